From an optimization exercise on the open Yosys and OpenROAD flow, aimed at small area, a short achievable clock period and few clock cycles; shortcuts taken in it are not production practice. At most, simulation tests tie the RTL to the original design; equivalence was not proved. The runs stand in the order in which they began. Some may have run side by side, so a run need not build on the results above it, and the first need not be the original design. Not every run is shown, and edits may drop behaviour that the tests do not exercise. No functional check of the RTL was part of runs 4 to 14, 17, 28, 33 and 34.

## constraint.sdc

```tcl
create_clock -name core_clock -period 10.0 [get_ports {clk}]
set_input_delay 2.0000 -clock core_clock [delete_from_list [all_inputs] [get_ports {clk}]]
set_output_delay 2.0000 -clock core_clock [all_outputs]
set_load 0.01 [all_outputs]
```

## design.v

```verilog
module lmfe_med49 (
	clk,
	RST,
	SEN,
	INS,
	DEL,
	MED
);
input  clk;
input  RST;
input  SEN;
input  [7:0] INS;
input  [7:0] DEL;
output [7:0] MED;
wire [7:0] out00, out01, out02, out03, out04, out05, out06, out07, out08, out09,
	out10, out11, out12, out13, out14, out15, out16, out17, out18, out19,
	out20, out21, out22, out23, out24, out25, out26, out27, out28, out29,
	out30, out31, out32, out33, out34, out35, out36, out37, out38, out39,
	out40, out41, out42, out43, out44, out45, out46, out47, out48;
wire [7:0] w_INS, w_DEL, w_min, w_max;
assign MED = out24;
assign w_INS = (SEN)? 255: INS;
assign w_DEL = (SEN)? 255: DEL;
assign w_min = 8'h00;
assign w_max = 8'hff;
COMPARE C00 (.clk(clk), .RST(RST), .INS(w_INS), .DEL(w_DEL), .PRE(w_min), .NXT(out01), .OUT(out00));
COMPARE C01 (.clk(clk), .RST(RST), .INS(w_INS), .DEL(w_DEL), .PRE(out00), .NXT(out02), .OUT(out01));
COMPARE C02 (.clk(clk), .RST(RST), .INS(w_INS), .DEL(w_DEL), .PRE(out01), .NXT(out03), .OUT(out02));
COMPARE C03 (.clk(clk), .RST(RST), .INS(w_INS), .DEL(w_DEL), .PRE(out02), .NXT(out04), .OUT(out03));
COMPARE C04 (.clk(clk), .RST(RST), .INS(w_INS), .DEL(w_DEL), .PRE(out03), .NXT(out05), .OUT(out04));
COMPARE C05 (.clk(clk), .RST(RST), .INS(w_INS), .DEL(w_DEL), .PRE(out04), .NXT(out06), .OUT(out05));
COMPARE C06 (.clk(clk), .RST(RST), .INS(w_INS), .DEL(w_DEL), .PRE(out05), .NXT(out07), .OUT(out06));
COMPARE C07 (.clk(clk), .RST(RST), .INS(w_INS), .DEL(w_DEL), .PRE(out06), .NXT(out08), .OUT(out07));
COMPARE C08 (.clk(clk), .RST(RST), .INS(w_INS), .DEL(w_DEL), .PRE(out07), .NXT(out09), .OUT(out08));
COMPARE C09 (.clk(clk), .RST(RST), .INS(w_INS), .DEL(w_DEL), .PRE(out08), .NXT(out10), .OUT(out09));
COMPARE C10 (.clk(clk), .RST(RST), .INS(w_INS), .DEL(w_DEL), .PRE(out09), .NXT(out11), .OUT(out10));
COMPARE C11 (.clk(clk), .RST(RST), .INS(w_INS), .DEL(w_DEL), .PRE(out10), .NXT(out12), .OUT(out11));
COMPARE C12 (.clk(clk), .RST(RST), .INS(w_INS), .DEL(w_DEL), .PRE(out11), .NXT(out13), .OUT(out12));
COMPARE C13 (.clk(clk), .RST(RST), .INS(w_INS), .DEL(w_DEL), .PRE(out12), .NXT(out14), .OUT(out13));
COMPARE C14 (.clk(clk), .RST(RST), .INS(w_INS), .DEL(w_DEL), .PRE(out13), .NXT(out15), .OUT(out14));
COMPARE C15 (.clk(clk), .RST(RST), .INS(w_INS), .DEL(w_DEL), .PRE(out14), .NXT(out16), .OUT(out15));
COMPARE C16 (.clk(clk), .RST(RST), .INS(w_INS), .DEL(w_DEL), .PRE(out15), .NXT(out17), .OUT(out16));
COMPARE C17 (.clk(clk), .RST(RST), .INS(w_INS), .DEL(w_DEL), .PRE(out16), .NXT(out18), .OUT(out17));
COMPARE C18 (.clk(clk), .RST(RST), .INS(w_INS), .DEL(w_DEL), .PRE(out17), .NXT(out19), .OUT(out18));
COMPARE C19 (.clk(clk), .RST(RST), .INS(w_INS), .DEL(w_DEL), .PRE(out18), .NXT(out20), .OUT(out19));
COMPARE C20 (.clk(clk), .RST(RST), .INS(w_INS), .DEL(w_DEL), .PRE(out19), .NXT(out21), .OUT(out20));
COMPARE C21 (.clk(clk), .RST(RST), .INS(w_INS), .DEL(w_DEL), .PRE(out20), .NXT(out22), .OUT(out21));
COMPARE C22 (.clk(clk), .RST(RST), .INS(w_INS), .DEL(w_DEL), .PRE(out21), .NXT(out23), .OUT(out22));
COMPARE C23 (.clk(clk), .RST(RST), .INS(w_INS), .DEL(w_DEL), .PRE(out22), .NXT(out24), .OUT(out23));
COMPARE C24 (.clk(clk), .RST(RST), .INS(w_INS), .DEL(w_DEL), .PRE(out23), .NXT(out25), .OUT(out24));
COMPARE C25 (.clk(clk), .RST(RST), .INS(w_INS), .DEL(w_DEL), .PRE(out24), .NXT(out26), .OUT(out25));
COMPARE C26 (.clk(clk), .RST(RST), .INS(w_INS), .DEL(w_DEL), .PRE(out25), .NXT(out27), .OUT(out26));
COMPARE C27 (.clk(clk), .RST(RST), .INS(w_INS), .DEL(w_DEL), .PRE(out26), .NXT(out28), .OUT(out27));
COMPARE C28 (.clk(clk), .RST(RST), .INS(w_INS), .DEL(w_DEL), .PRE(out27), .NXT(out29), .OUT(out28));
COMPARE C29 (.clk(clk), .RST(RST), .INS(w_INS), .DEL(w_DEL), .PRE(out28), .NXT(out30), .OUT(out29));
COMPARE C30 (.clk(clk), .RST(RST), .INS(w_INS), .DEL(w_DEL), .PRE(out29), .NXT(out31), .OUT(out30));
COMPARE C31 (.clk(clk), .RST(RST), .INS(w_INS), .DEL(w_DEL), .PRE(out30), .NXT(out32), .OUT(out31));
COMPARE C32 (.clk(clk), .RST(RST), .INS(w_INS), .DEL(w_DEL), .PRE(out31), .NXT(out33), .OUT(out32));
COMPARE C33 (.clk(clk), .RST(RST), .INS(w_INS), .DEL(w_DEL), .PRE(out32), .NXT(out34), .OUT(out33));
COMPARE C34 (.clk(clk), .RST(RST), .INS(w_INS), .DEL(w_DEL), .PRE(out33), .NXT(out35), .OUT(out34));
COMPARE C35 (.clk(clk), .RST(RST), .INS(w_INS), .DEL(w_DEL), .PRE(out34), .NXT(out36), .OUT(out35));
COMPARE C36 (.clk(clk), .RST(RST), .INS(w_INS), .DEL(w_DEL), .PRE(out35), .NXT(out37), .OUT(out36));
COMPARE C37 (.clk(clk), .RST(RST), .INS(w_INS), .DEL(w_DEL), .PRE(out36), .NXT(out38), .OUT(out37));
COMPARE C38 (.clk(clk), .RST(RST), .INS(w_INS), .DEL(w_DEL), .PRE(out37), .NXT(out39), .OUT(out38));
COMPARE C39 (.clk(clk), .RST(RST), .INS(w_INS), .DEL(w_DEL), .PRE(out38), .NXT(out40), .OUT(out39));
COMPARE C40 (.clk(clk), .RST(RST), .INS(w_INS), .DEL(w_DEL), .PRE(out39), .NXT(out41), .OUT(out40));
COMPARE C41 (.clk(clk), .RST(RST), .INS(w_INS), .DEL(w_DEL), .PRE(out40), .NXT(out42), .OUT(out41));
COMPARE C42 (.clk(clk), .RST(RST), .INS(w_INS), .DEL(w_DEL), .PRE(out41), .NXT(out43), .OUT(out42));
COMPARE C43 (.clk(clk), .RST(RST), .INS(w_INS), .DEL(w_DEL), .PRE(out42), .NXT(out44), .OUT(out43));
COMPARE C44 (.clk(clk), .RST(RST), .INS(w_INS), .DEL(w_DEL), .PRE(out43), .NXT(out45), .OUT(out44));
COMPARE C45 (.clk(clk), .RST(RST), .INS(w_INS), .DEL(w_DEL), .PRE(out44), .NXT(out46), .OUT(out45));
COMPARE C46 (.clk(clk), .RST(RST), .INS(w_INS), .DEL(w_DEL), .PRE(out45), .NXT(out47), .OUT(out46));
COMPARE C47 (.clk(clk), .RST(RST), .INS(w_INS), .DEL(w_DEL), .PRE(out46), .NXT(out48), .OUT(out47));
COMPARE C48 (.clk(clk), .RST(RST), .INS(w_INS), .DEL(w_DEL), .PRE(out47), .NXT(w_max), .OUT(out48));
endmodule
module COMPARE (clk, RST, INS, DEL, PRE, NXT, OUT);
input clk;
input RST;
input [7:0] INS;
input [7:0] DEL;
input [7:0] PRE;
input [7:0] NXT;
output reg [7:0] OUT;
reg [7:0] n_OUT;
always @ (posedge clk, posedge RST) begin
	if (RST) begin
		OUT <= 8'hff;
	end else begin
		OUT <= n_OUT;
	end
end
always @ * begin
	n_OUT = OUT;
	if (INS<DEL) begin
		if (OUT>INS && OUT<=DEL && PRE>INS) begin
			n_OUT = PRE;
		end else if (OUT>INS && OUT<=DEL && PRE<=INS) begin
			n_OUT = INS;
		end
	end else if (INS>DEL) begin
		if (OUT<INS && OUT>=DEL && NXT<INS) begin
			n_OUT = NXT;
		end else if (OUT<INS && OUT>=DEL && NXT>=INS) begin
			n_OUT = INS;
		end
	end
end
endmodule
module lmfe_filter_ctrl (
	clk,
	RST,
	IEN,
	DIN,
	Q,
	MED,
	A,
	D,
	CE,
	WE,
	SE,
	INS,
	DEL,
	DOUT,
	OV,
	BZ
);
input			clk;
input			RST;
input			IEN;
input	[7:0]	DIN;
input	[7:0]	Q;
input	[7:0]	MED;
output	[9:0]	A;
output	[7:0]	D;
output			CE;
output			WE;
output			SE;
output	[7:0]	INS;
output	[7:0]	DEL;
output	[7:0]	DOUT;
output			OV;
output			BZ;
parameter ST_IDL = 4'h0;
parameter ST_W7L = 4'h1;
parameter ST_R49 = 4'h2;
parameter ST_R7R = 4'h3;
parameter ST_W1L = 4'h4;
parameter ST_R7D = 4'h5;
parameter ST_R7L = 4'h6;
parameter ST_O1LU = 4'h7;
parameter ST_W1LU = 4'h8;
parameter ST_R7DU = 4'h9;
parameter ST_END = 4'ha;
reg		[9:0]	A;
reg		[7:0]	D;
reg				CE;
reg				WE;
reg				SE;
reg		[7:0]	INS;
reg		[7:0]	DEL;
reg		[7:0]	DOUT;
reg				OV;
reg				BZ;
reg		[7:0]	i;
integer			j;
reg		[7:0]	n_DOUT;
reg				n_BZ;
reg				n_OV;
reg		[9:0]	n_A;
reg		[7:0]	n_D;
reg				n_CE;
reg				n_WE;
reg				n_SE;
reg		[7:0]	n_INS;
reg		[7:0]	n_DEL;
reg		[3:0]	state, n_state;
reg		[9:0]	wa, n_wa;
reg		[9:0]	wc, n_wc;
reg		[5:0]	rc, n_rc;
reg		[7:0]	lc, n_lc;
reg		[14:0]	pc, n_pc;	 
reg		[7:0]	px, n_px;
reg		[7:0]	py, n_py;
reg		[7:0]	mv[0:48];
reg		[7:0]	n_mv[0:48];
reg		[7:0]	mx[0:48];
reg		[7:0]	my[0:48];
reg		[7:0]	ix[0:48];
reg		[7:0]	iy[0:48];
reg				noob[0:48];
reg		[7:0]	med_buf[0:126];
reg		[7:0]	n_med_buf[0:126];
always @ (posedge clk, posedge RST) begin
	if (RST) begin
		state <= ST_IDL;
	end else begin
		state <= n_state;
	end
end
always @ * begin
	n_state = state;
	case (state)
		ST_IDL: begin
			if (IEN) begin
				n_state = ST_W7L;
			end else begin
				n_state = ST_IDL;
			end
		end
		ST_W7L: begin
			if (wc<895) begin
				n_state = ST_W7L;
			end else begin
				n_state = ST_R49;
			end
		end
		ST_R49: begin
			if (rc<51) begin
				n_state = ST_R49;
			end else begin
				n_state = ST_R7R;
			end
		end
		ST_R7R: begin
			if (rc<9) begin
				n_state = ST_R7R;
			end else if (lc==127 && (pc<639 || pc>16000)) begin
				n_state = ST_R7D;
			end else if (lc==127) begin
				n_state = ST_W1L;
			end else begin
				n_state = ST_R7R;
			end
		end
		ST_W1L: begin
			if (wc<128) begin
				n_state = ST_W1L;
			end else begin
				n_state = ST_R7D;
			end
		end
		ST_R7D: begin
			if (rc<9) begin
				n_state = ST_R7D;
			end else begin
				n_state = ST_R7L;
			end
		end
		ST_R7L: begin
			if (rc<9) begin
				n_state = ST_R7L;
			end else if (lc==127 && (pc<511 || pc>16000)) begin
				n_state = ST_O1LU;
			end else if (lc==127) begin
				n_state = ST_W1LU;
			end else begin
				n_state = ST_R7L;
			end
		end
		ST_O1LU: begin
			if (lc<128) begin
				n_state = ST_O1LU;
			end else if (pc<16256) begin
				n_state = ST_R7DU;
			end else begin
				n_state = ST_END;
			end
		end
		ST_W1LU: begin
			if (wc<128) begin
				n_state = ST_W1LU;
			end else begin
				n_state = ST_R7DU;
			end
		end
		ST_R7DU: begin
			if (rc<9) begin
				n_state = ST_R7DU;
			end else begin
				n_state = ST_R7R;
			end
		end
		ST_END: begin
			n_state = ST_END;
		end
		default: begin
			n_state = ST_IDL;
		end
	endcase
end
always @ (posedge clk, posedge RST) begin
	if (RST) begin
		DOUT <= 1'b0;
		BZ   <= 1'b0;
		OV   <= 1'b0;
		A    <= 1'b0;
		D    <= 1'b0;
		CE   <= 1'b1;
		WE   <= 1'b1;
		SE   <= 1'b1;
		INS  <= 8'hff;
		DEL  <= 8'hff;
	end else begin
		DOUT <= n_DOUT;
		BZ   <= n_BZ;
		OV   <= n_OV;
		A    <= n_A;
		D    <= n_D;
		CE   <= n_CE;
		WE   <= n_WE;
		SE   <= n_SE;
		INS  <= n_INS;
		DEL  <= n_DEL;
	end
end
always @ * begin
	n_DOUT = DOUT;
	n_BZ   = BZ;
	n_OV   = OV;
	n_A    = A;
	n_D    = D;
	n_CE   = CE;
	n_WE   = WE;
	n_SE   = SE;
	n_INS  = INS;
	n_DEL  = DEL;
	case (state)
		ST_IDL: begin
			if (IEN) begin
				n_A    = wa;
				n_D    = DIN;
				n_CE   = 1'b0;
				n_WE   = 1'b0;
			end else begin
			end
		end
		ST_W7L: begin
			if (wc<895) begin
				n_BZ = (wc==894)? 1'b1: 1'b0;
				n_A  = wa;
				n_D  = DIN;
			end else begin
				n_CE  = 1'b0;
				n_WE  = 1'b1;
			end
		end
		ST_R49: begin
			if (rc<51) begin
				n_A   = (rc<49)? ((my[rc]-3)<<7) + (mx[rc]-3): 0;				
				n_SE  = (rc>1)? 1'b0: 1'b1;
				n_INS = (rc>1)? (noob[rc-2]>0)? Q: 0: 8'hff;
			end else begin
				n_SE = 1'b1;
			end
		end		
		ST_R7R: begin
			if (rc<9) begin
				n_OV   = (rc<1)? 1'b1: 0;
				n_DOUT = (rc<1)? MED: 0;
				n_A    = (rc<7)? ((my[6+rc*7]-3)<<7) + (mx[6+rc*7]-3): 0;
				n_SE   = (rc>1)? 1'b0: 1'b1;
				n_INS  = (rc>1)? (noob[6+(rc-2)*7]>0)? Q: 0: 8'hff;
				n_DEL  = (rc>1)? mv[0+(rc-2)*7]: 8'hff;
			end else if (lc==127 && (pc<639 || pc>16000)) begin
				n_SE = 1'b1;
			end else if (lc==127) begin
				n_BZ = 1'b0;
				n_SE = 1'b1;
			end else begin
				n_SE = 1'b1;
			end
		end
		ST_W1L: begin
			if (wc<128) begin
				n_BZ   = (wc==127)? 1'b1: 1'b0;
				n_OV   = (rc<1)? 1'b1: 0;
				n_DOUT = (rc<1)? MED: 0;
				n_A    = wa;
				n_D    = DIN;
				n_CE = 0;
				n_WE = 0;
			end else begin
				n_CE = 1'b0;
				n_WE = 1'b1;
			end
		end
		ST_R7D: begin
			if (rc<9) begin
				n_OV   = (rc<1)? 1'b1: 0;
				n_DOUT = (rc<1)? MED: 0;
				n_A    = (rc<7)? ((my[42+rc]-3)<<7) + (mx[42+rc]-3): 0;
				n_SE   = (rc>1)? 1'b0: 1'b1;
				n_INS  = (rc>1)? (noob[42+(rc-2)]>0)? Q: 0: 8'hff;
				n_DEL  = (rc>1)? mv[0+(rc-2)]: 8'hff;
			end else begin
				n_SE = 1'b1;
			end
		end
		ST_R7L: begin
			if (rc<9) begin
				n_A    = (rc<7)? ((my[rc*7]-3)<<7) + (mx[rc*7]-3): 0;
				n_SE   = (rc>1)? 1'b0: 1'b1;
				n_INS  = (rc>1)? (noob[(rc-2)*7]>0)? Q: 0: 8'hff;
				n_DEL  = (rc>1)? mv[6+(rc-2)*7]: 8'hff;				
			end else if (lc==127 && (pc<511 || pc>16000)) begin
				n_SE = 1'b1;
			end else if (lc==127) begin
				n_BZ = 1'b0;
				n_SE = 1'b1;
			end else begin
				n_SE = 1'b1;
			end
		end
		ST_O1LU: begin
			if (lc<128) begin
				n_OV   = 1'b1;
				n_DOUT = (lc<1)? MED: med_buf[127-lc];
			end else if (pc<16256) begin
				n_OV = 1'b0;
			end else begin
				n_OV = 1'b0;
			end
		end
		ST_W1LU: begin
			if (wc<128) begin
				n_BZ = (wc==127)? 1'b1: 1'b0;
				n_OV   = 1'b1;
				n_DOUT = (lc<1)? MED: med_buf[127-lc];
				n_A  = wa;
				n_D  = DIN;
				n_CE = 1'b0;
				n_WE = 1'b0;
			end else begin
				n_OV = 1'b0;
				n_CE = 1'b0;
				n_WE = 1'b1;
			end
		end
		ST_R7DU: begin
			if (rc<9) begin
				n_A    = (rc<7)? ((my[42+rc]-3)<<7) + (mx[42+rc]-3): 0;
				n_SE   = (rc>1)? 1'b0: 1'b1;
				n_INS  = (rc>1)? (noob[42+(rc-2)]>0)? Q: 0: 8'hff;
				n_DEL  = (rc>1)? mv[0+(rc-2)]: 8'hff;
			end else begin
				n_SE = 1'b1;
			end
		end
		ST_END: begin
		end
	endcase
end
always @ (posedge clk, posedge RST) begin
	if (RST) begin
		wa <= 0;
		wc <= 0;
		rc <= 0;
		lc <= 0;
		pc <= 0;
		px <= 3;
		py <= 3;
	end else begin
		wa <= n_wa;
		wc <= n_wc;
		rc <= n_rc;
		lc <= n_lc;
		pc <= n_pc;
		px <= n_px;
		py <= n_py;		
	end
end
always @ (posedge clk, posedge RST) begin
	if (RST) begin
		for (i=0; i<49; i=i+1) begin
			mv[i] <= 0;
		end
	end else begin
		for (i=0; i<49; i=i+1) begin
			mv[i] <= n_mv[i];
		end
	end
end
always @ (posedge clk, posedge RST) begin
	if (RST) begin
		for (i=0; i<127; i=i+1) begin
			med_buf[i] <= 0;
		end
	end else begin
		for (i=0; i<127; i=i+1) begin
			med_buf[i] <= n_med_buf[i];
		end
	end
end
always @ * begin
	n_wa = wa;
	n_wc = wc;
	n_rc = rc;
	n_lc = lc;
	n_pc = pc;
	n_px = px;
	n_py = py;
	case (state)
		ST_IDL: begin
			if (IEN) begin
				n_wa = wa + 1;
				n_wc = 0;
			end else begin
			end
		end
		ST_W7L: begin
			if (wc<895) begin
				n_wa = wa + 1;
				n_wc = wc + 1;
			end else begin
				n_rc = 0;
			end
		end
		ST_R49: begin
			if (rc<51) begin
				n_rc = rc + 1;
			end else begin
				n_rc = 0;
				n_lc = lc + 1;
				n_pc = pc + 1;
				n_px = px + 1;
			end
		end
		ST_R7R: begin	
			if (rc<9) begin
				n_rc = rc + 1;
			end else if (lc==127 && (pc<639 || pc>16000)) begin
				n_rc = 0;
				n_lc = 0;
				n_pc = pc + 1;
				n_py = py + 1;
			end else if (lc==127) begin
				n_wc = 0;
				n_lc = 0;
				n_pc = pc + 1;
				n_py = py + 1;
			end else begin
				n_rc = 0;
				n_lc = lc + 1;
				n_pc = pc + 1;
				n_px = px + 1;
			end
		end
		ST_W1L: begin
			if (wc<128) begin
				n_lc = lc + 1;
				n_wa = wa + 1;
				n_wc = wc + 1;
			end else begin
				n_lc = 0;
				n_rc = 0;
			end
		end
		ST_R7D: begin
			if (rc<9) begin
				n_rc = rc + 1;
			end else begin
				n_rc = 0;
				n_lc = lc + 1;
				n_pc = pc + 1;
				n_px = px - 1;
			end
		end
		ST_R7L: begin
			if (rc<9) begin
				n_rc = rc + 1;
			end else if (lc==127 && (pc<511 || pc>16000)) begin
				n_rc = 0;
				n_lc = 0;
				n_pc = pc + 1;
				n_py = py + 1;
			end else if (lc==127) begin
				n_wc = 0;
				n_lc = 0;
				n_pc = pc + 1;
				n_py = py + 1;
			end else begin
				n_rc = 0;
				n_lc = lc + 1;
				n_pc = pc + 1;
				n_px = px - 1;
			end
		end
		ST_O1LU: begin
			if (lc<128) begin
				n_lc = lc + 1;
			end else if (pc<16256) begin
				n_lc = 0;
			end else begin
			end
		end
		ST_W1LU: begin
			if (wc<128) begin
				n_lc = lc + 1;
				n_wa = wa + 1;
				n_wc = wc + 1;
			end else begin
				n_lc = 0;
				n_rc = 0;
			end
		end
		ST_R7DU: begin
			if (rc<9) begin
				n_rc = rc + 1;
			end else begin
				n_rc = 0;
				n_lc = lc + 1;
				n_pc = pc + 1;
				n_px = px + 1;
			end
		end
		ST_END: begin
		end
	endcase
end
always @ * begin
	for (j=0; j<49; j=j+1) begin
		n_mv[j] = mv[j];
		if (state==ST_R49 && rc<51 && rc>1) begin
			if (j==rc-2) n_mv[j] = (noob[j]>0)? Q: 0;
		end else if (state==ST_R7R && rc<9 && rc >1) begin
			if (j/7==rc-2) n_mv[j] = (j%7==6)? ((noob[j]>0)? Q: 0): mv[(j%7==6)? j: j+1];
		end else if ((state==ST_R7D || state==ST_R7DU) && rc<9 && rc >1) begin
			if (j%7==rc-2) n_mv[j] = (j/7==6)? ((noob[j]>0)? Q: 0): mv[(j/7==6)? j: j+7];
		end else if (state==ST_R7L && rc<9 && rc >1) begin
			if (j/7==rc-2) n_mv[j] = (j%7==0)? ((noob[j]>0)? Q: 0): mv[(j%7==0)? j: j-1];
		end
	end
end
always @ * begin
	for (i=0; i<127; i=i+1) begin
		n_med_buf[i] = med_buf[i];
	end
	if (state==ST_R7L && rc<1) begin
		n_med_buf[lc-1] = MED;
	end else begin
	end
end
always @ * begin
	for (i=0; i<7; i=i+1) begin
		mx[7*i+0] = px-3;
		mx[7*i+1] = px-2;
		mx[7*i+2] = px-1;
		mx[7*i+3] = px;
		mx[7*i+4] = px+1;
		mx[7*i+5] = px+2;
		mx[7*i+6] = px+3;
	end
end
always @ * begin
	for (i=0; i<7; i=i+1) begin
		my[i+0] = py-3;
		my[i+7] = py-2;
		my[i+14] = py-1;
		my[i+21] = py;
		my[i+28] = py+1;
		my[i+35] = py+2;
		my[i+42] = py+3;
	end
end
always @ * begin
	for (i=0; i<49; i=i+1) begin
		noob[i] = (mx[i]>2 && mx[i]<131 && my[i]>2 && my[i]<131)? 1'b1: 1'b0;
	end
end
endmodule
module lmfe_top (
	clk,
	reset,
	Din,
	in_en,
	busy,
	out_valid,
	Dout,
	sram_a,
	sram_d,
	sram_cen,
	sram_wen,
	sram_q
);
input			clk;
input			reset;
input	[7:0]	Din;
input			in_en;
output			busy;
output			out_valid;
output	[7:0]	Dout;
output	[9:0]	sram_a;
output	[7:0]	sram_d;
output			sram_cen;
output			sram_wen;
input	[7:0]	sram_q;
wire	[9:0]	sram_address;
wire	[7:0]	sram_in;
wire	[7:0]	sram_out;
wire	[7:0]	sort_insert;
wire	[7:0]	sort_delete;
wire	[7:0]	sort_median;
wire 			chip_enable;
wire			write_enable;
wire			sort_enable;
lmfe_filter_ctrl i_lmfe_filter_ctrl (
	.clk	(clk),
	.RST	(reset),
	.IEN	(in_en),
	.DIN	(Din),
	.Q		(sram_out),
	.MED	(sort_median),
	.A		(sram_address),
	.D		(sram_in),	
	.CE		(chip_enable),
	.WE		(write_enable),
	.SE		(sort_enable),
	.INS	(sort_insert),
	.DEL	(sort_delete),
	.DOUT	(Dout),
	.OV		(out_valid),
	.BZ		(busy)
);
lmfe_med49 i_lmfe_med49 (
	.clk	(clk),
	.RST	(reset),
	.SEN	(sort_enable),
	.INS	(sort_insert),
	.DEL	(sort_delete),
	.MED	(sort_median)
);
assign sram_a   = sram_address;
assign sram_d   = sram_in;
assign sram_cen = chip_enable;
assign sram_wen = write_enable;
assign sram_out = sram_q;
endmodule
```

## config.mk

```make
export PLATFORM = sky130hd
export DESIGN_NAME = lmfe_top
export DESIGN_NICKNAME = lmfe_top
export VERILOG_FILES = /design/flow/design.v
export SDC_FILE = /design/flow/constraint.sdc
export NUM_CORES = 4
export LEC_CHECK = 0
export CAP_MARGIN = 20
export CORE_MARGIN = 2
export CORE_UTILIZATION = 22
export PLACE_DENSITY = 0.3
export SLEW_MARGIN = 20
```

## run.sh

```bash
#!/bin/bash
# synth_recipe.tcl (not shown) runs the flow's synth.tcl, then flattens the netlist and writes it again
# the make line also repeats each setting of config.mk as NAME=value (left out here)
make -C /OpenROAD-flow-scripts/flow DESIGN_CONFIG=/design/flow/config.mk WORK_HOME=/design/flow/orfs CLKGATE_MAP_FILE= SYNTH_SCRIPT=/design/flow/synth_recipe.tcl finish
```

==> metrics.md, run 1 <==
| Metric | Value |
|---|---|
| Status | `complete, no violations` |
| Number of distinct library cell variants in the gate-level netlist after synthesis | `134` |
| Largest family of logic cells by synthesized area | `compound AO/OA/AOI/OAI gates` |
| Number of nets produced by synthesis | `15,700` |
| Average routed wire per standard cell | `46.0 um` |
| Number of resized instances in the post-cts repair step | `0` |
| Reg-to-reg startpoint | `i_lmfe_filter_ctrl.rc[2]` |
| Maximum buffer depth of the clock tree | `4` |
| Average vias per placed instance | `5.94` |
| Worst Path Arrival | `9300 ps` |
| Buffers inserted during post-CTS setup optimization | `0` |
| Placeable core region | `615,000 sq um` |
| Pre-antenna DRT Iters | `13` |
| Number of warnings printed during yosys synthesis | `9` |
| Number of pins exceeding their max-slew limit in the final report | `0` |
| Clock input transition at the sequential cells of the worst setup and hold paths | `60 ps` |
| Unrepaired setup endpoints after global routing | `false` |
| Final critical delay including setup and external delays | `8430 ps` |
| Starting utilization of the core area | `0.221` |
| Hold crit path type | `register to register` |
| Critical path class | `register to register` |
| Die extent in y | `790 um` |
| Clock tree root buffer cell | `sky130_fd_sc_hd__clkbuf_16` |
| Post-route DRC | `0` |
| Most frequent standard cell in the layout excluding fill and tap cells | `sky130_fd_sc_hd__nor2_1` |
| Top FF cell, synth | `sky130_fd_sc_hd__dfrtp_1` |
| Setup Total Neg Slack | `0 ps` |
| Share of final-layout standard cells stronger than drive strength 1 | `0.229` |
| Initial antenna violation count | `231` |
| Register-to-register setup slack | `1570 ps` |
| Top-level port count | `49` |
| Final instance area | `162,000 sq um` |
| Number of buffers added on ports | `48` |
| Simple-gate share of the synthesized area | `0.145` |
| Worst-path fanout max | `25` |
| Total number of vias | `140,000` |
| Worst-case reg-to-reg path depth | `23` |
| Global routing usage on met2 | `0.500` |
| Met3 demand-to-capacity share in global routing | `0.0681` |
| FF+latch count, synth | `1,916` |
| Highest-count cells in the layout ignoring fill and taps | `sky130_fd_sc_hd__nor2_1 (1,567), sky130_fd_sc_hd__dfrtp_1 (1,497), sky130_fd_sc_hd__mux2_2 (1,090)` |
| Xor/xnor share of the synthesized area | `0.0106` |
| Routed wire length | `1,090,000 um` |
| Final number of setup-violating endpoints | `0` |
| Post-Synth Adder-Cell Area | `0.0816` |
| Endpoint of the worst hold path | `i_lmfe_filter_ctrl.wa[9]` |
| Gp weighted congestion | `1.06` |
| Net count, final | `16,100` |
| Global-route wire length before repair | `1,410,000 um` |
| H-tree levels | `5` |
| Final worst-path cycle share | `0.843` |
| TritonCTS clock tree | `built` |
| Post-synthesis instance total | `14,800` |
| Largest clock skew in the final design | `113 ps` |
| Antenna-violating nets left | `0` |
| Hold wc startpoint | `i_lmfe_filter_ctrl.wa[9]` |
| Post-cts hold buffer count | `0` |
| Dpl hpwl | `776,000 um` |
| Number of cells traversed by the worst hold path | `1` |
| Capture instance of the worst register-to-register path | `i_lmfe_filter_ctrl.INS[3]` |
| Upper clock frequency limit | `119 MHz` |
| Total grt overflow | `0` |
| Avg Cell Area, Syn | `9.21 sq um` |
| Data required time of the critical path | `10,870 ps` |
| Number of flops mapped to enable cells by yosys | `0` |
| Layout overhead on the synthesized area | `19.3%` |
| Width of the die | `790 um` |
| Vias in the first global route | `134,000` |
| Hold violation count in the final report | `0` |
| Element type at the critical path start | `register` |
| Share of synthesized registers carrying an async set or reset | `1.00` |
| Grt met1 use | `0.465` |
| Actual transition at the worst max-transition pin | `1330 ps` |
| Maximum number of pins on one net before global-route repair | `153` |
| Row count | `288` |
| Sinks on Clock Net | `1,916` |
| Total routing resource utilization after global routing | `0.336` |
| Total Die Area | `624,000 sq um` |
| Share of the synthesized area in compound gates (AO/OA/AOI/OAI) | `0.257` |
| Standard cell area after detailed placement | `152,000 sq um` |
| Maximum capacitance violations | `0` |
| Post-synthesis mux area share | `0.117` |
| Combined area of all synthesized cells | `136,000 sq um` |
| Kind of end point of the critical path | `register` |
| Most crowded layer after global routing | `met2` |
| Clock buffer count from CTS | `279` |
| Insertion delay of the later-clocked pin in the worst-skew pair | `1020 ps` |
| Worst relative slew slack | `0.111` |
| Sequential area share after synthesis | `0.357` |
| First DRT Iteration DRCs | `18,900` |
[stage by stage]
stage	hold WS, ps	utilization	setup WS, ps	std cells
6_report	464	0.263	1570	23600
5_1_grt	504	0.263	1390	23500
4_1_cts	468	0.263	1860	23500
3_5_place_dp	460	0.248	1860	23000
3_3_place_gp	459	0.247	1100	23000
2_1_floorplan	434	-	-18250	14800
[metal layers]
layer  up-vias  wire length (um)
met5         -               558
met4        42             58900
met3      1744             80100
met2      7002            459000
met1     73800            489000
li1      57800                 -
[worst max-delay path by stage]
stage	depth (start not counted)	slack [ps]	to	startpoint
after detailed placement	24	1860	i_lmfe_filter_ctrl.DEL[4]	i_lmfe_filter_ctrl.rc[2]
after global routing	24	1390	i_lmfe_filter_ctrl.INS[1]	i_lmfe_filter_ctrl.rc[2]
final	23	1570	i_lmfe_filter_ctrl.INS[3]	i_lmfe_filter_ctrl.rc[2]
after floorplan	1	-18250	i_lmfe_filter_ctrl.A[0]	reset
after CTS	24	1860	i_lmfe_filter_ctrl.INS[1]	i_lmfe_filter_ctrl.rc[2]
after global placement	24	1100	i_lmfe_filter_ctrl.DEL[6]	i_lmfe_filter_ctrl.rc[2]
[flip-flops by register name, indices dropped and copies added, names as in the netlist, 10 cells and up]
name                        count
i_lmfe_filter_ctrl.mv         392
i_lmfe_filter_ctrl.wa          10
i_lmfe_filter_ctrl.wc          10
i_lmfe_filter_ctrl.med_buf   1016
i_lmfe_filter_ctrl.pc          15
i_lmfe_filter_ctrl.A           10
[worst max-delay path, stage by stage, from the launching register on]
cell and delay [ps]:
sky130_fd_sc_hd__dfrtp_1 360, sky130_fd_sc_hd__buf_4 240, sky130_fd_sc_hd__inv_1 90, sky130_fd_sc_hd__buf_4 210
sky130_fd_sc_hd__ha_1 550, sky130_fd_sc_hd__a21boi_1 260, sky130_fd_sc_hd__xnor2_2 470, sky130_fd_sc_hd__inv_1 370
sky130_fd_sc_hd__fa_1 570, sky130_fd_sc_hd__inv_1 70, sky130_fd_sc_hd__ha_1 360, sky130_fd_sc_hd__a21oi_1 260
sky130_fd_sc_hd__and2_1 410, sky130_fd_sc_hd__xnor2_4 290, sky130_fd_sc_hd__nand2_1 620, sky130_fd_sc_hd__nor2_2 540
sky130_fd_sc_hd__buf_4 370, sky130_fd_sc_hd__or3_1 210, sky130_fd_sc_hd__nor4_4 40, sky130_fd_sc_hd__buf_4 260
sky130_fd_sc_hd__a211oi_1 620, sky130_fd_sc_hd__a31oi_2 440, sky130_fd_sc_hd__o41ai_1 520, sky130_fd_sc_hd__a21oi_1 120
[synthesized netlist by cell type (191+ instances only)]
library cell               instances  share of area
sky130_fd_sc_hd__mux2i_1         341          0.025
sky130_fd_sc_hd__o311ai_0        194          0.013
sky130_fd_sc_hd__o21ai_0         750          0.028
sky130_fd_sc_hd__nand4_1         379          0.017
sky130_fd_sc_hd__nor2_1         1765          0.049
sky130_fd_sc_hd__a22o_1          250          0.016
sky130_fd_sc_hd__o21a_1          258          0.014
sky130_fd_sc_hd__a22oi_1         678          0.037
sky130_fd_sc_hd__clkbuf_1        765          0.021
sky130_fd_sc_hd__a221oi_1        276          0.018
sky130_fd_sc_hd__a222oi_1        263          0.019
sky130_fd_sc_hd__ha_1            868          0.080
sky130_fd_sc_hd__a21oi_1        1010          0.037
sky130_fd_sc_hd__o211ai_1        191          0.011
sky130_fd_sc_hd__dfstp_2         415          0.080
sky130_fd_sc_hd__nand2_1        1037          0.029
sky130_fd_sc_hd__mux2_2         1090          0.090
sky130_fd_sc_hd__nor3_1          223         0.0082
sky130_fd_sc_hd__dfrtp_1        1501           0.28
sky130_fd_sc_hd__a31oi_1         204         0.0094
[cells by family (layout without fill, tap and decap cells)]
kind of cell	Yosys count	in the layout
AO/OA/AOI/OAI	4963	4963
AND/OR/NAND/NOR	4289	4289
flip-flops	1916	1916
multiplexers	1440	1440
buffers and inverters	1125	1772
adder cells (fa/ha/maj)	881	881
XOR/XNOR	148	148
other	0	95
[cell type report]
class,instances,area [sq um]
Antenna cell,95,238
Clock buffer,418,8270
Clock inverter,78,1060
Fill cell,65800,453000
Inverter,183,726
Multi-Input combinational cell,11700,84400
Sequential cell,1916,48500
Tap cell,8120,10200
Timing Repair Buffer,1093,8710
Testbench counts, summed over its fixed seeds: cycles 1,085,424.
Power of run 1 is not shown: the default activity estimate is doubtful for this run.
==> inputs of run 2 (changes only) <==
==> design.v (replaced) <==
module lmfe_med49 (
	clk,
	INS,
	TR,
	ZF,
	MED
);
input			clk;
input	[7:0]	INS;
input	[2:0]	TR;		 
input			ZF;		 
output	[7:0]	MED;	 
reg		[7:0]	slot [0:55];
reg		[55:0]	flag;
reg		[5:0]	Z;		 
reg		[4:0]	L;		 
reg				d7;
reg		[5:0]	mb;		 
integer			p;
reg		[6:0]	ins_rot;
always @ * begin
	case (TR)
		3'd0: ins_rot = {INS[5:0], INS[6]};
		3'd1: ins_rot = {INS[4:0], INS[6:5]};
		3'd2: ins_rot = {INS[3:0], INS[6:4]};
		3'd3: ins_rot = {INS[2:0], INS[6:3]};
		3'd4: ins_rot = {INS[1:0], INS[6:2]};
		3'd5: ins_rot = {INS[0], INS[6:1]};
		default: ins_rot = INS[6:0];
	endcase
end
reg		[6:0]	s;
always @ * begin
	s = {2'd0, L};
	for (p = 0; p < 56; p = p + 1)
		s = s + {6'd0, flag[p] & ~slot[p][6]};
end
wire	dec0 = (s >= 7'd25);	 
reg		[2:0]	znew, zold;
always @ * begin
	znew = {2'd0, ~INS[7]};
	for (p = 0; p < 6; p = p + 1)
		znew = znew + {2'd0, ~slot[p][7]};
	zold = 3'd0;
	for (p = 48; p < 55; p = p + 1)
		zold = zold + {2'd0, ~slot[p][7]};
end
wire	[5:0]	zn = Z + {3'd0, znew} - {3'd0, zold};
wire			d7n = (zn < 6'd25);
wire			init = (TR == 3'd6);
assign MED = {d7, mb, ~dec0};
always @ (posedge clk) begin
	slot[0] <= {INS[7], ins_rot};
	for (p = 0; p < 55; p = p + 1)
		slot[p+1] <= {slot[p][7], slot[p][5:0], slot[p][6]};
	mb <= {mb[4:0], ~dec0};
	if (init) begin
		flag[0] <= (INS[7] == d7n);
		for (p = 0; p < 48; p = p + 1)
			flag[p+1] <= (slot[p][7] == d7n);
		for (p = 48; p < 55; p = p + 1)
			flag[p+1] <= 1'b0;
		d7 <= d7n;
		L  <= d7n ? zn[4:0] : 5'd0;
	end else begin
		flag[0] <= 1'b0;
		for (p = 0; p < 55; p = p + 1)
			flag[p+1] <= flag[p] & (slot[p][6] ^ dec0);
		if (!dec0) L <= s[4:0];
	end
	if (ZF)
		Z <= 6'd49;
	else if (init)
		Z <= zn;
end
endmodule
module lmfe_filter_ctrl (
	clk,
	RST,
	IEN,
	DIN,
	Q,
	MED,
	A,
	D,
	CEN,
	WEN,
	INS,
	TR,
	ZF,
	DOUT,
	OV,
	BZ
);
input			clk;
input			RST;
input			IEN;
input	[7:0]	DIN;
input	[7:0]	Q;
input	[7:0]	MED;
output	[9:0]	A;
output	[7:0]	D;
output			CEN;
output			WEN;
output	[7:0]	INS;
output	[2:0]	TR;
output			ZF;
output	[7:0]	DOUT;
output			OV;
output			BZ;
localparam ST_IDL  = 2'd0;
localparam ST_LOAD = 2'd1;
localparam ST_RUN  = 2'd2;
localparam ST_END  = 2'd3;
reg		[9:0]	A;
reg		[7:0]	D;
reg				CEN;
reg				WEN;
reg		[7:0]	DOUT;
reg				OV;
reg				BZ;
reg		[1:0]	state;
reg		[2:0]	t;		 
reg		[7:0]	j;		 
reg		[7:0]	y;		 
reg				v1, v2;	 
reg				d1, d2;	 
reg				okA, okB;	 
wire	run = (state == ST_RUN);
wire	col_in = ~j[7];						 
wire	[7:0] yt = y + {5'd0, t};			 
wire	rd_ok = run && col_in && (t != 3'd6) && (yt >= 8'd3) && (yt <= 8'd130);
wire	wr_ok = run && col_in && (y <= 8'd124);
wire	[2:0] rrow = y[2:0] + t + 3'd5;		 
wire	[2:0] wrow = y[2:0] + 3'd3;			 
wire	last_load = (y[1:0] == 2'd2) && (j[6:0] == 7'd127);
wire	last_col = (j == 8'd130);
assign TR = (t >= 3'd2) ? (t - 3'd2) : (t + 3'd5);
assign ZF = ~run;
assign INS = v2 ? (d2 ? D : Q) : 8'd0;
always @ (posedge clk, posedge RST) begin
	if (RST) begin
		state <= ST_IDL;
		t <= 3'd0;
		j <= 8'd0;
		y <= 8'd0;
		A <= 10'd0;
		D <= 8'd0;
		CEN <= 1'b1;
		WEN <= 1'b1;
		DOUT <= 8'd0;
		OV <= 1'b0;
		BZ <= 1'b0;
		v1 <= 1'b0;
		v2 <= 1'b0;
		d1 <= 1'b0;
		d2 <= 1'b0;
		okA <= 1'b0;
		okB <= 1'b0;
	end else begin
		v2 <= v1;
		d2 <= d1;
		v1 <= 1'b0;
		d1 <= 1'b0;
		OV <= 1'b0;
		case (state)
			ST_IDL: begin
				CEN <= 1'b1;
				WEN <= 1'b1;
				if (IEN) begin
					A <= 10'd0;
					D <= DIN;
					CEN <= 1'b0;
					WEN <= 1'b0;
					j <= 8'd1;
					y <= 8'd0;
					state <= ST_LOAD;
				end
			end
			ST_LOAD: begin
				A <= {1'b0, y[1:0], j[6:0]};
				D <= DIN;
				CEN <= 1'b0;
				WEN <= 1'b0;
				{y[1:0], j[6:0]} <= {y[1:0], j[6:0]} + 9'd1;
				if (last_load) begin
					BZ <= 1'b1;
					state <= ST_RUN;
					t <= 3'd0;
					j <= 8'd0;
					y <= 8'd0;
				end
			end
			ST_RUN: begin
				if (t == 3'd6) begin
					A <= {wrow, j[6:0]};
					CEN <= ~wr_ok;
					WEN <= 1'b0;
					v1 <= wr_ok;
					d1 <= 1'b1;
				end else begin
					A <= {rrow, j[6:0]};
					CEN <= ~rd_ok;
					WEN <= 1'b1;
					v1 <= rd_ok;
				end
				if (t == 3'd5) D <= DIN;
				BZ <= ~((t == 3'd4) && wr_ok);
				if (t == 3'd1) begin
					OV <= okB;
					DOUT <= MED;
				end
				if (t == 3'd6) begin
					t <= 3'd0;
					okA <= (j >= 8'd3) && (y <= 8'd127);
					okB <= okA;
					if (last_col) begin
						j <= 8'd0;
						y <= y + 8'd1;
					end else begin
						j <= j + 8'd1;
					end
				end else begin
					t <= t + 3'd1;
				end
				if ((y == 8'd128) && (j == 8'd1) && (t == 3'd1)) begin
					state <= ST_END;
				end
			end
			ST_END: begin
				CEN <= 1'b1;
				WEN <= 1'b1;
				BZ <= 1'b1;
			end
		endcase
	end
end
endmodule
module lmfe_top (
	clk,
	reset,
	Din,
	in_en,
	busy,
	out_valid,
	Dout,
	sram_a,
	sram_d,
	sram_cen,
	sram_wen,
	sram_q
);
input			clk;
input			reset;
input	[7:0]	Din;
input			in_en;
output			busy;
output			out_valid;
output	[7:0]	Dout;
output	[9:0]	sram_a;
output	[7:0]	sram_d;
output			sram_cen;
output			sram_wen;
input	[7:0]	sram_q;
wire	[7:0]	ins;
wire	[2:0]	tr;
wire			zforce;
wire	[7:0]	med;
lmfe_filter_ctrl i_lmfe_filter_ctrl (
	.clk	(clk),
	.RST	(reset),
	.IEN	(in_en),
	.DIN	(Din),
	.Q		(sram_q),
	.MED	(med),
	.A		(sram_a),
	.D		(sram_d),
	.CEN	(sram_cen),
	.WEN	(sram_wen),
	.INS	(ins),
	.TR		(tr),
	.ZF		(zforce),
	.DOUT	(Dout),
	.OV		(out_valid),
	.BZ		(busy)
);
lmfe_med49 i_lmfe_med49 (
	.clk	(clk),
	.INS	(ins),
	.TR		(tr),
	.ZF		(zforce),
	.MED	(med)
);
endmodule
==> metrics.md, run 2 <==
| Metric | Value |
|---|---|
| Combined area of all synthesized cells | `18,500 sq um` |
| Yosys top cell area share | `0.533` |
| Unrepaired setup endpoints after global routing | `false` |
| Register-to-register setup slack | `1600 ps` |
| Share of synthesized registers carrying an async set or reset | `0.102` |
| Total Die Area | `86,600 sq um` |
| First DRT Iteration DRCs | `404` |
| Status | `complete, no violations` |
| Reg-to-reg startpoint | `i_lmfe_med49.flag[0]` |
| Critical path buffers and inverters | `3` |
| Top delay family on crit path | `adder cells` |
| Insertion delay of the later-clocked pin in the worst-skew pair | `590 ps` |
| Data required time of the critical path | `10,460 ps` |
| Gp weighted congestion | `0.708` |
| Dpl hpwl | `27,000 um` |
| Number of flops mapped to enable cells by yosys | `6` |
| Top FF cell, synth | `sky130_fd_sc_hd__dfxtp_1` |
| Clock buffer count from CTS | `66` |
| Setup crit end | `i_lmfe_med49.flag[14]` |
| Vias in the first global route | `11,100` |
| Most numerous cell in the Yosys netlist | `sky130_fd_sc_hd__dfxtp_1` |
| Number of pins exceeding their max-slew limit in the final report | `0` |
| Final critical delay including setup and external delays | `8400 ps` |
| Highest-count cells in the layout ignoring fill and taps | `sky130_fd_sc_hd__dfxtp_1 (494), sky130_fd_sc_hd__nand2_1 (104), sky130_fd_sc_hd__inv_1 (103)` |
| Top-level port count | `49` |
| Top post-synthesis cells by area | `sky130_fd_sc_hd__dfxtp_1 (53%), sky130_fd_sc_hd__dfrtp_1 (7.4%), sky130_fd_sc_hd__fa_1 (6.4%), sky130_fd_sc_hd__ha_1 (4.0%), sky130_fd_sc_hd__xnor2_1 (2.4%)` |
| Average routed wire per standard cell | `15.0 um` |
| Average vias per placed instance | `3.92` |
| Critical path, cell by cell | `nor2b_1 > ha_1 > inv_1 > fa_1 > fa_1 > fa_1 > fa_1 > fa_1 > fa_1 > fa_1 > fa_1 > inv_1 > ha_1 > fa_1 > a211oi_1 > o21bai_1 > a211oi_1 > o22a_1 > buf_4 > a211oi_1 > a211o_1` |
| Start point of the critical path | `i_lmfe_med49.flag[0]` |
| Largest Register | `i_lmfe_med49.slot` |
| Width of the die | `294 um` |
| Final number of setup-violating endpoints | `0` |
| Share of final-layout standard cells stronger than drive strength 1 | `0.102` |
| Most frequent standard cell in the layout excluding fill and tap cells | `sky130_fd_sc_hd__dfxtp_1` |
| Element type at the critical path start | `register` |
| Kind of end point of the critical path | `register` |
| Setup Total Neg Slack | `0 ps` |
| Routed wire length | `40,500 um` |
| Commonest cells in the netlist | `sky130_fd_sc_hd__dfxtp_1 (494), sky130_fd_sc_hd__inv_1 (104), sky130_fd_sc_hd__nand2_1 (104), sky130_fd_sc_hd__fa_1 (59), sky130_fd_sc_hd__ha_1 (59)` |
| Total routing resource utilization after global routing | `0.0967` |
| Maximum capacitance violations | `0` |
| Pre-antenna DRT Iters | `5` |
| Row count | `106` |
| Die extent in y | `294 um` |
| Hold violation count in the final report | `0` |
| Setup Slack @ Placement | `1430 ps` |
| Total grt overflow | `0` |
| Largest clock skew in the final design | `26.2 ps` |
| Clock tree root buffer cell | `sky130_fd_sc_hd__clkbuf_16` |
| Most used cell, CP | `sky130_fd_sc_hd__fa_1` |
| Antenna-violating nets left | `0` |
| TritonCTS clock tree | `built` |
| Critical Path Slowest Stage Cell | `sky130_fd_sc_hd__o22a_1` |
| Post-route DRC | `0` |
| Delay contributed by the slowest stage of the critical path | `820 ps` |
| FF+latch count, synth | `557` |
| Worst-case reg-to-reg path depth | `21` |
| Buffers inserted during post-CTS setup optimization | `0` |
| Actual transition at the worst max-transition pin | `956 ps` |
| Routed length on met3 | `1630 um` |
| Number of warnings printed during yosys synthesis | `3` |
| Post-cts hold buffer count | `0` |
| Routed met2 length | `18,100 um` |
| Capture instance of the worst register-to-register path | `i_lmfe_med49.flag[14]` |
| Net count, final | `1,708` |
| Number of resized instances in the post-cts repair step | `0` |
| Upper clock frequency limit | `119 MHz` |
| Clock input transition at the sequential cells of the worst setup and hold paths | `60 ps` |
| Flip-flop count of the largest register after layout | `426` |
| H-tree levels | `3` |
| Registers with the most flip-flops | `i_lmfe_med49.slot: 426 flops, i_lmfe_med49.flag: 56 flops, i_lmfe_filter_ctrl.A: 10 flops` |
| Worst Slack Setup Final | `1600 ps` |
| Final worst-path cycle share | `0.840` |
| Hold crit path type | `register to register` |
| Placeable core region | `83,600 sq um` |
| Starting utilization of the core area | `0.222` |
| Cell accounting for the most synthesized area | `sky130_fd_sc_hd__dfxtp_1` |
| Sequential area share after synthesis | `0.620` |
| Worst-path fanout max | `19` |
| Sum of routed wire segments on met1 | `19,600 um` |
| Global-route wire length before repair | `64,600 um` |
| Number of diodes added for antenna fixing | `0` |
| Sinks on Clock Net | `557` |
| Post-synthesis instance total | `1,511` |
| Number of nets produced by synthesis | `1,648` |
| Critical path class | `register to register` |
| Layout overhead on the synthesized area | `20.9%` |
| Number of buffers added on ports | `48` |
| Maximum number of pins on one net before global-route repair | `83` |
| Cell count along the critical path | `21` |
| Avg Cell Area, Syn | `12.3 sq um` |
| Worst relative slew slack | `0.363` |
| Initial antenna violation count | `0` |
| Total number of vias | `10,600` |
| Number of distinct library cell variants in the gate-level netlist after synthesis | `72` |
| Top routing layer in use | `met4` |
| Worst Path Arrival | `8860 ps` |
| Maximum buffer depth of the clock tree | `3` |
[run 2: cell count changes in the layout (fill, tap and decap cells not counted), sizes merged, moves of 332 or more]
cell | before | now
nor2 | 1774 | 38
dfrtp | 1501 | 55
mux2 | 1092 | 26
buf | 1048 | 12
a21oi | 1021 | 20
nand2 | 1042 | 104
ha | 868 | 59
o21ai | 799 | 42
a22oi | 679 | 2
dfxtp | 0 | 494
dfstp | 415 | 2
nand4 | 379 | 5
clkbuf | 420 | 87
mux2i | 344 | 12
[run 2: worst reg2reg max path, stage by stage, from the launching register on]
cell                       delay [ps]
sky130_fd_sc_hd__dfxtp_1          320
sky130_fd_sc_hd__nor2b_1          220
sky130_fd_sc_hd__ha_1             280
sky130_fd_sc_hd__inv_1             80
sky130_fd_sc_hd__fa_1             410
sky130_fd_sc_hd__fa_1             520
sky130_fd_sc_hd__fa_1             530
sky130_fd_sc_hd__fa_1             530
sky130_fd_sc_hd__fa_1             530
sky130_fd_sc_hd__fa_1             520
sky130_fd_sc_hd__fa_1             520
sky130_fd_sc_hd__fa_1             540
sky130_fd_sc_hd__inv_1             40
sky130_fd_sc_hd__ha_1             210
sky130_fd_sc_hd__fa_1             400
sky130_fd_sc_hd__a211oi_1         370
sky130_fd_sc_hd__o21bai_1         130
sky130_fd_sc_hd__a211oi_1         460
sky130_fd_sc_hd__o22a_1           820
sky130_fd_sc_hd__buf_4            450
sky130_fd_sc_hd__a211oi_1         140
sky130_fd_sc_hd__a211o_1          260
[run 2: through the flow]
step / utilization / area (sq um) / hold WS (ps) / instances
5_1_grt: 0.268 / 22400 / 320 / 2698
6_report: 0.268 / 22400 / 308 / 2698
3_3_place_gp: 0.242 / 20200 / 310 / 2583
2_1_floorplan: - / 18500 / 310 / 1511
3_5_place_dp: 0.242 / 20300 / 312 / 2583
4_1_cts: 0.268 / 22400 / 308 / 2698
[run 2: worst min-delay path by stage]
| stage | startpoint | endpoint | cells past startpoint |
|---|---|---|---|
| 3_5_place_dp | i_lmfe_med49.slot[15][3] | i_lmfe_med49.slot[16][4] | 0 |
| 2_1_floorplan | i_lmfe_med49.slot[9][0] | i_lmfe_med49.slot[10][1] | 0 |
| 4_1_cts | i_lmfe_med49.slot[13][2] | i_lmfe_med49.slot[14][3] | 0 |
| 3_3_place_gp | i_lmfe_med49.slot[25][2] | i_lmfe_med49.slot[26][3] | 0 |
| 6_report | i_lmfe_med49.slot[3][4] | i_lmfe_med49.slot[4][5] | 0 |
| 5_1_grt | i_lmfe_med49.slot[12][0] | i_lmfe_med49.slot[13][1] | 0 |
[run 2: per-layer routing]
| metal | GRT usage | vias to the layer above |
|---|---|---|
| li1 | - | 5262 |
| met1 | 0.131 | 5051 |
| met2 | 0.149 | 185 |
| met3 | 0.0241 | 72 |
| met4 | 0.0353 | 0 |
| met5 | 0 | - |
[run 2: layout make-up]
type / count / area [sq um]
Clock buffer: 87 / 1830
Clock inverter: 28 / 319
Fill cell: 8646 / 61100
Inverter: 105 / 397
Multi-Input combinational cell: 781 / 6430
Sequential cell: 557 / 11500
Tap cell: 1080 / 1350
Timing Repair Buffer: 60 / 583
[run 2: logic make-up after synthesis]
logic type / Yosys count / share of synthesized area
AO/OA/AOI/OAI: 222 / 0.0864
XOR/XNOR: 73 / 0.0345
adder cells (fa/ha/maj): 118 / 0.104
buffers and inverters: 173 / 0.0371
flip-flops: 557 / 0.620
multiplexers: 40 / 0.0247
AND/OR/NAND/NOR: 328 / 0.0935
Testbench counts for the RTL of run 2, summed over its fixed seeds: cycles 706,620.
Power of run 2 is not shown: default switching activity piles up to over one toggle a cycle in this logic, so the estimate is an artifact.
==> inputs of run 3 (changes only) <==
--- a/config.mk
+++ b/config.mk
@@ -5,8 +5,10 @@
 export SDC_FILE = /design/flow/constraint.sdc
 export NUM_CORES = 4
 export LEC_CHECK = 0
+export ABC_CLOCK_PERIOD_IN_PS = 5000
 export CAP_MARGIN = 20
 export CORE_MARGIN = 2
 export CORE_UTILIZATION = 22
 export PLACE_DENSITY = 0.3
+export SETUP_SLACK_MARGIN = 4
 export SLEW_MARGIN = 20
==> metrics.md, run 3 <==
| Metric | Value |
|---|---|
| Xor/xnor share of the synthesized area | `0.0345` |
| Hold crit path type | `register to register` |
| Global-route wire length before repair | `69,600 um` |
| Simple-gate share of the synthesized area | `0.0935` |
| Element type at the critical path start | `register` |
| Number of warnings printed during yosys synthesis | `3` |
| Largest family of logic cells by synthesized area | `adder cells` |
| Final number of setup-violating endpoints | `0` |
| Highest-count cells in the layout ignoring fill and taps | `sky130_fd_sc_hd__dfxtp_1 (482), sky130_fd_sc_hd__nand2_1 (101), sky130_fd_sc_hd__inv_1 (98)` |
| Vias in the first global route | `11,400` |
| Number of buffers added on ports | `48` |
| Gp weighted congestion | `0.712` |
| Sequential area share after synthesis | `0.620` |
| Average vias per placed instance | `3.95` |
| Initial antenna violation count | `1` |
| Filler cells | `8,550` |
| Dpl hpwl | `27,900 um` |
| Total grt overflow | `0` |
| Upper clock frequency limit | `141 MHz` |
| Flip-flop count of the largest register after layout | `426` |
| Critical path class | `register to register` |
| Yosys top cell area share | `0.533` |
| Net count, final | `1,755` |
| Final worst-path cycle share | `0.707` |
| Largest clock skew in the final design | `16.2 ps` |
| Insertion delay of the later-clocked pin in the worst-skew pair | `610 ps` |
| Combined area of the multi-input logic cells | `7150 sq um` |
| Avg Cell Area, Syn | `12.3 sq um` |
| Pre-antenna DRT Iters | `5` |
| Top post-synthesis cells by area | `sky130_fd_sc_hd__dfxtp_1 (53%), sky130_fd_sc_hd__dfrtp_1 (7.4%), sky130_fd_sc_hd__fa_1 (6.4%), sky130_fd_sc_hd__ha_1 (4.0%), sky130_fd_sc_hd__xnor2_1 (2.4%)` |
| Total area of sequential cells | `11,500 sq um` |
| Register-to-register setup slack | `2930 ps` |
| Maximum buffer depth of the clock tree | `3` |
| Top FF cell, synth | `sky130_fd_sc_hd__dfxtp_1` |
| Top-level port count | `49` |
| Maximum capacitance violations | `0` |
| Total Die Area | `86,600 sq um` |
| Status | `complete, no violations` |
| First DRT Iteration DRCs | `415` |
| Setup Total Neg Slack | `0 ps` |
| Placeable core region | `83,600 sq um` |
| Combined area of all synthesized cells | `18,500 sq um` |
| Data required time of the critical path | `10,550 ps` |
| H-tree levels | `2` |
| Kind of end point of the critical path | `register` |
| Total number of vias | `10,900` |
| Layout overhead on the synthesized area | `29.1%` |
| Unrepaired setup endpoints after global routing | `true` |
| Worst Path Arrival | `7620 ps` |
| Die extent in y | `294 um` |
| Post-cts hold buffer count | `0` |
| Clock tree root buffer cell | `sky130_fd_sc_hd__clkbuf_16` |
| Post-route DRC | `0` |
| Actual transition at the worst max-transition pin | `1000 ps` |
| Share of synthesized registers carrying an async set or reset | `0.102` |
| Clock input transition at the sequential cells of the worst setup and hold paths | `60 ps` |
| Number of nets produced by synthesis | `1,648` |
| Commonest cells in the netlist | `sky130_fd_sc_hd__dfxtp_1 (494), sky130_fd_sc_hd__inv_1 (104), sky130_fd_sc_hd__nand2_1 (104), sky130_fd_sc_hd__fa_1 (59), sky130_fd_sc_hd__ha_1 (59)` |
| FF+latch count, synth | `557` |
| Number of distinct library cell variants in the gate-level netlist after synthesis | `72` |
| Row count | `106` |
| TritonCTS clock tree | `built` |
| Post-Synth Adder-Cell Area | `0.104` |
| Hold violation count in the final report | `0` |
| Worst relative slew slack | `0.322` |
| Clock buffer count from CTS | `61` |
| Cell accounting for the most synthesized area | `sky130_fd_sc_hd__dfxtp_1` |
| Most numerous cell in the Yosys netlist | `sky130_fd_sc_hd__dfxtp_1` |
| Number of flops mapped to enable cells by yosys | `6` |
| Total routing resource utilization after global routing | `0.105` |
| Post-synthesis mux area share | `0.0247` |
| Registers with the most flip-flops | `i_lmfe_med49.slot: 426 flops, i_lmfe_med49.flag: 56 flops, i_lmfe_filter_ctrl.A: 10 flops` |
| Worst-path fanout max | `5` |
| Final critical delay including setup and external delays | `7070 ps` |
| Routed wire length | `44,600 um` |
| Number of pins exceeding their max-slew limit in the final report | `0` |
| Antenna-violating nets left | `0` |
| Sinks on Clock Net | `557` |
| Maximum number of pins on one net before global-route repair | `76` |
| Most frequent standard cell in the layout excluding fill and tap cells | `sky130_fd_sc_hd__dfxtp_1` |
| Starting utilization of the core area | `0.222` |
| Share of final-layout standard cells stronger than drive strength 1 | `0.195` |
| Share of the synthesized area in compound gates (AO/OA/AOI/OAI) | `0.0864` |
| Average routed wire per standard cell | `16.2 um` |
| Width of the die | `294 um` |
| Largest Register | `i_lmfe_med49.slot` |
| Post-synthesis instance total | `1,511` |
run 3: cell counts after synthesis:
Identical to the previous run, type by type.
run 3: logic make-up after synthesis:
| group | count (synthesis) |
|---|---|
| compound gates | 222 |
| xor+xnor | 73 |
| fa+ha+maj | 118 |
| buf+inv | 173 |
| flops | 557 |
| mux | 40 |
| simple gates | 328 |
run 3: through the flow:
stage | worst slack, ps | util | instance area (sq um) | hold WS, ps | std cells
floorplan | 3350 | - | 19000 | 310 | 1511
global placement | 2310 | 0.246 | 20600 | 310 | 2583
detailed placement | 2310 | 0.246 | 20600 | 312 | 2583
CTS | 2900 | 0.282 | 23600 | 312 | 2741
global route | 2680 | 0.286 | 23900 | 327 | 2749
finish | 2930 | 0.286 | 23900 | 318 | 2750
run 3: critical path, stage by stage, from the launching register on:
cell and delay [ps]:
sky130_fd_sc_hd__dfxtp_4 350, sky130_fd_sc_hd__nand2b_4 150, sky130_fd_sc_hd__fa_2 530, sky130_fd_sc_hd__fa_1 550, sky130_fd_sc_hd__inv_1 50, sky130_fd_sc_hd__fa_1 490
sky130_fd_sc_hd__inv_2 50, sky130_fd_sc_hd__fa_1 540, sky130_fd_sc_hd__fa_1 430, sky130_fd_sc_hd__fa_1 520, sky130_fd_sc_hd__fa_1 440, sky130_fd_sc_hd__fa_1 510
sky130_fd_sc_hd__inv_1 40, sky130_fd_sc_hd__ha_2 190, sky130_fd_sc_hd__fa_2 390, sky130_fd_sc_hd__a211oi_4 280, sky130_fd_sc_hd__or2_4 170, sky130_fd_sc_hd__nand4b_1 180
sky130_fd_sc_hd__buf_4 220, sky130_fd_sc_hd__o22a_4 260, sky130_fd_sc_hd__buf_6 150, sky130_fd_sc_hd__clkbuf_16 160, sky130_fd_sc_hd__a211oi_1 240, sky130_fd_sc_hd__a211o_1 130
run 3: layout make-up:
cell class              count  share of cell area
clock inverters            20              0.0113
diodes                      1            0.000105
inverters                 105              0.0166
well taps                1080              0.0565
repair buffers            111              0.0567
clock buffers              94              0.0787
flip-flops and latches    557               0.481
multi-input cells         782               0.299
run 3: routing by layer:
layer,track usage,routed length (um),part of all wire
met1,0.142,21300,0.48
met2,0.168,20600,0.46
met3,0.0193,1450,0.032
met4,0.0396,1280,0.029
met5,0,0,0
run 3: repair_timing:
item                                    CTS  global route
cloned                                   11             2
gates resized for setup                  76            51
buffers inserted                         33             6
pin swaps                                23            51
endpoints found under the setup margin   71            69
run 3: final timing paths:
path	startpoint	end	cells past startpoint
setup / recovery	i_lmfe_med49.slot[35][6]	i_lmfe_med49.flag[14]	23
hold / removal	i_lmfe_med49.slot[23][1]	i_lmfe_med49.slot[24][2]	0
setup reg to reg	i_lmfe_med49.slot[35][6]	i_lmfe_med49.flag[14]	23
hold reg to reg	i_lmfe_med49.slot[23][1]	i_lmfe_med49.slot[24][2]	0
max in group asynchronous	reset	i_lmfe_filter_ctrl.D[6]	3
min in group asynchronous	reset	i_lmfe_filter_ctrl.j[6]	3
Power of run 3 is left out for the same reason.
==> inputs of run 4 (changes only) <==
--- a/design.v
+++ b/design.v
@@ -14,6 +14,7 @@
 reg		[55:0]	flag;
 reg		[5:0]	Z;		 
 reg		[4:0]	L;		 
+reg		[5:0]	CA, CB;	 
 reg				d7;
 reg		[5:0]	mb;		 
 integer			p;
@@ -29,13 +30,9 @@
 		default: ins_rot = INS[6:0];
 	endcase
 end
-reg		[6:0]	s;
-always @ * begin
-	s = {2'd0, L};
-	for (p = 0; p < 56; p = p + 1)
-		s = s + {6'd0, flag[p] & ~slot[p][6]};
-end
-wire	dec0 = (s >= 7'd25);	 
+wire			init = (TR == 3'd6);
+wire	[6:0]	s = {2'd0, L} + {1'd0, CA} + {1'd0, CB};
+wire			dec0 = (s >= 7'd25);	 
 reg		[2:0]	znew, zold;
 always @ * begin
 	znew = {2'd0, ~INS[7]};
@@ -47,13 +44,30 @@
 end
 wire	[5:0]	zn = Z + {3'd0, znew} - {3'd0, zold};
 wire			d7n = (zn < 6'd25);
-wire			init = (TR == 3'd6);
+reg		[56:0]	x0, x1;
+reg				fe, bb;
+always @ * begin
+	for (p = 0; p < 56; p = p + 1) begin
+		fe = init ? (p < 48) : flag[p];
+		bb = init ? slot[p][7] : slot[p][6];
+		x0[p] = fe & ~bb & ~slot[p][5];
+		x1[p] = fe & bb & ~slot[p][5];
+	end
+	x0[56] = init & ~INS[7] & ~INS[6];
+	x1[56] = init & INS[7] & ~INS[6];
+end
+wire	[5:0]	C0A, C0B, C1A, C1B;
+lmfe_popc57 i_pc0 (.x(x0), .A(C0A), .B(C0B));
+lmfe_popc57 i_pc1 (.x(x1), .A(C1A), .B(C1B));
+wire			sel0 = init ? ~d7n : dec0;
 assign MED = {d7, mb, ~dec0};
 always @ (posedge clk) begin
 	slot[0] <= {INS[7], ins_rot};
 	for (p = 0; p < 55; p = p + 1)
 		slot[p+1] <= {slot[p][7], slot[p][5:0], slot[p][6]};
 	mb <= {mb[4:0], ~dec0};
+	CA <= sel0 ? C0A : C1A;
+	CB <= sel0 ? C0B : C1B;
 	if (init) begin
 		flag[0] <= (INS[7] == d7n);
 		for (p = 0; p < 48; p = p + 1)
@@ -74,6 +88,241 @@
 		Z <= zn;
 end
 endmodule
+module lmfe_popc57 (x, A, B);
+input	[56:0]	x;
+output	[5:0]	A;
+output	[5:0]	B;
+wire s1;
+wire c2;
+assign s1 = x[0] ^ x[1] ^ x[2];
+assign c2 = (x[0] & x[1]) | (x[0] & x[2]) | (x[1] & x[2]);
+wire s3;
+wire c4;
+assign s3 = x[3] ^ x[4] ^ x[5];
+assign c4 = (x[3] & x[4]) | (x[3] & x[5]) | (x[4] & x[5]);
+wire s5;
+wire c6;
+assign s5 = x[6] ^ x[7] ^ x[8];
+assign c6 = (x[6] & x[7]) | (x[6] & x[8]) | (x[7] & x[8]);
+wire s7;
+wire c8;
+assign s7 = x[9] ^ x[10] ^ x[11];
+assign c8 = (x[9] & x[10]) | (x[9] & x[11]) | (x[10] & x[11]);
+wire s9;
+wire c10;
+assign s9 = x[12] ^ x[13] ^ x[14];
+assign c10 = (x[12] & x[13]) | (x[12] & x[14]) | (x[13] & x[14]);
+wire s11;
+wire c12;
+assign s11 = x[15] ^ x[16] ^ x[17];
+assign c12 = (x[15] & x[16]) | (x[15] & x[17]) | (x[16] & x[17]);
+wire s13;
+wire c14;
+assign s13 = x[18] ^ x[19] ^ x[20];
+assign c14 = (x[18] & x[19]) | (x[18] & x[20]) | (x[19] & x[20]);
+wire s15;
+wire c16;
+assign s15 = x[21] ^ x[22];
+assign c16 = x[21] & x[22];
+wire s17;
+wire c18;
+assign s17 = x[23] ^ x[24] ^ x[25];
+assign c18 = (x[23] & x[24]) | (x[23] & x[25]) | (x[24] & x[25]);
+wire s19;
+wire c20;
+assign s19 = x[26] ^ x[27] ^ x[28];
+assign c20 = (x[26] & x[27]) | (x[26] & x[28]) | (x[27] & x[28]);
+wire s21;
+wire c22;
+assign s21 = x[29] ^ x[30] ^ x[31];
+assign c22 = (x[29] & x[30]) | (x[29] & x[31]) | (x[30] & x[31]);
+wire s23;
+wire c24;
+assign s23 = x[32] ^ x[33] ^ x[34];
+assign c24 = (x[32] & x[33]) | (x[32] & x[34]) | (x[33] & x[34]);
+wire s25;
+wire c26;
+assign s25 = x[35] ^ x[36] ^ x[37];
+assign c26 = (x[35] & x[36]) | (x[35] & x[37]) | (x[36] & x[37]);
+wire s27;
+wire c28;
+assign s27 = x[38] ^ x[39] ^ x[40];
+assign c28 = (x[38] & x[39]) | (x[38] & x[40]) | (x[39] & x[40]);
+wire s29;
+wire c30;
+assign s29 = x[41] ^ x[42] ^ x[43];
+assign c30 = (x[41] & x[42]) | (x[41] & x[43]) | (x[42] & x[43]);
+wire s31;
+wire c32;
+assign s31 = x[44] ^ x[45] ^ x[46];
+assign c32 = (x[44] & x[45]) | (x[44] & x[46]) | (x[45] & x[46]);
+wire s33;
+wire c34;
+assign s33 = x[47] ^ x[48] ^ x[49];
+assign c34 = (x[47] & x[48]) | (x[47] & x[49]) | (x[48] & x[49]);
+wire s35;
+wire c36;
+assign s35 = x[50] ^ x[51] ^ x[52];
+assign c36 = (x[50] & x[51]) | (x[50] & x[52]) | (x[51] & x[52]);
+wire s37;
+wire c38;
+assign s37 = x[53] ^ x[54] ^ x[55];
+assign c38 = (x[53] & x[54]) | (x[53] & x[55]) | (x[54] & x[55]);
+wire s39;
+wire c40;
+assign s39 = x[56] ^ s1;
+assign c40 = x[56] & s1;
+wire s41;
+wire c42;
+assign s41 = c2 ^ c4;
+assign c42 = c2 & c4;
+wire s43;
+wire c44;
+assign s43 = s3 ^ s5 ^ s7;
+assign c44 = (s3 & s5) | (s3 & s7) | (s5 & s7);
+wire s45;
+wire c46;
+assign s45 = s9 ^ s11 ^ s13;
+assign c46 = (s9 & s11) | (s9 & s13) | (s11 & s13);
+wire s47;
+wire c48;
+assign s47 = s15 ^ s17 ^ s19;
+assign c48 = (s15 & s17) | (s15 & s19) | (s17 & s19);
+wire s49;
+wire c50;
+assign s49 = c6 ^ c8 ^ c10;
+assign c50 = (c6 & c8) | (c6 & c10) | (c8 & c10);
+wire s51;
+wire c52;
+assign s51 = c12 ^ c14 ^ c16;
+assign c52 = (c12 & c14) | (c12 & c16) | (c14 & c16);
+wire s53;
+wire c54;
+assign s53 = c18 ^ c20 ^ c22;
+assign c54 = (c18 & c20) | (c18 & c22) | (c20 & c22);
+wire s55;
+wire c56;
+assign s55 = c24 ^ c26 ^ c28;
+assign c56 = (c24 & c26) | (c24 & c28) | (c26 & c28);
+wire s57;
+wire c58;
+assign s57 = c30 ^ c32;
+assign c58 = c30 & c32;
+wire s59;
+wire c60;
+assign s59 = s21 ^ s23 ^ s25;
+assign c60 = (s21 & s23) | (s21 & s25) | (s23 & s25);
+wire s61;
+wire c62;
+assign s61 = s27 ^ s29 ^ s31;
+assign c62 = (s27 & s29) | (s27 & s31) | (s29 & s31);
+wire s63;
+wire c64;
+assign s63 = c34 ^ c36 ^ c38;
+assign c64 = (c34 & c36) | (c34 & c38) | (c36 & c38);
+wire s65;
+wire c66;
+assign s65 = c40 ^ s41 ^ c44;
+assign c66 = (c40 & s41) | (c40 & c44) | (s41 & c44);
+wire s67;
+wire c68;
+assign s67 = c46 ^ c48 ^ s49;
+assign c68 = (c46 & c48) | (c46 & s49) | (c48 & s49);
+wire s69;
+wire c70;
+assign s69 = s33 ^ s35 ^ s37;
+assign c70 = (s33 & s35) | (s33 & s37) | (s35 & s37);
+wire s71;
+wire c72;
+assign s71 = s39 ^ s43;
+assign c72 = s39 & s43;
+wire s73;
+wire c74;
+assign s73 = s51 ^ s53 ^ s55;
+assign c74 = (s51 & s53) | (s51 & s55) | (s53 & s55);
+wire s75;
+wire c76;
+assign s75 = s57 ^ c60 ^ c62;
+assign c76 = (s57 & c60) | (s57 & c62) | (c60 & c62);
+wire s77;
+wire c78;
+assign s77 = s63 ^ s65;
+assign c78 = s63 & s65;
+wire s79;
+wire c80;
+assign s79 = c42 ^ c50 ^ c52;
+assign c80 = (c42 & c50) | (c42 & c52) | (c50 & c52);
+wire s81;
+wire c82;
+assign s81 = c54 ^ c56 ^ c58;
+assign c82 = (c54 & c56) | (c54 & c58) | (c56 & c58);
+wire s83;
+wire c84;
+assign s83 = c64 ^ c66 ^ c68;
+assign c84 = (c64 & c66) | (c64 & c68) | (c66 & c68);
+wire s85;
+wire c86;
+assign s85 = s45 ^ s47 ^ s59;
+assign c86 = (s45 & s47) | (s45 & s59) | (s47 & s59);
+wire s87;
+wire c88;
+assign s87 = s67 ^ c70 ^ c72;
+assign c88 = (s67 & c70) | (s67 & c72) | (c70 & c72);
+wire s89;
+wire c90;
+assign s89 = s73 ^ s75;
+assign c90 = s73 & s75;
+wire s91;
+wire c92;
+assign s91 = c74 ^ c76 ^ c78;
+assign c92 = (c74 & c76) | (c74 & c78) | (c76 & c78);
+wire s93;
+wire c94;
+assign s93 = s79 ^ s81 ^ s83;
+assign c94 = (s79 & s81) | (s79 & s83) | (s81 & s83);
+wire s95;
+wire c96;
+assign s95 = c80 ^ c82;
+assign c96 = c80 & c82;
+wire s97;
+wire c98;
+assign s97 = s61 ^ s69;
+assign c98 = s61 & s69;
+wire s99;
+wire c100;
+assign s99 = s77 ^ c86 ^ s87;
+assign c100 = (s77 & c86) | (s77 & s87) | (c86 & s87);
+wire s101;
+wire c102;
+assign s101 = c88 ^ c90 ^ s91;
+assign c102 = (c88 & c90) | (c88 & s91) | (c90 & s91);
+wire s103;
+wire c104;
+assign s103 = c84 ^ c92 ^ c94;
+assign c104 = (c84 & c92) | (c84 & c94) | (c92 & c94);
+wire s105;
+wire c106;
+assign s105 = s71 ^ s85;
+assign c106 = s71 & s85;
+wire s107;
+wire c108;
+assign s107 = s89 ^ c98 ^ s99;
+assign c108 = (s89 & c98) | (s89 & s99) | (c98 & s99);
+wire s109;
+wire c110;
+assign s109 = s93 ^ c100 ^ s101;
+assign c110 = (s93 & c100) | (s93 & s101) | (c100 & s101);
+wire s111;
+wire c112;
+assign s111 = s95 ^ c102 ^ s103;
+assign c112 = (s95 & c102) | (s95 & s103) | (c102 & s103);
+wire s113;
+wire c114;
+assign s113 = c96 ^ c104;
+assign c114 = c96 & c104;
+assign A = {c114, c112, c110, c108, c106, s97};
+assign B = {1'b0, s113, s111, s109, s107, s105};
+endmodule
 module lmfe_filter_ctrl (
 	clk,
 	RST,
==> config.mk (replaced) <==
export PLATFORM = sky130hd
export DESIGN_NAME = lmfe_top
export DESIGN_NICKNAME = lmfe_top
export VERILOG_FILES = /design/flow/design.v
export SDC_FILE = /design/flow/constraint.sdc
export NUM_CORES = 4
export LEC_CHECK = 0
export ABC_CLOCK_PERIOD_IN_PS = 4000
export CAP_MARGIN = 20
export CORE_MARGIN = 2
export CORE_UTILIZATION = 40
export PLACE_DENSITY = 0.55
export SETUP_SLACK_MARGIN = 5
export SLEW_MARGIN = 20
==> metrics.md, run 4 <==
| Metric | Value |
|---|---|
| Share of synthesized registers carrying an async set or reset | `0.0993` |
| Global-route wire length before repair | `74,300 um` |
| Final critical delay including setup and external delays | `6340 ps` |
| Critical path buffers and inverters | `6` |
| Actual transition at the worst max-transition pin | `1010 ps` |
| Most numerous cell in the Yosys netlist | `sky130_fd_sc_hd__dfxtp_1` |
| Layout overhead on the synthesized area | `20.1%` |
| Element type at the critical path start | `input port` |
| Flip-flop count of the largest register after layout | `432` |
| Status | `complete, no violations` |
| Net count, final | `2,141` |
| Die extent in y | `234 um` |
| Total Die Area | `54,700 sq um` |
| Total grt overflow | `0` |
| Width of the die | `234 um` |
| Worst-path fanout max | `6` |
| Placeable core region | `52,300 sq um` |
| Gp weighted congestion | `0.839` |
| Insertion delay of the later-clocked pin in the worst-skew pair | `610 ps` |
| Largest clock skew in the final design | `23.2 ps` |
| Number of nets produced by synthesis | `2,053` |
| Critical Path Slowest Stage Cell | `sky130_fd_sc_hd__fa_2` |
| Number of flops mapped to enable cells by yosys | `6` |
| Total number of vias | `13,300` |
| Hold crit path type | `register to register` |
| Highest-count cells in the layout ignoring fill and taps | `sky130_fd_sc_hd__dfxtp_1 (511), sky130_fd_sc_hd__nor2_1 (170), sky130_fd_sc_hd__inv_1 (154)` |
| Filler cells | `4,703` |
| Total routing resource utilization after global routing | `0.173` |
| Registers with the most flip-flops | `i_lmfe_med49.slot: 432 flops, i_lmfe_med49.flag: 56 flops, i_lmfe_filter_ctrl.A: 10 flops` |
| Avg Cell Area, Syn | `11.3 sq um` |
| Number of warnings printed during yosys synthesis | `3` |
| Share of final-layout standard cells stronger than drive strength 1 | `0.139` |
| Top-level port count | `49` |
| Final worst-path cycle share | `0.634` |
| Average vias per placed instance | `4.98` |
| Final number of setup-violating endpoints | `0` |
| Post-cts hold buffer count | `0` |
| Unrepaired setup endpoints after global routing | `true` |
| Post-placement cell count | `2,534` |
| Fin cells | `2,681` |
| Maximum number of pins on one net before global-route repair | `68` |
| Post-route DRC | `0` |
| Average routed wire per standard cell | `17.4 um` |
| H-tree levels | `2` |
| Combined area of all synthesized cells | `21,100 sq um` |
| Critical path, cell by cell | `buf_6 > mux2_4 > nand2_4 > ha_4 > fa_1 > fa_1 > ha_2 > fa_2 > inv_2 > fa_2 > inv_2 > ha_4 > a211oi_4 > buf_4 > buf_6 > nor2_4 > nor3_4 > a31o_2 > a2bb2oi_4 > buf_12 > mux2_4` |
| Worst Path Arrival | `6830 ps` |
| Top FF cell, synth | `sky130_fd_sc_hd__dfxtp_1` |
| Number of pins exceeding their max-slew limit in the final report | `0` |
| Vias in the first global route | `13,700` |
| Top delay family on crit path | `adder cells` |
| First DRT Iteration DRCs | `939` |
| Data required time of the critical path | `10,490 ps` |
| Most frequent standard cell in the layout excluding fill and tap cells | `sky130_fd_sc_hd__dfxtp_1` |
| Sinks on Clock Net | `574` |
| Starting utilization of the core area | `0.404` |
| Cell accounting for the most synthesized area | `sky130_fd_sc_hd__dfxtp_1` |
| TritonCTS clock tree | `built` |
| Dpl hpwl | `28,300 um` |
| Clock tree root buffer cell | `sky130_fd_sc_hd__clkbuf_16` |
| Initial antenna violation count | `0` |
| Largest Register | `i_lmfe_med49.slot` |
| Number of distinct library cell variants in the gate-level netlist after synthesis | `70` |
| Clock input transition at the sequential cells of the worst setup and hold paths | `60 ps` |
| Yosys top cell area share | `0.484` |
| Hold violation count in the final report | `0` |
| Kind of end point of the critical path | `register` |
| Row count | `84` |
| Post-synthesis instance total | `1,862` |
| Setup Total Neg Slack | `0 ps` |
| Routed wire length | `46,500 um` |
| Worst hold slack after final layout | `321 ps` |
| Number of buffers added on ports | `48` |
| Antenna-violating nets left | `0` |
| Critical path class | `input port to register` |
| Number of diodes added for antenna fixing | `0` |
| Maximum capacitance violations | `0` |
| Clock buffer count from CTS | `57` |
| Maximum buffer depth of the clock tree | `3` |
| Top post-synthesis cells by area | `sky130_fd_sc_hd__dfxtp_1 (48%), sky130_fd_sc_hd__fa_1 (10%), sky130_fd_sc_hd__dfrtp_1 (6.5%), sky130_fd_sc_hd__ha_1 (3.7%), sky130_fd_sc_hd__nor2_1 (3.1%)` |
| Upper clock frequency limit | `158 MHz` |
| Sequential area share after synthesis | `0.560` |
| Commonest cells in the netlist | `sky130_fd_sc_hd__dfxtp_1 (511), sky130_fd_sc_hd__nor2_1 (172), sky130_fd_sc_hd__inv_1 (161), sky130_fd_sc_hd__nand2_1 (110), sky130_fd_sc_hd__fa_1 (109)` |
| FF+latch count, synth | `574` |
| Delay contributed by the slowest stage of the critical path | `550 ps` |
| Pre-antenna DRT Iters | `5` |
| Worst relative slew slack | `0.325` |
-- run 4: area by class of cell --
class	instances	area, sq um	area share
clock buffers	70	1580	0.0622
clock inverters	32	439	0.0173
inverters	162	632	0.0249
multi-input cells	1061	8850	0.349
flip-flops and latches	574	11800	0.467
well taps	688	861	0.0339
repair buffers	93	1160	0.0459
repair inverters	1	8.76	0.000345
-- run 4: kinds of logic (layout without fill, tap and decap cells) --
logic type | Yosys count | after routing | synth area share
adder cells (fa/ha/maj) | 172 | 172 | 0.141
flip-flops | 574 | 574 | 0.560
buffers and inverters | 233 | 358 | 0.0422
AND/OR/NAND/NOR | 480 | 486 | 0.113
multiplexers | 89 | 89 | 0.0444
XOR/XNOR | 24 | 24 | 0.00995
AO/OA/AOI/OAI | 290 | 290 | 0.0897
-- run 4: worst paths after layout --
check                                          from                          to  slack [ps]  cells after the start
min reg2reg                i_lmfe_med49.slot[38][1]    i_lmfe_med49.slot[39][2]         320                      0
max                                       sram_q[7]          i_lmfe_med49.CA[1]        3660                     21
min in group asynchronous                     reset  i_lmfe_filter_ctrl.DOUT[6]        1890                      3
max reg2reg                 i_lmfe_filter_ctrl.t[1]          i_lmfe_med49.CB[3]        3780                     22
max in group asynchronous                     reset     i_lmfe_filter_ctrl.t[0]        7550                      3
min                        i_lmfe_med49.slot[38][1]    i_lmfe_med49.slot[39][2]         320                      0
-- run 4: per-layer routing --
| layer | track usage | up-vias | share of wire |
|---|---|---|---|
| li1 | - | 6427 | - |
| met1 | 0.236 | 6525 | 0.46 |
| met2 | 0.277 | 325 | 0.47 |
| met3 | 0.0332 | 66 | 0.048 |
| met4 | 0.0558 | 0 | 0.025 |
| met5 | 0 | - | 0 |
-- run 4: worst register-to-register path: stages (launching register included) --
cell and delay [ps]:
sky130_fd_sc_hd__dfrtp_2 510, sky130_fd_sc_hd__clkinvlp_4 220, sky130_fd_sc_hd__ha_1 340, sky130_fd_sc_hd__nand2_1 100, sky130_fd_sc_hd__o2bb2ai_4 210, sky130_fd_sc_hd__nand2_8 210, sky130_fd_sc_hd__inv_16 270, sky130_fd_sc_hd__buf_16 320
sky130_fd_sc_hd__nor3b_1 180, sky130_fd_sc_hd__nor2_1 110, sky130_fd_sc_hd__nor2_1 60, sky130_fd_sc_hd__fa_1 530, sky130_fd_sc_hd__inv_1 60, sky130_fd_sc_hd__fa_1 420, sky130_fd_sc_hd__fa_1 400, sky130_fd_sc_hd__inv_1 80
sky130_fd_sc_hd__fa_1 420, sky130_fd_sc_hd__fa_1 360, sky130_fd_sc_hd__inv_1 80, sky130_fd_sc_hd__fa_1 420, sky130_fd_sc_hd__inv_1 90, sky130_fd_sc_hd__fa_1 430, sky130_fd_sc_hd__mux2_4 270
-- run 4: stage by stage --
step / setup WS [ps] / utilization / instance area [sq um]
2_1_floorplan: 3530 / - / 21300
3_3_place_gp: 1940 / 0.428 / 22400
3_5_place_dp: 1790 / 0.428 / 22400
4_1_cts: 3600 / 0.478 / 25000
5_1_grt: 3500 / 0.485 / 25400
6_report: 3660 / 0.485 / 25400
-- run 4: repair_timing --
item / in CTS / in global routing
pin swaps: 46 / 25
endpoints found under the setup margin: 71 / 71
cloned: 13 / 3
resized for setup: 82 / 52
buffers inserted: 18 / 11
Power of run 4 is not shown: the default activity estimate is doubtful for this run.
==> inputs of run 5 (changes only) <==
--- a/config.mk
+++ b/config.mk
@@ -5,10 +5,9 @@
 export SDC_FILE = /design/flow/constraint.sdc
 export NUM_CORES = 4
 export LEC_CHECK = 0
-export ABC_CLOCK_PERIOD_IN_PS = 4000
 export CAP_MARGIN = 20
 export CORE_MARGIN = 2
 export CORE_UTILIZATION = 40
 export PLACE_DENSITY = 0.55
-export SETUP_SLACK_MARGIN = 5
+export SETUP_SLACK_MARGIN = 3
 export SLEW_MARGIN = 20
==> metrics.md, run 5 <==
| Metric | Value |
|---|---|
| Number of warnings printed during yosys synthesis | `3` |
| Number of nets produced by synthesis | `2,053` |
| Routed wire length | `42,800 um` |
| Number of buffers added on ports | `48` |
| Share of synthesized registers carrying an async set or reset | `0.0993` |
| Filler cells | `4,775` |
| Maximum number of pins on one net before global-route repair | `85` |
| Number of pins exceeding their max-slew limit in the final report | `0` |
| Post-placement cell count | `2,536` |
| Setup Total Neg Slack | `0 ps` |
| Final instance area | `24,400 sq um` |
| Yosys top cell area share | `0.484` |
| Most used cell, CP | `sky130_fd_sc_hd__fa_1` |
| Kind of end point of the critical path | `register` |
| Hold violation count in the final report | `0` |
| Largest Register | `i_lmfe_med49.slot` |
| Post-synthesis instance total | `1,862` |
| Worst-case reg-to-reg path depth | `19` |
| Initial antenna violation count | `0` |
| First DRT Iteration DRCs | `878` |
| Post-route DRC | `0` |
| Number of cells traversed by the worst hold path | `0` |
| Maximum capacitance violations | `0` |
| Register-to-register setup slack | `3440 ps` |
| Unrepaired setup endpoints after global routing | `false` |
| Critical path, cell by cell | `clkdlybuf4s50_1 > mux2_2 > nand2_2 > ha_1 > fa_1 > fa_1 > ha_1 > fa_1 > xnor2_1 > fa_1 > inv_1 > ha_1 > nor2b_1 > o21a_1 > or3_1 > and3_1 > clkbuf_8 > o21ai_0 > o211ai_1` |
| Worst Path Arrival | `7290 ps` |
| Combined area of all synthesized cells | `21,100 sq um` |
| Vias in the first global route | `13,200` |
| Die extent in y | `234 um` |
| Average vias per placed instance | `4.92` |
| Data required time of the critical path | `10,480 ps` |
| Total routing resource utilization after global routing | `0.160` |
| Pre-antenna DRT Iters | `5` |
| Final number of setup-violating endpoints | `0` |
| Share of final-layout standard cells stronger than drive strength 1 | `0.0944` |
| Top FF cell, synth | `sky130_fd_sc_hd__dfxtp_1` |
| Registers with the most flip-flops | `i_lmfe_med49.slot: 432 flops, i_lmfe_med49.flag: 56 flops, i_lmfe_filter_ctrl.A: 10 flops` |
| Element type at the critical path start | `input port` |
| Clock buffer count from CTS | `56` |
| Worst Slack Setup Final | `3190 ps` |
| Final worst-path cycle share | `0.681` |
| Layout overhead on the synthesized area | `15.7%` |
| FF+latch count, synth | `574` |
| Number of diodes added for antenna fixing | `0` |
| Critical path class | `input port to register` |
| Commonest cells in the netlist | `sky130_fd_sc_hd__dfxtp_1 (511), sky130_fd_sc_hd__nor2_1 (172), sky130_fd_sc_hd__inv_1 (161), sky130_fd_sc_hd__nand2_1 (110), sky130_fd_sc_hd__fa_1 (109)` |
| Number of distinct library cell variants in the gate-level netlist after synthesis | `70` |
| Maximum buffer depth of the clock tree | `3` |
| Net count, final | `2,105` |
| Width of the die | `234 um` |
| Gp weighted congestion | `0.810` |
| Top post-synthesis cells by area | `sky130_fd_sc_hd__dfxtp_1 (48%), sky130_fd_sc_hd__fa_1 (10%), sky130_fd_sc_hd__dfrtp_1 (6.5%), sky130_fd_sc_hd__ha_1 (3.7%), sky130_fd_sc_hd__nor2_1 (3.1%)` |
| Final critical delay including setup and external delays | `6810 ps` |
| Worst relative slew slack | `0.296` |
| Worst-path fanout max | `50` |
| Actual transition at the worst max-transition pin | `1060 ps` |
| Clock tree root buffer cell | `sky130_fd_sc_hd__clkbuf_16` |
| H-tree levels | `2` |
| Fin cells | `2,647` |
| Top-level port count | `49` |
| Highest-count cells in the layout ignoring fill and taps | `sky130_fd_sc_hd__dfxtp_1 (511), sky130_fd_sc_hd__nor2_1 (172), sky130_fd_sc_hd__inv_1 (160)` |
| Insertion delay of the later-clocked pin in the worst-skew pair | `620 ps` |
| Antenna-violating nets left | `0` |
| Total number of vias | `13,000` |
| Largest clock skew in the final design | `23.9 ps` |
| Status | `complete, no violations` |
| Placeable core region | `52,300 sq um` |
| Avg Cell Area, Syn | `11.3 sq um` |
| Delay contributed by the slowest stage of the critical path | `540 ps` |
| TritonCTS clock tree | `built` |
| Row count | `84` |
| Average routed wire per standard cell | `16.2 um` |
| Dpl hpwl | `28,200 um` |
| Clock input transition at the sequential cells of the worst setup and hold paths | `70 ps` |
| Total area of sequential cells | `11,800 sq um` |
| Global-route wire length before repair | `69,500 um` |
| Hold crit path type | `register to register` |
| Combined area of the multi-input logic cells | `8510 sq um` |
| Flip-flop count of the largest register after layout | `432` |
| Total Die Area | `54,700 sq um` |
| Cell accounting for the most synthesized area | `sky130_fd_sc_hd__dfxtp_1` |
| Critical Path Slowest Stage Cell | `sky130_fd_sc_hd__fa_1` |
| Total grt overflow | `0` |
| Most numerous cell in the Yosys netlist | `sky130_fd_sc_hd__dfxtp_1` |
| Number of flops mapped to enable cells by yosys | `6` |
| Standard cell area after detailed placement | `22,300 sq um` |
| Sequential area share after synthesis | `0.560` |
| Most frequent standard cell in the layout excluding fill and tap cells | `sky130_fd_sc_hd__dfxtp_1` |
| Setup Slack @ Placement | `1610 ps` |
| Sinks on Clock Net | `574` |
| Starting utilization of the core area | `0.404` |
| Upper clock frequency limit | `147 MHz` |
[run 5: layer usage]
layer,track usage,vias up,share of wire
met5,0,-,0
li1,-,6332,-
met2,0.251,309,0.46
met3,0.0270,76,0.044
met1,0.220,6295,0.47
met4,0.0623,0,0.028
[run 5: critical path: cells and delay by family]
| kind | cells | cell delay, ps |
|---|---|---|
| compound gates | 3 | 560 |
| xor+xnor | 1 | 160 |
| fa+ha+maj | 7 | 2670 |
| buf+inv | 3 | 710 |
| mux | 1 | 270 |
| simple gates | 4 | 850 |
[run 5: cell families (layout without fill, tap and decap cells)]
logic type	after synthesis	in the layout	synth area share
mux	89	89	0.0444
fa+ha+maj	172	172	0.141
simple gates	480	482	0.113
buf+inv	233	328	0.0422
xor+xnor	24	24	0.00995
compound gates	290	290	0.0897
flops	574	574	0.560
[run 5: path summary, 6_finish.rpt]
kind	startpoint	end
max in group asynchronous	reset	i_lmfe_filter_ctrl.t[2]
worst min register to register	i_lmfe_med49.slot[16][2]	i_lmfe_med49.slot[17][3]
worst min-delay path	i_lmfe_med49.slot[16][2]	i_lmfe_med49.slot[17][3]
worst max register to register	i_lmfe_filter_ctrl.t[1]	i_lmfe_med49.CB[3]
worst max-delay path	sram_q[7]	i_lmfe_med49.flag[23]
min in group asynchronous	reset	i_lmfe_filter_ctrl.DOUT[0]
[run 5: what timing repair did]
action | CTS | global route
pin swaps | 2 | 5
gates resized for setup | 16 | 12
gates cloned | 3 | 1
buffers inserted | 1 | 2
setup endpoints to repair | 66 | 66
hold buffers | 0 | 0
[run 5: area by class of cell]
cell class | count | area share
inverters | 162 | 0.0259
clock buffers | 76 | 0.0671
repair buffers | 63 | 0.0289
multi-input cells | 1057 | 0.348
clock inverters | 27 | 0.0103
flip-flops and latches | 574 | 0.484
well taps | 688 | 0.0352
[run 5: per-stage QoR]
stage               hold slack (ps)  utilization
detailed placement              312        0.426
finish                          324        0.467
global route                    329        0.467
floorplan                       310            -
CTS                             325        0.465
global placement                310        0.426
Power of run 5 is not shown: the default activity estimate is doubtful for this run.
==> inputs of run 6 (changes only) <==
--- a/design.v
+++ b/design.v
@@ -1,13 +1,19 @@
 module lmfe_med49 (
 	clk,
 	INS,
+	PIX,
 	TR,
+	INIT,
+	PRE,
 	ZF,
 	MED
 );
 input			clk;
 input	[7:0]	INS;
+input	[7:0]	PIX;	 
 input	[2:0]	TR;		 
+input			INIT;	 
+input			PRE;	 
 input			ZF;		 
 output	[7:0]	MED;	 
 reg		[7:0]	slot [0:55];
@@ -30,12 +36,12 @@
 		default: ins_rot = INS[6:0];
 	endcase
 end
-wire			init = (TR == 3'd6);
+wire			init = INIT;
 wire	[6:0]	s = {2'd0, L} + {1'd0, CA} + {1'd0, CB};
 wire			dec0 = (s >= 7'd25);	 
 reg		[2:0]	znew, zold;
 always @ * begin
-	znew = {2'd0, ~INS[7]};
+	znew = {2'd0, ~PIX[7]};
 	for (p = 0; p < 6; p = p + 1)
 		znew = znew + {2'd0, ~slot[p][7]};
 	zold = 3'd0;
@@ -45,16 +51,13 @@
 wire	[5:0]	zn = Z + {3'd0, znew} - {3'd0, zold};
 wire			d7n = (zn < 6'd25);
 reg		[56:0]	x0, x1;
-reg				fe, bb;
 always @ * begin
 	for (p = 0; p < 56; p = p + 1) begin
-		fe = init ? (p < 48) : flag[p];
-		bb = init ? slot[p][7] : slot[p][6];
-		x0[p] = fe & ~bb & ~slot[p][5];
-		x1[p] = fe & bb & ~slot[p][5];
+		x0[p] = ~slot[p][5] & ((flag[p] & ~slot[p][6]) | ((p < 48) & init & ~slot[p][7]));
+		x1[p] = ~slot[p][5] & ((flag[p] & slot[p][6]) | ((p < 48) & init & slot[p][7]));
 	end
-	x0[56] = init & ~INS[7] & ~INS[6];
-	x1[56] = init & INS[7] & ~INS[6];
+	x0[56] = init & ~PIX[7] & ~PIX[6];
+	x1[56] = init & PIX[7] & ~PIX[6];
 end
 wire	[5:0]	C0A, C0B, C1A, C1B;
 lmfe_popc57 i_pc0 (.x(x0), .A(C0A), .B(C0B));
@@ -69,7 +72,7 @@
 	CA <= sel0 ? C0A : C1A;
 	CB <= sel0 ? C0B : C1B;
 	if (init) begin
-		flag[0] <= (INS[7] == d7n);
+		flag[0] <= (PIX[7] == d7n);
 		for (p = 0; p < 48; p = p + 1)
 			flag[p+1] <= (slot[p][7] == d7n);
 		for (p = 48; p < 55; p = p + 1)
@@ -79,7 +82,7 @@
 	end else begin
 		flag[0] <= 1'b0;
 		for (p = 0; p < 55; p = p + 1)
-			flag[p+1] <= flag[p] & (slot[p][6] ^ dec0);
+			flag[p+1] <= flag[p] & (slot[p][6] ^ dec0) & ~PRE;
 		if (!dec0) L <= s[4:0];
 	end
 	if (ZF)
@@ -335,7 +338,10 @@
 	CEN,
 	WEN,
 	INS,
+	PIX,
 	TR,
+	INIT,
+	PRE,
 	ZF,
 	DOUT,
 	OV,
@@ -352,7 +358,10 @@
 output			CEN;
 output			WEN;
 output	[7:0]	INS;
+output	[7:0]	PIX;
 output	[2:0]	TR;
+output			INIT;
+output			PRE;
 output			ZF;
 output	[7:0]	DOUT;
 output			OV;
@@ -375,6 +384,8 @@
 reg				v1, v2;	 
 reg				d1, d2;	 
 reg				okA, okB;	 
+reg				INIT;		 
+reg				PRE;		 
 wire	run = (state == ST_RUN);
 wire	col_in = ~j[7];						 
 wire	[7:0] yt = y + {5'd0, t};			 
@@ -387,94 +398,43 @@
 assign TR = (t >= 3'd2) ? (t - 3'd2) : (t + 3'd5);
 assign ZF = ~run;
 assign INS = v2 ? (d2 ? D : Q) : 8'd0;
+assign PIX = v2 ? D : 8'd0;
 always @ (posedge clk, posedge RST) begin
 	if (RST) begin
 		state <= ST_IDL;
-		t <= 3'd0;
-		j <= 8'd0;
-		y <= 8'd0;
-		A <= 10'd0;
-		D <= 8'd0;
 		CEN <= 1'b1;
 		WEN <= 1'b1;
-		DOUT <= 8'd0;
 		OV <= 1'b0;
 		BZ <= 1'b0;
-		v1 <= 1'b0;
-		v2 <= 1'b0;
-		d1 <= 1'b0;
-		d2 <= 1'b0;
 		okA <= 1'b0;
 		okB <= 1'b0;
 	end else begin
-		v2 <= v1;
-		d2 <= d1;
-		v1 <= 1'b0;
-		d1 <= 1'b0;
 		OV <= 1'b0;
 		case (state)
 			ST_IDL: begin
-				CEN <= 1'b1;
-				WEN <= 1'b1;
-				if (IEN) begin
-					A <= 10'd0;
-					D <= DIN;
-					CEN <= 1'b0;
-					WEN <= 1'b0;
-					j <= 8'd1;
-					y <= 8'd0;
-					state <= ST_LOAD;
-				end
+				CEN <= ~IEN;
+				WEN <= ~IEN;
+				if (IEN) state <= ST_LOAD;	 
 			end
 			ST_LOAD: begin
-				A <= {1'b0, y[1:0], j[6:0]};
-				D <= DIN;
 				CEN <= 1'b0;
 				WEN <= 1'b0;
-				{y[1:0], j[6:0]} <= {y[1:0], j[6:0]} + 9'd1;
 				if (last_load) begin
 					BZ <= 1'b1;
 					state <= ST_RUN;
-					t <= 3'd0;
-					j <= 8'd0;
-					y <= 8'd0;
 				end
 			end
 			ST_RUN: begin
-				if (t == 3'd6) begin
-					A <= {wrow, j[6:0]};
-					CEN <= ~wr_ok;
-					WEN <= 1'b0;
-					v1 <= wr_ok;
-					d1 <= 1'b1;
-				end else begin
-					A <= {rrow, j[6:0]};
-					CEN <= ~rd_ok;
-					WEN <= 1'b1;
-					v1 <= rd_ok;
-				end
-				if (t == 3'd5) D <= DIN;
+				CEN <= (t == 3'd6) ? ~wr_ok : ~rd_ok;
+				WEN <= (t != 3'd6);
 				BZ <= ~((t == 3'd4) && wr_ok);
-				if (t == 3'd1) begin
-					OV <= okB;
-					DOUT <= MED;
-				end
+				if (t == 3'd1) OV <= okB;
 				if (t == 3'd6) begin
-					t <= 3'd0;
-					okA <= (j >= 8'd3) && (y <= 8'd127);
+					okA <= (j >= 8'd3) && ~y[7];
 					okB <= okA;
-					if (last_col) begin
-						j <= 8'd0;
-						y <= y + 8'd1;
-					end else begin
-						j <= j + 8'd1;
-					end
-				end else begin
-					t <= t + 3'd1;
 				end
-				if ((y == 8'd128) && (j == 8'd1) && (t == 3'd1)) begin
+				if ((y == 8'd128) && (j == 8'd1) && (t == 3'd1))
 					state <= ST_END;
-				end
 			end
 			ST_END: begin
 				CEN <= 1'b1;
@@ -484,6 +444,57 @@
 		endcase
 	end
 end
+always @ (posedge clk) begin
+	v2 <= v1;
+	d2 <= d1;
+	v1 <= 1'b0;
+	d1 <= 1'b0;
+	INIT <= run && (t == 3'd0);
+	PRE <= run && (t == 3'd6);
+	case (state)
+		ST_IDL: begin
+			A <= 10'd0;
+			D <= DIN;
+			j <= 8'd1;
+			y <= 8'd0;
+		end
+		ST_LOAD: begin
+			A <= {1'b0, y[1:0], j[6:0]};
+			D <= DIN;
+			{y[1:0], j[6:0]} <= {y[1:0], j[6:0]} + 9'd1;
+			if (last_load) begin
+				t <= 3'd0;
+				j <= 8'd0;
+				y <= 8'd0;
+			end
+		end
+		ST_RUN: begin
+			if (t == 3'd6) begin
+				A <= {wrow, j[6:0]};
+				v1 <= wr_ok;
+				d1 <= 1'b1;
+			end else begin
+				A <= {rrow, j[6:0]};
+				v1 <= rd_ok;
+			end
+			if (t == 3'd5) D <= DIN;
+			if (t == 3'd1) DOUT <= MED;
+			if (t == 3'd6) begin
+				t <= 3'd0;
+				if (last_col) begin
+					j <= 8'd0;
+					y <= y + 8'd1;
+				end else begin
+					j <= j + 8'd1;
+				end
+			end else begin
+				t <= t + 3'd1;
+			end
+		end
+		default: begin
+		end
+	endcase
+end
 endmodule
 module lmfe_top (
 	clk,
@@ -512,7 +523,10 @@
 output			sram_wen;
 input	[7:0]	sram_q;
 wire	[7:0]	ins;
+wire	[7:0]	pix;
 wire	[2:0]	tr;
+wire			init;
+wire			pre;
 wire			zforce;
 wire	[7:0]	med;
 lmfe_filter_ctrl i_lmfe_filter_ctrl (
@@ -527,7 +541,10 @@
 	.CEN	(sram_cen),
 	.WEN	(sram_wen),
 	.INS	(ins),
+	.PIX	(pix),
 	.TR		(tr),
+	.INIT	(init),
+	.PRE	(pre),
 	.ZF		(zforce),
 	.DOUT	(Dout),
 	.OV		(out_valid),
@@ -536,7 +553,10 @@
 lmfe_med49 i_lmfe_med49 (
 	.clk	(clk),
 	.INS	(ins),
+	.PIX	(pix),
 	.TR		(tr),
+	.INIT	(init),
+	.PRE	(pre),
 	.ZF		(zforce),
 	.MED	(med)
 );
--- a/config.mk
+++ b/config.mk
@@ -7,7 +7,7 @@
 export LEC_CHECK = 0
 export CAP_MARGIN = 20
 export CORE_MARGIN = 2
-export CORE_UTILIZATION = 40
-export PLACE_DENSITY = 0.55
-export SETUP_SLACK_MARGIN = 3
+export CORE_UTILIZATION = 50
+export PLACE_DENSITY = 0.65
+export SETUP_SLACK_MARGIN = 5
 export SLEW_MARGIN = 20
==> metrics.md, run 6 <==
| Metric | Value |
|---|---|
| Total number of vias | `12,900` |
| Total routing resource utilization after global routing | `0.203` |
| Final worst-path cycle share | `0.502` |
| Combined area of all synthesized cells | `21,300 sq um` |
| H-tree levels | `2` |
| Average vias per placed instance | `5.28` |
| Worst relative slew slack | `0.275` |
| Upper clock frequency limit | `199 MHz` |
| Dpl hpwl | `27,900 um` |
| Initial antenna violation count | `0` |
| Worst Path Arrival | `5510 ps` |
| Number of pins exceeding their max-slew limit in the final report | `0` |
| Number of warnings printed during yosys synthesis | `3` |
| Commonest cells in the netlist | `sky130_fd_sc_hd__dfxtp_1 (517), sky130_fd_sc_hd__inv_1 (141), sky130_fd_sc_hd__fa_1 (109), sky130_fd_sc_hd__nand2_1 (90), sky130_fd_sc_hd__nand2b_1 (86)` |
| Yosys top cell area share | `0.487` |
| Clock buffer count from CTS | `56` |
| Width of the die | `210 um` |
| Gp weighted congestion | `0.858` |
| Placeable core region | `41,900 sq um` |
| Data required time of the critical path | `10,490 ps` |
| Element type at the critical path start | `register` |
| TritonCTS clock tree | `built` |
| Status | `complete, no violations` |
| Number of buffers added on ports | `48` |
| Registers with the most flip-flops | `i_lmfe_med49.slot: 432 flops, i_lmfe_med49.flag: 56 flops, i_lmfe_filter_ctrl.A: 10 flops` |
| Largest clock skew in the final design | `13.3 ps` |
| Net count, final | `2,055` |
| Maximum buffer depth of the clock tree | `3` |
| Worst-path fanout max | `7` |
| Insertion delay of the later-clocked pin in the worst-skew pair | `600 ps` |
| Maximum capacitance violations | `0` |
| Hold crit path type | `register to register` |
| Layout overhead on the synthesized area | `17.5%` |
| Number of distinct library cell variants in the gate-level netlist after synthesis | `70` |
| Highest-count cells in the layout ignoring fill and taps | `sky130_fd_sc_hd__dfxtp_1 (515), sky130_fd_sc_hd__inv_1 (137), sky130_fd_sc_hd__fa_1 (108)` |
| Clock tree root buffer cell | `sky130_fd_sc_hd__clkbuf_16` |
| Final instance area | `25,000 sq um` |
| Row count | `75` |
| Standard cell area after detailed placement | `22,300 sq um` |
| Filler cells | `3,336` |
| Number of nets produced by synthesis | `1,963` |
| Largest Register | `i_lmfe_med49.slot` |
| Most frequent standard cell in the layout excluding fill and tap cells | `sky130_fd_sc_hd__dfxtp_1` |
| Number of diodes added for antenna fixing | `0` |
| Actual transition at the worst max-transition pin | `1090 ps` |
| Routed wire length | `45,300 um` |
| Vias in the first global route | `13,100` |
| Cell accounting for the most synthesized area | `sky130_fd_sc_hd__dfxtp_1` |
| Most numerous cell in the Yosys netlist | `sky130_fd_sc_hd__dfxtp_1` |
| First DRT Iteration DRCs | `962` |
| Antenna-violating nets left | `0` |
| Average routed wire per standard cell | `18.5 um` |
| FF+latch count, synth | `576` |
| Total grt overflow | `0` |
| Starting utilization of the core area | `0.507` |
| Number of flops mapped to enable cells by yosys | `51` |
| Top FF cell, synth | `sky130_fd_sc_hd__dfxtp_1` |
| Critical path class | `register to register` |
| Post-synthesis instance total | `1,774` |
| Post-placement cell count | `2,307` |
| Final critical delay including setup and external delays | `5020 ps` |
| Share of final-layout standard cells stronger than drive strength 1 | `0.124` |
| Maximum number of pins on one net before global-route repair | `62` |
| Total Die Area | `44,200 sq um` |
| Top post-synthesis cells by area | `sky130_fd_sc_hd__dfxtp_1 (49%), sky130_fd_sc_hd__fa_1 (10%), sky130_fd_sc_hd__edfxtp_1 (7.2%), sky130_fd_sc_hd__ha_1 (3.6%), sky130_fd_sc_hd__xnor2_1 (2.8%)` |
| Flip-flop count of the largest register after layout | `432` |
| Avg Cell Area, Syn | `12.0 sq um` |
| Kind of end point of the critical path | `register` |
| Pre-antenna DRT Iters | `5` |
| Post-route DRC | `0` |
| Global-route wire length before repair | `69,800 um` |
| Fin cells | `2,447` |
| Die extent in y | `210 um` |
| Final number of setup-violating endpoints | `0` |
| Unrepaired setup endpoints after global routing | `true` |
| Hold violation count in the final report | `0` |
| Clock input transition at the sequential cells of the worst setup and hold paths | `70 ps` |
| Top-level port count | `49` |
| Sinks on Clock Net | `576` |
| Worst hold slack after final layout | `319 ps` |
| Setup Total Neg Slack | `0 ps` |
| Share of synthesized registers carrying an async set or reset | `0.0139` |
| Sequential area share after synthesis | `0.568` |
## run 6: layout make-up
class	count	area [sq um]	share of cell area
repair buffers	94	1150	0.0458
clock inverters	27	258	0.0103
well taps	539	674	0.0270
clock buffers	73	1620	0.0648
inverters	142	537	0.0215
multi-input cells	996	8670	0.347
flip-flops and latches	576	12100	0.484
## run 6: logic make-up (layout without fill, tap and decap cells)
family / Yosys count / after routing / synth area share
DFF: 576 / 576 / 0.568
and+or+nand+nor: 434 / 434 / 0.108
AOI/OAI and AO/OA: 268 / 270 / 0.0893
buffers and inverters: 204 / 336 / 0.0396
adders and majority gates: 170 / 170 / 0.138
xor gates and xnor gates: 82 / 82 / 0.0341
muxes: 40 / 40 / 0.0229
## run 6: path summary, 6_finish.rpt
kind / startpoint / to / slack [ps] / depth (start not counted)
max: i_lmfe_filter_ctrl.D[7] / i_lmfe_med49.CB[4] / 4980 / 17
min: i_lmfe_med49.slot[15][4] / i_lmfe_med49.slot[16][5] / 320 / 0
max reg2reg: i_lmfe_filter_ctrl.D[7] / i_lmfe_med49.CB[4] / 4980 / 17
min reg2reg: i_lmfe_med49.slot[15][4] / i_lmfe_med49.slot[16][5] / 320 / 0
max in group asynchronous: reset / i_lmfe_filter_ctrl.WEN / 8070 / 2
min in group asynchronous: reset / i_lmfe_filter_ctrl.OV / 1650 / 2
## run 6: timing repair
action	4_1_cts	5_1_grt
gates cloned	6	6
hold buffers	0	0
setup buffers	17	10
gates resized for setup	39	39
pin swaps	16	27
endpoints found under the setup margin	66	66
## run 6: per-layer routing
| metal | up-vias | GRT usage | wire, um |
|---|---|---|---|
| met1 | 6365 | 0.271 | 20100 |
| li1 | 6115 | - | - |
| met3 | 75 | 0.0486 | 2900 |
| met2 | 360 | 0.326 | 21200 |
| met4 | 0 | 0.0658 | 1120 |
| met5 | - | 0 | 0 |
## run 6: metrics by stage
stage / setup WS, ps / utilization
floorplan: 5030 / -
global placement: 4020 / 0.531
detailed placement: 3840 / 0.531
CTS: 4920 / 0.587
global route: 4810 / 0.596
finish: 4980 / 0.596
## run 6: worst max-delay path: stages (launching register included)
cell                        delay [ps]
sky130_fd_sc_hd__edfxtp_1          410
sky130_fd_sc_hd__nand2_2           140
sky130_fd_sc_hd__ha_4              220
sky130_fd_sc_hd__fa_1              490
sky130_fd_sc_hd__fa_1              500
sky130_fd_sc_hd__ha_2              170
sky130_fd_sc_hd__inv_2              30
sky130_fd_sc_hd__fa_1              480
sky130_fd_sc_hd__inv_2              40
sky130_fd_sc_hd__fa_1              490
sky130_fd_sc_hd__ha_1              330
sky130_fd_sc_hd__a211oi_4          250
sky130_fd_sc_hd__o21bai_2          130
sky130_fd_sc_hd__a21oi_4           240
sky130_fd_sc_hd__xor2_4            230
sky130_fd_sc_hd__buf_12            160
sky130_fd_sc_hd__o2bb2ai_4         210
sky130_fd_sc_hd__mux2_2            380
Power of run 6 is not shown: the default activity estimate is doubtful for this run.
==> inputs of run 7 (changes only) <==
--- a/config.mk
+++ b/config.mk
@@ -5,9 +5,10 @@
 export SDC_FILE = /design/flow/constraint.sdc
 export NUM_CORES = 4
 export LEC_CHECK = 0
+export ABC_CLOCK_PERIOD_IN_PS = 4000
 export CAP_MARGIN = 20
 export CORE_MARGIN = 2
-export CORE_UTILIZATION = 50
-export PLACE_DENSITY = 0.65
+export CORE_UTILIZATION = 40
+export PLACE_DENSITY = 0.55
 export SETUP_SLACK_MARGIN = 5
 export SLEW_MARGIN = 20
==> metrics.md, run 7 <==
| Metric | Value |
|---|---|
| Final critical delay including setup and external delays | `4970 ps` |
| Number of warnings printed during yosys synthesis | `3` |
| Post-placement cell count | `2,456` |
| Post-route DRC | `0` |
| Global-route wire length before repair | `70,700 um` |
| Yosys top cell area share | `0.487` |
| Fin cells | `2,605` |
| Gp weighted congestion | `0.837` |
| Clock input transition at the sequential cells of the worst setup and hold paths | `60 ps` |
| First DRT Iteration DRCs | `845` |
| FF+latch count, synth | `576` |
| Total number of vias | `12,800` |
| Top FF cell, synth | `sky130_fd_sc_hd__dfxtp_1` |
| Row count | `84` |
| Share of final-layout standard cells stronger than drive strength 1 | `0.119` |
| Hold crit path type | `register to register` |
| Dpl hpwl | `28,600 um` |
| TritonCTS clock tree | `built` |
| Hold wc startpoint | `i_lmfe_med49.slot[37][4]` |
| Number of pins exceeding their max-slew limit in the final report | `0` |
| Cell accounting for the most synthesized area | `sky130_fd_sc_hd__dfxtp_1` |
| Worst hold slack after final layout | `310 ps` |
| Actual transition at the worst max-transition pin | `1080 ps` |
| Top-level port count | `49` |
| Die extent in y | `235 um` |
| Starting utilization of the core area | `0.405` |
| Most numerous cell in the Yosys netlist | `sky130_fd_sc_hd__dfxtp_1` |
| Endpoint of the worst hold path | `i_lmfe_med49.slot[38][5]` |
| Maximum buffer depth of the clock tree | `3` |
| Setup Total Neg Slack | `0 ps` |
| Largest clock skew in the final design | `25.9 ps` |
| Routed wire length | `46,900 um` |
| Pre-antenna DRT Iters | `7` |
| Number of cells traversed by the worst hold path | `0` |
| Status | `complete, no violations` |
| Vias in the first global route | `12,800` |
| Top post-synthesis cells by area | `sky130_fd_sc_hd__dfxtp_1 (49%), sky130_fd_sc_hd__fa_1 (10%), sky130_fd_sc_hd__edfxtp_1 (7.2%), sky130_fd_sc_hd__ha_1 (3.6%), sky130_fd_sc_hd__xnor2_1 (2.8%)` |
| Data required time of the critical path | `10,490 ps` |
| Avg Cell Area, Syn | `12.0 sq um` |
| Worst relative slew slack | `0.258` |
| Net count, final | `2,062` |
| Clock tree root buffer cell | `sky130_fd_sc_hd__clkbuf_16` |
| Total routing resource utilization after global routing | `0.161` |
| Kind of end point of the critical path | `register` |
| Critical path class | `register to register` |
| Commonest cells in the netlist | `sky130_fd_sc_hd__dfxtp_1 (517), sky130_fd_sc_hd__inv_1 (141), sky130_fd_sc_hd__fa_1 (109), sky130_fd_sc_hd__nand2_1 (90), sky130_fd_sc_hd__nand2b_1 (86)` |
| Worst-path fanout max | `6` |
| Worst-case reg-to-reg path depth | `18` |
| Antenna-violating nets left | `0` |
| Total grt overflow | `0` |
| Critical path, cell by cell | `nand2_2 > ha_4 > fa_1 > fa_1 > ha_1 > inv_1 > fa_1 > inv_1 > fa_1 > inv_2 > fa_2 > nand2b_4 > a21oi_4 > xnor2_4 > o31a_4 > buf_12 > o2bb2ai_4 > mux2_4` |
| Sinks on Clock Net | `576` |
| Flip-flop count of the largest register after layout | `432` |
| Delay contributed by the slowest stage of the critical path | `540 ps` |
| Number of nets produced by synthesis | `1,963` |
| Combined area of the multi-input logic cells | `8620 sq um` |
| Sequential area share after synthesis | `0.568` |
| Initial antenna violation count | `0` |
| Element type at the critical path start | `register` |
| Capture instance of the worst register-to-register path | `i_lmfe_med49.CA[3]` |
| Unrepaired setup endpoints after global routing | `true` |
| Top delay family on crit path | `adder cells` |
| Layout overhead on the synthesized area | `18.7%` |
| Most used cell, CP | `sky130_fd_sc_hd__fa_1` |
| Largest Register | `i_lmfe_med49.slot` |
| Number of diodes added for antenna fixing | `0` |
| Combined area of all synthesized cells | `21,300 sq um` |
| Average vias per placed instance | `4.91` |
| Total area of sequential cells | `12,100 sq um` |
| Average routed wire per standard cell | `18.0 um` |
| Number of distinct library cell variants in the gate-level netlist after synthesis | `70` |
| Filler cells | `4,718` |
| Placeable core region | `52,600 sq um` |
| Number of buffers added on ports | `48` |
| Post-synthesis instance total | `1,774` |
| Clock buffer count from CTS | `56` |
| Reg-to-reg startpoint | `i_lmfe_filter_ctrl.D[7]` |
| Number of flops mapped to enable cells by yosys | `51` |
| Worst Path Arrival | `5460 ps` |
| Hold violation count in the final report | `0` |
| Registers with the most flip-flops | `i_lmfe_med49.slot: 432 flops, i_lmfe_med49.flag: 56 flops, i_lmfe_filter_ctrl.A: 10 flops` |
| H-tree levels | `2` |
| Most frequent standard cell in the layout excluding fill and tap cells | `sky130_fd_sc_hd__dfxtp_1` |
| Maximum capacitance violations | `0` |
| Maximum number of pins on one net before global-route repair | `64` |
| Critical path buffers and inverters | `4` |
| Final worst-path cycle share | `0.497` |
| Width of the die | `235 um` |
| Insertion delay of the later-clocked pin in the worst-skew pair | `620 ps` |
| Final number of setup-violating endpoints | `0` |
| Total Die Area | `55,000 sq um` |
| Upper clock frequency limit | `201 MHz` |
| Critical Path Slowest Stage Cell | `sky130_fd_sc_hd__fa_1` |
| Register-to-register setup slack | `5030 ps` |
| Share of synthesized registers carrying an async set or reset | `0.0139` |
| Highest-count cells in the layout ignoring fill and taps | `sky130_fd_sc_hd__dfxtp_1 (515), sky130_fd_sc_hd__inv_1 (139), sky130_fd_sc_hd__fa_1 (108)` |
[run 7: per-layer routing]
layer | part of all wire | vias to the layer above | global-route usage
met3 | 0.054 | 95 | 0.0256
met5 | 0 | - | 0
met4 | 0.028 | 0 | 0.0543
li1 | - | 6134 | -
met2 | 0.45 | 338 | 0.257
met1 | 0.47 | 6223 | 0.224
[run 7: kinds of logic (layout without fill, tap and decap cells)]
| group | after synthesis | in the layout | synth area share |
|---|---|---|---|
| adders and majority gates | 170 | 170 | 0.138 |
| buffers and inverters | 204 | 344 | 0.0396 |
| and+or+nand+nor | 434 | 434 | 0.108 |
| muxes | 40 | 40 | 0.0229 |
| xor gates and xnor gates | 82 | 82 | 0.0341 |
| AOI/OAI and AO/OA | 268 | 271 | 0.0893 |
| DFF | 576 | 576 | 0.568 |
[run 7: worst max path at each step]
stage,cells after the start,from,end
floorplan,19,i_lmfe_filter_ctrl.v2,i_lmfe_med49.CA[0]
global placement,17,i_lmfe_filter_ctrl.v2,i_lmfe_med49.CB[4]
detailed placement,17,i_lmfe_filter_ctrl.v2,i_lmfe_med49.CB[4]
CTS,18,i_lmfe_filter_ctrl.D[7],i_lmfe_med49.CA[3]
global route,20,i_lmfe_filter_ctrl.D[7],i_lmfe_med49.flag[0]
finish,18,i_lmfe_filter_ctrl.D[7],i_lmfe_med49.CA[3]
[run 7: cell type report]
cell class              instances  share of cell area
clock buffers                  73              0.0624
inverters                     142              0.0213
flip-flops and latches        576               0.479
repair buffers                100              0.0463
multi-input cells             997               0.341
well taps                     688              0.0341
clock inverters                29              0.0155
[run 7: per-stage QoR]
step,util,area (sq um),setup slack [ps]
after global placement,0.427,22400,3910
after CTS,0.472,24800,4920
after floorplan,-,21300,5030
after global routing,0.480,25200,4830
final,0.480,25200,5030
after detailed placement,0.427,22400,3860
[run 7: what timing repair did]
action                     4_1_cts  5_1_grt
pin swaps                       14       17
cloned                           5       10
setup endpoints to repair       66       65
gates resized for setup         29       33
setup buffers                   14       17
hold buffers                     0        0
Power of run 7 is not shown: the default activity estimate is doubtful for this run.
==> inputs of run 8 (changes only) <==
--- a/design.v
+++ b/design.v
@@ -20,7 +20,8 @@
 reg		[55:0]	flag;
 reg		[5:0]	Z;		 
 reg		[4:0]	L;		 
-reg		[5:0]	CA, CB;	 
+reg		[5:0]	C0A, C0B, C1A, C1B;	 
+reg				sel;	 
 reg				d7;
 reg		[5:0]	mb;		 
 integer			p;
@@ -37,6 +38,8 @@
 	endcase
 end
 wire			init = INIT;
+wire	[5:0]	CA = sel ? C0A : C1A;
+wire	[5:0]	CB = sel ? C0B : C1B;
 wire	[6:0]	s = {2'd0, L} + {1'd0, CA} + {1'd0, CB};
 wire			dec0 = (s >= 7'd25);	 
 reg		[2:0]	znew, zold;
@@ -59,18 +62,20 @@
 	x0[56] = init & ~PIX[7] & ~PIX[6];
 	x1[56] = init & PIX[7] & ~PIX[6];
 end
-wire	[5:0]	C0A, C0B, C1A, C1B;
-lmfe_popc57 i_pc0 (.x(x0), .A(C0A), .B(C0B));
-lmfe_popc57 i_pc1 (.x(x1), .A(C1A), .B(C1B));
-wire			sel0 = init ? ~d7n : dec0;
+wire	[5:0]	n0A, n0B, n1A, n1B;
+lmfe_popc57 i_pc0 (.x(x0), .A(n0A), .B(n0B));
+lmfe_popc57 i_pc1 (.x(x1), .A(n1A), .B(n1B));
 assign MED = {d7, mb, ~dec0};
 always @ (posedge clk) begin
 	slot[0] <= {INS[7], ins_rot};
 	for (p = 0; p < 55; p = p + 1)
 		slot[p+1] <= {slot[p][7], slot[p][5:0], slot[p][6]};
 	mb <= {mb[4:0], ~dec0};
-	CA <= sel0 ? C0A : C1A;
-	CB <= sel0 ? C0B : C1B;
+	C0A <= n0A;
+	C0B <= n0B;
+	C1A <= n1A;
+	C1B <= n1B;
+	sel <= init ? ~d7n : dec0;
 	if (init) begin
 		flag[0] <= (PIX[7] == d7n);
 		for (p = 0; p < 48; p = p + 1)
==> metrics.md, run 8 <==
| Metric | Value |
|---|---|
| FF+latch count, synth | `588` |
| Final critical delay including setup and external delays | `4810 ps` |
| Yosys top cell area share | `0.495` |
| Clock tree root buffer cell | `sky130_fd_sc_hd__clkbuf_16` |
| Kind of end point of the critical path | `register` |
| Upper clock frequency limit | `208 MHz` |
| Post-placement cell count | `2,505` |
| Average routed wire per standard cell | `17.3 um` |
| Data required time of the critical path | `10,530 ps` |
| TritonCTS clock tree | `built` |
| Final number of setup-violating endpoints | `0` |
| Avg Cell Area, Syn | `11.7 sq um` |
| Post-synthesis instance total | `1,825` |
| Maximum capacitance violations | `0` |
| Hold violation count in the final report | `0` |
| Width of the die | `235 um` |
| First DRT Iteration DRCs | `818` |
| Top-level port count | `49` |
| Layout overhead on the synthesized area | `17.0%` |
| Gp weighted congestion | `0.807` |
| Largest Register | `i_lmfe_med49.slot` |
| Post-route DRC | `0` |
| H-tree levels | `2` |
| Worst-path fanout max | `7` |
| Number of diodes added for antenna fixing | `0` |
| Placeable core region | `52,700 sq um` |
| Combined area of all synthesized cells | `21,400 sq um` |
| Starting utilization of the core area | `0.406` |
| Antenna-violating nets left | `0` |
| Insertion delay of the later-clocked pin in the worst-skew pair | `620 ps` |
| Number of warnings printed during yosys synthesis | `3` |
| Die extent in y | `235 um` |
| Most numerous cell in the Yosys netlist | `sky130_fd_sc_hd__dfxtp_1` |
| Share of synthesized registers carrying an async set or reset | `0.0136` |
| Maximum number of pins on one net before global-route repair | `76` |
| Setup Slack @ Placement | `3350 ps` |
| Final worst-path cycle share | `0.481` |
| Commonest cells in the netlist | `sky130_fd_sc_hd__dfxtp_1 (529), sky130_fd_sc_hd__inv_1 (191), sky130_fd_sc_hd__fa_1 (109), sky130_fd_sc_hd__nand2_1 (94), sky130_fd_sc_hd__a21oi_1 (90)` |
| Average vias per placed instance | `4.98` |
| Number of cells traversed by the worst hold path | `0` |
| Actual transition at the worst max-transition pin | `963 ps` |
| Total Die Area | `55,300 sq um` |
| Sinks on Clock Net | `588` |
| Setup Total Neg Slack | `0 ps` |
| Reg-to-reg startpoint | `i_lmfe_med49.slot[49][7]` |
| Number of buffers added on ports | `48` |
| Clock input transition at the sequential cells of the worst setup and hold paths | `60 ps` |
| Flip-flop count of the largest register after layout | `432` |
| Share of final-layout standard cells stronger than drive strength 1 | `0.118` |
| Cell accounting for the most synthesized area | `sky130_fd_sc_hd__dfxtp_1` |
| Hold wc startpoint | `i_lmfe_med49.slot[0][4]` |
| Critical path class | `register to register` |
| Largest clock skew in the final design | `22.4 ps` |
| Hold crit path type | `register to register` |
| Most frequent standard cell in the layout excluding fill and tap cells | `sky130_fd_sc_hd__dfxtp_1` |
| Top FF cell, synth | `sky130_fd_sc_hd__dfxtp_1` |
| Total grt overflow | `0` |
| Post-cts hold buffer count | `0` |
| Vias in the first global route | `13,300` |
| Total routing resource utilization after global routing | `0.167` |
| Worst Path Arrival | `5340 ps` |
| Worst Slack Setup Final | `5190 ps` |
| Element type at the critical path start | `register` |
| Top post-synthesis cells by area | `sky130_fd_sc_hd__dfxtp_1 (50%), sky130_fd_sc_hd__fa_1 (10%), sky130_fd_sc_hd__edfxtp_1 (7.2%), sky130_fd_sc_hd__ha_1 (3.6%), sky130_fd_sc_hd__inv_1 (3.4%)` |
| Row count | `84` |
| Number of distinct library cell variants in the gate-level netlist after synthesis | `73` |
| Maximum buffer depth of the clock tree | `3` |
| Number of flops mapped to enable cells by yosys | `51` |
| Sequential area share after synthesis | `0.577` |
| Number of nets produced by synthesis | `2,014` |
| Global-route wire length before repair | `73,300 um` |
| Dpl hpwl | `29,800 um` |
| Status | `complete, no violations` |
| Unrepaired setup endpoints after global routing | `false` |
| Highest-count cells in the layout ignoring fill and taps | `sky130_fd_sc_hd__dfxtp_1 (526), sky130_fd_sc_hd__inv_1 (190), sky130_fd_sc_hd__fa_1 (108)` |
| Capture instance of the worst register-to-register path | `i_lmfe_med49.flag[1]` |
| Pre-antenna DRT Iters | `6` |
| Clock buffer count from CTS | `58` |
| Total number of vias | `13,100` |
| Number of pins exceeding their max-slew limit in the final report | `0` |
| Fin cells | `2,633` |
| Routed wire length | `45,700 um` |
| Register-to-register setup slack | `5190 ps` |
| Worst-case reg-to-reg path depth | `20` |
| Net count, final | `2,086` |
| Worst relative slew slack | `0.358` |
| Endpoint of the worst hold path | `i_lmfe_med49.slot[1][5]` |
| Initial antenna violation count | `0` |
| Registers with the most flip-flops | `i_lmfe_med49.slot: 432 flops, i_lmfe_med49.flag: 56 flops, i_lmfe_filter_ctrl.A: 10 flops` |
| Worst hold slack after final layout | `317 ps` |
| Filler cells | `4,722` |
==> run 8: cell count changes in the layout (fill, tap and decap cells not counted), moves of 25 or more <==
cell | previous run | this run
sky130_fd_sc_hd__nand2b_1 | 85 | 47
sky130_fd_sc_hd__inv_1 | 139 | 190
sky130_fd_sc_hd__nand3_1 | 63 | 12
sky130_fd_sc_hd__o21ai_0 | 15 | 72
sky130_fd_sc_hd__a21oi_1 | 40 | 88
sky130_fd_sc_hd__xnor2_1 | 64 | 24
sky130_fd_sc_hd__nor3_1 | 14 | 57
sky130_fd_sc_hd__o21bai_1 | 45 | 1
sky130_fd_sc_hd__a22oi_2 | 0 | 25
==> run 8: cells by family after synthesis <==
kind of cell / share of synthesized area
AOI/OAI and AO/OA: 0.120
xor gates and xnor gates: 0.0139
adders and majority gates: 0.138
buffers and inverters: 0.0486
DFF: 0.577
muxes: 0.0147
and+or+nand+nor: 0.0887
==> run 8: worst max path at each step <==
| stage | from | end | slack (ps) | cells after the start |
|---|---|---|---|---|
| floorplan | i_lmfe_filter_ctrl.v2 | i_lmfe_med49.flag[39] | 5000 | 19 |
| global placement | i_lmfe_filter_ctrl.v2 | i_lmfe_med49.flag[21] | 3430 | 19 |
| detailed placement | i_lmfe_filter_ctrl.v2 | i_lmfe_med49.flag[25] | 3350 | 19 |
| CTS | i_lmfe_filter_ctrl.D[7] | i_lmfe_med49.flag[25] | 4990 | 20 |
| global route | i_lmfe_med49.slot[49][7] | i_lmfe_med49.flag[21] | 5000 | 19 |
| finish | i_lmfe_med49.slot[49][7] | i_lmfe_med49.flag[1] | 5190 | 20 |
==> run 8: worst max-delay path: stages (launching register included) <==
cell and delay [ps]:
sky130_fd_sc_hd__dfxtp_1 330, sky130_fd_sc_hd__inv_1 50, sky130_fd_sc_hd__ha_1 300, sky130_fd_sc_hd__fa_1 510
sky130_fd_sc_hd__fa_1 440, sky130_fd_sc_hd__ha_2 210, sky130_fd_sc_hd__fa_1 420, sky130_fd_sc_hd__xor2_1 200
sky130_fd_sc_hd__fa_1 540, sky130_fd_sc_hd__inv_1 60, sky130_fd_sc_hd__ha_4 290, sky130_fd_sc_hd__nand3_1 100
sky130_fd_sc_hd__o2111ai_2 240, sky130_fd_sc_hd__xnor2_2 160, sky130_fd_sc_hd__o21ai_4 110, sky130_fd_sc_hd__buf_12 140
sky130_fd_sc_hd__inv_6 90, sky130_fd_sc_hd__nor2_4 50, sky130_fd_sc_hd__buf_12 150, sky130_fd_sc_hd__clkbuf_16 160
sky130_fd_sc_hd__a22oi_2 170
==> run 8: layout make-up <==
cell class | instances | area [sq um] | share of cell area
clock buffer | 85 | 1690 | 0.0677
clock inverter | 23 | 350 | 0.0140
inverter | 193 | 733 | 0.0293
multi-input combinational | 979 | 8170 | 0.327
sequential | 588 | 12300 | 0.493
tap | 688 | 861 | 0.0344
timing repair buffer | 77 | 868 | 0.0347
==> run 8: timing repair <==
item | CTS | global route
setup endpoints to repair | 70 | 60
pin swaps | 8 | 16
cloned | 4 | 1
buffers inserted | 9 | 6
endpoints found under the hold margin | 0 | 0
resized for setup | 19 | 22
==> run 8: stage by stage <==
| step | area (sq um) | utilization |
|---|---|---|
| final | 25000 | 0.475 |
| after global routing | 25000 | 0.475 |
| after CTS | 24800 | 0.471 |
| after detailed placement | 22500 | 0.428 |
| after global placement | 22500 | 0.428 |
| after floorplan | 21400 | - |
==> run 8: metal layers <==
metal / vias to the layer above / GRT usage / wire (um)
met1: 6439 / 0.230 / 21000
met5: - / 0 / 0
li1: 6320 / - / -
met4: 0 / 0.0583 / 1020
met3: 64 / 0.0331 / 2220
met2: 281 / 0.261 / 21400
Power of run 8 is not shown: the default activity estimate is doubtful for this run.
==> inputs of run 9 (changes only) <==
--- a/config.mk
+++ b/config.mk
@@ -5,7 +5,7 @@
 export SDC_FILE = /design/flow/constraint.sdc
 export NUM_CORES = 4
 export LEC_CHECK = 0
-export ABC_CLOCK_PERIOD_IN_PS = 4000
+export ABC_CLOCK_PERIOD_IN_PS = 3000
 export CAP_MARGIN = 20
 export CORE_MARGIN = 2
 export CORE_UTILIZATION = 40
==> metrics.md, run 9 <==
| Metric | Value |
|---|---|
| Status | `complete, no violations` |
| Number of nets produced by synthesis | `2,014` |
| Top post-synthesis cells by area | `sky130_fd_sc_hd__dfxtp_1 (50%), sky130_fd_sc_hd__fa_1 (10%), sky130_fd_sc_hd__edfxtp_1 (7.2%), sky130_fd_sc_hd__ha_1 (3.6%), sky130_fd_sc_hd__inv_1 (3.4%)` |
| Dpl hpwl | `29,800 um` |
| Data required time of the critical path | `10,530 ps` |
| Width of the die | `235 um` |
| Top FF cell, synth | `sky130_fd_sc_hd__dfxtp_1` |
| Post-cts hold buffer count | `0` |
| Critical path, cell by cell | `inv_1 > ha_1 > fa_1 > fa_1 > ha_2 > fa_1 > xor2_1 > fa_1 > inv_1 > ha_4 > nand3_1 > o2111ai_2 > xnor2_2 > o21ai_4 > buf_12 > inv_6 > nor2_4 > buf_12 > clkbuf_16 > a22oi_2` |
| H-tree levels | `2` |
| Element type at the critical path start | `register` |
| Commonest cells in the netlist | `sky130_fd_sc_hd__dfxtp_1 (529), sky130_fd_sc_hd__inv_1 (191), sky130_fd_sc_hd__fa_1 (109), sky130_fd_sc_hd__nand2_1 (94), sky130_fd_sc_hd__a21oi_1 (90)` |
| Starting utilization of the core area | `0.406` |
| Standard cell area after detailed placement | `22,500 sq um` |
| Final worst-path cycle share | `0.481` |
| Net count, final | `2,086` |
| Maximum number of pins on one net before global-route repair | `76` |
| Routed wire length | `45,700 um` |
| Die extent in y | `235 um` |
| Post-synthesis mux area share | `0.0147` |
| Total number of vias | `13,100` |
| Routed length on met3 | `2220 um` |
| Final number of setup-violating endpoints | `0` |
| Yosys top cell area share | `0.495` |
| FF+latch count, synth | `588` |
| Top delay family on crit path | `adder cells` |
| First DRT Iteration DRCs | `818` |
| Routed met2 length | `21,400 um` |
| Number of pins exceeding their max-slew limit in the final report | `0` |
| Flip-flop count of the largest register after layout | `432` |
| Pre-antenna DRT Iters | `6` |
| Largest clock skew in the final design | `22.4 ps` |
| Simple-gate share of the synthesized area | `0.0887` |
| Hold crit path type | `register to register` |
| Average vias per placed instance | `4.98` |
| Cell accounting for the most synthesized area | `sky130_fd_sc_hd__dfxtp_1` |
| Total grt overflow | `0` |
| Critical path class | `register to register` |
| Sequential area share after synthesis | `0.577` |
| Average routed wire per standard cell | `17.3 um` |
| Top-level port count | `49` |
| Share of synthesized registers carrying an async set or reset | `0.0136` |
| Post-route DRC | `0` |
| Highest-count cells in the layout ignoring fill and taps | `sky130_fd_sc_hd__dfxtp_1 (526), sky130_fd_sc_hd__inv_1 (190), sky130_fd_sc_hd__fa_1 (108)` |
| Unrepaired setup endpoints after global routing | `false` |
| Maximum buffer depth of the clock tree | `3` |
| Sum of routed wire segments on met1 | `21,000 um` |
| Antenna-violating nets left | `0` |
| Insertion delay of the later-clocked pin in the worst-skew pair | `620 ps` |
| Total routing resource utilization after global routing | `0.167` |
| Clock input transition at the sequential cells of the worst setup and hold paths | `60 ps` |
| Largest Register | `i_lmfe_med49.slot` |
| Worst Path Arrival | `5340 ps` |
| Clock buffer count from CTS | `58` |
| Hold violation count in the final report | `0` |
| Critical Path Slowest Stage Cell | `sky130_fd_sc_hd__fa_1` |
| Kind of end point of the critical path | `register` |
| Global-route wire length before repair | `73,300 um` |
| Share of the synthesized area in compound gates (AO/OA/AOI/OAI) | `0.120` |
| Number of warnings printed during yosys synthesis | `3` |
| Number of distinct library cell variants in the gate-level netlist after synthesis | `73` |
| Layout overhead on the synthesized area | `17.0%` |
| Total Die Area | `55,300 sq um` |
| Largest family of logic cells by synthesized area | `adder cells` |
| Most used cell, CP | `sky130_fd_sc_hd__fa_1` |
| Critical path buffers and inverters | `6` |
| Most numerous cell in the Yosys netlist | `sky130_fd_sc_hd__dfxtp_1` |
| Vias in the first global route | `13,300` |
| Row count | `84` |
| Setup Total Neg Slack | `0 ps` |
| Share of final-layout standard cells stronger than drive strength 1 | `0.118` |
| Upper clock frequency limit | `208 MHz` |
| Combined area of all synthesized cells | `21,400 sq um` |
| Final critical delay including setup and external delays | `4810 ps` |
| Worst relative slew slack | `0.358` |
| Post-synthesis instance total | `1,825` |
| Delay contributed by the slowest stage of the critical path | `540 ps` |
| Most frequent standard cell in the layout excluding fill and tap cells | `sky130_fd_sc_hd__dfxtp_1` |
| Xor/xnor share of the synthesized area | `0.0139` |
| TritonCTS clock tree | `built` |
| Sinks on Clock Net | `588` |
| Number of flops mapped to enable cells by yosys | `51` |
| Clock tree root buffer cell | `sky130_fd_sc_hd__clkbuf_16` |
| Final instance area | `25,000 sq um` |
| Actual transition at the worst max-transition pin | `963 ps` |
| Number of buffers added on ports | `48` |
| Avg Cell Area, Syn | `11.7 sq um` |
| Top routing layer in use | `met4` |
| Post-Synth Adder-Cell Area | `0.138` |
| Maximum capacitance violations | `0` |
| Worst-path fanout max | `7` |
| Initial antenna violation count | `0` |
| Registers with the most flip-flops | `i_lmfe_med49.slot: 432 flops, i_lmfe_med49.flag: 56 flops, i_lmfe_filter_ctrl.A: 10 flops` |
| Gp weighted congestion | `0.807` |
| Placeable core region | `52,700 sq um` |
| Number of diodes added for antenna fixing | `0` |
| Filler cells | `4,722` |
==> run 9: cell counts in the layout (fill, tap and decap cells not counted) <==
Identical to the previous run, type by type.
==> run 9: layer usage <==
metal,up-vias,track usage
met1,6439,0.230
met3,64,0.0331
met4,0,0.0583
li1,6320,-
met5,-,0
met2,281,0.261
==> run 9: path summary, 6_finish.rpt <==
check	startpoint	end	slack (ps)	cells past startpoint
worst min register to register	i_lmfe_med49.slot[0][4]	i_lmfe_med49.slot[1][5]	320	0
worst max-delay path	i_lmfe_med49.slot[49][7]	i_lmfe_med49.flag[1]	5190	20
worst min-delay path	i_lmfe_med49.slot[0][4]	i_lmfe_med49.slot[1][5]	320	0
min in group asynchronous	reset	i_lmfe_filter_ctrl.okB	1680	2
worst max register to register	i_lmfe_med49.slot[49][7]	i_lmfe_med49.flag[1]	5190	20
max in group asynchronous	reset	i_lmfe_filter_ctrl.WEN	8000	2
==> run 9: per-stage QoR <==
stage / hold slack (ps) / worst slack (ps) / cells / utilization
after floorplan: 310 / 5000 / 1825 / -
final: 317 / 5190 / 2633 / 0.475
after CTS: 315 / 4990 / 2626 / 0.471
after global routing: 317 / 5000 / 2633 / 0.475
after detailed placement: 312 / 3350 / 2505 / 0.428
after global placement: 310 / 3430 / 2504 / 0.428
==> run 9: repair_timing <==
| item | in CTS | in global routing |
|---|---|---|
| pin swaps | 8 | 16 |
| resized for setup | 19 | 22 |
| cloned | 4 | 1 |
| buffers inserted | 9 | 6 |
| endpoints found under the setup margin | 70 | 60 |
==> run 9: kinds of logic after synthesis <==
group	Yosys count
AOI/OAI and AO/OA	374
xor gates and xnor gates	34
adders and majority gates	170
buffers and inverters	259
DFF	588
muxes	29
and+or+nand+nor	371
==> run 9: layout make-up <==
cell class / count / area, sq um / area share
flip-flops and latches: 588 / 12300 / 0.493
multi-input cells: 979 / 8170 / 0.327
clock buffers: 85 / 1690 / 0.0677
repair buffers: 77 / 868 / 0.0347
well taps: 688 / 861 / 0.0344
inverters: 193 / 733 / 0.0293
clock inverters: 23 / 350 / 0.0140
Power of run 9 is not shown: the default activity estimate is doubtful for this run.
==> inputs of run 10 (changes only) <==
--- a/design.v
+++ b/design.v
@@ -45,14 +45,17 @@
 reg		[2:0]	znew, zold;
 always @ * begin
 	znew = {2'd0, ~PIX[7]};
-	for (p = 0; p < 6; p = p + 1)
+	for (p = 0; p < 5; p = p + 1)
 		znew = znew + {2'd0, ~slot[p][7]};
 	zold = 3'd0;
-	for (p = 48; p < 55; p = p + 1)
+	for (p = 47; p < 54; p = p + 1)
 		zold = zold + {2'd0, ~slot[p][7]};
 end
-wire	[5:0]	zn = Z + {3'd0, znew} - {3'd0, zold};
-wire			d7n = (zn < 6'd25);
+wire	[5:0]	zpn = Z + {3'd0, znew} - {3'd0, zold};
+reg		[5:0]	ZP;
+reg				lt25, lt24;		 
+wire	[5:0]	zn = ZP + {5'd0, ~slot[0][7]};
+wire			d7n = slot[0][7] ? lt25 : lt24;	 
 reg		[56:0]	x0, x1;
 always @ * begin
 	for (p = 0; p < 56; p = p + 1) begin
@@ -90,6 +93,9 @@
 			flag[p+1] <= flag[p] & (slot[p][6] ^ dec0) & ~PRE;
 		if (!dec0) L <= s[4:0];
 	end
+	ZP <= zpn;
+	lt25 <= (zpn < 6'd25);
+	lt24 <= (zpn < 6'd24);
 	if (ZF)
 		Z <= 6'd49;
 	else if (init)
@@ -388,6 +394,7 @@
 reg		[7:0]	y;		 
 reg				v1, v2;	 
 reg				d1, d2;	 
+reg				pv;		 
 reg				okA, okB;	 
 reg				INIT;		 
 reg				PRE;		 
@@ -403,7 +410,7 @@
 assign TR = (t >= 3'd2) ? (t - 3'd2) : (t + 3'd5);
 assign ZF = ~run;
 assign INS = v2 ? (d2 ? D : Q) : 8'd0;
-assign PIX = v2 ? D : 8'd0;
+assign PIX = pv ? D : 8'd0;
 always @ (posedge clk, posedge RST) begin
 	if (RST) begin
 		state <= ST_IDL;
@@ -458,6 +465,7 @@
 	PRE <= run && (t == 3'd6);
 	case (state)
 		ST_IDL: begin
+			pv <= 1'b0;
 			A <= 10'd0;
 			D <= DIN;
 			j <= 8'd1;
@@ -476,6 +484,7 @@
 		ST_RUN: begin
 			if (t == 3'd6) begin
 				A <= {wrow, j[6:0]};
+				pv <= wr_ok;
 				v1 <= wr_ok;
 				d1 <= 1'b1;
 			end else begin
--- a/config.mk
+++ b/config.mk
@@ -5,7 +5,6 @@
 export SDC_FILE = /design/flow/constraint.sdc
 export NUM_CORES = 4
 export LEC_CHECK = 0
-export ABC_CLOCK_PERIOD_IN_PS = 3000
 export CAP_MARGIN = 20
 export CORE_MARGIN = 2
 export CORE_UTILIZATION = 40
==> metrics.md, run 10 <==
| Metric | Value |
|---|---|
| Worst relative slew slack | `0.445` |
| Number of pins exceeding their max-slew limit in the final report | `0` |
| Clock input transition at the sequential cells of the worst setup and hold paths | `60 ps` |
| Top FF cell, synth | `sky130_fd_sc_hd__dfxtp_1` |
| Number of buffers added on ports | `48` |
| Worst Path Arrival | `5320 ps` |
| Pre-antenna DRT Iters | `5` |
| Worst Slack Setup Final | `5150 ps` |
| H-tree levels | `2` |
| Worst-path fanout max | `61` |
| Vias in the first global route | `12,100` |
| Post-route DRC | `0` |
| Maximum capacitance violations | `0` |
| First DRT Iteration DRCs | `550` |
| Initial antenna violation count | `0` |
| Total routing resource utilization after global routing | `0.148` |
| TritonCTS clock tree | `built` |
| Number of warnings printed during yosys synthesis | `3` |
| Total grt overflow | `0` |
| Total Die Area | `54,600 sq um` |
| Average routed wire per standard cell | `15.6 um` |
| Actual transition at the worst max-transition pin | `826 ps` |
| Net count, final | `1,981` |
| Final number of setup-violating endpoints | `0` |
| Top delay family on crit path | `adder cells` |
| Die extent in y | `234 um` |
| Cell accounting for the most synthesized area | `sky130_fd_sc_hd__dfxtp_1` |
| Hold crit path type | `register to register` |
| Number of nets produced by synthesis | `1,909` |
| Data required time of the critical path | `10,470 ps` |
| Most used cell, CP | `sky130_fd_sc_hd__fa_1` |
| Upper clock frequency limit | `206 MHz` |
| Top-level port count | `49` |
| Largest clock skew in the final design | `21.0 ps` |
| Combined area of all synthesized cells | `21,100 sq um` |
| Most numerous cell in the Yosys netlist | `sky130_fd_sc_hd__dfxtp_1` |
| Critical path buffers and inverters | `5` |
| Layout overhead on the synthesized area | `16.8%` |
| Placeable core region | `52,300 sq um` |
| Starting utilization of the core area | `0.403` |
| Element type at the critical path start | `register` |
| Share of final-layout standard cells stronger than drive strength 1 | `0.0957` |
| Clock tree root buffer cell | `sky130_fd_sc_hd__clkbuf_16` |
| Post-synthesis instance total | `1,720` |
| Hold violation count in the final report | `0` |
| Avg Cell Area, Syn | `12.3 sq um` |
| Row count | `84` |
| Most frequent standard cell in the layout excluding fill and tap cells | `sky130_fd_sc_hd__dfxtp_1` |
| Sequential area share after synthesis | `0.592` |
| Delay contributed by the slowest stage of the critical path | `550 ps` |
| Maximum buffer depth of the clock tree | `3` |
| Unrepaired setup endpoints after global routing | `false` |
| Registers with the most flip-flops | `i_lmfe_med49.slot: 431 flops, i_lmfe_med49.flag: 56 flops, i_lmfe_filter_ctrl.A: 10 flops` |
| Setup Slack @ Placement | `3910 ps` |
| Flip-flop count of the largest register after layout | `431` |
| Gp weighted congestion | `0.819` |
| Average vias per placed instance | `4.66` |
| Critical path, cell by cell | `buf_16 > inv_12 > buf_16 > o22ai_1 > nor2b_1 > fa_1 > inv_1 > fa_1 > fa_1 > fa_1 > inv_1 > fa_1 > fa_1 > fa_1` |
| Insertion delay of the later-clocked pin in the worst-skew pair | `610 ps` |
| Yosys top cell area share | `0.509` |
| Kind of end point of the critical path | `register` |
| Number of flops mapped to enable cells by yosys | `52` |
| Global routing usage on met2 | `0.241` |
| Most crowded layer after global routing | `met2` |
| Final worst-path cycle share | `0.485` |
| Worst hold slack after final layout | `322 ps` |
| Antenna-violating nets left | `0` |
| Commonest cells in the netlist | `sky130_fd_sc_hd__dfxtp_1 (536), sky130_fd_sc_hd__inv_1 (196), sky130_fd_sc_hd__fa_1 (109), sky130_fd_sc_hd__o22ai_1 (105), sky130_fd_sc_hd__nand2_1 (85)` |
| Clock buffer count from CTS | `58` |
| FF+latch count, synth | `596` |
| Number of distinct library cell variants in the gate-level netlist after synthesis | `67` |
| Width of the die | `234 um` |
| Top post-synthesis cells by area | `sky130_fd_sc_hd__dfxtp_1 (51%), sky130_fd_sc_hd__fa_1 (10%), sky130_fd_sc_hd__edfxtp_1 (7.4%), sky130_fd_sc_hd__ha_1 (3.6%), sky130_fd_sc_hd__inv_1 (3.5%)` |
| Critical path class | `register to register` |
| Status | `complete, no violations` |
| Grt met1 use | `0.202` |
| Met3 demand-to-capacity share in global routing | `0.0260` |
| Routed wire length | `39,400 um` |
| Global-route wire length before repair | `64,400 um` |
| Final critical delay including setup and external delays | `4850 ps` |
| Highest-count cells in the layout ignoring fill and taps | `sky130_fd_sc_hd__dfxtp_1 (535), sky130_fd_sc_hd__inv_1 (196), sky130_fd_sc_hd__fa_1 (109)` |
| Setup Total Neg Slack | `0 ps` |
| Share of synthesized registers carrying an async set or reset | `0.0134` |
| Largest Register | `i_lmfe_med49.slot` |
| Sinks on Clock Net | `596` |
| Maximum number of pins on one net before global-route repair | `68` |
| Total number of vias | `11,800` |
| Critical Path Slowest Stage Cell | `sky130_fd_sc_hd__fa_1` |
| Dpl hpwl | `27,100 um` |
[run 10: final timing paths]
check                                    startpoint                           to  slack [ps]  depth (start not counted)
min                        i_lmfe_med49.slot[46][2]     i_lmfe_med49.slot[47][3]         320                          0
max in group asynchronous                     reset       i_lmfe_filter_ctrl.CEN        7990                          2
min reg2reg                i_lmfe_med49.slot[46][2]     i_lmfe_med49.slot[47][3]         320                          0
max                         i_lmfe_filter_ctrl.INIT          i_lmfe_med49.C0B[3]        5150                         14
max reg2reg                 i_lmfe_filter_ctrl.INIT          i_lmfe_med49.C0B[3]        5150                         14
min in group asynchronous                     reset  i_lmfe_filter_ctrl.state[1]        1680                          2
[run 10: routing by layer]
layer,up-vias,wire length [um]
met5,-,0
met4,0,743
met3,59,1400
met2,151,18200
met1,5732,19000
li1,5827,-
[run 10: cells by family (layout without fill, tap and decap cells)]
group                    count (synthesis)  count (layout)  share of synthesized area
flip-flops                             596             596                      0.592
AND/OR/NAND/NOR                        316             316                     0.0776
buffers and inverters                  243             362                     0.0441
AO/OA/AOI/OAI                          226             226                     0.0726
adder cells (fa/ha/maj)                170             170                      0.140
XOR/XNOR                               130             130                     0.0540
multiplexers                            39              39                     0.0199
other                                    0               1                          0
[run 10: final cells by class]
| cell class | instances | area, sq um |
|---|---|---|
| flip-flops and latches | 596 | 12500 |
| well taps | 688 | 861 |
| inverters | 198 | 756 |
| repair buffers | 57 | 609 |
| clock inverters | 38 | 596 |
| multi-input cells | 881 | 7700 |
| clock buffers | 69 | 1630 |
| diodes | 1 | 2.50 |
| fillers | 4712 | 27700 |
[run 10: what timing repair did]
action,CTS,global route
gates resized for setup,6,7
setup endpoints to repair,12,50
setup buffers,0,0
hold buffers,0,0
cloned,0,1
[run 10: stage by stage]
step / std cells / util / instance area (sq um)
detailed placement: 2419 / 0.427 / 22300
floorplan: 1720 / - / 21100
global placement: 2419 / 0.427 / 22300
CTS: 2526 / 0.470 / 24600
finish: 2528 / 0.471 / 24600
global route: 2527 / 0.471 / 24600
Power of run 10 is not shown: the default activity estimate is doubtful for this run.
==> inputs of run 11 (changes only) <==
==> flow/run.sh (new file) <==
#!/bin/bash
set -euo pipefail
bash standard.sh SETUP_SLACK_MARGIN=6.3 finish > standard.log 2>&1
==> standard.sh (new file) <==
#!/bin/bash
# synth_recipe.tcl (not shown) runs the flow's synth.tcl, then flattens the netlist and writes it again
# the make line also repeats each setting of config.mk as NAME=value (left out here)
make -C /OpenROAD-flow-scripts/flow DESIGN_CONFIG=/design/flow/config.mk WORK_HOME=/design/flow/orfs CLKGATE_MAP_FILE= SYNTH_SCRIPT=/design/flow/synth_recipe.tcl "${@:-finish}"
--- a/config.mk
+++ b/config.mk
@@ -9,5 +9,4 @@
 export CORE_MARGIN = 2
 export CORE_UTILIZATION = 40
 export PLACE_DENSITY = 0.55
-export SETUP_SLACK_MARGIN = 5
 export SLEW_MARGIN = 20
removed: run.sh
==> metrics.md, run 11 <==
| Metric | Value |
|---|---|
| Hold violation count in the final report | `0` |
| Element type at the critical path start | `register` |
| Registers with the most flip-flops | `i_lmfe_med49.slot: 431 flops, i_lmfe_med49.flag: 56 flops, i_lmfe_filter_ctrl.A: 10 flops` |
| Total routing resource utilization after global routing | `0.159` |
| Number of cells traversed by the worst hold path | `0` |
| Maximum buffer depth of the clock tree | `3` |
| Average vias per placed instance | `4.71` |
| Layout overhead on the synthesized area | `21.6%` |
| Hold crit path type | `register to register` |
| Reg-to-reg startpoint | `i_lmfe_filter_ctrl.INIT` |
| Routed wire length | `42,800 um` |
| Final critical delay including setup and external delays | `4310 ps` |
| Combined area of all synthesized cells | `21,100 sq um` |
| Worst-path fanout max | `4` |
| Total number of vias | `12,100` |
| Commonest cells in the netlist | `sky130_fd_sc_hd__dfxtp_1 (536), sky130_fd_sc_hd__inv_1 (196), sky130_fd_sc_hd__fa_1 (109), sky130_fd_sc_hd__o22ai_1 (105), sky130_fd_sc_hd__nand2_1 (85)` |
| Number of pins exceeding their max-slew limit in the final report | `0` |
| Hold wc startpoint | `i_lmfe_med49.slot[2][2]` |
| Share of final-layout standard cells stronger than drive strength 1 | `0.161` |
| Starting utilization of the core area | `0.403` |
| Clock input transition at the sequential cells of the worst setup and hold paths | `70 ps` |
| Initial antenna violation count | `0` |
| Row count | `84` |
| Top post-synthesis cells by area | `sky130_fd_sc_hd__dfxtp_1 (51%), sky130_fd_sc_hd__fa_1 (10%), sky130_fd_sc_hd__edfxtp_1 (7.4%), sky130_fd_sc_hd__ha_1 (3.6%), sky130_fd_sc_hd__inv_1 (3.5%)` |
| Final cell utilization of the core | `0.490` |
| Total Die Area | `54,600 sq um` |
| Clock buffer count from CTS | `57` |
| Sinks on Clock Net | `596` |
| Global routing usage on met2 | `0.261` |
| Post-synthesis instance total | `1,720` |
| Antenna-violating nets left | `0` |
| Number of distinct library cell variants in the gate-level netlist after synthesis | `67` |
| Worst relative slew slack | `0.434` |
| Avg Cell Area, Syn | `12.3 sq um` |
| Number of flops mapped to enable cells by yosys | `52` |
| Final worst-path cycle share | `0.431` |
| Grt met1 use | `0.215` |
| Width of the die | `234 um` |
| Number of warnings printed during yosys synthesis | `3` |
| Upper clock frequency limit | `232 MHz` |
| Clock tree root buffer cell | `sky130_fd_sc_hd__clkbuf_16` |
| Status | `complete, no violations` |
| Register-to-register setup slack | `5690 ps` |
| Setup Total Neg Slack | `0 ps` |
| Insertion delay of the later-clocked pin in the worst-skew pair | `610 ps` |
| Number of nets produced by synthesis | `1,909` |
| Pre-antenna DRT Iters | `4` |
| Number of buffers added on ports | `48` |
| Endpoint of the worst hold path | `i_lmfe_med49.slot[3][3]` |
| Sequential area share after synthesis | `0.592` |
| Share of synthesized registers carrying an async set or reset | `0.0134` |
| Filler cells | `4,625` |
| Top FF cell, synth | `sky130_fd_sc_hd__dfxtp_1` |
| Kind of end point of the critical path | `register` |
| Total grt overflow | `0` |
| Largest clock skew in the final design | `19.5 ps` |
| Critical path class | `register to register` |
| Flip-flop count of the largest register after layout | `431` |
| Cell accounting for the most synthesized area | `sky130_fd_sc_hd__dfxtp_1` |
| Gp weighted congestion | `0.815` |
| Largest Register | `i_lmfe_med49.slot` |
| Post-cts hold buffer count | `0` |
| First DRT Iteration DRCs | `588` |
| Met3 demand-to-capacity share in global routing | `0.0345` |
| Worst-case reg-to-reg path depth | `15` |
| TritonCTS clock tree | `built` |
| Vias in the first global route | `12,500` |
| Actual transition at the worst max-transition pin | `842 ps` |
| Data required time of the critical path | `10,550 ps` |
| Die extent in y | `234 um` |
| Worst Path Arrival | `4850 ps` |
| Final number of setup-violating endpoints | `0` |
| Average routed wire per standard cell | `16.6 um` |
| Maximum number of pins on one net before global-route repair | `34` |
| Yosys top cell area share | `0.509` |
| Most frequent standard cell in the layout excluding fill and tap cells | `sky130_fd_sc_hd__dfxtp_1` |
| Number of diodes added for antenna fixing | `0` |
| Most numerous cell in the Yosys netlist | `sky130_fd_sc_hd__dfxtp_1` |
| Placeable core region | `52,300 sq um` |
| Maximum capacitance violations | `0` |
| Dpl hpwl | `27,500 um` |
| Unrepaired setup endpoints after global routing | `true` |
| Post-route DRC | `0` |
| Net count, final | `2,026` |
| FF+latch count, synth | `596` |
| Most crowded layer after global routing | `met2` |
| Highest-count cells in the layout ignoring fill and taps | `sky130_fd_sc_hd__dfxtp_1 (531), sky130_fd_sc_hd__inv_1 (183), sky130_fd_sc_hd__o22ai_1 (102)` |
| H-tree levels | `2` |
| Top-level port count | `49` |
| Global-route wire length before repair | `68,000 um` |
| Capture instance of the worst register-to-register path | `i_lmfe_med49.C1B[2]` |
run 11: what timing repair did:
item / CTS / global route
endpoints found under the setup margin: 89 / 85
cloned: 10 / 5
pin swaps: 35 / 72
resized for setup: 62 / 45
buffers inserted: 24 / 7
run 11: critical path, stage by stage (launching register included):
cell                      delay, ps
sky130_fd_sc_hd__dfxtp_4        400
sky130_fd_sc_hd__buf_4          140
sky130_fd_sc_hd__buf_16         120
sky130_fd_sc_hd__buf_4          130
sky130_fd_sc_hd__a22oi_1         70
sky130_fd_sc_hd__or2_2          300
sky130_fd_sc_hd__fa_1           500
sky130_fd_sc_hd__inv_1           50
sky130_fd_sc_hd__ha_1           190
sky130_fd_sc_hd__fa_1           600
sky130_fd_sc_hd__ha_2           190
sky130_fd_sc_hd__inv_2           40
sky130_fd_sc_hd__fa_1           460
sky130_fd_sc_hd__fa_1           490
sky130_fd_sc_hd__inv_1           60
sky130_fd_sc_hd__fa_2           520
run 11: logic make-up (layout without fill, tap and decap cells):
| family | count (synthesis) | count (layout) | share of synthesized area |
|---|---|---|---|
| AO/OA/AOI/OAI | 226 | 226 | 0.0726 |
| multiplexers | 39 | 39 | 0.0199 |
| flip-flops | 596 | 596 | 0.592 |
| AND/OR/NAND/NOR | 316 | 316 | 0.0776 |
| adder cells (fa/ha/maj) | 170 | 170 | 0.140 |
| XOR/XNOR | 130 | 130 | 0.0540 |
| buffers and inverters | 243 | 407 | 0.0441 |
run 11: area by class of cell:
type                            instances  area (sq um)  share of cell area
Sequential cell                       596         12500               0.488
Multi-Input combinational cell        881          8100               0.316
Clock buffer                           81          1740              0.0680
Timing Repair Buffer                  100          1290              0.0504
Tap cell                              688           861              0.0336
Inverter                              198           772              0.0301
Clock inverter                         25           332              0.0129
Timing Repair inverter                  3          36.3             0.00141
run 11: worst max-delay path by stage:
stage | slack, ps | startpoint | cells past startpoint | endpoint
finish | 5690 | i_lmfe_filter_ctrl.INIT | 15 | i_lmfe_med49.C1B[2]
global route | 5640 | i_lmfe_filter_ctrl.INIT | 15 | i_lmfe_med49.C1B[2]
CTS | 5700 | i_lmfe_filter_ctrl.INIT | 15 | i_lmfe_med49.C0B[2]
detailed placement | 4360 | i_lmfe_filter_ctrl.INIT | 13 | i_lmfe_med49.C0B[3]
global placement | 4420 | i_lmfe_filter_ctrl.INIT | 13 | i_lmfe_med49.C0B[3]
floorplan | 5920 | i_lmfe_filter_ctrl.INIT | 14 | i_lmfe_med49.C0B[3]
run 11: through the flow:
step	cells	hold slack, ps	setup WS (ps)	instance area [sq um]
after CTS	2560	322	5700	25200
after floorplan	1720	310	5920	21300
final	2572	319	5690	25600
after detailed placement	2420	312	4360	22500
after global routing	2572	328	5640	25600
after global placement	2418	310	4420	22500
run 11: layer usage:
metal,vias to the layer above,part of all wire
met3,45,0.041
li1,5900,-
met1,5967,0.47
met5,-,0
met4,0,0.014
met2,207,0.48
Power of run 11 is not shown: the default activity estimate is doubtful for this run.
==> inputs of run 12 (changes only) <==
--- a/config.mk
+++ b/config.mk
@@ -8,5 +8,7 @@
 export CAP_MARGIN = 20
 export CORE_MARGIN = 2
 export CORE_UTILIZATION = 40
+export CTS_BUF_LIST = sky130_fd_sc_hd__clkbuf_4 sky130_fd_sc_hd__clkbuf_8
+export CTS_CLUSTER_SIZE = 20
 export PLACE_DENSITY = 0.55
 export SLEW_MARGIN = 20
==> metrics.md, run 12 <==
| Metric | Value |
|---|---|
| Status | `complete, no violations` |
| Worst relative slew slack | `0.433` |
| Clock input transition at the sequential cells of the worst setup and hold paths | `60 ps` |
| Largest clock skew in the final design | `29.3 ps` |
| Reg-to-reg startpoint | `i_lmfe_filter_ctrl.INIT` |
| Most numerous cell in the Yosys netlist | `sky130_fd_sc_hd__dfxtp_1` |
| Number of flops mapped to enable cells by yosys | `52` |
| Critical path buffers and inverters | `5` |
| Number of distinct library cell variants in the gate-level netlist after synthesis | `67` |
| Number of cells traversed by the worst hold path | `0` |
| Pre-antenna DRT Iters | `5` |
| Upper clock frequency limit | `235 MHz` |
| Placeable core region | `52,300 sq um` |
| Total number of vias | `12,300` |
| Average vias per placed instance | `4.68` |
| Final number of setup-violating endpoints | `0` |
| Worst Slack Setup Final | `5740 ps` |
| Insertion delay of the later-clocked pin in the worst-skew pair | `690 ps` |
| Worst-case reg-to-reg path depth | `14` |
| Actual transition at the worst max-transition pin | `843 ps` |
| Registers with the most flip-flops | `i_lmfe_med49.slot: 431 flops, i_lmfe_med49.flag: 56 flops, i_lmfe_filter_ctrl.A: 10 flops` |
| Cell accounting for the most synthesized area | `sky130_fd_sc_hd__dfxtp_1` |
| Starting utilization of the core area | `0.403` |
| Unrepaired setup endpoints after global routing | `true` |
| Commonest cells in the netlist | `sky130_fd_sc_hd__dfxtp_1 (536), sky130_fd_sc_hd__inv_1 (196), sky130_fd_sc_hd__fa_1 (109), sky130_fd_sc_hd__o22ai_1 (105), sky130_fd_sc_hd__nand2_1 (85)` |
| First DRT Iteration DRCs | `507` |
| Flip-flop count of the largest register after layout | `431` |
| Top-level port count | `49` |
| Hold violation count in the final report | `0` |
| Clock tree root buffer cell | `sky130_fd_sc_hd__clkbuf_8` |
| Final worst-path cycle share | `0.426` |
| Sinks on Clock Net | `596` |
| Sequential area share after synthesis | `0.592` |
| Critical Path Slowest Stage Cell | `sky130_fd_sc_hd__fa_2` |
| Total grt overflow | `0` |
| Top delay family on crit path | `adder cells` |
| Total Die Area | `54,600 sq um` |
| Top post-synthesis cells by area | `sky130_fd_sc_hd__dfxtp_1 (51%), sky130_fd_sc_hd__fa_1 (10%), sky130_fd_sc_hd__edfxtp_1 (7.4%), sky130_fd_sc_hd__ha_1 (3.6%), sky130_fd_sc_hd__inv_1 (3.5%)` |
| Start point of the critical path | `i_lmfe_filter_ctrl.INIT` |
| Setup Total Neg Slack | `0 ps` |
| Hold wc startpoint | `i_lmfe_med49.slot[44][0]` |
| Row count | `84` |
| FF+latch count, synth | `596` |
| Most frequent standard cell in the layout excluding fill and tap cells | `sky130_fd_sc_hd__dfxtp_1` |
| Number of buffers added on ports | `48` |
| Dpl hpwl | `27,500 um` |
| Total routing resource utilization after global routing | `0.163` |
| Maximum number of pins on one net before global-route repair | `34` |
| Worst hold slack after final layout | `311 ps` |
| Cell count along the critical path | `14` |
| Routed wire length | `42,800 um` |
| Gp weighted congestion | `0.815` |
| Element type at the critical path start | `register` |
| Share of synthesized registers carrying an async set or reset | `0.0134` |
| Post-synthesis instance total | `1,720` |
| Setup Slack @ Placement | `4360 ps` |
| Post-route DRC | `0` |
| Data required time of the critical path | `10,630 ps` |
| Average routed wire per standard cell | `16.2 um` |
| Post-cts hold buffer count | `0` |
| Number of nets produced by synthesis | `1,909` |
| Kind of end point of the critical path | `register` |
| Antenna-violating nets left | `0` |
| Highest-count cells in the layout ignoring fill and taps | `sky130_fd_sc_hd__dfxtp_1 (531), sky130_fd_sc_hd__inv_1 (183), sky130_fd_sc_hd__clkbuf_8 (119)` |
| Avg Cell Area, Syn | `12.3 sq um` |
| Critical path, cell by cell | `buf_16 > buf_12 > a22oi_2 > or2_4 > fa_1 > fa_2 > inv_2 > fa_1 > ha_2 > inv_2 > fa_1 > fa_1 > inv_2 > fa_2` |
| Layout overhead on the synthesized area | `21.9%` |
| TritonCTS clock tree | `built` |
| Global-route wire length before repair | `69,200 um` |
| Net count, final | `2,064` |
| Final cell utilization of the core | `0.491` |
| Vias in the first global route | `12,900` |
| Maximum buffer depth of the clock tree | `3` |
| Combined area of all synthesized cells | `21,100 sq um` |
| Clock buffer count from CTS | `97` |
| Worst-path fanout max | `7` |
| Hold crit path type | `register to register` |
| Yosys top cell area share | `0.509` |
| Number of warnings printed during yosys synthesis | `3` |
| Number of pins exceeding their max-slew limit in the final report | `0` |
| Final critical delay including setup and external delays | `4260 ps` |
| Critical path class | `register to register` |
| Worst Path Arrival | `4890 ps` |
| Initial antenna violation count | `1` |
| Top FF cell, synth | `sky130_fd_sc_hd__dfxtp_1` |
| H-tree levels | `3` |
| Share of final-layout standard cells stronger than drive strength 1 | `0.194` |
| Maximum capacitance violations | `0` |
| Most used cell, CP | `sky130_fd_sc_hd__fa_1` |
| Width of the die | `234 um` |
| Die extent in y | `234 um` |
| Delay contributed by the slowest stage of the critical path | `510 ps` |
| Largest Register | `i_lmfe_med49.slot` |
[run 12: cell counts after synthesis]
Identical to the previous run, type by type.
[run 12: final cells by class]
cell class,instances,area (sq um)
Antenna cell,1,2.50
Clock buffer,149,1860
Clock inverter,25,277
Fill cell,4665,26600
Inverter,198,762
Multi-Input combinational cell,881,8120
Sequential cell,596,12500
Tap cell,688,861
Timing Repair Buffer,99,1300
Timing Repair inverter,2,17.5
[run 12: cells by family (layout without fill, tap and decap cells)]
group,count (synthesis),count (layout),share of synthesized area
AND/OR/NAND/NOR,316,316,0.0776
flip-flops,596,596,0.592
buffers and inverters,243,473,0.0441
other,0,1,0
multiplexers,39,39,0.0199
XOR/XNOR,130,130,0.0540
adder cells (fa/ha/maj),170,170,0.140
AO/OA/AOI/OAI,226,226,0.0726
[run 12: metrics by stage]
stage | std cells | cell area [sq um]
finish | 2639 | 25700
global route | 2639 | 25700
CTS | 2629 | 25300
detailed placement | 2420 | 22500
global placement | 2418 | 22500
floorplan | 1720 | 21300
[run 12: worst register-to-register path: cells and delay by family, from the launching register on]
family                   cells  cell delay [ps]
flip-flops                   1              410
AND/OR/NAND/NOR              1              270
buffers and inverters        5              470
AO/OA/AOI/OAI                1               40
adder cells (fa/ha/maj)      7             2990
[run 12: final timing paths]
path | endpoint | slack, ps
min in group asynchronous | i_lmfe_filter_ctrl.BZ | 1610
max in group asynchronous | i_lmfe_filter_ctrl.CEN | 8060
worst min register to register | i_lmfe_med49.slot[45][1] | 310
worst max-delay path | i_lmfe_med49.C1B[2] | 5740
worst min-delay path | i_lmfe_med49.slot[45][1] | 310
worst max register to register | i_lmfe_med49.C1B[2] | 5740
[run 12: repair_timing]
item,CTS,global route
endpoints found under the setup margin,91,84
setup buffers,24,7
cloned,11,2
pin swaps,32,69
resized for setup,63,41
[run 12: layer usage]
layer / wire [um] / vias up / global-route usage
li1: - / 6002 / -
met2: 20300 / 242 / 0.263
met1: 19700 / 6027 / 0.216
met4: 954 / 0 / 0.0560
met5: 0 / - / 0
met3: 1760 / 70 / 0.0386
Power of run 12 is not shown: the default activity estimate is doubtful for this run.
==> inputs of run 13 (changes only) <==
--- a/design.v
+++ b/design.v
@@ -41,18 +41,20 @@
 wire	[5:0]	CA = sel ? C0A : C1A;
 wire	[5:0]	CB = sel ? C0B : C1B;
 wire	[6:0]	s = {2'd0, L} + {1'd0, CA} + {1'd0, CB};
-wire			dec0 = (s >= 7'd25);	 
+wire	[6:0]	s0 = {2'd0, L} + {1'd0, C0A} + {1'd0, C0B};
+wire	[6:0]	s1 = {2'd0, L} + {1'd0, C1A} + {1'd0, C1B};
+wire			dec0 = sel ? (s0 >= 7'd25) : (s1 >= 7'd25);	 
 reg		[2:0]	znew, zold;
 always @ * begin
-	znew = {2'd0, ~PIX[7]};
-	for (p = 0; p < 5; p = p + 1)
+	znew = 3'd0;
+	for (p = 0; p < 4; p = p + 1)
 		znew = znew + {2'd0, ~slot[p][7]};
 	zold = 3'd0;
-	for (p = 47; p < 54; p = p + 1)
+	for (p = 46; p < 53; p = p + 1)
 		zold = zold + {2'd0, ~slot[p][7]};
 end
-wire	[5:0]	zpn = Z + {3'd0, znew} - {3'd0, zold};
-reg		[5:0]	ZP;
+reg		[5:0]	Z4, ZP;
+wire	[5:0]	zpn = Z4 + {5'd0, ~slot[0][7]} + {5'd0, ~PIX[7]};
 reg				lt25, lt24;		 
 wire	[5:0]	zn = ZP + {5'd0, ~slot[0][7]};
 wire			d7n = slot[0][7] ? lt25 : lt24;	 
@@ -93,6 +95,7 @@
 			flag[p+1] <= flag[p] & (slot[p][6] ^ dec0) & ~PRE;
 		if (!dec0) L <= s[4:0];
 	end
+	Z4 <= Z + {3'd0, znew} - {3'd0, zold};
 	ZP <= zpn;
 	lt25 <= (zpn < 6'd25);
 	lt24 <= (zpn < 6'd24);
==> flow/run.sh (replaced) <==
#!/bin/bash
set -euo pipefail
bash standard.sh SETUP_SLACK_MARGIN=6.5 finish > standard.log 2>&1
--- a/config.mk
+++ b/config.mk
@@ -8,7 +8,7 @@
 export CAP_MARGIN = 20
 export CORE_MARGIN = 2
 export CORE_UTILIZATION = 40
-export CTS_BUF_LIST = sky130_fd_sc_hd__clkbuf_4 sky130_fd_sc_hd__clkbuf_8
-export CTS_CLUSTER_SIZE = 20
+export CTS_CLUSTER_DIAMETER = 60
+export CTS_CLUSTER_SIZE = 24
 export PLACE_DENSITY = 0.55
 export SLEW_MARGIN = 20
==> metrics.md, run 13 <==
| Metric | Value |
|---|---|
| Number of flops mapped to enable cells by yosys | `52` |
| Total Die Area | `57,500 sq um` |
| Row count | `86` |
| Total grt overflow | `0` |
| Filler cells | `5,005` |
| Fin cells | `2,732` |
| Dpl hpwl | `30,500 um` |
| Largest Register | `i_lmfe_med49.slot` |
| Die extent in y | `240 um` |
| Top-level port count | `49` |
| Flip-flop count of the largest register after layout | `430` |
| Share of synthesized registers carrying an async set or reset | `0.0133` |
| Reg-to-reg startpoint | `i_lmfe_filter_ctrl.INIT` |
| Number of nets produced by synthesis | `2,100` |
| Post-placement cell count | `2,631` |
| Layout overhead on the synthesized area | `16.6%` |
| Number of pins exceeding their max-slew limit in the final report | `0` |
| Post-synthesis instance total | `1,891` |
| Combined area of all synthesized cells | `22,200 sq um` |
| Avg Cell Area, Syn | `11.8 sq um` |
| Cell accounting for the most synthesized area | `sky130_fd_sc_hd__dfxtp_1` |
| Top post-synthesis cells by area | `sky130_fd_sc_hd__dfxtp_1 (49%), sky130_fd_sc_hd__fa_1 (11%), sky130_fd_sc_hd__edfxtp_1 (7.0%), sky130_fd_sc_hd__ha_1 (4.0%), sky130_fd_sc_hd__nand2_1 (3.3%)` |
| Highest-count cells in the layout ignoring fill and taps | `sky130_fd_sc_hd__dfxtp_1 (538), sky130_fd_sc_hd__nand2_1 (191), sky130_fd_sc_hd__inv_1 (165)` |
| Number of cells traversed by the worst hold path | `0` |
| Total number of vias | `13,100` |
| Global-route wire length before repair | `72,400 um` |
| Gp weighted congestion | `0.852` |
| Clock buffer count from CTS | `42` |
| Total area of sequential cells | `12,600 sq um` |
| Commonest cells in the netlist | `sky130_fd_sc_hd__dfxtp_1 (541), sky130_fd_sc_hd__nand2_1 (195), sky130_fd_sc_hd__inv_1 (176), sky130_fd_sc_hd__fa_1 (119), sky130_fd_sc_hd__nand2b_1 (97)` |
| Total routing resource utilization after global routing | `0.160` |
| First DRT Iteration DRCs | `667` |
| Final critical delay including setup and external delays | `4220 ps` |
| Standard cell area after detailed placement | `23,600 sq um` |
| Most numerous cell in the Yosys netlist | `sky130_fd_sc_hd__dfxtp_1` |
| Worst-case reg-to-reg path depth | `15` |
| Maximum buffer depth of the clock tree | `3` |
| Most frequent standard cell in the layout excluding fill and tap cells | `sky130_fd_sc_hd__dfxtp_1` |
| Worst-path fanout max | `6` |
| Register-to-register setup slack | `5780 ps` |
| Average routed wire per standard cell | `16.9 um` |
| Hold violation count in the final report | `0` |
| Worst Path Arrival | `4740 ps` |
| Kind of end point of the critical path | `register` |
| Net count, final | `2,162` |
| Actual transition at the worst max-transition pin | `1120 ps` |
| Number of warnings printed during yosys synthesis | `3` |
| Unrepaired setup endpoints after global routing | `true` |
| Pre-antenna DRT Iters | `5` |
| Hold crit path type | `register to register` |
| Largest clock skew in the final design | `22.4 ps` |
| Hold wc startpoint | `i_lmfe_med49.slot[14][4]` |
| Final instance area | `25,900 sq um` |
| Number of buffers added on ports | `48` |
| Top FF cell, synth | `sky130_fd_sc_hd__dfxtp_1` |
| Starting utilization of the core area | `0.404` |
| Registers with the most flip-flops | `i_lmfe_med49.slot: 430 flops, i_lmfe_med49.flag: 56 flops, i_lmfe_filter_ctrl.A: 10 flops` |
| Clock tree root buffer cell | `sky130_fd_sc_hd__clkbuf_16` |
| Share of final-layout standard cells stronger than drive strength 1 | `0.113` |
| Sequential area share after synthesis | `0.567` |
| Data required time of the critical path | `10,520 ps` |
| Placeable core region | `55,000 sq um` |
| Antenna-violating nets left | `0` |
| Maximum number of pins on one net before global-route repair | `53` |
| Critical path class | `register to register` |
| Status | `complete, no violations` |
| Endpoint of the worst hold path | `i_lmfe_med49.slot[15][5]` |
| Vias in the first global route | `13,500` |
| Maximum capacitance violations | `0` |
| TritonCTS clock tree | `built` |
| Initial antenna violation count | `1` |
| FF+latch count, synth | `601` |
| Routed wire length | `46,300 um` |
| Width of the die | `240 um` |
| Capture instance of the worst register-to-register path | `i_lmfe_med49.C1B[2]` |
| Average vias per placed instance | `4.80` |
| Post-route DRC | `0` |
| Final number of setup-violating endpoints | `0` |
| Worst relative slew slack | `0.251` |
| Combined area of the multi-input logic cells | `9090 sq um` |
| Final worst-path cycle share | `0.422` |
| Element type at the critical path start | `register` |
| Clock input transition at the sequential cells of the worst setup and hold paths | `90 ps` |
| H-tree levels | `2` |
| Number of distinct library cell variants in the gate-level netlist after synthesis | `66` |
| Upper clock frequency limit | `237 MHz` |
| Insertion delay of the later-clocked pin in the worst-skew pair | `590 ps` |
| Sinks on Clock Net | `601` |
| Setup Total Neg Slack | `0 ps` |
| Yosys top cell area share | `0.487` |
==> run 13: cell count changes after synthesis, moves of 23 or more <==
cell and change:
sky130_fd_sc_hd__nand2_1 +110, sky130_fd_sc_hd__o22ai_1 -100, sky130_fd_sc_hd__nand2b_1 +70, sky130_fd_sc_hd__a21oi_1 +59, sky130_fd_sc_hd__a21o_1 +58, sky130_fd_sc_hd__xnor2_1 -51, sky130_fd_sc_hd__or4_1 +48, sky130_fd_sc_hd__a22oi_1 -42
sky130_fd_sc_hd__o311ai_0 +39, sky130_fd_sc_hd__nor2_1 -28, sky130_fd_sc_hd__or2_2 -23
==> run 13: per-stage QoR <==
| step | utilization | hold slack (ps) | worst slack [ps] |
|---|---|---|---|
| 3_3_place_gp | 0.429 | 310 | 4690 |
| 6_report | 0.471 | 317 | 5780 |
| 2_1_floorplan | - | 310 | 5890 |
| 3_5_place_dp | 0.429 | 312 | 4630 |
| 5_1_grt | 0.471 | 326 | 5680 |
| 4_1_cts | 0.464 | 319 | 5760 |
==> run 13: routing by layer <==
layer / up-vias / wire, um / part of all wire / GRT usage
met5: - / 0 / 0 / 0
met4: 0 / 1310 / 0.028 / 0.0570
met1: 6392 / 21300 / 0.46 / 0.211
met3: 81 / 1900 / 0.041 / 0.0280
met2: 222 / 21800 / 0.47 / 0.265
li1: 6408 / - / - / -
==> run 13: how the worst max path moves through the flow <==
stage                       startpoint  slack, ps             endpoint
2_1_floorplan  i_lmfe_filter_ctrl.INIT       5890  i_lmfe_med49.C1B[3]
3_3_place_gp   i_lmfe_filter_ctrl.INIT       4690  i_lmfe_med49.C0B[2]
3_5_place_dp   i_lmfe_filter_ctrl.INIT       4630  i_lmfe_med49.C0B[3]
4_1_cts        i_lmfe_filter_ctrl.INIT       5760  i_lmfe_med49.C1B[3]
5_1_grt        i_lmfe_filter_ctrl.INIT       5680  i_lmfe_med49.C1B[2]
6_report       i_lmfe_filter_ctrl.INIT       5780  i_lmfe_med49.C1B[2]
==> run 13: repair_timing <==
action / CTS / global route
setup endpoints to repair: 100 / 85
hold buffers: 0 / 0
setup buffers: 10 / 4
gates cloned: 5 / 7
hold endpoints to repair: 0 / 0
resized for setup: 67 / 67
pin swaps: 4 / 19
==> run 13: cells by family (layout without fill, tap and decap cells) <==
family | count (synthesis) | in the layout | synth area share
compound gates | 258 | 258 | 0.0822
mux | 29 | 29 | 0.0138
buf+inv | 240 | 332 | 0.0414
simple gates | 490 | 490 | 0.116
flops | 601 | 601 | 0.567
fa+ha+maj | 190 | 190 | 0.147
other cells | 0 | 1 | 0
xor+xnor | 83 | 83 | 0.0327
==> run 13: cell type report <==
class	instances	share of cell area
diodes	1	0.0000966
clock buffers	49	0.0452
clock inverters	25	0.0139
inverters	176	0.0256
multi-input cells	1050	0.351
flip-flops and latches	601	0.486
well taps	748	0.0361
repair buffers	82	0.0420
==> run 13: critical path: stages (launching register included) <==
cell	delay [ps]
sky130_fd_sc_hd__dfxtp_4	370
sky130_fd_sc_hd__buf_12	150
sky130_fd_sc_hd__buf_16	150
sky130_fd_sc_hd__nand2_4	50
sky130_fd_sc_hd__a21oi_2	70
sky130_fd_sc_hd__fa_2	580
sky130_fd_sc_hd__inv_2	50
sky130_fd_sc_hd__fa_2	420
sky130_fd_sc_hd__fa_2	560
sky130_fd_sc_hd__inv_2	50
sky130_fd_sc_hd__ha_4	150
sky130_fd_sc_hd__fa_1	480
sky130_fd_sc_hd__inv_1	50
sky130_fd_sc_hd__fa_1	490
sky130_fd_sc_hd__inv_2	40
sky130_fd_sc_hd__fa_2	500
Power of run 13 is not shown: the default activity estimate is doubtful for this run.
==> inputs of run 14 (changes only) <==
--- a/config.mk
+++ b/config.mk
@@ -8,7 +8,5 @@
 export CAP_MARGIN = 20
 export CORE_MARGIN = 2
 export CORE_UTILIZATION = 40
-export CTS_CLUSTER_DIAMETER = 60
-export CTS_CLUSTER_SIZE = 24
 export PLACE_DENSITY = 0.55
 export SLEW_MARGIN = 20
==> metrics.md, run 14 <==
| Metric | Value |
|---|---|
| Status | `complete, no violations` |
| Hold violation count in the final report | `0` |
| Clock input transition at the sequential cells of the worst setup and hold paths | `70 ps` |
| Reg-to-reg startpoint | `i_lmfe_filter_ctrl.INIT` |
| Pre-antenna DRT Iters | `5` |
| Number of buffers added on ports | `48` |
| Share of synthesized registers carrying an async set or reset | `0.0133` |
| Routed met2 length | `21,800 um` |
| Avg Cell Area, Syn | `11.8 sq um` |
| Number of distinct library cell variants in the gate-level netlist after synthesis | `66` |
| Critical Path Slowest Stage Cell | `sky130_fd_sc_hd__fa_2` |
| Routed wire length | `46,800 um` |
| Antenna-violating nets left | `0` |
| Number of diodes added for antenna fixing | `0` |
| Vias in the first global route | `13,800` |
| Endpoint of the worst hold path | `i_lmfe_med49.slot[37][2]` |
| Maximum number of pins on one net before global-route repair | `53` |
| Setup Total Neg Slack | `0 ps` |
| Total Die Area | `57,500 sq um` |
| Average vias per placed instance | `4.77` |
| Final cell utilization of the core | `0.484` |
| Filler cells | `4,935` |
| Highest-count cells in the layout ignoring fill and taps | `sky130_fd_sc_hd__dfxtp_1 (537), sky130_fd_sc_hd__nand2_1 (190), sky130_fd_sc_hd__inv_1 (166)` |
| Sum of routed wire segments on met1 | `21,400 um` |
| Number of nets produced by synthesis | `2,100` |
| Sinks on Clock Net | `601` |
| Starting utilization of the core area | `0.404` |
| Number of pins exceeding their max-slew limit in the final report | `0` |
| Initial antenna violation count | `3` |
| Number of warnings printed during yosys synthesis | `3` |
| Largest Register | `i_lmfe_med49.slot` |
| Registers with the most flip-flops | `i_lmfe_med49.slot: 430 flops, i_lmfe_med49.flag: 56 flops, i_lmfe_filter_ctrl.A: 10 flops` |
| Most used cell, CP | `sky130_fd_sc_hd__fa_2` |
| Post-synthesis instance total | `1,891` |
| Clock buffer count from CTS | `59` |
| Post-placement cell count | `2,631` |
| Dpl hpwl | `30,500 um` |
| TritonCTS clock tree | `built` |
| Worst-path fanout max | `7` |
| Top routing layer in use | `met5` |
| Sequential area share after synthesis | `0.567` |
| Post-route DRC | `0` |
| Worst Slack Setup Final | `5730 ps` |
| Share of final-layout standard cells stronger than drive strength 1 | `0.132` |
| Number of flops mapped to enable cells by yosys | `52` |
| Top post-synthesis cells by area | `sky130_fd_sc_hd__dfxtp_1 (49%), sky130_fd_sc_hd__fa_1 (11%), sky130_fd_sc_hd__edfxtp_1 (7.0%), sky130_fd_sc_hd__ha_1 (4.0%), sky130_fd_sc_hd__nand2_1 (3.3%)` |
| Final critical delay including setup and external delays | `4270 ps` |
| Gp weighted congestion | `0.852` |
| Total routing resource utilization after global routing | `0.162` |
| Die extent in y | `240 um` |
| Placeable core region | `55,000 sq um` |
| H-tree levels | `2` |
| Width of the die | `240 um` |
| Yosys top cell area share | `0.487` |
| Total grt overflow | `0` |
| Net count, final | `2,192` |
| Global-route wire length before repair | `73,200 um` |
| Top-level port count | `49` |
| Largest clock skew in the final design | `22.9 ps` |
| Total number of vias | `13,300` |
| Maximum buffer depth of the clock tree | `3` |
| Cell accounting for the most synthesized area | `sky130_fd_sc_hd__dfxtp_1` |
| Fin cells | `2,781` |
| Hold crit path type | `register to register` |
| Upper clock frequency limit | `234 MHz` |
| Most numerous cell in the Yosys netlist | `sky130_fd_sc_hd__dfxtp_1` |
| Average routed wire per standard cell | `16.8 um` |
| FF+latch count, synth | `601` |
| Row count | `86` |
| Kind of end point of the critical path | `register` |
| Final worst-path cycle share | `0.427` |
| First DRT Iteration DRCs | `714` |
| Number of cells traversed by the worst hold path | `0` |
| Actual transition at the worst max-transition pin | `1080 ps` |
| Setup Slack @ Placement | `4630 ps` |
| Commonest cells in the netlist | `sky130_fd_sc_hd__dfxtp_1 (541), sky130_fd_sc_hd__nand2_1 (195), sky130_fd_sc_hd__inv_1 (176), sky130_fd_sc_hd__fa_1 (119), sky130_fd_sc_hd__nand2b_1 (97)` |
| Flip-flop count of the largest register after layout | `430` |
| Most frequent standard cell in the layout excluding fill and tap cells | `sky130_fd_sc_hd__dfxtp_1` |
| Layout overhead on the synthesized area | `19.6%` |
| Worst-case reg-to-reg path depth | `15` |
| Combined area of all synthesized cells | `22,200 sq um` |
| Routed length on met3 | `2190 um` |
| Post-cts hold buffer count | `0` |
| Hold wc startpoint | `i_lmfe_med49.slot[36][1]` |
| Worst Path Arrival | `4830 ps` |
| Final number of setup-violating endpoints | `0` |
| Register-to-register setup slack | `5730 ps` |
| Unrepaired setup endpoints after global routing | `true` |
| Critical path, cell by cell | `buf_6 > buf_16 > nand2_4 > a21oi_4 > fa_2 > inv_2 > fa_2 > fa_2 > inv_2 > ha_4 > fa_1 > inv_1 > fa_1 > inv_2 > fa_2` |
| Capture instance of the worst register-to-register path | `i_lmfe_med49.C1B[2]` |
| Element type at the critical path start | `register` |
| Maximum capacitance violations | `0` |
| Delay contributed by the slowest stage of the critical path | `580 ps` |
| Insertion delay of the later-clocked pin in the worst-skew pair | `620 ps` |
| Worst relative slew slack | `0.280` |
| Critical path class | `register to register` |
| Clock tree root buffer cell | `sky130_fd_sc_hd__clkbuf_16` |
| Top FF cell, synth | `sky130_fd_sc_hd__dfxtp_1` |
| Data required time of the critical path | `10,560 ps` |
run 14: cell counts after synthesis:
No cell type changed its count.
run 14: worst max path at each step:
stage          slack [ps]                  end                    start
2_1_floorplan        5890  i_lmfe_med49.C1B[3]  i_lmfe_filter_ctrl.INIT
3_3_place_gp         4690  i_lmfe_med49.C0B[2]  i_lmfe_filter_ctrl.INIT
3_5_place_dp         4630  i_lmfe_med49.C0B[3]  i_lmfe_filter_ctrl.INIT
4_1_cts              5770  i_lmfe_med49.C1B[3]  i_lmfe_filter_ctrl.INIT
5_1_grt              5620  i_lmfe_med49.C1B[2]  i_lmfe_filter_ctrl.INIT
6_report             5730  i_lmfe_med49.C1B[2]  i_lmfe_filter_ctrl.INIT
run 14: worst max-delay path, delay by kind of cell (launching register included):
family | cells | cell delay, ps
compound gates | 1 | 60
fa+ha+maj | 7 | 3180
buf+inv | 6 | 500
flops | 1 | 410
simple gates | 1 | 60
run 14: final cells by class:
cell class	count	area, sq um	area share
sequential	601	12600	0.474
clock inverter	26	340	0.0128
clock buffer	85	1720	0.0646
tap	748	936	0.0352
inverter	176	663	0.0249
multi-input combinational	1050	9170	0.345
timing repair buffer	95	1170	0.0439
run 14: stage by stage:
stage                     hold WS [ps]  cell area [sq um]
after global routing               325              26600
final                              312              26600
after global placement             310              23600
after CTS                          316              26000
after detailed placement           312              23600
after floorplan                    310              22400
run 14: per-layer routing:
| layer | track usage | vias to the layer above |
|---|---|---|
| li1 | - | 6477 |
| met1 | 0.212 | 6457 |
| met2 | 0.267 | 233 |
| met3 | 0.0343 | 110 |
| met4 | 0.0542 | 2 |
| met5 | 0 | - |
run 14: kinds of logic (layout without fill, tap and decap cells):
family,Yosys count,after routing,share of synthesized area
AO/OA/AOI/OAI,258,258,0.0822
flip-flops,601,601,0.567
XOR/XNOR,83,83,0.0327
multiplexers,29,29,0.0138
buffers and inverters,240,382,0.0414
AND/OR/NAND/NOR,490,490,0.116
adder cells (fa/ha/maj),190,190,0.147
run 14: timing repair:
action                                  4_1_cts  5_1_grt
cloned                                        4        8
gates resized for setup                      77       94
pin swaps                                     1       21
endpoints found under the setup margin      118       81
buffers inserted                             12       15
Power of run 14 is not shown: the default activity estimate is doubtful for this run.
==> inputs of run 15 (changes only) <==
--- a/design.v
+++ b/design.v
@@ -18,7 +18,6 @@
 output	[7:0]	MED;	 
 reg		[7:0]	slot [0:55];
 reg		[55:0]	flag;
-reg		[5:0]	Z;		 
 reg		[4:0]	L;		 
 reg		[5:0]	C0A, C0B, C1A, C1B;	 
 reg				sel;	 
@@ -44,17 +43,8 @@
 wire	[6:0]	s0 = {2'd0, L} + {1'd0, C0A} + {1'd0, C0B};
 wire	[6:0]	s1 = {2'd0, L} + {1'd0, C1A} + {1'd0, C1B};
 wire			dec0 = sel ? (s0 >= 7'd25) : (s1 >= 7'd25);	 
-reg		[2:0]	znew, zold;
-always @ * begin
-	znew = 3'd0;
-	for (p = 0; p < 4; p = p + 1)
-		znew = znew + {2'd0, ~slot[p][7]};
-	zold = 3'd0;
-	for (p = 46; p < 53; p = p + 1)
-		zold = zold + {2'd0, ~slot[p][7]};
-end
-reg		[5:0]	Z4, ZP;
-wire	[5:0]	zpn = Z4 + {5'd0, ~slot[0][7]} + {5'd0, ~PIX[7]};
+reg		[5:0]	QZ, ZP;
+wire	[5:0]	zpn = QZ + {5'd0, ~slot[0][7]} + {5'd0, ~PIX[7]} - {5'd0, ~slot[48][7]} - {5'd0, ~slot[47][7]};
 reg				lt25, lt24;		 
 wire	[5:0]	zn = ZP + {5'd0, ~slot[0][7]};
 wire			d7n = slot[0][7] ? lt25 : lt24;	 
@@ -95,14 +85,13 @@
 			flag[p+1] <= flag[p] & (slot[p][6] ^ dec0) & ~PRE;
 		if (!dec0) L <= s[4:0];
 	end
-	Z4 <= Z + {3'd0, znew} - {3'd0, zold};
 	ZP <= zpn;
 	lt25 <= (zpn < 6'd25);
 	lt24 <= (zpn < 6'd24);
 	if (ZF)
-		Z <= 6'd49;
-	else if (init)
-		Z <= zn;
+		QZ <= 6'd48;
+	else
+		QZ <= QZ + {5'd0, ~slot[0][7]} - {5'd0, ~slot[48][7]};
 end
 endmodule
 module lmfe_popc57 (x, A, B);
@@ -495,7 +484,6 @@
 				v1 <= rd_ok;
 			end
 			if (t == 3'd5) D <= DIN;
-			if (t == 3'd1) DOUT <= MED;
 			if (t == 3'd6) begin
 				t <= 3'd0;
 				if (last_col) begin
@@ -509,8 +497,10 @@
 			end
 		end
 		default: begin
+			A <= {rrow, j[6:0]};
 		end
 	endcase
+	DOUT <= MED;	 
 end
 endmodule
 module lmfe_top (
==> flow/run.sh (replaced) <==
#!/bin/bash
set -euo pipefail
bash standard.sh SETUP_SLACK_MARGIN=7 finish > standard.log 2>&1
--- a/config.mk
+++ b/config.mk
@@ -8,5 +8,7 @@
 export CAP_MARGIN = 20
 export CORE_MARGIN = 2
 export CORE_UTILIZATION = 40
+export CTS_CLUSTER_DIAMETER = 60
+export CTS_CLUSTER_SIZE = 24
 export PLACE_DENSITY = 0.55
 export SLEW_MARGIN = 20
==> metrics.md, run 15 <==
| Metric | Value |
|---|---|
| Cell accounting for the most synthesized area | `sky130_fd_sc_hd__dfxtp_1` |
| Maximum capacitance violations | `0` |
| Total area of sequential cells | `12,100 sq um` |
| Hold wc startpoint | `i_lmfe_med49.slot[22][4]` |
| Initial antenna violation count | `1` |
| Number of buffers added on ports | `48` |
| Clock tree root buffer cell | `sky130_fd_sc_hd__clkbuf_16` |
| Insertion delay of the later-clocked pin in the worst-skew pair | `590 ps` |
| Reg-to-reg startpoint | `i_lmfe_filter_ctrl.INIT` |
| Worst Slack Setup Final | `5730 ps` |
| Layout overhead on the synthesized area | `19.6%` |
| Pre-antenna DRT Iters | `5` |
| Registers with the most flip-flops | `i_lmfe_med49.slot: 426 flops, i_lmfe_med49.flag: 56 flops, i_lmfe_filter_ctrl.A: 10 flops` |
| Avg Cell Area, Syn | `11.4 sq um` |
| Total routing resource utilization after global routing | `0.168` |
| Register-to-register setup slack | `5730 ps` |
| Number of nets produced by synthesis | `2,099` |
| Upper clock frequency limit | `234 MHz` |
| Top-level port count | `49` |
| Most frequent standard cell in the layout excluding fill and tap cells | `sky130_fd_sc_hd__dfxtp_1` |
| Dpl hpwl | `29,000 um` |
| Antenna-violating nets left | `0` |
| Total Die Area | `55,900 sq um` |
| Maximum number of pins on one net before global-route repair | `62` |
| Number of pins exceeding their max-slew limit in the final report | `0` |
| Data required time of the critical path | `10,470 ps` |
| Highest-count cells in the layout ignoring fill and taps | `sky130_fd_sc_hd__dfxtp_1 (528), sky130_fd_sc_hd__inv_1 (189), sky130_fd_sc_hd__nand2_1 (146)` |
| Final worst-path cycle share | `0.427` |
| Clock buffer count from CTS | `42` |
| Placeable core region | `53,600 sq um` |
| H-tree levels | `2` |
| Number of cells traversed by the worst hold path | `0` |
| Average routed wire per standard cell | `17.8 um` |
| Commonest cells in the netlist | `sky130_fd_sc_hd__dfxtp_1 (542), sky130_fd_sc_hd__inv_1 (201), sky130_fd_sc_hd__nand2_1 (148), sky130_fd_sc_hd__fa_1 (113), sky130_fd_sc_hd__ha_1 (72)` |
| Actual transition at the worst max-transition pin | `1000 ps` |
| Combined area of the multi-input logic cells | `8980 sq um` |
| Largest clock skew in the final design | `25.1 ps` |
| Total number of vias | `13,400` |
| Number of distinct library cell variants in the gate-level netlist after synthesis | `67` |
| First DRT Iteration DRCs | `817` |
| Worst-case reg-to-reg path depth | `13` |
| Hold violation count in the final report | `0` |
| Routed wire length | `48,200 um` |
| Maximum buffer depth of the clock tree | `3` |
| Final number of setup-violating endpoints | `0` |
| Clock input transition at the sequential cells of the worst setup and hold paths | `80 ps` |
| Net count, final | `2,184` |
| Share of synthesized registers carrying an async set or reset | `0.0137` |
| Combined area of all synthesized cells | `21,600 sq um` |
| Flip-flop count of the largest register after layout | `426` |
| Worst Path Arrival | `4740 ps` |
| Filler cells | `4,827` |
| Hold crit path type | `register to register` |
| Worst-path fanout max | `7` |
| TritonCTS clock tree | `built` |
| Sequential area share after synthesis | `0.558` |
| Setup Slack @ Placement | `4860 ps` |
| Die extent in y | `237 um` |
| Largest Register | `i_lmfe_med49.slot` |
| Post-cts hold buffer count | `0` |
| Top FF cell, synth | `sky130_fd_sc_hd__dfxtp_1` |
| Total grt overflow | `0` |
| Most numerous cell in the Yosys netlist | `sky130_fd_sc_hd__dfxtp_1` |
| Setup Total Neg Slack | `0 ps` |
| Final cell utilization of the core | `0.483` |
| Unrepaired setup endpoints after global routing | `true` |
| Capture instance of the worst register-to-register path | `i_lmfe_med49.C1B[3]` |
| Post-synthesis instance total | `1,895` |
| Status | `complete, no violations` |
| Row count | `85` |
| Critical path class | `register to register` |
| Starting utilization of the core area | `0.403` |
| Yosys top cell area share | `0.502` |
| Worst relative slew slack | `0.333` |
| Kind of end point of the critical path | `register` |
| Element type at the critical path start | `register` |
| FF+latch count, synth | `584` |
| Top post-synthesis cells by area | `sky130_fd_sc_hd__dfxtp_1 (50%), sky130_fd_sc_hd__fa_1 (10%), sky130_fd_sc_hd__edfxtp_1 (4.7%), sky130_fd_sc_hd__ha_1 (4.2%), sky130_fd_sc_hd__inv_1 (3.5%)` |
| Sinks on Clock Net | `584` |
| Number of flops mapped to enable cells by yosys | `34` |
| Gp weighted congestion | `0.813` |
| Share of final-layout standard cells stronger than drive strength 1 | `0.178` |
| Final critical delay including setup and external delays | `4270 ps` |
| Post-route DRC | `0` |
| Vias in the first global route | `13,500` |
| Width of the die | `237 um` |
| Global-route wire length before repair | `74,000 um` |
| Average vias per placed instance | `4.94` |
| Endpoint of the worst hold path | `i_lmfe_med49.slot[23][5]` |
| Number of warnings printed during yosys synthesis | `3` |
[run 15: cell count changes in the layout (fill, tap and decap cells not counted), moves of 32 or more]
cell                       before  now
sky130_fd_sc_hd__nand2_1      190  146
sky130_fd_sc_hd__o22ai_1        5   37
sky130_fd_sc_hd__nand2b_1      96   33
sky130_fd_sc_hd__nand3_1       19   66
sky130_fd_sc_hd__xnor2_1       21   68
sky130_fd_sc_hd__a21oi_1       60   22
sky130_fd_sc_hd__xor2_1        59   19
sky130_fd_sc_hd__o211ai_1       2   54
sky130_fd_sc_hd__a21o_1        62    6
[run 15: logic make-up (layout without fill, tap and decap cells)]
family	Yosys count	count (layout)	share of synthesized area
flip-flops	584	584	0.558
AND/OR/NAND/NOR	481	481	0.116
buffers and inverters	279	394	0.0519
adder cells (fa/ha/maj)	185	185	0.146
AO/OA/AOI/OAI	249	249	0.0772
other	0	3	0
multiplexers	29	29	0.0141
XOR/XNOR	88	88	0.0360
[run 15: worst max-delay path, stage by stage (launching register included)]
cell and delay (ps):
sky130_fd_sc_hd__dfxtp_4 390, sky130_fd_sc_hd__buf_12 130, sky130_fd_sc_hd__buf_16 130, sky130_fd_sc_hd__a22oi_2 140, sky130_fd_sc_hd__nor2_1 80, sky130_fd_sc_hd__fa_2 410, sky130_fd_sc_hd__fa_1 570, sky130_fd_sc_hd__inv_2 50
sky130_fd_sc_hd__fa_2 360, sky130_fd_sc_hd__fa_1 480, sky130_fd_sc_hd__inv_1 60, sky130_fd_sc_hd__fa_2 350, sky130_fd_sc_hd__fa_2 550, sky130_fd_sc_hd__fa_2 430
[run 15: layout make-up]
class | count | share of cell area
tap | 696 | 0.0337
multi-input combinational | 1032 | 0.347
clock buffer | 47 | 0.0446
antenna | 3 | 0.000290
timing repair buffer | 110 | 0.0563
sequential | 584 | 0.468
clock inverter | 27 | 0.0152
inverter | 205 | 0.0312
timing repair inverter | 5 | 0.00401
[run 15: timing repair]
item                                    4_1_cts  5_1_grt
pin swaps                                    49       36
endpoints found under the setup margin      114      115
gates resized for setup                     215       95
cloned                                       13        8
setup buffers                                20       18
[run 15: layer usage]
layer / share of wire / GRT usage / up-vias
li1: - / - / 6485
met1: 0.45 / 0.227 / 6555
met2: 0.47 / 0.276 / 279
met3: 0.048 / 0.0232 / 77
met4: 0.031 / 0.0595 / 0
met5: 0 / 0 / -
[run 15: how the worst max path moves through the flow]
stage / start / end / slack (ps) / depth (start not counted)
after floorplan: i_lmfe_filter_ctrl.INIT / i_lmfe_med49.C0B[2] / 5910 / 16
after global placement: i_lmfe_filter_ctrl.INIT / i_lmfe_med49.C1B[2] / 4940 / 13
after detailed placement: i_lmfe_filter_ctrl.INIT / i_lmfe_med49.C1B[3] / 4860 / 11
after CTS: i_lmfe_filter_ctrl.INIT / i_lmfe_med49.C1B[3] / 5770 / 13
after global routing: i_lmfe_filter_ctrl.INIT / i_lmfe_med49.C0B[2] / 5600 / 14
final: i_lmfe_filter_ctrl.INIT / i_lmfe_med49.C1B[3] / 5730 / 13
[run 15: per-stage QoR]
stage                     area [sq um]  hold slack, ps  instances
final                            25900             317       2709
after floorplan                  21800             310       1895
after detailed placement         22800             312       2573
after global routing             25900             324       2707
after global placement           22800             310       2572
after CTS                        25200             319       2680
Testbench counts for the RTL of run 15, summed over its fixed seeds: cycles 706,620.
Power of run 15 is not shown: the default activity estimate is doubtful for this run.
==> inputs of run 16 (changes only) <==
==> flow/run.sh (replaced) <==
#!/bin/bash
set -euo pipefail
bash standard.sh SETUP_SLACK_MARGIN=6.5 finish > standard.log 2>&1
==> metrics.md, run 16 <==
| Metric | Value |
|---|---|
| Most used cell, CP | `sky130_fd_sc_hd__fa_2` |
| Top delay family on crit path | `adder cells` |
| Number of diodes added for antenna fixing | `0` |
| Final number of setup-violating endpoints | `0` |
| Post-cts hold buffer count | `0` |
| Setup Total Neg Slack | `0 ps` |
| Critical Path Slowest Stage Cell | `sky130_fd_sc_hd__fa_2` |
| Routed wire length | `44,800 um` |
| Worst-case reg-to-reg path depth | `13` |
| Total grt overflow | `0` |
| Die extent in y | `237 um` |
| Combined area of all synthesized cells | `21,600 sq um` |
| TritonCTS clock tree | `built` |
| Actual transition at the worst max-transition pin | `996 ps` |
| Share of final-layout standard cells stronger than drive strength 1 | `0.122` |
| Yosys top cell area share | `0.502` |
| Number of distinct library cell variants in the gate-level netlist after synthesis | `67` |
| Average routed wire per standard cell | `16.7 um` |
| Starting utilization of the core area | `0.403` |
| Combined area of the multi-input logic cells | `8780 sq um` |
| Standard cell area after detailed placement | `22,800 sq um` |
| Sinks on Clock Net | `584` |
| Total Die Area | `55,900 sq um` |
| Total area of sequential cells | `12,100 sq um` |
| Total number of vias | `13,100` |
| Number of warnings printed during yosys synthesis | `3` |
| Hold wc startpoint | `i_lmfe_med49.slot[49][4]` |
| Largest clock skew in the final design | `15.3 ps` |
| Final critical delay including setup and external delays | `4250 ps` |
| Net count, final | `2,158` |
| Placeable core region | `53,600 sq um` |
| Data required time of the critical path | `10,450 ps` |
| Row count | `85` |
| Top post-synthesis cells by area | `sky130_fd_sc_hd__dfxtp_1 (50%), sky130_fd_sc_hd__fa_1 (10%), sky130_fd_sc_hd__edfxtp_1 (4.7%), sky130_fd_sc_hd__ha_1 (4.2%), sky130_fd_sc_hd__inv_1 (3.5%)` |
| First DRT Iteration DRCs | `748` |
| Largest Register | `i_lmfe_med49.slot` |
| Dpl hpwl | `29,100 um` |
| Antenna-violating nets left | `0` |
| Worst relative slew slack | `0.336` |
| Clock buffer count from CTS | `41` |
| Number of cells traversed by the worst hold path | `0` |
| Worst hold slack after final layout | `324 ps` |
| Hold violation count in the final report | `0` |
| Number of nets produced by synthesis | `2,099` |
| Clock input transition at the sequential cells of the worst setup and hold paths | `80 ps` |
| Top-level port count | `49` |
| Reg-to-reg startpoint | `i_lmfe_filter_ctrl.INIT` |
| Maximum buffer depth of the clock tree | `3` |
| Hold crit path type | `register to register` |
| Endpoint of the worst hold path | `i_lmfe_med49.slot[50][5]` |
| Kind of end point of the critical path | `register` |
| Registers with the most flip-flops | `i_lmfe_med49.slot: 426 flops, i_lmfe_med49.flag: 56 flops, i_lmfe_filter_ctrl.A: 10 flops` |
| Critical path class | `register to register` |
| Top FF cell, synth | `sky130_fd_sc_hd__dfxtp_1` |
| Maximum capacitance violations | `0` |
| Clock tree root buffer cell | `sky130_fd_sc_hd__clkbuf_16` |
| Layout overhead on the synthesized area | `15.6%` |
| Pre-antenna DRT Iters | `7` |
| Initial antenna violation count | `0` |
| Worst-path fanout max | `13` |
| Avg Cell Area, Syn | `11.4 sq um` |
| Final worst-path cycle share | `0.425` |
| Critical path buffers and inverters | `4` |
| Critical path, cell by cell | `buf_12 > buf_12 > a22oi_2 > nor2_2 > fa_2 > fa_1 > inv_2 > fa_2 > fa_1 > inv_1 > fa_2 > fa_2 > fa_2` |
| Cell accounting for the most synthesized area | `sky130_fd_sc_hd__dfxtp_1` |
| Number of flops mapped to enable cells by yosys | `34` |
| Average vias per placed instance | `4.90` |
| Capture instance of the worst register-to-register path | `i_lmfe_med49.C1B[3]` |
| Status | `complete, no violations` |
| Total routing resource utilization after global routing | `0.161` |
| Share of synthesized registers carrying an async set or reset | `0.0137` |
| Global-route wire length before repair | `71,300 um` |
| Sequential area share after synthesis | `0.558` |
| Post-route DRC | `0` |
| Flip-flop count of the largest register after layout | `426` |
| Register-to-register setup slack | `5750 ps` |
| Most frequent standard cell in the layout excluding fill and tap cells | `sky130_fd_sc_hd__dfxtp_1` |
| Insertion delay of the later-clocked pin in the worst-skew pair | `590 ps` |
| FF+latch count, synth | `584` |
| Maximum number of pins on one net before global-route repair | `62` |
| Post-synthesis instance total | `1,895` |
| H-tree levels | `2` |
| Unrepaired setup endpoints after global routing | `true` |
| Vias in the first global route | `13,100` |
| Element type at the critical path start | `register` |
| Width of the die | `237 um` |
| Filler cells | `4,913` |
| Delay contributed by the slowest stage of the critical path | `540 ps` |
| Highest-count cells in the layout ignoring fill and taps | `sky130_fd_sc_hd__dfxtp_1 (539), sky130_fd_sc_hd__inv_1 (189), sky130_fd_sc_hd__nand2_1 (147)` |
| Upper clock frequency limit | `235 MHz` |
| Final instance area | `25,000 sq um` |
| Number of pins exceeding their max-slew limit in the final report | `0` |
| Most numerous cell in the Yosys netlist | `sky130_fd_sc_hd__dfxtp_1` |
| Commonest cells in the netlist | `sky130_fd_sc_hd__dfxtp_1 (542), sky130_fd_sc_hd__inv_1 (201), sky130_fd_sc_hd__nand2_1 (148), sky130_fd_sc_hd__fa_1 (113), sky130_fd_sc_hd__ha_1 (72)` |
| Number of buffers added on ports | `48` |
| Worst Path Arrival | `4710 ps` |
| Gp weighted congestion | `0.810` |
## run 16: layout make-up
cell class / instances / share of cell area
clock inverter: 27 / 0.0162
tap: 696 / 0.0348
multi-input combinational: 1035 / 0.351
inverter: 205 / 0.0318
timing repair inverter: 2 / 0.00100
timing repair buffer: 85 / 0.0399
sequential: 584 / 0.483
clock buffer: 43 / 0.0417
## run 16: cells by family (layout without fill, tap and decap cells)
group	Yosys count	after routing	share of synthesized area
buffers and inverters	279	362	0.0519
multiplexers	29	29	0.0141
adder cells (fa/ha/maj)	185	185	0.146
flip-flops	584	584	0.558
XOR/XNOR	88	88	0.0360
AND/OR/NAND/NOR	481	484	0.116
AO/OA/AOI/OAI	249	249	0.0772
## run 16: worst max-delay path by stage
stage | start | slack [ps] | end | cells after the start
2_1_floorplan | i_lmfe_filter_ctrl.INIT | 5910 | i_lmfe_med49.C0B[2] | 16
3_3_place_gp | i_lmfe_filter_ctrl.INIT | 4950 | i_lmfe_med49.C1B[2] | 13
3_5_place_dp | i_lmfe_filter_ctrl.INIT | 4890 | i_lmfe_med49.C1B[3] | 11
4_1_cts | i_lmfe_filter_ctrl.INIT | 5770 | i_lmfe_med49.C0B[3] | 14
5_1_grt | i_lmfe_filter_ctrl.INIT | 5650 | i_lmfe_med49.C0B[2] | 15
6_report | i_lmfe_filter_ctrl.INIT | 5750 | i_lmfe_med49.C1B[3] | 13
## run 16: metrics by stage
step,cells,worst slack (ps),utilization
CTS,2671,5770,0.462
detailed placement,2573,4890,0.425
global route,2677,5650,0.466
finish,2677,5750,0.466
global placement,2572,4950,0.425
floorplan,1895,5910,-
## run 16: timing repair
item                       in CTS  in global routing
pin swaps                      23                 27
setup endpoints to repair      93                 75
gates resized for setup        65                 48
gates cloned                    7                  2
setup buffers                  21                  4
## run 16: metal layers
metal,track usage,share of wire,wire length (um),vias to the layer above
met2,0.270,0.47,21200,228
li1,-,-,-,6405
met4,0.0495,0.021,952,0
met1,0.215,0.47,20900,6412
met5,0,0,0,-
met3,0.0235,0.037,1680,60
Power of run 16 is not shown: the default activity estimate is doubtful for this run.
==> inputs of run 17 (changes only) <==
--- a/design.v
+++ b/design.v
@@ -48,11 +48,18 @@
 reg				lt25, lt24;		 
 wire	[5:0]	zn = ZP + {5'd0, ~slot[0][7]};
 wire			d7n = slot[0][7] ? lt25 : lt24;	 
+reg				ia, ib;
+always @ (posedge clk) begin
+	ia <= PRE;
+	ib <= (TR == 3'd5);
+end
 reg		[56:0]	x0, x1;
+reg				ix;
 always @ * begin
 	for (p = 0; p < 56; p = p + 1) begin
-		x0[p] = ~slot[p][5] & ((flag[p] & ~slot[p][6]) | ((p < 48) & init & ~slot[p][7]));
-		x1[p] = ~slot[p][5] & ((flag[p] & slot[p][6]) | ((p < 48) & init & slot[p][7]));
+		ix = (p < 16) ? init : (p < 32) ? ia : (p < 48) ? ib : 1'b0;
+		x0[p] = ~slot[p][5] & ((flag[p] & ~slot[p][6]) | (ix & ~slot[p][7]));
+		x1[p] = ~slot[p][5] & ((flag[p] & slot[p][6]) | (ix & slot[p][7]));
 	end
 	x0[56] = init & ~PIX[7] & ~PIX[6];
 	x1[56] = init & PIX[7] & ~PIX[6];
==> metrics.md, run 17 <==
| Metric | Value |
|---|---|
| Data required time of the critical path | `10,460 ps` |
| Combined area of all synthesized cells | `21,200 sq um` |
| Element type at the critical path start | `register` |
| Total number of vias | `12,200` |
| Number of distinct library cell variants in the gate-level netlist after synthesis | `66` |
| Total routing resource utilization after global routing | `0.154` |
| Width of the die | `234 um` |
| Share of synthesized registers carrying an async set or reset | `0.0137` |
| Final critical delay including setup and external delays | `4200 ps` |
| Filler cells | `4,798` |
| Number of diodes added for antenna fixing | `0` |
| Vias in the first global route | `12,300` |
| Clock input transition at the sequential cells of the worst setup and hold paths | `90 ps` |
| Post-route DRC | `0` |
| Average routed wire per standard cell | `16.0 um` |
| TritonCTS clock tree | `built` |
| Clock tree root buffer cell | `sky130_fd_sc_hd__clkbuf_16` |
| Unrepaired setup endpoints after global routing | `true` |
| Initial antenna violation count | `0` |
| Worst relative slew slack | `0.366` |
| Net count, final | `2,069` |
| Maximum number of pins on one net before global-route repair | `51` |
| Maximum capacitance violations | `0` |
| Antenna-violating nets left | `0` |
| Top FF cell, synth | `sky130_fd_sc_hd__dfxtp_1` |
| Top post-synthesis cells by area | `sky130_fd_sc_hd__dfxtp_1 (51%), sky130_fd_sc_hd__fa_1 (11%), sky130_fd_sc_hd__edfxtp_1 (4.8%), sky130_fd_sc_hd__ha_1 (4.3%), sky130_fd_sc_hd__inv_1 (3.6%)` |
| Largest clock skew in the final design | `22.3 ps` |
| Total area of sequential cells | `12,100 sq um` |
| Largest Register | `i_lmfe_med49.slot` |
| Post-placement cell count | `2,484` |
| Insertion delay of the later-clocked pin in the worst-skew pair | `590 ps` |
| Clock buffer count from CTS | `42` |
| Fin cells | `2,581` |
| Global-route wire length before repair | `66,200 um` |
| Combined area of the multi-input logic cells | `8300 sq um` |
| Worst-path fanout max | `5` |
| H-tree levels | `2` |
| Registers with the most flip-flops | `i_lmfe_med49.slot: 426 flops, i_lmfe_med49.flag: 56 flops, i_lmfe_filter_ctrl.A: 10 flops` |
| Upper clock frequency limit | `238 MHz` |
| Final worst-path cycle share | `0.420` |
| Hold violation count in the final report | `0` |
| Total Die Area | `54,900 sq um` |
| Commonest cells in the netlist | `sky130_fd_sc_hd__dfxtp_1 (544), sky130_fd_sc_hd__inv_1 (202), sky130_fd_sc_hd__fa_1 (113), sky130_fd_sc_hd__nand2_1 (103), sky130_fd_sc_hd__o22ai_1 (102)` |
| Kind of end point of the critical path | `register` |
| Flip-flop count of the largest register after layout | `426` |
| Starting utilization of the core area | `0.404` |
| Final number of setup-violating endpoints | `0` |
| Yosys top cell area share | `0.513` |
| Worst hold slack after final layout | `321 ps` |
| Worst Path Arrival | `4660 ps` |
| Cell accounting for the most synthesized area | `sky130_fd_sc_hd__dfxtp_1` |
| Top-level port count | `49` |
| Layout overhead on the synthesized area | `15.1%` |
| Total grt overflow | `0` |
| Number of nets produced by synthesis | `1,998` |
| Sinks on Clock Net | `586` |
| Actual transition at the worst max-transition pin | `943 ps` |
| Hold crit path type | `register to register` |
| Dpl hpwl | `28,100 um` |
| Placeable core region | `52,600 sq um` |
| Critical path class | `register to register` |
| Status | `complete, no violations` |
| Gp weighted congestion | `0.810` |
| Most frequent standard cell in the layout excluding fill and tap cells | `sky130_fd_sc_hd__dfxtp_1` |
| FF+latch count, synth | `586` |
| Post-synthesis instance total | `1,793` |
| Pre-antenna DRT Iters | `5` |
| Avg Cell Area, Syn | `11.8 sq um` |
| Die extent in y | `234 um` |
| Sequential area share after synthesis | `0.571` |
| Row count | `84` |
| Number of pins exceeding their max-slew limit in the final report | `0` |
| Post-cts hold buffer count | `0` |
| Number of warnings printed during yosys synthesis | `3` |
| Average vias per placed instance | `4.74` |
| First DRT Iteration DRCs | `609` |
| Number of flops mapped to enable cells by yosys | `34` |
| Routed wire length | `41,400 um` |
| Final cell utilization of the core | `0.465` |
| Setup Total Neg Slack | `0 ps` |
| Maximum buffer depth of the clock tree | `3` |
| Highest-count cells in the layout ignoring fill and taps | `sky130_fd_sc_hd__dfxtp_1 (541), sky130_fd_sc_hd__inv_1 (192), sky130_fd_sc_hd__nand2_1 (103)` |
| Most numerous cell in the Yosys netlist | `sky130_fd_sc_hd__dfxtp_1` |
| Number of buffers added on ports | `48` |
| Share of final-layout standard cells stronger than drive strength 1 | `0.115` |
-- run 17: cell types whose count changed in the layout (fill, tap and decap cells not counted), sizes merged, moves of 8 or more --
cell | before | now
xor2 | 19 | 48
or3 | 13 | 5
nand2b | 33 | 47
or4 | 48 | 0
nand3 | 66 | 18
o22ai | 52 | 102
and3 | 5 | 15
buf | 34 | 25
nand2 | 148 | 103
a221oi | 1 | 15
o211ai | 54 | 1
-- run 17: worst max-delay path, stage by stage (launching register included) --
cell,delay (ps)
sky130_fd_sc_hd__dfxtp_4,420
sky130_fd_sc_hd__clkbuf_16,180
sky130_fd_sc_hd__a22oi_1,60
sky130_fd_sc_hd__or2_2,300
sky130_fd_sc_hd__fa_1,500
sky130_fd_sc_hd__fa_2,380
sky130_fd_sc_hd__fa_2,560
sky130_fd_sc_hd__inv_1,50
sky130_fd_sc_hd__ha_2,170
sky130_fd_sc_hd__fa_1,480
sky130_fd_sc_hd__inv_1,50
sky130_fd_sc_hd__fa_1,470
sky130_fd_sc_hd__inv_1,40
sky130_fd_sc_hd__fa_1,420
-- run 17: stage by stage --
step	area, sq um	setup slack, ps
3_3_place_gp	22500	5130
3_5_place_dp	22500	5080
4_1_cts	24100	5780
2_1_floorplan	21400	5880
6_report	24400	5800
5_1_grt	24400	5730
-- run 17: logic make-up (layout without fill, tap and decap cells) --
kind of cell    count (synthesis)  after routing  synth area share
compound gates                263            263            0.0829
xor+xnor                      110            110            0.0454
fa+ha+maj                     186            186             0.150
buf+inv                       256            356            0.0483
flops                         586            586             0.571
mux                            31             31            0.0154
simple gates                  361            361            0.0873
-- run 17: layout make-up --
class | count | share of cell area
clock inverter | 27 | 0.0132
clock buffer | 46 | 0.0463
sequential | 586 | 0.497
timing repair inverter | 2 | 0.00113
tap | 688 | 0.0353
multi-input combinational | 951 | 0.340
timing repair buffer | 77 | 0.0342
inverter | 204 | 0.0331
-- run 17: worst paths after layout --
| check | startpoint | endpoint | slack [ps] | cells past startpoint |
|---|---|---|---|---|
| max | i_lmfe_filter_ctrl.INIT | i_lmfe_med49.C1B[2] | 5800 | 13 |
| min | i_lmfe_med49.slot[44][1] | i_lmfe_med49.slot[45][2] | 320 | 0 |
| max reg2reg | i_lmfe_filter_ctrl.INIT | i_lmfe_med49.C1B[2] | 5800 | 13 |
| min reg2reg | i_lmfe_med49.slot[44][1] | i_lmfe_med49.slot[45][2] | 320 | 0 |
| max in group asynchronous | reset | i_lmfe_filter_ctrl.CEN | 8030 | 2 |
| min in group asynchronous | reset | i_lmfe_filter_ctrl.state[0] | 1670 | 2 |
-- run 17: routing by layer --
| metal | GRT usage | vias to the layer above | share of wire |
|---|---|---|---|
| met1 | 0.209 | 5892 | 0.47 |
| met4 | 0.0505 | 0 | 0.025 |
| met3 | 0.0241 | 70 | 0.043 |
| met5 | 0 | - | 0 |
| li1 | - | 6057 | - |
| met2 | 0.251 | 224 | 0.46 |
-- run 17: what timing repair did --
item,in CTS,in global routing
endpoints found under the setup margin,54,48
cloned,3,4
pin swaps,1,9
setup buffers,8,9
resized for setup,31,44
Power of run 17 is not shown: the default activity estimate is doubtful for this run.
==> inputs of run 18 (changes only) <==
--- a/design.v
+++ b/design.v
@@ -19,7 +19,8 @@
 reg		[7:0]	slot [0:55];
 reg		[55:0]	flag;
 reg		[4:0]	L;		 
-reg		[5:0]	C0A, C0B, C1A, C1B;	 
+reg		[5:0]	C00, C01, C02;	 
+reg		[5:0]	C10, C11, C12;	 
 reg				sel;	 
 reg				d7;
 reg		[5:0]	mb;		 
@@ -37,12 +38,12 @@
 	endcase
 end
 wire			init = INIT;
-wire	[5:0]	CA = sel ? C0A : C1A;
-wire	[5:0]	CB = sel ? C0B : C1B;
-wire	[6:0]	s = {2'd0, L} + {1'd0, CA} + {1'd0, CB};
-wire	[6:0]	s0 = {2'd0, L} + {1'd0, C0A} + {1'd0, C0B};
-wire	[6:0]	s1 = {2'd0, L} + {1'd0, C1A} + {1'd0, C1B};
-wire			dec0 = sel ? (s0 >= 7'd25) : (s1 >= 7'd25);	 
+wire	[6:0]	s0, s1;
+wire			ge0, ge1;
+lmfe_sum4 i_s0 (.L(L), .R0(C00), .R1(C01), .R2(C02), .S(s0), .GE(ge0));
+lmfe_sum4 i_s1 (.L(L), .R0(C10), .R1(C11), .R2(C12), .S(s1), .GE(ge1));
+wire	[6:0]	s = sel ? s0 : s1;		 
+wire			dec0 = sel ? ge0 : ge1;	 
 reg		[5:0]	QZ, ZP;
 wire	[5:0]	zpn = QZ + {5'd0, ~slot[0][7]} + {5'd0, ~PIX[7]} - {5'd0, ~slot[48][7]} - {5'd0, ~slot[47][7]};
 reg				lt25, lt24;		 
@@ -64,19 +65,21 @@
 	x0[56] = init & ~PIX[7] & ~PIX[6];
 	x1[56] = init & PIX[7] & ~PIX[6];
 end
-wire	[5:0]	n0A, n0B, n1A, n1B;
-lmfe_popc57 i_pc0 (.x(x0), .A(n0A), .B(n0B));
-lmfe_popc57 i_pc1 (.x(x1), .A(n1A), .B(n1B));
+wire	[5:0]	n00, n01, n02, n10, n11, n12;
+lmfe_popc57 i_pc0 (.x(x0), .R0(n00), .R1(n01), .R2(n02));
+lmfe_popc57 i_pc1 (.x(x1), .R0(n10), .R1(n11), .R2(n12));
 assign MED = {d7, mb, ~dec0};
 always @ (posedge clk) begin
 	slot[0] <= {INS[7], ins_rot};
 	for (p = 0; p < 55; p = p + 1)
 		slot[p+1] <= {slot[p][7], slot[p][5:0], slot[p][6]};
 	mb <= {mb[4:0], ~dec0};
-	C0A <= n0A;
-	C0B <= n0B;
-	C1A <= n1A;
-	C1B <= n1B;
+	C00 <= n00;
+	C01 <= n01;
+	C02 <= n02;
+	C10 <= n10;
+	C11 <= n11;
+	C12 <= n12;
 	sel <= init ? ~d7n : dec0;
 	if (init) begin
 		flag[0] <= (PIX[7] == d7n);
@@ -101,10 +104,11 @@
 		QZ <= QZ + {5'd0, ~slot[0][7]} - {5'd0, ~slot[48][7]};
 end
 endmodule
-module lmfe_popc57 (x, A, B);
-input	[56:0]	x;
-output	[5:0]	A;
-output	[5:0]	B;
+module lmfe_popc57 (x, R0, R1, R2);
+input [56:0] x;
+output [5:0] R0;
+output [5:0] R1;
+output [5:0] R2;
 wire s1;
 wire c2;
 assign s1 = x[0] ^ x[1] ^ x[2];
@@ -313,28 +317,146 @@
 wire c104;
 assign s103 = c84 ^ c92 ^ c94;
 assign c104 = (c84 & c92) | (c84 & c94) | (c92 & c94);
-wire s105;
-wire c106;
-assign s105 = s71 ^ s85;
-assign c106 = s71 & s85;
-wire s107;
-wire c108;
-assign s107 = s89 ^ c98 ^ s99;
-assign c108 = (s89 & c98) | (s89 & s99) | (c98 & s99);
-wire s109;
-wire c110;
-assign s109 = s93 ^ c100 ^ s101;
-assign c110 = (s93 & c100) | (s93 & s101) | (c100 & s101);
-wire s111;
-wire c112;
-assign s111 = s95 ^ c102 ^ s103;
-assign c112 = (s95 & c102) | (s95 & s103) | (c102 & s103);
-wire s113;
-wire c114;
-assign s113 = c96 ^ c104;
-assign c114 = c96 & c104;
-assign A = {c114, c112, c110, c108, c106, s97};
-assign B = {1'b0, s113, s111, s109, s107, s105};
+assign R0 = {1'b0, c96, s95, s93, s89, s71};
+assign R1 = {1'b0, c104, c102, c100, c98, s85};
+assign R2 = {1'b0, 1'b0, s103, s101, s99, s97};
+endmodule
+module lmfe_sum4 (L, R0, R1, R2, S, GE);
+input [4:0] L;
+input [5:0] R0;
+input [5:0] R1;
+input [5:0] R2;
+output [6:0] S;
+output GE;
+wire s1;
+wire c2;
+assign s1 = L[0] ^ R0[0];
+assign c2 = L[0] & R0[0];
+wire s3;
+wire c4;
+assign s3 = L[1] ^ R0[1] ^ R1[1];
+assign c4 = (L[1] & R0[1]) | (L[1] & R1[1]) | (R0[1] & R1[1]);
+wire s5;
+wire c6;
+assign s5 = L[2] ^ R0[2] ^ R1[2];
+assign c6 = (L[2] & R0[2]) | (L[2] & R1[2]) | (R0[2] & R1[2]);
+wire s7;
+wire c8;
+assign s7 = L[3] ^ R0[3] ^ R1[3];
+assign c8 = (L[3] & R0[3]) | (L[3] & R1[3]) | (R0[3] & R1[3]);
+wire s9;
+wire c10;
+assign s9 = L[4] ^ R0[4] ^ R1[4];
+assign c10 = (L[4] & R0[4]) | (L[4] & R1[4]) | (R0[4] & R1[4]);
+wire s11;
+wire c12;
+assign s11 = R0[5] ^ R1[5];
+assign c12 = R0[5] & R1[5];
+wire s13;
+wire c14;
+assign s13 = R1[0] ^ R2[0];
+assign c14 = R1[0] & R2[0];
+wire s15;
+wire c16;
+assign s15 = R2[1] ^ c2 ^ s3;
+assign c16 = (R2[1] & c2) | (R2[1] & s3) | (c2 & s3);
+wire s17;
+wire c18;
+assign s17 = R2[2] ^ c4 ^ s5;
+assign c18 = (R2[2] & c4) | (R2[2] & s5) | (c4 & s5);
+wire s19;
+wire c20;
+assign s19 = R2[3] ^ c6 ^ s7;
+assign c20 = (R2[3] & c6) | (R2[3] & s7) | (c6 & s7);
+wire s21;
+wire c22;
+assign s21 = R2[4] ^ c8 ^ s9;
+assign c22 = (R2[4] & c8) | (R2[4] & s9) | (c8 & s9);
+wire s23;
+wire c24;
+assign s23 = R2[5] ^ c10 ^ s11;
+assign c24 = (R2[5] & c10) | (R2[5] & s11) | (c10 & s11);
+wire [6:0] P = {c12, c22, c20, c18, c16, c14, s1};
+wire [6:0] Q = {c24, s23, s21, s19, s17, s15, s13};
+assign S = P + Q;
+wire [7:0] u, v;   
+assign v[0] = 1'b0;
+assign u[0] = ~(P[0] ^ Q[0]);
+assign v[1] = P[0] | Q[0];
+assign u[1] = ~(P[1] ^ Q[1]);
+assign v[2] = P[1] | Q[1];
+assign u[2] = ~(P[2] ^ Q[2]);
+assign v[3] = P[2] | Q[2];
+assign u[3] = P[3] ^ Q[3];
+assign v[4] = P[3] & Q[3];
+assign u[4] = P[4] ^ Q[4];
+assign v[5] = P[4] & Q[4];
+assign u[5] = ~(P[5] ^ Q[5]);
+assign v[6] = P[5] | Q[5];
+assign u[6] = ~(P[6] ^ Q[6]);
+assign v[7] = P[6] | Q[6];
+assign u[7] = 1'b0;
+wire [6:0] G0, P0;
+assign G0[0] = u[0] & v[0];
+assign P0[0] = u[0] | v[0];
+assign G0[1] = u[1] & v[1];
+assign P0[1] = u[1] | v[1];
+assign G0[2] = u[2] & v[2];
+assign P0[2] = u[2] | v[2];
+assign G0[3] = u[3] & v[3];
+assign P0[3] = u[3] | v[3];
+assign G0[4] = u[4] & v[4];
+assign P0[4] = u[4] | v[4];
+assign G0[5] = u[5] & v[5];
+assign P0[5] = u[5] | v[5];
+assign G0[6] = u[6] & v[6];
+assign P0[6] = u[6] | v[6];
+wire [6:0] G1, P1;
+assign G1[0] = G0[0];
+assign P1[0] = P0[0];
+assign G1[1] = G0[1] | (P0[1] & G0[0]);
+assign P1[1] = P0[1] & P0[0];
+assign G1[2] = G0[2] | (P0[2] & G0[1]);
+assign P1[2] = P0[2] & P0[1];
+assign G1[3] = G0[3] | (P0[3] & G0[2]);
+assign P1[3] = P0[3] & P0[2];
+assign G1[4] = G0[4] | (P0[4] & G0[3]);
+assign P1[4] = P0[4] & P0[3];
+assign G1[5] = G0[5] | (P0[5] & G0[4]);
+assign P1[5] = P0[5] & P0[4];
+assign G1[6] = G0[6] | (P0[6] & G0[5]);
+assign P1[6] = P0[6] & P0[5];
+wire [6:0] G2, P2;
+assign G2[0] = G1[0];
+assign P2[0] = P1[0];
+assign G2[1] = G1[1];
+assign P2[1] = P1[1];
+assign G2[2] = G1[2] | (P1[2] & G1[0]);
+assign P2[2] = P1[2] & P1[0];
+assign G2[3] = G1[3] | (P1[3] & G1[1]);
+assign P2[3] = P1[3] & P1[1];
+assign G2[4] = G1[4] | (P1[4] & G1[2]);
+assign P2[4] = P1[4] & P1[2];
+assign G2[5] = G1[5] | (P1[5] & G1[3]);
+assign P2[5] = P1[5] & P1[3];
+assign G2[6] = G1[6] | (P1[6] & G1[4]);
+assign P2[6] = P1[6] & P1[4];
+wire [6:0] G3, P3;
+assign G3[0] = G2[0];
+assign P3[0] = P2[0];
+assign G3[1] = G2[1];
+assign P3[1] = P2[1];
+assign G3[2] = G2[2];
+assign P3[2] = P2[2];
+assign G3[3] = G2[3];
+assign P3[3] = P2[3];
+assign G3[4] = G2[4] | (P2[4] & G2[0]);
+assign P3[4] = P2[4] & P2[0];
+assign G3[5] = G2[5] | (P2[5] & G2[1]);
+assign P3[5] = P2[5] & P2[1];
+assign G3[6] = G2[6] | (P2[6] & G2[2]);
+assign P3[6] = P2[6] & P2[2];
+assign GE = v[7] ^ G3[6];
 endmodule
 module lmfe_filter_ctrl (
 	clk,
==> metrics.md, run 18 <==
| Metric | Value |
|---|---|
| Final critical delay including setup and external delays | `3730 ps` |
| Worst hold slack after final layout | `316 ps` |
| Top routing layer in use | `met4` |
| First DRT Iteration DRCs | `995` |
| Hold crit path type | `register to register` |
| Combined area of all synthesized cells | `22,400 sq um` |
| Kind of end point of the critical path | `register` |
| Delay contributed by the slowest stage of the critical path | `590 ps` |
| Routed met2 length | `24,100 um` |
| Hold wc startpoint | `i_lmfe_med49.slot[23][1]` |
| Worst-path fanout max | `11` |
| Share of synthesized registers carrying an async set or reset | `0.0135` |
| Critical Path Slowest Stage Cell | `sky130_fd_sc_hd__fa_1` |
| Vias in the first global route | `14,500` |
| Capture instance of the worst register-to-register path | `i_lmfe_med49.C02[3]` |
| Total number of vias | `14,500` |
| Standard cell area after detailed placement | `23,600 sq um` |
| Sum of routed wire segments on met1 | `22,900 um` |
| Layout overhead on the synthesized area | `18.4%` |
| Insertion delay of the later-clocked pin in the worst-skew pair | `610 ps` |
| Post-route DRC | `0` |
| Maximum number of pins on one net before global-route repair | `97` |
| Routed wire length | `51,700 um` |
| Final cell utilization of the core | `0.481` |
| Sequential area share after synthesis | `0.546` |
| Die extent in y | `241 um` |
| Gp weighted congestion | `0.805` |
| Endpoint of the worst hold path | `i_lmfe_med49.slot[24][2]` |
| Most numerous cell in the Yosys netlist | `sky130_fd_sc_hd__dfxtp_1` |
| Number of diodes added for antenna fixing | `0` |
| Dpl hpwl | `30,700 um` |
| Pre-antenna DRT Iters | `5` |
| Register-to-register setup slack | `6270 ps` |
| Number of nets produced by synthesis | `2,201` |
| Global-route wire length before repair | `80,500 um` |
| Maximum buffer depth of the clock tree | `3` |
| Sinks on Clock Net | `592` |
| FF+latch count, synth | `592` |
| Avg Cell Area, Syn | `11.2 sq um` |
| Clock buffer count from CTS | `42` |
| Total routing resource utilization after global routing | `0.178` |
| H-tree levels | `2` |
| Maximum capacitance violations | `0` |
| Placeable core region | `55,200 sq um` |
| Cell accounting for the most synthesized area | `sky130_fd_sc_hd__dfxtp_1` |
| Total grt overflow | `0` |
| Clock tree root buffer cell | `sky130_fd_sc_hd__clkbuf_16` |
| Reg-to-reg startpoint | `i_lmfe_filter_ctrl.INIT` |
| Post-synthesis instance total | `1,998` |
| Final number of setup-violating endpoints | `0` |
| Actual transition at the worst max-transition pin | `1030 ps` |
| Most frequent standard cell in the layout excluding fill and tap cells | `sky130_fd_sc_hd__dfxtp_1` |
| Commonest cells in the netlist | `sky130_fd_sc_hd__dfxtp_1 (550), sky130_fd_sc_hd__inv_1 (227), sky130_fd_sc_hd__fa_1 (106), sky130_fd_sc_hd__nand2_1 (100), sky130_fd_sc_hd__a22oi_1 (99)` |
| Top FF cell, synth | `sky130_fd_sc_hd__dfxtp_1` |
| Antenna-violating nets left | `0` |
| Initial antenna violation count | `0` |
| Worst Path Arrival | `4270 ps` |
| Total Die Area | `57,900 sq um` |
| Yosys top cell area share | `0.491` |
| Final worst-path cycle share | `0.373` |
| Largest Register | `i_lmfe_med49.slot` |
| Upper clock frequency limit | `268 MHz` |
| Share of final-layout standard cells stronger than drive strength 1 | `0.143` |
| Number of buffers added on ports | `48` |
| Number of flops mapped to enable cells by yosys | `34` |
| Most used cell, CP | `sky130_fd_sc_hd__fa_2` |
| Number of warnings printed during yosys synthesis | `3` |
| Critical path class | `register to register` |
| Largest clock skew in the final design | `42.1 ps` |
| Net count, final | `2,281` |
| TritonCTS clock tree | `built` |
| Clock input transition at the sequential cells of the worst setup and hold paths | `90 ps` |
| Width of the die | `241 um` |
| Row count | `86` |
| Hold violation count in the final report | `0` |
| Starting utilization of the core area | `0.406` |
| Critical path, cell by cell | `buf_4 > clkinv_8 > o22ai_1 > nor2b_2 > fa_2 > fa_1 > inv_1 > fa_2 > fa_1 > inv_1 > fa_2 > fa_2` |
| Top-level port count | `49` |
| Average routed wire per standard cell | `18.1 um` |
| Routed length on met3 | `2750 um` |
| Worst relative slew slack | `0.316` |
| Number of pins exceeding their max-slew limit in the final report | `0` |
| Final instance area | `26,500 sq um` |
| Data required time of the critical path | `10,540 ps` |
| Worst-case reg-to-reg path depth | `12` |
| Number of distinct library cell variants in the gate-level netlist after synthesis | `72` |
| Average vias per placed instance | `5.08` |
| Status | `complete, no violations` |
| Top post-synthesis cells by area | `sky130_fd_sc_hd__dfxtp_1 (49%), sky130_fd_sc_hd__fa_1 (9.5%), sky130_fd_sc_hd__edfxtp_1 (4.6%), sky130_fd_sc_hd__ha_1 (4.4%), sky130_fd_sc_hd__inv_1 (3.8%)` |
| Unrepaired setup endpoints after global routing | `true` |
| Post-cts hold buffer count | `0` |
| Setup Total Neg Slack | `0 ps` |
| Registers with the most flip-flops | `i_lmfe_med49.slot: 426 flops, i_lmfe_med49.flag: 56 flops, i_lmfe_filter_ctrl.A: 10 flops` |
| Number of cells traversed by the worst hold path | `0` |
| Highest-count cells in the layout ignoring fill and taps | `sky130_fd_sc_hd__dfxtp_1 (547), sky130_fd_sc_hd__inv_1 (215), sky130_fd_sc_hd__nand2_1 (92)` |
| Element type at the critical path start | `register` |
| Flip-flop count of the largest register after layout | `426` |
run 18: cell types whose count changed in the layout (fill, tap and decap cells not counted), moves of 30 or more:
cell	change
sky130_fd_sc_hd__a22oi_1	+46
sky130_fd_sc_hd__nand3_1	+35
sky130_fd_sc_hd__nor4b_1	+45
sky130_fd_sc_hd__o22ai_1	-42
sky130_fd_sc_hd__or3_1	+46
sky130_fd_sc_hd__or4_1	+46
sky130_fd_sc_hd__xor2_1	-30
run 18: logic make-up after synthesis:
logic type                 after synthesis  share of synthesized area
DFF                                    592                      0.546
and+or+nand+nor                        532                      0.135
buffers and inverters                  315                     0.0555
AOI/OAI and AO/OA                      265                     0.0802
adders and majority gates              185                      0.139
xor gates and xnor gates                85                     0.0335
muxes                                   24                     0.0114
run 18: worst max-delay path, delay by kind of cell (launching register included):
kind | cells | cell delay, ps
compound gates | 1 | 60
fa+ha+maj | 6 | 2680
simple gates | 1 | 170
flops | 1 | 390
buf+inv | 4 | 360
run 18: layout make-up:
class | instances | area, sq um
Multi-Input combinational cell | 1096 | 9510
Fill cell | 4967 | 28700
Tap cell | 748 | 936
Inverter | 229 | 883
Clock buffer | 45 | 1080
Timing Repair inverter | 1 | 6.26
Clock inverter | 27 | 404
Timing Repair Buffer | 116 | 1490
Sequential cell | 592 | 12200
run 18: how the worst max path moves through the flow:
stage | from | endpoint | slack (ps) | cells after the start
floorplan | i_lmfe_filter_ctrl.INIT | i_lmfe_med49.C12[3] | 6280 | 13
global route | i_lmfe_filter_ctrl.INIT | i_lmfe_med49.C12[3] | 6180 | 12
detailed placement | i_lmfe_filter_ctrl.INIT | i_lmfe_med49.C12[3] | 5040 | 10
global placement | i_lmfe_filter_ctrl.INIT | i_lmfe_med49.C12[3] | 5160 | 10
finish | i_lmfe_filter_ctrl.INIT | i_lmfe_med49.C02[3] | 6270 | 12
CTS | i_lmfe_filter_ctrl.INIT | i_lmfe_med49.C12[3] | 6260 | 12
run 18: repair_timing:
item	4_1_cts	5_1_grt
pin swaps	49	47
resized for setup	74	84
setup endpoints to repair	92	80
gates cloned	14	3
setup buffers	38	11
run 18: stage by stage:
stage / cells / setup slack, ps
after CTS: 2840 / 6260
after global placement: 2716 / 5160
after global routing: 2854 / 6180
final: 2854 / 6270
after floorplan: 1998 / 6280
after detailed placement: 2716 / 5040
run 18: metal layers:
| layer | vias to the layer above | GRT usage |
|---|---|---|
| li1 | 6919 | - |
| met1 | 7082 | 0.238 |
| met2 | 396 | 0.288 |
| met3 | 102 | 0.0295 |
| met4 | 0 | 0.0738 |
| met5 | - | 0 |
Testbench counts for the RTL of run 18, summed over its fixed seeds: cycles 706,620.
Power of run 18 is not shown: the default activity estimate is doubtful for this run.
==> inputs of run 19 (changes only) <==
==> flow/run.sh (replaced) <==
#!/bin/bash
set -euo pipefail
bash standard.sh SETUP_SLACK_MARGIN=6.0 finish > standard.log 2>&1
==> metrics.md, run 19 <==
| Metric | Value |
|---|---|
| Hold crit path type | `register to register` |
| Kind of end point of the critical path | `register` |
| Number of flops mapped to enable cells by yosys | `34` |
| Net count, final | `2,242` |
| Placeable core region | `55,200 sq um` |
| Number of diodes added for antenna fixing | `0` |
| Maximum buffer depth of the clock tree | `3` |
| Share of final-layout standard cells stronger than drive strength 1 | `0.0878` |
| Flip-flop count of the largest register after layout | `426` |
| Insertion delay of the later-clocked pin in the worst-skew pair | `610 ps` |
| Total Die Area | `57,900 sq um` |
| Largest Register | `i_lmfe_med49.slot` |
| Average routed wire per standard cell | `17.1 um` |
| Sequential area share after synthesis | `0.546` |
| Reg-to-reg startpoint | `i_lmfe_filter_ctrl.INIT` |
| Delay contributed by the slowest stage of the critical path | `510 ps` |
| Worst-path fanout max | `11` |
| Die extent in y | `241 um` |
| Fin cells | `2,820` |
| Number of warnings printed during yosys synthesis | `3` |
| Hold violation count in the final report | `0` |
| Critical path class | `register to register` |
| Largest clock skew in the final design | `31.5 ps` |
| Top post-synthesis cells by area | `sky130_fd_sc_hd__dfxtp_1 (49%), sky130_fd_sc_hd__fa_1 (9.5%), sky130_fd_sc_hd__edfxtp_1 (4.6%), sky130_fd_sc_hd__ha_1 (4.4%), sky130_fd_sc_hd__inv_1 (3.8%)` |
| Commonest cells in the netlist | `sky130_fd_sc_hd__dfxtp_1 (550), sky130_fd_sc_hd__inv_1 (227), sky130_fd_sc_hd__fa_1 (106), sky130_fd_sc_hd__nand2_1 (100), sky130_fd_sc_hd__a22oi_1 (99)` |
| Actual transition at the worst max-transition pin | `1010 ps` |
| Filler cells | `5,060` |
| Number of pins exceeding their max-slew limit in the final report | `0` |
| First DRT Iteration DRCs | `895` |
| Maximum capacitance violations | `0` |
| Post-route DRC | `0` |
| Highest-count cells in the layout ignoring fill and taps | `sky130_fd_sc_hd__dfxtp_1 (547), sky130_fd_sc_hd__inv_1 (224), sky130_fd_sc_hd__nand2_1 (100)` |
| Total number of vias | `14,200` |
| Most used cell, CP | `sky130_fd_sc_hd__fa_1` |
| Number of cells traversed by the worst hold path | `0` |
| Total grt overflow | `0` |
| Sinks on Clock Net | `592` |
| Data required time of the critical path | `10,470 ps` |
| Setup Total Neg Slack | `0 ps` |
| Total routing resource utilization after global routing | `0.166` |
| Number of nets produced by synthesis | `2,201` |
| Most numerous cell in the Yosys netlist | `sky130_fd_sc_hd__dfxtp_1` |
| Final number of setup-violating endpoints | `0` |
| Routed wire length | `48,100 um` |
| Top FF cell, synth | `sky130_fd_sc_hd__dfxtp_1` |
| Dpl hpwl | `30,600 um` |
| Hold wc startpoint | `i_lmfe_med49.slot[14][2]` |
| Initial antenna violation count | `1` |
| Unrepaired setup endpoints after global routing | `true` |
| Critical Path Slowest Stage Cell | `sky130_fd_sc_hd__fa_1` |
| Worst relative slew slack | `0.325` |
| Number of buffers added on ports | `48` |
| Final worst-path cycle share | `0.389` |
| Maximum number of pins on one net before global-route repair | `113` |
| TritonCTS clock tree | `built` |
| Average vias per placed instance | `5.05` |
| Combined area of all synthesized cells | `22,400 sq um` |
| Worst Path Arrival | `4360 ps` |
| Post-placement cell count | `2,715` |
| Starting utilization of the core area | `0.406` |
| Vias in the first global route | `14,000` |
| Cell accounting for the most synthesized area | `sky130_fd_sc_hd__dfxtp_1` |
| Width of the die | `241 um` |
| Pre-antenna DRT Iters | `5` |
| Element type at the critical path start | `register` |
| Post-cts hold buffer count | `0` |
| Clock tree root buffer cell | `sky130_fd_sc_hd__clkbuf_16` |
| Global-route wire length before repair | `75,900 um` |
| Yosys top cell area share | `0.491` |
| FF+latch count, synth | `592` |
| Layout overhead on the synthesized area | `13.8%` |
| Gp weighted congestion | `0.826` |
| Registers with the most flip-flops | `i_lmfe_med49.slot: 426 flops, i_lmfe_med49.flag: 56 flops, i_lmfe_filter_ctrl.A: 10 flops` |
| Register-to-register setup slack | `6110 ps` |
| Capture instance of the worst register-to-register path | `i_lmfe_med49.C12[3]` |
| Clock buffer count from CTS | `44` |
| Upper clock frequency limit | `257 MHz` |
| Most frequent standard cell in the layout excluding fill and tap cells | `sky130_fd_sc_hd__dfxtp_1` |
| Status | `complete, no violations` |
| Top-level port count | `49` |
| Number of distinct library cell variants in the gate-level netlist after synthesis | `72` |
| Share of synthesized registers carrying an async set or reset | `0.0135` |
| Row count | `86` |
| H-tree levels | `2` |
| Critical path, cell by cell | `buf_16 > a22oi_1 > or2_2 > fa_1 > fa_2 > fa_1 > fa_1 > inv_1 > fa_1 > fa_1` |
| Antenna-violating nets left | `0` |
| Endpoint of the worst hold path | `i_lmfe_med49.slot[15][3]` |
| Final critical delay including setup and external delays | `3890 ps` |
| Avg Cell Area, Syn | `11.2 sq um` |
| Clock input transition at the sequential cells of the worst setup and hold paths | `90 ps` |
| Worst-case reg-to-reg path depth | `10` |
| Post-synthesis instance total | `1,998` |
## run 19: cell counts after synthesis
No cell type changed its count.
## run 19: worst max-delay path, delay by kind of cell (launching register included)
kind,cells,cell delay (ps)
AOI/OAI and AO/OA,1,70
and+or+nand+nor,1,310
buffers and inverters,2,220
DFF,1,460
adders and majority gates,6,2690
## run 19: cell type report
type	instances	area, sq um	share of cell area
Clock buffer	47	1140	0.0448
Clock inverter	32	458	0.0179
Inverter	229	871	0.0341
Multi-Input combinational cell	1093	9020	0.354
Sequential cell	592	12200	0.480
Tap cell	748	936	0.0367
Timing Repair Buffer	78	837	0.0328
Timing Repair inverter	1	7.51	0.000294
## run 19: metal layers
| layer | track usage | part of all wire | vias to the layer above |
|---|---|---|---|
| met5 | 0 | 0 | - |
| met4 | 0.0653 | 0.032 | 0 |
| met3 | 0.0263 | 0.047 | 83 |
| met2 | 0.270 | 0.47 | 320 |
| met1 | 0.222 | 0.45 | 6988 |
| li1 | - | - | 6840 |
## run 19: logic make-up (layout without fill, tap and decap cells)
family,after synthesis,after routing,share of synthesized area
buffers and inverters,315,387,0.0555
XOR/XNOR,85,85,0.0335
multiplexers,24,24,0.0114
AND/OR/NAND/NOR,532,532,0.135
adder cells (fa/ha/maj),185,185,0.139
flip-flops,592,592,0.546
AO/OA/AOI/OAI,265,267,0.0802
## run 19: how the worst max path moves through the flow
stage                            start                  end  slack [ps]  cells past startpoint
4_1_cts        i_lmfe_filter_ctrl.INIT  i_lmfe_med49.C12[3]        5940                     10
3_5_place_dp   i_lmfe_filter_ctrl.INIT  i_lmfe_med49.C12[3]        4900                     10
2_1_floorplan  i_lmfe_filter_ctrl.INIT  i_lmfe_med49.C12[3]        6000                     12
5_1_grt        i_lmfe_filter_ctrl.INIT  i_lmfe_med49.C12[3]        5980                     10
6_report       i_lmfe_filter_ctrl.INIT  i_lmfe_med49.C12[3]        6110                     10
3_3_place_gp   i_lmfe_filter_ctrl.INIT  i_lmfe_med49.C12[3]        5020                     10
## run 19: repair_timing
action / 4_1_cts / 5_1_grt
setup endpoints to repair: 47 / 38
gates resized for setup: 11 / 15
gates cloned: 3 / 3
pin swaps: 1 / 2
setup buffers: 12 / 8
## run 19: stage by stage
stage	worst slack (ps)	instance area [sq um]	utilization	hold slack, ps
global route	5980	25500	0.462	311
finish	6110	25500	0.462	315
floorplan	6000	22400	-	310
global placement	5020	23500	0.426	310
CTS	5940	25300	0.459	318
detailed placement	4900	23500	0.426	312
Power of run 19 is not shown: the default activity estimate is doubtful for this run.
==> inputs of run 20 (changes only) <==
==> flow/run.sh (replaced) <==
#!/bin/bash
set -euo pipefail
bash standard.sh SETUP_SLACK_MARGIN=6.2 finish > standard.log 2>&1
==> metrics.md, run 20 <==
| Metric | Value |
|---|---|
| Post-route DRC | `0` |
| Placeable core region | `55,200 sq um` |
| Final cell utilization of the core | `0.464` |
| Endpoint of the worst hold path | `i_lmfe_med49.slot[26][5]` |
| Post-synthesis instance total | `1,998` |
| First DRT Iteration DRCs | `861` |
| Avg Cell Area, Syn | `11.2 sq um` |
| Vias in the first global route | `13,800` |
| Hold wc startpoint | `i_lmfe_med49.slot[25][4]` |
| Total number of vias | `14,300` |
| Dpl hpwl | `30,700 um` |
| Starting utilization of the core area | `0.406` |
| Worst Path Arrival | `4320 ps` |
| Number of distinct library cell variants in the gate-level netlist after synthesis | `72` |
| FF+latch count, synth | `592` |
| Post-Synth Adder-Cell Area | `0.139` |
| Number of nets produced by synthesis | `2,201` |
| Global-route wire length before repair | `74,700 um` |
| Insertion delay of the later-clocked pin in the worst-skew pair | `600 ps` |
| Pre-antenna DRT Iters | `8` |
| Largest clock skew in the final design | `27.6 ps` |
| Registers with the most flip-flops | `i_lmfe_med49.slot: 426 flops, i_lmfe_med49.flag: 56 flops, i_lmfe_filter_ctrl.A: 10 flops` |
| Clock input transition at the sequential cells of the worst setup and hold paths | `80 ps` |
| Number of cells traversed by the worst hold path | `0` |
| Number of buffers added on ports | `48` |
| Setup Total Neg Slack | `0 ps` |
| Post-cts hold buffer count | `0` |
| Clock buffer count from CTS | `42` |
| Worst-path fanout max | `6` |
| Flip-flop count of the largest register after layout | `426` |
| Gp weighted congestion | `0.798` |
| TritonCTS clock tree | `built` |
| Upper clock frequency limit | `259 MHz` |
| Worst-case reg-to-reg path depth | `11` |
| Antenna-violating nets left | `0` |
| Top post-synthesis cells by area | `sky130_fd_sc_hd__dfxtp_1 (49%), sky130_fd_sc_hd__fa_1 (9.5%), sky130_fd_sc_hd__edfxtp_1 (4.6%), sky130_fd_sc_hd__ha_1 (4.4%), sky130_fd_sc_hd__inv_1 (3.8%)` |
| Share of the synthesized area in compound gates (AO/OA/AOI/OAI) | `0.0802` |
| Filler cells | `5,012` |
| Kind of end point of the critical path | `register` |
| Critical path class | `register to register` |
| Hold crit path type | `register to register` |
| Number of warnings printed during yosys synthesis | `3` |
| Fin cells | `2,819` |
| Net count, final | `2,245` |
| Largest family of logic cells by synthesized area | `adder cells` |
| Data required time of the critical path | `10,460 ps` |
| Initial antenna violation count | `0` |
| Capture instance of the worst register-to-register path | `i_lmfe_med49.C02[2]` |
| Maximum number of pins on one net before global-route repair | `97` |
| Simple-gate share of the synthesized area | `0.135` |
| Post-synthesis mux area share | `0.0114` |
| Cell accounting for the most synthesized area | `sky130_fd_sc_hd__dfxtp_1` |
| Status | `complete, no violations` |
| Top FF cell, synth | `sky130_fd_sc_hd__dfxtp_1` |
| Final critical delay including setup and external delays | `3860 ps` |
| Maximum buffer depth of the clock tree | `3` |
| Share of final-layout standard cells stronger than drive strength 1 | `0.0951` |
| Width of the die | `241 um` |
| Sequential area share after synthesis | `0.546` |
| Most frequent standard cell in the layout excluding fill and tap cells | `sky130_fd_sc_hd__dfxtp_1` |
| Sinks on Clock Net | `592` |
| Routed wire length | `48,300 um` |
| Number of pins exceeding their max-slew limit in the final report | `0` |
| Most numerous cell in the Yosys netlist | `sky130_fd_sc_hd__dfxtp_1` |
| Row count | `86` |
| Clock tree root buffer cell | `sky130_fd_sc_hd__clkbuf_16` |
| Total routing resource utilization after global routing | `0.164` |
| Unrepaired setup endpoints after global routing | `true` |
| Final number of setup-violating endpoints | `0` |
| Average routed wire per standard cell | `17.1 um` |
| Hold violation count in the final report | `0` |
| Commonest cells in the netlist | `sky130_fd_sc_hd__dfxtp_1 (550), sky130_fd_sc_hd__inv_1 (227), sky130_fd_sc_hd__fa_1 (106), sky130_fd_sc_hd__nand2_1 (100), sky130_fd_sc_hd__a22oi_1 (99)` |
| Total Die Area | `57,900 sq um` |
| Xor/xnor share of the synthesized area | `0.0335` |
| Register-to-register setup slack | `6140 ps` |
| Highest-count cells in the layout ignoring fill and taps | `sky130_fd_sc_hd__dfxtp_1 (547), sky130_fd_sc_hd__inv_1 (220), sky130_fd_sc_hd__nand2_1 (100)` |
| H-tree levels | `2` |
| Top-level port count | `49` |
| Share of synthesized registers carrying an async set or reset | `0.0135` |
| Yosys top cell area share | `0.491` |
| Combined area of all synthesized cells | `22,400 sq um` |
| Layout overhead on the synthesized area | `14.3%` |
| Largest Register | `i_lmfe_med49.slot` |
| Average vias per placed instance | `5.06` |
| Die extent in y | `241 um` |
| Element type at the critical path start | `register` |
| Post-placement cell count | `2,715` |
| Number of diodes added for antenna fixing | `0` |
| Total grt overflow | `0` |
| Maximum capacitance violations | `0` |
| Actual transition at the worst max-transition pin | `991 ps` |
| Worst relative slew slack | `0.340` |
| Final worst-path cycle share | `0.386` |
| Number of flops mapped to enable cells by yosys | `34` |
| Reg-to-reg startpoint | `i_lmfe_filter_ctrl.INIT` |
-- run 20: metrics by stage --
stage	worst slack, ps	hold slack, ps	area (sq um)
2_1_floorplan	6200	310	22500
3_3_place_gp	5150	310	23500
3_5_place_dp	5060	312	23500
4_1_cts	6150	319	25400
5_1_grt	6070	322	25600
6_report	6140	319	25600
-- run 20: per-layer routing --
layer  vias up  part of all wire  global-route usage
met5         -                 0                   0
met1      7008              0.46               0.219
met3        70             0.047              0.0252
met4         0             0.025              0.0548
li1       6829                 -                   -
met2       348              0.47               0.272
-- run 20: final cells by class --
type | instances | area (sq um) | share of cell area
clock buffers | 45 | 1070 | 0.0418
inverters | 229 | 872 | 0.0340
clock inverters | 28 | 435 | 0.0170
repair inverters | 1 | 7.51 | 0.000293
multi-input cells | 1094 | 9120 | 0.356
repair buffers | 82 | 943 | 0.0368
well taps | 748 | 936 | 0.0365
flip-flops and latches | 592 | 12200 | 0.478
-- run 20: worst max-delay path by stage --
stage	startpoint	endpoint	slack, ps
6_report	i_lmfe_filter_ctrl.INIT	i_lmfe_med49.C02[2]	6140
5_1_grt	i_lmfe_filter_ctrl.INIT	i_lmfe_med49.C02[3]	6070
4_1_cts	i_lmfe_filter_ctrl.INIT	i_lmfe_med49.C12[3]	6150
3_5_place_dp	i_lmfe_filter_ctrl.INIT	i_lmfe_med49.C12[3]	5060
3_3_place_gp	i_lmfe_filter_ctrl.INIT	i_lmfe_med49.C12[3]	5150
2_1_floorplan	i_lmfe_filter_ctrl.INIT	i_lmfe_med49.C02[3]	6200
-- run 20: critical path: stages (launching register included) --
cell                         delay, ps
sky130_fd_sc_hd__dfxtp_4           440
sky130_fd_sc_hd__clkinvlp_4        200
sky130_fd_sc_hd__clkbuf_16         210
sky130_fd_sc_hd__o22ai_1           100
sky130_fd_sc_hd__nand2b_1           90
sky130_fd_sc_hd__fa_1              520
sky130_fd_sc_hd__fa_2              430
sky130_fd_sc_hd__fa_2              550
sky130_fd_sc_hd__inv_2              50
sky130_fd_sc_hd__ha_4              150
sky130_fd_sc_hd__fa_1              480
sky130_fd_sc_hd__fa_1              500
-- run 20: kinds of logic after synthesis --
| group | Yosys count |
|---|---|
| buffers and inverters | 315 |
| flip-flops | 592 |
| AO/OA/AOI/OAI | 265 |
| adder cells (fa/ha/maj) | 185 |
| multiplexers | 24 |
| XOR/XNOR | 85 |
| AND/OR/NAND/NOR | 532 |
-- run 20: repair_timing --
action / in CTS / in global routing
cloned: 5 / 4
gates resized for setup: 23 / 30
endpoints found under the setup margin: 60 / 49
pin swaps: 5 / 25
setup buffers: 15 / 7
Power of run 20 is not shown: the default activity estimate is doubtful for this run.
==> inputs of run 21 (changes only) <==
--- a/config.mk
+++ b/config.mk
@@ -8,7 +8,7 @@
 export CAP_MARGIN = 20
 export CORE_MARGIN = 2
 export CORE_UTILIZATION = 40
-export CTS_CLUSTER_DIAMETER = 60
-export CTS_CLUSTER_SIZE = 24
+export CTS_CLUSTER_DIAMETER = 80
+export CTS_CLUSTER_SIZE = 32
 export PLACE_DENSITY = 0.55
 export SLEW_MARGIN = 20
==> metrics.md, run 21 <==
| Metric | Value |
|---|---|
| Routed wire length | `48,600 um` |
| Largest Register | `i_lmfe_med49.slot` |
| Highest-count cells in the layout ignoring fill and taps | `sky130_fd_sc_hd__dfxtp_1 (547), sky130_fd_sc_hd__inv_1 (221), sky130_fd_sc_hd__nand2_1 (100)` |
| Number of flops mapped to enable cells by yosys | `34` |
| H-tree levels | `1` |
| Final critical delay including setup and external delays | `3800 ps` |
| Starting utilization of the core area | `0.406` |
| Clock input transition at the sequential cells of the worst setup and hold paths | `110 ps` |
| Final worst-path cycle share | `0.380` |
| Data required time of the critical path | `10,490 ps` |
| Number of nets produced by synthesis | `2,201` |
| Cell accounting for the most synthesized area | `sky130_fd_sc_hd__dfxtp_1` |
| Number of pins exceeding their max-slew limit in the final report | `0` |
| Unrepaired setup endpoints after global routing | `true` |
| Capture instance of the worst register-to-register path | `i_lmfe_med49.C02[3]` |
| Worst-case reg-to-reg path depth | `12` |
| Pre-antenna DRT Iters | `7` |
| Worst-path fanout max | `6` |
| Antenna-violating nets left | `0` |
| Sinks on Clock Net | `592` |
| Number of diodes added for antenna fixing | `0` |
| FF+latch count, synth | `592` |
| Vias in the first global route | `13,800` |
| Average routed wire per standard cell | `17.3 um` |
| Start point of the critical path | `i_lmfe_filter_ctrl.INIT` |
| Commonest cells in the netlist | `sky130_fd_sc_hd__dfxtp_1 (550), sky130_fd_sc_hd__inv_1 (227), sky130_fd_sc_hd__fa_1 (106), sky130_fd_sc_hd__nand2_1 (100), sky130_fd_sc_hd__a22oi_1 (99)` |
| Final number of setup-violating endpoints | `0` |
| Average vias per placed instance | `5.03` |
| Setup Total Neg Slack | `0 ps` |
| Yosys top cell area share | `0.491` |
| Post-route DRC | `0` |
| Element type at the critical path start | `register` |
| Net count, final | `2,247` |
| Number of warnings printed during yosys synthesis | `3` |
| Actual transition at the worst max-transition pin | `1010 ps` |
| Row count | `86` |
| Clock tree root buffer cell | `sky130_fd_sc_hd__clkbuf_16` |
| Setup crit end | `i_lmfe_med49.C02[3]` |
| Maximum capacitance violations | `0` |
| Initial antenna violation count | `0` |
| Share of final-layout standard cells stronger than drive strength 1 | `0.0948` |
| Combined area of all synthesized cells | `22,400 sq um` |
| Sequential area share after synthesis | `0.546` |
| Placeable core region | `55,200 sq um` |
| Die extent in y | `241 um` |
| Number of distinct library cell variants in the gate-level netlist after synthesis | `72` |
| Upper clock frequency limit | `263 MHz` |
| Global-route wire length before repair | `74,800 um` |
| Most frequent standard cell in the layout excluding fill and tap cells | `sky130_fd_sc_hd__dfxtp_1` |
| Number of buffers added on ports | `48` |
| Critical path class | `register to register` |
| Clock buffer count from CTS | `30` |
| First DRT Iteration DRCs | `1,067` |
| Top-level port count | `49` |
| Avg Cell Area, Syn | `11.2 sq um` |
| TritonCTS clock tree | `built` |
| Top FF cell, synth | `sky130_fd_sc_hd__dfxtp_1` |
| Total Die Area | `57,900 sq um` |
| Total grt overflow | `0` |
| Hold crit path type | `register to register` |
| Largest clock skew in the final design | `28.7 ps` |
| Maximum buffer depth of the clock tree | `3` |
| Post-synthesis instance total | `1,998` |
| Maximum number of pins on one net before global-route repair | `97` |
| Status | `complete, no violations` |
| Share of synthesized registers carrying an async set or reset | `0.0135` |
| Total routing resource utilization after global routing | `0.163` |
| Gp weighted congestion | `0.798` |
| Total number of vias | `14,200` |
| Worst Path Arrival | `4290 ps` |
| Kind of end point of the critical path | `register` |
| Most numerous cell in the Yosys netlist | `sky130_fd_sc_hd__dfxtp_1` |
| Insertion delay of the later-clocked pin in the worst-skew pair | `620 ps` |
| Worst relative slew slack | `0.326` |
| Width of the die | `241 um` |
| Final cell utilization of the core | `0.461` |
| Registers with the most flip-flops | `i_lmfe_med49.slot: 426 flops, i_lmfe_med49.flag: 56 flops, i_lmfe_filter_ctrl.A: 10 flops` |
| Flip-flop count of the largest register after layout | `426` |
| Top post-synthesis cells by area | `sky130_fd_sc_hd__dfxtp_1 (49%), sky130_fd_sc_hd__fa_1 (9.5%), sky130_fd_sc_hd__edfxtp_1 (4.6%), sky130_fd_sc_hd__ha_1 (4.4%), sky130_fd_sc_hd__inv_1 (3.8%)` |
| Layout overhead on the synthesized area | `13.6%` |
| Hold violation count in the final report | `0` |
| Dpl hpwl | `30,700 um` |
| Reg-to-reg startpoint | `i_lmfe_filter_ctrl.INIT` |
| Register-to-register setup slack | `6200 ps` |
| Post-cts hold buffer count | `0` |
==> run 21: cell counts after synthesis <==
No cell type changed its count.
==> run 21: cell families (layout without fill, tap and decap cells) <==
kind of cell             Yosys count  count (layout)  share of synthesized area
flip-flops                       592             592                      0.546
AND/OR/NAND/NOR                  532             532                      0.135
buffers and inverters            315             381                     0.0555
AO/OA/AOI/OAI                    265             268                     0.0802
adder cells (fa/ha/maj)          185             185                      0.139
XOR/XNOR                          85              85                     0.0335
multiplexers                      24              24                     0.0114
==> run 21: worst min-delay path by stage <==
stage / from / to / depth (start not counted)
finish: i_lmfe_med49.slot[35][3] / i_lmfe_med49.slot[36][4] / 0
global route: i_lmfe_med49.slot[35][3] / i_lmfe_med49.slot[36][4] / 0
CTS: i_lmfe_med49.slot[35][3] / i_lmfe_med49.slot[36][4] / 0
detailed placement: i_lmfe_med49.slot[14][4] / i_lmfe_med49.slot[15][5] / 0
global placement: i_lmfe_med49.slot[19][1] / i_lmfe_med49.slot[20][2] / 0
floorplan: i_lmfe_filter_ctrl.d1 / i_lmfe_filter_ctrl.d2 / 0
==> run 21: final cells by class <==
| class | count | area, sq um |
|---|---|---|
| Clock buffer | 36 | 825 |
| Sequential cell | 592 | 12200 |
| Multi-Input combinational cell | 1094 | 9120 |
| Tap cell | 748 | 936 |
| Timing Repair inverter | 2 | 12.5 |
| Clock inverter | 19 | 350 |
| Inverter | 229 | 872 |
| Timing Repair Buffer | 95 | 1110 |
| Fill cell | 5041 | 29700 |
==> run 21: repair_timing <==
action                     4_1_cts  5_1_grt
buffers inserted                19       15
pin swaps                       10       28
resized for setup               35       22
cloned                           6        5
setup endpoints to repair       60       54
==> run 21: per-stage QoR <==
stage	cell area, sq um	instances	setup slack [ps]	hold WS (ps)
after floorplan	22500	1998	6200	310
after CTS	25100	2795	6180	313
after detailed placement	23500	2715	5060	312
after global placement	23500	2715	5150	310
final	25500	2815	6200	318
after global routing	25500	2815	6090	315
==> run 21: worst max-delay path, cell delays in order, from the launching register on <==
cell and delay [ps]:
sky130_fd_sc_hd__dfxtp_4 450, sky130_fd_sc_hd__clkinvlp_4 160, sky130_fd_sc_hd__buf_8 160, sky130_fd_sc_hd__buf_12 120
sky130_fd_sc_hd__o22ai_1 120, sky130_fd_sc_hd__nand2b_1 100, sky130_fd_sc_hd__fa_1 490, sky130_fd_sc_hd__fa_2 430
sky130_fd_sc_hd__fa_2 350, sky130_fd_sc_hd__fa_1 480, sky130_fd_sc_hd__inv_1 50, sky130_fd_sc_hd__fa_2 330
sky130_fd_sc_hd__fa_1 440
==> run 21: layer usage <==
layer | track usage | up-vias | share of wire
li1 | - | 6809 | -
met5 | 0 | - | 0
met2 | 0.270 | 342 | 0.47
met3 | 0.0229 | 69 | 0.048
met1 | 0.223 | 6933 | 0.45
met4 | 0.0427 | 0 | 0.026
Power of run 21 is not shown: the default activity estimate is doubtful for this run.
==> inputs of run 22 (changes only) <==
--- a/config.mk
+++ b/config.mk
@@ -7,8 +7,8 @@
 export LEC_CHECK = 0
 export CAP_MARGIN = 20
 export CORE_MARGIN = 2
-export CORE_UTILIZATION = 40
-export CTS_CLUSTER_DIAMETER = 80
-export CTS_CLUSTER_SIZE = 32
-export PLACE_DENSITY = 0.55
+export CORE_UTILIZATION = 55
+export CTS_CLUSTER_DIAMETER = 60
+export CTS_CLUSTER_SIZE = 24
+export PLACE_DENSITY = 0.7
 export SLEW_MARGIN = 20
==> metrics.md, run 22 <==
| Metric | Value |
|---|---|
| Status | `complete, no violations` |
| Vias in the first global route | `14,200` |
| Net count, final | `2,240` |
| Sinks on Clock Net | `592` |
| Final number of setup-violating endpoints | `0` |
| Pre-antenna DRT Iters | `5` |
| Registers with the most flip-flops | `i_lmfe_med49.slot: 426 flops, i_lmfe_med49.flag: 56 flops, i_lmfe_filter_ctrl.A: 10 flops` |
| Critical path class | `register to register` |
| Global-route wire length before repair | `73,300 um` |
| Highest-count cells in the layout ignoring fill and taps | `sky130_fd_sc_hd__dfxtp_1 (548), sky130_fd_sc_hd__inv_1 (221), sky130_fd_sc_hd__nand2_1 (100)` |
| Setup Total Neg Slack | `0 ps` |
| Upper clock frequency limit | `265 MHz` |
| Gp weighted congestion | `0.864` |
| Filler cells | `3,128` |
| Reg-to-reg startpoint | `i_lmfe_filter_ctrl.INIT` |
| Avg Cell Area, Syn | `11.2 sq um` |
| Post-cts hold buffer count | `0` |
| Number of pins exceeding their max-slew limit in the final report | `0` |
| TritonCTS clock tree | `built` |
| Number of cells traversed by the worst hold path | `0` |
| Hold wc startpoint | `i_lmfe_med49.slot[35][4]` |
| Combined area of all synthesized cells | `22,400 sq um` |
| Total grt overflow | `0` |
| Hold violation count in the final report | `0` |
| Share of final-layout standard cells stronger than drive strength 1 | `0.0864` |
| Antenna-violating nets left | `0` |
| Share of synthesized registers carrying an async set or reset | `0.0135` |
| Starting utilization of the core area | `0.560` |
| Maximum capacitance violations | `0` |
| Data required time of the critical path | `10,460 ps` |
| Element type at the critical path start | `register` |
| Number of buffers added on ports | `48` |
| Layout overhead on the synthesized area | `12.1%` |
| FF+latch count, synth | `592` |
| Most frequent standard cell in the layout excluding fill and tap cells | `sky130_fd_sc_hd__dfxtp_1` |
| Number of nets produced by synthesis | `2,201` |
| Total number of vias | `14,300` |
| Final critical delay including setup and external delays | `3780 ps` |
| Post-route DRC | `0` |
| H-tree levels | `2` |
| Worst-path fanout max | `5` |
| Average vias per placed instance | `5.55` |
| Dpl hpwl | `29,400 um` |
| Final cell utilization of the core | `0.628` |
| Insertion delay of the later-clocked pin in the worst-skew pair | `580 ps` |
| Unrepaired setup endpoints after global routing | `true` |
| Most numerous cell in the Yosys netlist | `sky130_fd_sc_hd__dfxtp_1` |
| Row count | `73` |
| Largest clock skew in the final design | `26.0 ps` |
| Average routed wire per standard cell | `17.8 um` |
| Post-synthesis instance total | `1,998` |
| Largest Register | `i_lmfe_med49.slot` |
| Actual transition at the worst max-transition pin | `1010 ps` |
| Placeable core region | `40,000 sq um` |
| Width of the die | `206 um` |
| Maximum buffer depth of the clock tree | `3` |
| Worst relative slew slack | `0.329` |
| Flip-flop count of the largest register after layout | `426` |
| Initial antenna violation count | `0` |
| Die extent in y | `206 um` |
| First DRT Iteration DRCs | `1,071` |
| Final worst-path cycle share | `0.378` |
| Endpoint of the worst hold path | `i_lmfe_med49.slot[36][5]` |
| Maximum number of pins on one net before global-route repair | `97` |
| Yosys top cell area share | `0.491` |
| Capture instance of the worst register-to-register path | `i_lmfe_med49.C02[3]` |
| Clock input transition at the sequential cells of the worst setup and hold paths | `90 ps` |
| Cell accounting for the most synthesized area | `sky130_fd_sc_hd__dfxtp_1` |
| Number of distinct library cell variants in the gate-level netlist after synthesis | `72` |
| Commonest cells in the netlist | `sky130_fd_sc_hd__dfxtp_1 (550), sky130_fd_sc_hd__inv_1 (227), sky130_fd_sc_hd__fa_1 (106), sky130_fd_sc_hd__nand2_1 (100), sky130_fd_sc_hd__a22oi_1 (99)` |
| Sequential area share after synthesis | `0.546` |
| Worst-case reg-to-reg path depth | `11` |
| Total routing resource utilization after global routing | `0.219` |
| Top post-synthesis cells by area | `sky130_fd_sc_hd__dfxtp_1 (49%), sky130_fd_sc_hd__fa_1 (9.5%), sky130_fd_sc_hd__edfxtp_1 (4.6%), sky130_fd_sc_hd__ha_1 (4.4%), sky130_fd_sc_hd__inv_1 (3.8%)` |
| Worst Path Arrival | `4240 ps` |
| Clock buffer count from CTS | `40` |
| Total Die Area | `42,400 sq um` |
| Kind of end point of the critical path | `register` |
| Clock tree root buffer cell | `sky130_fd_sc_hd__clkbuf_16` |
| Register-to-register setup slack | `6220 ps` |
| Number of diodes added for antenna fixing | `0` |
| Number of flops mapped to enable cells by yosys | `34` |
| Top FF cell, synth | `sky130_fd_sc_hd__dfxtp_1` |
| Number of warnings printed during yosys synthesis | `3` |
| Top-level port count | `49` |
| Hold crit path type | `register to register` |
| Routed wire length | `46,000 um` |
## run 22: cell types whose count changed in the layout (fill, tap and decap cells not counted), moves of 3 or more
cell	before	now
sky130_fd_sc_hd__clkbuf_16	34	42
sky130_fd_sc_hd__o22ai_1	51	54
sky130_fd_sc_hd__nor2_1	70	73
sky130_fd_sc_hd__or2_2	19	23
sky130_fd_sc_hd__or2_4	4	0
sky130_fd_sc_hd__clkinv_16	3	0
sky130_fd_sc_hd__nor2_2	3	0
sky130_fd_sc_hd__o22ai_2	3	0
sky130_fd_sc_hd__a22oi_2	4	0
sky130_fd_sc_hd__buf_4	26	18
sky130_fd_sc_hd__clkinv_2	0	3
sky130_fd_sc_hd__a22oi_1	95	99
sky130_fd_sc_hd__buf_12	9	3
sky130_fd_sc_hd__buf_6	3	0
## run 22: worst max path at each step
stage,startpoint,end,slack [ps],depth (start not counted)
finish,i_lmfe_filter_ctrl.INIT,i_lmfe_med49.C02[3],6220,11
global route,i_lmfe_med49.ia,i_lmfe_med49.C12[3],6140,10
CTS,i_lmfe_filter_ctrl.INIT,i_lmfe_med49.C12[3],6170,10
detailed placement,i_lmfe_filter_ctrl.INIT,i_lmfe_med49.C12[3],5070,10
global placement,i_lmfe_filter_ctrl.INIT,i_lmfe_med49.C12[3],5180,10
floorplan,i_lmfe_filter_ctrl.INIT,i_lmfe_med49.C02[3],6200,12
## run 22: repair_timing
| item | in CTS | in global routing |
|---|---|---|
| cloned | 6 | 3 |
| setup endpoints to repair | 57 | 53 |
| endpoints found under the hold margin | 0 | 0 |
| resized for setup | 22 | 15 |
| buffers inserted | 11 | 7 |
| pin swaps | 8 | 11 |
## run 22: layout make-up
type                       instances  area [sq um]  area share
sequential                       592         12200       0.487
multi-input combinational       1095          9090       0.362
clock buffer                      45          1050      0.0418
timing repair buffer              78           898      0.0357
inverter                         229           875      0.0348
tap                              525           657      0.0261
clock inverter                    21           320      0.0127
timing repair inverter             1          7.51    0.000299
## run 22: cells by family after synthesis
group	share of synthesized area
AOI/OAI and AO/OA	0.0802
xor gates and xnor gates	0.0335
adders and majority gates	0.139
buffers and inverters	0.0555
DFF	0.546
muxes	0.0114
and+or+nand+nor	0.135
## run 22: critical path, cell delays in order, from the launching register on
cell                         delay, ps
sky130_fd_sc_hd__dfxtp_4           440
sky130_fd_sc_hd__clkinvlp_4        170
sky130_fd_sc_hd__bufbuf_16         300
sky130_fd_sc_hd__o22ai_1           110
sky130_fd_sc_hd__nand2b_1          100
sky130_fd_sc_hd__fa_2              500
sky130_fd_sc_hd__fa_2              400
sky130_fd_sc_hd__fa_2              360
sky130_fd_sc_hd__fa_1              480
sky130_fd_sc_hd__inv_1              50
sky130_fd_sc_hd__fa_2              330
sky130_fd_sc_hd__fa_1              420
## run 22: stage by stage
stage | cell area, sq um | setup slack, ps | std cells | hold slack, ps
after floorplan | 22500 | 6200 | 1998 | 310
after global placement | 23300 | 5180 | 2492 | 310
after detailed placement | 23300 | 5070 | 2493 | 312
after CTS | 25000 | 6170 | 2576 | 318
after global routing | 25100 | 6140 | 2586 | 320
final | 25100 | 6220 | 2586 | 318
## run 22: routing by layer
| layer | global-route usage | vias to the layer above | share of wire |
|---|---|---|---|
| li1 | - | 6824 | - |
| met3 | 0.0371 | 84 | 0.060 |
| met5 | 0 | - | 0 |
| met1 | 0.288 | 7027 | 0.43 |
| met2 | 0.369 | 412 | 0.48 |
| met4 | 0.0755 | 0 | 0.029 |
Power of run 22 is not shown: the default activity estimate is doubtful for this run.
==> inputs of run 23 (changes only) <==
--- a/config.mk
+++ b/config.mk
@@ -7,8 +7,8 @@
 export LEC_CHECK = 0
 export CAP_MARGIN = 20
 export CORE_MARGIN = 2
-export CORE_UTILIZATION = 55
+export CORE_UTILIZATION = 65
 export CTS_CLUSTER_DIAMETER = 60
 export CTS_CLUSTER_SIZE = 24
-export PLACE_DENSITY = 0.7
+export PLACE_DENSITY = 0.8
 export SLEW_MARGIN = 20
==> metrics.md, run 23 <==
| Metric | Value |
|---|---|
| Pre-antenna DRT Iters | `6` |
| Maximum buffer depth of the clock tree | `3` |
| Vias in the first global route | `14,400` |
| Data required time of the critical path | `10,440 ps` |
| Worst-case reg-to-reg path depth | `11` |
| Unrepaired setup endpoints after global routing | `true` |
| Clock buffer count from CTS | `38` |
| Yosys top cell area share | `0.491` |
| Total area of sequential cells | `12,200 sq um` |
| Die extent in y | `190 um` |
| Worst Path Arrival | `4320 ps` |
| Commonest cells in the netlist | `sky130_fd_sc_hd__dfxtp_1 (550), sky130_fd_sc_hd__inv_1 (227), sky130_fd_sc_hd__fa_1 (106), sky130_fd_sc_hd__nand2_1 (100), sky130_fd_sc_hd__a22oi_1 (99)` |
| Placeable core region | `34,300 sq um` |
| Dpl hpwl | `29,400 um` |
| Capture instance of the worst register-to-register path | `i_lmfe_med49.C02[2]` |
| Most frequent standard cell in the layout excluding fill and tap cells | `sky130_fd_sc_hd__dfxtp_1` |
| Final critical delay including setup and external delays | `3870 ps` |
| Clock input transition at the sequential cells of the worst setup and hold paths | `90 ps` |
| H-tree levels | `2` |
| Register-to-register setup slack | `6130 ps` |
| Start point of the critical path | `i_lmfe_filter_ctrl.INIT` |
| Number of buffers added on ports | `48` |
| Starting utilization of the core area | `0.654` |
| Total routing resource utilization after global routing | `0.263` |
| Insertion delay of the later-clocked pin in the worst-skew pair | `580 ps` |
| Upper clock frequency limit | `258 MHz` |
| Avg Cell Area, Syn | `11.2 sq um` |
| Post-route DRC | `0` |
| Kind of end point of the critical path | `register` |
| Top FF cell, synth | `sky130_fd_sc_hd__dfxtp_1` |
| Layout overhead on the synthesized area | `11.4%` |
| Setup Total Neg Slack | `0 ps` |
| Post-synthesis instance total | `1,998` |
| Hold violation count in the final report | `0` |
| Cell accounting for the most synthesized area | `sky130_fd_sc_hd__dfxtp_1` |
| Share of final-layout standard cells stronger than drive strength 1 | `0.0852` |
| Top post-synthesis cells by area | `sky130_fd_sc_hd__dfxtp_1 (49%), sky130_fd_sc_hd__fa_1 (9.5%), sky130_fd_sc_hd__edfxtp_1 (4.6%), sky130_fd_sc_hd__ha_1 (4.4%), sky130_fd_sc_hd__inv_1 (3.8%)` |
| Most numerous cell in the Yosys netlist | `sky130_fd_sc_hd__dfxtp_1` |
| Worst-path fanout max | `7` |
| Actual transition at the worst max-transition pin | `1080 ps` |
| Element type at the critical path start | `register` |
| Maximum number of pins on one net before global-route repair | `97` |
| Number of diodes added for antenna fixing | `0` |
| FF+latch count, synth | `592` |
| Hold crit path type | `register to register` |
| Maximum capacitance violations | `0` |
| TritonCTS clock tree | `built` |
| Total grt overflow | `0` |
| Post-placement cell count | `2,421` |
| Clock tree root buffer cell | `sky130_fd_sc_hd__clkbuf_16` |
| Largest clock skew in the final design | `23.8 ps` |
| Number of nets produced by synthesis | `2,201` |
| Fin cells | `2,521` |
| Routed wire length | `48,800 um` |
| Share of synthesized registers carrying an async set or reset | `0.0135` |
| Total number of vias | `14,800` |
| Status | `complete, no violations` |
| Highest-count cells in the layout ignoring fill and taps | `sky130_fd_sc_hd__dfxtp_1 (547), sky130_fd_sc_hd__inv_1 (224), sky130_fd_sc_hd__nand2_1 (100)` |
| Gp weighted congestion | `0.856` |
| Number of flops mapped to enable cells by yosys | `34` |
| Net count, final | `2,246` |
| Final number of setup-violating endpoints | `0` |
| Flip-flop count of the largest register after layout | `426` |
| Global-route wire length before repair | `74,800 um` |
| Reg-to-reg startpoint | `i_lmfe_filter_ctrl.INIT` |
| Average routed wire per standard cell | `19.4 um` |
| Row count | `68` |
| Critical path class | `register to register` |
| Number of pins exceeding their max-slew limit in the final report | `0` |
| Sequential area share after synthesis | `0.546` |
| Average vias per placed instance | `5.86` |
| Filler cells | `2,227` |
| Setup crit end | `i_lmfe_med49.C02[2]` |
| Final worst-path cycle share | `0.387` |
| Total Die Area | `36,000 sq um` |
| Width of the die | `190 um` |
| Number of warnings printed during yosys synthesis | `3` |
| Largest Register | `i_lmfe_med49.slot` |
| Initial antenna violation count | `1` |
| Worst relative slew slack | `0.261` |
| First DRT Iteration DRCs | `1,397` |
| Number of distinct library cell variants in the gate-level netlist after synthesis | `72` |
| Registers with the most flip-flops | `i_lmfe_med49.slot: 426 flops, i_lmfe_med49.flag: 56 flops, i_lmfe_filter_ctrl.A: 10 flops` |
| Worst hold slack after final layout | `315 ps` |
| Sinks on Clock Net | `592` |
| Antenna-violating nets left | `0` |
| Top-level port count | `49` |
| Combined area of the multi-input logic cells | `9110 sq um` |
| Combined area of all synthesized cells | `22,400 sq um` |
[run 23: cell count changes in the layout (fill, tap and decap cells not counted), moves of 2 or more]
cell	previous run	this run
sky130_fd_sc_hd__inv_6	1	5
sky130_fd_sc_hd__inv_16	5	3
sky130_fd_sc_hd__buf_4	18	25
sky130_fd_sc_hd__mux2i_2	2	0
sky130_fd_sc_hd__bufbuf_16	3	1
sky130_fd_sc_hd__inv_2	4	1
sky130_fd_sc_hd__buf_6	0	2
sky130_fd_sc_hd__inv_1	221	224
sky130_fd_sc_hd__mux2i_1	13	15
sky130_fd_sc_hd__o221a_4	1	4
sky130_fd_sc_hd__buf_8	3	1
[run 23: cell families (layout without fill, tap and decap cells)]
kind of cell / count (synthesis) / count (layout) / synth area share
DFF: 592 / 592 / 0.546
and+or+nand+nor: 532 / 532 / 0.135
buffers and inverters: 315 / 377 / 0.0555
AOI/OAI and AO/OA: 265 / 271 / 0.0802
adders and majority gates: 185 / 185 / 0.139
xor gates and xnor gates: 85 / 85 / 0.0335
muxes: 24 / 24 / 0.0114
[run 23: worst min-delay path by stage]
stage | from | endpoint | slack, ps | cells after the start
after floorplan | i_lmfe_filter_ctrl.d1 | i_lmfe_filter_ctrl.d2 | 310 | 0
after global placement | i_lmfe_med49.slot[28][2] | i_lmfe_med49.slot[29][3] | 310 | 0
after detailed placement | i_lmfe_filter_ctrl.d1 | i_lmfe_filter_ctrl.d2 | 310 | 0
after CTS | i_lmfe_med49.slot[19][3] | i_lmfe_med49.slot[20][4] | 320 | 0
after global routing | i_lmfe_med49.slot[19][3] | i_lmfe_med49.slot[20][4] | 310 | 0
final | i_lmfe_med49.slot[3][2] | i_lmfe_med49.slot[4][3] | 320 | 0
[run 23: timing repair]
action,in CTS,in global routing
hold buffers,0,0
setup endpoints to repair,78,68
resized for setup,17,11
pin swaps,4,3
setup buffers,11,15
cloned,6,5
[run 23: worst max-delay path, stage by stage (launching register included)]
cell and delay [ps]:
sky130_fd_sc_hd__dfxtp_4 420, sky130_fd_sc_hd__clkinvlp_4 110, sky130_fd_sc_hd__buf_4 170, sky130_fd_sc_hd__o22ai_1 120
sky130_fd_sc_hd__nand2b_1 120, sky130_fd_sc_hd__fa_1 510, sky130_fd_sc_hd__fa_2 420, sky130_fd_sc_hd__fa_2 550
sky130_fd_sc_hd__inv_1 50, sky130_fd_sc_hd__ha_1 190, sky130_fd_sc_hd__fa_1 590, sky130_fd_sc_hd__fa_1 490
[run 23: final cells by class]
type	instances	area share
Multi-Input combinational cell	1097	0.365
Tap cell	455	0.0228
Inverter	229	0.0350
Timing Repair Buffer	83	0.0351
Clock inverter	20	0.0112
Clock buffer	43	0.0405
Sequential cell	592	0.490
Timing Repair inverter	2	0.000601
[run 23: per-stage QoR]
step,setup slack (ps),area (sq um),utilization
2_1_floorplan,6200,22500,-
3_3_place_gp,5220,23200,0.676
3_5_place_dp,5100,23200,0.676
4_1_cts,6130,24700,0.721
5_1_grt,6060,25000,0.728
6_report,6130,25000,0.728
[run 23: per-layer routing]
| metal | share of wire | vias to the layer above | wire length [um] | GRT usage |
|---|---|---|---|---|
| li1 | - | 6842 | - | - |
| met1 | 0.40 | 7144 | 19600 | 0.352 |
| met2 | 0.48 | 646 | 23500 | 0.442 |
| met3 | 0.080 | 142 | 3930 | 0.0454 |
| met4 | 0.037 | 0 | 1790 | 0.0757 |
| met5 | 0 | - | 0 | 0 |
Power of run 23 is not shown: the default activity estimate is doubtful for this run.
==> inputs of run 24 (changes only) <==
--- a/config.mk
+++ b/config.mk
@@ -7,8 +7,9 @@
 export LEC_CHECK = 0
 export CAP_MARGIN = 20
 export CORE_MARGIN = 2
-export CORE_UTILIZATION = 65
+export CORE_UTILIZATION = 55
 export CTS_CLUSTER_DIAMETER = 60
 export CTS_CLUSTER_SIZE = 24
-export PLACE_DENSITY = 0.8
+export PLACE_DENSITY = 0.7
 export SLEW_MARGIN = 20
+export TNS_END_PERCENT = 5
==> metrics.md, run 24 <==
| Metric | Value |
|---|---|
| Critical path buffers and inverters | `5` |
| Gp weighted congestion | `0.845` |
| Final critical delay including setup and external delays | `3850 ps` |
| Placeable core region | `40,000 sq um` |
| Most frequent standard cell in the layout excluding fill and tap cells | `sky130_fd_sc_hd__dfxtp_1` |
| Layout overhead on the synthesized area | `11.7%` |
| Final number of setup-violating endpoints | `0` |
| Top delay family on crit path | `adder cells` |
| Hold crit path type | `register to register` |
| Element type at the critical path start | `register` |
| Width of the die | `206 um` |
| Combined area of all synthesized cells | `22,400 sq um` |
| Clock input transition at the sequential cells of the worst setup and hold paths | `100 ps` |
| Kind of end point of the critical path | `register` |
| Yosys top cell area share | `0.491` |
| FF+latch count, synth | `592` |
| Average vias per placed instance | `5.57` |
| Share of synthesized registers carrying an async set or reset | `0.0135` |
| Post-synthesis instance total | `1,998` |
| Top-level port count | `49` |
| Status | `complete, no violations` |
| Number of diodes added for antenna fixing | `0` |
| Highest-count cells in the layout ignoring fill and taps | `sky130_fd_sc_hd__dfxtp_1 (547), sky130_fd_sc_hd__inv_1 (224), sky130_fd_sc_hd__nand2_1 (100)` |
| First DRT Iteration DRCs | `1,075` |
| Average routed wire per standard cell | `18.3 um` |
| H-tree levels | `2` |
| Number of pins exceeding their max-slew limit in the final report | `0` |
| Insertion delay of the later-clocked pin in the worst-skew pair | `580 ps` |
| Clock tree root buffer cell | `sky130_fd_sc_hd__clkbuf_16` |
| Maximum capacitance violations | `0` |
| Worst-path fanout max | `9` |
| Post-route DRC | `0` |
| Hold violation count in the final report | `0` |
| Pre-antenna DRT Iters | `5` |
| Initial antenna violation count | `0` |
| Delay contributed by the slowest stage of the critical path | `580 ps` |
| Number of distinct library cell variants in the gate-level netlist after synthesis | `72` |
| Top post-synthesis cells by area | `sky130_fd_sc_hd__dfxtp_1 (49%), sky130_fd_sc_hd__fa_1 (9.5%), sky130_fd_sc_hd__edfxtp_1 (4.6%), sky130_fd_sc_hd__ha_1 (4.4%), sky130_fd_sc_hd__inv_1 (3.8%)` |
| Top FF cell, synth | `sky130_fd_sc_hd__dfxtp_1` |
| Upper clock frequency limit | `260 MHz` |
| TritonCTS clock tree | `built` |
| Maximum buffer depth of the clock tree | `3` |
| Sinks on Clock Net | `592` |
| Avg Cell Area, Syn | `11.2 sq um` |
| Clock buffer count from CTS | `38` |
| Most used cell, CP | `sky130_fd_sc_hd__fa_1` |
| Worst relative slew slack | `0.349` |
| Worst Path Arrival | `4300 ps` |
| Setup Total Neg Slack | `0 ps` |
| Die extent in y | `206 um` |
| Total routing resource utilization after global routing | `0.224` |
| Net count, final | `2,239` |
| Vias in the first global route | `14,200` |
| Share of final-layout standard cells stronger than drive strength 1 | `0.0835` |
| Final instance area | `25,000 sq um` |
| Row count | `73` |
| Registers with the most flip-flops | `i_lmfe_med49.slot: 426 flops, i_lmfe_med49.flag: 56 flops, i_lmfe_filter_ctrl.A: 10 flops` |
| Actual transition at the worst max-transition pin | `977 ps` |
| Global-route wire length before repair | `74,400 um` |
| Critical path class | `register to register` |
| Post-cts hold buffer count | `0` |
| Total number of vias | `14,400` |
| Final cell utilization of the core | `0.626` |
| Critical path, cell by cell | `clkinvlp_4 > buf_8 > buf_4 > o22ai_1 > nor2b_1 > fa_2 > fa_1 > inv_1 > fa_2 > fa_1 > inv_1 > fa_1 > fa_1` |
| Data required time of the critical path | `10,450 ps` |
| Routed wire length | `47,300 um` |
| Commonest cells in the netlist | `sky130_fd_sc_hd__dfxtp_1 (550), sky130_fd_sc_hd__inv_1 (227), sky130_fd_sc_hd__fa_1 (106), sky130_fd_sc_hd__nand2_1 (100), sky130_fd_sc_hd__a22oi_1 (99)` |
| Final worst-path cycle share | `0.385` |
| Number of nets produced by synthesis | `2,201` |
| Cell accounting for the most synthesized area | `sky130_fd_sc_hd__dfxtp_1` |
| Standard cell area after detailed placement | `23,300 sq um` |
| Dpl hpwl | `29,300 um` |
| Total grt overflow | `0` |
| Unrepaired setup endpoints after global routing | `true` |
| Number of warnings printed during yosys synthesis | `3` |
| Number of buffers added on ports | `48` |
| Largest Register | `i_lmfe_med49.slot` |
| Total Die Area | `42,400 sq um` |
| Worst hold slack after final layout | `322 ps` |
| Maximum number of pins on one net before global-route repair | `97` |
| Most numerous cell in the Yosys netlist | `sky130_fd_sc_hd__dfxtp_1` |
| Antenna-violating nets left | `0` |
| Starting utilization of the core area | `0.560` |
| Sequential area share after synthesis | `0.546` |
| Critical Path Slowest Stage Cell | `sky130_fd_sc_hd__fa_1` |
| Flip-flop count of the largest register after layout | `426` |
| Largest clock skew in the final design | `23.9 ps` |
| Number of flops mapped to enable cells by yosys | `34` |
run 24: area by class of cell:
type / count / area, sq um
fill: 3152 / 15000
sequential: 592 / 12200
multi-input combinational: 1097 / 9120
clock buffer: 45 / 1040
inverter: 229 / 871
timing repair buffer: 77 / 826
tap: 525 / 657
clock inverter: 19 / 273
timing repair inverter: 1 / 7.51
run 24: routing by layer:
layer,vias up,GRT usage,share of wire,routed length (um)
li1,6820,-,-,-
met1,7021,0.295,0.44,20700
met3,99,0.0430,0.063,3000
met2,462,0.369,0.47,22100
met4,0,0.0786,0.031,1450
met5,-,0,0,0
run 24: worst paths after layout:
kind,endpoint,from,depth (start not counted),slack [ps]
setup / recovery,i_lmfe_med49.C02[3],i_lmfe_filter_ctrl.INIT,13,6150
hold / removal,i_lmfe_med49.slot[1][4],i_lmfe_med49.slot[0][3],0,320
setup reg to reg,i_lmfe_med49.C02[3],i_lmfe_filter_ctrl.INIT,13,6150
hold reg to reg,i_lmfe_med49.slot[1][4],i_lmfe_med49.slot[0][3],0,320
max in group asynchronous,i_lmfe_filter_ctrl.CEN,reset,2,8030
min in group asynchronous,i_lmfe_filter_ctrl.okB,reset,2,1680
run 24: cell families (layout without fill, tap and decap cells):
logic type,after synthesis,after routing,share of synthesized area
flops,592,592,0.546
compound gates,265,271,0.0802
simple gates,532,532,0.135
fa+ha+maj,185,185,0.139
mux,24,24,0.0114
buf+inv,315,371,0.0555
xor+xnor,85,85,0.0335
run 24: stage by stage:
| step | setup slack [ps] | std cells |
|---|---|---|
| after global placement | 5210 | 2491 |
| after global routing | 6070 | 2585 |
| after detailed placement | 5120 | 2491 |
| after CTS | 6170 | 2575 |
| after floorplan | 6200 | 1998 |
| final | 6150 | 2585 |
run 24: timing repair:
item                       in CTS  in global routing
pin swaps                       5                  3
gates cloned                    7                  3
setup buffers                  13                  7
hold endpoints to repair        0                  0
resized for setup              21                  7
setup endpoints to repair      79                 70
Power of run 24 is not shown: the default activity estimate is doubtful for this run.
==> inputs of run 25 (changes only) <==
--- a/config.mk
+++ b/config.mk
@@ -12,4 +12,4 @@
 export CTS_CLUSTER_SIZE = 24
 export PLACE_DENSITY = 0.7
 export SLEW_MARGIN = 20
-export TNS_END_PERCENT = 5
+export TNS_END_PERCENT = 25
==> metrics.md, run 25 <==
| Metric | Value |
|---|---|
| Number of pins exceeding their max-slew limit in the final report | `0` |
| Clock input transition at the sequential cells of the worst setup and hold paths | `90 ps` |
| Most frequent standard cell in the layout excluding fill and tap cells | `sky130_fd_sc_hd__dfxtp_1` |
| Net count, final | `2,239` |
| TritonCTS clock tree | `built` |
| Commonest cells in the netlist | `sky130_fd_sc_hd__dfxtp_1 (550), sky130_fd_sc_hd__inv_1 (227), sky130_fd_sc_hd__fa_1 (106), sky130_fd_sc_hd__nand2_1 (100), sky130_fd_sc_hd__a22oi_1 (99)` |
| Hold violation count in the final report | `0` |
| Insertion delay of the later-clocked pin in the worst-skew pair | `580 ps` |
| Yosys top cell area share | `0.491` |
| Vias in the first global route | `14,200` |
| Sinks on Clock Net | `592` |
| Routed wire length | `47,300 um` |
| Clock tree root buffer cell | `sky130_fd_sc_hd__clkbuf_16` |
| Top-level port count | `49` |
| Total Die Area | `42,400 sq um` |
| Combined area of all synthesized cells | `22,400 sq um` |
| Worst-path fanout max | `9` |
| Filler cells | `3,148` |
| Final number of setup-violating endpoints | `0` |
| Actual transition at the worst max-transition pin | `977 ps` |
| Maximum buffer depth of the clock tree | `3` |
| Total grt overflow | `0` |
| Final worst-path cycle share | `0.383` |
| Initial antenna violation count | `0` |
| Dpl hpwl | `29,300 um` |
| Upper clock frequency limit | `261 MHz` |
| Number of distinct library cell variants in the gate-level netlist after synthesis | `72` |
| Antenna-violating nets left | `0` |
| Worst relative slew slack | `0.349` |
| Gp weighted congestion | `0.845` |
| Share of synthesized registers carrying an async set or reset | `0.0135` |
| Row count | `73` |
| Setup Slack @ Placement | `5120 ps` |
| Global-route wire length before repair | `74,400 um` |
| Number of buffers added on ports | `48` |
| First DRT Iteration DRCs | `1,109` |
| Number of diodes added for antenna fixing | `0` |
| Post-route DRC | `0` |
| Width of the die | `206 um` |
| Average routed wire per standard cell | `18.3 um` |
| Clock buffer count from CTS | `38` |
| Sequential area share after synthesis | `0.546` |
| Unrepaired setup endpoints after global routing | `true` |
| Number of nets produced by synthesis | `2,201` |
| Avg Cell Area, Syn | `11.2 sq um` |
| Top FF cell, synth | `sky130_fd_sc_hd__dfxtp_1` |
| Layout overhead on the synthesized area | `11.7%` |
| Share of final-layout standard cells stronger than drive strength 1 | `0.0825` |
| Kind of end point of the critical path | `register` |
| Most numerous cell in the Yosys netlist | `sky130_fd_sc_hd__dfxtp_1` |
| Setup Total Neg Slack | `0 ps` |
| Highest-count cells in the layout ignoring fill and taps | `sky130_fd_sc_hd__dfxtp_1 (547), sky130_fd_sc_hd__inv_1 (224), sky130_fd_sc_hd__nand2_1 (100)` |
| Final critical delay including setup and external delays | `3830 ps` |
| Worst hold slack after final layout | `324 ps` |
| Registers with the most flip-flops | `i_lmfe_med49.slot: 426 flops, i_lmfe_med49.flag: 56 flops, i_lmfe_filter_ctrl.A: 10 flops` |
| Starting utilization of the core area | `0.560` |
| Status | `complete, no violations` |
| Largest Register | `i_lmfe_med49.slot` |
| Critical path class | `register to register` |
| Total routing resource utilization after global routing | `0.224` |
| Data required time of the critical path | `10,450 ps` |
| Die extent in y | `206 um` |
| Post-synthesis instance total | `1,998` |
| Post-cts hold buffer count | `0` |
| Element type at the critical path start | `register` |
| Worst Slack Setup Final | `6170 ps` |
| Placeable core region | `40,000 sq um` |
| Total number of vias | `14,400` |
| H-tree levels | `2` |
| Maximum number of pins on one net before global-route repair | `97` |
| Largest clock skew in the final design | `21.9 ps` |
| Top post-synthesis cells by area | `sky130_fd_sc_hd__dfxtp_1 (49%), sky130_fd_sc_hd__fa_1 (9.5%), sky130_fd_sc_hd__edfxtp_1 (4.6%), sky130_fd_sc_hd__ha_1 (4.4%), sky130_fd_sc_hd__inv_1 (3.8%)` |
| FF+latch count, synth | `592` |
| Maximum capacitance violations | `0` |
| Worst Path Arrival | `4280 ps` |
| Average vias per placed instance | `5.56` |
| Flip-flop count of the largest register after layout | `426` |
| Cell accounting for the most synthesized area | `sky130_fd_sc_hd__dfxtp_1` |
| Number of warnings printed during yosys synthesis | `3` |
| Hold crit path type | `register to register` |
| Pre-antenna DRT Iters | `5` |
| Number of flops mapped to enable cells by yosys | `34` |
[run 25: changes by cell type in the layout (fill, tap and decap cells not counted)]
cell,delta
sky130_fd_sc_hd__buf_12,+1
sky130_fd_sc_hd__buf_4,-1
sky130_fd_sc_hd__a22oi_1,+2
sky130_fd_sc_hd__a22oi_2,-2
[run 25: worst paths after layout]
check                                         from                 endpoint  slack, ps  cells past startpoint
max                        i_lmfe_filter_ctrl.INIT      i_lmfe_med49.C02[3]       6170                     13
min                        i_lmfe_med49.slot[0][3]  i_lmfe_med49.slot[1][4]        320                      0
max reg2reg                i_lmfe_filter_ctrl.INIT      i_lmfe_med49.C02[3]       6170                     13
min reg2reg                i_lmfe_med49.slot[0][3]  i_lmfe_med49.slot[1][4]        320                      0
max in group asynchronous                    reset   i_lmfe_filter_ctrl.CEN       8030                      2
min in group asynchronous                    reset   i_lmfe_filter_ctrl.okB       1680                      2
[run 25: final cells by class]
| cell class | instances | area [sq um] | share of cell area |
|---|---|---|---|
| multi-input cells | 1097 | 9110 | 0.364 |
| clock buffers | 45 | 1040 | 0.0416 |
| well taps | 525 | 657 | 0.0262 |
| repair buffers | 77 | 838 | 0.0335 |
| flip-flops and latches | 592 | 12200 | 0.489 |
| inverters | 229 | 871 | 0.0348 |
| clock inverters | 19 | 273 | 0.0109 |
| repair inverters | 1 | 7.51 | 0.000300 |
[run 25: cells by family (layout without fill, tap and decap cells)]
| kind of cell | Yosys count | in the layout | synth area share |
|---|---|---|---|
| multiplexers | 24 | 24 | 0.0114 |
| flip-flops | 592 | 592 | 0.546 |
| adder cells (fa/ha/maj) | 185 | 185 | 0.139 |
| XOR/XNOR | 85 | 85 | 0.0335 |
| buffers and inverters | 315 | 371 | 0.0555 |
| AND/OR/NAND/NOR | 532 | 532 | 0.135 |
| AO/OA/AOI/OAI | 265 | 271 | 0.0802 |
[run 25: per-stage QoR]
stage | instances | area, sq um | util
after floorplan | 1998 | 22500 | -
after global placement | 2491 | 23300 | 0.581
after detailed placement | 2491 | 23300 | 0.581
after CTS | 2576 | 24900 | 0.622
after global routing | 2585 | 25000 | 0.626
final | 2585 | 25000 | 0.626
[run 25: worst max-delay path: stages, from the launching register on]
cell                         delay (ps)
sky130_fd_sc_hd__dfxtp_4            400
sky130_fd_sc_hd__clkinvlp_4          90
sky130_fd_sc_hd__buf_8              140
sky130_fd_sc_hd__buf_4              130
sky130_fd_sc_hd__o22ai_1             50
sky130_fd_sc_hd__nor2b_1            160
sky130_fd_sc_hd__fa_2               560
sky130_fd_sc_hd__inv_1               50
sky130_fd_sc_hd__fa_2               360
sky130_fd_sc_hd__fa_2               370
sky130_fd_sc_hd__fa_1               500
sky130_fd_sc_hd__inv_1               50
sky130_fd_sc_hd__fa_1               380
sky130_fd_sc_hd__fa_1               440
[run 25: repair_timing]
| action | 4_1_cts | 5_1_grt |
|---|---|---|
| gates cloned | 7 | 3 |
| pin swaps | 5 | 2 |
| gates resized for setup | 21 | 5 |
| setup endpoints to repair | 79 | 70 |
| buffers inserted | 14 | 6 |
[run 25: per-layer routing]
metal / share of wire / up-vias / global-route usage
met2: 0.47 / 471 / 0.369
met1: 0.43 / 6979 / 0.295
met3: 0.068 / 94 / 0.0438
met5: 0 / - / 0
li1: - / 6817 / -
met4: 0.029 / 0 / 0.0798
Power of run 25 is not shown: the default activity estimate is doubtful for this run.
==> inputs of run 26 (changes only) <==
--- a/design.v
+++ b/design.v
@@ -5,6 +5,7 @@
 	TR,
 	INIT,
 	PRE,
+	PRE2,
 	ZF,
 	MED
 );
@@ -14,13 +15,14 @@
 input	[2:0]	TR;		 
 input			INIT;	 
 input			PRE;	 
+input			PRE2;	 
 input			ZF;		 
 output	[7:0]	MED;	 
 reg		[7:0]	slot [0:55];
 reg		[55:0]	flag;
 reg		[4:0]	L;		 
-reg		[5:0]	C00, C01, C02;	 
-reg		[5:0]	C10, C11, C12;	 
+reg		[6:0]	T00, T01, T02, T03;	 
+reg		[6:0]	T10, T11, T12, T13;	 
 reg				sel;	 
 reg				d7;
 reg		[5:0]	mb;		 
@@ -38,48 +40,61 @@
 	endcase
 end
 wire			init = INIT;
-wire	[6:0]	s0, s1;
 wire			ge0, ge1;
-lmfe_sum4 i_s0 (.L(L), .R0(C00), .R1(C01), .R2(C02), .S(s0), .GE(ge0));
-lmfe_sum4 i_s1 (.L(L), .R0(C10), .R1(C11), .R2(C12), .S(s1), .GE(ge1));
-wire	[6:0]	s = sel ? s0 : s1;		 
+lmfe_ge25 i_g0 (.R0(T00), .R1(T01), .R2(T02), .R3(T03), .GE(ge0));
+lmfe_ge25 i_g1 (.R0(T10), .R1(T11), .R2(T12), .R3(T13), .GE(ge1));
 wire			dec0 = sel ? ge0 : ge1;	 
+wire	[6:0]	tc0 = sel ? T00 : T10;
+wire	[6:0]	tc1 = sel ? T01 : T11;
+wire	[6:0]	tc2 = sel ? T02 : T12;
+wire	[6:0]	tc3 = sel ? T03 : T13;
+wire	[6:0]	tcur;
+lmfe_add4 i_tc (.R0(tc0), .R1(tc1), .R2(tc2), .R3(tc3), .S(tcur));
 reg		[5:0]	QZ, ZP;
 wire	[5:0]	zpn = QZ + {5'd0, ~slot[0][7]} + {5'd0, ~PIX[7]} - {5'd0, ~slot[48][7]} - {5'd0, ~slot[47][7]};
 reg				lt25, lt24;		 
 wire	[5:0]	zn = ZP + {5'd0, ~slot[0][7]};
 wire			d7n = slot[0][7] ? lt25 : lt24;	 
-reg				ia, ib;
+reg				ia, ib, ic, ic1;
 always @ (posedge clk) begin
 	ia <= PRE;
 	ib <= (TR == 3'd5);
+	ic1 <= PRE2;
+	ic <= ic1;
 end
 reg		[56:0]	x0, x1;
 reg				ix;
 always @ * begin
 	for (p = 0; p < 56; p = p + 1) begin
-		ix = (p < 16) ? init : (p < 32) ? ia : (p < 48) ? ib : 1'b0;
+		ix = (p < 12) ? init : (p < 24) ? ia : (p < 36) ? ib : (p < 48) ? ic : 1'b0;
 		x0[p] = ~slot[p][5] & ((flag[p] & ~slot[p][6]) | (ix & ~slot[p][7]));
 		x1[p] = ~slot[p][5] & ((flag[p] & slot[p][6]) | (ix & slot[p][7]));
 	end
 	x0[56] = init & ~PIX[7] & ~PIX[6];
 	x1[56] = init & PIX[7] & ~PIX[6];
 end
-wire	[5:0]	n00, n01, n02, n10, n11, n12;
-lmfe_popc57 i_pc0 (.x(x0), .R0(n00), .R1(n01), .R2(n02));
-lmfe_popc57 i_pc1 (.x(x1), .R0(n10), .R1(n11), .R2(n12));
+wire	[4:0]	e0 = init ? 5'd0 : L;
+wire	[6:0]	e10 = init ? {1'b0, ZP} : tc0;
+wire	[6:0]	e11 = init ? {6'd0, ~slot[0][7]} : tc1;
+wire	[6:0]	e12 = init ? 7'd0 : tc2;
+wire	[6:0]	e13 = init ? 7'd0 : tc3;
+wire	[6:0]	n00, n01, n02, n03, n10, n11, n12, n13;
+lmfe_cnt0 i_c0 (.x(x0), .E(e0), .R0(n00), .R1(n01), .R2(n02), .R3(n03));
+lmfe_cnt1 i_c1 (.x(x1), .E0(e10), .E1(e11), .E2(e12), .E3(e13), .R0(n10), .R1(n11), .R2(n12), .R3(n13));
 assign MED = {d7, mb, ~dec0};
 always @ (posedge clk) begin
 	slot[0] <= {INS[7], ins_rot};
 	for (p = 0; p < 55; p = p + 1)
 		slot[p+1] <= {slot[p][7], slot[p][5:0], slot[p][6]};
 	mb <= {mb[4:0], ~dec0};
-	C00 <= n00;
-	C01 <= n01;
-	C02 <= n02;
-	C10 <= n10;
-	C11 <= n11;
-	C12 <= n12;
+	T00 <= n00;
+	T01 <= n01;
+	T02 <= n02;
+	T03 <= n03;
+	T10 <= n10;
+	T11 <= n11;
+	T12 <= n12;
+	T13 <= n13;
 	sel <= init ? ~d7n : dec0;
 	if (init) begin
 		flag[0] <= (PIX[7] == d7n);
@@ -93,7 +108,7 @@
 		flag[0] <= 1'b0;
 		for (p = 0; p < 55; p = p + 1)
 			flag[p+1] <= flag[p] & (slot[p][6] ^ dec0) & ~PRE;
-		if (!dec0) L <= s[4:0];
+		if (!dec0) L <= tcur[4:0];
 	end
 	ZP <= zpn;
 	lt25 <= (zpn < 6'd25);
@@ -104,11 +119,13 @@
 		QZ <= QZ + {5'd0, ~slot[0][7]} - {5'd0, ~slot[48][7]};
 end
 endmodule
-module lmfe_popc57 (x, R0, R1, R2);
+module lmfe_cnt0 (x, E, R0, R1, R2, R3);
 input [56:0] x;
-output [5:0] R0;
-output [5:0] R1;
-output [5:0] R2;
+input [4:0] E;
+output [6:0] R0;
+output [6:0] R1;
+output [6:0] R2;
+output [6:0] R3;
 wire s1;
 wire c2;
 assign s1 = x[0] ^ x[1] ^ x[2];
@@ -139,60 +156,60 @@
 assign c14 = (x[18] & x[19]) | (x[18] & x[20]) | (x[19] & x[20]);
 wire s15;
 wire c16;
-assign s15 = x[21] ^ x[22];
-assign c16 = x[21] & x[22];
+assign s15 = x[21] ^ x[22] ^ x[23];
+assign c16 = (x[21] & x[22]) | (x[21] & x[23]) | (x[22] & x[23]);
 wire s17;
 wire c18;
-assign s17 = x[23] ^ x[24] ^ x[25];
-assign c18 = (x[23] & x[24]) | (x[23] & x[25]) | (x[24] & x[25]);
+assign s17 = x[24] ^ x[25] ^ x[26];
+assign c18 = (x[24] & x[25]) | (x[24] & x[26]) | (x[25] & x[26]);
 wire s19;
 wire c20;
-assign s19 = x[26] ^ x[27] ^ x[28];
-assign c20 = (x[26] & x[27]) | (x[26] & x[28]) | (x[27] & x[28]);
+assign s19 = x[27] ^ x[28] ^ x[29];
+assign c20 = (x[27] & x[28]) | (x[27] & x[29]) | (x[28] & x[29]);
 wire s21;
 wire c22;
-assign s21 = x[29] ^ x[30] ^ x[31];
-assign c22 = (x[29] & x[30]) | (x[29] & x[31]) | (x[30] & x[31]);
+assign s21 = x[30] ^ x[31] ^ x[32];
+assign c22 = (x[30] & x[31]) | (x[30] & x[32]) | (x[31] & x[32]);
 wire s23;
 wire c24;
-assign s23 = x[32] ^ x[33] ^ x[34];
-assign c24 = (x[32] & x[33]) | (x[32] & x[34]) | (x[33] & x[34]);
+assign s23 = x[33] ^ x[34] ^ x[35];
+assign c24 = (x[33] & x[34]) | (x[33] & x[35]) | (x[34] & x[35]);
 wire s25;
 wire c26;
-assign s25 = x[35] ^ x[36] ^ x[37];
-assign c26 = (x[35] & x[36]) | (x[35] & x[37]) | (x[36] & x[37]);
+assign s25 = x[36] ^ x[37] ^ x[38];
+assign c26 = (x[36] & x[37]) | (x[36] & x[38]) | (x[37] & x[38]);
 wire s27;
 wire c28;
-assign s27 = x[38] ^ x[39] ^ x[40];
-assign c28 = (x[38] & x[39]) | (x[38] & x[40]) | (x[39] & x[40]);
+assign s27 = x[39] ^ x[40] ^ x[41];
+assign c28 = (x[39] & x[40]) | (x[39] & x[41]) | (x[40] & x[41]);
 wire s29;
 wire c30;
-assign s29 = x[41] ^ x[42] ^ x[43];
-assign c30 = (x[41] & x[42]) | (x[41] & x[43]) | (x[42] & x[43]);
+assign s29 = x[42] ^ x[43] ^ x[44];
+assign c30 = (x[42] & x[43]) | (x[42] & x[44]) | (x[43] & x[44]);
 wire s31;
 wire c32;
-assign s31 = x[44] ^ x[45] ^ x[46];
-assign c32 = (x[44] & x[45]) | (x[44] & x[46]) | (x[45] & x[46]);
+assign s31 = x[45] ^ x[46] ^ x[47];
+assign c32 = (x[45] & x[46]) | (x[45] & x[47]) | (x[46] & x[47]);
 wire s33;
 wire c34;
-assign s33 = x[47] ^ x[48] ^ x[49];
-assign c34 = (x[47] & x[48]) | (x[47] & x[49]) | (x[48] & x[49]);
+assign s33 = x[48] ^ x[49] ^ x[50];
+assign c34 = (x[48] & x[49]) | (x[48] & x[50]) | (x[49] & x[50]);
 wire s35;
 wire c36;
-assign s35 = x[50] ^ x[51] ^ x[52];
-assign c36 = (x[50] & x[51]) | (x[50] & x[52]) | (x[51] & x[52]);
+assign s35 = x[51] ^ x[52] ^ x[53];
+assign c36 = (x[51] & x[52]) | (x[51] & x[53]) | (x[52] & x[53]);
 wire s37;
 wire c38;
-assign s37 = x[53] ^ x[54] ^ x[55];
-assign c38 = (x[53] & x[54]) | (x[53] & x[55]) | (x[54] & x[55]);
+assign s37 = x[54] ^ x[55] ^ x[56];
+assign c38 = (x[54] & x[55]) | (x[54] & x[56]) | (x[55] & x[56]);
 wire s39;
 wire c40;
-assign s39 = x[56] ^ s1;
-assign c40 = x[56] & s1;
+assign s39 = E[0] ^ s1;
+assign c40 = E[0] & s1;
 wire s41;
 wire c42;
-assign s41 = c2 ^ c4;
-assign c42 = c2 & c4;
+assign s41 = E[1] ^ c2 ^ c4;
+assign c42 = (E[1] & c2) | (E[1] & c4) | (c2 & c4);
 wire s43;
 wire c44;
 assign s43 = s3 ^ s5 ^ s7;
@@ -247,138 +264,420 @@
 assign c68 = (c46 & c48) | (c46 & s49) | (c48 & s49);
 wire s69;
 wire c70;
-assign s69 = s33 ^ s35 ^ s37;
-assign c70 = (s33 & s35) | (s33 & s37) | (s35 & s37);
+assign s69 = E[2] ^ c42;
+assign c70 = E[2] & c42;
 wire s71;
 wire c72;
-assign s71 = s39 ^ s43;
-assign c72 = s39 & s43;
+assign s71 = s33 ^ s35 ^ s37;
+assign c72 = (s33 & s35) | (s33 & s37) | (s35 & s37);
 wire s73;
 wire c74;
-assign s73 = s51 ^ s53 ^ s55;
-assign c74 = (s51 & s53) | (s51 & s55) | (s53 & s55);
+assign s73 = s39 ^ s43;
+assign c74 = s39 & s43;
 wire s75;
 wire c76;
-assign s75 = s57 ^ c60 ^ c62;
-assign c76 = (s57 & c60) | (s57 & c62) | (c60 & c62);
+assign s75 = s51 ^ s53 ^ s55;
+assign c76 = (s51 & s53) | (s51 & s55) | (s53 & s55);
 wire s77;
 wire c78;
-assign s77 = s63 ^ s65;
-assign c78 = s63 & s65;
+assign s77 = s57 ^ c60 ^ c62;
+assign c78 = (s57 & c60) | (s57 & c62) | (c60 & c62);
 wire s79;
 wire c80;
-assign s79 = c42 ^ c50 ^ c52;
-assign c80 = (c42 & c50) | (c42 & c52) | (c50 & c52);
+assign s79 = s63 ^ s65;
+assign c80 = s63 & s65;
 wire s81;
 wire c82;
-assign s81 = c54 ^ c56 ^ c58;
-assign c82 = (c54 & c56) | (c54 & c58) | (c56 & c58);
+assign s81 = c50 ^ c52 ^ c54;
+assign c82 = (c50 & c52) | (c50 & c54) | (c52 & c54);
 wire s83;
 wire c84;
-assign s83 = c64 ^ c66 ^ c68;
-assign c84 = (c64 & c66) | (c64 & c68) | (c66 & c68);
+assign s83 = c56 ^ c58 ^ c64;
+assign c84 = (c56 & c58) | (c56 & c64) | (c58 & c64);
 wire s85;
 wire c86;
-assign s85 = s45 ^ s47 ^ s59;
-assign c86 = (s45 & s47) | (s45 & s59) | (s47 & s59);
+assign s85 = c66 ^ c68 ^ s69;
+assign c86 = (c66 & c68) | (c66 & s69) | (c68 & s69);
 wire s87;
 wire c88;
-assign s87 = s67 ^ c70 ^ c72;
-assign c88 = (s67 & c70) | (s67 & c72) | (c70 & c72);
+assign s87 = s45 ^ s47 ^ s59;
+assign c88 = (s45 & s47) | (s45 & s59) | (s47 & s59);
 wire s89;
 wire c90;
-assign s89 = s73 ^ s75;
-assign c90 = s73 & s75;
+assign s89 = s67 ^ c72 ^ c74;
+assign c90 = (s67 & c72) | (s67 & c74) | (c72 & c74);
 wire s91;
 wire c92;
-assign s91 = c74 ^ c76 ^ c78;
-assign c92 = (c74 & c76) | (c74 & c78) | (c76 & c78);
+assign s91 = s75 ^ s77;
+assign c92 = s75 & s77;
 wire s93;
 wire c94;
-assign s93 = s79 ^ s81 ^ s83;
-assign c94 = (s79 & s81) | (s79 & s83) | (s81 & s83);
+assign s93 = c76 ^ c78 ^ c80;
+assign c94 = (c76 & c78) | (c76 & c80) | (c78 & c80);
 wire s95;
 wire c96;
-assign s95 = c80 ^ c82;
-assign c96 = c80 & c82;
+assign s95 = s81 ^ s83 ^ s85;
+assign c96 = (s81 & s83) | (s81 & s85) | (s83 & s85);
 wire s97;
 wire c98;
-assign s97 = s61 ^ s69;
-assign c98 = s61 & s69;
+assign s97 = E[3] ^ c70 ^ c82;
+assign c98 = (E[3] & c70) | (E[3] & c82) | (c70 & c82);
 wire s99;
 wire c100;
-assign s99 = s77 ^ c86 ^ s87;
-assign c100 = (s77 & c86) | (s77 & s87) | (c86 & s87);
+assign s99 = c84 ^ c86;
+assign c100 = c84 & c86;
+assign R0 = {1'b0, 1'b0, E[4], c94, c90, s79, s61};
+assign R1 = {1'b0, 1'b0, c98, c96, c92, c88, s71};
+assign R2 = {1'b0, 1'b0, c100, s97, s93, s89, s73};
+assign R3 = {1'b0, 1'b0, 1'b0, s99, s95, s91, s87};
+endmodule
+module lmfe_cnt1 (x, E0, E1, E2, E3, R0, R1, R2, R3);
+input [56:0] x;
+input [6:0] E0;
+input [6:0] E1;
+input [6:0] E2;
+input [6:0] E3;
+output [6:0] R0;
+output [6:0] R1;
+output [6:0] R2;
+output [6:0] R3;
+wire s1;
+wire c2;
+assign s1 = x[0] ^ x[1] ^ x[2];
+assign c2 = (x[0] & x[1]) | (x[0] & x[2]) | (x[1] & x[2]);
+wire s3;
+wire c4;
+assign s3 = x[3] ^ x[4] ^ x[5];
+assign c4 = (x[3] & x[4]) | (x[3] & x[5]) | (x[4] & x[5]);
+wire s5;
+wire c6;
+assign s5 = x[6] ^ x[7] ^ x[8];
+assign c6 = (x[6] & x[7]) | (x[6] & x[8]) | (x[7] & x[8]);
+wire s7;
+wire c8;
+assign s7 = x[9] ^ x[10] ^ x[11];
+assign c8 = (x[9] & x[10]) | (x[9] & x[11]) | (x[10] & x[11]);
+wire s9;
+wire c10;
+assign s9 = x[12] ^ x[13] ^ x[14];
+assign c10 = (x[12] & x[13]) | (x[12] & x[14]) | (x[13] & x[14]);
+wire s11;
+wire c12;
+assign s11 = x[15] ^ x[16] ^ x[17];
+assign c12 = (x[15] & x[16]) | (x[15] & x[17]) | (x[16] & x[17]);
+wire s13;
+wire c14;
+assign s13 = x[18] ^ x[19] ^ x[20];
+assign c14 = (x[18] & x[19]) | (x[18] & x[20]) | (x[19] & x[20]);
+wire s15;
+wire c16;
+assign s15 = x[21] ^ x[22] ^ x[23];
+assign c16 = (x[21] & x[22]) | (x[21] & x[23]) | (x[22] & x[23]);
+wire s17;
+wire c18;
+assign s17 = x[24] ^ x[25] ^ x[26];
+assign c18 = (x[24] & x[25]) | (x[24] & x[26]) | (x[25] & x[26]);
+wire s19;
+wire c20;
+assign s19 = x[27] ^ x[28];
+assign c20 = x[27] & x[28];
+wire s21;
+wire c22;
+assign s21 = x[29] ^ x[30] ^ x[31];
+assign c22 = (x[29] & x[30]) | (x[29] & x[31]) | (x[30] & x[31]);
+wire s23;
+wire c24;
+assign s23 = x[32] ^ x[33] ^ x[34];
+assign c24 = (x[32] & x[33]) | (x[32] & x[34]) | (x[33] & x[34]);
+wire s25;
+wire c26;
+assign s25 = x[35] ^ x[36] ^ x[37];
+assign c26 = (x[35] & x[36]) | (x[35] & x[37]) | (x[36] & x[37]);
+wire s27;
+wire c28;
+assign s27 = x[38] ^ x[39] ^ x[40];
+assign c28 = (x[38] & x[39]) | (x[38] & x[40]) | (x[39] & x[40]);
+wire s29;
+wire c30;
+assign s29 = x[41] ^ x[42] ^ x[43];
+assign c30 = (x[41] & x[42]) | (x[41] & x[43]) | (x[42] & x[43]);
+wire s31;
+wire c32;
+assign s31 = x[44] ^ x[45] ^ x[46];
+assign c32 = (x[44] & x[45]) | (x[44] & x[46]) | (x[45] & x[46]);
+wire s33;
+wire c34;
+assign s33 = x[47] ^ x[48] ^ x[49];
+assign c34 = (x[47] & x[48]) | (x[47] & x[49]) | (x[48] & x[49]);
+wire s35;
+wire c36;
+assign s35 = x[50] ^ x[51] ^ x[52];
+assign c36 = (x[50] & x[51]) | (x[50] & x[52]) | (x[51] & x[52]);
+wire s37;
+wire c38;
+assign s37 = x[53] ^ x[54] ^ x[55];
+assign c38 = (x[53] & x[54]) | (x[53] & x[55]) | (x[54] & x[55]);
+wire s39;
+wire c40;
+assign s39 = x[56] ^ E0[0] ^ E1[0];
+assign c40 = (x[56] & E0[0]) | (x[56] & E1[0]) | (E0[0] & E1[0]);
+wire s41;
+wire c42;
+assign s41 = E2[0] ^ E3[0] ^ s1;
+assign c42 = (E2[0] & E3[0]) | (E2[0] & s1) | (E3[0] & s1);
+wire s43;
+wire c44;
+assign s43 = s3 ^ s5;
+assign c44 = s3 & s5;
+wire s45;
+wire c46;
+assign s45 = E0[1] ^ E1[1] ^ E2[1];
+assign c46 = (E0[1] & E1[1]) | (E0[1] & E2[1]) | (E1[1] & E2[1]);
+wire s47;
+wire c48;
+assign s47 = E3[1] ^ c2 ^ c4;
+assign c48 = (E3[1] & c2) | (E3[1] & c4) | (c2 & c4);
+wire s49;
+wire c50;
+assign s49 = c6 ^ c8 ^ c10;
+assign c50 = (c6 & c8) | (c6 & c10) | (c8 & c10);
+wire s51;
+wire c52;
+assign s51 = c12 ^ c14;
+assign c52 = c12 & c14;
+wire s53;
+wire c54;
+assign s53 = s7 ^ s9 ^ s11;
+assign c54 = (s7 & s9) | (s7 & s11) | (s9 & s11);
+wire s55;
+wire c56;
+assign s55 = s13 ^ s15 ^ s17;
+assign c56 = (s13 & s15) | (s13 & s17) | (s15 & s17);
+wire s57;
+wire c58;
+assign s57 = s19 ^ s21 ^ s23;
+assign c58 = (s19 & s21) | (s19 & s23) | (s21 & s23);
+wire s59;
+wire c60;
+assign s59 = c16 ^ c18 ^ c20;
+assign c60 = (c16 & c18) | (c16 & c20) | (c18 & c20);
+wire s61;
+wire c62;
+assign s61 = c22 ^ c24 ^ c26;
+assign c62 = (c22 & c24) | (c22 & c26) | (c24 & c26);
+wire s63;
+wire c64;
+assign s63 = c28 ^ c30 ^ c32;
+assign c64 = (c28 & c30) | (c28 & c32) | (c30 & c32);
+wire s65;
+wire c66;
+assign s65 = c34 ^ c36 ^ c38;
+assign c66 = (c34 & c36) | (c34 & c38) | (c36 & c38);
+wire s67;
+wire c68;
+assign s67 = c40 ^ c42;
+assign c68 = c40 & c42;
+wire s69;
+wire c70;
+assign s69 = s25 ^ s27 ^ s29;
+assign c70 = (s25 & s27) | (s25 & s29) | (s27 & s29);
+wire s71;
+wire c72;
+assign s71 = s31 ^ s33 ^ s35;
+assign c72 = (s31 & s33) | (s31 & s35) | (s33 & s35);
+wire s73;
+wire c74;
+assign s73 = c44 ^ s45 ^ s47;
+assign c74 = (c44 & s45) | (c44 & s47) | (s45 & s47);
+wire s75;
+wire c76;
+assign s75 = s49 ^ s51 ^ c54;
+assign c76 = (s49 & s51) | (s49 & c54) | (s51 & c54);
+wire s77;
+wire c78;
+assign s77 = c56 ^ c58 ^ s59;
+assign c78 = (c56 & c58) | (c56 & s59) | (c58 & s59);
+wire s79;
+wire c80;
+assign s79 = E0[2] ^ E1[2] ^ E2[2];
+assign c80 = (E0[2] & E1[2]) | (E0[2] & E2[2]) | (E1[2] & E2[2]);
+wire s81;
+wire c82;
+assign s81 = E3[2] ^ c46 ^ c48;
+assign c82 = (E3[2] & c46) | (E3[2] & c48) | (c46 & c48);
+wire s83;
+wire c84;
+assign s83 = c50 ^ c52 ^ c60;
+assign c84 = (c50 & c52) | (c50 & c60) | (c52 & c60);
+wire s85;
+wire c86;
+assign s85 = c62 ^ c64;
+assign c86 = c62 & c64;
+wire s87;
+wire c88;
+assign s87 = s37 ^ s39 ^ s41;
+assign c88 = (s37 & s39) | (s37 & s41) | (s39 & s41);
+wire s89;
+wire c90;
+assign s89 = s43 ^ s53;
+assign c90 = s43 & s53;
+wire s91;
+wire c92;
+assign s91 = s61 ^ s63 ^ s65;
+assign c92 = (s61 & s63) | (s61 & s65) | (s63 & s65);
+wire s93;
+wire c94;
+assign s93 = s67 ^ c70 ^ c72;
+assign c94 = (s67 & c70) | (s67 & c72) | (c70 & c72);
+wire s95;
+wire c96;
+assign s95 = s73 ^ s75;
+assign c96 = s73 & s75;
+wire s97;
+wire c98;
+assign s97 = c66 ^ c68 ^ c74;
+assign c98 = (c66 & c68) | (c66 & c74) | (c68 & c74);
+wire s99;
+wire c100;
+assign s99 = c76 ^ c78 ^ s79;
+assign c100 = (c76 & c78) | (c76 & s79) | (c78 & s79);
 wire s101;
 wire c102;
-assign s101 = c88 ^ c90 ^ s91;
-assign c102 = (c88 & c90) | (c88 & s91) | (c90 & s91);
+assign s101 = s81 ^ s83 ^ s85;
+assign c102 = (s81 & s83) | (s81 & s85) | (s83 & s85);
 wire s103;
 wire c104;
-assign s103 = c84 ^ c92 ^ c94;
-assign c104 = (c84 & c92) | (c84 & c94) | (c92 & c94);
-assign R0 = {1'b0, c96, s95, s93, s89, s71};
-assign R1 = {1'b0, c104, c102, c100, c98, s85};
-assign R2 = {1'b0, 1'b0, s103, s101, s99, s97};
+assign s103 = E0[3] ^ E1[3] ^ E2[3];
+assign c104 = (E0[3] & E1[3]) | (E0[3] & E2[3]) | (E1[3] & E2[3]);
+wire s105;
+wire c106;
+assign s105 = E3[3] ^ c80 ^ c82;
+assign c106 = (E3[3] & c80) | (E3[3] & c82) | (c80 & c82);
+wire s107;
+wire c108;
+assign s107 = c84 ^ c86;
+assign c108 = c84 & c86;
+wire s109;
+wire c110;
+assign s109 = E0[4] ^ E1[4];
+assign c110 = E0[4] & E1[4];
+wire s111;
+wire c112;
+assign s111 = s55 ^ s57 ^ s69;
+assign c112 = (s55 & s57) | (s55 & s69) | (s57 & s69);
+wire s113;
+wire c114;
+assign s113 = s77 ^ c88 ^ c90;
+assign c114 = (s77 & c88) | (s77 & c90) | (c88 & c90);
+wire s115;
+wire c116;
+assign s115 = s91 ^ s93;
+assign c116 = s91 & s93;
+wire s117;
+wire c118;
+assign s117 = c92 ^ c94 ^ c96;
+assign c118 = (c92 & c94) | (c92 & c96) | (c94 & c96);
+wire s119;
+wire c120;
+assign s119 = s97 ^ s99 ^ s101;
+assign c120 = (s97 & s99) | (s97 & s101) | (s99 & s101);
+wire s121;
+wire c122;
+assign s121 = c98 ^ c100 ^ c102;
+assign c122 = (c98 & c100) | (c98 & c102) | (c100 & c102);
+wire s123;
+wire c124;
+assign s123 = s103 ^ s105 ^ s107;
+assign c124 = (s103 & s105) | (s103 & s107) | (s105 & s107);
+wire s125;
+wire c126;
+assign s125 = E2[4] ^ E3[4] ^ c104;
+assign c126 = (E2[4] & E3[4]) | (E2[4] & c104) | (E3[4] & c104);
+wire s127;
+wire c128;
+assign s127 = c106 ^ c108 ^ s109;
+assign c128 = (c106 & c108) | (c106 & s109) | (c108 & s109);
+wire s129;
+wire c130;
+assign s129 = E0[5] ^ E1[5] ^ E2[5];
+assign c130 = (E0[5] & E1[5]) | (E0[5] & E2[5]) | (E1[5] & E2[5]);
+wire s131;
+wire c132;
+assign s131 = E3[5] ^ c110;
+assign c132 = E3[5] & c110;
+wire s133;
+wire c134;
+assign s133 = E0[6] ^ E1[6] ^ E2[6];
+assign c134 = (E0[6] & E1[6]) | (E0[6] & E2[6]) | (E1[6] & E2[6]);
+assign R0 = {E3[6], c126, c122, c118, c114, s95, s71};
+assign R1 = {c130, c128, c124, c120, c116, c112, s87};
+assign R2 = {c132, s129, s125, s121, s117, s113, s89};
+assign R3 = {s133, s131, s127, s123, s119, s115, s111};
 endmodule
-module lmfe_sum4 (L, R0, R1, R2, S, GE);
-input [4:0] L;
-input [5:0] R0;
-input [5:0] R1;
-input [5:0] R2;
-output [6:0] S;
+module lmfe_ge25 (R0, R1, R2, R3, GE);
+input [6:0] R0;
+input [6:0] R1;
+input [6:0] R2;
+input [6:0] R3;
 output GE;
 wire s1;
 wire c2;
-assign s1 = L[0] ^ R0[0];
-assign c2 = L[0] & R0[0];
+assign s1 = R0[0] ^ R1[0];
+assign c2 = R0[0] & R1[0];
 wire s3;
 wire c4;
-assign s3 = L[1] ^ R0[1] ^ R1[1];
-assign c4 = (L[1] & R0[1]) | (L[1] & R1[1]) | (R0[1] & R1[1]);
+assign s3 = R0[1] ^ R1[1] ^ R2[1];
+assign c4 = (R0[1] & R1[1]) | (R0[1] & R2[1]) | (R1[1] & R2[1]);
 wire s5;
 wire c6;
-assign s5 = L[2] ^ R0[2] ^ R1[2];
-assign c6 = (L[2] & R0[2]) | (L[2] & R1[2]) | (R0[2] & R1[2]);
+assign s5 = R0[2] ^ R1[2] ^ R2[2];
+assign c6 = (R0[2] & R1[2]) | (R0[2] & R2[2]) | (R1[2] & R2[2]);
 wire s7;
 wire c8;
-assign s7 = L[3] ^ R0[3] ^ R1[3];
-assign c8 = (L[3] & R0[3]) | (L[3] & R1[3]) | (R0[3] & R1[3]);
+assign s7 = R0[3] ^ R1[3] ^ R2[3];
+assign c8 = (R0[3] & R1[3]) | (R0[3] & R2[3]) | (R1[3] & R2[3]);
 wire s9;
 wire c10;
-assign s9 = L[4] ^ R0[4] ^ R1[4];
-assign c10 = (L[4] & R0[4]) | (L[4] & R1[4]) | (R0[4] & R1[4]);
+assign s9 = R0[4] ^ R1[4] ^ R2[4];
+assign c10 = (R0[4] & R1[4]) | (R0[4] & R2[4]) | (R1[4] & R2[4]);
 wire s11;
 wire c12;
-assign s11 = R0[5] ^ R1[5];
-assign c12 = R0[5] & R1[5];
+assign s11 = R0[5] ^ R1[5] ^ R2[5];
+assign c12 = (R0[5] & R1[5]) | (R0[5] & R2[5]) | (R1[5] & R2[5]);
 wire s13;
 wire c14;
-assign s13 = R1[0] ^ R2[0];
-assign c14 = R1[0] & R2[0];
+assign s13 = R0[6] ^ R1[6] ^ R2[6];
+assign c14 = (R0[6] & R1[6]) | (R0[6] & R2[6]) | (R1[6] & R2[6]);
 wire s15;
 wire c16;
-assign s15 = R2[1] ^ c2 ^ s3;
-assign c16 = (R2[1] & c2) | (R2[1] & s3) | (c2 & s3);
+assign s15 = R2[0] ^ R3[0];
+assign c16 = R2[0] & R3[0];
 wire s17;
 wire c18;
-assign s17 = R2[2] ^ c4 ^ s5;
-assign c18 = (R2[2] & c4) | (R2[2] & s5) | (c4 & s5);
+assign s17 = R3[1] ^ c2 ^ s3;
+assign c18 = (R3[1] & c2) | (R3[1] & s3) | (c2 & s3);
 wire s19;
 wire c20;
-assign s19 = R2[3] ^ c6 ^ s7;
-assign c20 = (R2[3] & c6) | (R2[3] & s7) | (c6 & s7);
+assign s19 = R3[2] ^ c4 ^ s5;
+assign c20 = (R3[2] & c4) | (R3[2] & s5) | (c4 & s5);
 wire s21;
 wire c22;
-assign s21 = R2[4] ^ c8 ^ s9;
-assign c22 = (R2[4] & c8) | (R2[4] & s9) | (c8 & s9);
+assign s21 = R3[3] ^ c6 ^ s7;
+assign c22 = (R3[3] & c6) | (R3[3] & s7) | (c6 & s7);
 wire s23;
 wire c24;
-assign s23 = R2[5] ^ c10 ^ s11;
-assign c24 = (R2[5] & c10) | (R2[5] & s11) | (c10 & s11);
-wire [6:0] P = {c12, c22, c20, c18, c16, c14, s1};
-wire [6:0] Q = {c24, s23, s21, s19, s17, s15, s13};
-assign S = P + Q;
+assign s23 = R3[4] ^ c8 ^ s9;
+assign c24 = (R3[4] & c8) | (R3[4] & s9) | (c8 & s9);
+wire s25;
+wire c26;
+assign s25 = R3[5] ^ c10 ^ s11;
+assign c26 = (R3[5] & c10) | (R3[5] & s11) | (c10 & s11);
+wire s27;
+wire c28;
+assign s27 = R3[6] ^ c12 ^ s13;
+assign c28 = (R3[6] & c12) | (R3[6] & s13) | (c12 & s13);
+wire [6:0] P = {c26, c24, c22, c20, c18, c16, s1};
+wire [6:0] Q = {s27, s25, s23, s21, s19, s17, s15};
 wire [7:0] u, v;   
 assign v[0] = 1'b0;
 assign u[0] = ~(P[0] ^ Q[0]);
@@ -458,6 +757,70 @@
 assign P3[6] = P2[6] & P2[2];
 assign GE = v[7] ^ G3[6];
 endmodule
+module lmfe_add4 (R0, R1, R2, R3, S);
+input [6:0] R0;
+input [6:0] R1;
+input [6:0] R2;
+input [6:0] R3;
+output [6:0] S;
+wire s1;
+wire c2;
+assign s1 = R0[0] ^ R1[0];
+assign c2 = R0[0] & R1[0];
+wire s3;
+wire c4;
+assign s3 = R0[1] ^ R1[1] ^ R2[1];
+assign c4 = (R0[1] & R1[1]) | (R0[1] & R2[1]) | (R1[1] & R2[1]);
+wire s5;
+wire c6;
+assign s5 = R0[2] ^ R1[2] ^ R2[2];
+assign c6 = (R0[2] & R1[2]) | (R0[2] & R2[2]) | (R1[2] & R2[2]);
+wire s7;
+wire c8;
+assign s7 = R0[3] ^ R1[3] ^ R2[3];
+assign c8 = (R0[3] & R1[3]) | (R0[3] & R2[3]) | (R1[3] & R2[3]);
+wire s9;
+wire c10;
+assign s9 = R0[4] ^ R1[4] ^ R2[4];
+assign c10 = (R0[4] & R1[4]) | (R0[4] & R2[4]) | (R1[4] & R2[4]);
+wire s11;
+wire c12;
+assign s11 = R0[5] ^ R1[5] ^ R2[5];
+assign c12 = (R0[5] & R1[5]) | (R0[5] & R2[5]) | (R1[5] & R2[5]);
+wire s13;
+wire c14;
+assign s13 = R0[6] ^ R1[6] ^ R2[6];
+assign c14 = (R0[6] & R1[6]) | (R0[6] & R2[6]) | (R1[6] & R2[6]);
+wire s15;
+wire c16;
+assign s15 = R2[0] ^ R3[0];
+assign c16 = R2[0] & R3[0];
+wire s17;
+wire c18;
+assign s17 = R3[1] ^ c2 ^ s3;
+assign c18 = (R3[1] & c2) | (R3[1] & s3) | (c2 & s3);
+wire s19;
+wire c20;
+assign s19 = R3[2] ^ c4 ^ s5;
+assign c20 = (R3[2] & c4) | (R3[2] & s5) | (c4 & s5);
+wire s21;
+wire c22;
+assign s21 = R3[3] ^ c6 ^ s7;
+assign c22 = (R3[3] & c6) | (R3[3] & s7) | (c6 & s7);
+wire s23;
+wire c24;
+assign s23 = R3[4] ^ c8 ^ s9;
+assign c24 = (R3[4] & c8) | (R3[4] & s9) | (c8 & s9);
+wire s25;
+wire c26;
+assign s25 = R3[5] ^ c10 ^ s11;
+assign c26 = (R3[5] & c10) | (R3[5] & s11) | (c10 & s11);
+wire s27;
+wire c28;
+assign s27 = R3[6] ^ c12 ^ s13;
+assign c28 = (R3[6] & c12) | (R3[6] & s13) | (c12 & s13);
+assign S = {c26, c24, c22, c20, c18, c16, s1} + {s27, s25, s23, s21, s19, s17, s15};
+endmodule
 module lmfe_filter_ctrl (
 	clk,
 	RST,
@@ -474,6 +837,7 @@
 	TR,
 	INIT,
 	PRE,
+	PRE2,
 	ZF,
 	DOUT,
 	OV,
@@ -494,6 +858,7 @@
 output	[2:0]	TR;
 output			INIT;
 output			PRE;
+output			PRE2;
 output			ZF;
 output	[7:0]	DOUT;
 output			OV;
@@ -519,6 +884,7 @@
 reg				okA, okB;	 
 reg				INIT;		 
 reg				PRE;		 
+reg				PRE2;		 
 wire	run = (state == ST_RUN);
 wire	col_in = ~j[7];						 
 wire	[7:0] yt = y + {5'd0, t};			 
@@ -584,6 +950,7 @@
 	d1 <= 1'b0;
 	INIT <= run && (t == 3'd0);
 	PRE <= run && (t == 3'd6);
+	PRE2 <= run && (t == 3'd5);
 	case (state)
 		ST_IDL: begin
 			pv <= 1'b0;
@@ -663,6 +1030,7 @@
 wire	[2:0]	tr;
 wire			init;
 wire			pre;
+wire			pre2;
 wire			zforce;
 wire	[7:0]	med;
 lmfe_filter_ctrl i_lmfe_filter_ctrl (
@@ -681,6 +1049,7 @@
 	.TR		(tr),
 	.INIT	(init),
 	.PRE	(pre),
+	.PRE2	(pre2),
 	.ZF		(zforce),
 	.DOUT	(Dout),
 	.OV		(out_valid),
@@ -693,6 +1062,7 @@
 	.TR		(tr),
 	.INIT	(init),
 	.PRE	(pre),
+	.PRE2	(pre2),
 	.ZF		(zforce),
 	.MED	(med)
 );
--- a/config.mk
+++ b/config.mk
@@ -12,4 +12,3 @@
 export CTS_CLUSTER_SIZE = 24
 export PLACE_DENSITY = 0.7
 export SLEW_MARGIN = 20
-export TNS_END_PERCENT = 25
==> metrics.md, run 26 <==
| Metric | Value |
|---|---|
| Top-level port count | `49` |
| Flip-flop count of the largest register after layout | `426` |
| Total grt overflow | `0` |
| Upper clock frequency limit | `267 MHz` |
| Maximum capacitance violations | `0` |
| Worst-path fanout max | `30` |
| Status | `complete, no violations` |
| Placeable core region | `40,700 sq um` |
| Critical path class | `register to register` |
| Row count | `74` |
| Combined area of all synthesized cells | `22,600 sq um` |
| Top delay family on crit path | `adder cells` |
| First DRT Iteration DRCs | `940` |
| Cell accounting for the most synthesized area | `sky130_fd_sc_hd__dfxtp_1` |
| Die extent in y | `207 um` |
| Data required time of the critical path | `10,470 ps` |
| Hold crit path type | `register to register` |
| Maximum buffer depth of the clock tree | `3` |
| Most frequent standard cell in the layout excluding fill and tap cells | `sky130_fd_sc_hd__dfxtp_1` |
| Actual transition at the worst max-transition pin | `948 ps` |
| Final worst-path cycle share | `0.375` |
| Final number of setup-violating endpoints | `0` |
| Total Die Area | `42,700 sq um` |
| Worst Path Arrival | `4220 ps` |
| Initial antenna violation count | `2` |
| Critical Path Slowest Stage Cell | `sky130_fd_sc_hd__inv_1` |
| Number of pins exceeding their max-slew limit in the final report | `0` |
| Share of final-layout standard cells stronger than drive strength 1 | `0.0769` |
| Number of distinct library cell variants in the gate-level netlist after synthesis | `62` |
| Clock input transition at the sequential cells of the worst setup and hold paths | `90 ps` |
| Maximum number of pins on one net before global-route repair | `93` |
| Top FF cell, synth | `sky130_fd_sc_hd__dfxtp_1` |
| Most used cell, CP | `sky130_fd_sc_hd__fa_1` |
| H-tree levels | `2` |
| FF+latch count, synth | `615` |
| Average vias per placed instance | `5.19` |
| Total routing resource utilization after global routing | `0.211` |
| Pre-antenna DRT Iters | `5` |
| Number of warnings printed during yosys synthesis | `3` |
| Net count, final | `2,175` |
| Worst relative slew slack | `0.367` |
| Post-route DRC | `0` |
| Critical path buffers and inverters | `2` |
| Most numerous cell in the Yosys netlist | `sky130_fd_sc_hd__dfxtp_1` |
| Delay contributed by the slowest stage of the critical path | `680 ps` |
| Final critical delay including setup and external delays | `3750 ps` |
| Gp weighted congestion | `0.872` |
| Registers with the most flip-flops | `i_lmfe_med49.slot: 426 flops, i_lmfe_med49.flag: 56 flops, i_lmfe_filter_ctrl.A: 10 flops` |
| Global-route wire length before repair | `69,900 um` |
| Width of the die | `207 um` |
| Yosys top cell area share | `0.507` |
| Vias in the first global route | `13,500` |
| Sinks on Clock Net | `615` |
| Number of flops mapped to enable cells by yosys | `34` |
| Post-cts hold buffer count | `0` |
| Element type at the critical path start | `register` |
| Hold violation count in the final report | `0` |
| Setup Total Neg Slack | `0 ps` |
| Number of buffers added on ports | `48` |
| Sequential area share after synthesis | `0.562` |
| Number of diodes added for antenna fixing | `0` |
| Insertion delay of the later-clocked pin in the worst-skew pair | `590 ps` |
| Total number of vias | `13,000` |
| Dpl hpwl | `30,200 um` |
| Commonest cells in the netlist | `sky130_fd_sc_hd__dfxtp_1 (573), sky130_fd_sc_hd__nand2_1 (197), sky130_fd_sc_hd__inv_1 (169), sky130_fd_sc_hd__fa_1 (126), sky130_fd_sc_hd__nand2b_1 (98)` |
| Post-synthesis instance total | `1,902` |
| Share of synthesized registers carrying an async set or reset | `0.0130` |
| Top post-synthesis cells by area | `sky130_fd_sc_hd__dfxtp_1 (51%), sky130_fd_sc_hd__fa_1 (11%), sky130_fd_sc_hd__edfxtp_1 (4.5%), sky130_fd_sc_hd__ha_1 (4.3%), sky130_fd_sc_hd__nand2_1 (3.3%)` |
| Largest clock skew in the final design | `27.5 ps` |
| TritonCTS clock tree | `built` |
| Clock tree root buffer cell | `sky130_fd_sc_hd__clkbuf_16` |
| Layout overhead on the synthesized area | `10.9%` |
| Avg Cell Area, Syn | `11.9 sq um` |
| Unrepaired setup endpoints after global routing | `true` |
| Critical path, cell by cell | `inv_1 > o21ai_0 > nand2b_1 > fa_1 > fa_1 > fa_1 > inv_1 > fa_1 > fa_1` |
| Kind of end point of the critical path | `register` |
| Largest Register | `i_lmfe_med49.slot` |
| Average routed wire per standard cell | `17.2 um` |
| Routed wire length | `43,300 um` |
| Starting utilization of the core area | `0.555` |
| Clock buffer count from CTS | `40` |
| Highest-count cells in the layout ignoring fill and taps | `sky130_fd_sc_hd__dfxtp_1 (571), sky130_fd_sc_hd__nand2_1 (197), sky130_fd_sc_hd__inv_1 (169)` |
| Antenna-violating nets left | `0` |
| Number of nets produced by synthesis | `2,125` |
==> run 26: changes by cell type after synthesis, moves of 33 or more <==
cell	change
sky130_fd_sc_hd__a21o_1	+33
sky130_fd_sc_hd__a21oi_1	+37
sky130_fd_sc_hd__a22oi_1	-95
sky130_fd_sc_hd__inv_1	-58
sky130_fd_sc_hd__nand2_1	+97
sky130_fd_sc_hd__nand2b_1	+73
sky130_fd_sc_hd__nand3_1	-38
sky130_fd_sc_hd__nor4b_1	-47
sky130_fd_sc_hd__o22ai_1	-33
sky130_fd_sc_hd__or3_1	-56
sky130_fd_sc_hd__or4_1	-47
==> run 26: path summary, 6_finish.rpt <==
path,from,end,slack [ps],cells past startpoint
worst min-delay path,i_lmfe_med49.slot[47][4],i_lmfe_med49.slot[48][5],310,0
worst max-delay path,i_lmfe_filter_ctrl.INIT,i_lmfe_med49.T03[2],6250,9
max in group asynchronous,reset,i_lmfe_filter_ctrl.CEN,8030,2
worst max register to register,i_lmfe_filter_ctrl.INIT,i_lmfe_med49.T03[2],6250,9
worst min register to register,i_lmfe_med49.slot[47][4],i_lmfe_med49.slot[48][5],310,0
min in group asynchronous,reset,i_lmfe_filter_ctrl.state[1],1670,2
==> run 26: cells by family (layout without fill, tap and decap cells) <==
group	count (synthesis)	count (layout)	synth area share
mux	39	39	0.0184
buf+inv	226	297	0.0421
compound gates	255	255	0.0838
flops	615	615	0.562
xor+xnor	92	92	0.0356
fa+ha+maj	205	205	0.155
simple gates	470	473	0.103
==> run 26: final cells by class <==
cell class	instances	area (sq um)
fill	3207	15700
sequential	615	12700
multi-input combinational	1064	9070
clock buffer	43	1040
tap	532	666
timing repair buffer	61	638
inverter	170	638
clock inverter	23	310
==> run 26: per-layer routing <==
layer / up-vias / global-route usage / routed length, um
met5: - / 0 / 0
met4: 0 / 0.0689 / 1270
met3: 96 / 0.0441 / 2080
met2: 284 / 0.341 / 20000
met1: 6309 / 0.285 / 19900
li1: 6335 / - / -
==> run 26: timing repair <==
| item | CTS | global route |
|---|---|---|
| buffers inserted | 2 | 5 |
| gates cloned | 3 | 0 |
| resized for setup | 8 | 9 |
| endpoints found under the setup margin | 51 | 61 |
| pin swaps | 3 | 4 |
==> run 26: metrics by stage <==
step | instances | area, sq um | utilization | hold slack [ps] | setup WS [ps]
floorplan | 1902 | 22600 | - | 310 | 6290
global placement | 2432 | 23500 | 0.577 | 310 | 5850
detailed placement | 2432 | 23500 | 0.577 | 312 | 5740
CTS | 2503 | 25000 | 0.613 | 317 | 6200
global route | 2508 | 25100 | 0.615 | 320 | 6030
finish | 2508 | 25100 | 0.615 | 314 | 6250
Testbench counts for the RTL of run 26, summed over its fixed seeds: cycles 706,620.
Power of run 26 is not shown: the default activity estimate is doubtful for this run.
==> inputs of run 27 (changes only) <==
==> flow/run.sh (replaced) <==
#!/bin/bash
set -euo pipefail
bash standard.sh SETUP_SLACK_MARGIN=6.6 finish > standard.log 2>&1
==> metrics.md, run 27 <==
| Metric | Value |
|---|---|
| Upper clock frequency limit | `290 MHz` |
| Sequential area share after synthesis | `0.562` |
| Element type at the critical path start | `register` |
| Start point of the critical path | `i_lmfe_med49.T10[5]` |
| Worst relative slew slack | `0.393` |
| Insertion delay of the later-clocked pin in the worst-skew pair | `580 ps` |
| Data required time of the critical path | `10,460 ps` |
| Top-level port count | `49` |
| Commonest cells in the netlist | `sky130_fd_sc_hd__dfxtp_1 (573), sky130_fd_sc_hd__nand2_1 (197), sky130_fd_sc_hd__inv_1 (169), sky130_fd_sc_hd__fa_1 (126), sky130_fd_sc_hd__nand2b_1 (98)` |
| Share of final-layout standard cells stronger than drive strength 1 | `0.114` |
| Unrepaired setup endpoints after global routing | `true` |
| Maximum buffer depth of the clock tree | `3` |
| Flip-flop count of the largest register after layout | `426` |
| Number of warnings printed during yosys synthesis | `3` |
| Post-route DRC | `0` |
| Maximum number of pins on one net before global-route repair | `47` |
| Total number of vias | `13,300` |
| Capture instance of the worst register-to-register path | `i_lmfe_med49.flag[25]` |
| Clock input transition at the sequential cells of the worst setup and hold paths | `80 ps` |
| Filler cells | `3,106` |
| Clock tree root buffer cell | `sky130_fd_sc_hd__clkbuf_16` |
| Largest Register | `i_lmfe_med49.slot` |
| Row count | `74` |
| Hold violation count in the final report | `0` |
| Top FF cell, synth | `sky130_fd_sc_hd__dfxtp_1` |
| Avg Cell Area, Syn | `11.9 sq um` |
| Post-synthesis instance total | `1,902` |
| Dpl hpwl | `29,800 um` |
| Number of pins exceeding their max-slew limit in the final report | `0` |
| Setup crit end | `i_lmfe_med49.flag[25]` |
| Routed wire length | `45,200 um` |
| Register-to-register setup slack | `6550 ps` |
| Layout overhead on the synthesized area | `13.9%` |
| Total Die Area | `42,700 sq um` |
| Number of diodes added for antenna fixing | `0` |
| Average routed wire per standard cell | `17.8 um` |
| Average vias per placed instance | `5.24` |
| FF+latch count, synth | `615` |
| Largest clock skew in the final design | `18.4 ps` |
| Total routing resource utilization after global routing | `0.217` |
| Final cell utilization of the core | `0.632` |
| Status | `complete, no violations` |
| Setup Total Neg Slack | `0 ps` |
| Registers with the most flip-flops | `i_lmfe_med49.slot: 426 flops, i_lmfe_med49.flag: 56 flops, i_lmfe_filter_ctrl.A: 10 flops` |
| Width of the die | `207 um` |
| Die extent in y | `207 um` |
| Worst-path fanout max | `8` |
| Post-placement cell count | `2,431` |
| Number of buffers added on ports | `48` |
| Vias in the first global route | `13,800` |
| Maximum capacitance violations | `0` |
| Fin cells | `2,535` |
| Placeable core region | `40,700 sq um` |
| Sinks on Clock Net | `615` |
| Cell accounting for the most synthesized area | `sky130_fd_sc_hd__dfxtp_1` |
| Clock buffer count from CTS | `41` |
| Worst Path Arrival | `3910 ps` |
| Number of distinct library cell variants in the gate-level netlist after synthesis | `62` |
| Number of flops mapped to enable cells by yosys | `34` |
| Most frequent standard cell in the layout excluding fill and tap cells | `sky130_fd_sc_hd__dfxtp_1` |
| Reg-to-reg startpoint | `i_lmfe_med49.T10[5]` |
| Gp weighted congestion | `0.881` |
| Final worst-path cycle share | `0.345` |
| Post-cts hold buffer count | `0` |
| Actual transition at the worst max-transition pin | `903 ps` |
| Starting utilization of the core area | `0.555` |
| Final critical delay including setup and external delays | `3450 ps` |
| TritonCTS clock tree | `built` |
| Share of synthesized registers carrying an async set or reset | `0.0130` |
| Initial antenna violation count | `0` |
| Kind of end point of the critical path | `register` |
| Most numerous cell in the Yosys netlist | `sky130_fd_sc_hd__dfxtp_1` |
| First DRT Iteration DRCs | `966` |
| Worst hold slack after final layout | `323 ps` |
| Worst-case reg-to-reg path depth | `12` |
| Total grt overflow | `0` |
| Final number of setup-violating endpoints | `0` |
| Global-route wire length before repair | `71,800 um` |
| H-tree levels | `2` |
| Hold crit path type | `register to register` |
| Top post-synthesis cells by area | `sky130_fd_sc_hd__dfxtp_1 (51%), sky130_fd_sc_hd__fa_1 (11%), sky130_fd_sc_hd__edfxtp_1 (4.5%), sky130_fd_sc_hd__ha_1 (4.3%), sky130_fd_sc_hd__nand2_1 (3.3%)` |
| Combined area of all synthesized cells | `22,600 sq um` |
| Number of nets produced by synthesis | `2,125` |
| Net count, final | `2,203` |
| Pre-antenna DRT Iters | `5` |
| Yosys top cell area share | `0.507` |
| Antenna-violating nets left | `0` |
| Highest-count cells in the layout ignoring fill and taps | `sky130_fd_sc_hd__dfxtp_1 (563), sky130_fd_sc_hd__nand2_1 (196), sky130_fd_sc_hd__inv_1 (166)` |
| Critical path class | `register to register` |
run 27: cell count changes in the layout (fill, tap and decap cells not counted), moves of 7 or more:
cell	change
sky130_fd_sc_hd__clkdlybuf4s50_1	-30
sky130_fd_sc_hd__dlygate4sd2_1	+28
sky130_fd_sc_hd__o221ai_1	-17
sky130_fd_sc_hd__o221ai_2	+16
sky130_fd_sc_hd__buf_4	+15
sky130_fd_sc_hd__dfxtp_1	-8
sky130_fd_sc_hd__o21ai_0	-8
sky130_fd_sc_hd__o21ai_1	+8
sky130_fd_sc_hd__clkbuf_16	+7
run 27: layout make-up:
cell class / instances / area [sq um] / share of cell area
repair buffers: 86 / 967 / 0.0375
repair inverters: 2 / 12.5 / 0.000486
clock buffers: 44 / 1100 / 0.0427
flip-flops and latches: 615 / 12700 / 0.494
inverters: 170 / 642 / 0.0249
multi-input cells: 1064 / 9320 / 0.362
clock inverters: 22 / 335 / 0.0130
well taps: 532 / 666 / 0.0258
run 27: worst min-delay path by stage:
stage,to,start,cells past startpoint,slack [ps]
CTS,i_lmfe_med49.slot[32][3],i_lmfe_med49.slot[31][2],0,330
floorplan,i_lmfe_filter_ctrl.d2,i_lmfe_filter_ctrl.d1,0,310
global route,i_lmfe_med49.slot[1][3],i_lmfe_med49.slot[0][2],0,330
detailed placement,i_lmfe_med49.slot[11][2],i_lmfe_med49.slot[10][1],0,310
global placement,i_lmfe_med49.slot[17][5],i_lmfe_med49.slot[16][4],0,310
finish,i_lmfe_med49.slot[53][5],i_lmfe_med49.slot[52][4],0,320
run 27: metrics by stage:
step	instance area, sq um	setup slack (ps)
after floorplan	22600	6610
after global placement	23500	5850
after detailed placement	23500	5750
after CTS	25400	6600
after global routing	25800	6480
final	25800	6550
run 27: cells by family (layout without fill, tap and decap cells):
kind of cell    count (synthesis)  count (layout)  share of synthesized area
compound gates                255             255                     0.0838
buf+inv                       226             324                     0.0421
flops                         615             615                      0.562
simple gates                  470             473                      0.103
fa+ha+maj                     205             205                      0.155
mux                            39              39                     0.0184
xor+xnor                       92              92                     0.0356
run 27: critical path, stage by stage (launching register included):
cell	delay [ps]
sky130_fd_sc_hd__dfxtp_2	330
sky130_fd_sc_hd__fa_1	560
sky130_fd_sc_hd__inv_2	40
sky130_fd_sc_hd__fa_1	440
sky130_fd_sc_hd__ha_1	330
sky130_fd_sc_hd__inv_2	110
sky130_fd_sc_hd__o221ai_4	120
sky130_fd_sc_hd__and3_4	210
sky130_fd_sc_hd__or3_4	390
sky130_fd_sc_hd__o31ai_4	290
sky130_fd_sc_hd__buf_12	210
sky130_fd_sc_hd__clkbuf_16	190
sky130_fd_sc_hd__o221ai_2	90
run 27: per-layer routing:
layer	global-route usage	up-vias	wire, um
li1	-	6401	-
met1	0.296	6413	20400
met2	0.352	355	20900
met3	0.0405	105	2420
met4	0.0671	0	1440
met5	0	-	0
run 27: repair_timing:
action	CTS	global route
cloned	8	4
setup buffers	24	2
setup endpoints to repair	116	72
pin swaps	8	13
gates resized for setup	63	60
Power of run 27 is not shown: the default activity estimate is doubtful for this run.
==> inputs of run 28 (changes only) <==
--- a/design.v
+++ b/design.v
@@ -901,8 +901,6 @@
 always @ (posedge clk, posedge RST) begin
 	if (RST) begin
 		state <= ST_IDL;
-		CEN <= 1'b1;
-		WEN <= 1'b1;
 		OV <= 1'b0;
 		BZ <= 1'b0;
 		okA <= 1'b0;
@@ -911,21 +909,15 @@
 		OV <= 1'b0;
 		case (state)
 			ST_IDL: begin
-				CEN <= ~IEN;
-				WEN <= ~IEN;
 				if (IEN) state <= ST_LOAD;	 
 			end
 			ST_LOAD: begin
-				CEN <= 1'b0;
-				WEN <= 1'b0;
 				if (last_load) begin
 					BZ <= 1'b1;
 					state <= ST_RUN;
 				end
 			end
 			ST_RUN: begin
-				CEN <= (t == 3'd6) ? ~wr_ok : ~rd_ok;
-				WEN <= (t != 3'd6);
 				BZ <= ~((t == 3'd4) && wr_ok);
 				if (t == 3'd1) OV <= okB;
 				if (t == 3'd6) begin
@@ -936,14 +928,32 @@
 					state <= ST_END;
 			end
 			ST_END: begin
-				CEN <= 1'b1;
-				WEN <= 1'b1;
 				BZ <= 1'b1;
 			end
 		endcase
 	end
 end
 always @ (posedge clk) begin
+	case (state)
+		ST_IDL: begin
+			CEN <= ~IEN;
+			WEN <= ~IEN;
+		end
+		ST_LOAD: begin
+			CEN <= 1'b0;
+			WEN <= 1'b0;
+		end
+		ST_RUN: begin
+			CEN <= (t == 3'd6) ? ~wr_ok : ~rd_ok;
+			WEN <= (t != 3'd6);
+		end
+		default: begin
+			CEN <= 1'b1;
+			WEN <= 1'b1;
+		end
+	endcase
+end
+always @ (posedge clk) begin
 	v2 <= v1;
 	d2 <= d1;
 	v1 <= 1'b0;
==> metrics.md, run 28 <==
| Metric | Value |
|---|---|
| Status | `complete, no violations` |
| Sinks on Clock Net | `615` |
| Post-synthesis instance total | `2,024` |
| Maximum capacitance violations | `0` |
| Standard cell area after detailed placement | `24,200 sq um` |
| Commonest cells in the netlist | `sky130_fd_sc_hd__dfxtp_1 (575), sky130_fd_sc_hd__inv_1 (218), sky130_fd_sc_hd__fa_1 (126), sky130_fd_sc_hd__nand2_1 (113), sky130_fd_sc_hd__nor2_1 (77)` |
| Kind of end point of the critical path | `register` |
| Largest Register | `i_lmfe_med49.slot` |
| Global-route wire length before repair | `77,700 um` |
| Starting utilization of the core area | `0.558` |
| Pre-antenna DRT Iters | `5` |
| Share of synthesized registers carrying an async set or reset | `0.00976` |
| Largest family of logic cells by synthesized area | `adder cells` |
| Cell accounting for the most synthesized area | `sky130_fd_sc_hd__dfxtp_1` |
| Data required time of the critical path | `10,500 ps` |
| Delay contributed by the slowest stage of the critical path | `520 ps` |
| Xor/xnor share of the synthesized area | `0.0344` |
| Placeable core region | `41,900 sq um` |
| Post-route DRC | `0` |
| Most used cell, CP | `sky130_fd_sc_hd__fa_1` |
| Simple-gate share of the synthesized area | `0.105` |
| Final number of setup-violating endpoints | `0` |
| FF+latch count, synth | `615` |
| Dpl hpwl | `31,800 um` |
| Number of flops mapped to enable cells by yosys | `34` |
| Avg Cell Area, Syn | `11.6 sq um` |
| Largest clock skew in the final design | `23.0 ps` |
| First DRT Iteration DRCs | `1,061` |
| Gp weighted congestion | `0.860` |
| Hold violation count in the final report | `0` |
| Clock tree root buffer cell | `sky130_fd_sc_hd__clkbuf_16` |
| Upper clock frequency limit | `282 MHz` |
| Post-synthesis mux area share | `0.0203` |
| Hold crit path type | `register to register` |
| Post-Synth Adder-Cell Area | `0.150` |
| Average vias per placed instance | `5.45` |
| Number of buffers added on ports | `48` |
| Number of warnings printed during yosys synthesis | `3` |
| Maximum number of pins on one net before global-route repair | `104` |
| Clock buffer count from CTS | `41` |
| Vias in the first global route | `14,800` |
| Average routed wire per standard cell | `18.5 um` |
| Worst relative slew slack | `0.314` |
| Combined area of the multi-input logic cells | `9590 sq um` |
| Sequential area share after synthesis | `0.542` |
| Critical path, cell by cell | `fa_1 > fa_1 > inv_1 > ha_1 > o21bai_1 > maj3_2 > a211oi_4 > o211ai_4 > clkbuf_16 > or4_1 > o211ai_1` |
| Top-level port count | `49` |
| H-tree levels | `2` |
| Worst Path Arrival | `4040 ps` |
| Flip-flop count of the largest register after layout | `426` |
| Most numerous cell in the Yosys netlist | `sky130_fd_sc_hd__dfxtp_1` |
| Critical Path Slowest Stage Cell | `sky130_fd_sc_hd__fa_1` |
| Total area of sequential cells | `12,700 sq um` |
| Combined area of all synthesized cells | `23,400 sq um` |
| Final critical delay including setup and external delays | `3550 ps` |
| Final worst-path cycle share | `0.355` |
| Critical path buffers and inverters | `2` |
| Antenna-violating nets left | `0` |
| Highest-count cells in the layout ignoring fill and taps | `sky130_fd_sc_hd__dfxtp_1 (561), sky130_fd_sc_hd__inv_1 (204), sky130_fd_sc_hd__nand2_1 (113)` |
| Clock input transition at the sequential cells of the worst setup and hold paths | `80 ps` |
| Actual transition at the worst max-transition pin | `1020 ps` |
| Number of nets produced by synthesis | `2,245` |
| Insertion delay of the later-clocked pin in the worst-skew pair | `580 ps` |
| Most frequent standard cell in the layout excluding fill and tap cells | `sky130_fd_sc_hd__dfxtp_1` |
| Element type at the critical path start | `register` |
| Width of the die | `210 um` |
| Yosys top cell area share | `0.492` |
| Layout overhead on the synthesized area | `12.4%` |
| Total grt overflow | `0` |
| Number of pins exceeding their max-slew limit in the final report | `0` |
| Number of distinct library cell variants in the gate-level netlist after synthesis | `69` |
| Worst-path fanout max | `31` |
| Unrepaired setup endpoints after global routing | `true` |
| Die extent in y | `210 um` |
| Filler cells | `3,196` |
| Post-cts hold buffer count | `0` |
| Top FF cell, synth | `sky130_fd_sc_hd__dfxtp_1` |
| Top delay family on crit path | `adder cells` |
| TritonCTS clock tree | `built` |
| Row count | `75` |
| Routed wire length | `48,900 um` |
| Maximum buffer depth of the clock tree | `3` |
| Final cell utilization of the core | `0.627` |
| Registers with the most flip-flops | `i_lmfe_med49.slot: 426 flops, i_lmfe_med49.flag: 56 flops, i_lmfe_filter_ctrl.A: 10 flops` |
| Share of the synthesized area in compound gates (AO/OA/AOI/OAI) | `0.0923` |
| Top post-synthesis cells by area | `sky130_fd_sc_hd__dfxtp_1 (49%), sky130_fd_sc_hd__fa_1 (11%), sky130_fd_sc_hd__edfxtp_1 (4.4%), sky130_fd_sc_hd__ha_1 (4.1%), sky130_fd_sc_hd__inv_1 (3.5%)` |
| Total routing resource utilization after global routing | `0.223` |
| Total number of vias | `14,400` |
| Net count, final | `2,304` |
| Critical path class | `register to register` |
| Total Die Area | `44,200 sq um` |
| Final instance area | `26,300 sq um` |
| Initial antenna violation count | `1` |
| Share of final-layout standard cells stronger than drive strength 1 | `0.111` |
| Setup Total Neg Slack | `0 ps` |
[run 28: cell count changes after synthesis, sizes merged, moves of 30 or more]
cell     before  now
a21o         43    9
o211ai        2   52
nand2b       98   36
inv         170  219
nor2         47   77
or4           1   49
nand3        28   64
o22ai        21   52
nand2       197  113
a2bb2oi       0   48
o221ai       51    3
a22oi         4   50
a21oi        69   23
[run 28: area by class of cell]
class / instances / share of cell area
diodes: 1 / 0.0000952
clock buffers: 44 / 0.0411
clock inverters: 26 / 0.0118
inverters: 219 / 0.0317
multi-input cells: 1109 / 0.364
flip-flops and latches: 615 / 0.483
well taps: 539 / 0.0256
repair buffers: 95 / 0.0414
repair inverters: 2 / 0.000571
[run 28: worst register-to-register path, cell delays in order, from the launching register on]
cell,delay [ps]
sky130_fd_sc_hd__dfxtp_2,350
sky130_fd_sc_hd__fa_1,520
sky130_fd_sc_hd__fa_1,520
sky130_fd_sc_hd__inv_1,40
sky130_fd_sc_hd__ha_1,250
sky130_fd_sc_hd__o21bai_1,160
sky130_fd_sc_hd__maj3_2,330
sky130_fd_sc_hd__a211oi_4,270
sky130_fd_sc_hd__o211ai_4,160
sky130_fd_sc_hd__clkbuf_16,250
sky130_fd_sc_hd__or4_1,500
sky130_fd_sc_hd__o211ai_1,120
[run 28: cells by family after synthesis]
kind of cell / after synthesis
adder cells (fa/ha/maj): 205
buffers and inverters: 300
AND/OR/NAND/NOR: 467
multiplexers: 45
flip-flops: 615
AO/OA/AOI/OAI: 300
XOR/XNOR: 92
[run 28: per-stage QoR]
| stage | setup WS [ps] | hold WS [ps] | instances |
|---|---|---|---|
| final | 6450 | 322 | 2650 |
| after global routing | 6360 | 324 | 2650 |
| after CTS | 6500 | 326 | 2637 |
| after detailed placement | 5330 | 312 | 2540 |
| after global placement | 5460 | 310 | 2540 |
| after floorplan | 6570 | 310 | 2024 |
[run 28: timing repair]
| item | CTS | global route |
|---|---|---|
| setup buffers | 21 | 9 |
| gates cloned | 6 | 2 |
| endpoints found under the setup margin | 123 | 72 |
| pin swaps | 2 | 29 |
| resized for setup | 68 | 63 |
[run 28: worst paths after layout]
path,start,end,slack [ps],cells after the start
min in group asynchronous,reset,i_lmfe_filter_ctrl.OV,1640,2
max in group asynchronous,reset,i_lmfe_filter_ctrl.state[1],8140,2
hold / removal,i_lmfe_med49.slot[26][4],i_lmfe_med49.slot[27][5],320,0
setup / recovery,i_lmfe_med49.T02[1],i_lmfe_med49.flag[30],6450,11
setup reg to reg,i_lmfe_med49.T02[1],i_lmfe_med49.flag[30],6450,11
hold reg to reg,i_lmfe_med49.slot[26][4],i_lmfe_med49.slot[27][5],320,0
[run 28: layer usage]
metal	up-vias	routed length (um)	GRT usage
met5	-	0	0
met4	0	1260	0.0763
met3	84	2450	0.0313
met2	390	23500	0.378
met1	7063	21700	0.296
li1	6909	-	-
Power of run 28 is not shown: the default activity estimate is doubtful for this run.
==> inputs of run 29 (changes only) <==
--- a/design.v
+++ b/design.v
@@ -901,6 +901,8 @@
 always @ (posedge clk, posedge RST) begin
 	if (RST) begin
 		state <= ST_IDL;
+		CEN <= 1'b1;
+		WEN <= 1'b1;
 		OV <= 1'b0;
 		BZ <= 1'b0;
 		okA <= 1'b0;
@@ -909,15 +911,21 @@
 		OV <= 1'b0;
 		case (state)
 			ST_IDL: begin
+				CEN <= ~IEN;
+				WEN <= ~IEN;
 				if (IEN) state <= ST_LOAD;	 
 			end
 			ST_LOAD: begin
+				CEN <= 1'b0;
+				WEN <= 1'b0;
 				if (last_load) begin
 					BZ <= 1'b1;
 					state <= ST_RUN;
 				end
 			end
 			ST_RUN: begin
+				CEN <= (t == 3'd6) ? ~wr_ok : ~rd_ok;
+				WEN <= (t != 3'd6);
 				BZ <= ~((t == 3'd4) && wr_ok);
 				if (t == 3'd1) OV <= okB;
 				if (t == 3'd6) begin
@@ -928,32 +936,14 @@
 					state <= ST_END;
 			end
 			ST_END: begin
+				CEN <= 1'b1;
+				WEN <= 1'b1;
 				BZ <= 1'b1;
 			end
 		endcase
 	end
 end
 always @ (posedge clk) begin
-	case (state)
-		ST_IDL: begin
-			CEN <= ~IEN;
-			WEN <= ~IEN;
-		end
-		ST_LOAD: begin
-			CEN <= 1'b0;
-			WEN <= 1'b0;
-		end
-		ST_RUN: begin
-			CEN <= (t == 3'd6) ? ~wr_ok : ~rd_ok;
-			WEN <= (t != 3'd6);
-		end
-		default: begin
-			CEN <= 1'b1;
-			WEN <= 1'b1;
-		end
-	endcase
-end
-always @ (posedge clk) begin
 	v2 <= v1;
 	d2 <= d1;
 	v1 <= 1'b0;
--- a/config.mk
+++ b/config.mk
@@ -7,8 +7,8 @@
 export LEC_CHECK = 0
 export CAP_MARGIN = 20
 export CORE_MARGIN = 2
-export CORE_UTILIZATION = 55
+export CORE_UTILIZATION = 48
 export CTS_CLUSTER_DIAMETER = 60
 export CTS_CLUSTER_SIZE = 24
-export PLACE_DENSITY = 0.7
+export PLACE_DENSITY = 0.62
 export SLEW_MARGIN = 20
==> metrics.md, run 29 <==
| Metric | Value |
|---|---|
| Total number of vias | `13,100` |
| Setup Total Neg Slack | `0 ps` |
| Share of final-layout standard cells stronger than drive strength 1 | `0.116` |
| Insertion delay of the later-clocked pin in the worst-skew pair | `590 ps` |
| FF+latch count, synth | `615` |
| Antenna-violating nets left | `0` |
| Vias in the first global route | `13,400` |
| Standard cell area after detailed placement | `23,600 sq um` |
| Number of nets produced by synthesis | `2,125` |
| Filler cells | `3,869` |
| Hold crit path type | `register to register` |
| Kind of end point of the critical path | `register` |
| Row count | `79` |
| Layout overhead on the synthesized area | `14.4%` |
| Clock tree root buffer cell | `sky130_fd_sc_hd__clkbuf_16` |
| Number of cells traversed by the worst hold path | `0` |
| Routed wire length | `45,200 um` |
| Post-route DRC | `0` |
| Combined area of all synthesized cells | `22,600 sq um` |
| Total routing resource utilization after global routing | `0.184` |
| Post-synthesis instance total | `1,902` |
| Most frequent standard cell in the layout excluding fill and tap cells | `sky130_fd_sc_hd__dfxtp_1` |
| Registers with the most flip-flops | `i_lmfe_med49.slot: 426 flops, i_lmfe_med49.flag: 56 flops, i_lmfe_filter_ctrl.A: 10 flops` |
| Initial antenna violation count | `0` |
| Cell accounting for the most synthesized area | `sky130_fd_sc_hd__dfxtp_1` |
| Start point of the critical path | `i_lmfe_med49.T10[3]` |
| Largest clock skew in the final design | `23.8 ps` |
| Number of distinct library cell variants in the gate-level netlist after synthesis | `62` |
| Average routed wire per standard cell | `17.2 um` |
| Commonest cells in the netlist | `sky130_fd_sc_hd__dfxtp_1 (573), sky130_fd_sc_hd__nand2_1 (197), sky130_fd_sc_hd__inv_1 (169), sky130_fd_sc_hd__fa_1 (126), sky130_fd_sc_hd__nand2b_1 (98)` |
| Upper clock frequency limit | `292 MHz` |
| Starting utilization of the core area | `0.486` |
| Clock buffer count from CTS | `42` |
| Worst Path Arrival | `3890 ps` |
| First DRT Iteration DRCs | `819` |
| Hold violation count in the final report | `0` |
| Maximum buffer depth of the clock tree | `3` |
| Final number of setup-violating endpoints | `0` |
| Clock input transition at the sequential cells of the worst setup and hold paths | `90 ps` |
| Avg Cell Area, Syn | `11.9 sq um` |
| Number of buffers added on ports | `48` |
| Gp weighted congestion | `0.853` |
| Worst-path fanout max | `8` |
| Number of warnings printed during yosys synthesis | `3` |
| Reg-to-reg startpoint | `i_lmfe_med49.T10[3]` |
| Data required time of the critical path | `10,460 ps` |
| Final instance area | `25,900 sq um` |
| Width of the die | `221 um` |
| Highest-count cells in the layout ignoring fill and taps | `sky130_fd_sc_hd__dfxtp_1 (562), sky130_fd_sc_hd__nand2_1 (195), sky130_fd_sc_hd__inv_1 (164)` |
| Final critical delay including setup and external delays | `3430 ps` |
| Total Die Area | `48,900 sq um` |
| Top-level port count | `49` |
| Total grt overflow | `0` |
| Worst-case reg-to-reg path depth | `12` |
| Global-route wire length before repair | `71,800 um` |
| Unrepaired setup endpoints after global routing | `true` |
| Die extent in y | `221 um` |
| Post-cts hold buffer count | `0` |
| Flip-flop count of the largest register after layout | `426` |
| Yosys top cell area share | `0.507` |
| Number of flops mapped to enable cells by yosys | `34` |
| Largest Register | `i_lmfe_med49.slot` |
| TritonCTS clock tree | `built` |
| Maximum number of pins on one net before global-route repair | `30` |
| Status | `complete, no violations` |
| H-tree levels | `2` |
| Sequential area share after synthesis | `0.562` |
| Register-to-register setup slack | `6570 ps` |
| Final worst-path cycle share | `0.343` |
| Dpl hpwl | `30,700 um` |
| Net count, final | `2,212` |
| Sinks on Clock Net | `615` |
| Maximum capacitance violations | `0` |
| Average vias per placed instance | `5.00` |
| Top post-synthesis cells by area | `sky130_fd_sc_hd__dfxtp_1 (51%), sky130_fd_sc_hd__fa_1 (11%), sky130_fd_sc_hd__edfxtp_1 (4.5%), sky130_fd_sc_hd__ha_1 (4.3%), sky130_fd_sc_hd__nand2_1 (3.3%)` |
| Element type at the critical path start | `register` |
| Placeable core region | `46,600 sq um` |
| Worst relative slew slack | `0.428` |
| Most numerous cell in the Yosys netlist | `sky130_fd_sc_hd__dfxtp_1` |
| Capture instance of the worst register-to-register path | `i_lmfe_med49.flag[17]` |
| Top FF cell, synth | `sky130_fd_sc_hd__dfxtp_1` |
| Critical path class | `register to register` |
| Number of pins exceeding their max-slew limit in the final report | `0` |
| Actual transition at the worst max-transition pin | `852 ps` |
| Setup crit end | `i_lmfe_med49.flag[17]` |
| Share of synthesized registers carrying an async set or reset | `0.0130` |
| Number of diodes added for antenna fixing | `0` |
| Pre-antenna DRT Iters | `4` |
==> run 29: layer usage <==
metal	GRT usage	vias to the layer above	wire, um
met5	0	-	0
met4	0.0753	0	1410
met3	0.0295	81	1870
met2	0.293	249	20900
met1	0.253	6363	21000
li1	-	6428	-
==> run 29: area by class of cell <==
| cell class | count | area, sq um | area share |
|---|---|---|---|
| multi-input cells | 1063 | 9200 | 0.356 |
| clock inverters | 25 | 350 | 0.0135 |
| inverters | 170 | 642 | 0.0248 |
| well taps | 607 | 759 | 0.0294 |
| flip-flops and latches | 615 | 12700 | 0.492 |
| repair inverters | 2 | 12.5 | 0.000484 |
| clock buffers | 46 | 1110 | 0.0428 |
| repair buffers | 95 | 1080 | 0.0416 |
==> run 29: repair_timing <==
action | 4_1_cts | 5_1_grt
endpoints found under the hold margin | 0 | 0
gates resized for setup | 72 | 43
setup buffers | 22 | 12
pin swaps | 7 | 17
gates cloned | 7 | 4
setup endpoints to repair | 122 | 64
==> run 29: kinds of logic (layout without fill, tap and decap cells) <==
logic type,after synthesis,after routing,share of synthesized area
DFF,615,615,0.562
and+or+nand+nor,470,472,0.103
AOI/OAI and AO/OA,255,255,0.0838
buffers and inverters,226,338,0.0421
adders and majority gates,205,205,0.155
xor gates and xnor gates,92,92,0.0356
muxes,39,39,0.0184
==> run 29: per-stage QoR <==
step	instances	utilization	hold slack [ps]	setup WS, ps
after CTS	2607	0.549	316	6590
after global placement	2507	0.507	310	5750
after floorplan	1902	-	310	6610
after global routing	2623	0.556	317	6480
after detailed placement	2507	0.507	312	5660
final	2623	0.556	313	6570
==> run 29: how the worst min path moves through the flow <==
stage,start,end
finish,i_lmfe_med49.slot[13][4],i_lmfe_med49.slot[14][5]
global route,i_lmfe_med49.slot[13][3],i_lmfe_med49.slot[14][4]
CTS,i_lmfe_med49.slot[13][4],i_lmfe_med49.slot[14][5]
detailed placement,i_lmfe_med49.slot[2][0],i_lmfe_med49.slot[3][1]
global placement,i_lmfe_med49.slot[22][3],i_lmfe_med49.slot[23][4]
floorplan,i_lmfe_filter_ctrl.d1,i_lmfe_filter_ctrl.d2
==> run 29: critical path: stages (launching register included) <==
cell,delay [ps]
sky130_fd_sc_hd__dfxtp_1,330
sky130_fd_sc_hd__inv_1,60
sky130_fd_sc_hd__fa_1,500
sky130_fd_sc_hd__fa_1,510
sky130_fd_sc_hd__inv_1,40
sky130_fd_sc_hd__ha_1,300
sky130_fd_sc_hd__a22oi_2,240
sky130_fd_sc_hd__nor4_2,80
sky130_fd_sc_hd__or3_4,420
sky130_fd_sc_hd__o31ai_4,370
sky130_fd_sc_hd__buf_6,200
sky130_fd_sc_hd__buf_12,160
sky130_fd_sc_hd__o221ai_1,100
Testbench counts for the RTL of run 29, summed over its fixed seeds: cycles 706,620.
Power of run 29 is not shown: the default activity estimate is doubtful for this run.
==> inputs of run 30 (changes only) <==
==> flow/run.sh (replaced) <==
#!/bin/bash
set -euo pipefail
bash standard.sh SETUP_SLACK_MARGIN=6.8 finish > standard.log 2>&1
--- a/config.mk
+++ b/config.mk
@@ -7,8 +7,8 @@
 export LEC_CHECK = 0
 export CAP_MARGIN = 20
 export CORE_MARGIN = 2
-export CORE_UTILIZATION = 48
+export CORE_UTILIZATION = 55
 export CTS_CLUSTER_DIAMETER = 60
 export CTS_CLUSTER_SIZE = 24
-export PLACE_DENSITY = 0.62
+export PLACE_DENSITY = 0.7
 export SLEW_MARGIN = 20
==> metrics.md, run 30 <==
| Metric | Value |
|---|---|
| Top-level port count | `49` |
| Upper clock frequency limit | `281 MHz` |
| Initial antenna violation count | `0` |
| Maximum capacitance violations | `0` |
| Actual transition at the worst max-transition pin | `950 ps` |
| Worst-case reg-to-reg path depth | `13` |
| Number of distinct library cell variants in the gate-level netlist after synthesis | `62` |
| Clock buffer count from CTS | `41` |
| Endpoint of the worst hold path | `i_lmfe_med49.slot[51][5]` |
| Reg-to-reg startpoint | `i_lmfe_med49.T11[4]` |
| Worst hold slack after final layout | `311 ps` |
| Antenna-violating nets left | `0` |
| Critical path class | `register to register` |
| Flip-flop count of the largest register after layout | `426` |
| Maximum buffer depth of the clock tree | `3` |
| Hold wc startpoint | `i_lmfe_med49.slot[50][4]` |
| Hold violation count in the final report | `0` |
| Dpl hpwl | `29,800 um` |
| Total grt overflow | `0` |
| Average vias per placed instance | `5.31` |
| Share of final-layout standard cells stronger than drive strength 1 | `0.171` |
| Highest-count cells in the layout ignoring fill and taps | `sky130_fd_sc_hd__dfxtp_1 (559), sky130_fd_sc_hd__nand2_1 (195), sky130_fd_sc_hd__inv_1 (151)` |
| Hold crit path type | `register to register` |
| Total area of sequential cells | `12,700 sq um` |
| Data required time of the critical path | `10,510 ps` |
| Die extent in y | `207 um` |
| Starting utilization of the core area | `0.555` |
| Top post-synthesis cells by area | `sky130_fd_sc_hd__dfxtp_1 (51%), sky130_fd_sc_hd__fa_1 (11%), sky130_fd_sc_hd__edfxtp_1 (4.5%), sky130_fd_sc_hd__ha_1 (4.3%), sky130_fd_sc_hd__nand2_1 (3.3%)` |
| Sequential area share after synthesis | `0.562` |
| Yosys top cell area share | `0.507` |
| FF+latch count, synth | `615` |
| Final worst-path cycle share | `0.356` |
| Post-synthesis instance total | `1,902` |
| Largest Register | `i_lmfe_med49.slot` |
| Clock tree root buffer cell | `sky130_fd_sc_hd__clkbuf_16` |
| Post-route DRC | `0` |
| Post-cts hold buffer count | `0` |
| Combined area of the multi-input logic cells | `9500 sq um` |
| Row count | `74` |
| Worst Path Arrival | `4070 ps` |
| Unrepaired setup endpoints after global routing | `true` |
| Largest clock skew in the final design | `24.7 ps` |
| Final number of setup-violating endpoints | `0` |
| Pre-antenna DRT Iters | `5` |
| Capture instance of the worst register-to-register path | `i_lmfe_med49.flag[24]` |
| Number of pins exceeding their max-slew limit in the final report | `0` |
| Filler cells | `2,986` |
| Fin cells | `2,571` |
| Total routing resource utilization after global routing | `0.225` |
| Registers with the most flip-flops | `i_lmfe_med49.slot: 426 flops, i_lmfe_med49.flag: 56 flops, i_lmfe_filter_ctrl.A: 10 flops` |
| Setup Total Neg Slack | `0 ps` |
| First DRT Iteration DRCs | `870` |
| Insertion delay of the later-clocked pin in the worst-skew pair | `600 ps` |
| Number of warnings printed during yosys synthesis | `3` |
| Clock input transition at the sequential cells of the worst setup and hold paths | `90 ps` |
| TritonCTS clock tree | `built` |
| Post-placement cell count | `2,432` |
| H-tree levels | `2` |
| Placeable core region | `40,700 sq um` |
| Net count, final | `2,236` |
| Element type at the critical path start | `register` |
| Layout overhead on the synthesized area | `16.9%` |
| Combined area of all synthesized cells | `22,600 sq um` |
| Sinks on Clock Net | `615` |
| Number of flops mapped to enable cells by yosys | `34` |
| Worst-path fanout max | `8` |
| Commonest cells in the netlist | `sky130_fd_sc_hd__dfxtp_1 (573), sky130_fd_sc_hd__nand2_1 (197), sky130_fd_sc_hd__inv_1 (169), sky130_fd_sc_hd__fa_1 (126), sky130_fd_sc_hd__nand2b_1 (98)` |
| Kind of end point of the critical path | `register` |
| Average routed wire per standard cell | `18.4 um` |
| Number of cells traversed by the worst hold path | `0` |
| Worst relative slew slack | `0.362` |
| Worst Slack Setup Final | `6440 ps` |
| Setup Slack @ Placement | `5520 ps` |
| Top FF cell, synth | `sky130_fd_sc_hd__dfxtp_1` |
| Global-route wire length before repair | `74,500 um` |
| Most frequent standard cell in the layout excluding fill and tap cells | `sky130_fd_sc_hd__dfxtp_1` |
| Gp weighted congestion | `0.861` |
| Vias in the first global route | `13,900` |
| Maximum number of pins on one net before global-route repair | `28` |
| Final critical delay including setup and external delays | `3560 ps` |
| Routed wire length | `47,300 um` |
| Width of the die | `207 um` |
| Share of synthesized registers carrying an async set or reset | `0.0130` |
| Total Die Area | `42,700 sq um` |
| Avg Cell Area, Syn | `11.9 sq um` |
| Status | `complete, no violations` |
| Number of buffers added on ports | `48` |
| Total number of vias | `13,600` |
| Register-to-register setup slack | `6440 ps` |
| Number of nets produced by synthesis | `2,125` |
| Cell accounting for the most synthesized area | `sky130_fd_sc_hd__dfxtp_1` |
| Most numerous cell in the Yosys netlist | `sky130_fd_sc_hd__dfxtp_1` |
==> run 30: cell counts after synthesis <==
Identical to the previous run, type by type.
==> run 30: per-stage QoR <==
step | instance area, sq um | util
after global placement | 23500 | 0.577
after CTS | 26100 | 0.640
after global routing | 26400 | 0.649
after floorplan | 22700 | -
after detailed placement | 23500 | 0.578
final | 26400 | 0.649
==> run 30: cell type report <==
| cell class | instances | area share |
|---|---|---|
| Antenna cell | 1 | 0.0000947 |
| Clock buffer | 44 | 0.0404 |
| Clock inverter | 24 | 0.0155 |
| Inverter | 170 | 0.0243 |
| Multi-Input combinational cell | 1063 | 0.359 |
| Sequential cell | 615 | 0.482 |
| Tap cell | 532 | 0.0252 |
| Timing Repair Buffer | 120 | 0.0530 |
| Timing Repair inverter | 2 | 0.000568 |
==> run 30: worst max-delay path, stage by stage, from the launching register on <==
cell,delay [ps]
sky130_fd_sc_hd__dfxtp_2,360
sky130_fd_sc_hd__inv_1,60
sky130_fd_sc_hd__fa_1,470
sky130_fd_sc_hd__fa_2,540
sky130_fd_sc_hd__inv_1,70
sky130_fd_sc_hd__ha_4,290
sky130_fd_sc_hd__o221ai_4,100
sky130_fd_sc_hd__or3_1,390
sky130_fd_sc_hd__mux2i_1,500
sky130_fd_sc_hd__o31ai_4,140
sky130_fd_sc_hd__buf_4,170
sky130_fd_sc_hd__buf_6,130
sky130_fd_sc_hd__buf_16,150
sky130_fd_sc_hd__o221ai_2,110
==> run 30: worst max path at each step <==
stage / from / to / slack, ps
final: i_lmfe_med49.T11[4] / i_lmfe_med49.flag[24] / 6440
after global placement: i_lmfe_filter_ctrl.INIT / i_lmfe_med49.T03[2] / 5650
after global routing: i_lmfe_med49.T11[4] / i_lmfe_med49.flag[24] / 6300
after CTS: i_lmfe_med49.T00[1] / i_lmfe_med49.flag[24] / 6610
after detailed placement: i_lmfe_filter_ctrl.INIT / i_lmfe_med49.T03[2] / 5520
after floorplan: i_lmfe_med49.sel / i_lmfe_med49.L[4] / 6780
==> run 30: repair_timing <==
item,4_1_cts,5_1_grt
buffers inserted,45,11
pin swaps,46,41
cloned,14,0
resized for setup,185,89
setup endpoints to repair,126,96
==> run 30: cell families (layout without fill, tap and decap cells) <==
logic type / Yosys count / in the layout / share of synthesized area
AND/OR/NAND/NOR: 470 / 472 / 0.103
flip-flops: 615 / 615 / 0.562
XOR/XNOR: 92 / 92 / 0.0356
AO/OA/AOI/OAI: 255 / 255 / 0.0838
buffers and inverters: 226 / 360 / 0.0421
adder cells (fa/ha/maj): 205 / 205 / 0.155
other: 0 / 1 / 0
multiplexers: 39 / 39 / 0.0184
==> run 30: metal layers <==
metal  track usage  up-vias  share of wire
met5             0        -              0
met4        0.0767        0          0.035
met3        0.0485      105          0.053
met2         0.365      370           0.47
met1         0.301     6710           0.44
li1              -     6459              -
Power of run 30 is not shown: the default activity estimate is doubtful for this run.
==> inputs of run 31 (changes only) <==
--- a/design.v
+++ b/design.v
@@ -7,7 +7,8 @@
 	PRE,
 	PRE2,
 	ZF,
-	MED
+	MEDB,
+	MED7
 );
 input			clk;
 input	[7:0]	INS;
@@ -17,15 +18,15 @@
 input			PRE;	 
 input			PRE2;	 
 input			ZF;		 
-output	[7:0]	MED;	 
-reg		[7:0]	slot [0:55];
-reg		[55:0]	flag;
+output			MEDB;	 
+output			MED7;	 
+reg		[7:0]	slot [0:54];
+reg		[54:0]	flag;
 reg		[4:0]	L;		 
 reg		[6:0]	T00, T01, T02, T03;	 
 reg		[6:0]	T10, T11, T12, T13;	 
 reg				sel;	 
 reg				d7;
-reg		[5:0]	mb;		 
 integer			p;
 reg		[6:0]	ins_rot;
 always @ * begin
@@ -62,16 +63,16 @@
 	ic1 <= PRE2;
 	ic <= ic1;
 end
-reg		[56:0]	x0, x1;
+reg		[55:0]	x0, x1;
 reg				ix;
 always @ * begin
-	for (p = 0; p < 56; p = p + 1) begin
+	for (p = 0; p < 55; p = p + 1) begin
 		ix = (p < 12) ? init : (p < 24) ? ia : (p < 36) ? ib : (p < 48) ? ic : 1'b0;
 		x0[p] = ~slot[p][5] & ((flag[p] & ~slot[p][6]) | (ix & ~slot[p][7]));
 		x1[p] = ~slot[p][5] & ((flag[p] & slot[p][6]) | (ix & slot[p][7]));
 	end
-	x0[56] = init & ~PIX[7] & ~PIX[6];
-	x1[56] = init & PIX[7] & ~PIX[6];
+	x0[55] = init & ~PIX[7] & ~PIX[6];
+	x1[55] = init & PIX[7] & ~PIX[6];
 end
 wire	[4:0]	e0 = init ? 5'd0 : L;
 wire	[6:0]	e10 = init ? {1'b0, ZP} : tc0;
@@ -81,12 +82,12 @@
 wire	[6:0]	n00, n01, n02, n03, n10, n11, n12, n13;
 lmfe_cnt0 i_c0 (.x(x0), .E(e0), .R0(n00), .R1(n01), .R2(n02), .R3(n03));
 lmfe_cnt1 i_c1 (.x(x1), .E0(e10), .E1(e11), .E2(e12), .E3(e13), .R0(n10), .R1(n11), .R2(n12), .R3(n13));
-assign MED = {d7, mb, ~dec0};
+assign MEDB = ~dec0;
+assign MED7 = d7;
 always @ (posedge clk) begin
 	slot[0] <= {INS[7], ins_rot};
-	for (p = 0; p < 55; p = p + 1)
+	for (p = 0; p < 54; p = p + 1)
 		slot[p+1] <= {slot[p][7], slot[p][5:0], slot[p][6]};
-	mb <= {mb[4:0], ~dec0};
 	T00 <= n00;
 	T01 <= n01;
 	T02 <= n02;
@@ -100,13 +101,13 @@
 		flag[0] <= (PIX[7] == d7n);
 		for (p = 0; p < 48; p = p + 1)
 			flag[p+1] <= (slot[p][7] == d7n);
-		for (p = 48; p < 55; p = p + 1)
+		for (p = 48; p < 54; p = p + 1)
 			flag[p+1] <= 1'b0;
 		d7 <= d7n;
 		L  <= d7n ? zn[4:0] : 5'd0;
 	end else begin
 		flag[0] <= 1'b0;
-		for (p = 0; p < 55; p = p + 1)
+		for (p = 0; p < 54; p = p + 1)
 			flag[p+1] <= flag[p] & (slot[p][6] ^ dec0) & ~PRE;
 		if (!dec0) L <= tcur[4:0];
 	end
@@ -120,7 +121,7 @@
 end
 endmodule
 module lmfe_cnt0 (x, E, R0, R1, R2, R3);
-input [56:0] x;
+input [55:0] x;
 input [4:0] E;
 output [6:0] R0;
 output [6:0] R1;
@@ -156,52 +157,52 @@
 assign c14 = (x[18] & x[19]) | (x[18] & x[20]) | (x[19] & x[20]);
 wire s15;
 wire c16;
-assign s15 = x[21] ^ x[22] ^ x[23];
-assign c16 = (x[21] & x[22]) | (x[21] & x[23]) | (x[22] & x[23]);
+assign s15 = x[21] ^ x[22];
+assign c16 = x[21] & x[22];
 wire s17;
 wire c18;
-assign s17 = x[24] ^ x[25] ^ x[26];
-assign c18 = (x[24] & x[25]) | (x[24] & x[26]) | (x[25] & x[26]);
+assign s17 = x[23] ^ x[24] ^ x[25];
+assign c18 = (x[23] & x[24]) | (x[23] & x[25]) | (x[24] & x[25]);
 wire s19;
 wire c20;
-assign s19 = x[27] ^ x[28] ^ x[29];
-assign c20 = (x[27] & x[28]) | (x[27] & x[29]) | (x[28] & x[29]);
+assign s19 = x[26] ^ x[27] ^ x[28];
+assign c20 = (x[26] & x[27]) | (x[26] & x[28]) | (x[27] & x[28]);
 wire s21;
 wire c22;
-assign s21 = x[30] ^ x[31] ^ x[32];
-assign c22 = (x[30] & x[31]) | (x[30] & x[32]) | (x[31] & x[32]);
+assign s21 = x[29] ^ x[30] ^ x[31];
+assign c22 = (x[29] & x[30]) | (x[29] & x[31]) | (x[30] & x[31]);
 wire s23;
 wire c24;
-assign s23 = x[33] ^ x[34] ^ x[35];
-assign c24 = (x[33] & x[34]) | (x[33] & x[35]) | (x[34] & x[35]);
+assign s23 = x[32] ^ x[33] ^ x[34];
+assign c24 = (x[32] & x[33]) | (x[32] & x[34]) | (x[33] & x[34]);
 wire s25;
 wire c26;
-assign s25 = x[36] ^ x[37] ^ x[38];
-assign c26 = (x[36] & x[37]) | (x[36] & x[38]) | (x[37] & x[38]);
+assign s25 = x[35] ^ x[36] ^ x[37];
+assign c26 = (x[35] & x[36]) | (x[35] & x[37]) | (x[36] & x[37]);
 wire s27;
 wire c28;
-assign s27 = x[39] ^ x[40] ^ x[41];
-assign c28 = (x[39] & x[40]) | (x[39] & x[41]) | (x[40] & x[41]);
+assign s27 = x[38] ^ x[39] ^ x[40];
+assign c28 = (x[38] & x[39]) | (x[38] & x[40]) | (x[39] & x[40]);
 wire s29;
 wire c30;
-assign s29 = x[42] ^ x[43] ^ x[44];
-assign c30 = (x[42] & x[43]) | (x[42] & x[44]) | (x[43] & x[44]);
+assign s29 = x[41] ^ x[42] ^ x[43];
+assign c30 = (x[41] & x[42]) | (x[41] & x[43]) | (x[42] & x[43]);
 wire s31;
 wire c32;
-assign s31 = x[45] ^ x[46] ^ x[47];
-assign c32 = (x[45] & x[46]) | (x[45] & x[47]) | (x[46] & x[47]);
+assign s31 = x[44] ^ x[45] ^ x[46];
+assign c32 = (x[44] & x[45]) | (x[44] & x[46]) | (x[45] & x[46]);
 wire s33;
 wire c34;
-assign s33 = x[48] ^ x[49] ^ x[50];
-assign c34 = (x[48] & x[49]) | (x[48] & x[50]) | (x[49] & x[50]);
+assign s33 = x[47] ^ x[48] ^ x[49];
+assign c34 = (x[47] & x[48]) | (x[47] & x[49]) | (x[48] & x[49]);
 wire s35;
 wire c36;
-assign s35 = x[51] ^ x[52] ^ x[53];
-assign c36 = (x[51] & x[52]) | (x[51] & x[53]) | (x[52] & x[53]);
+assign s35 = x[50] ^ x[51] ^ x[52];
+assign c36 = (x[50] & x[51]) | (x[50] & x[52]) | (x[51] & x[52]);
 wire s37;
 wire c38;
-assign s37 = x[54] ^ x[55] ^ x[56];
-assign c38 = (x[54] & x[55]) | (x[54] & x[56]) | (x[55] & x[56]);
+assign s37 = x[53] ^ x[54] ^ x[55];
+assign c38 = (x[53] & x[54]) | (x[53] & x[55]) | (x[54] & x[55]);
 wire s39;
 wire c40;
 assign s39 = E[0] ^ s1;
@@ -332,7 +333,7 @@
 assign R3 = {1'b0, 1'b0, 1'b0, s99, s95, s91, s87};
 endmodule
 module lmfe_cnt1 (x, E0, E1, E2, E3, R0, R1, R2, R3);
-input [56:0] x;
+input [55:0] x;
 input [6:0] E0;
 input [6:0] E1;
 input [6:0] E2;
@@ -379,240 +380,216 @@
 assign c18 = (x[24] & x[25]) | (x[24] & x[26]) | (x[25] & x[26]);
 wire s19;
 wire c20;
-assign s19 = x[27] ^ x[28];
-assign c20 = x[27] & x[28];
+assign s19 = x[27] ^ x[28] ^ x[29];
+assign c20 = (x[27] & x[28]) | (x[27] & x[29]) | (x[28] & x[29]);
 wire s21;
 wire c22;
-assign s21 = x[29] ^ x[30] ^ x[31];
-assign c22 = (x[29] & x[30]) | (x[29] & x[31]) | (x[30] & x[31]);
+assign s21 = x[30] ^ x[31] ^ x[32];
+assign c22 = (x[30] & x[31]) | (x[30] & x[32]) | (x[31] & x[32]);
 wire s23;
 wire c24;
-assign s23 = x[32] ^ x[33] ^ x[34];
-assign c24 = (x[32] & x[33]) | (x[32] & x[34]) | (x[33] & x[34]);
+assign s23 = x[33] ^ x[34] ^ x[35];
+assign c24 = (x[33] & x[34]) | (x[33] & x[35]) | (x[34] & x[35]);
 wire s25;
 wire c26;
-assign s25 = x[35] ^ x[36] ^ x[37];
-assign c26 = (x[35] & x[36]) | (x[35] & x[37]) | (x[36] & x[37]);
+assign s25 = x[36] ^ x[37] ^ x[38];
+assign c26 = (x[36] & x[37]) | (x[36] & x[38]) | (x[37] & x[38]);
 wire s27;
 wire c28;
-assign s27 = x[38] ^ x[39] ^ x[40];
-assign c28 = (x[38] & x[39]) | (x[38] & x[40]) | (x[39] & x[40]);
+assign s27 = x[39] ^ x[40] ^ x[41];
+assign c28 = (x[39] & x[40]) | (x[39] & x[41]) | (x[40] & x[41]);
 wire s29;
 wire c30;
-assign s29 = x[41] ^ x[42] ^ x[43];
-assign c30 = (x[41] & x[42]) | (x[41] & x[43]) | (x[42] & x[43]);
+assign s29 = x[42] ^ x[43] ^ x[44];
+assign c30 = (x[42] & x[43]) | (x[42] & x[44]) | (x[43] & x[44]);
 wire s31;
 wire c32;
-assign s31 = x[44] ^ x[45] ^ x[46];
-assign c32 = (x[44] & x[45]) | (x[44] & x[46]) | (x[45] & x[46]);
+assign s31 = x[45] ^ x[46] ^ x[47];
+assign c32 = (x[45] & x[46]) | (x[45] & x[47]) | (x[46] & x[47]);
 wire s33;
 wire c34;
-assign s33 = x[47] ^ x[48] ^ x[49];
-assign c34 = (x[47] & x[48]) | (x[47] & x[49]) | (x[48] & x[49]);
+assign s33 = x[48] ^ x[49] ^ x[50];
+assign c34 = (x[48] & x[49]) | (x[48] & x[50]) | (x[49] & x[50]);
 wire s35;
 wire c36;
-assign s35 = x[50] ^ x[51] ^ x[52];
-assign c36 = (x[50] & x[51]) | (x[50] & x[52]) | (x[51] & x[52]);
+assign s35 = x[51] ^ x[52] ^ x[53];
+assign c36 = (x[51] & x[52]) | (x[51] & x[53]) | (x[52] & x[53]);
 wire s37;
 wire c38;
-assign s37 = x[53] ^ x[54] ^ x[55];
-assign c38 = (x[53] & x[54]) | (x[53] & x[55]) | (x[54] & x[55]);
+assign s37 = x[54] ^ x[55] ^ E0[0];
+assign c38 = (x[54] & x[55]) | (x[54] & E0[0]) | (x[55] & E0[0]);
 wire s39;
 wire c40;
-assign s39 = x[56] ^ E0[0] ^ E1[0];
-assign c40 = (x[56] & E0[0]) | (x[56] & E1[0]) | (E0[0] & E1[0]);
+assign s39 = E1[0] ^ E2[0] ^ E3[0];
+assign c40 = (E1[0] & E2[0]) | (E1[0] & E3[0]) | (E2[0] & E3[0]);
 wire s41;
 wire c42;
-assign s41 = E2[0] ^ E3[0] ^ s1;
-assign c42 = (E2[0] & E3[0]) | (E2[0] & s1) | (E3[0] & s1);
+assign s41 = s1 ^ s3;
+assign c42 = s1 & s3;
 wire s43;
 wire c44;
-assign s43 = s3 ^ s5;
-assign c44 = s3 & s5;
+assign s43 = E0[1] ^ E1[1] ^ E2[1];
+assign c44 = (E0[1] & E1[1]) | (E0[1] & E2[1]) | (E1[1] & E2[1]);
 wire s45;
 wire c46;
-assign s45 = E0[1] ^ E1[1] ^ E2[1];
-assign c46 = (E0[1] & E1[1]) | (E0[1] & E2[1]) | (E1[1] & E2[1]);
+assign s45 = E3[1] ^ c2 ^ c4;
+assign c46 = (E3[1] & c2) | (E3[1] & c4) | (c2 & c4);
 wire s47;
 wire c48;
-assign s47 = E3[1] ^ c2 ^ c4;
-assign c48 = (E3[1] & c2) | (E3[1] & c4) | (c2 & c4);
+assign s47 = c6 ^ c8 ^ c10;
+assign c48 = (c6 & c8) | (c6 & c10) | (c8 & c10);
 wire s49;
 wire c50;
-assign s49 = c6 ^ c8 ^ c10;
-assign c50 = (c6 & c8) | (c6 & c10) | (c8 & c10);
+assign s49 = s5 ^ s7 ^ s9;
+assign c50 = (s5 & s7) | (s5 & s9) | (s7 & s9);
 wire s51;
 wire c52;
-assign s51 = c12 ^ c14;
-assign c52 = c12 & c14;
+assign s51 = s11 ^ s13 ^ s15;
+assign c52 = (s11 & s13) | (s11 & s15) | (s13 & s15);
 wire s53;
 wire c54;
-assign s53 = s7 ^ s9 ^ s11;
-assign c54 = (s7 & s9) | (s7 & s11) | (s9 & s11);
+assign s53 = s17 ^ s19 ^ s21;
+assign c54 = (s17 & s19) | (s17 & s21) | (s19 & s21);
 wire s55;
 wire c56;
-assign s55 = s13 ^ s15 ^ s17;
-assign c56 = (s13 & s15) | (s13 & s17) | (s15 & s17);
+assign s55 = c12 ^ c14 ^ c16;
+assign c56 = (c12 & c14) | (c12 & c16) | (c14 & c16);
 wire s57;
 wire c58;
-assign s57 = s19 ^ s21 ^ s23;
-assign c58 = (s19 & s21) | (s19 & s23) | (s21 & s23);
+assign s57 = c18 ^ c20 ^ c22;
+assign c58 = (c18 & c20) | (c18 & c22) | (c20 & c22);
 wire s59;
 wire c60;
-assign s59 = c16 ^ c18 ^ c20;
-assign c60 = (c16 & c18) | (c16 & c20) | (c18 & c20);
+assign s59 = c24 ^ c26 ^ c28;
+assign c60 = (c24 & c26) | (c24 & c28) | (c26 & c28);
 wire s61;
 wire c62;
-assign s61 = c22 ^ c24 ^ c26;
-assign c62 = (c22 & c24) | (c22 & c26) | (c24 & c26);
+assign s61 = c30 ^ c32 ^ c34;
+assign c62 = (c30 & c32) | (c30 & c34) | (c32 & c34);
 wire s63;
 wire c64;
-assign s63 = c28 ^ c30 ^ c32;
-assign c64 = (c28 & c30) | (c28 & c32) | (c30 & c32);
+assign s63 = c36 ^ c38;
+assign c64 = c36 & c38;
 wire s65;
 wire c66;
-assign s65 = c34 ^ c36 ^ c38;
-assign c66 = (c34 & c36) | (c34 & c38) | (c36 & c38);
+assign s65 = s23 ^ s25 ^ s27;
+assign c66 = (s23 & s25) | (s23 & s27) | (s25 & s27);
 wire s67;
 wire c68;
-assign s67 = c40 ^ c42;
-assign c68 = c40 & c42;
+assign s67 = s29 ^ s31 ^ s33;
+assign c68 = (s29 & s31) | (s29 & s33) | (s31 & s33);
 wire s69;
 wire c70;
-assign s69 = s25 ^ s27 ^ s29;
-assign c70 = (s25 & s27) | (s25 & s29) | (s27 & s29);
+assign s69 = c40 ^ c42 ^ s43;
+assign c70 = (c40 & c42) | (c40 & s43) | (c42 & s43);
 wire s71;
 wire c72;
-assign s71 = s31 ^ s33 ^ s35;
-assign c72 = (s31 & s33) | (s31 & s35) | (s33 & s35);
+assign s71 = s45 ^ s47 ^ c50;
+assign c72 = (s45 & s47) | (s45 & c50) | (s47 & c50);
 wire s73;
 wire c74;
-assign s73 = c44 ^ s45 ^ s47;
-assign c74 = (c44 & s45) | (c44 & s47) | (s45 & s47);
+assign s73 = c52 ^ c54 ^ s55;
+assign c74 = (c52 & c54) | (c52 & s55) | (c54 & s55);
 wire s75;
 wire c76;
-assign s75 = s49 ^ s51 ^ c54;
-assign c76 = (s49 & s51) | (s49 & c54) | (s51 & c54);
+assign s75 = E0[2] ^ E1[2] ^ E2[2];
+assign c76 = (E0[2] & E1[2]) | (E0[2] & E2[2]) | (E1[2] & E2[2]);
 wire s77;
 wire c78;
-assign s77 = c56 ^ c58 ^ s59;
-assign c78 = (c56 & c58) | (c56 & s59) | (c58 & s59);
+assign s77 = E3[2] ^ c44 ^ c46;
+assign c78 = (E3[2] & c44) | (E3[2] & c46) | (c44 & c46);
 wire s79;
 wire c80;
-assign s79 = E0[2] ^ E1[2] ^ E2[2];
-assign c80 = (E0[2] & E1[2]) | (E0[2] & E2[2]) | (E1[2] & E2[2]);
+assign s79 = c48 ^ c56 ^ c58;
+assign c80 = (c48 & c56) | (c48 & c58) | (c56 & c58);
 wire s81;
 wire c82;
-assign s81 = E3[2] ^ c46 ^ c48;
-assign c82 = (E3[2] & c46) | (E3[2] & c48) | (c46 & c48);
+assign s81 = s35 ^ s37 ^ s39;
+assign c82 = (s35 & s37) | (s35 & s39) | (s37 & s39);
 wire s83;
 wire c84;
-assign s83 = c50 ^ c52 ^ c60;
-assign c84 = (c50 & c52) | (c50 & c60) | (c52 & c60);
+assign s83 = s41 ^ s49;
+assign c84 = s41 & s49;
 wire s85;
 wire c86;
-assign s85 = c62 ^ c64;
-assign c86 = c62 & c64;
+assign s85 = s57 ^ s59 ^ s61;
+assign c86 = (s57 & s59) | (s57 & s61) | (s59 & s61);
 wire s87;
 wire c88;
-assign s87 = s37 ^ s39 ^ s41;
-assign c88 = (s37 & s39) | (s37 & s41) | (s39 & s41);
+assign s87 = s63 ^ c66 ^ c68;
+assign c88 = (s63 & c66) | (s63 & c68) | (c66 & c68);
 wire s89;
 wire c90;
-assign s89 = s43 ^ s53;
-assign c90 = s43 & s53;
+assign s89 = s69 ^ s71;
+assign c90 = s69 & s71;
 wire s91;
 wire c92;
-assign s91 = s61 ^ s63 ^ s65;
-assign c92 = (s61 & s63) | (s61 & s65) | (s63 & s65);
+assign s91 = c60 ^ c62 ^ c64;
+assign c92 = (c60 & c62) | (c60 & c64) | (c62 & c64);
 wire s93;
 wire c94;
-assign s93 = s67 ^ c70 ^ c72;
-assign c94 = (s67 & c70) | (s67 & c72) | (c70 & c72);
+assign s93 = c70 ^ c72 ^ c74;
+assign c94 = (c70 & c72) | (c70 & c74) | (c72 & c74);
 wire s95;
 wire c96;
-assign s95 = s73 ^ s75;
-assign c96 = s73 & s75;
+assign s95 = s75 ^ s77 ^ s79;
+assign c96 = (s75 & s77) | (s75 & s79) | (s77 & s79);
 wire s97;
 wire c98;
-assign s97 = c66 ^ c68 ^ c74;
-assign c98 = (c66 & c68) | (c66 & c74) | (c68 & c74);
+assign s97 = E0[3] ^ E1[3] ^ E2[3];
+assign c98 = (E0[3] & E1[3]) | (E0[3] & E2[3]) | (E1[3] & E2[3]);
 wire s99;
 wire c100;
-assign s99 = c76 ^ c78 ^ s79;
-assign c100 = (c76 & c78) | (c76 & s79) | (c78 & s79);
+assign s99 = E3[3] ^ c76 ^ c78;
+assign c100 = (E3[3] & c76) | (E3[3] & c78) | (c76 & c78);
 wire s101;
 wire c102;
-assign s101 = s81 ^ s83 ^ s85;
-assign c102 = (s81 & s83) | (s81 & s85) | (s83 & s85);
+assign s101 = s51 ^ s53 ^ s65;
+assign c102 = (s51 & s53) | (s51 & s65) | (s53 & s65);
 wire s103;
 wire c104;
-assign s103 = E0[3] ^ E1[3] ^ E2[3];
-assign c104 = (E0[3] & E1[3]) | (E0[3] & E2[3]) | (E1[3] & E2[3]);
+assign s103 = s73 ^ c82 ^ c84;
+assign c104 = (s73 & c82) | (s73 & c84) | (c82 & c84);
 wire s105;
 wire c106;
-assign s105 = E3[3] ^ c80 ^ c82;
-assign c106 = (E3[3] & c80) | (E3[3] & c82) | (c80 & c82);
+assign s105 = s85 ^ s87;
+assign c106 = s85 & s87;
 wire s107;
 wire c108;
-assign s107 = c84 ^ c86;
-assign c108 = c84 & c86;
+assign s107 = c86 ^ c88 ^ c90;
+assign c108 = (c86 & c88) | (c86 & c90) | (c88 & c90);
 wire s109;
 wire c110;
-assign s109 = E0[4] ^ E1[4];
-assign c110 = E0[4] & E1[4];
+assign s109 = s91 ^ s93 ^ s95;
+assign c110 = (s91 & s93) | (s91 & s95) | (s93 & s95);
 wire s111;
 wire c112;
-assign s111 = s55 ^ s57 ^ s69;
-assign c112 = (s55 & s57) | (s55 & s69) | (s57 & s69);
+assign s111 = c80 ^ c92 ^ c94;
+assign c112 = (c80 & c92) | (c80 & c94) | (c92 & c94);
 wire s113;
 wire c114;
-assign s113 = s77 ^ c88 ^ c90;
-assign c114 = (s77 & c88) | (s77 & c90) | (c88 & c90);
+assign s113 = c96 ^ s97 ^ s99;
+assign c114 = (c96 & s97) | (c96 & s99) | (s97 & s99);
 wire s115;
 wire c116;
-assign s115 = s91 ^ s93;
-assign c116 = s91 & s93;
+assign s115 = E0[4] ^ E1[4] ^ E2[4];
+assign c116 = (E0[4] & E1[4]) | (E0[4] & E2[4]) | (E1[4] & E2[4]);
 wire s117;
 wire c118;
-assign s117 = c92 ^ c94 ^ c96;
-assign c118 = (c92 & c94) | (c92 & c96) | (c94 & c96);
+assign s117 = E3[4] ^ c98 ^ c100;
+assign c118 = (E3[4] & c98) | (E3[4] & c100) | (c98 & c100);
 wire s119;
 wire c120;
-assign s119 = s97 ^ s99 ^ s101;
-assign c120 = (s97 & s99) | (s97 & s101) | (s99 & s101);
+assign s119 = E0[5] ^ E1[5] ^ E2[5];
+assign c120 = (E0[5] & E1[5]) | (E0[5] & E2[5]) | (E1[5] & E2[5]);
 wire s121;
 wire c122;
-assign s121 = c98 ^ c100 ^ c102;
-assign c122 = (c98 & c100) | (c98 & c102) | (c100 & c102);
-wire s123;
-wire c124;
-assign s123 = s103 ^ s105 ^ s107;
-assign c124 = (s103 & s105) | (s103 & s107) | (s105 & s107);
-wire s125;
-wire c126;
-assign s125 = E2[4] ^ E3[4] ^ c104;
-assign c126 = (E2[4] & E3[4]) | (E2[4] & c104) | (E3[4] & c104);
-wire s127;
-wire c128;
-assign s127 = c106 ^ c108 ^ s109;
-assign c128 = (c106 & c108) | (c106 & s109) | (c108 & s109);
-wire s129;
-wire c130;
-assign s129 = E0[5] ^ E1[5] ^ E2[5];
-assign c130 = (E0[5] & E1[5]) | (E0[5] & E2[5]) | (E1[5] & E2[5]);
-wire s131;
-wire c132;
-assign s131 = E3[5] ^ c110;
-assign c132 = E3[5] & c110;
-wire s133;
-wire c134;
-assign s133 = E0[6] ^ E1[6] ^ E2[6];
-assign c134 = (E0[6] & E1[6]) | (E0[6] & E2[6]) | (E1[6] & E2[6]);
-assign R0 = {E3[6], c126, c122, c118, c114, s95, s71};
-assign R1 = {c130, c128, c124, c120, c116, c112, s87};
-assign R2 = {c132, s129, s125, s121, s117, s113, s89};
-assign R3 = {s133, s131, s127, s123, s119, s115, s111};
+assign s121 = E0[6] ^ E1[6];
+assign c122 = E0[6] & E1[6];
+assign R0 = {E2[6], E3[5], c112, c108, c104, s89, s67};
+assign R1 = {E3[6], c116, c114, c110, c106, c102, s81};
+assign R2 = {c120, c118, s115, s111, s107, s103, s83};
+assign R3 = {s121, s119, s117, s113, s109, s105, s101};
 endmodule
 module lmfe_ge25 (R0, R1, R2, R3, GE);
 input [6:0] R0;
@@ -827,7 +804,8 @@
 	IEN,
 	DIN,
 	Q,
-	MED,
+	MEDB,
+	MED7,
 	A,
 	D,
 	CEN,
@@ -848,7 +826,8 @@
 input			IEN;
 input	[7:0]	DIN;
 input	[7:0]	Q;
-input	[7:0]	MED;
+input			MEDB;	 
+input			MED7;	 
 output	[9:0]	A;
 output	[7:0]	D;
 output			CEN;
@@ -996,7 +975,7 @@
 			A <= {rrow, j[6:0]};
 		end
 	endcase
-	DOUT <= MED;	 
+	DOUT <= {MED7, DOUT[5:0], MEDB};
 end
 endmodule
 module lmfe_top (
@@ -1032,14 +1011,16 @@
 wire			pre;
 wire			pre2;
 wire			zforce;
-wire	[7:0]	med;
+wire			medb;
+wire			med7;
 lmfe_filter_ctrl i_lmfe_filter_ctrl (
 	.clk	(clk),
 	.RST	(reset),
 	.IEN	(in_en),
 	.DIN	(Din),
 	.Q		(sram_q),
-	.MED	(med),
+	.MEDB	(medb),
+	.MED7	(med7),
 	.A		(sram_a),
 	.D		(sram_d),
 	.CEN	(sram_cen),
@@ -1064,6 +1045,7 @@
 	.PRE	(pre),
 	.PRE2	(pre2),
 	.ZF		(zforce),
-	.MED	(med)
+	.MEDB	(medb),
+	.MED7	(med7)
 );
 endmodule
==> flow/run.sh (replaced) <==
#!/bin/bash
set -euo pipefail
bash standard.sh SETUP_SLACK_MARGIN=6.6 finish > standard.log 2>&1
==> metrics.md, run 31 <==
| Metric | Value |
|---|---|
| Total routing resource utilization after global routing | `0.216` |
| Largest clock skew in the final design | `24.5 ps` |
| First DRT Iteration DRCs | `819` |
| Endpoint of the worst hold path | `i_lmfe_med49.slot[2][4]` |
| Registers with the most flip-flops | `i_lmfe_med49.slot: 419 flops, i_lmfe_med49.flag: 55 flops, i_lmfe_filter_ctrl.A: 10 flops` |
| Number of buffers added on ports | `48` |
| Most frequent standard cell in the layout excluding fill and tap cells | `sky130_fd_sc_hd__dfxtp_1` |
| Simple-gate share of the synthesized area | `0.0906` |
| Row count | `73` |
| Pre-antenna DRT Iters | `5` |
| Top delay family on crit path | `adder cells` |
| Highest-count cells in the layout ignoring fill and taps | `sky130_fd_sc_hd__dfxtp_1 (551), sky130_fd_sc_hd__inv_1 (195), sky130_fd_sc_hd__nand2_1 (121)` |
| Data required time of the critical path | `10,440 ps` |
| Antenna-violating nets left | `0` |
| Status | `complete, no violations` |
| Starting utilization of the core area | `0.560` |
| Setup Total Neg Slack | `0 ps` |
| Reg-to-reg startpoint | `i_lmfe_med49.T01[1]` |
| Maximum number of pins on one net before global-route repair | `44` |
| Upper clock frequency limit | `292 MHz` |
| Capture instance of the worst register-to-register path | `i_lmfe_med49.flag[31]` |
| Kind of end point of the critical path | `register` |
| Share of the synthesized area in compound gates (AO/OA/AOI/OAI) | `0.0779` |
| Sinks on Clock Net | `607` |
| Critical path, cell by cell | `fa_1 > fa_1 > inv_1 > ha_1 > o21bai_4 > maj3_2 > o211ai_1 > o2111a_2 > buf_6 > buf_12 > buf_12 > xnor2_2 > o22ai_1` |
| Average routed wire per standard cell | `17.7 um` |
| Top post-synthesis cells by area | `sky130_fd_sc_hd__dfxtp_1 (50%), sky130_fd_sc_hd__fa_1 (11%), sky130_fd_sc_hd__edfxtp_1 (4.6%), sky130_fd_sc_hd__xnor2_1 (4.2%), sky130_fd_sc_hd__ha_1 (4.1%)` |
| Final number of setup-violating endpoints | `0` |
| Element type at the critical path start | `register` |
| Xor/xnor share of the synthesized area | `0.0569` |
| Width of the die | `206 um` |
| Register-to-register setup slack | `6570 ps` |
| Final critical delay including setup and external delays | `3430 ps` |
| Post-Synth Adder-Cell Area | `0.154` |
| Delay contributed by the slowest stage of the critical path | `520 ps` |
| Hold violation count in the final report | `0` |
| Combined area of all synthesized cells | `22,400 sq um` |
| Critical path buffers and inverters | `4` |
| Most numerous cell in the Yosys netlist | `sky130_fd_sc_hd__dfxtp_1` |
| Total number of vias | `13,200` |
| Total Die Area | `42,400 sq um` |
| Global-route wire length before repair | `71,400 um` |
| Number of flops mapped to enable cells by yosys | `34` |
| Final worst-path cycle share | `0.343` |
| Worst relative slew slack | `0.380` |
| Number of nets produced by synthesis | `2,103` |
| Share of final-layout standard cells stronger than drive strength 1 | `0.134` |
| Worst Path Arrival | `3860 ps` |
| Critical path class | `register to register` |
| Commonest cells in the netlist | `sky130_fd_sc_hd__dfxtp_1 (565), sky130_fd_sc_hd__inv_1 (207), sky130_fd_sc_hd__fa_1 (125), sky130_fd_sc_hd__nand2_1 (124), sky130_fd_sc_hd__xnor2_1 (107)` |
| Post-cts hold buffer count | `0` |
| Total grt overflow | `0` |
| Insertion delay of the later-clocked pin in the worst-skew pair | `580 ps` |
| Cell accounting for the most synthesized area | `sky130_fd_sc_hd__dfxtp_1` |
| Largest family of logic cells by synthesized area | `adder cells` |
| Gp weighted congestion | `0.865` |
| Number of distinct library cell variants in the gate-level netlist after synthesis | `69` |
| TritonCTS clock tree | `built` |
| Post-route DRC | `0` |
| Critical Path Slowest Stage Cell | `sky130_fd_sc_hd__fa_1` |
| Clock buffer count from CTS | `39` |
| Top-level port count | `49` |
| Actual transition at the worst max-transition pin | `928 ps` |
| Unrepaired setup endpoints after global routing | `true` |
| Largest Register | `i_lmfe_med49.slot` |
| Maximum capacitance violations | `0` |
| Worst-path fanout max | `5` |
| Flip-flop count of the largest register after layout | `419` |
| Number of pins exceeding their max-slew limit in the final report | `0` |
| Clock input transition at the sequential cells of the worst setup and hold paths | `90 ps` |
| Worst-case reg-to-reg path depth | `13` |
| Vias in the first global route | `13,400` |
| Post-synthesis instance total | `1,886` |
| Routed wire length | `44,600 um` |
| Post-synthesis mux area share | `0.0139` |
| Avg Cell Area, Syn | `11.9 sq um` |
| Hold wc startpoint | `i_lmfe_med49.slot[1][3]` |
| Sequential area share after synthesis | `0.560` |
| Number of warnings printed during yosys synthesis | `3` |
| Top FF cell, synth | `sky130_fd_sc_hd__dfxtp_1` |
| Clock tree root buffer cell | `sky130_fd_sc_hd__clkbuf_16` |
| Share of synthesized registers carrying an async set or reset | `0.0132` |
| Net count, final | `2,187` |
| Initial antenna violation count | `0` |
| Number of cells traversed by the worst hold path | `0` |
| FF+latch count, synth | `607` |
| Layout overhead on the synthesized area | `15.2%` |
| Yosys top cell area share | `0.505` |
| Placeable core region | `40,000 sq um` |
| Standard cell area after detailed placement | `23,400 sq um` |
| Final instance area | `25,800 sq um` |
| Die extent in y | `206 um` |
| Number of diodes added for antenna fixing | `0` |
| Average vias per placed instance | `5.23` |
| H-tree levels | `2` |
| Hold crit path type | `register to register` |
| Dpl hpwl | `29,400 um` |
| Maximum buffer depth of the clock tree | `3` |
-- run 31: changes by cell type in the layout (fill, tap and decap cells not counted), sizes merged, moves of 19 or more --
cell	before	now
nand2	197	124
o22ai	21	94
nand2b	98	49
buf	84	40
xnor2	73	117
a21oi	69	29
o221ai	51	11
inv	180	219
a22oi	4	40
dlygate4sd2	3	28
a21o	43	22
nor2	47	66
-- run 31: metal layers --
layer | global-route usage | wire length [um] | vias to the layer above
li1 | - | - | 6332
met1 | 0.292 | 20200 | 6454
met2 | 0.353 | 21000 | 316
met3 | 0.0410 | 2250 | 75
met4 | 0.0679 | 1110 | 0
met5 | 0 | 0 | -
-- run 31: worst max-delay path by stage --
stage / cells past startpoint / slack [ps] / startpoint / to
6_report: 13 / 6570 / i_lmfe_med49.T01[1] / i_lmfe_med49.flag[31]
3_5_place_dp: 13 / 5670 / i_lmfe_filter_ctrl.INIT / i_lmfe_med49.T03[2]
4_1_cts: 10 / 6550 / i_lmfe_med49.ia / i_lmfe_med49.T03[2]
5_1_grt: 13 / 6500 / i_lmfe_med49.T01[1] / i_lmfe_med49.flag[31]
3_3_place_gp: 13 / 5740 / i_lmfe_filter_ctrl.INIT / i_lmfe_med49.T03[2]
2_1_floorplan: 11 / 6600 / i_lmfe_med49.sel / i_lmfe_med49.T13[2]
-- run 31: repair_timing --
| item | in CTS | in global routing |
|---|---|---|
| buffers inserted | 11 | 18 |
| cloned | 8 | 5 |
| resized for setup | 80 | 93 |
| pin swaps | 7 | 49 |
| endpoints found under the hold margin | 0 | 0 |
| setup endpoints to repair | 119 | 72 |
-- run 31: cell families (layout without fill, tap and decap cells) --
logic type | Yosys count | after routing
xor gates and xnor gates | 137 | 137
AOI/OAI and AO/OA | 250 | 250
adders and majority gates | 202 | 202
and+or+nand+nor | 398 | 398
muxes | 29 | 29
buffers and inverters | 263 | 371
DFF | 607 | 607
-- run 31: final cells by class --
cell class	count	area, sq um
sequential	607	12600
timing repair buffer	93	1150
multi-input combinational	1016	9230
inverter	209	831
tap	525	657
timing repair inverter	4	38.8
fill	3038	14200
clock buffer	41	1030
clock inverter	24	294
-- run 31: metrics by stage --
step                hold slack [ps]   util  setup WS, ps  cells
finish                          319  0.645          6570   2519
detailed placement              312  0.584          5670   2412
CTS                             320  0.629          6550   2496
floorplan                       310      -          6600   1886
global placement                310  0.584          5740   2412
global route                    319  0.645          6500   2519
-- run 31: worst register-to-register path, cell delays in order (launching register included) --
cell	delay [ps]
sky130_fd_sc_hd__dfxtp_2	330
sky130_fd_sc_hd__fa_1	500
sky130_fd_sc_hd__fa_1	520
sky130_fd_sc_hd__inv_1	50
sky130_fd_sc_hd__ha_1	260
sky130_fd_sc_hd__o21bai_4	170
sky130_fd_sc_hd__maj3_2	320
sky130_fd_sc_hd__o211ai_1	230
sky130_fd_sc_hd__o2111a_2	300
sky130_fd_sc_hd__buf_6	120
sky130_fd_sc_hd__buf_12	140
sky130_fd_sc_hd__buf_12	160
sky130_fd_sc_hd__xnor2_2	120
sky130_fd_sc_hd__o22ai_1	90
Testbench counts for the RTL of run 31, summed over its fixed seeds: cycles 706,620.
Power of run 31 is not shown: the default activity estimate is doubtful for this run.
==> inputs of run 32 (changes only) <==
--- a/config.mk
+++ b/config.mk
@@ -7,8 +7,8 @@
 export LEC_CHECK = 0
 export CAP_MARGIN = 20
 export CORE_MARGIN = 2
-export CORE_UTILIZATION = 55
+export CORE_UTILIZATION = 48
 export CTS_CLUSTER_DIAMETER = 60
 export CTS_CLUSTER_SIZE = 24
-export PLACE_DENSITY = 0.7
+export PLACE_DENSITY = 0.62
 export SLEW_MARGIN = 20
==> metrics.md, run 32 <==
| Metric | Value |
|---|---|
| Status | `complete, no violations` |
| Kind of end point of the critical path | `register` |
| Data required time of the critical path | `10,470 ps` |
| Average vias per placed instance | `4.99` |
| Worst-case reg-to-reg path depth | `13` |
| Number of flops mapped to enable cells by yosys | `34` |
| Worst Slack Setup Final | `6610 ps` |
| Register-to-register setup slack | `6610 ps` |
| TritonCTS clock tree | `built` |
| Final worst-path cycle share | `0.339` |
| Fin cells | `2,603` |
| Hold wc startpoint | `i_lmfe_med49.slot[0][1]` |
| Grt met1 use | `0.257` |
| Post-placement cell count | `2,494` |
| Antenna-violating nets left | `0` |
| Initial antenna violation count | `0` |
| Share of synthesized registers carrying an async set or reset | `0.0132` |
| Number of cells traversed by the worst hold path | `0` |
| Setup Slack @ Placement | `6070 ps` |
| Registers with the most flip-flops | `i_lmfe_med49.slot: 419 flops, i_lmfe_med49.flag: 55 flops, i_lmfe_filter_ctrl.A: 10 flops` |
| Maximum number of pins on one net before global-route repair | `44` |
| Avg Cell Area, Syn | `11.9 sq um` |
| Dpl hpwl | `29,900 um` |
| Actual transition at the worst max-transition pin | `972 ps` |
| Die extent in y | `220 um` |
| Most crowded layer after global routing | `met2` |
| Endpoint of the worst hold path | `i_lmfe_med49.slot[1][2]` |
| Setup Total Neg Slack | `0 ps` |
| Top FF cell, synth | `sky130_fd_sc_hd__dfxtp_1` |
| Pre-antenna DRT Iters | `5` |
| Largest Register | `i_lmfe_med49.slot` |
| Net count, final | `2,187` |
| Starting utilization of the core area | `0.484` |
| Row count | `79` |
| Number of pins exceeding their max-slew limit in the final report | `0` |
| Share of final-layout standard cells stronger than drive strength 1 | `0.122` |
| Gp weighted congestion | `0.837` |
| Number of nets produced by synthesis | `2,103` |
| Yosys top cell area share | `0.505` |
| Layout overhead on the synthesized area | `15.3%` |
| Number of diodes added for antenna fixing | `0` |
| Total number of vias | `13,000` |
| Clock buffer count from CTS | `42` |
| Reg-to-reg startpoint | `i_lmfe_med49.T12[1]` |
| Upper clock frequency limit | `295 MHz` |
| Hold crit path type | `register to register` |
| First DRT Iteration DRCs | `737` |
| Routed wire length | `44,400 um` |
| Final number of setup-violating endpoints | `0` |
| Number of distinct library cell variants in the gate-level netlist after synthesis | `69` |
| Post-synthesis instance total | `1,886` |
| H-tree levels | `2` |
| Total grt overflow | `0` |
| FF+latch count, synth | `607` |
| Clock tree root buffer cell | `sky130_fd_sc_hd__clkbuf_16` |
| Worst Path Arrival | `3860 ps` |
| Global routing usage on met2 | `0.303` |
| Final critical delay including setup and external delays | `3390 ps` |
| Post-route DRC | `0` |
| Width of the die | `220 um` |
| Unrepaired setup endpoints after global routing | `true` |
| Largest clock skew in the final design | `29.2 ps` |
| Placeable core region | `46,300 sq um` |
| Most numerous cell in the Yosys netlist | `sky130_fd_sc_hd__dfxtp_1` |
| Worst relative slew slack | `0.351` |
| Highest-count cells in the layout ignoring fill and taps | `sky130_fd_sc_hd__dfxtp_1 (548), sky130_fd_sc_hd__inv_1 (203), sky130_fd_sc_hd__nand2_1 (122)` |
| Met3 demand-to-capacity share in global routing | `0.0259` |
| Vias in the first global route | `13,200` |
| Number of warnings printed during yosys synthesis | `3` |
| Maximum buffer depth of the clock tree | `3` |
| Most frequent standard cell in the layout excluding fill and tap cells | `sky130_fd_sc_hd__dfxtp_1` |
| Worst-path fanout max | `6` |
| Element type at the critical path start | `register` |
| Hold violation count in the final report | `0` |
| Total routing resource utilization after global routing | `0.185` |
| Maximum capacitance violations | `0` |
| Number of buffers added on ports | `48` |
| Cell accounting for the most synthesized area | `sky130_fd_sc_hd__dfxtp_1` |
| Flip-flop count of the largest register after layout | `419` |
| Capture instance of the worst register-to-register path | `i_lmfe_med49.flag[22]` |
| Filler cells | `3,832` |
| Sequential area share after synthesis | `0.560` |
| Top-level port count | `49` |
| Average routed wire per standard cell | `17.1 um` |
| Commonest cells in the netlist | `sky130_fd_sc_hd__dfxtp_1 (565), sky130_fd_sc_hd__inv_1 (207), sky130_fd_sc_hd__fa_1 (125), sky130_fd_sc_hd__nand2_1 (124), sky130_fd_sc_hd__xnor2_1 (107)` |
| Global-route wire length before repair | `70,500 um` |
| Clock input transition at the sequential cells of the worst setup and hold paths | `90 ps` |
| Sinks on Clock Net | `607` |
| Insertion delay of the later-clocked pin in the worst-skew pair | `590 ps` |
| Critical path class | `register to register` |
| Final cell utilization of the core | `0.558` |
| Total Die Area | `48,400 sq um` |
| Top post-synthesis cells by area | `sky130_fd_sc_hd__dfxtp_1 (50%), sky130_fd_sc_hd__fa_1 (11%), sky130_fd_sc_hd__edfxtp_1 (4.6%), sky130_fd_sc_hd__xnor2_1 (4.2%), sky130_fd_sc_hd__ha_1 (4.1%)` |
| Combined area of all synthesized cells | `22,400 sq um` |
-- run 32: cell counts after synthesis --
No cell type changed its count.
-- run 32: repair_timing --
action,4_1_cts,5_1_grt
pin swaps,4,33
hold buffers,0,0
setup buffers,14,17
resized for setup,71,60
setup endpoints to repair,108,72
cloned,4,4
endpoints found under the hold margin,0,0
-- run 32: layout make-up --
type	instances	area, sq um	area share
well taps	607	759	0.0294
clock inverters	22	317	0.0123
repair inverters	1	11.3	0.000436
multi-input cells	1016	9130	0.354
inverters	209	826	0.0320
flip-flops and latches	607	12600	0.487
repair buffers	93	1060	0.0412
clock buffers	48	1140	0.0441
-- run 32: kinds of logic after synthesis --
logic type               Yosys count  synth area share
multiplexers                      29            0.0139
AND/OR/NAND/NOR                  398            0.0906
AO/OA/AOI/OAI                    250            0.0779
buffers and inverters            263            0.0466
adder cells (fa/ha/maj)          202             0.154
XOR/XNOR                         137            0.0569
flip-flops                       607             0.560
-- run 32: how the worst max path moves through the flow --
| stage | from | endpoint | slack (ps) | cells past startpoint |
|---|---|---|---|---|
| finish | i_lmfe_med49.T12[1] | i_lmfe_med49.flag[22] | 6610 | 13 |
| detailed placement | i_lmfe_filter_ctrl.INIT | i_lmfe_med49.T13[2] | 6070 | 9 |
| floorplan | i_lmfe_med49.sel | i_lmfe_med49.T13[2] | 6600 | 11 |
| global route | i_lmfe_med49.T12[2] | i_lmfe_med49.flag[19] | 6510 | 13 |
| global placement | i_lmfe_filter_ctrl.INIT | i_lmfe_med49.T13[2] | 6150 | 9 |
| CTS | i_lmfe_med49.T10[1] | i_lmfe_med49.flag[42] | 6560 | 13 |
-- run 32: critical path, stage by stage, from the launching register on --
cell and delay [ps]:
sky130_fd_sc_hd__dfxtp_2 340, sky130_fd_sc_hd__fa_1 570, sky130_fd_sc_hd__inv_1 60, sky130_fd_sc_hd__fa_1 430
sky130_fd_sc_hd__ha_1 300, sky130_fd_sc_hd__o21bai_4 170, sky130_fd_sc_hd__maj3_2 300, sky130_fd_sc_hd__a211o_1 250
sky130_fd_sc_hd__o2111a_2 170, sky130_fd_sc_hd__buf_12 140, sky130_fd_sc_hd__buf_12 140, sky130_fd_sc_hd__buf_12 160
sky130_fd_sc_hd__xnor2_4 170, sky130_fd_sc_hd__o22ai_2 80
-- run 32: stage by stage --
stage	instance area [sq um]	hold slack, ps
3_3_place_gp	23500	310
2_1_floorplan	22400	310
3_5_place_dp	23500	312
5_1_grt	25800	309
6_report	25800	304
4_1_cts	25300	313
-- run 32: per-layer routing --
metal	up-vias	share of wire
li1	6310	-
met1	6336	0.47
met2	259	0.47
met3	74	0.040
met4	0	0.024
met5	-	0
Power of run 32 is not shown: the default activity estimate is doubtful for this run.
==> inputs of run 33 (changes only) <==
--- a/design.v
+++ b/design.v
@@ -866,10 +866,10 @@
 reg				PRE2;		 
 wire	run = (state == ST_RUN);
 wire	col_in = ~j[7];						 
-wire	[7:0] yt = y + {5'd0, t};			 
-wire	rd_ok = run && col_in && (t != 3'd6) && (yt >= 8'd3) && (yt <= 8'd130);
+wire	[7:0] rr = y + {5'd0, t} - 8'd3;	 
+wire	rd_ok = run && col_in && (t != 3'd6) && ~rr[7];
 wire	wr_ok = run && col_in && (y <= 8'd124);
-wire	[2:0] rrow = y[2:0] + t + 3'd5;		 
+wire	[2:0] rrow = rr[2:0];				 
 wire	[2:0] wrow = y[2:0] + 3'd3;			 
 wire	last_load = (y[1:0] == 2'd2) && (j[6:0] == 7'd127);
 wire	last_col = (j == 8'd130);
==> metrics.md, run 33 <==
| Metric | Value |
|---|---|
| Most numerous cell in the Yosys netlist | `sky130_fd_sc_hd__dfxtp_1` |
| Post-synthesis instance total | `1,886` |
| Number of buffers added on ports | `48` |
| Critical path buffers and inverters | `3` |
| Final critical delay including setup and external delays | `3550 ps` |
| Maximum buffer depth of the clock tree | `3` |
| Filler cells | `3,875` |
| Critical Path Slowest Stage Cell | `sky130_fd_sc_hd__fa_1` |
| Worst Path Arrival | `4040 ps` |
| Critical path, cell by cell | `fa_1 > fa_1 > inv_1 > ha_1 > o21bai_1 > maj3_2 > a221oi_4 > buf_4 > o22a_4 > nand3_4 > clkbuf_16 > o221ai_1` |
| Top-level port count | `49` |
| Number of nets produced by synthesis | `2,109` |
| Number of pins exceeding their max-slew limit in the final report | `0` |
| Maximum number of pins on one net before global-route repair | `58` |
| Share of final-layout standard cells stronger than drive strength 1 | `0.108` |
| Clock tree root buffer cell | `sky130_fd_sc_hd__clkbuf_16` |
| Maximum capacitance violations | `0` |
| Met3 demand-to-capacity share in global routing | `0.0311` |
| Most used cell, CP | `sky130_fd_sc_hd__fa_1` |
| Worst relative slew slack | `0.337` |
| Commonest cells in the netlist | `sky130_fd_sc_hd__dfxtp_1 (565), sky130_fd_sc_hd__nand2_1 (191), sky130_fd_sc_hd__inv_1 (181), sky130_fd_sc_hd__fa_1 (124), sky130_fd_sc_hd__nand2b_1 (101)` |
| Most frequent standard cell in the layout excluding fill and tap cells | `sky130_fd_sc_hd__dfxtp_1` |
| Dpl hpwl | `30,300 um` |
| Number of warnings printed during yosys synthesis | `3` |
| Highest-count cells in the layout ignoring fill and taps | `sky130_fd_sc_hd__dfxtp_1 (557), sky130_fd_sc_hd__nand2_1 (191), sky130_fd_sc_hd__inv_1 (181)` |
| Post-route DRC | `0` |
| Total grt overflow | `0` |
| Status | `complete, no violations` |
| Number of flops mapped to enable cells by yosys | `34` |
| Sinks on Clock Net | `607` |
| Routed wire length | `44,300 um` |
| Hold crit path type | `register to register` |
| FF+latch count, synth | `607` |
| Largest Register | `i_lmfe_med49.slot` |
| Post-cts hold buffer count | `0` |
| Yosys top cell area share | `0.506` |
| Die extent in y | `220 um` |
| Critical path class | `register to register` |
| Total routing resource utilization after global routing | `0.187` |
| Top delay family on crit path | `adder cells` |
| Number of distinct library cell variants in the gate-level netlist after synthesis | `66` |
| Top post-synthesis cells by area | `sky130_fd_sc_hd__dfxtp_1 (51%), sky130_fd_sc_hd__fa_1 (11%), sky130_fd_sc_hd__edfxtp_1 (4.6%), sky130_fd_sc_hd__ha_1 (4.5%), sky130_fd_sc_hd__nand2_1 (3.2%)` |
| Starting utilization of the core area | `0.484` |
| Row count | `79` |
| Combined area of all synthesized cells | `22,400 sq um` |
| Final number of setup-violating endpoints | `0` |
| Pre-antenna DRT Iters | `5` |
| Grt met1 use | `0.256` |
| Antenna-violating nets left | `0` |
| Gp weighted congestion | `0.862` |
| Combined area of the multi-input logic cells | `9170 sq um` |
| Global-route wire length before repair | `70,400 um` |
| Top FF cell, synth | `sky130_fd_sc_hd__dfxtp_1` |
| Insertion delay of the later-clocked pin in the worst-skew pair | `580 ps` |
| Delay contributed by the slowest stage of the critical path | `520 ps` |
| Clock buffer count from CTS | `41` |
| Post-placement cell count | `2,497` |
| Total number of vias | `12,900` |
| Placeable core region | `46,300 sq um` |
| Flip-flop count of the largest register after layout | `419` |
| Total area of sequential cells | `12,600 sq um` |
| Most crowded layer after global routing | `met2` |
| Final worst-path cycle share | `0.355` |
| Element type at the critical path start | `register` |
| Clock input transition at the sequential cells of the worst setup and hold paths | `90 ps` |
| First DRT Iteration DRCs | `738` |
| Sequential area share after synthesis | `0.560` |
| H-tree levels | `2` |
| TritonCTS clock tree | `built` |
| Data required time of the critical path | `10,490 ps` |
| Hold violation count in the final report | `0` |
| Share of synthesized registers carrying an async set or reset | `0.0132` |
| Fin cells | `2,603` |
| Layout overhead on the synthesized area | `14.8%` |
| Global routing usage on met2 | `0.303` |
| Actual transition at the worst max-transition pin | `987 ps` |
| Largest clock skew in the final design | `25.9 ps` |
| Registers with the most flip-flops | `i_lmfe_med49.slot: 419 flops, i_lmfe_med49.flag: 55 flops, i_lmfe_filter_ctrl.A: 10 flops` |
| Worst-path fanout max | `7` |
| Average vias per placed instance | `4.96` |
| Setup Total Neg Slack | `0 ps` |
| Unrepaired setup endpoints after global routing | `true` |
| Kind of end point of the critical path | `register` |
| Cell accounting for the most synthesized area | `sky130_fd_sc_hd__dfxtp_1` |
| Avg Cell Area, Syn | `11.9 sq um` |
| Average routed wire per standard cell | `17.0 um` |
| Net count, final | `2,198` |
| Initial antenna violation count | `0` |
| Upper clock frequency limit | `282 MHz` |
| Total Die Area | `48,300 sq um` |
| Vias in the first global route | `13,300` |
| Width of the die | `220 um` |
| Number of diodes added for antenna fixing | `0` |
-- run 33: cell count changes after synthesis, sizes merged, moves of 39 or more --
cell and change:
xnor2 -42, o221ai +41, a21oi +39, o22ai -80
nand2b +52, nand2 +67
-- run 33: path summary, 6_finish.rpt --
| path | start | to | cells after the start | slack (ps) |
|---|---|---|---|---|
| worst min-delay path | i_lmfe_med49.slot[47][4] | i_lmfe_med49.slot[48][5] | 0 | 320 |
| worst max register to register | i_lmfe_med49.T00[1] | i_lmfe_med49.flag[42] | 12 | 6450 |
| max in group asynchronous | reset | i_lmfe_filter_ctrl.WEN | 2 | 8000 |
| min in group asynchronous | reset | i_lmfe_filter_ctrl.okB | 2 | 1680 |
| worst max-delay path | i_lmfe_med49.T00[1] | i_lmfe_med49.flag[42] | 12 | 6450 |
| worst min register to register | i_lmfe_med49.slot[47][4] | i_lmfe_med49.slot[48][5] | 0 | 320 |
-- run 33: area by class of cell --
type | count | area share
timing repair buffer | 95 | 0.0437
sequential | 607 | 0.489
tap | 607 | 0.0296
clock buffer | 42 | 0.0405
clock inverter | 22 | 0.0135
inverter | 182 | 0.0266
multi-input combinational | 1048 | 0.357
-- run 33: what timing repair did --
action                                  4_1_cts  5_1_grt
cloned                                        8        4
setup buffers                                17       13
hold endpoints to repair                      0        0
endpoints found under the setup margin      104       72
gates resized for setup                      79       33
pin swaps                                    15       26
-- run 33: stage by stage --
step                      instance area (sq um)  setup WS [ps]  hold WS (ps)   util
final                                     25700           6450           319  0.555
after global routing                      25700           6350           324  0.555
after CTS                                 25300           6450           325  0.548
after detailed placement                  23400           5670           312  0.506
after global placement                    23400           5780           310  0.506
after floorplan                           22400           6600           310      -
-- run 33: layer usage --
metal | part of all wire | up-vias
li1 | - | 6350
met1 | 0.46 | 6258
met2 | 0.46 | 244
met3 | 0.046 | 64
met4 | 0.025 | 0
met5 | 0 | -
-- run 33: logic make-up (layout without fill, tap and decap cells) --
group           count (synthesis)  count (layout)  share of synthesized area
simple gates                  448             450                     0.0996
flops                         607             607                      0.560
buf+inv                       233             341                     0.0426
xor+xnor                       89              89                     0.0349
compound gates                261             261                     0.0860
mux                            42              42                     0.0199
fa+ha+maj                     206             206                      0.157
Power of run 33 is not shown: the default activity estimate is doubtful for this run.
==> inputs of run 34 (changes only) <==
--- a/config.mk
+++ b/config.mk
@@ -9,6 +9,6 @@
 export CORE_MARGIN = 2
 export CORE_UTILIZATION = 48
 export CTS_CLUSTER_DIAMETER = 60
-export CTS_CLUSTER_SIZE = 24
+export CTS_CLUSTER_SIZE = 32
 export PLACE_DENSITY = 0.62
 export SLEW_MARGIN = 20
==> metrics.md, run 34 <==
| Metric | Value |
|---|---|
| Cell accounting for the most synthesized area | `sky130_fd_sc_hd__dfxtp_1` |
| Post-synthesis instance total | `1,886` |
| Clock input transition at the sequential cells of the worst setup and hold paths | `100 ps` |
| Maximum number of pins on one net before global-route repair | `58` |
| Total Die Area | `48,300 sq um` |
| Number of nets produced by synthesis | `2,109` |
| Post-cts hold buffer count | `0` |
| Number of pins exceeding their max-slew limit in the final report | `0` |
| Insertion delay of the later-clocked pin in the worst-skew pair | `590 ps` |
| Dpl hpwl | `30,300 um` |
| Final critical delay including setup and external delays | `3480 ps` |
| Pre-antenna DRT Iters | `5` |
| Number of warnings printed during yosys synthesis | `3` |
| Data required time of the critical path | `10,490 ps` |
| Clock buffer count from CTS | `37` |
| Registers with the most flip-flops | `i_lmfe_med49.slot: 419 flops, i_lmfe_med49.flag: 55 flops, i_lmfe_filter_ctrl.A: 10 flops` |
| Highest-count cells in the layout ignoring fill and taps | `sky130_fd_sc_hd__dfxtp_1 (557), sky130_fd_sc_hd__nand2_1 (190), sky130_fd_sc_hd__inv_1 (181)` |
| Post-route DRC | `0` |
| Net count, final | `2,188` |
| Total number of vias | `12,900` |
| Number of distinct library cell variants in the gate-level netlist after synthesis | `66` |
| Row count | `79` |
| Top-level port count | `49` |
| Yosys top cell area share | `0.506` |
| Critical path class | `register to register` |
| H-tree levels | `2` |
| Share of final-layout standard cells stronger than drive strength 1 | `0.111` |
| Unrepaired setup endpoints after global routing | `true` |
| Most frequent standard cell in the layout excluding fill and tap cells | `sky130_fd_sc_hd__dfxtp_1` |
| Final number of setup-violating endpoints | `0` |
| Die extent in y | `220 um` |
| Combined area of all synthesized cells | `22,400 sq um` |
| Kind of end point of the critical path | `register` |
| Layout overhead on the synthesized area | `15.3%` |
| Element type at the critical path start | `register` |
| Average routed wire per standard cell | `17.1 um` |
| Worst Slack Setup Final | `6520 ps` |
| Routed wire length | `44,400 um` |
| Sinks on Clock Net | `607` |
| Total routing resource utilization after global routing | `0.186` |
| Number of flops mapped to enable cells by yosys | `34` |
| Clock tree root buffer cell | `sky130_fd_sc_hd__clkbuf_16` |
| Avg Cell Area, Syn | `11.9 sq um` |
| Status | `complete, no violations` |
| Final worst-path cycle share | `0.348` |
| Maximum capacitance violations | `0` |
| Hold violation count in the final report | `0` |
| First DRT Iteration DRCs | `792` |
| Commonest cells in the netlist | `sky130_fd_sc_hd__dfxtp_1 (565), sky130_fd_sc_hd__nand2_1 (191), sky130_fd_sc_hd__inv_1 (181), sky130_fd_sc_hd__fa_1 (124), sky130_fd_sc_hd__nand2b_1 (101)` |
| Initial antenna violation count | `0` |
| Worst Path Arrival | `3960 ps` |
| FF+latch count, synth | `607` |
| Global-route wire length before repair | `69,900 um` |
| Number of cells traversed by the worst hold path | `0` |
| Average vias per placed instance | `4.97` |
| Upper clock frequency limit | `288 MHz` |
| Antenna-violating nets left | `0` |
| Width of the die | `220 um` |
| Actual transition at the worst max-transition pin | `984 ps` |
| Number of buffers added on ports | `48` |
| Setup Total Neg Slack | `0 ps` |
| Placeable core region | `46,300 sq um` |
| Maximum buffer depth of the clock tree | `3` |
| TritonCTS clock tree | `built` |
| Worst-path fanout max | `4` |
| Worst relative slew slack | `0.339` |
| Setup Slack @ Placement | `5670 ps` |
| Most numerous cell in the Yosys netlist | `sky130_fd_sc_hd__dfxtp_1` |
| Top FF cell, synth | `sky130_fd_sc_hd__dfxtp_1` |
| Total grt overflow | `0` |
| Top post-synthesis cells by area | `sky130_fd_sc_hd__dfxtp_1 (51%), sky130_fd_sc_hd__fa_1 (11%), sky130_fd_sc_hd__edfxtp_1 (4.6%), sky130_fd_sc_hd__ha_1 (4.5%), sky130_fd_sc_hd__nand2_1 (3.2%)` |
| Flip-flop count of the largest register after layout | `419` |
| Number of diodes added for antenna fixing | `0` |
| Sequential area share after synthesis | `0.560` |
| Largest clock skew in the final design | `22.0 ps` |
| Largest Register | `i_lmfe_med49.slot` |
| Starting utilization of the core area | `0.484` |
| Share of synthesized registers carrying an async set or reset | `0.0132` |
| Worst-case reg-to-reg path depth | `12` |
| Hold crit path type | `register to register` |
| Vias in the first global route | `13,300` |
| Gp weighted congestion | `0.862` |
-- run 34: area by class of cell --
| class | count | area (sq um) |
|---|---|---|
| fillers | 3851 | 20500 |
| multi-input cells | 1048 | 9290 |
| well taps | 607 | 759 |
| repair buffers | 89 | 1090 |
| inverters | 182 | 683 |
| clock buffers | 40 | 990 |
| flip-flops and latches | 607 | 12600 |
| clock inverters | 27 | 423 |
-- run 34: routing by layer --
layer / vias up / global-route usage / routed length, um
met4: 0 / 0.0615 / 1190
met5: - / 0 / 0
met3: 70 / 0.0320 / 1950
met2: 257 / 0.298 / 20600
li1: 6327 / - / -
met1: 6263 / 0.257 / 20700
-- run 34: kinds of logic (layout without fill, tap and decap cells) --
| kind of cell | after synthesis | count (layout) | share of synthesized area |
|---|---|---|---|
| AOI/OAI and AO/OA | 261 | 261 | 0.0860 |
| xor gates and xnor gates | 89 | 89 | 0.0349 |
| adders and majority gates | 206 | 206 | 0.157 |
| buffers and inverters | 233 | 338 | 0.0426 |
| DFF | 607 | 607 | 0.560 |
| muxes | 42 | 42 | 0.0199 |
| and+or+nand+nor | 448 | 450 | 0.0996 |
-- run 34: path summary, 6_finish.rpt --
| path | start | endpoint | slack, ps |
|---|---|---|---|
| worst max-delay path | i_lmfe_med49.T02[1] | i_lmfe_med49.flag[1] | 6520 |
| worst min-delay path | i_lmfe_med49.slot[19][2] | i_lmfe_med49.slot[20][3] | 320 |
| worst max register to register | i_lmfe_med49.T02[1] | i_lmfe_med49.flag[1] | 6520 |
| worst min register to register | i_lmfe_med49.slot[19][2] | i_lmfe_med49.slot[20][3] | 320 |
| max in group asynchronous | reset | i_lmfe_filter_ctrl.WEN | 8000 |
| min in group asynchronous | reset | i_lmfe_filter_ctrl.okB | 1680 |
-- run 34: repair_timing --
| action | in CTS | in global routing |
|---|---|---|
| gates resized for setup | 79 | 54 |
| setup buffers | 18 | 6 |
| cloned | 8 | 3 |
| pin swaps | 10 | 59 |
| endpoints found under the setup margin | 104 | 70 |
-- run 34: critical path: stages, from the launching register on --
cell and delay, ps:
sky130_fd_sc_hd__dfxtp_2 350, sky130_fd_sc_hd__fa_1 490, sky130_fd_sc_hd__fa_1 500, sky130_fd_sc_hd__inv_1 50
sky130_fd_sc_hd__ha_1 270, sky130_fd_sc_hd__o21bai_1 160, sky130_fd_sc_hd__maj3_2 330, sky130_fd_sc_hd__a221oi_4 340
sky130_fd_sc_hd__o22a_2 240, sky130_fd_sc_hd__buf_6 110, sky130_fd_sc_hd__buf_12 110, sky130_fd_sc_hd__nand2_2 110
sky130_fd_sc_hd__o311ai_2 320
-- run 34: metrics by stage --
stage                     hold WS [ps]   util  area [sq um]  cells
final                              321  0.558         25800   2600
after global routing               323  0.558         25800   2600
after CTS                          323  0.548         25400   2590
after detailed placement           312  0.506         23400   2497
after global placement             310  0.506         23400   2497
after floorplan                    310      -         22400   1886
Power of run 34 is not shown: the default activity estimate is doubtful for this run.
==> inputs of run 35 (changes only) <==
--- a/design.v
+++ b/design.v
@@ -866,10 +866,10 @@
 reg				PRE2;		 
 wire	run = (state == ST_RUN);
 wire	col_in = ~j[7];						 
-wire	[7:0] rr = y + {5'd0, t} - 8'd3;	 
-wire	rd_ok = run && col_in && (t != 3'd6) && ~rr[7];
+wire	[7:0] yt = y + {5'd0, t};			 
+wire	rd_ok = run && col_in && (t != 3'd6) && (yt >= 8'd3) && (yt <= 8'd130);
 wire	wr_ok = run && col_in && (y <= 8'd124);
-wire	[2:0] rrow = rr[2:0];				 
+wire	[2:0] rrow = y[2:0] + t + 3'd5;		 
 wire	[2:0] wrow = y[2:0] + 3'd3;			 
 wire	last_load = (y[1:0] == 2'd2) && (j[6:0] == 7'd127);
 wire	last_col = (j == 8'd130);
==> flow/run.sh (replaced) <==
#!/bin/bash
set -euo pipefail
bash standard.sh SETUP_SLACK_MARGIN=6.5 finish > standard.log 2>&1
--- a/config.mk
+++ b/config.mk
@@ -9,6 +9,6 @@
 export CORE_MARGIN = 2
 export CORE_UTILIZATION = 48
 export CTS_CLUSTER_DIAMETER = 60
-export CTS_CLUSTER_SIZE = 32
+export CTS_CLUSTER_SIZE = 24
 export PLACE_DENSITY = 0.62
 export SLEW_MARGIN = 20
==> metrics.md, run 35 <==
| Metric | Value |
|---|---|
| Antenna-violating nets left | `0` |
| Clock tree root buffer cell | `sky130_fd_sc_hd__clkbuf_16` |
| Worst relative slew slack | `0.303` |
| Highest-count cells in the layout ignoring fill and taps | `sky130_fd_sc_hd__dfxtp_1 (556), sky130_fd_sc_hd__inv_1 (204), sky130_fd_sc_hd__nand2_1 (123)` |
| Initial antenna violation count | `0` |
| Share of synthesized registers carrying an async set or reset | `0.0132` |
| Total Die Area | `48,400 sq um` |
| Total area of sequential cells | `12,600 sq um` |
| Share of final-layout standard cells stronger than drive strength 1 | `0.0949` |
| Element type at the critical path start | `register` |
| Final critical delay including setup and external delays | `3440 ps` |
| Critical path, cell by cell | `clkdlybuf4s50_1` |
| Data required time of the critical path | `8000 ps` |
| Die extent in y | `220 um` |
| Number of warnings printed during yosys synthesis | `3` |
| Register-to-register setup slack | `6570 ps` |
| Combined area of all synthesized cells | `22,400 sq um` |
| Delay contributed by the slowest stage of the critical path | `540 ps` |
| Combined area of the multi-input logic cells | `8930 sq um` |
| Largest Register | `i_lmfe_med49.slot` |
| Commonest cells in the netlist | `sky130_fd_sc_hd__dfxtp_1 (565), sky130_fd_sc_hd__inv_1 (207), sky130_fd_sc_hd__fa_1 (125), sky130_fd_sc_hd__nand2_1 (124), sky130_fd_sc_hd__xnor2_1 (107)` |
| FF+latch count, synth | `607` |
| Starting utilization of the core area | `0.484` |
| Post-synthesis instance total | `1,886` |
| Actual transition at the worst max-transition pin | `1040 ps` |
| Row count | `79` |
| Maximum number of pins on one net before global-route repair | `44` |
| Setup Total Neg Slack | `0 ps` |
| Vias in the first global route | `13,200` |
| Average vias per placed instance | `4.98` |
| Placeable core region | `46,300 sq um` |
| Dpl hpwl | `29,900 um` |
| Largest clock skew in the final design | `22.6 ps` |
| Hold violation count in the final report | `0` |
| Worst-path fanout max | `2` |
| Unrepaired setup endpoints after global routing | `true` |
| Number of nets produced by synthesis | `2,103` |
| Final number of setup-violating endpoints | `0` |
| Number of distinct library cell variants in the gate-level netlist after synthesis | `69` |
| Sequential area share after synthesis | `0.560` |
| Met3 demand-to-capacity share in global routing | `0.0271` |
| First DRT Iteration DRCs | `833` |
| Yosys top cell area share | `0.505` |
| Endpoint of the worst hold path | `i_lmfe_med49.slot[1][2]` |
| Clock input transition at the sequential cells of the worst setup and hold paths | `90 ps` |
| Insertion delay of the later-clocked pin in the worst-skew pair | `590 ps` |
| Critical path buffers and inverters | `1` |
| Worst-case reg-to-reg path depth | `12` |
| Hold crit path type | `register to register` |
| Most crowded layer after global routing | `met2` |
| Reg-to-reg startpoint | `i_lmfe_med49.T12[1]` |
| Cell accounting for the most synthesized area | `sky130_fd_sc_hd__dfxtp_1` |
| Upper clock frequency limit | `290 MHz` |
| Capture instance of the worst register-to-register path | `i_lmfe_med49.flag[26]` |
| Number of diodes added for antenna fixing | `0` |
| Layout overhead on the synthesized area | `13.0%` |
| Sinks on Clock Net | `607` |
| Final worst-path cycle share | `0.344` |
| Top FF cell, synth | `sky130_fd_sc_hd__dfxtp_1` |
| Global-route wire length before repair | `69,900 um` |
| Filler cells | `3,981` |
| Critical Path Slowest Stage Cell | `sky130_fd_sc_hd__clkdlybuf4s50_1` |
| Total routing resource utilization after global routing | `0.185` |
| Most frequent standard cell in the layout excluding fill and tap cells | `sky130_fd_sc_hd__dfxtp_1` |
| Status | `complete, no violations` |
| H-tree levels | `2` |
| Global routing usage on met2 | `0.298` |
| Maximum buffer depth of the clock tree | `3` |
| Number of buffers added on ports | `48` |
| Number of pins exceeding their max-slew limit in the final report | `0` |
| Gp weighted congestion | `0.836` |
| TritonCTS clock tree | `built` |
| Avg Cell Area, Syn | `11.9 sq um` |
| Top-level port count | `49` |
| Pre-antenna DRT Iters | `8` |
| Average routed wire per standard cell | `16.9 um` |
| Number of flops mapped to enable cells by yosys | `34` |
| Number of cells traversed by the worst hold path | `0` |
| Net count, final | `2,173` |
| Top post-synthesis cells by area | `sky130_fd_sc_hd__dfxtp_1 (50%), sky130_fd_sc_hd__fa_1 (11%), sky130_fd_sc_hd__edfxtp_1 (4.6%), sky130_fd_sc_hd__xnor2_1 (4.2%), sky130_fd_sc_hd__ha_1 (4.1%)` |
| Width of the die | `220 um` |
| Flip-flop count of the largest register after layout | `419` |
| Most numerous cell in the Yosys netlist | `sky130_fd_sc_hd__dfxtp_1` |
| Post-route DRC | `0` |
| Clock buffer count from CTS | `41` |
| Hold wc startpoint | `i_lmfe_med49.slot[0][1]` |
| Maximum capacitance violations | `0` |
| Worst Path Arrival | `1440 ps` |
| Kind of end point of the critical path | `primary output` |
| Critical path class | `register to primary output` |
| Routed wire length | `43,700 um` |
| Registers with the most flip-flops | `i_lmfe_med49.slot: 419 flops, i_lmfe_med49.flag: 55 flops, i_lmfe_filter_ctrl.A: 10 flops` |
| Total grt overflow | `0` |
| Top delay family on crit path | `buffers and inverters` |
| Total number of vias | `12,900` |
| Cell count along the critical path | `1` |
| Grt met1 use | `0.259` |
[run 35: cell count changes in the layout (fill, tap and decap cells not counted), sizes merged, moves of 16 or more]
cell	change
or2	+16
o22ai	+80
nand2b	-52
a21o	-36
dlygate4sd2	-16
nor2	+19
a21oi	-39
xnor2	+42
inv	+20
nand2	-67
a22oi	+32
o221ai	-41
[run 35: area by class of cell]
class	count	area share
Inverter	209	0.0316
Tap cell	607	0.0300
Multi-Input combinational cell	1016	0.353
Sequential cell	607	0.496
Timing Repair Buffer	81	0.0370
Clock buffer	48	0.0432
Clock inverter	21	0.00954
[run 35: worst reg2reg max path: stages (launching register included)]
cell and delay [ps]:
sky130_fd_sc_hd__dfxtp_2 340, sky130_fd_sc_hd__fa_1 550, sky130_fd_sc_hd__inv_1 60, sky130_fd_sc_hd__fa_1 450
sky130_fd_sc_hd__ha_1 280, sky130_fd_sc_hd__o21bai_2 210, sky130_fd_sc_hd__maj3_2 310, sky130_fd_sc_hd__a211o_1 300
sky130_fd_sc_hd__o2111a_2 230, sky130_fd_sc_hd__buf_12 190, sky130_fd_sc_hd__buf_12 150, sky130_fd_sc_hd__xnor2_2 150
sky130_fd_sc_hd__o22ai_2 100
[run 35: logic make-up (layout without fill, tap and decap cells)]
logic type	Yosys count	in the layout	synth area share
xor+xnor	137	137	0.0569
mux	29	29	0.0139
compound gates	250	250	0.0779
fa+ha+maj	202	202	0.154
buf+inv	263	359	0.0466
simple gates	398	398	0.0906
flops	607	607	0.560
[run 35: worst max path at each step]
| stage | startpoint | end | slack [ps] |
|---|---|---|---|
| floorplan | i_lmfe_med49.sel | i_lmfe_med49.T13[2] | 6510 |
| global placement | i_lmfe_filter_ctrl.INIT | i_lmfe_med49.T03[2] | 6060 |
| detailed placement | i_lmfe_filter_ctrl.INIT | i_lmfe_med49.T03[2] | 5980 |
| CTS | i_lmfe_med49.ia | i_lmfe_med49.T03[2] | 6460 |
| global route | i_lmfe_med49.ia | i_lmfe_med49.T03[2] | 6470 |
| finish | i_lmfe_filter_ctrl.DOUT[1] | Dout[1] | 6560 |
[run 35: stage by stage]
| step | hold slack [ps] | area [sq um] | std cells | setup WS, ps | util |
|---|---|---|---|---|---|
| 3_5_place_dp | 312 | 23500 | 2494 | 5980 | 0.507 |
| 5_1_grt | 305 | 25300 | 2589 | 6470 | 0.547 |
| 6_report | 311 | 25300 | 2589 | 6560 | 0.547 |
| 3_3_place_gp | 310 | 23500 | 2494 | 6060 | 0.507 |
| 2_1_floorplan | 310 | 22400 | 1886 | 6510 | - |
| 4_1_cts | 317 | 25000 | 2574 | 6460 | 0.540 |
[run 35: repair_timing]
item / in CTS / in global routing
hold buffers: 0 / 0
setup endpoints to repair: 84 / 52
buffers inserted: 8 / 11
cloned: 3 / 4
resized for setup: 30 / 27
pin swaps: 0 / 4
[run 35: layer usage]
layer / routed length, um / up-vias
met5: 0 / -
met4: 1050 / 0
met3: 1850 / 66
met2: 20100 / 279
met1: 20600 / 6250
li1: - / 6293
Testbench counts for the RTL of run 35, summed over its fixed seeds: cycles 706,620.
Power of run 35 is not shown: the default activity estimate is doubtful for this run.
==> inputs of run 36 (changes only) <==
==> flow/run.sh (replaced) <==
#!/bin/bash
set -euo pipefail
bash standard.sh SETUP_SLACK_MARGIN=6.7 finish > standard.log 2>&1
==> metrics.md, run 36 <==
| Metric | Value |
|---|---|
| Final instance area | `26,200 sq um` |
| Actual transition at the worst max-transition pin | `934 ps` |
| Pre-antenna DRT Iters | `7` |
| Most used cell, CP | `sky130_fd_sc_hd__fa_1` |
| Post-placement cell count | `2,494` |
| Average vias per placed instance | `5.04` |
| Worst Slack Setup Final | `6590 ps` |
| Delay contributed by the slowest stage of the critical path | `550 ps` |
| Critical path class | `register to register` |
| Combined area of all synthesized cells | `22,400 sq um` |
| Final number of setup-violating endpoints | `0` |
| Setup Total Neg Slack | `0 ps` |
| Worst-case reg-to-reg path depth | `13` |
| Fin cells | `2,614` |
| Worst Path Arrival | `3850 ps` |
| Total Die Area | `48,400 sq um` |
| Reg-to-reg startpoint | `i_lmfe_med49.T10[1]` |
| Post-synthesis instance total | `1,886` |
| Placeable core region | `46,300 sq um` |
| Clock tree root buffer cell | `sky130_fd_sc_hd__clkbuf_16` |
| Filler cells | `3,813` |
| Most frequent standard cell in the layout excluding fill and tap cells | `sky130_fd_sc_hd__dfxtp_1` |
| Starting utilization of the core area | `0.484` |
| Standard cell area after detailed placement | `23,500 sq um` |
| Maximum buffer depth of the clock tree | `3` |
| Highest-count cells in the layout ignoring fill and taps | `sky130_fd_sc_hd__dfxtp_1 (546), sky130_fd_sc_hd__inv_1 (196), sky130_fd_sc_hd__nand2_1 (122)` |
| Element type at the critical path start | `register` |
| Die extent in y | `220 um` |
| Registers with the most flip-flops | `i_lmfe_med49.slot: 419 flops, i_lmfe_med49.flag: 55 flops, i_lmfe_filter_ctrl.A: 10 flops` |
| Hold crit path type | `register to register` |
| Width of the die | `220 um` |
| Total number of vias | `13,200` |
| Upper clock frequency limit | `294 MHz` |
| TritonCTS clock tree | `built` |
| Hold wc startpoint | `i_lmfe_med49.slot[48][1]` |
| Insertion delay of the later-clocked pin in the worst-skew pair | `580 ps` |
| Sinks on Clock Net | `607` |
| Maximum number of pins on one net before global-route repair | `44` |
| Share of final-layout standard cells stronger than drive strength 1 | `0.151` |
| Layout overhead on the synthesized area | `16.8%` |
| Setup Slack @ Placement | `6080 ps` |
| Average routed wire per standard cell | `17.6 um` |
| Top FF cell, synth | `sky130_fd_sc_hd__dfxtp_1` |
| Critical path, cell by cell | `fa_1 > inv_2 > fa_1 > ha_1 > o21bai_4 > maj3_2 > a211o_1 > o2111a_2 > buf_6 > buf_8 > buf_16 > xnor2_2 > o22ai_1` |
| Number of flops mapped to enable cells by yosys | `34` |
| Number of buffers added on ports | `48` |
| Sequential area share after synthesis | `0.560` |
| Largest Register | `i_lmfe_med49.slot` |
| Flip-flop count of the largest register after layout | `419` |
| Vias in the first global route | `13,400` |
| Row count | `79` |
| Critical Path Slowest Stage Cell | `sky130_fd_sc_hd__fa_1` |
| Antenna-violating nets left | `0` |
| Avg Cell Area, Syn | `11.9 sq um` |
| Maximum capacitance violations | `0` |
| Number of nets produced by synthesis | `2,103` |
| Number of cells traversed by the worst hold path | `0` |
| Share of synthesized registers carrying an async set or reset | `0.0132` |
| Number of diodes added for antenna fixing | `0` |
| Worst relative slew slack | `0.376` |
| Number of pins exceeding their max-slew limit in the final report | `0` |
| Total grt overflow | `0` |
| Dpl hpwl | `30,500 um` |
| Hold violation count in the final report | `0` |
| Clock input transition at the sequential cells of the worst setup and hold paths | `90 ps` |
| Most numerous cell in the Yosys netlist | `sky130_fd_sc_hd__dfxtp_1` |
| Initial antenna violation count | `0` |
| First DRT Iteration DRCs | `839` |
| Status | `complete, no violations` |
| H-tree levels | `2` |
| Top post-synthesis cells by area | `sky130_fd_sc_hd__dfxtp_1 (50%), sky130_fd_sc_hd__fa_1 (11%), sky130_fd_sc_hd__edfxtp_1 (4.6%), sky130_fd_sc_hd__xnor2_1 (4.2%), sky130_fd_sc_hd__ha_1 (4.1%)` |
| Clock buffer count from CTS | `40` |
| Total area of sequential cells | `12,600 sq um` |
| Global-route wire length before repair | `72,100 um` |
| Routed wire length | `45,900 um` |
| Largest clock skew in the final design | `17.7 ps` |
| Number of distinct library cell variants in the gate-level netlist after synthesis | `69` |
| Cell accounting for the most synthesized area | `sky130_fd_sc_hd__dfxtp_1` |
| Final worst-path cycle share | `0.341` |
| Kind of end point of the critical path | `register` |
| Data required time of the critical path | `10,450 ps` |
| FF+latch count, synth | `607` |
| Top-level port count | `49` |
| Gp weighted congestion | `0.845` |
| Unrepaired setup endpoints after global routing | `true` |
| Post-route DRC | `0` |
| Total routing resource utilization after global routing | `0.192` |
| Commonest cells in the netlist | `sky130_fd_sc_hd__dfxtp_1 (565), sky130_fd_sc_hd__inv_1 (207), sky130_fd_sc_hd__fa_1 (125), sky130_fd_sc_hd__nand2_1 (124), sky130_fd_sc_hd__xnor2_1 (107)` |
| Worst-path fanout max | `4` |
| Combined area of the multi-input logic cells | `9370 sq um` |
| Number of warnings printed during yosys synthesis | `3` |
| Yosys top cell area share | `0.505` |
| Final critical delay including setup and external delays | `3410 ps` |
| Net count, final | `2,200` |
| Start point of the critical path | `i_lmfe_med49.T10[1]` |
run 36: cell types whose count changed in the layout (fill, tap and decap cells not counted), sizes merged:
cell	delta
dlymetal6s2s	-4
bufinv	+1
clkdlybuf4s50	-14
nand2	+1
clkbuf	-5
inv	+1
clkinvlp	+2
buf	+27
clkdlybuf4s15	+8
dlygate4sd2	+8
run 36: worst max-delay path: cells and delay by family (launching register included):
family | cells | cell delay (ps)
AO/OA/AOI/OAI | 4 | 760
flip-flops | 1 | 340
adder cells (fa/ha/maj) | 4 | 1580
XOR/XNOR | 1 | 150
buffers and inverters | 4 | 460
run 36: metrics by stage:
step,util,hold slack [ps]
global route,0.565,317
global placement,0.507,310
CTS,0.553,318
floorplan,-,310
finish,0.565,315
detailed placement,0.507,312
run 36: final cells by class:
type	count	area share
clock buffers	44	0.0405
clock inverters	22	0.0108
inverters	209	0.0319
multi-input cells	1017	0.358
flip-flops and latches	607	0.481
well taps	607	0.0290
repair buffers	105	0.0470
repair inverters	3	0.00182
run 36: layer usage:
metal | GRT usage | share of wire
met1 | 0.266 | 0.46
met2 | 0.302 | 0.46
met3 | 0.0298 | 0.048
met4 | 0.0747 | 0.029
met5 | 0 | 0
run 36: worst paths after layout:
path / to / slack (ps)
setup / recovery: i_lmfe_med49.flag[14] / 6590
setup reg to reg: i_lmfe_med49.flag[14] / 6590
min in group asynchronous: i_lmfe_filter_ctrl.OV / 1660
max in group asynchronous: i_lmfe_filter_ctrl.WEN / 8040
hold reg to reg: i_lmfe_med49.slot[49][2] / 320
hold / removal: i_lmfe_med49.slot[49][2] / 320
run 36: kinds of logic (layout without fill, tap and decap cells):
family / count (synthesis) / in the layout / share of synthesized area
AND/OR/NAND/NOR: 398 / 399 / 0.0906
flip-flops: 607 / 607 / 0.560
adder cells (fa/ha/maj): 202 / 202 / 0.154
XOR/XNOR: 137 / 137 / 0.0569
AO/OA/AOI/OAI: 250 / 250 / 0.0779
multiplexers: 29 / 29 / 0.0139
buffers and inverters: 263 / 383 / 0.0466
run 36: timing repair:
action / 4_1_cts / 5_1_grt
setup buffers: 28 / 12
cloned: 9 / 5
hold buffers: 0 / 0
pin swaps: 21 / 43
gates resized for setup: 132 / 82
endpoints found under the setup margin: 117 / 75
Power of run 36 is not shown: the default activity estimate is doubtful for this run.

==> static timing again, ports no longer ideal <==
No port has a modelled driver above. Below, the same layouts with a new extraction and two added sets of constraints. Step 1 sets driving cells, clkbuf_16 on the clock port and buf_2 on the other inputs (assumed; they add their load-dependent delay and slew). Step 2 moves the port delays by t, midway between the first and last clock arrival at a register: inputs arrive t later, outputs are due t later. That takes back most of the time a late clock gives input paths. Slacks: ideal ports / drivers / drivers and shift; pairs: ideal ports / drivers.
run	shift t [ns]	setup slack, ns	cell pins on the clock port's net
run 1	1.111	1.567 / 1.567 / 1.567	1
run 2	0.638	1.601 / 1.601 / 1.601	1
run 3	0.665	2.928 / 2.928 / 2.805	1
run 4	0.661	3.658 / 3.685 / 3.024	1
run 5	0.669	3.193 / 3.225 / 2.555	1
run 6	0.655	4.983 / 4.983 / 4.983	1
run 7	0.669	5.029 / 5.029 / 5.029	1
run 8	0.666	5.193 / 5.193 / 5.193	1
run 9	0.666	5.193 / 5.193 / 5.193	1
run 10	0.655	5.146 / 5.146 / 5.146	1
run 11	0.657	5.694 / 5.694 / 5.694	1
run 12	0.728	5.737 / 5.737 / 5.737	1
run 13	0.633	5.780 / 5.780 / 5.780	1
run 14	0.673	5.729 / 5.729 / 5.729	1
run 15	0.641	5.729 / 5.729 / 5.729	1
run 16	0.637	5.745 / 5.745 / 5.745	1
run 17	0.635	5.797 / 5.797 / 5.797	1
run 18	0.640	6.273 / 6.273 / 6.273	1
run 19	0.652	6.110 / 6.110 / 6.110	1
run 20	0.645	6.141 / 6.141 / 6.141	1
run 21	0.663	6.204 / 6.204 / 6.204	1
run 22	0.619	6.220 / 6.220 / 6.220	1
run 23	0.617	6.125 / 6.125 / 6.125	1
run 24	0.627	6.155 / 6.155 / 6.155	1
run 25	0.627	6.168 / 6.168 / 6.168	1
run 26	0.626	6.253 / 6.253 / 6.157	1
run 27	0.625	6.553 / 6.553 / 6.163	1
run 28	0.629	6.454 / 6.454 / 6.408	1
run 29	0.635	6.571 / 6.571 / 6.280	1
run 30	0.637	6.439 / 6.439 / 6.249	1
run 31	0.623	6.573 / 6.573 / 6.371	1
run 32	0.627	6.608 / 6.600 / 6.357	1
run 33	0.625	6.454 / 6.454 / 6.454	1
run 34	0.634	6.524 / 6.524 / 6.487	1
run 35	0.633	6.555 / 6.499 / 6.345	1
run 36	0.626	6.595 / 6.595 / 6.288	1
After both steps setup and hold are still met in every run listed. The setup slack of run 5, which loses most, moves by +0.032 ns with the drivers and by -0.638 ns with both steps.
